Source: an optimization exercise on an open RTL-to-GDS flow (aim: small area, a short achievable clock period and few clock cycles per item). Production flows keep margins and buffers that such runs may drop. Where RTL was checked, it was by simulation tests only, not by an equivalence proof against the original. The runs stand in the order in which they began. Some may have run side by side, so a run need not build on the results above it, and the first need not be the original design. Not every run is shown, and edits may drop behaviour that the tests do not exercise. The RTL of runs 2, 4 to 12, 17, 18, 21, 25, 30, 33, 37 and 42 was laid out without a check of its function. Power figures rest on the tool's default switching activity, not on a simulated workload.

`run.sh`:
```
#!/bin/bash
# synth_recipe.tcl (not shown) runs the flow's synth.tcl, then flattens the netlist and writes it again
# the make line also repeats each setting of config.mk as NAME=value (left out here)
make -C /OpenROAD-flow-scripts/flow DESIGN_CONFIG=/design/flow/config.mk WORK_HOME=/design/flow/orfs CLKGATE_MAP_FILE= SYNTH_SCRIPT=/design/flow/synth_recipe.tcl finish
```
`config.mk`:
```
export PLATFORM = sky130hd
export DESIGN_NAME = Divider
export DESIGN_NICKNAME = Divider
export VERILOG_FILES = /design/flow/design.v
export SDC_FILE = /design/flow/constraint.sdc
export NUM_CORES = 4
export LEC_CHECK = 0
export CAP_MARGIN = 20
export CORE_MARGIN = 2
export CORE_UTILIZATION = 40
export PLACE_DENSITY = 0.6
export SLEW_MARGIN = 20
```
`constraint.sdc`:
```
create_clock -name core_clock -period 5.0 [get_ports {CLK}]
set_input_delay 1.0000 -clock core_clock [delete_from_list [all_inputs] [get_ports {CLK}]]
set_output_delay 1.0000 -clock core_clock [all_outputs]
set_load 0.01 [all_outputs]
```
`design.v`:
```
module Divider(CLK, CS, WE, SN, AD, DI, DO, DONE);
    input CLK;
    input CS;
    input WE;
    input SN;
    input AD;
    input [17:0] DI;
    output DONE;
    output [17:0] DO;
    reg [17:0] num;  
    reg [17:0] den;  
    reg [17:0] quo;  
    reg [17:0] rem;  
    reg neg_quo;  
    reg neg_rem;  
    reg [4:0] cnt;
    reg busy;    
    assign DONE = cnt == 0;
    assign DO = (!AD & !neg_quo) ? quo :
                (!AD &  neg_quo) ? (~quo) + 1 :
                ( AD & !neg_rem) ? rem :
                (~rem) + 1;
    always @ (posedge CLK) begin
        busy = (cnt != 5'd0);
        casex ({CS, WE, AD})
            3'b110: begin
                if (SN && DI[17]) begin
                    neg_quo = 1;
                    neg_rem = 1;
                    num = (~DI) + 1;
                end
                else begin
                    neg_quo = 0;
                    neg_rem = 0;
                    num = DI;
                end
            end
            3'b111: begin
                if (SN && DI[17]) begin
                    neg_quo = !neg_quo;
                    den = (~DI) + 1;
                end
                else begin
                    den = DI;
                end
                quo = 0;
                rem = 0;
                cnt = 18;
            end
        endcase
        if (busy) begin
            rem = {rem[16:0], num[17]};
            num = {num[16:0], 1'd0};
            if (rem >= den) begin
                rem = rem - den;
                quo = {quo[16:0], 1'd1};
            end
            else begin
                quo = {quo[16:0], 1'd0};
            end
            cnt = cnt - 1;
        end
    end
endmodule
```
==> metrics.cfg, run 1 <==
[outcome]
outcome = complete, no violations

[sta]
post-route-period-util = 0.938
finalCriticalPeriod_ns = 4.69
clock-skew-final_ns = 0.00783
achievable-frequency_ghz = 0.213
rsz0062_at_grt = false
timing.setup.tns_ns = 0
final-max-slew-violation-count = 0
hold_violations = 0
relSlewSlack = 0.488
setup_viol = 0
worstMarginPinSlew_ns = 0.768

[critical_path]
cp_max_fo = 9
max_stage_delay_ns = 0.47
crit_path_end = rem[0]$_DFF_P_
endpoint_kind = register
destination_of_the_worst_register_to_register_timing_path = rem[0]$_DFF_P_
cp_data_arrival_time_ns = 4.97
required_ns = 5.28
category_of_the_worst_setup_path_launch_point = primary input
timing.setup.critical_path_class = in -> reg
worst-r2r-cell-count = 8
cp_cell_sequence = clkdlybuf4s50_1 -> nor4_1 -> nand3_1 -> o41ai_1 -> xor2_1 -> o21a_1 -> ha_1 -> a21oi_1 -> o21a_1 -> o21ai_0 -> a221oi_1 -> and2_1 -> mux2_4 -> a21oi_2
critPathSlowestCell = clkdlybuf4s50_1
critical_path.most_common_cell = o21a_1
regToRegSetupSlack_ns = 2.11
worst_r2r_startpoint = rem[4]$_DFF_P_
crit_start = DI[8]

[flow_run]
drv.max_cap_violation_count = 0

[global_routing]
grt_start_max_net_pins = 69
grt-ovfl-total = 0
first_global_vias = 4684
grt_first_pass_wirelength_um = 23100
antenna_found_initial = 0
gr-usage-all-layers = 0.200

[die]
core_region_area_um2 = 13200
placement_rows = 42
num_io_pins = 42
floorplan.die_area_um2 = 14400
floorplan.die.height_um = 120
die_width_um = 120
initial_utilization = 0.407

[synth]
synth.cell_area_um2 = 5370
post-synth-top-area-cell = dfxtp_1
ys_ff_latch = 79
synth.yosys.warnings = 1
synth_cell_type_count = 57
synthesis.instances = 688
synth.top_cells.by_area = dfxtp_1 28%, nand2_1 8.5%, a21oi_1 6.9%
proportion_of_register_bits_with_asynchronous_set_or_reset_after_synthesis = 0
count_of_flip_flops_with_a_built_in_enable_after_synthesis = 4
most_common_cell_in_the_synthesized_netlist = nand2_1
ys.flop_type = dfxtp_1
synth-seq-area-share = 0.302
leading_cell_types_by_count_after_synthesis = 121 x nand2_1, 75 x dfxtp_1, 74 x a21oi_1
synth.avg_cell_area_um2 = 7.81
top_cell_type_s_share_of_synthesized_area = 0.280

[detailed_routing]
antenna_left = 0
drc_errors = 0
wl_per_cell_um = 15.2
drt_wl_total_um = 13900
drt-initial-drc-count = 226
avgViaCountPerCell = 5.30
drt-pass1-iter-count = 5
vias = 4833

[final_layout]
syn_to_final_growth_pct = 18.2
antenna-diode-count = 0
post-route-util = 0.481
final_net_count = 777
drive_gt1_frac = 0.0829

[clock_tree]
post_cts_repair_setup_buffers = 0
postCtsResizedCells = 0
cts_tree = built
cts_hold_repair.buffers = 0
clock_tree_root = clkbuf_16
tritoncts_num_sinks = 79
cts.clk_slew.worst_paths_ns = 0.07
numCtsBuffers = 9
worst_skew_pair.late_latency_ns = 0.35
number_of_levels_in_the_clock_h_tree = 3
ctsLongestPathBuffers = 2

[power_and_ir_drop]
static-leakage-power_nw = 2.65
power.density_cell_area_nw_per_um2 = 657
vdd_drop_max_v = 0.000314

[placed_design]
finalWeightedCongestion = 0.934
portbufs = 41
dpl.hpwl_um = 10600

[worst_hold_path]
holdCritPathClass = reg -> reg

==> placed cells by master (no fill, tap or decap), types with 4 or more instances in the layout <==
| cell type | count |
|---|---|
| o31ai_1 | 12 |
| xnor2_1 | 31 |
| and2_1 | 26 |
| inv_1 | 28 |
| clkdlybuf4s50_1 | 41 |
| o21ai_0 | 35 |
| a21oi_1 | 74 |
| o21a_1 | 11 |
| mux4_2 | 10 |
| a21o_1 | 7 |
| ha_1 | 22 |
| nand2b_1 | 6 |
| nor3_1 | 9 |
| clkbuf_16 | 9 |
| o211ai_1 | 5 |
| nand3_1 | 8 |
| a31oi_1 | 8 |
| nor2_1 | 47 |
| xor2_1 | 30 |
| nand4_1 | 5 |
| dfxtp_1 | 75 |
| buf_4 | 27 |
| edfxtp_1 | 4 |
| nand2_1 | 121 |
| a211oi_1 | 4 |
| nor2b_1 | 4 |
| a21boi_0 | 4 |
| or4_1 | 6 |
| mux2i_1 | 14 |
| o41ai_1 | 4 |
| or3_1 | 6 |
==> where the power goes <==
group	switching (mW)	internal (mW)	leakage [nW]	total, mW
Combinational	1.24	1.14	1.84	2.38
Clock	0.293	0.347	0.140	0.640
Sequential	0.250	0.905	0.668	1.16
Total	1.78	2.39	2.65	4.17
==> state kept, by name (all words and copies together) (netlist names) <==
register	flops
cnt	5
quo	18
neg_quo	1
num	18
den	18
rem	18
neg_rem	1
==> per-stage QoR <==
stage	hold WS [ns]	area (um2)	power, mW	std cells	worst slack, ns
floorplan	0.431	5370	2.80	688	0.570
global placement	0.442	6060	3.49	896	0.0670
detailed placement	0.457	6060	3.52	896	0.0181
CTS	0.467	6350	4.18	912	0.365
global route	0.481	6350	4.53	912	0.143
finish	0.472	6350	4.17	912	0.312
==> area by class of cell <==
| cell class | instances | area, um2 |
|---|---|---|
| fill | 1316 | 6840 |
| clock buffer | 9 | 225 |
| sequential | 79 | 1620 |
| tap | 176 | 220 |
| inverter | 30 | 113 |
| clock inverter | 7 | 65.1 |
| timing repair buffer | 69 | 633 |
| multi-input combinational | 542 | 3470 |
==> cells by family (layout without fill, tap and decap cells) <==
group | after synthesis | after routing | share of synthesized area
multiplexers | 25 | 25 | 0.0708
adder cells (fa/ha/maj) | 23 | 23 | 0.0550
XOR/XNOR | 61 | 61 | 0.0995
flip-flops | 79 | 79 | 0.302
AO/OA/AOI/OAI | 183 | 183 | 0.208
AND/OR/NAND/NOR | 250 | 250 | 0.213
buffers and inverters | 67 | 115 | 0.0519
==> worst max-delay path: cells and delay by family <==
kind	cells	cell delay (ns)
simple gates	3	1.02
mux	1	0.34
buf+inv	1	0.47
fa+ha+maj	1	0.34
compound gates	7	1.60
xor+xnor	1	0.18
==> worst min-delay path by stage <==
stage | cells past startpoint | start | endpoint | slack (ns)
after CTS | 2 | num[0]$_SDFF_PN0_ | num[0]$_SDFF_PN0_ | 0.47
final | 2 | num[0]$_SDFF_PN0_ | num[0]$_SDFF_PN0_ | 0.47
after global placement | 2 | num[0]$_SDFF_PN0_ | num[0]$_SDFF_PN0_ | 0.44
after floorplan | 2 | den[4]$_DFF_P_ | den[4]$_DFF_P_ | 0.43
after detailed placement | 2 | num[0]$_SDFF_PN0_ | num[0]$_SDFF_PN0_ | 0.46
after global routing | 2 | num[0]$_SDFF_PN0_ | num[0]$_SDFF_PN0_ | 0.48
==> layer usage <==
layer | GRT usage | wire (um)
met5 | 0 | 0
met2 | 0.334 | 6670
met1 | 0.264 | 6570
met4 | 0.0478 | 142
met3 | 0.0437 | 481
Testbench counts, summed over its fixed seeds: cycles 48,008, items 2,400.
==> run 2: changes to the inputs <==
==> design.v (replaced) <==
module Divider(CLK, CS, WE, SN, AD, DI, DO, DONE);
    input CLK;
    input CS;
    input WE;
    input SN;
    input AD;
    input [17:0] DI;
    output DONE;
    output [17:0] DO;
    reg [17:0] R;        
    reg [17:0] D;        
    reg [17:0] Q;        
    reg [3:0]  K;        
    reg        busy;
    reg        neg_quo;
    reg        neg_rem;
    function [4:0] lzc;
        input [17:0] x;
        integer i;
        begin
            lzc = 5'd18;
            for (i = 0; i < 18; i = i + 1)
                if (x[i]) lzc = 5'd17 - i;
        end
    endfunction
    wire        neg_in = SN & DI[17];
    wire [17:0] mag_in = neg_in ? (~DI + 18'd1) : DI;
    wire [4:0]  lz_n = lzc(R);
    wire [4:0]  lz_d = lzc(mag_in);
    wire [5:0]  ldiff = {1'b0, lz_d} - {1'b0, lz_n};
    wire        d_zero = (lz_d == 5'd18);
    wire        q_zero = ldiff[5];           
    wire [17:0] D2 = D << {K, 1'b0};
    wire [18:0] D1 = {D2, 1'b0};
    wire [18:0] s1 = {1'b0, R} - D1;
    wire        c1 = ~s1[18] & ~D2[17];
    wire [17:0] R1 = c1 ? s1[17:0] : R;
    wire [18:0] s2 = {1'b0, R1} - {1'b0, D2};
    wire        c2 = ~s2[18];
    wire [17:0] R2 = c2 ? s2[17:0] : R1;
    assign DONE = ~busy;
    wire [17:0] quo_out = neg_quo ? (~Q + 18'd1) : Q;
    wire [17:0] rem_out = neg_rem ? (~R + 18'd1) : R;
    assign DO = AD ? rem_out : quo_out;
    always @(posedge CLK) begin
        if (busy) begin
            R <= R2;
            Q <= {Q[15:0], c1, c2};
            K <= K - 4'd1;
            if (K == 4'd0) busy <= 1'b0;
        end
        else if (CS & WE & ~AD) begin
            R <= mag_in;
            neg_quo <= neg_in;
            neg_rem <= neg_in;
        end
        else if (CS & WE & AD) begin
            D <= mag_in;
            neg_quo <= neg_quo ^ neg_in;
            Q <= {18{d_zero}};
            K <= ldiff[4:1];
            busy <= ~d_zero & ~q_zero;
        end
    end
endmodule
==> metrics.cfg, run 2 <==
[sta]
clock-skew-final_ns = 0.0104  ; +0.00260 ns
rsz0062_at_grt = true
relSlewSlack = 0.328  ; -0.160
finalCriticalPeriod_ns = 5.54  ; +0.850 ns
final-max-slew-violation-count = 0  ; unchanged
hold_violations = 0  ; unchanged
postLayoutSetupSlackWorst_ns = -0.538  ; -0.850 ns
achievable-frequency_ghz = 0.181  ; -15%
timing.setup.tns_ns = -9.38  ; -9.38 ns
setup_viol = 20  ; +20
post-route-period-util = 1.11  ; +0.170
worstMarginPinSlew_ns = 1.01  ; +0.237 ns

[outcome]
outcome = complete, but fails checks
check.faults = setup timing

[global_routing]
grt_first_pass_wirelength_um = 35300  ; +53%
gr-usage-all-layers = 0.245  ; +0.0447
first_global_vias = 6932  ; +48%
grt_start_max_net_pins = 47  ; -32%
antenna_found_initial = 0  ; unchanged
grt-ovfl-total = 0  ; unchanged

[worst_hold_path]
holdCritPathClass = reg -> reg

[die]
floorplan.die_area_um2 = 18400  ; +28%
die_width_um = 136  ; +13%
placement_rows = 48  ; +14%
floorplan.die.height_um = 136  ; +13%
core_region_area_um2 = 17100  ; +30%
initial_utilization = 0.404  ; -0.00299
num_io_pins = 42  ; unchanged

[critical_path]
timing.setup.critical_path_class = reg -> reg
endpoint_kind = register
category_of_the_worst_setup_path_launch_point = register
cp_max_fo = 8  ; -1
cp_data_arrival_time_ns = 5.61  ; +0.64 ns
required_ns = 5.07  ; -0.21 ns

[synth]
post-synth-top-area-cell = edfxtp_1
synth.cell_area_um2 = 6920  ; +29%
synth.yosys.warnings = 1  ; unchanged
ys_ff_latch = 61  ; -23%
synth.avg_cell_area_um2 = 8.31  ; +6.4%
synthesis.instances = 833  ; +21%
proportion_of_register_bits_with_asynchronous_set_or_reset_after_synthesis = 0  ; unchanged
count_of_flip_flops_with_a_built_in_enable_after_synthesis = 60  ; +56
top_cell_type_s_share_of_synthesized_area = 0.260  ; -0.0191
synth_cell_type_count = 75  ; +32%
most_common_cell_in_the_synthesized_netlist = nand2_1
synth-seq-area-share = 0.263  ; -0.0386
synth.top_cells.by_area = edfxtp_1 26%, ha_1 8.3%, xnor2_1 5.8%
ys.flop_type = edfxtp_1
leading_cell_types_by_count_after_synthesis = 99 x nand2_1, 72 x o21ai_0, 60 x edfxtp_1

[final_layout]
syn_to_final_growth_pct = 40.4
fillers = 1570  ; +19%
layout.cell_area.non_filler_um2 = 9710  ; +53%
final_common_cell = buf_4
final_net_count = 1121  ; +44%
top_regs = D x18, Q x18, R x18
antenna-diode-count = 0  ; unchanged
drive_gt1_frac = 0.306  ; +0.224
mostFrequentLayoutCells = 199 x buf_4, 96 x nand2_1, 60 x edfxtp_1

[detailed_routing]
antenna_left = 0  ; unchanged
vias = 7061  ; +46%
drc_errors = 0  ; unchanged
drt-pass1-iter-count = 5  ; unchanged
drt-initial-drc-count = 486  ; +120%
drt_wl_total_um = 21900  ; +58%
avgViaCountPerCell = 5.52  ; +4.2%
wl_per_cell_um = 17.1  ; +12%

[clock_tree]
tritoncts_num_sinks = 61  ; -23%
cts_tree = built
ctsLongestPathBuffers = 2  ; unchanged
number_of_levels_in_the_clock_h_tree = 3  ; unchanged
cts_hold_repair.buffers = 0  ; unchanged
cts.clk_slew.worst_paths_ns = 0.06  ; about the same
clock_tree_root = clkbuf_16
numCtsBuffers = 9  ; unchanged
worst_skew_pair.late_latency_ns = 0.33  ; -0.02 ns

[placed_design]
dpl.hpwl_um = 17400  ; +64%
postPlaceCellArea_um2 = 8990  ; +48%
finalWeightedCongestion = 0.918  ; -1.8%
portbufs = 41  ; unchanged

[flow_run]
drv.max_cap_violation_count = 0  ; unchanged

==> run 2: area by class of cell <==
| cell class | instances | area [um2] | area share |
|---|---|---|---|
| clock buffers | 12 | 246 | 0.0254 |
| multi-input cells | 682 | 5100 | 0.525 |
| well taps | 225 | 282 | 0.0290 |
| inverters | 45 | 170 | 0.0175 |
| repair buffers | 250 | 2050 | 0.211 |
| flip-flops and latches | 61 | 1820 | 0.188 |
| clock inverters | 4 | 47.5 | 0.00489 |
==> run 2: logic make-up (layout without fill, tap and decap cells) <==
kind of cell	count (synthesis)	in the layout	synth area share
AO/OA/AOI/OAI	252	252	0.242
AND/OR/NAND/NOR	271	271	0.194
adder cells (fa/ha/maj)	49	49	0.0919
flip-flops	61	61	0.263
buffers and inverters	90	311	0.0523
XOR/XNOR	73	73	0.0935
multiplexers	37	37	0.0635
==> run 2: critical path, cell delays in order (launching register included) <==
cell and delay, ns:
edfxtp_1 0.41, buf_6 0.16, buf_6 0.13, mux2i_2 0.15
or3_1 0.34, a21o_1 0.23, ha_1 0.22, or3_1 0.41
o21ai_2 0.18, a21boi_2 0.09, o221ai_2 0.22, buf_12 0.17
mux2_4 0.17, inv_2 0.05, fa_2 0.33, a21o_1 0.17
a21o_1 0.16, a2111o_1 0.41, a221oi_2 0.32, a31oi_2 0.16
a31oi_1 0.16, buf_4 0.21, buf_6 0.11, nor3_2 0.03
a221o_1 0.27
==> run 2: routing by layer <==
| layer | routed length (um) | vias to the layer above | track usage |
|---|---|---|---|
| met4 | 374 | 0 | 0.0799 |
| li1 | - | 3515 | - |
| met1 | 9990 | 3356 | 0.328 |
| met3 | 779 | 26 | 0.0243 |
| met2 | 10700 | 164 | 0.415 |
| met5 | 0 | - | 0 |
==> run 2: final timing paths <==
| path | start | to | slack (ns) | cells after the start |
|---|---|---|---|---|
| worst max-delay path | K[0]$_DFFE_PP_ | R[8]$_DFFE_PN_ | -0.54 | 24 |
| worst min-delay path | Q[3]$_DFFE_PP_ | Q[5]$_DFFE_PP_ | 0.60 | 2 |
| worst max register to register | K[0]$_DFFE_PP_ | R[8]$_DFFE_PN_ | -0.54 | 24 |
| worst min register to register | Q[3]$_DFFE_PP_ | Q[5]$_DFFE_PP_ | 0.60 | 2 |
==> run 2: repair_timing <==
item | CTS | global route
endpoints found under the hold margin | 0 | 0
gates resized for setup | 35 | 21
pin swaps | 19 | 10
cloned | 1 | 0
endpoints found under the setup margin | 20 | 21
buffers inserted | 16 | 5
==> run 2: per-stage QoR <==
stage	hold slack, ns	util	instances	setup WS, ns
3_5_place_dp	0.594	0.525	1241	-0.701
5_1_grt	0.644	0.568	1279	-0.739
4_1_cts	0.599	0.559	1274	-0.493
2_1_floorplan	0.550	-	833	-0.431
6_report	0.598	0.568	1279	-0.538
3_3_place_gp	0.588	0.525	1241	-0.601
Power of run 2 is left out: the tool's default activity adds up to more than one toggle a clock period on the data nets, which glitch-free logic cannot reach.
==> run 3: changes to the inputs <==
==> design.v (replaced) <==
module Divider(CLK, CS, WE, SN, AD, DI, DO, DONE);
    input CLK;
    input CS;
    input WE;
    input SN;
    input AD;
    input [17:0] DI;
    output DONE;
    output [17:0] DO;
    reg [17:0] R;        
    reg [17:0] D;        
    reg [17:0] Q;        
    reg [4:0]  K;        
    reg        busy;
    reg        first;
    reg        neg_quo;
    reg        neg_rem;
    function [4:0] lzc;
        input [17:0] x;
        integer i;
        begin
            lzc = 5'd18;
            for (i = 0; i < 18; i = i + 1)
                if (x[i]) lzc = 5'd17 - i;
        end
    endfunction
    wire        wr_n = CS & WE & ~AD;
    wire        wr_d = CS & WE & AD;
    wire        neg_in = SN & DI[17];
    wire [17:0] mag_in = neg_in ? (~DI + 18'd1) : DI;
    wire [5:0]  lz = {1'b0, lzc(D)} - {1'b0, lzc(R)};
    wire        align = first & ~lz[5] & (lz[4:0] != 5'd0);
    wire [18:0] diff = {1'b0, R} - {1'b0, D};
    wire        c = ~diff[18];
    wire        step = busy & ~align;
    assign DONE = ~busy | (first & ~c & ~align);
    wire [17:0] quo_out = neg_quo ? (~Q + 18'd1) : Q;
    wire [17:0] rem_out = neg_rem ? (~R + 18'd1) : R;
    assign DO = AD ? rem_out : quo_out;
    always @(posedge CLK) begin
        if (wr_n)
            R <= mag_in;
        else if (step & c)
            R <= diff[17:0];
        if (wr_d)
            D <= mag_in;
        else if (align)
            D <= D << lz[4:0];
        else
            D <= D >> 1;
        if (wr_d)
            Q <= {18{DI == 18'd0}};
        else if (step)
            Q <= {Q[16:0], c};
        K <= align ? lz[4:0] : K - 5'd1;
        if (wr_d) begin
            busy <= (DI != 18'd0);
            first <= 1'b1;
        end
        else begin
            if (step & (first | (K == 5'd0))) busy <= 1'b0;
            first <= 1'b0;
        end
        if (wr_n) begin
            neg_quo <= neg_in;
            neg_rem <= neg_in;
        end
        else if (wr_d)
            neg_quo <= neg_quo ^ neg_in;
    end
endmodule
==> metrics.cfg, run 3 <==
[outcome]
outcome = complete, no violations

[die]
placement_rows = 44  ; -8.3%
die_width_um = 126  ; -7.0%
floorplan.die_area_um2 = 15900  ; -14%
num_io_pins = 42  ; unchanged
floorplan.die.height_um = 126  ; -7.0%
initial_utilization = 0.410  ; +0.00528
core_region_area_um2 = 14500  ; -15%

[sta]
finalCriticalPeriod_ns = 4.68  ; -0.859 ns
timing.setup.tns_ns = 0  ; +9.38 ns
clock-skew-final_ns = 0.00909  ; -0.00133 ns
rsz0062_at_grt = false
achievable-frequency_ghz = 0.214  ; +18%
setup_viol = 0  ; -100%
hold_violations = 0  ; unchanged
final-max-slew-violation-count = 0  ; unchanged
post-route-period-util = 0.936  ; -0.172
worstMarginPinSlew_ns = 0.832  ; -0.174 ns
relSlewSlack = 0.438  ; +0.110

[synth]
post-synth-top-area-cell = edfxtp_1
synth_cell_type_count = 70  ; -6.7%
synth.cell_area_um2 = 5950  ; -14%
most_common_cell_in_the_synthesized_netlist = nand2_1
count_of_flip_flops_with_a_built_in_enable_after_synthesis = 41  ; -32%
synth-seq-area-share = 0.281  ; +0.0176
ys.flop_type = edfxtp_1
leading_cell_types_by_count_after_synthesis = 87 x nand2_1, 79 x nor2_1, 52 x o21ai_0
top_cell_type_s_share_of_synthesized_area = 0.207  ; -0.0535
proportion_of_register_bits_with_asynchronous_set_or_reset_after_synthesis = 0  ; unchanged
synthesis.instances = 736  ; -12%
synth.yosys.warnings = 1  ; unchanged
synth.top_cells.by_area = edfxtp_1 21%, dfxtp_1 7.4%, ha_1 6.3%
synth.avg_cell_area_um2 = 8.09  ; -2.6%
ys_ff_latch = 63  ; +3.3%

[placed_design]
dpl.hpwl_um = 14700  ; -15%
finalWeightedCongestion = 0.971  ; +5.9%
portbufs = 41  ; unchanged

[critical_path]
crit_buf_inv = 2  ; -4
required_ns = 4.00  ; -1.07 ns
category_of_the_worst_setup_path_launch_point = register
crit_start = D[1]$_DFF_P_
timing.setup.critical_path_class = reg -> out
endpoint_kind = output port
cp_data_arrival_time_ns = 3.68  ; -1.93 ns
cp_max_fo = 5  ; -3
worst_r2r_startpoint = D[1]$_DFF_P_
worst-r2r-cell-count = 13  ; -46%
destination_of_the_worst_register_to_register_timing_path = R[17]$_DFFE_PP_
critical-path-top-delay-family = compound AO/OA/AOI/OAI gates
max_stage_delay_ns = 0.46  ; +0.05 ns
regToRegSetupSlack_ns = 0.81  ; +1.35 ns
critical_path.most_common_cell = a311oi_1
cp_cell_sequence = buf_4 -> o211ai_1 -> a311oi_1 -> nor3_1 -> o311ai_0 -> a311oi_1 -> fa_2 -> a21o_1 -> a21oi_2 -> xnor2_1 -> o31ai_4 -> nand2_1 -> o21ai_1 -> clkbuf_2
crit_path_end = DONE
critical_path_depth = 14  ; -42%
critPathSlowestCell = fa_2

[clock_tree]
cts_hold_repair.buffers = 0  ; unchanged
clock_tree_root = clkbuf_16
cts_tree = built
worst_skew_pair.late_latency_ns = 0.35  ; +0.02 ns
cts.clk_slew.worst_paths_ns = 0.06  ; about the same
ctsLongestPathBuffers = 2  ; unchanged
number_of_levels_in_the_clock_h_tree = 3  ; unchanged
tritoncts_num_sinks = 63  ; +3.3%
numCtsBuffers = 9  ; unchanged

[global_routing]
antenna_found_initial = 0  ; unchanged
gr-usage-all-layers = 0.246  ; +0.00127
grt_start_max_net_pins = 30  ; -36%
grt-ovfl-total = 0  ; unchanged
first_global_vias = 5558  ; -20%
grt_first_pass_wirelength_um = 30600  ; -13%

[detailed_routing]
drc_errors = 0  ; unchanged
antenna_left = 0  ; unchanged
drt-initial-drc-count = 613  ; +26%
avgViaCountPerCell = 6.10  ; +11%
vias = 5950  ; -16%
drt_wl_total_um = 19500  ; -11%
wl_per_cell_um = 20.0  ; +17%
drt-pass1-iter-count = 5  ; unchanged

[final_layout]
top_regs = D x18, Q x18, R x18
final_net_count = 841  ; -25%
final_common_cell = nand2_1
syn_to_final_growth_pct = 18.4
mostFrequentLayoutCells = 87 x nand2_1, 79 x nor2_1, 51 x o21ai_0
post-route-util = 0.485  ; -0.0826
antenna-diode-count = 0  ; unchanged
drive_gt1_frac = 0.0973  ; -0.209

[flow_run]
drv.max_cap_violation_count = 0  ; unchanged

[worst_hold_path]
holdCritPathClass = reg -> reg

## run 3: changes by cell type after synthesis, sizes merged, moves of 11 or more
cell	change
edfxtp	-19
or3	-13
dfxtp	+21
ha	-16
nand2	-13
o21ai	-19
mux2	-14
or2	-11
o21a	-13
nor2	+29
## run 3: worst min-delay path by stage
stage | from | end | cells after the start
global placement | D[1]$_DFF_P_ | D[0]$_DFF_P_ | 2
global route | K[3]$_DFF_P_ | K[3]$_DFF_P_ | 2
finish | D[1]$_DFF_P_ | D[0]$_DFF_P_ | 2
CTS | D[1]$_DFF_P_ | D[0]$_DFF_P_ | 2
floorplan | K[3]$_DFF_P_ | K[3]$_DFF_P_ | 2
detailed placement | D[1]$_DFF_P_ | D[0]$_DFF_P_ | 2
## run 3: kinds of logic after synthesis
family,Yosys count,synth area share
buffers and inverters,76,0.0490
flip-flops,63,0.281
multiplexers,21,0.0523
adder cells (fa/ha/maj),32,0.0698
AO/OA/AOI/OAI,216,0.246
XOR/XNOR,63,0.0927
AND/OR/NAND/NOR,264,0.208
other,1,0.000630
## run 3: per-layer routing
metal,vias to the layer above,track usage,share of wire
met3,48,0.0518,0.080
met5,-,0,0
li1,2806,-,-
met2,285,0.392,0.46
met4,0,0.0834,0.025
met1,2811,0.333,0.44
## run 3: final cells by class
cell class | count | area, um2
Fill cell | 1389 | 7490
Multi-Input combinational cell | 598 | 4010
Sequential cell | 63 | 1670
Timing Repair Buffer | 74 | 653
Tap cell | 184 | 230
Clock buffer | 10 | 229
Inverter | 40 | 150
Clock inverter | 6 | 109
## run 3: worst register-to-register path, cell delays in order, from the launching register on
cell and delay (ns):
dfxtp_1 0.39, buf_4 0.16, o211ai_1 0.10, a311oi_1 0.29, nor3_1 0.07, o311ai_0 0.42
a311oi_1 0.26, fa_2 0.46, a21o_1 0.21, a21oi_2 0.20, xnor2_1 0.15, o31ai_4 0.24
buf_4 0.32, a31o_2 0.55
## run 3: stage by stage
stage                     instances  hold WS [ns]  setup slack [ns]  cell area, um2
final                           975         0.567             0.321            7050
after global routing            975         0.608            0.0343            7050
after CTS                       973         0.547             0.209            7040
after detailed placement        954         0.544          -0.00144            6670
after global placement          954         0.513             0.146            6670
after floorplan                 737         0.536             0.342            5960
## run 3: timing repair
item / CTS / global route
buffers inserted: 3 / 2
pin swaps: 0 / 4
gates resized for setup: 5 / 2
setup endpoints to repair: 1 / 1
Testbench counts for the RTL of run 3, summed over its fixed seeds: cycles 9,863, items 2,400.
Power of run 3 is not shown: the default activity estimate is doubtful for this run.
==> run 4: changes to the inputs <==
--- a/design.v
+++ b/design.v
@@ -33,7 +33,7 @@
     wire [18:0] diff = {1'b0, R} - {1'b0, D};
     wire        c = ~diff[18];
     wire        step = busy & ~align;
-    assign DONE = ~busy | (first & ~c & ~align);
+    assign DONE = ~busy | (first & ~c);    
     wire [17:0] quo_out = neg_quo ? (~Q + 18'd1) : Q;
     wire [17:0] rem_out = neg_rem ? (~R + 18'd1) : R;
     assign DO = AD ? rem_out : quo_out;
--- a/config.mk
+++ b/config.mk
@@ -7,6 +7,7 @@
 export LEC_CHECK = 0
 export CAP_MARGIN = 20
 export CORE_MARGIN = 2
-export CORE_UTILIZATION = 40
-export PLACE_DENSITY = 0.6
+export CORE_UTILIZATION = 60
+export PLACE_DENSITY = 0.7
+export SETUP_SLACK_MARGIN = 1.2
 export SLEW_MARGIN = 20
==> metrics.cfg, run 4 <==
[outcome]
outcome = complete, no violations

[placed_design]
dpl.hpwl_um = 14800  ; +0.18%
place.detailed.instances = 928  ; -2.7%
portbufs = 41  ; unchanged
place_ws_ns = 0.610  ; +0.611 ns
finalWeightedCongestion = 0.941  ; -3.2%

[synth]
leading_cell_types_by_count_after_synthesis = 89 x nand2_1, 88 x nor2_1, 55 x a21oi_1
post-synth-top-area-cell = edfxtp_1
synth-seq-area-share = 0.268  ; -0.0130
synth.cell_area_um2 = 6240  ; +4.8%
most_common_cell_in_the_synthesized_netlist = nand2_1
synthesis.instances = 782  ; +6.3%
synth.top_cells.by_area = edfxtp_1 20%, dfxtp_1 7.1%, ha_1 6.0%
proportion_of_register_bits_with_asynchronous_set_or_reset_after_synthesis = 0  ; unchanged
synth.yosys.warnings = 1  ; unchanged
synth_cell_type_count = 74  ; +5.7%
count_of_flip_flops_with_a_built_in_enable_after_synthesis = 41  ; unchanged
top_cell_type_s_share_of_synthesized_area = 0.197  ; -0.00954
ys.flop_type = edfxtp_1
ys_ff_latch = 63  ; unchanged
synth.avg_cell_area_um2 = 7.98  ; -1.3%

[sta]
clock-skew-final_ns = 0.00903  ; -0.0000651 ns
rsz0062_at_grt = true
achievable-frequency_ghz = 0.255  ; +19%
postLayoutSetupSlackWorst_ns = 1.07  ; +0.752 ns
hold_violations = 0  ; unchanged
relSlewSlack = 0.399  ; -0.0391
final-max-slew-violation-count = 0  ; unchanged
timing.setup.tns_ns = 0  ; unchanged
worstMarginPinSlew_ns = 0.893  ; +0.0612 ns
post-route-period-util = 0.785  ; -0.150
finalCriticalPeriod_ns = 3.93  ; -0.752 ns
setup_viol = 0  ; unchanged

[critical_path]
timing.setup.critical_path_class = reg -> reg
critical-path-top-delay-family = adder cells
cp_cell_sequence = inv_2 -> ha_4 -> inv_1 -> ha_1 -> inv_1 -> o21ai_1 -> a211oi_1 -> nor3_1 -> nor3_1 -> o31ai_2 -> buf_4 -> fa_2 -> clkbuf_16 -> buf_4 -> mux2i_1 -> mux2i_1 -> nor3_1 -> a311oi_1 -> o211ai_1
max_stage_delay_ns = 0.64  ; +0.18 ns
required_ns = 5.20  ; +1.20 ns
critPathSlowestCell = fa_2
cp_data_arrival_time_ns = 4.12  ; +0.44 ns
crit_buf_inv = 6  ; +4
cp_max_fo = 5  ; unchanged
endpoint_kind = register
critical_path.most_common_cell = nor3_1
category_of_the_worst_setup_path_launch_point = register

[die]
die_width_um = 106  ; -16%
core_region_area_um2 = 10200  ; -30%
placement_rows = 37  ; -16%
initial_utilization = 0.610  ; +0.200
num_io_pins = 42  ; unchanged
floorplan.die.height_um = 106  ; -16%
floorplan.die_area_um2 = 11200  ; -29%

[final_layout]
antenna-diode-count = 0  ; unchanged
drive_gt1_frac = 0.176  ; +0.0785
syn_to_final_growth_pct = 22.6
final_net_count = 903  ; +7.4%
instances_no_fill = 989  ; +1.4%
final_common_cell = nor2_1
mostFrequentLayoutCells = 86 x nor2_1, 83 x nand2_1, 52 x a21oi_1
top_regs = D x18, Q x18, R x18

[clock_tree]
worst_skew_pair.late_latency_ns = 0.36  ; about the same
ctsLongestPathBuffers = 2  ; unchanged
numCtsBuffers = 9  ; unchanged
clock_tree_root = clkbuf_8
cts.clk_slew.worst_paths_ns = 0.08  ; +0.02 ns
cts_hold_repair.buffers = 0  ; unchanged
cts_tree = built
number_of_levels_in_the_clock_h_tree = 3  ; unchanged
tritoncts_num_sinks = 63  ; unchanged

[global_routing]
grt_start_max_net_pins = 34  ; +13%
grt-ovfl-total = 0  ; unchanged
grt_first_pass_wirelength_um = 31900  ; +4.3%
first_global_vias = 6016  ; +8.2%
gr-usage-all-layers = 0.367  ; +0.121
antenna_found_initial = 0  ; unchanged

[flow_run]
drv.max_cap_violation_count = 0  ; unchanged

[detailed_routing]
antenna_left = 0  ; unchanged
avgViaCountPerCell = 6.59  ; +8.0%
vias = 6517  ; +9.5%
drt-initial-drc-count = 750  ; +22%
drc_errors = 0  ; unchanged
drt-pass1-iter-count = 6  ; +1
drt_wl_total_um = 21100  ; +8.4%
wl_per_cell_um = 21.4  ; +6.8%

[worst_hold_path]
holdCritPathClass = reg -> reg

## run 4: cell count changes after synthesis, moves of 6 or more
cell / change
o21ai_0: -14
nor2_1: +9
o22a_1: +6
mux2i_1: +16
o21a_1: +8
o221ai_1: -8
nand4_1: +7
buf_2: +13
o41ai_1: -6
nor3_1: +8
o21ai_1: +11
## run 4: area by class of cell
class / instances / area [um2]
Tap cell: 136 / 170
Fill cell: 761 / 2580
Sequential cell: 63 / 1690
Timing Repair Buffer: 97 / 915
Multi-Input combinational cell: 634 / 4480
Clock buffer: 9 / 124
Inverter: 43 / 161
Clock inverter: 7 / 111
## run 4: repair_timing
action                                  CTS  global route
cloned                                    3             1
setup buffers                            21            20
endpoints found under the setup margin   77            68
pin swaps                                10            24
resized for setup                        48            39
hold endpoints to repair                  0             0
## run 4: routing by layer
metal / wire [um] / global-route usage / vias up
met5: 0 / 0 / -
met4: 877 / 0.173 / 0
met3: 1940 / 0.0797 / 79
met2: 9800 / 0.583 / 404
met1: 8500 / 0.477 / 3052
li1: - / - / 2982
## run 4: metrics by stage
step	hold WS [ns]	util	instance area [um2]
2_1_floorplan	0.508	-	6240
3_3_place_gp	0.577	0.657	6720
3_5_place_dp	0.588	0.657	6720
4_1_cts	0.541	0.717	7330
5_1_grt	0.561	0.748	7650
6_report	0.552	0.748	7650
## run 4: worst reg2reg max path, stage by stage, from the launching register on
cell and delay, ns:
edfxtp_1 0.41, inv_2 0.13, ha_4 0.14, inv_1 0.04, ha_1 0.17, inv_1 0.05, o21ai_1 0.07, a211oi_1 0.24
nor3_1 0.10, nor3_1 0.24, o31ai_2 0.08, buf_4 0.16, fa_2 0.64, clkbuf_16 0.19, buf_4 0.11, mux2i_1 0.32
mux2i_1 0.15, nor3_1 0.23, a311oi_1 0.09, o211ai_1 0.21
## run 4: cell families after synthesis
group | synth area share
buf+inv | 0.0577
other cells | 0.000601
xor+xnor | 0.0898
simple gates | 0.220
compound gates | 0.220
mux | 0.0774
flops | 0.268
fa+ha+maj | 0.0666
## run 4: worst paths after layout
check | start | to | slack (ns) | cells past startpoint
setup / recovery | R[1]$_DFFE_PP_ | D[16]$_DFFE_PP_ | 1.07 | 19
hold / removal | D[1]$_DFF_P_ | D[0]$_DFF_P_ | 0.55 | 2
setup reg to reg | R[1]$_DFFE_PP_ | D[16]$_DFFE_PP_ | 1.07 | 19
hold reg to reg | D[1]$_DFF_P_ | D[0]$_DFF_P_ | 0.55 | 2
Power of run 4 is not shown: the default activity estimate is doubtful for this run.
==> run 5: changes to the inputs <==
--- a/config.mk
+++ b/config.mk
@@ -9,5 +9,4 @@
 export CORE_MARGIN = 2
 export CORE_UTILIZATION = 60
 export PLACE_DENSITY = 0.7
-export SETUP_SLACK_MARGIN = 1.2
 export SLEW_MARGIN = 20
==> metrics.cfg, run 5 <==
[sta]
finalCriticalPeriod_ns = 4.66  ; +0.731 ns
timing.setup.tns_ns = 0  ; unchanged
hold_violations = 0  ; unchanged
worstMarginPinSlew_ns = 0.781  ; -0.112 ns
holdWs_ns = 0.566  ; +0.0147 ns
post-route-period-util = 0.932  ; +0.146
postLayoutSetupSlackWorst_ns = 0.342  ; -0.731 ns
achievable-frequency_ghz = 0.215  ; -16%
relSlewSlack = 0.479  ; +0.0801
setup_viol = 0  ; unchanged
clock-skew-final_ns = 0.00701  ; -0.00202 ns
rsz0062_at_grt = false
final-max-slew-violation-count = 0  ; unchanged

[detailed_routing]
drc_errors = 0  ; unchanged
drt-pass1-iter-count = 6  ; unchanged
vias = 6186  ; -5.1%
antenna_left = 0  ; unchanged
drt_wl_total_um = 18900  ; -11%
avgViaCountPerCell = 6.55  ; -0.55%
wl_per_cell_um = 20.0  ; -6.3%
drt-initial-drc-count = 584  ; -22%

[global_routing]
antenna_found_initial = 0  ; unchanged
grt-ovfl-total = 0  ; unchanged
gr-usage-all-layers = 0.346  ; -0.0211
grt_first_pass_wirelength_um = 30400  ; -4.7%
first_global_vias = 5701  ; -5.2%
grt_start_max_net_pins = 35  ; +2.9%

[clock_tree]
cts.clk_slew.worst_paths_ns = 0.08  ; about the same
worst_skew_pair.late_latency_ns = 0.36  ; about the same
numCtsBuffers = 9  ; unchanged
tritoncts_num_sinks = 63  ; unchanged
ctsLongestPathBuffers = 2  ; unchanged
clock_tree_root = clkbuf_8
number_of_levels_in_the_clock_h_tree = 3  ; unchanged
post_cts_repair_setup_buffers = 0  ; -100%
cts_tree = built
postCtsResizedCells = 0  ; -100%
cts_hold_repair.buffers = 0  ; unchanged

[synth]
ys.flop_type = edfxtp_1
synthesis.instances = 782  ; unchanged
proportion_of_register_bits_with_asynchronous_set_or_reset_after_synthesis = 0  ; unchanged
synth.avg_cell_area_um2 = 7.98  ; unchanged
synth.yosys.warnings = 1  ; unchanged
count_of_flip_flops_with_a_built_in_enable_after_synthesis = 41  ; unchanged
leading_cell_types_by_count_after_synthesis = 89 x nand2_1, 88 x nor2_1, 55 x a21oi_1
ys_ff_latch = 63  ; unchanged
most_common_cell_in_the_synthesized_netlist = nand2_1
synth.cell_area_um2 = 6240  ; unchanged
synth.top_cells.by_area = edfxtp_1 20%, dfxtp_1 7.1%, ha_1 6.0%
post-synth-top-area-cell = edfxtp_1
top_cell_type_s_share_of_synthesized_area = 0.197  ; unchanged
synth-seq-area-share = 0.268  ; unchanged
synth_cell_type_count = 74  ; unchanged

[critical_path]
cp_data_arrival_time_ns = 4.65  ; +0.53 ns
cp_max_fo = 18  ; +13
required_ns = 5.00  ; -0.20 ns
timing.setup.critical_path_class = reg -> reg
category_of_the_worst_setup_path_launch_point = register
endpoint_kind = register

[die]
num_io_pins = 42  ; unchanged
die_width_um = 106  ; unchanged
floorplan.die_area_um2 = 11200  ; unchanged
placement_rows = 37  ; unchanged
core_region_area_um2 = 10200  ; unchanged
initial_utilization = 0.610  ; unchanged
floorplan.die.height_um = 106  ; unchanged

[outcome]
outcome = complete, no violations

[placed_design]
finalWeightedCongestion = 0.959  ; +1.9%
portbufs = 41  ; unchanged
dpl.hpwl_um = 14400  ; -2.7%
place_ws_ns = 0.463  ; -0.147 ns

[final_layout]
syn_to_final_growth_pct = 11.2
final_common_cell = nand2_1
drive_gt1_frac = 0.0668  ; -0.109
antenna-diode-count = 0  ; unchanged
fillers = 869  ; +14%
final_net_count = 858  ; -5.0%
post-route-util = 0.678  ; -0.0698
mostFrequentLayoutCells = 89 x nand2_1, 88 x nor2_1, 55 x a21oi_1
top_regs = D x18, Q x18, R x18

[worst_hold_path]
holdCritPathClass = reg -> reg

[flow_run]
drv.max_cap_violation_count = 0  ; unchanged

-- run 5: kinds of logic after synthesis --
kind of cell    Yosys count  synth area share
other cells               1          0.000601
mux                      39            0.0774
fa+ha+maj                32            0.0666
flops                    63             0.268
simple gates            286             0.220
buf+inv                  88            0.0577
compound gates          209             0.220
xor+xnor                 64            0.0898
-- run 5: stage by stage --
step	instance area, um2	cells
final	6940	944
after global routing	6940	944
after CTS	6940	944
after detailed placement	6720	928
after global placement	6720	928
after floorplan	6240	783
-- run 5: per-layer routing --
metal	vias up	track usage	wire, um
met4	0	0.127	529
met2	347	0.556	8780
met3	43	0.0423	1630
met1	2913	0.480	7950
li1	2883	-	-
met5	-	0	0
-- run 5: critical path, cell delays in order, from the launching register on --
cell	delay, ns
edfxtp_1	0.46
inv_1	0.16
ha_1	0.18
o21bai_1	0.07
a21oi_1	0.16
nor2_1	0.05
nor2_1	0.10
o21ai_0	0.08
a221oi_1	0.46
ha_1	0.27
inv_1	0.06
fa_1	0.45
or2_1	0.24
o22ai_1	0.28
a32o_1	0.37
and3_1	0.25
a21o_1	0.65
-- run 5: final timing paths --
| kind | end | startpoint | slack, ns | cells after the start |
|---|---|---|---|---|
| max | R[3]$_DFFE_PP_ | R[1]$_DFFE_PP_ | 0.34 | 16 |
| min | K[4]$_DFF_P_ | K[4]$_DFF_P_ | 0.57 | 2 |
| max reg2reg | R[3]$_DFFE_PP_ | R[1]$_DFFE_PP_ | 0.34 | 16 |
| min reg2reg | K[4]$_DFF_P_ | K[4]$_DFF_P_ | 0.57 | 2 |
-- run 5: area by class of cell --
class | count | area [um2] | area share
Multi-Input combinational cell | 632 | 4210 | 0.607
Sequential cell | 63 | 1670 | 0.241
Timing Repair Buffer | 54 | 508 | 0.0732
Tap cell | 136 | 170 | 0.0245
Inverter | 43 | 161 | 0.0233
Clock buffer | 10 | 149 | 0.0215
Clock inverter | 6 | 66.3 | 0.00956
Power of run 5 is not shown: the default activity estimate is doubtful for this run.
==> run 6: changes to the inputs <==
--- a/design.v
+++ b/design.v
@@ -10,6 +10,7 @@
     reg [17:0] R;        
     reg [17:0] D;        
     reg [17:0] Q;        
+    reg [4:0]  L;        
     reg [4:0]  K;        
     reg        busy;
     reg        first;
@@ -28,12 +29,31 @@
     wire        wr_d = CS & WE & AD;
     wire        neg_in = SN & DI[17];
     wire [17:0] mag_in = neg_in ? (~DI + 18'd1) : DI;
-    wire [5:0]  lz = {1'b0, lzc(D)} - {1'b0, lzc(R)};
-    wire        align = first & ~lz[5] & (lz[4:0] != 5'd0);
-    wire [18:0] diff = {1'b0, R} - {1'b0, D};
-    wire        c = ~diff[18];
+    wire [4:0]  lz_in = lzc(mag_in);
+    wire [5:0]  kd = {1'b0, lz_in} - {1'b0, L};
+    wire        d_zero = (DI == 18'd0);
+    wire        align = first & (K != 5'd0);
+    wire [18:0] sg [0:5];
+    wire [18:0] sp [0:5];
+    assign sg[0] = {R & ~D, 1'b1};
+    assign sp[0] = {R ^ ~D, 1'b0};
+    genvar l, i;
+    generate for (l = 0; l < 5; l = l + 1) begin : lv
+        for (i = 0; i < 19; i = i + 1) begin : b
+            if ((i >> l) & 1) begin : m
+                localparam integer j = ((i >> l) << l) - 1;
+                assign sg[l+1][i] = sg[l][i] | (sp[l][i] & sg[l][j]);
+                assign sp[l+1][i] = sp[l][i] & sp[l][j];
+            end else begin : t
+                assign sg[l+1][i] = sg[l][i];
+                assign sp[l+1][i] = sp[l][i];
+            end
+        end
+    end endgenerate
+    wire [18:0] diff = {sg[5][18], sp[0][18:1] ^ sg[5][17:0]};
+    wire        c = diff[18];
     wire        step = busy & ~align;
-    assign DONE = ~busy | (first & ~c);    
+    assign DONE = ~busy;
     wire [17:0] quo_out = neg_quo ? (~Q + 18'd1) : Q;
     wire [17:0] rem_out = neg_rem ? (~R + 18'd1) : R;
     assign DO = AD ? rem_out : quo_out;
@@ -42,23 +62,28 @@
             R <= mag_in;
         else if (step & c)
             R <= diff[17:0];
+        if (wr_n)
+            L <= lz_in;
         if (wr_d)
             D <= mag_in;
         else if (align)
-            D <= D << lz[4:0];
+            D <= D << K;
         else
             D <= D >> 1;
         if (wr_d)
-            Q <= {18{DI == 18'd0}};
+            Q <= {18{d_zero}};
         else if (step)
             Q <= {Q[16:0], c};
-        K <= align ? lz[4:0] : K - 5'd1;
+        if (wr_d)
+            K <= kd[4:0];
+        else if (~align)
+            K <= K - 5'd1;
         if (wr_d) begin
-            busy <= (DI != 18'd0);
+            busy <= ~d_zero & ~kd[5];
             first <= 1'b1;
         end
         else begin
-            if (step & (first | (K == 5'd0))) busy <= 1'b0;
+            if (step & (K == 5'd0)) busy <= 1'b0;
             first <= 1'b0;
         end
         if (wr_n) begin
--- a/config.mk
+++ b/config.mk
@@ -5,8 +5,10 @@
 export SDC_FILE = /design/flow/constraint.sdc
 export NUM_CORES = 4
 export LEC_CHECK = 0
+export ABC_CLOCK_PERIOD_IN_PS = 3500
 export CAP_MARGIN = 20
 export CORE_MARGIN = 2
 export CORE_UTILIZATION = 60
 export PLACE_DENSITY = 0.7
+export SETUP_SLACK_MARGIN = 1.0
 export SLEW_MARGIN = 20
==> metrics.cfg, run 6 <==
[power_and_ir_drop]
vdd_drop_max_v = 0.000274
static-leakage-power_nw = 2.93
power.density_cell_area_nw_per_um2 = 515

[clock_tree]
cts_tree = built
cts.clk_slew.worst_paths_ns = 0.08  ; about the same
clock_tree_root = clkbuf_8
worst_skew_pair.late_latency_ns = 0.36  ; about the same
tritoncts_num_sinks = 68  ; +7.9%
ctsLongestPathBuffers = 2  ; unchanged
numCtsBuffers = 9  ; unchanged
cts_hold_repair.buffers = 0  ; unchanged
number_of_levels_in_the_clock_h_tree = 3  ; unchanged

[critical_path]
crit_start = DI[8]
crit_path_end = busy$_SDFFCE_PN0P_
timing.setup.critical_path_class = in -> reg
category_of_the_worst_setup_path_launch_point = primary input
cp_data_arrival_time_ns = 4.09  ; -0.56 ns
required_ns = 5.12  ; +0.12 ns
destination_of_the_worst_register_to_register_timing_path = Q[3]$_DFFE_PP_
worst_r2r_startpoint = K[1]$_DFFE_PP_
endpoint_kind = register
worst-r2r-cell-count = 7  ; -9
regToRegSetupSlack_ns = 1.53  ; +1.19 ns
cp_max_fo = 6  ; -12

[synth]
ys.flop_type = edfxtp_1
post-synth-top-area-cell = edfxtp_1
proportion_of_register_bits_with_asynchronous_set_or_reset_after_synthesis = 0  ; unchanged
synth_cell_type_count = 68  ; -8.1%
ys_ff_latch = 68  ; +7.9%
leading_cell_types_by_count_after_synthesis = 62 x nor2_1, 57 x a21oi_1, 55 x nand2_1
synth.top_cells.by_area = edfxtp_1 26%, dfxtp_1 5.8%, ha_1 5.7%
synth-seq-area-share = 0.318  ; +0.0503
synth.yosys.warnings = 1  ; unchanged
synthesis.instances = 683  ; -13%
most_common_cell_in_the_synthesized_netlist = nor2_1
top_cell_type_s_share_of_synthesized_area = 0.260  ; +0.0630
count_of_flip_flops_with_a_built_in_enable_after_synthesis = 51  ; +24%
synth.cell_area_um2 = 5880  ; -5.7%
synth.avg_cell_area_um2 = 8.61  ; +8.0%

[sta]
post-route-period-util = 0.795  ; -0.137
achievable-frequency_ghz = 0.252  ; +17%
final-max-slew-violation-count = 0  ; unchanged
rsz0062_at_grt = true
finalCriticalPeriod_ns = 3.98  ; -0.683 ns
hold_violations = 0  ; unchanged
relSlewSlack = 0.414  ; -0.0659
setup_viol = 0  ; unchanged
clock-skew-final_ns = 0.00748  ; +0.000475 ns
worstMarginPinSlew_ns = 0.880  ; +0.0988 ns
timing.setup.tns_ns = 0  ; unchanged

[detailed_routing]
drc_errors = 0  ; unchanged
wl_per_cell_um = 18.2  ; -8.9%
avgViaCountPerCell = 6.15  ; -6.1%
drt_wl_total_um = 16200  ; -14%
vias = 5463  ; -12%
antenna_left = 0  ; unchanged
drt-pass1-iter-count = 5  ; -1
drt-initial-drc-count = 343  ; -41%

[placed_design]
portbufs = 41  ; unchanged
finalWeightedCongestion = 0.964  ; +0.56%
dpl.hpwl_um = 11900  ; -17%

[final_layout]
post-route-util = 0.749  ; +0.0706
drive_gt1_frac = 0.177  ; +0.111
final_net_count = 805  ; -6.2%
antenna-diode-count = 0  ; unchanged
final_common_cell = nor2_1
top_regs = D x18, Q x18, R x18
mostFrequentLayoutCells = 59 x nor2_1, 53 x nand2_1, 53 x a21oi_1
syn_to_final_growth_pct = 22.7

[die]
core_region_area_um2 = 9640  ; -5.8%
placement_rows = 36  ; -2.7%
floorplan.die.height_um = 103  ; -2.8%
num_io_pins = 42  ; unchanged
floorplan.die_area_um2 = 10600  ; -5.5%
initial_utilization = 0.610  ; about the same
die_width_um = 103  ; -2.8%

[global_routing]
gr-usage-all-layers = 0.306  ; -0.0399
grt-ovfl-total = 0  ; unchanged
first_global_vias = 5245  ; -8.0%
grt_start_max_net_pins = 36  ; +2.9%
grt_first_pass_wirelength_um = 25300  ; -17%
antenna_found_initial = 0  ; unchanged

[outcome]
outcome = complete, no violations

[worst_hold_path]
holdCritPathClass = reg -> reg

[flow_run]
drv.max_cap_violation_count = 0  ; unchanged

-- run 6: cell types whose count changed in the layout (fill, tap and decap cells not counted), sizes merged, moves of 6 or more --
| cell | previous run | this run |
|---|---|---|
| or3 | 4 | 11 |
| a221oi | 3 | 9 |
| o21a | 11 | 20 |
| buf | 13 | 49 |
| nor4 | 13 | 5 |
| dlygate4sd2 | 0 | 7 |
| nand3 | 16 | 10 |
| mux4 | 7 | 0 |
| nor2 | 89 | 62 |
| nand2 | 90 | 56 |
| edfxtp | 41 | 51 |
| nand4 | 12 | 0 |
| clkdlybuf4s50 | 41 | 26 |
| nor3 | 23 | 13 |
-- run 6: worst min path at each step --
| stage | slack (ns) | cells past startpoint | end | startpoint |
|---|---|---|---|---|
| after floorplan | 0.48 | 2 | D[15]$_DFF_P_ | first$_DFF_P_ |
| after global placement | 0.51 | 2 | D[15]$_DFF_P_ | first$_DFF_P_ |
| after detailed placement | 0.51 | 2 | D[15]$_DFF_P_ | first$_DFF_P_ |
| after CTS | 0.52 | 2 | D[15]$_DFF_P_ | first$_DFF_P_ |
| after global routing | 0.56 | 2 | D[15]$_DFF_P_ | first$_DFF_P_ |
| final | 0.52 | 2 | D[15]$_DFF_P_ | first$_DFF_P_ |
-- run 6: power breakdown --
group / switching (mW) / leakage (nW) / internal [mW]
logic: 1.06 / 2.16 / 0.913
registers: 0.277 / 0.630 / 0.867
clock network: 0.226 / 0.133 / 0.381
-- run 6: area by class of cell --
type | count | area, um2
flip-flops and latches | 68 | 1870
clock buffers | 9 | 124
multi-input cells | 542 | 4010
fillers | 757 | 2420
inverters | 40 | 155
repair buffers | 89 | 756
well taps | 133 | 166
clock inverters | 7 | 139
-- run 6: layer usage --
metal,vias up,part of all wire,track usage
li1,2630,-,-
met1,2570,0.41,0.384
met2,219,0.50,0.529
met3,44,0.058,0.0427
met4,0,0.029,0.127
met5,-,0,0
-- run 6: metrics by stage --
stage               cell area, um2  setup WS, ns  instances  hold slack, ns  total power [mW]
finish                        7220          1.02        888           0.521              3.72
global route                  7220         0.863        888           0.560              3.99
CTS                           7000         0.975        877           0.523              3.65
detailed placement            6510         0.184        846           0.513              3.01
global placement              6510         0.274        846           0.506              2.94
floorplan                     5900          1.02        684           0.482              2.48
-- run 6: cells by family after synthesis --
| family | Yosys count | synth area share |
|---|---|---|
| mux | 30 | 0.0517 |
| flops | 68 | 0.318 |
| fa+ha+maj | 32 | 0.0744 |
| xor+xnor | 62 | 0.0936 |
| buf+inv | 74 | 0.0474 |
| simple gates | 199 | 0.168 |
| other cells | 1 | 0.000637 |
| compound gates | 217 | 0.246 |
-- run 6: worst max-delay path: stages --
cell and delay, ns:
dlygate4sd2_1 0.34, nor3_4 0.36, nand3_4 0.17, o21a_1 0.25, xor2_2 0.20, or2_1 0.25
or3_1 0.32, a21oi_2 0.23, ha_1 0.26, a21o_1 0.16, a21o_1 0.18, a21o_1 0.17
a21oi_1 0.13, nor2_1 0.05
-- run 6: repair_timing --
| item | 4_1_cts | 5_1_grt |
|---|---|---|
| setup endpoints to repair | 9 | 14 |
| setup buffers | 15 | 11 |
| pin swaps | 13 | 22 |
| resized for setup | 41 | 46 |
==> run 7: changes to the inputs <==
--- a/config.mk
+++ b/config.mk
@@ -5,10 +5,10 @@
 export SDC_FILE = /design/flow/constraint.sdc
 export NUM_CORES = 4
 export LEC_CHECK = 0
-export ABC_CLOCK_PERIOD_IN_PS = 3500
 export CAP_MARGIN = 20
 export CORE_MARGIN = 2
 export CORE_UTILIZATION = 60
+export CTS_BUF_LIST = sky130_fd_sc_hd__clkbuf_8
+export CTS_CLUSTER_SIZE = 32
 export PLACE_DENSITY = 0.7
-export SETUP_SLACK_MARGIN = 1.0
 export SLEW_MARGIN = 20
==> metrics.cfg, run 7 <==
[synth]
count_of_flip_flops_with_a_built_in_enable_after_synthesis = 51  ; unchanged
synth.cell_area_um2 = 5880  ; unchanged
synth.top_cells.by_area = edfxtp_1 26%, dfxtp_1 5.8%, ha_1 5.7%
synth.avg_cell_area_um2 = 8.61  ; unchanged
top_cell_type_s_share_of_synthesized_area = 0.260  ; unchanged
proportion_of_register_bits_with_asynchronous_set_or_reset_after_synthesis = 0  ; unchanged
leading_cell_types_by_count_after_synthesis = 62 x nor2_1, 57 x a21oi_1, 55 x nand2_1
synthesis.instances = 683  ; unchanged
synth_cell_type_count = 68  ; unchanged
synth-seq-area-share = 0.318  ; unchanged
most_common_cell_in_the_synthesized_netlist = nor2_1
ys_ff_latch = 68  ; unchanged
post-synth-top-area-cell = edfxtp_1
synth.yosys.warnings = 1  ; unchanged
ys.flop_type = edfxtp_1

[placed_design]
dpl.hpwl_um = 12000  ; +0.99%
finalWeightedCongestion = 1.01  ; +4.6%
portbufs = 41  ; unchanged

[final_layout]
antenna-diode-count = 0  ; unchanged
fillers = 798  ; +5.4%
top_regs = D x18, Q x18, R x18
final_common_cell = nor2_1
mostFrequentLayoutCells = 62 x nor2_1, 57 x a21oi_1, 55 x nand2_1
multi_input_gate_area_in_the_final_layout_um2 = 3740  ; -6.7%
post-route-util = 0.697  ; -0.0514
syn_to_final_growth_pct = 14.2
layout.area.seq_um2 = 1870  ; unchanged
final_net_count = 779  ; -3.2%
drive_gt1_frac = 0.0850  ; -0.0924

[sta]
final-max-slew-violation-count = 0  ; unchanged
timing.setup.tns_ns = 0  ; unchanged
finalCriticalPeriod_ns = 4.47  ; +0.499 ns
post-route-period-util = 0.895  ; +0.0997
setup_viol = 0  ; unchanged
worstMarginPinSlew_ns = 0.932  ; +0.0523 ns
hold_violations = 0  ; unchanged
relSlewSlack = 0.379  ; -0.0349
clock-skew-final_ns = 0.00840  ; +0.000919 ns
rsz0062_at_grt = false
achievable-frequency_ghz = 0.224  ; -11%

[detailed_routing]
drc_errors = 0  ; unchanged
vias = 5421  ; -0.77%
drt-initial-drc-count = 391  ; +14%
wl_per_cell_um = 18.2  ; -0.43%
drt-pass1-iter-count = 5  ; unchanged
drt_wl_total_um = 15700  ; -3.3%
avgViaCountPerCell = 6.29  ; +2.2%
antenna_left = 0  ; unchanged

[clock_tree]
worst_skew_pair.late_latency_ns = 0.37  ; about the same
tritoncts_num_sinks = 68  ; unchanged
numCtsBuffers = 9  ; unchanged
cts_hold_repair.buffers = 0  ; unchanged
cts_tree = built
clock_tree_root = clkbuf_8
post_cts_repair_setup_buffers = 0  ; -15
postCtsResizedCells = 0  ; -100%
number_of_levels_in_the_clock_h_tree = 3  ; unchanged
ctsLongestPathBuffers = 2  ; unchanged
cts.clk_slew.worst_paths_ns = 0.07  ; about the same

[critical_path]
required_ns = 5.12  ; about the same
worst_r2r_startpoint = K[1]$_DFFE_PP_
max_stage_delay_ns = 0.64  ; +0.28 ns
destination_of_the_worst_register_to_register_timing_path = Q[4]$_DFFE_PP_
regToRegSetupSlack_ns = 1.47  ; -0.06 ns
worst-r2r-cell-count = 7  ; unchanged
cp_data_arrival_time_ns = 4.59  ; +0.50 ns
critical_path.most_common_cell = a21o_1
cp_cell_sequence = clkdlybuf4s50_1 -> or4_1 -> o21ai_0 -> o21ai_0 -> a32oi_1 -> a31oi_1 -> or3_1 -> a21oi_1 -> ha_1 -> a21o_1 -> a21o_1 -> a21o_1 -> a21oi_1 -> nor2_1
crit_start = DI[2]
cp_max_fo = 6  ; unchanged
timing.setup.critical_path_class = in -> reg
critPathSlowestCell = or4_1
category_of_the_worst_setup_path_launch_point = primary input
crit_path_end = busy$_SDFFCE_PN0P_
endpoint_kind = register

[die]
initial_utilization = 0.610  ; unchanged
floorplan.die.height_um = 103  ; unchanged
die_width_um = 103  ; unchanged
placement_rows = 36  ; unchanged
core_region_area_um2 = 9640  ; unchanged
floorplan.die_area_um2 = 10600  ; unchanged
num_io_pins = 42  ; unchanged

[flow_run]
drv.max_cap_violation_count = 0  ; unchanged

[worst_hold_path]
holdCritPathClass = reg -> reg

[global_routing]
grt-ovfl-total = 0  ; unchanged
first_global_vias = 5111  ; -2.6%
grt_start_max_net_pins = 36  ; unchanged
antenna_found_initial = 0  ; unchanged
gr-usage-all-layers = 0.305  ; -0.00133
grt_first_pass_wirelength_um = 24900  ; -1.7%

[power_and_ir_drop]
vdd_drop_max_v = 0.000254  ; -7.3%
static-leakage-power_nw = 2.66  ; -9.1%
power.density_cell_area_nw_per_um2 = 530  ; +2.9%

[outcome]
outcome = complete, no violations

## run 7: cells by family (layout without fill, tap and decap cells)
kind of cell,count (synthesis),count (layout),share of synthesized area
muxes,30,30,0.0517
other,1,2,0.000637
AOI/OAI and AO/OA,217,217,0.246
DFF,68,68,0.318
xor gates and xnor gates,62,62,0.0936
and+or+nand+nor,199,199,0.168
adders and majority gates,32,32,0.0744
buffers and inverters,74,119,0.0474
## run 7: area by class of cell
| cell class | instances | share of cell area |
|---|---|---|
| Tap cell | 133 | 0.0248 |
| Timing Repair Buffer | 63 | 0.0856 |
| Clock buffer | 13 | 0.0266 |
| Multi-Input combinational cell | 542 | 0.556 |
| Inverter | 40 | 0.0223 |
| Clock inverter | 3 | 0.00633 |
| Sequential cell | 68 | 0.278 |
## run 7: worst min-delay path by stage
stage | start | endpoint | cells after the start
3_5_place_dp | first$_DFF_P_ | D[15]$_DFF_P_ | 2
5_1_grt | first$_DFF_P_ | D[15]$_DFF_P_ | 2
6_report | first$_DFF_P_ | D[15]$_DFF_P_ | 2
4_1_cts | first$_DFF_P_ | D[15]$_DFF_P_ | 2
2_1_floorplan | first$_DFF_P_ | D[15]$_DFF_P_ | 2
3_3_place_gp | first$_DFF_P_ | D[15]$_DFF_P_ | 2
## run 7: per-layer routing
layer,wire [um],up-vias,part of all wire,global-route usage
li1,-,2581,-,-
met1,6570,2584,0.42,0.381
met2,7700,221,0.49,0.528
met3,850,35,0.054,0.0325
met4,534,0,0.034,0.140
met5,0,-,0,0
## run 7: report_power, final
group          switching (mW)  internal, mW  total (mW)
Combinational            1.03         0.886        1.92
Clock                   0.224         0.284       0.509
Sequential              0.272         0.867        1.14
Total                    1.53          2.04        3.57
## run 7: worst max-delay path, delay by kind of cell
family | cells | cell delay [ns]
buffers and inverters | 1 | 0.55
AO/OA/AOI/OAI | 9 | 1.72
adder cells (fa/ha/maj) | 1 | 0.31
AND/OR/NAND/NOR | 3 | 1.03
## run 7: through the flow
step | setup WS [ns] | power [mW] | std cells | cell area [um2] | hold slack (ns)
floorplan | 0.844 | 2.48 | 684 | 5890 | 0.482
global placement | 0.221 | 2.94 | 846 | 6500 | 0.495
detailed placement | 0.164 | 3.02 | 846 | 6500 | 0.511
CTS | 0.530 | 3.53 | 862 | 6720 | 0.520
global route | 0.148 | 3.82 | 862 | 6720 | 0.564
finish | 0.526 | 3.57 | 862 | 6720 | 0.523
==> run 8: changes to the inputs <==
--- a/design.v
+++ b/design.v
@@ -10,7 +10,6 @@
     reg [17:0] R;        
     reg [17:0] D;        
     reg [17:0] Q;        
-    reg [4:0]  L;        
     reg [4:0]  K;        
     reg        busy;
     reg        first;
@@ -29,10 +28,16 @@
     wire        wr_d = CS & WE & AD;
     wire        neg_in = SN & DI[17];
     wire [17:0] mag_in = neg_in ? (~DI + 18'd1) : DI;
-    wire [4:0]  lz_in = lzc(mag_in);
-    wire [5:0]  kd = {1'b0, lz_in} - {1'b0, L};
     wire        d_zero = (DI == 18'd0);
-    wire        align = first & (K != 5'd0);
+    wire [17:0] rmask;
+    genvar m;
+    generate for (m = 0; m < 18; m = m + 1) begin : rm
+        assign rmask[m] = |R[17:m];
+    end endgenerate
+    wire        d_big = |(mag_in & ~rmask);      
+    wire [17:0] rlead = rmask & ~{1'b0, rmask[17:1]};   
+    wire [4:0]  kk = K - lzc(R);
+    wire        align = first & ~|(D & rlead);        
     wire [18:0] sg [0:5];
     wire [18:0] sp [0:5];
     assign sg[0] = {R & ~D, 1'b1};
@@ -62,12 +67,10 @@
             R <= mag_in;
         else if (step & c)
             R <= diff[17:0];
-        if (wr_n)
-            L <= lz_in;
         if (wr_d)
             D <= mag_in;
         else if (align)
-            D <= D << K;
+            D <= D << kk;
         else
             D <= D >> 1;
         if (wr_d)
@@ -75,15 +78,17 @@
         else if (step)
             Q <= {Q[16:0], c};
         if (wr_d)
-            K <= kd[4:0];
-        else if (~align)
+            K <= lzc(mag_in);
+        else if (first)
+            K <= kk;
+        else
             K <= K - 5'd1;
         if (wr_d) begin
-            busy <= ~d_zero & ~kd[5];
+            busy <= ~d_zero & ~d_big;
             first <= 1'b1;
         end
         else begin
-            if (step & (K == 5'd0)) busy <= 1'b0;
+            if (step & (first | (K == 5'd0))) busy <= 1'b0;
             first <= 1'b0;
         end
         if (wr_n) begin
==> config.mk (replaced) <==
export PLATFORM = sky130hd
export DESIGN_NAME = Divider
export DESIGN_NICKNAME = Divider
export VERILOG_FILES = /design/flow/design.v
export SDC_FILE = /design/flow/constraint.sdc
export NUM_CORES = 4
export LEC_CHECK = 0
export ABC_CLOCK_PERIOD_IN_PS = 3500
export CAP_MARGIN = 20
export CORE_MARGIN = 2
export CORE_UTILIZATION = 60
export PLACE_DENSITY = 0.7
export SETUP_SLACK_MARGIN = 1.0
export SLEW_MARGIN = 20
==> metrics.cfg, run 8 <==
[outcome]
outcome = complete, no violations

[final_layout]
mostFrequentLayoutCells = 93 x nand2_1, 67 x nor2_1, 52 x o21ai_0
antenna-diode-count = 0  ; unchanged
top_regs = D x18, Q x18, R x18
final_net_count = 889  ; +14%
layout.area.seq_um2 = 1670  ; -11%
fillers = 824  ; +3.3%
final_common_cell = nand2_1
drive_gt1_frac = 0.121  ; +0.0359
layout.cell_area.non_filler_um2 = 7290  ; +8.4%
multi_input_gate_area_in_the_final_layout_um2 = 4320  ; +16%
syn_to_final_growth_pct = 16.0
post-route-util = 0.712  ; +0.0151

[worst_hold_path]
hold_path_startpoint = D[10]$_DFF_P_
holdCritPathClass = reg -> reg
min_delay_path_depth = 2  ; unchanged

[sta]
achievable-frequency_ghz = 0.253  ; +13%
final-max-slew-violation-count = 0  ; unchanged
clock-skew-final_ns = 0.0104  ; +0.00200 ns
timing.setup.tns_ns = 0  ; unchanged
setup_viol = 0  ; unchanged
finalCriticalPeriod_ns = 3.96  ; -0.516 ns
post-route-period-util = 0.792  ; -0.103
rsz0062_at_grt = true
hold_violations = 0  ; unchanged
relSlewSlack = 0.345  ; -0.0338
worstMarginPinSlew_ns = 0.983  ; +0.0508 ns

[synth]
synth-seq-area-share = 0.266  ; -0.0521
proportion_of_register_bits_with_asynchronous_set_or_reset_after_synthesis = 0  ; unchanged
synthesis.instances = 779  ; +14%
synth.avg_cell_area_um2 = 8.06  ; -6.4%
top_cell_type_s_share_of_synthesized_area = 0.196  ; -0.0643
synth.top_cells.by_area = edfxtp_1 20%, dfxtp_1 7.0%, ha_1 6.2%
synth.yosys.warnings = 1  ; unchanged
ys.flop_type = edfxtp_1
synth_cell_type_count = 70  ; +2.9%
leading_cell_types_by_count_after_synthesis = 93 x nand2_1, 68 x nor2_1, 56 x o21ai_0
synth.cell_area_um2 = 6280  ; +6.8%
post-synth-top-area-cell = edfxtp_1
ys_ff_latch = 63  ; -7.4%
most_common_cell_in_the_synthesized_netlist = nand2_1
count_of_flip_flops_with_a_built_in_enable_after_synthesis = 41  ; -20%

[global_routing]
first_global_vias = 5972  ; +17%
grt-ovfl-total = 0  ; unchanged
antenna_found_initial = 0  ; unchanged
grt_first_pass_wirelength_um = 31400  ; +26%
grt_start_max_net_pins = 35  ; -2.8%
gr-usage-all-layers = 0.361  ; +0.0566

[clock_tree]
number_of_levels_in_the_clock_h_tree = 3  ; unchanged
cts_tree = built
clock_tree_root = clkbuf_8
numCtsBuffers = 9  ; unchanged
cts.clk_slew.worst_paths_ns = 0.08  ; about the same
tritoncts_num_sinks = 63  ; -7.4%
worst_skew_pair.late_latency_ns = 0.38  ; about the same
ctsLongestPathBuffers = 2  ; unchanged
cts_hold_repair.buffers = 0  ; unchanged

[detailed_routing]
drt-initial-drc-count = 665  ; +70%
vias = 6402  ; +18%
antenna_left = 0  ; unchanged
avgViaCountPerCell = 6.59  ; +4.8%
drt-pass1-iter-count = 7  ; +2
drc_errors = 0  ; unchanged
drt_wl_total_um = 20700  ; +32%
wl_per_cell_um = 21.3  ; +17%

[placed_design]
portbufs = 41  ; unchanged
postPlaceCellArea_um2 = 6750  ; +3.9%
dpl.hpwl_um = 15100  ; +26%
finalWeightedCongestion = 0.944  ; -6.4%

[critical_path]
cp_max_fo = 7  ; +1
category_of_the_worst_setup_path_launch_point = register
cp_data_arrival_time_ns = 4.26  ; -0.33 ns
endpoint_kind = register
worst_r2r_startpoint = R[1]$_DFFE_PP_
timing.setup.critical_path_class = reg -> reg
required_ns = 5.30  ; +0.18 ns
worst-r2r-cell-count = 19  ; +12
crit_start = R[1]$_DFFE_PP_

[flow_run]
drv.max_cap_violation_count = 0  ; unchanged

[die]
die_width_um = 106  ; +3.2%
floorplan.die.height_um = 106  ; +3.2%
placement_rows = 37  ; +2.8%
core_region_area_um2 = 10200  ; +6.1%
num_io_pins = 42  ; unchanged
floorplan.die_area_um2 = 11300  ; +6.5%
initial_utilization = 0.614  ; +0.00371

-- run 8: cell count changes after synthesis, moves of 6 or more --
cell and delta:
nor2_1 +6, nand4_1 +9, or4_1 +6, nor2b_1 -7, nor4_1 +6, nand3_1 +7
o21ai_0 +7, a221oi_1 -8, edfxtp_1 -10, buf_2 +6, mux2i_1 +7, and3_1 +7
nand2_1 +38, buf_6 +6
-- run 8: cells by family after synthesis --
| family | count (synthesis) | share of synthesized area |
|---|---|---|
| mux | 38 | 0.0631 |
| compound gates | 220 | 0.227 |
| simple gates | 266 | 0.210 |
| flops | 63 | 0.266 |
| fa+ha+maj | 36 | 0.0777 |
| xor+xnor | 67 | 0.0934 |
| buf+inv | 89 | 0.0629 |
-- run 8: stage by stage --
stage	hold slack [ns]	setup WS, ns	std cells
global placement	0.584	0.873	927
CTS	0.589	0.909	952
floorplan	0.483	1.01	779
finish	0.603	1.04	971
global route	0.613	0.847	971
detailed placement	0.575	0.790	927
-- run 8: worst max-delay path, cell delays in order (launching register included) --
cell and delay [ns]:
edfxtp_1 0.38, inv_2 0.06, buf_4 0.13, ha_2 0.19
inv_1 0.06, ha_1 0.13, nand2_1 0.06, a211oi_1 0.25
o21ai_0 0.10, a211oi_1 0.25, or3_1 0.19, inv_1 0.08
fa_2 0.59, clkinv_2 0.16, o211a_1 0.17, a21oi_1 0.23
nand2_1 0.08, and3_1 0.16, a2111o_1 0.40, a31oi_1 0.21
-- run 8: final timing paths --
path | slack, ns | end
worst max-delay path | 1.04 | D[14]$_DFF_P_
worst max register to register | 1.04 | D[14]$_DFF_P_
worst min register to register | 0.60 | D[9]$_DFF_P_
worst min-delay path | 0.60 | D[9]$_DFF_P_
-- run 8: what timing repair did --
action | CTS | global route
setup buffers | 9 | 19
setup endpoints to repair | 21 | 21
gates resized for setup | 14 | 19
pin swaps | 5 | 9
-- run 8: cell type report --
| cell class | instances | area share |
|---|---|---|
| Multi-Input combinational cell | 627 | 0.593 |
| Sequential cell | 63 | 0.229 |
| Timing Repair Buffer | 85 | 0.104 |
| Tap cell | 136 | 0.0233 |
| Inverter | 44 | 0.0228 |
| Clock buffer | 9 | 0.0170 |
| Clock inverter | 7 | 0.0110 |
-- run 8: routing by layer --
layer / up-vias / share of wire / global-route usage
met3: 93 / 0.10 / 0.0852
met2: 416 / 0.47 / 0.587
li1: 2921 / - / -
met4: 0 / 0.051 / 0.181
met5: - / 0 / 0
met1: 2972 / 0.38 / 0.447
Power of run 8 is not shown: the default activity estimate is doubtful for this run.
==> run 9: changes to the inputs <==
--- a/config.mk
+++ b/config.mk
@@ -5,10 +5,10 @@
 export SDC_FILE = /design/flow/constraint.sdc
 export NUM_CORES = 4
 export LEC_CHECK = 0
-export ABC_CLOCK_PERIOD_IN_PS = 3500
+export ABC_CLOCK_PERIOD_IN_PS = 3000
 export CAP_MARGIN = 20
 export CORE_MARGIN = 2
 export CORE_UTILIZATION = 60
 export PLACE_DENSITY = 0.7
-export SETUP_SLACK_MARGIN = 1.0
+export SETUP_SLACK_MARGIN = 1.6
 export SLEW_MARGIN = 20
==> metrics.cfg, run 9 <==
[synth]
synth.area.mux_share = 0.0631  ; unchanged
most_common_cell_in_the_synthesized_netlist = nand2_1
synth.cell_area_um2 = 6280  ; unchanged
yosys.area_share.simple = 0.210  ; unchanged
ys.flop_type = edfxtp_1
synth_cell_type_count = 70  ; unchanged
leading_cell_types_by_count_after_synthesis = 93 x nand2_1, 68 x nor2_1, 56 x o21ai_0
largest_family_of_logic_cells_by_synthesized_area = compound AO/OA/AOI/OAI gates
synth.top_cells.by_area = edfxtp_1 20%, dfxtp_1 7.0%, ha_1 6.2%
top_cell_type_s_share_of_synthesized_area = 0.196  ; unchanged
synth_compound_area_frac = 0.227  ; unchanged
synth-seq-area-share = 0.266  ; unchanged
proportion_of_register_bits_with_asynchronous_set_or_reset_after_synthesis = 0  ; unchanged
synth.avg_cell_area_um2 = 8.06  ; unchanged
ys_ff_latch = 63  ; unchanged
synth_fa_ha_area_frac = 0.0777  ; unchanged
post-synth-top-area-cell = edfxtp_1
count_of_flip_flops_with_a_built_in_enable_after_synthesis = 41  ; unchanged
synth.yosys.warnings = 1  ; unchanged
synthesis.instances = 779  ; unchanged
synth-xor-area-share = 0.0934  ; unchanged

[detailed_routing]
drt_wl_total_um = 23700  ; +14%
drc_errors = 0  ; unchanged
drt-initial-drc-count = 1083  ; +63%
antenna_left = 0  ; unchanged
wl_per_cell_um = 23.1  ; +8.5%
drt-pass1-iter-count = 9  ; +2
avgViaCountPerCell = 6.88  ; +4.4%
vias = 7043  ; +10%

[final_layout]
final_common_cell = nand2_1
drive_gt1_frac = 0.253  ; +0.132
final_net_count = 941  ; +5.8%
post-route-util = 0.794  ; +0.0813
top_regs = D x18, Q x18, R x18
syn_to_final_growth_pct = 29.3
antenna-diode-count = 0  ; unchanged
mostFrequentLayoutCells = 87 x nand2_1, 84 x buf_4, 63 x nor2_1
fillers = 676  ; -18%

[critical_path]
category_of_the_worst_setup_path_launch_point = register
required_ns = 5.13  ; -0.17 ns
regToRegSetupSlack_ns = 1.04  ; about the same
destination_of_the_worst_register_to_register_timing_path = D[16]$_DFFE_PP_
crit_start = R[1]$_DFFE_PP_
worst-r2r-cell-count = 19  ; unchanged
endpoint_kind = register
cp_max_fo = 7  ; unchanged
worst_r2r_startpoint = R[1]$_DFFE_PP_
cp_data_arrival_time_ns = 4.08  ; -0.18 ns
crit_path_end = D[16]$_DFFE_PP_
timing.setup.critical_path_class = reg -> reg

[sta]
postLayoutSetupSlackWorst_ns = 1.04  ; +0.000550 ns
hold_violations = 0  ; unchanged
rsz0062_at_grt = true
achievable-frequency_ghz = 0.253  ; about the same
relSlewSlack = 0.518  ; +0.173
post-route-period-util = 0.792  ; about the same
worstMarginPinSlew_ns = 0.720  ; -0.262 ns
setup_viol = 0  ; unchanged
final-max-slew-violation-count = 0  ; unchanged
clock-skew-final_ns = 0.0133  ; +0.00294 ns
finalCriticalPeriod_ns = 3.96  ; -0.000550 ns
timing.setup.tns_ns = 0  ; unchanged
holdWs_ns = 0.615  ; +0.0126 ns

[clock_tree]
ctsLongestPathBuffers = 2  ; unchanged
cts_hold_repair.buffers = 0  ; unchanged
cts.clk_slew.worst_paths_ns = 0.09  ; about the same
tritoncts_num_sinks = 63  ; unchanged
cts_tree = built
numCtsBuffers = 9  ; unchanged
clock_tree_root = clkbuf_8
worst_skew_pair.late_latency_ns = 0.37  ; about the same
number_of_levels_in_the_clock_h_tree = 3  ; unchanged

[placed_design]
finalWeightedCongestion = 0.978  ; +3.6%
portbufs = 41  ; unchanged
dpl.hpwl_um = 15000  ; -0.56%
place_ws_ns = 0.862  ; +0.0716 ns

[worst_hold_path]
holdCritPathClass = reg -> reg

[die]
initial_utilization = 0.614  ; unchanged
die_width_um = 106  ; unchanged
floorplan.die_area_um2 = 11300  ; unchanged
core_region_area_um2 = 10200  ; unchanged
num_io_pins = 42  ; unchanged
placement_rows = 37  ; unchanged
floorplan.die.height_um = 106  ; unchanged

[global_routing]
grt_first_pass_wirelength_um = 33400  ; +6.5%
first_global_vias = 6362  ; +6.5%
grt-ovfl-total = 0  ; unchanged
antenna_found_initial = 0  ; unchanged
gr-usage-all-layers = 0.382  ; +0.0211
grt_start_max_net_pins = 37  ; +5.7%

[outcome]
outcome = complete, no violations

[flow_run]
drv.max_cap_violation_count = 0  ; unchanged

## run 9: cell counts after synthesis
No cell type changed its count.
## run 9: cell type report
cell class,instances,area [um2],share of cell area
clock buffers,9,124,0.0153
well taps,136,170,0.0210
multi-input cells,628,4730,0.582
flip-flops and latches,63,1670,0.206
inverters,44,175,0.0216
repair buffers,136,1150,0.142
clock inverters,7,97.6,0.0120
## run 9: worst min path at each step
stage                     slack [ns]     startpoint  cells after the start            to
after floorplan                 0.48  D[10]$_DFF_P_                      2  D[9]$_DFF_P_
after global placement          0.59   D[6]$_DFF_P_                      2  D[5]$_DFF_P_
after detailed placement        0.59  D[10]$_DFF_P_                      2  D[9]$_DFF_P_
after CTS                       0.60  D[10]$_DFF_P_                      2  D[9]$_DFF_P_
after global routing            0.64  D[10]$_DFF_P_                      2  D[9]$_DFF_P_
final                           0.62  D[10]$_DFF_P_                      2  D[9]$_DFF_P_
## run 9: cells by family after synthesis
family,Yosys count
buffers and inverters,89
XOR/XNOR,67
adder cells (fa/ha/maj),36
AND/OR/NAND/NOR,266
AO/OA/AOI/OAI,220
flip-flops,63
multiplexers,38
## run 9: metrics by stage
step	std cells	cell area, um2
detailed placement	924	6780
CTS	990	7660
global placement	924	6780
global route	1023	8120
floorplan	779	6360
finish	1023	8120
## run 9: worst max-delay path, stage by stage, from the launching register on
cell      delay (ns)
edfxtp_1        0.39
inv_2           0.08
buf_4           0.15
ha_4            0.17
inv_1           0.06
ha_1            0.14
nand2_1         0.09
a211oi_2        0.28
o21ai_1         0.08
a211oi_1        0.26
or3_1           0.21
inv_1           0.08
fa_2            0.64
clkinv_4        0.11
mux2i_1         0.16
mux2i_1         0.24
nand2b_4        0.17
a21oi_2         0.06
o311ai_1        0.23
o21ai_1         0.10
## run 9: routing by layer
metal,share of wire,global-route usage
met5,0,0
met3,0.11,0.0803
met1,0.36,0.469
met4,0.063,0.202
met2,0.46,0.630
## run 9: repair_timing
item,CTS,global route
buffers inserted,49,32
cloned,1,1
hold endpoints to repair,0,0
resized for setup,91,62
setup endpoints to repair,98,77
pin swaps,24,21
Power of run 9 is not shown: the default activity estimate is doubtful for this run.
==> run 10: changes to the inputs <==
==> flow/run.sh (new file) <==
#!/bin/bash
# The standard layout (standard.sh, unchanged synthesis and steps),
# with the port buffers that buffer_ports inserts made plain buf_2 cells
# instead of the delay buffers it picks by default.
set -euo pipefail
export BUFFER_PORTS_ARGS="-buffer_cell sky130_fd_sc_hd__buf_2"
bash standard.sh > standard.log 2>&1
==> standard.sh (new file) <==
#!/bin/bash
# synth_recipe.tcl (not shown) runs the flow's synth.tcl, then flattens the netlist and writes it again
# the make line also repeats each setting of config.mk as NAME=value (left out here)
make -C /OpenROAD-flow-scripts/flow DESIGN_CONFIG=/design/flow/config.mk WORK_HOME=/design/flow/orfs CLKGATE_MAP_FILE= SYNTH_SCRIPT=/design/flow/synth_recipe.tcl "${@:-finish}"
--- a/config.mk
+++ b/config.mk
@@ -5,10 +5,10 @@
 export SDC_FILE = /design/flow/constraint.sdc
 export NUM_CORES = 4
 export LEC_CHECK = 0
-export ABC_CLOCK_PERIOD_IN_PS = 3000
+export ABC_CLOCK_PERIOD_IN_PS = 3500
 export CAP_MARGIN = 20
 export CORE_MARGIN = 2
 export CORE_UTILIZATION = 60
 export PLACE_DENSITY = 0.7
-export SETUP_SLACK_MARGIN = 1.6
+export SETUP_SLACK_MARGIN = 1.0
 export SLEW_MARGIN = 20
removed: run.sh
==> metrics.cfg, run 10 <==
[placed_design]
dpl.hpwl_um = 14800  ; -1.4%
finalWeightedCongestion = 0.955  ; -2.3%
portbufs = 41  ; unchanged

[synth]
most_common_cell_in_the_synthesized_netlist = nand2_1
synth.area.mux_share = 0.0631  ; unchanged
top_cell_type_s_share_of_synthesized_area = 0.196  ; unchanged
leading_cell_types_by_count_after_synthesis = 93 x nand2_1, 68 x nor2_1, 56 x o21ai_0
synth.yosys.warnings = 1  ; unchanged
synth-seq-area-share = 0.266  ; unchanged
synth_cell_type_count = 70  ; unchanged
synth.avg_cell_area_um2 = 8.06  ; unchanged
post-synth-top-area-cell = edfxtp_1
synth_fa_ha_area_frac = 0.0777  ; unchanged
synth.top_cells.by_area = edfxtp_1 20%, dfxtp_1 7.0%, ha_1 6.2%
yosys.area_share.simple = 0.210  ; unchanged
count_of_flip_flops_with_a_built_in_enable_after_synthesis = 41  ; unchanged
synthesis.instances = 779  ; unchanged
synth_compound_area_frac = 0.227  ; unchanged
ys.flop_type = edfxtp_1
largest_family_of_logic_cells_by_synthesized_area = compound AO/OA/AOI/OAI gates
synth.cell_area_um2 = 6280  ; unchanged
synth-xor-area-share = 0.0934  ; unchanged
proportion_of_register_bits_with_asynchronous_set_or_reset_after_synthesis = 0  ; unchanged
ys_ff_latch = 63  ; unchanged

[worst_hold_path]
hold_path_startpoint = D[9]$_DFF_P_
min_delay_path_depth = 2  ; unchanged
holdCritPathClass = reg -> reg
worst_hold_path.endpoint = D[8]$_DFF_P_

[global_routing]
gr-usage-all-layers = 0.350  ; -0.0319
grt_first_pass_wirelength_um = 30700  ; -8.2%
antenna_found_initial = 0  ; unchanged
grt_start_max_net_pins = 38  ; +2.7%
first_global_vias = 5820  ; -8.5%
grt-ovfl-total = 0  ; unchanged

[sta]
timing.setup.tns_ns = 0  ; unchanged
finalCriticalPeriod_ns = 3.85  ; -0.111 ns
post-route-period-util = 0.769  ; -0.0222
rsz0062_at_grt = true
achievable-frequency_ghz = 0.260  ; +2.9%
worstMarginPinSlew_ns = 0.836  ; +0.115 ns
final-max-slew-violation-count = 0  ; unchanged
clock-skew-final_ns = 0.0136  ; +0.000277 ns
relSlewSlack = 0.439  ; -0.0793
setup_viol = 0  ; unchanged
hold_violations = 0  ; unchanged

[die]
floorplan.die.height_um = 106  ; unchanged
num_io_pins = 42  ; unchanged
initial_utilization = 0.614  ; unchanged
placement_rows = 37  ; unchanged
die_width_um = 106  ; unchanged
floorplan.die_area_um2 = 11300  ; unchanged
core_region_area_um2 = 10200  ; unchanged

[flow_run]
drv.max_cap_violation_count = 0  ; unchanged

[clock_tree]
cts_hold_repair.buffers = 0  ; unchanged
number_of_levels_in_the_clock_h_tree = 3  ; unchanged
cts_tree = built
cts.clk_slew.worst_paths_ns = 0.09  ; about the same
clock_tree_root = clkbuf_8
numCtsBuffers = 9  ; unchanged
ctsLongestPathBuffers = 2  ; unchanged
tritoncts_num_sinks = 63  ; unchanged
worst_skew_pair.late_latency_ns = 0.37  ; about the same

[critical_path]
destination_of_the_worst_register_to_register_timing_path = D[17]$_DFFE_PP_
cp_max_fo = 7  ; unchanged
max_stage_delay_ns = 0.68  ; +0.04 ns
category_of_the_worst_setup_path_launch_point = register
worst_r2r_startpoint = R[0]$_DFFE_PP_
endpoint_kind = register
worst-r2r-cell-count = 18  ; -1
cp_data_arrival_time_ns = 4.06  ; -0.02 ns
critPathSlowestCell = fa_2
crit_start = R[0]$_DFFE_PP_
timing.setup.critical_path_class = reg -> reg
regToRegSetupSlack_ns = 1.15  ; +0.11 ns
cp_cell_sequence = ha_4 -> o21bai_1 -> a21oi_1 -> nor2_1 -> nor2_1 -> o21bai_1 -> a221oi_2 -> o21ai_1 -> a21oi_2 -> ha_4 -> fa_2 -> buf_8 -> mux2i_2 -> mux2i_1 -> mux2i_1 -> nand2b_1 -> a211o_1 -> o21ai_0
required_ns = 5.21  ; +0.08 ns

[detailed_routing]
avgViaCountPerCell = 6.60  ; -4.2%
drt-initial-drc-count = 644  ; -41%
wl_per_cell_um = 20.9  ; -9.6%
drt-pass1-iter-count = 8  ; -1
vias = 6327  ; -10%
antenna_left = 0  ; unchanged
drc_errors = 0  ; unchanged
drt_wl_total_um = 20000  ; -15%

[final_layout]
mostFrequentLayoutCells = 93 x nand2_1, 67 x nor2_1, 52 x o21ai_0
antenna-diode-count = 0  ; unchanged
final_common_cell = nand2_1
fillers = 870  ; +29%
syn_to_final_growth_pct = 12.4
post-route-util = 0.690  ; -0.103
top_regs = D x18, Q x18, R x18
final_net_count = 877  ; -6.8%
drive_gt1_frac = 0.163  ; -0.0897

[outcome]
outcome = complete, no violations

==> run 10: final cells by class <==
cell class                 instances  area, um2  area share
multi-input combinational        627       4350       0.615
inverter                          44        168      0.0237
sequential                        63       1670       0.237
clock inverter                     7        104      0.0147
tap                              136        170      0.0241
clock buffer                       9        124      0.0175
timing repair buffer              73        480      0.0680
==> run 10: cell families (layout without fill, tap and decap cells) <==
family                     Yosys count  in the layout
AOI/OAI and AO/OA                  220            220
xor gates and xnor gates            67             67
adders and majority gates           36             36
buffers and inverters               89            133
DFF                                 63             63
muxes                               38             38
and+or+nand+nor                    266            266
==> run 10: repair_timing <==
action / in CTS / in global routing
pin swaps: 4 / 14
gates resized for setup: 9 / 27
setup endpoints to repair: 8 / 13
buffers inserted: 5 / 11
gates cloned: 0 / 2
hold endpoints to repair: 0 / 0
==> run 10: how the worst max path moves through the flow <==
stage | end | slack [ns] | cells past startpoint
after detailed placement | D[17]$_DFFE_PP_ | 0.76 | 21
after floorplan | R[0]$_DFFE_PP_ | 1.01 | 9
after global placement | D[17]$_DFFE_PP_ | 0.85 | 21
after CTS | D[17]$_DFFE_PP_ | 1.06 | 21
after global routing | D[17]$_DFFE_PP_ | 0.95 | 18
final | D[17]$_DFFE_PP_ | 1.15 | 18
==> run 10: layer usage <==
layer | wire [um] | up-vias | part of all wire | GRT usage
li1 | - | 2903 | - | -
met2 | 9440 | 359 | 0.47 | 0.577
met4 | 839 | 0 | 0.042 | 0.155
met3 | 1810 | 66 | 0.090 | 0.0595
met5 | 0 | - | 0 | 0
met1 | 7950 | 2999 | 0.40 | 0.451
==> run 10: critical path: cells and delay by family, from the launching register on <==
kind	cells	cell delay (ns)
AOI/OAI and AO/OA	8	1.16
adders and majority gates	3	1.07
buffers and inverters	1	0.19
DFF	1	0.48
muxes	3	0.55
and+or+nand+nor	3	0.24
==> run 10: per-stage QoR <==
stage          area [um2]  std cells  hold slack [ns]  worst slack [ns]
2_1_floorplan        6280        779            0.483              1.01
3_3_place_gp         6530        925            0.580             0.847
3_5_place_dp         6530        925            0.584             0.763
4_1_cts              6830        946            0.596              1.06
5_1_grt              7060        959            0.612             0.952
6_report             7060        959            0.601              1.15
Power of run 10 is not shown: the default activity estimate is doubtful for this run.
==> run 11: changes to the inputs <==
--- a/design.v
+++ b/design.v
@@ -11,6 +11,7 @@
     reg [17:0] D;        
     reg [17:0] Q;        
     reg [4:0]  K;        
+    reg [4:0]  L;        
     reg        busy;
     reg        first;
     reg        neg_quo;
@@ -35,9 +36,8 @@
         assign rmask[m] = |R[17:m];
     end endgenerate
     wire        d_big = |(mag_in & ~rmask);      
-    wire [17:0] rlead = rmask & ~{1'b0, rmask[17:1]};   
-    wire [4:0]  kk = K - lzc(R);
-    wire        align = first & ~|(D & rlead);        
+    wire [4:0]  kk = K - L;
+    wire        align = first & (K != L);            
     wire [18:0] sg [0:5];
     wire [18:0] sp [0:5];
     assign sg[0] = {R & ~D, 1'b1};
@@ -77,6 +77,7 @@
             Q <= {18{d_zero}};
         else if (step)
             Q <= {Q[16:0], c};
+        L <= lzc(R);
         if (wr_d)
             K <= lzc(mag_in);
         else if (first)
==> metrics.cfg, run 11 <==
[outcome]
outcome = complete, no violations

[sta]
setup_viol = 0  ; unchanged
final-max-slew-violation-count = 0  ; unchanged
post-route-period-util = 0.750  ; -0.0190
relSlewSlack = 0.306  ; -0.133
postLayoutSetupSlackWorst_ns = 1.25  ; +0.0951 ns
timing.setup.tns_ns = 0  ; unchanged
clock-skew-final_ns = 0.0183  ; +0.00465 ns
finalCriticalPeriod_ns = 3.75  ; -0.0951 ns
achievable-frequency_ghz = 0.267  ; +2.5%
rsz0062_at_grt = false
hold_violations = 0  ; unchanged
worstMarginPinSlew_ns = 1.04  ; +0.206 ns

[detailed_routing]
avgViaCountPerCell = 6.33  ; -4.1%
drt-initial-drc-count = 679  ; +5.4%
drc_errors = 0  ; unchanged
antenna_left = 0  ; unchanged
drt_wl_total_um = 18700  ; -6.8%
drt-pass1-iter-count = 5  ; -3
wl_per_cell_um = 19.6  ; -6.4%
vias = 6037  ; -4.6%

[critical_path]
cp_cell_sequence = or3_1 -> nor4_1 -> nand3_1 -> o31ai_1 -> xnor2_1 -> nor2_1 -> a21oi_1 -> buf_2
regToRegSetupSlack_ns = 1.39  ; +0.24 ns
worst_r2r_startpoint = R[2]$_DFFE_PP_
cp_data_arrival_time_ns = 2.75  ; -1.31 ns
destination_of_the_worst_register_to_register_timing_path = R[10]$_DFFE_PP_
endpoint_kind = output port
worst-r2r-cell-count = 9  ; -9
timing.setup.critical_path_class = reg -> out
max_stage_delay_ns = 0.48  ; -0.20 ns
required_ns = 4.00  ; -1.21 ns
critPathSlowestCell = edfxtp_1
category_of_the_worst_setup_path_launch_point = register
cp_max_fo = 5  ; -2

[synth]
leading_cell_types_by_count_after_synthesis = 102 x nand2_1, 69 x nor2_1, 67 x a21oi_1
synth-seq-area-share = 0.277  ; +0.0109
most_common_cell_in_the_synthesized_netlist = nand2_1
synth_cell_type_count = 76  ; +8.6%
count_of_flip_flops_with_a_built_in_enable_after_synthesis = 41  ; unchanged
synth.cell_area_um2 = 6400  ; +1.8%
post-synth-top-area-cell = edfxtp_1
synthesis.instances = 797  ; +2.3%
proportion_of_register_bits_with_asynchronous_set_or_reset_after_synthesis = 0  ; unchanged
top_cell_type_s_share_of_synthesized_area = 0.192  ; -0.00349
ys_ff_latch = 68  ; +7.9%
ys.flop_type = edfxtp_1
synth.avg_cell_area_um2 = 8.03  ; -0.49%
synth.yosys.warnings = 1  ; unchanged
synth.top_cells.by_area = edfxtp_1 19%, dfxtp_1 8.5%, mux2i_1 6.6%

[placed_design]
dpl.hpwl_um = 14100  ; -4.7%
place.detailed.instances = 938  ; +1.4%
portbufs = 41  ; unchanged
place_ws_ns = 1.21  ; +0.445 ns
finalWeightedCongestion = 0.968  ; +1.4%

[clock_tree]
cts_tree = built
number_of_levels_in_the_clock_h_tree = 3  ; unchanged
cts.clk_slew.worst_paths_ns = 0.09  ; about the same
cts_hold_repair.buffers = 0  ; unchanged
clock_tree_root = clkbuf_8
numCtsBuffers = 9  ; unchanged
worst_skew_pair.late_latency_ns = 0.37  ; about the same
tritoncts_num_sinks = 68  ; +7.9%
postCtsResizedCells = 0  ; -9
post_cts_repair_setup_buffers = 0  ; -5
ctsLongestPathBuffers = 2  ; unchanged

[flow_run]
drv.max_cap_violation_count = 0  ; unchanged

[final_layout]
fillers = 915  ; +5.2%
post-route-util = 0.657  ; -0.0338
syn_to_final_growth_pct = 5.99
final_common_cell = nand2_1
antenna-diode-count = 0  ; unchanged
multi_input_gate_area_in_the_final_layout_um2 = 4180  ; -3.9%
layout.area.seq_um2 = 1770  ; +6.0%
mostFrequentLayoutCells = 102 x nand2_1, 69 x nor2_1, 67 x a21oi_1
top_regs = D x18, Q x18, R x18
final_net_count = 870  ; -0.80%
drive_gt1_frac = 0.104  ; -0.0589
instances_no_fill = 954  ; -0.52%

[global_routing]
first_global_vias = 5733  ; -1.5%
grt_start_max_net_pins = 37  ; -2.6%
grt_first_pass_wirelength_um = 29600  ; -3.8%
gr-usage-all-layers = 0.335  ; -0.0153
antenna_found_initial = 0  ; unchanged
grt-ovfl-total = 0  ; unchanged

[worst_hold_path]
min_delay_path_depth = 1  ; -1
holdCritPathClass = reg -> reg
hold_path_startpoint = R[17]$_DFFE_PP_
worst_hold_path.endpoint = L[0]$_SDFF_PP0_

[die]
placement_rows = 37  ; unchanged
die_width_um = 107  ; +0.87%
core_region_area_um2 = 10300  ; +0.91%
initial_utilization = 0.620  ; +0.00552
floorplan.die.height_um = 107  ; +0.87%
num_io_pins = 42  ; unchanged
floorplan.die_area_um2 = 11500  ; +1.7%

==> run 11: cell count changes after synthesis, sizes merged, moves of 7 or more <==
| cell | previous run | this run |
|---|---|---|
| a21oi | 53 | 67 |
| buf | 19 | 8 |
| clkbuf | 26 | 38 |
| inv | 42 | 55 |
| mux2i | 34 | 42 |
| nand2 | 95 | 102 |
| o21a | 21 | 7 |
| or4 | 10 | 3 |
==> run 11: per-layer routing <==
layer	track usage	wire [um]	up-vias
li1	-	-	2882
met3	0.0581	1510	52
met4	0.165	795	0
met5	0	0	-
met1	0.446	7940	2812
met2	0.526	8430	291
==> run 11: worst max path at each step <==
stage                   startpoint                 end  slack (ns)  cells after the start
floorplan           R[2]$_DFFE_PP_      R[0]$_DFFE_PP_        1.08                      8
global placement             DI[0]  busy$_SDFFCE_PN0P_        1.22                     10
global route        R[2]$_DFFE_PP_     R[10]$_DFFE_PP_        1.05                      9
finish              Q[2]$_DFFE_PP_              DO[17]        1.25                      8
CTS                 Q[2]$_DFFE_PP_              DO[17]        1.27                      8
detailed placement           DI[3]  busy$_SDFFCE_PN0P_        1.21                      8
==> run 11: worst max-delay path, delay by kind of cell, from the launching register on <==
family | cells | cell delay, ns
buffers and inverters | 1 | 0.17
xor gates and xnor gates | 1 | 0.16
and+or+nand+nor | 4 | 1.06
DFF | 1 | 0.48
AOI/OAI and AO/OA | 2 | 0.50
==> run 11: cells by family after synthesis <==
family	count (synthesis)	synth area share
buffers and inverters	103	0.0696
and+or+nand+nor	261	0.195
AOI/OAI and AO/OA	218	0.219
DFF	68	0.277
adders and majority gates	34	0.0724
xor gates and xnor gates	67	0.0941
muxes	46	0.0728
==> run 11: metrics by stage <==
stage | hold WS (ns) | cell area [um2]
global route | 0.574 | 6780
finish | 0.549 | 6780
CTS | 0.549 | 6780
global placement | 0.527 | 6620
detailed placement | 0.524 | 6620
floorplan | 0.471 | 6400
==> run 11: layout make-up <==
type                    count  share of cell area
well taps                 136              0.0251
clock buffers              11              0.0194
repair buffers             52              0.0425
clock inverters             5             0.00425
inverters                  56              0.0310
flip-flops and latches     68               0.261
multi-input cells         626               0.616
Power of run 11 is not shown: the default activity estimate is doubtful for this run.
==> run 12: changes to the inputs <==
--- a/config.mk
+++ b/config.mk
@@ -10,5 +10,5 @@
 export CORE_MARGIN = 2
 export CORE_UTILIZATION = 60
 export PLACE_DENSITY = 0.7
-export SETUP_SLACK_MARGIN = 1.0
+export SETUP_SLACK_MARGIN = 1.5
 export SLEW_MARGIN = 20
==> metrics.cfg, run 12 <==
[sta]
relSlewSlack = 0.428  ; +0.123
rsz0062_at_grt = true
final-max-slew-violation-count = 0  ; unchanged
achievable-frequency_ghz = 0.285  ; +6.9%
postLayoutSetupSlackWorst_ns = 1.49  ; +0.241 ns
post-route-period-util = 0.702  ; -0.0482
clock-skew-final_ns = 0.00979  ; -0.00848 ns
worstMarginPinSlew_ns = 0.855  ; -0.186 ns
setup_viol = 0  ; unchanged
hold_violations = 0  ; unchanged
timing.setup.tns_ns = 0  ; unchanged
finalCriticalPeriod_ns = 3.51  ; -0.241 ns

[synth]
synth_compound_area_frac = 0.219  ; unchanged
synth-xor-area-share = 0.0941  ; unchanged
synth.top_cells.by_area = edfxtp_1 19%, dfxtp_1 8.5%, mux2i_1 6.6%
leading_cell_types_by_count_after_synthesis = 102 x nand2_1, 69 x nor2_1, 67 x a21oi_1
synth_fa_ha_area_frac = 0.0724  ; unchanged
largest_family_of_logic_cells_by_synthesized_area = compound AO/OA/AOI/OAI gates
post-synth-top-area-cell = edfxtp_1
ys_ff_latch = 68  ; unchanged
synth.area.mux_share = 0.0728  ; unchanged
count_of_flip_flops_with_a_built_in_enable_after_synthesis = 41  ; unchanged
proportion_of_register_bits_with_asynchronous_set_or_reset_after_synthesis = 0  ; unchanged
synth.cell_area_um2 = 6400  ; unchanged
synth.avg_cell_area_um2 = 8.03  ; unchanged
synth-seq-area-share = 0.277  ; unchanged
synthesis.instances = 797  ; unchanged
synth_cell_type_count = 76  ; unchanged
ys.flop_type = edfxtp_1
most_common_cell_in_the_synthesized_netlist = nand2_1
top_cell_type_s_share_of_synthesized_area = 0.192  ; unchanged
yosys.area_share.simple = 0.195  ; unchanged
synth.yosys.warnings = 1  ; unchanged

[global_routing]
antenna_found_initial = 1  ; +1
gr-usage-all-layers = 0.340  ; +0.00485
grt_start_max_net_pins = 37  ; unchanged
grt-ovfl-total = 0  ; unchanged
grt_first_pass_wirelength_um = 29900  ; +1.3%
first_global_vias = 5838  ; +1.8%

[die]
core_region_area_um2 = 10300  ; unchanged
placement_rows = 37  ; unchanged
floorplan.die_area_um2 = 11500  ; unchanged
num_io_pins = 42  ; unchanged
die_width_um = 107  ; unchanged
floorplan.die.height_um = 107  ; unchanged
initial_utilization = 0.620  ; unchanged

[detailed_routing]
wl_per_cell_um = 20.2  ; +3.0%
avgViaCountPerCell = 6.48  ; +2.4%
vias = 6288  ; +4.2%
antenna_left = 0  ; unchanged
drt_wl_total_um = 19500  ; +4.7%
drc_errors = 0  ; unchanged
drt-pass1-iter-count = 5  ; unchanged
drt-initial-drc-count = 670  ; -1.3%

[worst_hold_path]
holdCritPathClass = reg -> reg
min_delay_path_depth = 2  ; +1

[final_layout]
post-route-util = 0.684  ; +0.0270
syn_to_final_growth_pct = 10.3
top_regs = D x18, Q x18, R x18
final_common_cell = nand2_1
mostFrequentLayoutCells = 102 x nand2_1, 68 x nor2_1, 67 x a21oi_1
final_net_count = 885  ; +1.7%
drive_gt1_frac = 0.143  ; +0.0389

[clock_tree]
worst_skew_pair.late_latency_ns = 0.36  ; about the same
numCtsBuffers = 9  ; unchanged
number_of_levels_in_the_clock_h_tree = 3  ; unchanged
cts_tree = built
tritoncts_num_sinks = 68  ; unchanged
cts.clk_slew.worst_paths_ns = 0.07  ; -0.02 ns
cts_hold_repair.buffers = 0  ; unchanged
clock_tree_root = clkbuf_8
ctsLongestPathBuffers = 2  ; unchanged

[flow_run]
drv.max_cap_violation_count = 0  ; unchanged

[placed_design]
place_ws_ns = 1.12  ; -0.0854 ns
portbufs = 41  ; unchanged
dpl.hpwl_um = 14600  ; +3.4%
finalWeightedCongestion = 0.982  ; +1.4%

[critical_path]
required_ns = 4.00  ; about the same
destination_of_the_worst_register_to_register_timing_path = R[3]$_DFFE_PP_
timing.setup.critical_path_class = reg -> out
crit_path_end = DO[14]
crit_start = Q[4]$_DFFE_PP_
category_of_the_worst_setup_path_launch_point = register
cp_max_fo = 3  ; -2
cp_data_arrival_time_ns = 2.51  ; -0.24 ns
regToRegSetupSlack_ns = 1.66  ; +0.27 ns
worst_r2r_startpoint = R[1]$_DFFE_PP_
endpoint_kind = output port
worst-r2r-cell-count = 9  ; unchanged

[outcome]
outcome = complete, no violations

run 12: cell counts after synthesis:
Identical to the previous run, type by type.
run 12: logic make-up after synthesis:
logic type               Yosys count
flip-flops                        68
AO/OA/AOI/OAI                    218
multiplexers                      46
XOR/XNOR                          67
AND/OR/NAND/NOR                  261
buffers and inverters            103
adder cells (fa/ha/maj)           34
run 12: layout make-up:
class,count,area [um2]
antenna,1,2.50
clock buffer,11,141
clock inverter,5,26.3
fill,876,3270
inverter,56,210
multi-input combinational,626,4340
sequential,68,1770
tap,136,170
timing repair buffer,67,400
run 12: worst max-delay path, cell delays in order (launching register included):
cell and delay [ns]:
edfxtp_1 0.41, or3_4 0.45, o21ai_4 0.24, o21a_1 0.19, nand2_1 0.11, o31ai_2 0.25, xor2_1 0.23, mux2i_1 0.11
buf_2 0.17
run 12: how the worst min path moves through the flow:
stage                                  to  slack (ns)            start
after floorplan           L[0]$_SDFF_PP0_        0.47  R[17]$_DFFE_PP_
after global placement      D[10]$_DFF_P_        0.51    D[11]$_DFF_P_
after detailed placement    D[10]$_DFF_P_        0.52    D[11]$_DFF_P_
after CTS                   D[10]$_DFF_P_        0.53    D[11]$_DFF_P_
after global routing        D[10]$_DFF_P_        0.56    D[11]$_DFF_P_
final                       D[10]$_DFF_P_        0.53    D[11]$_DFF_P_
run 12: what timing repair did:
item	4_1_cts	5_1_grt
gates cloned	0	0
pin swaps	1	3
setup endpoints to repair	28	44
gates resized for setup	14	16
buffers inserted	3	12
run 12: through the flow:
| step | std cells | hold WS, ns | cell area (um2) |
|---|---|---|---|
| detailed placement | 938 | 0.520 | 6620 |
| global placement | 938 | 0.512 | 6620 |
| finish | 970 | 0.531 | 7060 |
| global route | 969 | 0.560 | 7060 |
| CTS | 957 | 0.530 | 6870 |
| floorplan | 797 | 0.471 | 6400 |
run 12: routing by layer:
metal,GRT usage,part of all wire,vias to the layer above
met3,0.0708,0.094,65
met5,0,0,-
met2,0.505,0.44,328
met1,0.467,0.42,2987
met4,0.173,0.041,0
li1,-,-,2908
Power of run 12 is not shown: the default activity estimate is doubtful for this run.
==> run 13: changes to the inputs <==
--- a/design.v
+++ b/design.v
@@ -30,14 +30,12 @@
     wire        neg_in = SN & DI[17];
     wire [17:0] mag_in = neg_in ? (~DI + 18'd1) : DI;
     wire        d_zero = (DI == 18'd0);
-    wire [17:0] rmask;
-    genvar m;
-    generate for (m = 0; m < 18; m = m + 1) begin : rm
-        assign rmask[m] = |R[17:m];
-    end endgenerate
-    wire        d_big = |(mag_in & ~rmask);      
+    wire        neg_q_in = neg_quo ^ neg_in;
     wire [4:0]  kk = K - L;
-    wire        align = first & (K != L);            
+    wire        q_zero = first & (K < L);            
+    wire        align = first & (K > L);
+    wire        step = busy & ~first | first & (K == L);
+    wire        pre = first & neg_quo;               
     wire [18:0] sg [0:5];
     wire [18:0] sp [0:5];
     assign sg[0] = {R & ~D, 1'b1};
@@ -55,18 +53,17 @@
             end
         end
     end endgenerate
-    wire [18:0] diff = {sg[5][18], sp[0][18:1] ^ sg[5][17:0]};
-    wire        c = diff[18];
-    wire        step = busy & ~align;
-    assign DONE = ~busy;
-    wire [17:0] quo_out = neg_quo ? (~Q + 18'd1) : Q;
+    wire [17:0] diff = sp[0][18:1] ^ sg[5][17:0];
+    wire        c = sg[5][18];                   
+    assign DONE = ~busy | q_zero;
+    wire [17:0] quo_out = Q ^ {18{neg_quo}};
     wire [17:0] rem_out = neg_rem ? (~R + 18'd1) : R;
     assign DO = AD ? rem_out : quo_out;
     always @(posedge CLK) begin
         if (wr_n)
             R <= mag_in;
-        else if (step & c)
-            R <= diff[17:0];
+        else if ((step | pre) & c)
+            R <= diff;
         if (wr_d)
             D <= mag_in;
         else if (align)
@@ -74,9 +71,11 @@
         else
             D <= D >> 1;
         if (wr_d)
-            Q <= {18{d_zero}};
+            Q <= {{17{d_zero | neg_q_in}}, d_zero ^ neg_q_in};
         else if (step)
-            Q <= {Q[16:0], c};
+            Q <= {Q[16:0] & ~{17{pre & c}}, c ^ pre};
+        else if (align)
+            Q <= 18'd0;
         L <= lzc(R);
         if (wr_d)
             K <= lzc(mag_in);
@@ -85,11 +84,11 @@
         else
             K <= K - 5'd1;
         if (wr_d) begin
-            busy <= ~d_zero & ~d_big;
-            first <= 1'b1;
+            busy <= ~d_zero;
+            first <= ~d_zero;
         end
         else begin
-            if (step & (first | (K == 5'd0))) busy <= 1'b0;
+            if (q_zero | step & (first | (K == 5'd0))) busy <= 1'b0;
             first <= 1'b0;
         end
         if (wr_n) begin
@@ -97,6 +96,6 @@
             neg_rem <= neg_in;
         end
         else if (wr_d)
-            neg_quo <= neg_quo ^ neg_in;
+            neg_quo <= neg_q_in;
     end
 endmodule
--- a/config.mk
+++ b/config.mk
@@ -10,5 +10,5 @@
 export CORE_MARGIN = 2
 export CORE_UTILIZATION = 60
 export PLACE_DENSITY = 0.7
-export SETUP_SLACK_MARGIN = 1.5
+export SETUP_SLACK_MARGIN = 2.0
 export SLEW_MARGIN = 20
==> metrics.cfg, run 13 <==
[sta]
rsz0062_at_grt = true
postLayoutSetupSlackWorst_ns = 1.65  ; +0.164 ns
relSlewSlack = 0.246  ; -0.183
timing.setup.tns_ns = 0  ; unchanged
setup_viol = 0  ; unchanged
worstMarginPinSlew_ns = 1.13  ; +0.276 ns
clock-skew-final_ns = 0.00807  ; -0.00172 ns
finalCriticalPeriod_ns = 3.35  ; -0.164 ns
final-max-slew-violation-count = 0  ; unchanged
post-route-period-util = 0.669  ; -0.0328
achievable-frequency_ghz = 0.299  ; +4.9%
hold_violations = 0  ; unchanged

[final_layout]
syn_to_final_growth_pct = 23.1
final_net_count = 891  ; +0.68%
antenna-diode-count = 0  ; -1
top_regs = D x18, Q x18, R x18
drive_gt1_frac = 0.256  ; +0.113
instances_no_fill = 973  ; +0.31%
mostFrequentLayoutCells = 72 x nor2_1, 67 x a21oi_1, 62 x buf_4
final_common_cell = nor2_1

[detailed_routing]
drt-pass1-iter-count = 8  ; +3
drc_errors = 0  ; unchanged
drt_wl_total_um = 20500  ; +5.0%
avgViaCountPerCell = 6.50  ; +0.34%
wl_per_cell_um = 21.1  ; +4.7%
vias = 6329  ; +0.65%
antenna_left = 0  ; unchanged
drt-initial-drc-count = 617  ; -7.9%

[synth]
synth.yosys.warnings = 1  ; unchanged
synth_cell_type_count = 66  ; -13%
most_common_cell_in_the_synthesized_netlist = nor2_1
post-synth-top-area-cell = edfxtp_1
top_cell_type_s_share_of_synthesized_area = 0.198  ; +0.00566
synthesis.instances = 755  ; -5.3%
proportion_of_register_bits_with_asynchronous_set_or_reset_after_synthesis = 0  ; unchanged
synth.top_cells.by_area = edfxtp_1 20%, dfxtp_1 8.7%, ha_1 6.2%
leading_cell_types_by_count_after_synthesis = 77 x nor2_1, 71 x a21oi_1, 52 x nand2_1
synth-seq-area-share = 0.285  ; +0.00814
synth.cell_area_um2 = 6210  ; -2.9%
count_of_flip_flops_with_a_built_in_enable_after_synthesis = 41  ; unchanged
ys.flop_type = edfxtp_1
synth.avg_cell_area_um2 = 8.23  ; +2.5%
ys_ff_latch = 68  ; unchanged

[global_routing]
antenna_found_initial = 0  ; -1
first_global_vias = 5849  ; +0.19%
grt-ovfl-total = 0  ; unchanged
grt_start_max_net_pins = 40  ; +8.1%
gr-usage-all-layers = 0.351  ; +0.0113
grt_first_pass_wirelength_um = 30500  ; +1.9%

[critical_path]
required_ns = 4.00  ; about the same
regToRegSetupSlack_ns = 1.91  ; +0.25 ns
endpoint_kind = output port
cp_max_fo = 4  ; +1
timing.setup.critical_path_class = reg -> out
worst-r2r-cell-count = 12  ; +3
category_of_the_worst_setup_path_launch_point = register
crit_start = R[6]$_DFFE_PP_
crit_path_end = DO[13]
destination_of_the_worst_register_to_register_timing_path = Q[14]$_DFFE_PP_
cp_data_arrival_time_ns = 2.35  ; -0.16 ns
worst_r2r_startpoint = R[6]$_DFFE_PP_

[die]
num_io_pins = 42  ; unchanged
floorplan.die.height_um = 106  ; -1.4%
core_region_area_um2 = 10200  ; -1.3%
placement_rows = 37  ; unchanged
initial_utilization = 0.610  ; -0.00949
die_width_um = 106  ; -1.4%
floorplan.die_area_um2 = 11200  ; -2.8%

[placed_design]
dpl.hpwl_um = 14000  ; -3.8%
portbufs = 41  ; unchanged
finalWeightedCongestion = 0.989  ; +0.73%
place.detailed.instances = 891  ; -5.0%
place_ws_ns = 1.32  ; +0.200 ns

[flow_run]
drv.max_cap_violation_count = 0  ; unchanged

[clock_tree]
numCtsBuffers = 9  ; unchanged
clock_tree_root = clkbuf_8
cts.clk_slew.worst_paths_ns = 0.08  ; about the same
cts_tree = built
tritoncts_num_sinks = 68  ; unchanged
number_of_levels_in_the_clock_h_tree = 3  ; unchanged
worst_skew_pair.late_latency_ns = 0.36  ; about the same
ctsLongestPathBuffers = 2  ; unchanged

[worst_hold_path]
holdCritPathClass = reg -> reg
hold_path_startpoint = R[16]$_DFFE_PP_

[outcome]
outcome = complete, no violations

run 13: worst min-delay path by stage:
stage,end,slack (ns),cells after the start
after global routing,L[1]$_SDFF_PP0_,0.58,1
after detailed placement,L[1]$_SDFF_PP0_,0.54,1
after CTS,L[1]$_SDFF_PP0_,0.55,1
after global placement,L[1]$_SDFF_PP0_,0.53,1
final,L[1]$_SDFF_PP0_,0.55,1
after floorplan,L[1]$_SDFF_PP0_,0.49,1
run 13: layout make-up:
class | instances | area (um2)
clock inverter | 5 | 28.8
tap | 136 | 170
fill | 733 | 2540
sequential | 68 | 1780
timing repair inverter | 1 | 5.00
inverter | 50 | 201
timing repair buffer | 113 | 863
clock buffer | 11 | 131
multi-input combinational | 589 | 4470
run 13: what timing repair did:
action | in CTS | in global routing
hold buffers | 0 | 0
endpoints found under the setup margin | 85 | 70
cloned | 3 | 0
hold endpoints to repair | 0 | 0
resized for setup | 55 | 49
buffers inserted | 33 | 30
pin swaps | 7 | 19
run 13: logic make-up after synthesis:
logic type | after synthesis | synth area share
xor+xnor | 69 | 0.0973
mux | 33 | 0.0636
compound gates | 230 | 0.244
buf+inv | 98 | 0.0618
fa+ha+maj | 36 | 0.0785
simple gates | 221 | 0.170
flops | 68 | 0.285
run 13: critical path, cell delays in order, from the launching register on:
cell	delay, ns
edfxtp_1	0.49
nor4_4	0.40
nand3_2	0.24
o41ai_2	0.38
xor2_1	0.13
a21oi_1	0.19
buf_2	0.15
run 13: per-stage QoR:
stage | util | hold slack [ns] | instance area, um2
CTS | 0.704 | 0.552 | 7170
finish | 0.751 | 0.555 | 7650
global route | 0.751 | 0.582 | 7650
global placement | 0.640 | 0.533 | 6520
floorplan | - | 0.490 | 6310
detailed placement | 0.640 | 0.543 | 6520
run 13: layer usage:
metal | wire [um] | track usage | vias to the layer above
met4 | 926 | 0.163 | 0
li1 | - | - | 2916
met3 | 2020 | 0.0662 | 71
met5 | 0 | 0 | -
met2 | 9530 | 0.568 | 364
met1 | 8050 | 0.455 | 2978
Testbench counts for the RTL of run 13, summed over its fixed seeds: cycles 10,057, items 2,400.
Power of run 13 is not shown: the default activity estimate is doubtful for this run.
==> run 14: changes to the inputs <==
--- a/config.mk
+++ b/config.mk
@@ -10,5 +10,5 @@
 export CORE_MARGIN = 2
 export CORE_UTILIZATION = 60
 export PLACE_DENSITY = 0.7
-export SETUP_SLACK_MARGIN = 2.0
+export SETUP_SLACK_MARGIN = 1.5
 export SLEW_MARGIN = 20
==> metrics.cfg, run 14 <==
[outcome]
outcome = complete, no violations

[detailed_routing]
drt_wl_total_um = 17700  ; -14%
drt-initial-drc-count = 609  ; -1.3%
vias = 5872  ; -7.2%
antenna_left = 0  ; unchanged
avgViaCountPerCell = 6.43  ; -1.1%
wl_per_cell_um = 19.4  ; -7.9%
drc_errors = 0  ; unchanged
drt-pass1-iter-count = 5  ; -3

[synth]
synth_cell_type_count = 66  ; unchanged
synth.area.mux_share = 0.0636  ; unchanged
yosys.area_share.simple = 0.170  ; unchanged
post-synth-top-area-cell = edfxtp_1
most_common_cell_in_the_synthesized_netlist = nor2_1
largest_family_of_logic_cells_by_synthesized_area = compound AO/OA/AOI/OAI gates
synth-seq-area-share = 0.285  ; unchanged
synthesis.instances = 755  ; unchanged
synth.top_cells.by_area = edfxtp_1 20%, dfxtp_1 8.7%, ha_1 6.2%
synth_compound_area_frac = 0.244  ; unchanged
synth.avg_cell_area_um2 = 8.23  ; unchanged
proportion_of_register_bits_with_asynchronous_set_or_reset_after_synthesis = 0  ; unchanged
ys.flop_type = edfxtp_1
ys_ff_latch = 68  ; unchanged
synth.yosys.warnings = 1  ; unchanged
synth-xor-area-share = 0.0973  ; unchanged
count_of_flip_flops_with_a_built_in_enable_after_synthesis = 41  ; unchanged
leading_cell_types_by_count_after_synthesis = 77 x nor2_1, 71 x a21oi_1, 52 x nand2_1
top_cell_type_s_share_of_synthesized_area = 0.198  ; unchanged
synth.cell_area_um2 = 6210  ; unchanged
synth_fa_ha_area_frac = 0.0785  ; unchanged

[clock_tree]
cts_hold_repair.buffers = 0  ; unchanged
ctsLongestPathBuffers = 2  ; unchanged
cts.clk_slew.worst_paths_ns = 0.08  ; about the same
tritoncts_num_sinks = 68  ; unchanged
cts_tree = built
number_of_levels_in_the_clock_h_tree = 3  ; unchanged
numCtsBuffers = 9  ; unchanged
clock_tree_root = clkbuf_8
worst_skew_pair.late_latency_ns = 0.36  ; about the same

[final_layout]
final_net_count = 831  ; -6.7%
mostFrequentLayoutCells = 76 x nor2_1, 71 x a21oi_1, 52 x nand2_1
final_common_cell = nor2_1
antenna-diode-count = 0  ; unchanged
syn_to_final_growth_pct = 8.74
drive_gt1_frac = 0.126  ; -0.130
top_regs = D x18, Q x18, R x18
fillers = 909  ; +24%

[global_routing]
grt_start_max_net_pins = 40  ; unchanged
antenna_found_initial = 0  ; unchanged
first_global_vias = 5435  ; -7.1%
grt_first_pass_wirelength_um = 28200  ; -7.4%
grt-ovfl-total = 0  ; unchanged
gr-usage-all-layers = 0.321  ; -0.0300

[critical_path]
endpoint_kind = register
cp_max_fo = 11  ; +7
critPathSlowestCell = fa_2
destination_of_the_worst_register_to_register_timing_path = D[16]$_DFFE_PP_
max_stage_delay_ns = 0.75  ; +0.26 ns
worst-r2r-cell-count = 9  ; -3
category_of_the_worst_setup_path_launch_point = register
cp_data_arrival_time_ns = 3.48  ; +1.13 ns
regToRegSetupSlack_ns = 1.58  ; -0.33 ns
required_ns = 5.06  ; +1.06 ns
timing.setup.critical_path_class = reg -> reg
cp_cell_sequence = inv_1 -> ha_2 -> inv_1 -> fa_2 -> mux4_2 -> mux2i_1 -> mux2i_1 -> a2111oi_0 -> a311oi_1
worst_r2r_startpoint = K[0]$_DFF_P_
crit_path_end = D[16]$_DFFE_PP_
crit_start = K[0]$_DFF_P_

[sta]
finalCriticalPeriod_ns = 3.42  ; +0.0717 ns
timing.setup.tns_ns = 0  ; unchanged
hold_violations = 0  ; unchanged
post-route-period-util = 0.684  ; +0.0143
clock-skew-final_ns = 0.0111  ; +0.00307 ns
worstMarginPinSlew_ns = 1.10  ; -0.0291 ns
rsz0062_at_grt = true
setup_viol = 0  ; unchanged
relSlewSlack = 0.265  ; +0.0194
achievable-frequency_ghz = 0.293  ; -2.1%
final-max-slew-violation-count = 0  ; unchanged

[placed_design]
finalWeightedCongestion = 0.954  ; -3.6%
dpl.hpwl_um = 13300  ; -5.2%
portbufs = 41  ; unchanged

[worst_hold_path]
holdCritPathClass = reg -> reg

[die]
floorplan.die_area_um2 = 11200  ; unchanged
core_region_area_um2 = 10200  ; unchanged
initial_utilization = 0.610  ; unchanged
num_io_pins = 42  ; unchanged
die_width_um = 106  ; unchanged
floorplan.die.height_um = 106  ; unchanged
placement_rows = 37  ; unchanged

[flow_run]
drv.max_cap_violation_count = 0  ; unchanged

==> run 14: cell counts after synthesis <==
No cell type changed its count.
==> run 14: repair_timing <==
item,in CTS,in global routing
setup endpoints to repair,12,31
resized for setup,4,11
gates cloned,0,1
buffers inserted,0,5
pin swaps,0,3
==> run 14: worst max-delay path, delay by kind of cell, from the launching register on <==
family | cells | cell delay [ns]
buffers and inverters | 2 | 0.19
DFF | 1 | 0.32
AOI/OAI and AO/OA | 2 | 0.76
muxes | 3 | 0.88
adders and majority gates | 2 | 0.97
==> run 14: cell type report <==
type | instances | area [um2] | share of cell area
Multi-Input combinational cell | 589 | 4130 | 0.611
Sequential cell | 68 | 1770 | 0.262
Timing Repair Buffer | 54 | 300 | 0.0444
Inverter | 50 | 191 | 0.0283
Tap cell | 136 | 170 | 0.0252
Clock buffer | 10 | 128 | 0.0189
Clock inverter | 6 | 65.1 | 0.00963
==> run 14: per-layer routing <==
| layer | share of wire | global-route usage | up-vias |
|---|---|---|---|
| met1 | 0.44 | 0.458 | 2779 |
| met5 | 0 | 0 | - |
| met3 | 0.081 | 0.0439 | 45 |
| met2 | 0.44 | 0.488 | 265 |
| met4 | 0.034 | 0.138 | 0 |
| li1 | - | - | 2783 |
==> run 14: kinds of logic after synthesis <==
logic type / after synthesis
buf+inv: 98
mux: 33
fa+ha+maj: 36
xor+xnor: 69
compound gates: 230
flops: 68
simple gates: 221
==> run 14: per-stage QoR <==
| stage | area [um2] | util | hold slack (ns) | setup slack, ns | cells |
|---|---|---|---|---|---|
| after floorplan | 6230 | - | 0.490 | 1.53 | 755 |
| after global placement | 6450 | 0.634 | 0.541 | 1.30 | 891 |
| after detailed placement | 6450 | 0.634 | 0.554 | 1.28 | 891 |
| after CTS | 6670 | 0.655 | 0.562 | 1.52 | 907 |
| after global routing | 6760 | 0.663 | 0.587 | 1.47 | 913 |
| final | 6760 | 0.663 | 0.556 | 1.58 | 913 |
==> run 14: worst min path at each step <==
| stage | startpoint | to | slack, ns | cells past startpoint |
|---|---|---|---|---|
| after floorplan | R[16]$_DFFE_PP_ | L[1]$_SDFF_PP0_ | 0.49 | 1 |
| after global placement | D[14]$_DFF_P_ | D[13]$_DFF_P_ | 0.54 | 2 |
| after detailed placement | D[14]$_DFF_P_ | D[13]$_DFF_P_ | 0.55 | 2 |
| after CTS | R[17]$_DFFE_PP_ | L[0]$_SDFF_PP0_ | 0.56 | 1 |
| after global routing | R[17]$_DFFE_PP_ | L[0]$_SDFF_PP0_ | 0.59 | 1 |
| final | R[17]$_DFFE_PP_ | L[0]$_SDFF_PP0_ | 0.56 | 1 |
Power of run 14 is not shown: the default activity estimate is doubtful for this run.
==> run 15: changes to the inputs <==
--- a/config.mk
+++ b/config.mk
@@ -8,7 +8,7 @@
 export ABC_CLOCK_PERIOD_IN_PS = 3500
 export CAP_MARGIN = 20
 export CORE_MARGIN = 2
-export CORE_UTILIZATION = 60
-export PLACE_DENSITY = 0.7
+export CORE_UTILIZATION = 75
+export PLACE_DENSITY = 0.85
 export SETUP_SLACK_MARGIN = 1.5
 export SLEW_MARGIN = 20
==> metrics.cfg, run 15 <==
[sta]
worstMarginPinSlew_ns = 1.12  ; +0.0209 ns
clock-skew-final_ns = 0.0137  ; +0.00260 ns
timing.setup.tns_ns = 0  ; unchanged
post-route-period-util = 0.710  ; +0.0267
achievable-frequency_ghz = 0.282  ; -3.8%
hold_violations = 0  ; unchanged
setup_viol = 0  ; unchanged
rsz0062_at_grt = true
relSlewSlack = 0.246  ; -0.0193
final-max-slew-violation-count = 0  ; unchanged
finalCriticalPeriod_ns = 3.55  ; +0.133 ns

[synth]
synth.top_cells.by_area = edfxtp_1 20%, dfxtp_1 8.7%, ha_1 6.2%
top_cell_type_s_share_of_synthesized_area = 0.198  ; unchanged
synth-seq-area-share = 0.285  ; unchanged
synth.avg_cell_area_um2 = 8.23  ; unchanged
proportion_of_register_bits_with_asynchronous_set_or_reset_after_synthesis = 0  ; unchanged
synth_cell_type_count = 66  ; unchanged
synth.yosys.warnings = 1  ; unchanged
count_of_flip_flops_with_a_built_in_enable_after_synthesis = 41  ; unchanged
synthesis.instances = 755  ; unchanged
ys_ff_latch = 68  ; unchanged
synth.cell_area_um2 = 6210  ; unchanged
post-synth-top-area-cell = edfxtp_1
leading_cell_types_by_count_after_synthesis = 77 x nor2_1, 71 x a21oi_1, 52 x nand2_1
most_common_cell_in_the_synthesized_netlist = nor2_1
ys.flop_type = edfxtp_1

[critical_path]
cp_data_arrival_time_ns = 2.55  ; -0.93 ns
endpoint_kind = output port
worst_r2r_startpoint = D[1]$_DFF_P_
worst-r2r-cell-count = 13  ; +4
regToRegSetupSlack_ns = 1.67  ; +0.09 ns
crit_start = R[7]$_DFFE_PP_
cp_max_fo = 6  ; -5
required_ns = 4.00  ; -1.06 ns
timing.setup.critical_path_class = reg -> out
category_of_the_worst_setup_path_launch_point = register

[final_layout]
final_common_cell = nor2_1
antenna-diode-count = 0  ; unchanged
syn_to_final_growth_pct = 7.69
layout.cell_area.non_filler_um2 = 6690  ; -0.96%
fillers = 521  ; -43%
top_regs = D x18, Q x18, R x18
drive_gt1_frac = 0.125  ; -0.000803
mostFrequentLayoutCells = 76 x nor2_1, 70 x a21oi_1, 52 x nand2_1
final_net_count = 828  ; -0.36%

[global_routing]
grt_first_pass_wirelength_um = 29500  ; +4.5%
grt-ovfl-total = 0  ; unchanged
grt_start_max_net_pins = 40  ; unchanged
gr-usage-all-layers = 0.429  ; +0.107
first_global_vias = 5888  ; +8.3%
antenna_found_initial = 0  ; unchanged

[detailed_routing]
drt-pass1-iter-count = 9  ; +4
drt_wl_total_um = 19200  ; +8.0%
drc_errors = 0  ; unchanged
drt-initial-drc-count = 776  ; +27%
antenna_left = 0  ; unchanged
wl_per_cell_um = 21.8  ; +12%
avgViaCountPerCell = 7.17  ; +11%
vias = 6301  ; +7.3%

[clock_tree]
ctsLongestPathBuffers = 2  ; unchanged
cts.clk_slew.worst_paths_ns = 0.09  ; about the same
numCtsBuffers = 9  ; unchanged
cts_tree = built
tritoncts_num_sinks = 68  ; unchanged
number_of_levels_in_the_clock_h_tree = 3  ; unchanged
cts_hold_repair.buffers = 0  ; unchanged
worst_skew_pair.late_latency_ns = 0.38  ; +0.02 ns
clock_tree_root = clkbuf_8

[outcome]
outcome = complete, no violations

[die]
num_io_pins = 42  ; unchanged
placement_rows = 33  ; -11%
initial_utilization = 0.764  ; +0.154
floorplan.die_area_um2 = 9030  ; -19%
floorplan.die.height_um = 95.0  ; -10%
die_width_um = 95.0  ; -10%
core_region_area_um2 = 8130  ; -20%

[worst_hold_path]
hold_path_startpoint = D[14]$_DFF_P_
min_delay_path_depth = 2  ; +1
holdCritPathClass = reg -> reg

[flow_run]
drv.max_cap_violation_count = 0  ; unchanged

[placed_design]
finalWeightedCongestion = 1.02  ; +6.9%
postPlaceCellArea_um2 = 6410  ; -0.60%
portbufs = 41  ; unchanged
dpl.hpwl_um = 13500  ; +1.5%

[run 15: cell counts after synthesis]
Identical to the previous run, type by type.
[run 15: critical path, cell delays in order (launching register included)]
cell,delay (ns)
edfxtp_1,0.55
nor4_4,0.45
nand3_1,0.26
o41ai_2,0.44
xnor2_1,0.20
a21oi_1,0.10
buf_2,0.17
[run 15: path summary, 6_finish.rpt]
path | end
worst min register to register | D[13]$_DFF_P_
worst max-delay path | DO[16]
worst min-delay path | D[13]$_DFF_P_
worst max register to register | Q[17]$_DFFE_PP_
[run 15: cells by family after synthesis]
group                    share of synthesized area
adder cells (fa/ha/maj)                     0.0785
buffers and inverters                       0.0618
XOR/XNOR                                    0.0973
AO/OA/AOI/OAI                                0.244
multiplexers                                0.0636
flip-flops                                   0.285
AND/OR/NAND/NOR                              0.170
[run 15: per-stage QoR]
step | setup slack, ns | hold slack [ns] | utilization | cells
finish | 1.45 | 0.563 | 0.823 | 879
floorplan | 1.53 | 0.490 | - | 755
global placement | 1.36 | 0.533 | 0.788 | 860
CTS | 1.48 | 0.564 | 0.814 | 876
global route | 1.39 | 0.596 | 0.823 | 879
detailed placement | 1.33 | 0.543 | 0.788 | 860
[run 15: metal layers]
metal | part of all wire | GRT usage
met2 | 0.44 | 0.642
met3 | 0.12 | 0.139
met5 | 0 | 0
met4 | 0.072 | 0.279
met1 | 0.36 | 0.530
[run 15: what timing repair did]
action                     4_1_cts  5_1_grt
pin swaps                        0        1
setup endpoints to repair       29       49
buffers inserted                 0        3
gates resized for setup          5        9
[run 15: layout make-up]
type | instances | area (um2) | area share
clock buffers | 9 | 124 | 0.0185
clock inverters | 7 | 52.6 | 0.00785
inverters | 50 | 188 | 0.0280
multi-input cells | 589 | 4140 | 0.619
flip-flops and latches | 68 | 1770 | 0.265
well taps | 105 | 131 | 0.0196
repair buffers | 51 | 280 | 0.0419
Power of run 15 is not shown: the default activity estimate is doubtful for this run.
==> run 16: changes to the inputs <==
--- a/config.mk
+++ b/config.mk
@@ -8,7 +8,7 @@
 export ABC_CLOCK_PERIOD_IN_PS = 3500
 export CAP_MARGIN = 20
 export CORE_MARGIN = 2
-export CORE_UTILIZATION = 75
-export PLACE_DENSITY = 0.85
-export SETUP_SLACK_MARGIN = 1.5
+export CORE_UTILIZATION = 60
+export PLACE_DENSITY = 0.7
+export SETUP_SLACK_MARGIN = 1.3
 export SLEW_MARGIN = 20
==> metrics.cfg, run 16 <==
[detailed_routing]
drt_wl_total_um = 17900  ; -6.5%
drt-initial-drc-count = 508  ; -35%
antenna_left = 0  ; unchanged
wl_per_cell_um = 19.8  ; -9.4%
avgViaCountPerCell = 6.42  ; -11%
vias = 5819  ; -7.6%
drt-pass1-iter-count = 7  ; -2
drc_errors = 0  ; unchanged

[synth]
synth-xor-area-share = 0.0973  ; unchanged
ys.flop_type = edfxtp_1
synth.area.mux_share = 0.0636  ; unchanged
synth.avg_cell_area_um2 = 8.23  ; unchanged
post-synth-top-area-cell = edfxtp_1
synth.top_cells.by_area = edfxtp_1 20%, dfxtp_1 8.7%, ha_1 6.2%
synth.yosys.warnings = 1  ; unchanged
proportion_of_register_bits_with_asynchronous_set_or_reset_after_synthesis = 0  ; unchanged
yosys.area_share.simple = 0.170  ; unchanged
synth.cell_area_um2 = 6210  ; unchanged
ys_ff_latch = 68  ; unchanged
synth_compound_area_frac = 0.244  ; unchanged
synth_cell_type_count = 66  ; unchanged
synth_fa_ha_area_frac = 0.0785  ; unchanged
largest_family_of_logic_cells_by_synthesized_area = compound AO/OA/AOI/OAI gates
leading_cell_types_by_count_after_synthesis = 77 x nor2_1, 71 x a21oi_1, 52 x nand2_1
synthesis.instances = 755  ; unchanged
most_common_cell_in_the_synthesized_netlist = nor2_1
synth-seq-area-share = 0.285  ; unchanged
top_cell_type_s_share_of_synthesized_area = 0.198  ; unchanged
count_of_flip_flops_with_a_built_in_enable_after_synthesis = 41  ; unchanged

[sta]
relSlewSlack = 0.269  ; +0.0230
hold_violations = 0  ; unchanged
finalCriticalPeriod_ns = 3.53  ; -0.0239 ns
postLayoutSetupSlackWorst_ns = 1.47  ; +0.0239 ns
achievable-frequency_ghz = 0.283  ; +0.68%
final-max-slew-violation-count = 0  ; unchanged
worstMarginPinSlew_ns = 1.10  ; -0.0264 ns
setup_viol = 0  ; unchanged
timing.setup.tns_ns = 0  ; unchanged
post-route-period-util = 0.705  ; -0.00479
rsz0062_at_grt = false
clock-skew-final_ns = 0.0173  ; +0.00357 ns

[critical_path]
endpoint_kind = output port
crit_path_end = DO[16]
category_of_the_worst_setup_path_launch_point = register
cp_data_arrival_time_ns = 2.53  ; -0.02 ns
worst_r2r_startpoint = L[1]$_SDFF_PP0_
critical_path_depth = 6  ; unchanged
max_stage_delay_ns = 0.52  ; -0.03 ns
critPathSlowestCell = edfxtp_1
timing.setup.critical_path_class = reg -> out
crit_start = R[2]$_DFFE_PP_
cp_max_fo = 7  ; +1
cp_cell_sequence = nor4_4 -> nand3_1 -> o41ai_1 -> xnor2_1 -> a21oi_1 -> buf_2
crit_buf_inv = 1  ; unchanged
destination_of_the_worst_register_to_register_timing_path = Q[15]$_DFFE_PP_
critical-path-top-delay-family = simple AND/OR/NAND/NOR gates
regToRegSetupSlack_ns = 1.56  ; -0.11 ns
required_ns = 4.00  ; about the same
worst-r2r-cell-count = 7  ; -6

[placed_design]
portbufs = 41  ; unchanged
dpl.hpwl_um = 13500  ; -0.20%
finalWeightedCongestion = 0.968  ; -5.0%
place.detailed.instances = 891  ; +3.6%
postPlaceCellArea_um2 = 6440  ; +0.49%
place_ws_ns = 1.31  ; -0.0194 ns

[clock_tree]
ctsLongestPathBuffers = 2  ; unchanged
clock_tree_root = clkbuf_8
number_of_levels_in_the_clock_h_tree = 3  ; unchanged
tritoncts_num_sinks = 68  ; unchanged
post_cts_repair_setup_buffers = 0  ; unchanged
cts.clk_slew.worst_paths_ns = 0.08  ; about the same
worst_skew_pair.late_latency_ns = 0.38  ; about the same
numCtsBuffers = 9  ; unchanged
cts_tree = built
cts_hold_repair.buffers = 0  ; unchanged

[global_routing]
first_global_vias = 5511  ; -6.4%
antenna_found_initial = 0  ; unchanged
grt-ovfl-total = 0  ; unchanged
grt_first_pass_wirelength_um = 28500  ; -3.4%
gr-usage-all-layers = 0.324  ; -0.104
grt_start_max_net_pins = 40  ; unchanged

[worst_hold_path]
holdCritPathClass = reg -> reg

[outcome]
outcome = complete, no violations

[final_layout]
mostFrequentLayoutCells = 77 x nor2_1, 71 x a21oi_1, 52 x nand2_1
final_net_count = 825  ; -0.36%
layout.cell_area.non_filler_um2 = 6680  ; -0.21%
top_regs = D x18, Q x18, R x18
syn_to_final_growth_pct = 7.47
antenna-diode-count = 0  ; unchanged
instances_no_fill = 907  ; +3.2%
drive_gt1_frac = 0.110  ; -0.0151
final_common_cell = nor2_1

[die]
floorplan.die.height_um = 106  ; +11%
floorplan.die_area_um2 = 11200  ; +24%
num_io_pins = 42  ; unchanged
initial_utilization = 0.610  ; -0.154
die_width_um = 106  ; +11%
placement_rows = 37  ; +12%
core_region_area_um2 = 10200  ; +25%

[flow_run]
drv.max_cap_violation_count = 0  ; unchanged

==> run 16: changes by cell type in the layout (fill, tap and decap cells not counted), moves of 2 or more <==
cell | previous run | this run
o41ai_1 | 2 | 4
buf_4 | 10 | 7
nor4_2 | 2 | 0
o41ai_2 | 3 | 1
nor4_1 | 8 | 10
==> run 16: worst min path at each step <==
stage / startpoint / cells after the start / slack, ns / endpoint
6_report: Q[15]$_DFFE_PP_ / 1 / 0.58 / Q[16]$_DFFE_PP_
5_1_grt: R[17]$_DFFE_PP_ / 1 / 0.60 / L[0]$_SDFF_PP0_
4_1_cts: D[14]$_DFF_P_ / 2 / 0.57 / D[13]$_DFF_P_
3_5_place_dp: D[14]$_DFF_P_ / 2 / 0.56 / D[13]$_DFF_P_
3_3_place_gp: D[14]$_DFF_P_ / 2 / 0.54 / D[13]$_DFF_P_
2_1_floorplan: R[16]$_DFFE_PP_ / 1 / 0.49 / L[1]$_SDFF_PP0_
==> run 16: cell type report <==
class	instances	area, um2
Fill cell	898	3510
Tap cell	136	170
Multi-Input combinational cell	589	4090
Inverter	50	188
Timing Repair Buffer	48	258
Clock buffer	9	124
Clock inverter	7	76.3
Sequential cell	68	1770
==> run 16: stage by stage <==
stage | utilization | hold slack, ns
2_1_floorplan | - | 0.490
3_3_place_gp | 0.633 | 0.539
3_5_place_dp | 0.633 | 0.556
4_1_cts | 0.654 | 0.573
5_1_grt | 0.656 | 0.604
6_report | 0.656 | 0.577
==> run 16: cell families after synthesis <==
| group | after synthesis |
|---|---|
| compound gates | 230 |
| flops | 68 |
| mux | 33 |
| buf+inv | 98 |
| fa+ha+maj | 36 |
| xor+xnor | 69 |
| simple gates | 221 |
==> run 16: metal layers <==
metal	part of all wire	up-vias	wire, um	track usage
met5	0	-	0	0
met4	0.033	0	590	0.133
met3	0.076	41	1370	0.0656
met2	0.45	245	8100	0.490
met1	0.44	2758	7870	0.453
li1	-	2775	-	-
==> run 16: what timing repair did <==
action / in CTS / in global routing
setup endpoints to repair: 8 / 8
resized for setup: 2 / 3
gates cloned: 0 / 0
Power of run 16 is not shown: the default activity estimate is doubtful for this run.
==> run 17: changes to the inputs <==
==> design.v (replaced) <==
module Divider(CLK, CS, WE, SN, AD, DI, DO, DONE);
    input CLK;
    input CS;
    input WE;
    input SN;
    input AD;
    input [17:0] DI;
    output DONE;
    output [17:0] DO;
    reg [17:0] R;        
    reg [18:0] D;        
    reg [17:0] Q;        
    reg [5:0]  K;        
    reg        busy;
    reg        first;
    reg        neg_quo;
    reg        neg_rem;
    function [4:0] lzc;
        input [17:0] x;
        integer i;
        begin
            lzc = 5'd18;
            for (i = 0; i < 18; i = i + 1)
                if (x[i]) lzc = 5'd17 - i;
        end
    endfunction
    wire        wr_n = CS & WE & ~AD;
    wire        wr_d = CS & WE & AD;
    wire        neg_in = SN & DI[17];
    wire        di_zero = (DI == 18'd0);
    wire        neg_q_in = neg_quo ^ neg_in;
    wire [17:0] por;
    genvar m;
    generate for (m = 0; m < 18; m = m + 1) begin : po
        if (m == 0) begin : z
            assign por[m] = 1'b0;
        end else begin : o
            assign por[m] = |DI[m-1:0];
        end
    end endgenerate
    wire [17:0] nmag = DI ^ ({18{~neg_in}} & por);
    wire [4:0]  lz_in = lzc(~nmag);              
    wire        q_zero = first & K[5];           
    wire        align = first & ~K[5] & (K != 6'd0);
    wire        step = busy & ~first | first & (K == 6'd0);
    wire        pre = first & neg_quo;           
    wire [18:0] a = {neg_rem & R[17], R};
    wire [18:0] sg [0:5];
    wire [18:0] sp [0:5];
    assign sg[0] = a & D;
    assign sp[0] = a ^ D;
    genvar l, i;
    generate for (l = 0; l < 5; l = l + 1) begin : lv
        for (i = 0; i < 19; i = i + 1) begin : b
            if ((i >> l) & 1) begin : m
                localparam integer j = ((i >> l) << l) - 1;
                assign sg[l+1][i] = sg[l][i] | (sp[l][i] & sg[l][j]);
                assign sp[l+1][i] = sp[l][i] & sp[l][j];
            end else begin : t
                assign sg[l+1][i] = sg[l][i];
                assign sp[l+1][i] = sp[l][i];
            end
        end
    end endgenerate
    wire [17:0] cy = {sg[5][16:0] | (sp[5][16:0] & {17{neg_rem}}), neg_rem};
    wire [17:0] sum = sp[0][17:0] ^ cy;
    wire        sign0 = sp[0][18] ^ sg[5][17];   
    wire        c = sign0 ^ ~neg_rem;            
    assign DONE = ~busy | q_zero;
    assign DO = AD ? R : Q ^ {18{neg_quo}};
    wire [37:0] dsh = {D, {19{neg_rem}}} << K[4:0];
    always @(posedge CLK) begin
        if (wr_n)
            R <= DI;
        else if ((step | pre) & c)
            R <= sum;
        if (wr_d)
            D <= {1'b1, nmag} ^ {19{neg_rem}};
        else if (align)
            D <= dsh[37:19];
        else
            D <= {D[18], D[18:1]};
        if (wr_d)
            Q <= {{17{di_zero | neg_q_in}}, di_zero ^ neg_q_in};
        else if (step)
            Q <= {Q[16:0] & ~{17{pre & c}}, c ^ pre};
        else if (align)
            Q <= 18'd0;
        if (wr_n)
            K <= di_zero ? 6'd18 : {1'b0, lz_in};
        else if (wr_d)
            K <= {1'b0, lz_in} - K;
        else if (busy)
            K <= K - 6'd1;
        if (wr_d) begin
            busy <= ~di_zero;
            first <= ~di_zero;
        end
        else begin
            if (q_zero | step & (first | K[5])) busy <= 1'b0;
            first <= 1'b0;
        end
        if (wr_n) begin
            neg_quo <= neg_in;
            neg_rem <= neg_in;
        end
        else if (wr_d)
            neg_quo <= neg_q_in;
    end
endmodule
--- a/config.mk
+++ b/config.mk
@@ -10,5 +10,5 @@
 export CORE_MARGIN = 2
 export CORE_UTILIZATION = 60
 export PLACE_DENSITY = 0.7
-export SETUP_SLACK_MARGIN = 1.3
+export SETUP_SLACK_MARGIN = 1.7
 export SLEW_MARGIN = 20
==> metrics.cfg, run 17 <==
[placed_design]
place_ws_ns = 0.507  ; -0.799 ns
finalWeightedCongestion = 1.01  ; +4.1%
place.detailed.instances = 885  ; -0.67%
postPlaceCellArea_um2 = 6560  ; +1.7%
dpl.hpwl_um = 13800  ; +2.1%
portbufs = 41  ; unchanged

[synth]
yosys.area_share.simple = 0.164  ; -0.00547
synth_compound_area_frac = 0.265  ; +0.0213
top_cell_type_s_share_of_synthesized_area = 0.224  ; +0.0262
post-synth-top-area-cell = edfxtp_1
ys.flop_type = edfxtp_1
synth_fa_ha_area_frac = 0.0581  ; -0.0205
synth-xor-area-share = 0.111  ; +0.0141
most_common_cell_in_the_synthesized_netlist = nand2_1
synth.top_cells.by_area = edfxtp_1 22%, xnor2_1 8.8%, nand2_1 5.9%
synth-seq-area-share = 0.282  ; -0.00352
largest_family_of_logic_cells_by_synthesized_area = compound AO/OA/AOI/OAI gates
synthesis.instances = 760  ; +0.66%
proportion_of_register_bits_with_asynchronous_set_or_reset_after_synthesis = 0  ; unchanged
synth.yosys.warnings = 1  ; unchanged
ys_ff_latch = 65  ; -4.4%
synth.avg_cell_area_um2 = 8.28  ; +0.58%
synth.cell_area_um2 = 6290  ; +1.2%
synth_cell_type_count = 73  ; +11%
count_of_flip_flops_with_a_built_in_enable_after_synthesis = 47  ; +15%
synth.area.mux_share = 0.0660  ; +0.00240
leading_cell_types_by_count_after_synthesis = 99 x nand2_1, 73 x o21ai_0, 63 x xnor2_1

[die]
num_io_pins = 42  ; unchanged
placement_rows = 37  ; unchanged
initial_utilization = 0.615  ; +0.00482
floorplan.die.height_um = 106  ; +0.60%
floorplan.die_area_um2 = 11300  ; +1.2%
die_width_um = 106  ; +0.60%
core_region_area_um2 = 10200  ; +0.45%

[final_layout]
instances_no_fill = 914  ; +0.77%
drive_gt1_frac = 0.185  ; +0.0748
layout.cell_area.non_filler_um2 = 7070  ; +5.8%
mostFrequentLayoutCells = 98 x nand2_1, 70 x o21ai_0, 61 x xnor2_1
final_net_count = 824  ; -0.12%
top_regs = D x19, Q x18, R x18
post-route-util = 0.691  ; +0.0352
syn_to_final_growth_pct = 12.4
multi_input_gate_area_in_the_final_layout_um2 = 4360  ; +6.6%
final_common_cell = nand2_1
top_register = D
fillers = 874  ; -2.7%
antenna-diode-count = 0  ; unchanged
max_ffs_per_register = 19
layout.area.seq_um2 = 1780  ; +0.21%

[power_and_ir_drop]
static-leakage-power_nw = 2.78
power.share.combinational = 0.535
totalPowerFinal_mw = 3.55
sequentialPowerShare = 0.305
vdd_drop_max_v = 0.000376
power.clock.fraction = 0.160
power.net_switching_mw = 1.54
power.density_cell_area_nw_per_um2 = 502
internal_power_mw = 2.01
power.share.switching = 0.433

[detailed_routing]
drt-initial-drc-count = 681  ; +34%
wl_per_cell_um = 20.9  ; +5.8%
vias = 6053  ; +4.0%
drt-pass1-iter-count = 8  ; +1
avgViaCountPerCell = 6.62  ; +3.2%
drt_wl_total_um = 19100  ; +6.7%
drc_errors = 0  ; unchanged
antenna_left = 0  ; unchanged

[global_routing]
gr-usage-all-layers = 0.345  ; +0.0208
first_global_vias = 5540  ; +0.53%
antenna_found_initial = 0  ; unchanged
grt_first_pass_wirelength_um = 30100  ; +5.6%
grt_start_max_net_pins = 50  ; +25%
grt-ovfl-total = 0  ; unchanged

[sta]
setup_viol = 0  ; unchanged
relSlewSlack = 0.281  ; +0.0128
hold_violations = 0  ; unchanged
postLayoutSetupSlackWorst_ns = 1.03  ; -0.441 ns
clock-skew-final_ns = 0.0174  ; +0.0000470 ns
holdWs_ns = 0.577  ; -0.000208 ns
finalCriticalPeriod_ns = 3.97  ; +0.441 ns
timing.setup.tns_ns = 0  ; unchanged
rsz0062_at_grt = true
post-route-period-util = 0.794  ; +0.0881
achievable-frequency_ghz = 0.252  ; -11%
final-max-slew-violation-count = 0  ; unchanged
worstMarginPinSlew_ns = 1.08  ; -0.0191 ns

[clock_tree]
tritoncts_num_sinks = 65  ; -4.4%
numCtsBuffers = 9  ; unchanged
cts_tree = built
number_of_levels_in_the_clock_h_tree = 3  ; unchanged
worst_skew_pair.late_latency_ns = 0.37  ; about the same
cts.clk_slew.worst_paths_ns = 0.08  ; about the same
ctsLongestPathBuffers = 2  ; unchanged
clock_tree_root = clkbuf_8

[worst_hold_path]
holdCritPathClass = reg -> reg

[flow_run]
drv.max_cap_violation_count = 0  ; unchanged

[critical_path]
timing.setup.critical_path_class = in -> reg
category_of_the_worst_setup_path_launch_point = primary input
cp_max_fo = 5  ; -2
endpoint_kind = register
required_ns = 5.11  ; +1.11 ns
cp_data_arrival_time_ns = 4.08  ; +1.55 ns

[outcome]
outcome = complete, no violations

==> run 17: worst max-delay path, stage by stage <==
cell      delay (ns)
buf_12          0.10
or4_4           0.59
nor2_4          0.16
o31ai_2         0.09
a221o_1         0.30
nor3_2          0.18
o221ai_2        0.12
a21oi_2         0.22
ha_2            0.20
inv_2           0.04
fa_2            0.34
a21oi_2         0.14
nor2_1          0.06
nor2_1          0.12
xor2_1          0.15
a21oi_1         0.08
o31ai_1         0.09
o21ai_1         0.09
==> run 17: worst paths after layout <==
| kind | cells after the start | start | slack [ns] | endpoint |
|---|---|---|---|---|
| worst max register to register | 8 | K[2]$_DFFE_PP_ | 1.59 | K[5]$_SDFFCE_PP0P_ |
| worst min-delay path | 1 | Q[4]$_DFFE_PP_ | 0.58 | Q[5]$_DFFE_PP_ |
| worst max-delay path | 18 | DI[0] | 1.03 | K[4]$_DFFE_PP_ |
| worst min register to register | 1 | Q[4]$_DFFE_PP_ | 0.58 | Q[5]$_DFFE_PP_ |
==> run 17: timing repair <==
item / 4_1_cts / 5_1_grt
pin swaps: 18 / 17
setup buffers: 11 / 2
gates resized for setup: 21 / 19
setup endpoints to repair: 70 / 70
hold buffers: 0 / 0
==> run 17: power groups by stage <==
| stage | clock network, mW | logic, mW | registers (mW) |
|---|---|---|---|
| 2_1_floorplan | 0 | 1.43 | 0.945 |
| 3_5_place_dp | 0 | 1.75 | 1.09 |
| 4_1_cts | 0.564 | 1.81 | 1.07 |
| 3_3_place_gp | 0 | 1.71 | 1.08 |
| 5_1_grt | 0.581 | 2.09 | 1.10 |
| 6_report | 0.567 | 1.90 | 1.08 |
==> run 17: per-layer routing <==
layer / GRT usage / vias up / routed length (um) / share of wire
li1: - / 2805 / - / -
met1: 0.489 / 2872 / 8140 / 0.43
met2: 0.537 / 328 / 8530 / 0.45
met3: 0.0546 / 48 / 1840 / 0.096
met4: 0.117 / 0 / 611 / 0.032
met5: 0 / - / 0 / 0
==> run 17: final cells by class <==
cell class | count | area share
repair buffers | 64 | 0.0616
well taps | 136 | 0.0241
flip-flops and latches | 65 | 0.251
clock buffers | 10 | 0.0181
clock inverters | 6 | 0.0163
multi-input cells | 611 | 0.617
inverters | 22 | 0.0120
==> run 17: logic make-up after synthesis <==
logic type      after synthesis
other cells                   1
flops                        65
fa+ha+maj                    28
buf+inv                      84
xor+xnor                     80
simple gates                219
mux                          28
compound gates              255
==> run 18: changes to the inputs <==
--- a/config.mk
+++ b/config.mk
@@ -10,5 +10,5 @@
 export CORE_MARGIN = 2
 export CORE_UTILIZATION = 60
 export PLACE_DENSITY = 0.7
-export SETUP_SLACK_MARGIN = 1.7
+export SETUP_SLACK_MARGIN = 1.5
 export SLEW_MARGIN = 20
==> metrics.cfg, run 18 <==
[sta]
clock-skew-final_ns = 0.0141  ; -0.00326 ns
hold_violations = 0  ; unchanged
timing.setup.tns_ns = 0  ; unchanged
worstMarginPinSlew_ns = 1.06  ; -0.0200 ns
holdWs_ns = 0.568  ; -0.00968 ns
achievable-frequency_ghz = 0.245  ; -2.7%
post-route-period-util = 0.815  ; +0.0218
rsz0062_at_grt = true
final-max-slew-violation-count = 0  ; unchanged
setup_viol = 0  ; unchanged
finalCriticalPeriod_ns = 4.08  ; +0.109 ns
postLayoutSetupSlackWorst_ns = 0.923  ; -0.109 ns
relSlewSlack = 0.295  ; +0.0134

[die]
initial_utilization = 0.615  ; unchanged
core_region_area_um2 = 10200  ; unchanged
placement_rows = 37  ; unchanged
die_width_um = 106  ; unchanged
num_io_pins = 42  ; unchanged
floorplan.die.height_um = 106  ; unchanged
floorplan.die_area_um2 = 11300  ; unchanged

[final_layout]
layout.area.seq_um2 = 1770  ; -0.14%
multi_input_gate_area_in_the_final_layout_um2 = 4420  ; +1.4%
post-route-util = 0.694  ; +0.00294
max_ffs_per_register = 19  ; unchanged
antenna-diode-count = 0  ; unchanged
top_regs = D x19, Q x18, R x18
final_common_cell = nand2_1
top_register = D
fillers = 880  ; +0.69%
layout.cell_area.non_filler_um2 = 7100  ; +0.42%
drive_gt1_frac = 0.196  ; +0.0108
instances_no_fill = 917  ; +0.33%
mostFrequentLayoutCells = 99 x nand2_1, 72 x o21ai_0, 59 x xnor2_1
final_net_count = 828  ; +0.49%
syn_to_final_growth_pct = 12.8

[clock_tree]
cts_hold_repair.buffers = 0  ; unchanged
ctsLongestPathBuffers = 2  ; unchanged
number_of_levels_in_the_clock_h_tree = 3  ; unchanged
clock_tree_root = clkbuf_8
worst_skew_pair.late_latency_ns = 0.37  ; about the same
numCtsBuffers = 9  ; unchanged
tritoncts_num_sinks = 65  ; unchanged
cts.clk_slew.worst_paths_ns = 0.07  ; about the same
cts_tree = built

[outcome]
outcome = complete, no violations

[detailed_routing]
drc_errors = 0  ; unchanged
vias = 6046  ; -0.12%
antenna_left = 0  ; unchanged
drt-pass1-iter-count = 8  ; unchanged
avgViaCountPerCell = 6.59  ; -0.44%
wl_per_cell_um = 20.8  ; -0.66%
drt_wl_total_um = 19100  ; -0.33%
drt-initial-drc-count = 636  ; -6.6%

[synth]
ys_ff_latch = 65  ; unchanged
top_cell_type_s_share_of_synthesized_area = 0.224  ; unchanged
post-synth-top-area-cell = edfxtp_1
synth-seq-area-share = 0.282  ; unchanged
leading_cell_types_by_count_after_synthesis = 99 x nand2_1, 73 x o21ai_0, 63 x xnor2_1
ys.flop_type = edfxtp_1
proportion_of_register_bits_with_asynchronous_set_or_reset_after_synthesis = 0  ; unchanged
synth.cell_area_um2 = 6290  ; unchanged
synth.top_cells.by_area = edfxtp_1 22%, xnor2_1 8.8%, nand2_1 5.9%
most_common_cell_in_the_synthesized_netlist = nand2_1
synth.avg_cell_area_um2 = 8.28  ; unchanged
synthesis.instances = 760  ; unchanged
synth_cell_type_count = 73  ; unchanged
count_of_flip_flops_with_a_built_in_enable_after_synthesis = 47  ; unchanged
synth.yosys.warnings = 1  ; unchanged

[placed_design]
place.detailed.instances = 885  ; unchanged
place_ws_ns = 0.473  ; -0.0342 ns
finalWeightedCongestion = 0.993  ; -1.5%
postPlaceCellArea_um2 = 6560  ; unchanged
portbufs = 41  ; unchanged
dpl.hpwl_um = 13800  ; +0.29%

[global_routing]
first_global_vias = 5568  ; +0.51%
grt_first_pass_wirelength_um = 29600  ; -1.5%
grt_start_max_net_pins = 50  ; unchanged
grt-ovfl-total = 0  ; unchanged
gr-usage-all-layers = 0.340  ; -0.00540
antenna_found_initial = 0  ; unchanged

[critical_path]
destination_of_the_worst_register_to_register_timing_path = K[5]$_SDFFCE_PP0P_
required_ns = 5.10  ; about the same
regToRegSetupSlack_ns = 1.57  ; -0.02 ns
worst-r2r-cell-count = 8  ; unchanged
category_of_the_worst_setup_path_launch_point = primary input
cp_data_arrival_time_ns = 4.17  ; +0.09 ns
cp_max_fo = 7  ; +2
timing.setup.critical_path_class = in -> reg
crit_start = DI[7]
endpoint_kind = register
worst_r2r_startpoint = K[2]$_DFFE_PP_

[power_and_ir_drop]
static-leakage-power_nw = 2.80  ; +0.73%
vdd_drop_max_v = 0.000386  ; +2.7%
totalPowerFinal_mw = 3.46  ; -2.5%
power.density_cell_area_nw_per_um2 = 487  ; -2.9%

[worst_hold_path]
min_delay_path_depth = 1  ; unchanged
holdCritPathClass = reg -> reg
worst_hold_path.endpoint = Q[1]$_DFFE_PP_
hold_path_startpoint = Q[0]$_DFFE_PP_

[flow_run]
drv.max_cap_violation_count = 0  ; unchanged

## run 18: per-layer routing
layer,vias to the layer above,global-route usage,share of wire
met4,0,0.135,0.031
met1,2886,0.472,0.42
met3,46,0.0570,0.091
li1,2811,-,-
met5,-,0,0
met2,303,0.528,0.46
## run 18: cell type report
class	count	share of cell area
Clock buffer	9	0.0175
Clock inverter	6	0.00846
Multi-Input combinational cell	611	0.623
Tap cell	136	0.0240
Timing Repair Buffer	68	0.0656
Sequential cell	65	0.250
Inverter	22	0.0120
## run 18: logic make-up after synthesis
| kind of cell | share of synthesized area |
|---|---|
| AO/OA/AOI/OAI | 0.265 |
| XOR/XNOR | 0.111 |
| adder cells (fa/ha/maj) | 0.0581 |
| buffers and inverters | 0.0529 |
| flip-flops | 0.282 |
| multiplexers | 0.0660 |
| other | 0.000596 |
| AND/OR/NAND/NOR | 0.164 |
## run 18: timing repair
action	CTS	global route
endpoints found under the setup margin	42	40
hold endpoints to repair	0	0
setup buffers	12	5
pin swaps	18	17
gates resized for setup	25	26
## run 18: worst max-delay path by stage
stage,cells past startpoint,to
floorplan,18,K[4]$_DFFE_PP_
global placement,18,K[4]$_DFFE_PP_
detailed placement,18,K[4]$_DFFE_PP_
CTS,18,K[4]$_DFFE_PP_
global route,18,K[4]$_DFFE_PP_
finish,18,K[4]$_DFFE_PP_
## run 18: power by group
part	internal [mW]	switching, mW
Clock	0.225	0.217
Sequential	0.844	0.245
Combinational	0.843	1.09
## run 18: critical path, stage by stage
cell and delay, ns:
buf_4 0.16, or4_4 0.51, nor4_4 0.31, o2bb2ai_1 0.10
a211oi_1 0.27, a21o_1 0.14, o221ai_2 0.10, a21oi_2 0.21
ha_2 0.21, inv_2 0.04, fa_2 0.34, a21oi_2 0.13
nor2_1 0.06, nor2_1 0.13, xor2_1 0.16, a21oi_1 0.08
o31ai_1 0.10, o21ai_1 0.12
==> run 19: changes to the inputs <==
--- a/design.v
+++ b/design.v
@@ -10,7 +10,8 @@
     reg [17:0] R;        
     reg [18:0] D;        
     reg [17:0] Q;        
-    reg [5:0]  K;        
+    reg [4:0]  K;        
+    reg [4:0]  L;        
     reg        busy;
     reg        first;
     reg        neg_quo;
@@ -40,9 +41,10 @@
     end endgenerate
     wire [17:0] nmag = DI ^ ({18{~neg_in}} & por);
     wire [4:0]  lz_in = lzc(~nmag);              
-    wire        q_zero = first & K[5];           
-    wire        align = first & ~K[5] & (K != 6'd0);
-    wire        step = busy & ~first | first & (K == 6'd0);
+    wire [4:0]  kk = K - L;
+    wire        q_zero = first & (K < L);        
+    wire        align = first & (K > L);
+    wire        step = busy & ~first | first & (K == L);
     wire        pre = first & neg_quo;           
     wire [18:0] a = {neg_rem & R[17], R};
     wire [18:0] sg [0:5];
@@ -68,7 +70,7 @@
     wire        c = sign0 ^ ~neg_rem;            
     assign DONE = ~busy | q_zero;
     assign DO = AD ? R : Q ^ {18{neg_quo}};
-    wire [37:0] dsh = {D, {19{neg_rem}}} << K[4:0];
+    wire [37:0] dsh = {D, {19{neg_rem}}} << kk;
     always @(posedge CLK) begin
         if (wr_n)
             R <= DI;
@@ -87,17 +89,19 @@
         else if (align)
             Q <= 18'd0;
         if (wr_n)
-            K <= di_zero ? 6'd18 : {1'b0, lz_in};
-        else if (wr_d)
-            K <= {1'b0, lz_in} - K;
-        else if (busy)
-            K <= K - 6'd1;
+            L <= di_zero ? 5'd18 : lz_in;
+        if (wr_d)
+            K <= lz_in;
+        else if (first)
+            K <= kk;
+        else
+            K <= K - 5'd1;
         if (wr_d) begin
             busy <= ~di_zero;
             first <= ~di_zero;
         end
         else begin
-            if (q_zero | step & (first | K[5])) busy <= 1'b0;
+            if (q_zero | step & (first | (K == 5'd0))) busy <= 1'b0;
             first <= 1'b0;
         end
         if (wr_n) begin
--- a/config.mk
+++ b/config.mk
@@ -9,6 +9,9 @@
 export CAP_MARGIN = 20
 export CORE_MARGIN = 2
 export CORE_UTILIZATION = 60
+export CTS_BUF_LIST = sky130_fd_sc_hd__clkbuf_16
+export CTS_CLUSTER_DIAMETER = 150
+export CTS_CLUSTER_SIZE = 40
 export PLACE_DENSITY = 0.7
 export SETUP_SLACK_MARGIN = 1.5
 export SLEW_MARGIN = 20
==> metrics.cfg, run 19 <==
[outcome]
outcome = complete, no violations

[placed_design]
postPlaceCellArea_um2 = 6630  ; +1.1%
portbufs = 41  ; unchanged
finalWeightedCongestion = 0.956  ; -3.7%
dpl.hpwl_um = 14300  ; +3.8%

[die]
floorplan.die.height_um = 107  ; +0.67%
floorplan.die_area_um2 = 11500  ; +1.3%
num_io_pins = 42  ; unchanged
initial_utilization = 0.618  ; +0.00297
die_width_um = 107  ; +0.67%
core_region_area_um2 = 10300  ; +0.91%
placement_rows = 37  ; unchanged

[synth]
synth.yosys.warnings = 1  ; unchanged
synth_cell_type_count = 64  ; -12%
most_common_cell_in_the_synthesized_netlist = nand2_1
synth.cell_area_um2 = 6380  ; +1.4%
top_cell_type_s_share_of_synthesized_area = 0.217  ; -0.00779
ys_ff_latch = 69  ; +6.2%
synth.top_cells.by_area = edfxtp_1 22%, xnor2_1 8.4%, dfxtp_1 7.2%
count_of_flip_flops_with_a_built_in_enable_after_synthesis = 46  ; -2.1%
ys.flop_type = edfxtp_1
synth-seq-area-share = 0.289  ; +0.00712
synthesis.instances = 783  ; +3.0%
post-synth-top-area-cell = edfxtp_1
proportion_of_register_bits_with_asynchronous_set_or_reset_after_synthesis = 0  ; unchanged
leading_cell_types_by_count_after_synthesis = 99 x nand2_1, 64 x o21ai_0, 61 x xnor2_1
synth.avg_cell_area_um2 = 8.15  ; -1.6%

[critical_path]
cp_max_fo = 17  ; +10
timing.setup.critical_path_class = reg -> reg
required_ns = 5.20  ; +0.10 ns
cp_data_arrival_time_ns = 3.56  ; -0.61 ns
category_of_the_worst_setup_path_launch_point = register
endpoint_kind = register
worst-r2r-cell-count = 12  ; +4

[final_layout]
syn_to_final_growth_pct = 8.55
mostFrequentLayoutCells = 99 x nand2_1, 64 x o21ai_0, 61 x xnor2_1
drive_gt1_frac = 0.117  ; -0.0789
layout.area.seq_um2 = 1840  ; +3.9%
multi_input_gate_area_in_the_final_layout_um2 = 4220  ; -4.5%
top_register = D
layout.cell_area.non_filler_um2 = 6920  ; -2.5%
antenna-diode-count = 0  ; unchanged
final_common_cell = nand2_1
top_regs = D x19, Q x18, R x18
final_net_count = 842  ; +1.7%
max_ffs_per_register = 19  ; unchanged
fillers = 894  ; +1.6%

[sta]
post-route-period-util = 0.672  ; -0.143
finalCriticalPeriod_ns = 3.36  ; -0.715 ns
final-max-slew-violation-count = 0  ; unchanged
achievable-frequency_ghz = 0.297  ; +21%
worstMarginPinSlew_ns = 1.06  ; -0.00135 ns
setup_viol = 0  ; unchanged
rsz0062_at_grt = false
hold_violations = 0  ; unchanged
clock-skew-final_ns = 0.00948  ; -0.00462 ns
relSlewSlack = 0.296  ; +0.000901
timing.setup.tns_ns = 0  ; unchanged

[global_routing]
grt_first_pass_wirelength_um = 30000  ; +1.4%
first_global_vias = 5530  ; -0.68%
grt-ovfl-total = 0  ; unchanged
gr-usage-all-layers = 0.342  ; +0.00251
antenna_found_initial = 0  ; unchanged
grt_start_max_net_pins = 40  ; -20%

[worst_hold_path]
holdCritPathClass = reg -> reg
min_delay_path_depth = 1  ; unchanged

[clock_tree]
numCtsBuffers = 9  ; unchanged
cts.clk_slew.worst_paths_ns = 0.05  ; -0.02 ns
cts_tree = built
tritoncts_num_sinks = 69  ; +6.2%
post_cts_repair_setup_buffers = 1  ; -11
postCtsResizedCells = 0  ; -100%
cts_hold_repair.buffers = 0  ; unchanged
worst_skew_pair.late_latency_ns = 0.34  ; -0.03 ns
clock_tree_root = clkbuf_16
number_of_levels_in_the_clock_h_tree = 3  ; unchanged
ctsLongestPathBuffers = 2  ; unchanged

[detailed_routing]
avgViaCountPerCell = 6.51  ; -1.2%
antenna_left = 0  ; unchanged
drt-initial-drc-count = 672  ; +5.7%
vias = 6063  ; +0.28%
drt-pass1-iter-count = 6  ; -2
drt_wl_total_um = 19300  ; +1.4%
drc_errors = 0  ; unchanged
wl_per_cell_um = 20.8  ; -0.11%

[power_and_ir_drop]
static-leakage-power_nw = 2.79  ; -0.21%
vdd_drop_max_v = 0.000803  ; +110%
totalPowerFinal_mw = 4.61  ; +33%
power.density_cell_area_nw_per_um2 = 666  ; +37%

[flow_run]
drv.max_cap_violation_count = 0  ; unchanged

-- run 19: changes by cell type in the layout (fill, tap and decap cells not counted), sizes merged, moves of 10 or more --
| cell | delta |
|---|---|
| a21oi | +10 |
| o22ai | +13 |
| a211oi | -10 |
| o21ai | -13 |
| mux2i | +12 |
| buf | -10 |
-- run 19: path summary, 6_finish.rpt --
path / startpoint / end / slack [ns]
max: K[0]$_DFF_P_ / D[5]$_DFF_P_ / 1.64
min: Q[1]$_DFFE_PP_ / Q[2]$_DFFE_PP_ / 0.59
max reg2reg: K[0]$_DFF_P_ / D[5]$_DFF_P_ / 1.64
min reg2reg: Q[1]$_DFFE_PP_ / Q[2]$_DFFE_PP_ / 0.59
-- run 19: logic make-up after synthesis --
family          count (synthesis)  share of synthesized area
xor+xnor                       78                      0.107
mux                            34                     0.0645
buf+inv                        81                     0.0504
compound gates                259                      0.258
flops                          69                      0.289
simple gates                  233                      0.172
fa+ha+maj                      29                     0.0592
-- run 19: through the flow --
step / setup slack [ns] / util / hold WS (ns) / cells
after floorplan: 1.67 / - / 0.493 / 783
after global placement: 1.23 / 0.642 / 0.552 / 914
after detailed placement: 1.11 / 0.642 / 0.573 / 914
after CTS: 1.77 / 0.670 / 0.586 / 931
after global routing: 1.51 / 0.671 / 0.612 / 931
final: 1.64 / 0.671 / 0.587 / 931
-- run 19: power by group --
part	total [mW]	leakage [nW]	switching [mW]	internal, mW
clock network	0.619	0.139	0.240	0.379
logic	2.87	2.02	1.71	1.16
registers	1.12	0.635	0.229	0.887
-- run 19: layout make-up --
cell class,instances,share of cell area
clock buffer,9,0.0325
multi-input combinational,633,0.610
clock inverter,7,0.00867
timing repair buffer,58,0.0481
sequential,69,0.266
tap,136,0.0246
inverter,19,0.0103
-- run 19: worst max-delay path: stages, from the launching register on --
cell      delay (ns)
dfxtp_1         0.33
inv_1           0.11
ha_1            0.21
inv_1           0.07
fa_1            0.43
a21o_1          0.20
a21oi_1         0.25
xnor2_1         0.10
buf_4           0.21
a21oi_1         0.74
a21oi_1         0.26
o211ai_1        0.22
a22oi_1         0.10
-- run 19: layer usage --
metal  share of wire  track usage  up-vias  wire (um)
met2            0.43        0.512      309       8380
li1                -            -     2886          -
met3           0.097       0.0784       46       1870
met4           0.039        0.135        0        759
met5               0            0        -          0
met1            0.43        0.478     2822       8310
Testbench counts for the RTL of run 19, summed over its fixed seeds: cycles 10,107, items 2,400.
==> run 20: changes to the inputs <==
==> config.mk (replaced) <==
export PLATFORM = sky130hd
export DESIGN_NAME = Divider
export DESIGN_NICKNAME = Divider
export VERILOG_FILES = /design/flow/design.v
export SDC_FILE = /design/flow/constraint.sdc
export NUM_CORES = 4
export LEC_CHECK = 0
export CAP_MARGIN = 20
export CORE_MARGIN = 2
export CORE_UTILIZATION = 60
export PLACE_DENSITY = 0.7
export SETUP_SLACK_MARGIN = 1.5
export SLEW_MARGIN = 20
==> metrics.cfg, run 20 <==
[sta]
setup_viol = 0  ; unchanged
final-max-slew-violation-count = 0  ; unchanged
relSlewSlack = 0.284  ; -0.0122
worstMarginPinSlew_ns = 1.07  ; +0.0183 ns
clock-skew-final_ns = 0.0142  ; +0.00472 ns
rsz0062_at_grt = false
postLayoutSetupSlackWorst_ns = 1.68  ; +0.0443 ns
post-route-period-util = 0.664  ; -0.00887
hold_violations = 0  ; unchanged
finalCriticalPeriod_ns = 3.32  ; -0.0443 ns
timing.setup.tns_ns = 0  ; unchanged
achievable-frequency_ghz = 0.301  ; +1.3%

[detailed_routing]
wl_per_cell_um = 20.5  ; -1.1%
vias = 5994  ; -1.1%
avgViaCountPerCell = 6.44  ; -1.1%
drt_wl_total_um = 19100  ; -1.1%
antenna_left = 0  ; unchanged
drt-initial-drc-count = 677  ; +0.74%
drt-pass1-iter-count = 6  ; unchanged
drc_errors = 0  ; unchanged

[clock_tree]
cts_hold_repair.buffers = 0  ; unchanged
number_of_levels_in_the_clock_h_tree = 3  ; unchanged
numCtsBuffers = 9  ; unchanged
cts.clk_slew.worst_paths_ns = 0.07  ; +0.02 ns
clock_tree_root = clkbuf_8
cts_tree = built
tritoncts_num_sinks = 69  ; unchanged
ctsLongestPathBuffers = 2  ; unchanged
worst_skew_pair.late_latency_ns = 0.34  ; about the same

[final_layout]
top_register = D
final_net_count = 842  ; unchanged
drive_gt1_frac = 0.118  ; +0.00126
top_regs = D x19, Q x18, R x18
mostFrequentLayoutCells = 99 x nand2_1, 64 x o21ai_0, 61 x xnor2_1
antenna-diode-count = 0  ; unchanged
max_ffs_per_register = 19  ; unchanged
syn_to_final_growth_pct = 7.12
instances_no_fill = 931  ; unchanged
final_common_cell = nand2_1

[die]
initial_utilization = 0.618  ; unchanged
num_io_pins = 42  ; unchanged
floorplan.die.height_um = 107  ; unchanged
core_region_area_um2 = 10300  ; unchanged
placement_rows = 37  ; unchanged
die_width_um = 107  ; unchanged
floorplan.die_area_um2 = 11500  ; unchanged

[placed_design]
place_ws_ns = 1.11  ; unchanged
dpl.hpwl_um = 14300  ; unchanged
place.detailed.instances = 914  ; unchanged
portbufs = 41  ; unchanged
finalWeightedCongestion = 0.956  ; unchanged

[critical_path]
category_of_the_worst_setup_path_launch_point = register
cp_data_arrival_time_ns = 3.53  ; -0.03 ns
max_stage_delay_ns = 0.70  ; -0.04 ns
critPathSlowestCell = a21oi_1
endpoint_kind = register
cp_max_fo = 17  ; unchanged
cp_cell_sequence = inv_1 -> ha_1 -> inv_1 -> fa_1 -> a21o_1 -> a21oi_1 -> xnor2_1 -> buf_4 -> a21oi_1 -> a21oi_1 -> o211ai_1 -> a22oi_1
required_ns = 5.21  ; about the same
critical_path.most_common_cell = a21oi_1
timing.setup.critical_path_class = reg -> reg

[synth]
ys.flop_type = edfxtp_1
synth.avg_cell_area_um2 = 8.15  ; unchanged
synth-seq-area-share = 0.289  ; unchanged
largest_family_of_logic_cells_by_synthesized_area = compound AO/OA/AOI/OAI gates
post-synth-top-area-cell = edfxtp_1
proportion_of_register_bits_with_asynchronous_set_or_reset_after_synthesis = 0  ; unchanged
ys_ff_latch = 69  ; unchanged
synth_cell_type_count = 64  ; unchanged
synth.area.mux_share = 0.0645  ; unchanged
leading_cell_types_by_count_after_synthesis = 99 x nand2_1, 64 x o21ai_0, 61 x xnor2_1
synth_fa_ha_area_frac = 0.0592  ; unchanged
synthesis.instances = 783  ; unchanged
synth-xor-area-share = 0.107  ; unchanged
synth.cell_area_um2 = 6380  ; unchanged
top_cell_type_s_share_of_synthesized_area = 0.217  ; unchanged
synth.top_cells.by_area = edfxtp_1 22%, xnor2_1 8.4%, dfxtp_1 7.2%
synth_compound_area_frac = 0.258  ; unchanged
count_of_flip_flops_with_a_built_in_enable_after_synthesis = 46  ; unchanged
most_common_cell_in_the_synthesized_netlist = nand2_1
yosys.area_share.simple = 0.172  ; unchanged
synth.yosys.warnings = 1  ; unchanged

[global_routing]
globalRouteMet1Util = 0.479  ; +0.000970
grt.met2_usage = 0.509  ; -0.00316
antenna_found_initial = 0  ; unchanged
groute.layer.met3.usage = 0.0705  ; -0.00790
gr-usage-all-layers = 0.339  ; -0.00340
grt-ovfl-total = 0  ; unchanged
grt_most_used_layer = met2
grt_start_max_net_pins = 40  ; unchanged
first_global_vias = 5529  ; -0.018%
grt_first_pass_wirelength_um = 29800  ; -0.83%

[power_and_ir_drop]
sequentialPowerShare = 0.252  ; +0.010
power.share.switching = 0.485  ; +0.0105
power.net_switching_mw = 2.15  ; -1.7%
vdd_drop_max_v = 0.000792  ; -1.4%
power.share.combinational = 0.644  ; +0.021
internal_power_mw = 2.29  ; -5.7%
power.density_cell_area_nw_per_um2 = 649  ; -2.5%
power.clock.fraction = 0.104  ; -0.030
static-leakage-power_nw = 2.74  ; -1.8%

[worst_hold_path]
holdCritPathClass = reg -> reg

[flow_run]
drv.max_cap_violation_count = 0  ; unchanged

[outcome]
outcome = complete, no violations

-- run 20: cell counts after synthesis --
Identical to the previous run, type by type.
-- run 20: timing repair --
item,in CTS,in global routing
resized for setup,0,0
setup buffers,1,0
setup endpoints to repair,17,0
-- run 20: per-layer routing --
metal	share of wire	wire, um	up-vias
met5	0	0	-
li1	-	-	2888
met2	0.44	8400	298
met1	0.42	8110	2771
met3	0.10	1980	37
met4	0.033	622	0
-- run 20: cells by family (layout without fill, tap and decap cells) --
family	count (synthesis)	after routing
DFF	69	69
xor gates and xnor gates	78	78
AOI/OAI and AO/OA	259	259
adders and majority gates	29	29
muxes	34	34
and+or+nand+nor	233	233
buffers and inverters	81	93
-- run 20: final timing paths --
path | from | slack [ns] | cells after the start | endpoint
min reg2reg | Q[1]$_DFFE_PP_ | 0.59 | 1 | Q[2]$_DFFE_PP_
min | Q[1]$_DFFE_PP_ | 0.59 | 1 | Q[2]$_DFFE_PP_
max reg2reg | K[0]$_DFF_P_ | 1.68 | 12 | D[5]$_DFF_P_
max | K[0]$_DFF_P_ | 1.68 | 12 | D[5]$_DFF_P_
-- run 20: power groups by stage --
stage / registers [mW] / logic (mW) / clock network [mW]
2_1_floorplan: 0.999 / 2.19 / 0
3_3_place_gp: 1.12 / 2.73 / 0
3_5_place_dp: 1.12 / 2.77 / 0
4_1_cts: 1.11 / 2.79 / 0.460
5_1_grt: 1.13 / 3.14 / 0.486
6_report: 1.12 / 2.85 / 0.461
-- run 20: cell type report --
cell class                 count  area (um2)
inverter                      19        71.3
clock inverter                 4        48.8
tap                          136         170
fill                         912        3490
timing repair buffer          58         333
sequential                    69        1840
clock buffer                  12         145
multi-input combinational    633        4220
-- run 20: critical path, delay by kind of cell (launching register included) --
kind                     cells  cell delay [ns]
AO/OA/AOI/OAI                6             1.74
adder cells (fa/ha/maj)      2             0.64
buffers and inverters        3             0.38
flip-flops                   1             0.33
XOR/XNOR                     1             0.10
-- run 20: per-stage QoR --
step / power [mW] / hold slack (ns) / util / cell area, um2
finish: 4.43 / 0.592 / 0.662 / 6830
CTS: 4.36 / 0.590 / 0.662 / 6830
global placement: 3.85 / 0.552 / 0.642 / 6630
detailed placement: 3.89 / 0.573 / 0.642 / 6630
floorplan: 3.18 / 0.493 / - / 6380
global route: 4.75 / 0.620 / 0.662 / 6830
==> run 21: changes to the inputs <==
--- a/design.v
+++ b/design.v
@@ -69,7 +69,7 @@
     wire        sign0 = sp[0][18] ^ sg[5][17];   
     wire        c = sign0 ^ ~neg_rem;            
     assign DONE = ~busy | q_zero;
-    assign DO = AD ? R : Q ^ {18{neg_quo}};
+    assign DO = AD ? R : Q;
     wire [37:0] dsh = {D, {19{neg_rem}}} << kk;
     always @(posedge CLK) begin
         if (wr_n)
@@ -83,11 +83,11 @@
         else
             D <= {D[18], D[18:1]};
         if (wr_d)
-            Q <= {{17{di_zero | neg_q_in}}, di_zero ^ neg_q_in};
+            Q <= {{17{di_zero & ~neg_q_in}}, di_zero};
         else if (step)
-            Q <= {Q[16:0] & ~{17{pre & c}}, c ^ pre};
+            Q <= pre ? {18{c}} : {Q[16:0], c ^ neg_quo};
         else if (align)
-            Q <= 18'd0;
+            Q <= {18{neg_quo}};
         if (wr_n)
             L <= di_zero ? 5'd18 : lz_in;
         if (wr_d)
--- a/config.mk
+++ b/config.mk
@@ -5,6 +5,7 @@
 export SDC_FILE = /design/flow/constraint.sdc
 export NUM_CORES = 4
 export LEC_CHECK = 0
+export ABC_CLOCK_PERIOD_IN_PS = 3500
 export CAP_MARGIN = 20
 export CORE_MARGIN = 2
 export CORE_UTILIZATION = 60
==> metrics.cfg, run 21 <==
[synth]
synth.yosys.warnings = 1  ; unchanged
synth_cell_type_count = 73  ; +14%
ys.flop_type = edfxtp_1
synthesis.instances = 800  ; +2.2%
post-synth-top-area-cell = edfxtp_1
most_common_cell_in_the_synthesized_netlist = nand2_1
top_cell_type_s_share_of_synthesized_area = 0.211  ; -0.00547
synth-seq-area-share = 0.281  ; -0.00729
largest_family_of_logic_cells_by_synthesized_area = compound AO/OA/AOI/OAI gates
leading_cell_types_by_count_after_synthesis = 80 x nand2_1, 66 x nor2_1, 65 x a21oi_1
synth.avg_cell_area_um2 = 8.18  ; +0.41%
synth_compound_area_frac = 0.259  ; +0.00172
synth_fa_ha_area_frac = 0.0539  ; -0.00532
count_of_flip_flops_with_a_built_in_enable_after_synthesis = 46  ; unchanged
yosys.area_share.simple = 0.196  ; +0.0239
synth.top_cells.by_area = edfxtp_1 21%, dfxtp_1 7.0%, a21oi_1 5.0%
proportion_of_register_bits_with_asynchronous_set_or_reset_after_synthesis = 0  ; unchanged
ys_ff_latch = 69  ; unchanged
synth.cell_area_um2 = 6540  ; +2.6%
synth-xor-area-share = 0.0616  ; -0.0455
synth.area.mux_share = 0.0962  ; +0.0316

[sta]
clock-skew-final_ns = 0.0134  ; -0.000782 ns
worstMarginPinSlew_ns = 0.857  ; -0.217 ns
hold_violations = 0  ; unchanged
final-max-slew-violation-count = 0  ; unchanged
post-route-period-util = 0.674  ; +0.0109
rsz0062_at_grt = true
setup_viol = 0  ; unchanged
timing.setup.tns_ns = 0  ; unchanged
finalCriticalPeriod_ns = 3.37  ; +0.0546 ns
achievable-frequency_ghz = 0.297  ; -1.6%
relSlewSlack = 0.428  ; +0.145

[clock_tree]
cts.clk_slew.worst_paths_ns = 0.08  ; about the same
ctsLongestPathBuffers = 2  ; unchanged
cts_tree = built
tritoncts_num_sinks = 69  ; unchanged
clock_tree_root = clkbuf_8
numCtsBuffers = 9  ; unchanged
number_of_levels_in_the_clock_h_tree = 3  ; unchanged
worst_skew_pair.late_latency_ns = 0.37  ; +0.03 ns

[detailed_routing]
drt-initial-drc-count = 761  ; +12%
maxUsedRoutingLayer = met4
drc_errors = 0  ; unchanged
avgViaCountPerCell = 6.77  ; +5.1%
vias = 6411  ; +7.0%
routed_wl_met3_um = 1750  ; -12%
wirelength_met1_um = 8850  ; +9.1%
drt_wl_total_um = 20200  ; +5.6%
drt-pass1-iter-count = 5  ; -1
antenna_left = 0  ; unchanged
wl_per_cell_um = 21.3  ; +3.8%
route.met2.wl_um = 8990  ; +7.1%

[power_and_ir_drop]
power.net_switching_mw = 2.18  ; +1.4%
vdd_drop_max_v = 0.000822  ; +3.9%
sequentialPowerShare = 0.238  ; -0.014
power.density_cell_area_nw_per_um2 = 635  ; -2.1%
power.clock.fraction = 0.105  ; about the same
internal_power_mw = 2.27  ; -0.79%
power.share.switching = 0.490  ; +0.00541
static-leakage-power_nw = 2.72  ; -0.78%
power.share.combinational = 0.657  ; +0.013

[critical_path]
category_of_the_worst_setup_path_launch_point = register
timing.setup.critical_path_class = reg -> out
crit_start = L[1]$_SDFFCE_PP1P_
required_ns = 4.00  ; -1.21 ns
cp_data_arrival_time_ns = 2.37  ; -1.16 ns
cp_max_fo = 4  ; -13
worst_r2r_startpoint = K[0]$_DFF_P_
endpoint_kind = output port
regToRegSetupSlack_ns = 1.70  ; +0.02 ns

[die]
num_io_pins = 42  ; unchanged
core_region_area_um2 = 10700  ; +4.1%
initial_utilization = 0.609  ; -0.00888
floorplan.die.height_um = 108  ; +1.2%
die_width_um = 108  ; +1.2%
placement_rows = 38  ; +2.7%
floorplan.die_area_um2 = 11800  ; +2.5%

[final_layout]
drive_gt1_frac = 0.152  ; +0.0342
multi_input_gate_area_in_the_final_layout_um2 = 4410  ; +4.5%
final_common_cell = nand2_1
mostFrequentLayoutCells = 79 x nand2_1, 65 x nor2_1, 65 x a21oi_1
final_net_count = 852  ; +1.2%
fillers = 930  ; +2.0%
layout.area.seq_um2 = 1840  ; unchanged
max_ffs_per_register = 19  ; unchanged
top_regs = D x19, Q x18, R x18
top_register = D
antenna-diode-count = 0  ; unchanged
instances_no_fill = 947  ; +1.7%
syn_to_final_growth_pct = 6.92

[global_routing]
grt-ovfl-total = 0  ; unchanged
antenna_found_initial = 0  ; unchanged
first_global_vias = 5779  ; +4.5%
grt_first_pass_wirelength_um = 31500  ; +5.9%
grt_start_max_net_pins = 35  ; -13%
gr-usage-all-layers = 0.352  ; +0.0134

[placed_design]
portbufs = 41  ; unchanged
place.detailed.instances = 931  ; +1.9%
finalWeightedCongestion = 0.987  ; +3.3%
dpl.hpwl_um = 14800  ; +3.1%

[worst_hold_path]
holdCritPathClass = reg -> reg
hold_path_startpoint = D[6]$_DFF_P_

[flow_run]
drv.max_cap_violation_count = 0  ; unchanged

[outcome]
outcome = complete, no violations

run 21: path summary, 6_finish.rpt:
check | end | cells past startpoint
worst max register to register | D[16]$_DFF_P_ | 11
worst min register to register | D[5]$_DFF_P_ | 2
worst max-delay path | DONE | 10
worst min-delay path | D[5]$_DFF_P_ | 2
run 21: logic make-up after synthesis:
family,after synthesis
mux,57
fa+ha+maj,27
buf+inv,83
xor+xnor,46
flops,69
compound gates,262
simple gates,256
run 21: worst max-delay path: stages (launching register included):
cell	delay, ns
edfxtp_1	0.40
inv_2	0.09
ha_1	0.24
nor2b_1	0.15
o21a_1	0.20
o21a_1	0.22
o21a_2	0.25
nor2_4	0.16
nand2_1	0.07
nand2_1	0.10
buf_2	0.14
run 21: repair_timing:
action                     4_1_cts  5_1_grt
hold endpoints to repair         0        0
setup endpoints to repair        0       62
hold buffers                     0        0
gates resized for setup          0       10
setup buffers                    0        0
run 21: routing by layer:
layer / GRT usage / up-vias
li1: - / 2997
met1: 0.504 / 3056
met2: 0.529 / 320
met3: 0.0567 / 38
met4: 0.137 / 0
met5: 0 / -
run 21: cell type report:
cell class | count | area share
multi-input combinational | 648 | 0.631
sequential | 69 | 0.263
timing repair buffer | 54 | 0.0433
tap | 140 | 0.0250
clock buffer | 10 | 0.0182
inverter | 20 | 0.0107
clock inverter | 6 | 0.00894
run 21: through the flow:
step / area, um2 / utilization / setup slack, ns / hold slack (ns) / power [mW]
global placement: 6770 / 0.630 / 1.33 / 0.532 / 3.80
CTS: 6960 / 0.648 / 1.53 / 0.530 / 4.35
floorplan: 6540 / - / 1.92 / 0.480 / 3.18
detailed placement: 6770 / 0.630 / 1.14 / 0.520 / 3.88
global route: 7000 / 0.651 / 1.50 / 0.586 / 4.77
finish: 7000 / 0.651 / 1.63 / 0.532 / 4.45
run 21: power groups by stage:
stage,logic [mW],clock network [mW],registers [mW]
after floorplan,2.20,0,0.981
after global placement,2.74,0,1.06
after detailed placement,2.81,0,1.07
after CTS,2.83,0.467,1.06
after global routing,3.20,0.492,1.08
final,2.92,0.467,1.06
==> run 22: changes to the inputs <==
--- a/design.v
+++ b/design.v
@@ -69,7 +69,7 @@
     wire        sign0 = sp[0][18] ^ sg[5][17];   
     wire        c = sign0 ^ ~neg_rem;            
     assign DONE = ~busy | q_zero;
-    assign DO = AD ? R : Q;
+    assign DO = AD ? R : Q ^ {18{neg_quo}};
     wire [37:0] dsh = {D, {19{neg_rem}}} << kk;
     always @(posedge CLK) begin
         if (wr_n)
@@ -83,11 +83,11 @@
         else
             D <= {D[18], D[18:1]};
         if (wr_d)
-            Q <= {{17{di_zero & ~neg_q_in}}, di_zero};
+            Q <= {{17{di_zero | neg_q_in}}, di_zero ^ neg_q_in};
         else if (step)
-            Q <= pre ? {18{c}} : {Q[16:0], c ^ neg_quo};
+            Q <= {Q[16:0] & ~{17{pre & c}}, c ^ pre};
         else if (align)
-            Q <= {18{neg_quo}};
+            Q <= 18'd0;
         if (wr_n)
             L <= di_zero ? 5'd18 : lz_in;
         if (wr_d)
--- a/config.mk
+++ b/config.mk
@@ -5,10 +5,10 @@
 export SDC_FILE = /design/flow/constraint.sdc
 export NUM_CORES = 4
 export LEC_CHECK = 0
-export ABC_CLOCK_PERIOD_IN_PS = 3500
 export CAP_MARGIN = 20
 export CORE_MARGIN = 2
 export CORE_UTILIZATION = 60
 export PLACE_DENSITY = 0.7
 export SETUP_SLACK_MARGIN = 1.5
 export SLEW_MARGIN = 20
+export TNS_END_PERCENT = 0
==> metrics.cfg, run 22 <==
[outcome]
outcome = complete, no violations

[sta]
achievable-frequency_ghz = 0.301  ; +1.6%
final-max-slew-violation-count = 0  ; unchanged
hold_violations = 0  ; unchanged
timing.setup.tns_ns = 0  ; unchanged
setup_viol = 0  ; unchanged
rsz0062_at_grt = false
holdWs_ns = 0.592  ; +0.0601 ns
postLayoutSetupSlackWorst_ns = 1.68  ; +0.0546 ns
worstMarginPinSlew_ns = 1.07  ; +0.217 ns
relSlewSlack = 0.284  ; -0.145
finalCriticalPeriod_ns = 3.32  ; -0.0546 ns
clock-skew-final_ns = 0.0142  ; +0.000782 ns
post-route-period-util = 0.664  ; -0.0109

[detailed_routing]
antenna_left = 0  ; unchanged
avgViaCountPerCell = 6.44  ; -4.9%
drt-pass1-iter-count = 6  ; +1
wl_per_cell_um = 20.5  ; -3.7%
drt-initial-drc-count = 677  ; -11%
drt_wl_total_um = 19100  ; -5.3%
drc_errors = 0  ; unchanged
vias = 5994  ; -6.5%

[final_layout]
final_net_count = 842  ; -1.2%
layout.cell_area.non_filler_um2 = 6830  ; -2.3%
final_common_cell = nand2_1
max_ffs_per_register = 19  ; unchanged
top_regs = D x19, Q x18, R x18
syn_to_final_growth_pct = 7.12
top_register = D
instances_no_fill = 931  ; -1.7%
mostFrequentLayoutCells = 99 x nand2_1, 64 x o21ai_0, 61 x xnor2_1
fillers = 912  ; -1.9%
antenna-diode-count = 0  ; unchanged
drive_gt1_frac = 0.118  ; -0.0342

[clock_tree]
cts.clk_slew.worst_paths_ns = 0.07  ; about the same
numCtsBuffers = 9  ; unchanged
clock_tree_root = clkbuf_8
ctsLongestPathBuffers = 2  ; unchanged
number_of_levels_in_the_clock_h_tree = 3  ; unchanged
tritoncts_num_sinks = 69  ; unchanged
worst_skew_pair.late_latency_ns = 0.34  ; -0.03 ns
postCtsResizedCells = 0  ; unchanged
cts_tree = built

[power_and_ir_drop]
power.clock.fraction = 0.104  ; about the same
internal_power_mw = 2.29  ; +0.79%
power.net_switching_mw = 2.15  ; -1.4%
power.share.switching = 0.485  ; -0.00541
static-leakage-power_nw = 2.74  ; +0.79%
power.share.combinational = 0.644  ; -0.013
vdd_drop_max_v = 0.000792  ; -3.7%
power.density_cell_area_nw_per_um2 = 649  ; +2.1%
sequentialPowerShare = 0.252  ; +0.014

[flow_run]
drv.max_cap_violation_count = 0  ; unchanged

[critical_path]
cp_max_fo = 17  ; +13
required_ns = 5.21  ; +1.21 ns
category_of_the_worst_setup_path_launch_point = register
cp_data_arrival_time_ns = 3.53  ; +1.16 ns
endpoint_kind = register
timing.setup.critical_path_class = reg -> reg

[placed_design]
postPlaceCellArea_um2 = 6630  ; -2.1%
dpl.hpwl_um = 14300  ; -3.0%
portbufs = 41  ; unchanged
place_ws_ns = 1.11  ; -0.0354 ns
finalWeightedCongestion = 0.956  ; -3.2%
place.detailed.instances = 914  ; -1.8%

[die]
die_width_um = 107  ; -1.2%
placement_rows = 37  ; -2.6%
core_region_area_um2 = 10300  ; -3.9%
floorplan.die_area_um2 = 11500  ; -2.4%
floorplan.die.height_um = 107  ; -1.2%
num_io_pins = 42  ; unchanged
initial_utilization = 0.618  ; +0.00888

[synth]
most_common_cell_in_the_synthesized_netlist = nand2_1
synthesis.instances = 783  ; -2.1%
synth.area.mux_share = 0.0645  ; -0.0316
synth_cell_type_count = 64  ; -12%
synth.avg_cell_area_um2 = 8.15  ; -0.41%
leading_cell_types_by_count_after_synthesis = 99 x nand2_1, 64 x o21ai_0, 61 x xnor2_1
synth-xor-area-share = 0.107  ; +0.0455
largest_family_of_logic_cells_by_synthesized_area = compound AO/OA/AOI/OAI gates
post-synth-top-area-cell = edfxtp_1
proportion_of_register_bits_with_asynchronous_set_or_reset_after_synthesis = 0  ; unchanged
synth.cell_area_um2 = 6380  ; -2.5%
yosys.area_share.simple = 0.172  ; -0.0239
synth_compound_area_frac = 0.258  ; -0.00172
ys_ff_latch = 69  ; unchanged
top_cell_type_s_share_of_synthesized_area = 0.217  ; +0.00547
synth.yosys.warnings = 1  ; unchanged
synth_fa_ha_area_frac = 0.0592  ; +0.00532
synth-seq-area-share = 0.289  ; +0.00729
synth.top_cells.by_area = edfxtp_1 22%, xnor2_1 8.4%, dfxtp_1 7.2%
count_of_flip_flops_with_a_built_in_enable_after_synthesis = 46  ; unchanged
ys.flop_type = edfxtp_1

[global_routing]
first_global_vias = 5529  ; -4.3%
gr-usage-all-layers = 0.339  ; -0.0134
grt_first_pass_wirelength_um = 29800  ; -5.5%
grt-ovfl-total = 0  ; unchanged
antenna_found_initial = 0  ; unchanged
grt_start_max_net_pins = 40  ; +14%

[worst_hold_path]
holdCritPathClass = reg -> reg

==> run 22: changes by cell type after synthesis, moves of 12 or more <==
cell / delta
a21o_1: +19
mux2_2: -20
xnor2_1: +27
nor2_1: -16
nand2_1: +19
a21oi_1: -12
o21ai_0: +14
==> run 22: per-stage QoR <==
step	util	power, mW
final	0.662	4.43
after floorplan	-	3.18
after detailed placement	0.642	3.89
after global placement	0.642	3.85
after global routing	0.662	4.75
after CTS	0.662	4.36
==> run 22: routing by layer <==
metal / track usage / wire length (um) / vias up
li1: - / - / 2888
met2: 0.509 / 8400 / 298
met4: 0.127 / 622 / 0
met1: 0.479 / 8110 / 2771
met3: 0.0705 / 1980 / 37
met5: 0 / 0 / -
==> run 22: kinds of logic after synthesis <==
kind of cell             after synthesis
AO/OA/AOI/OAI                        259
XOR/XNOR                              78
adder cells (fa/ha/maj)               29
buffers and inverters                 81
flip-flops                            69
multiplexers                          34
AND/OR/NAND/NOR                      233
==> run 22: path summary, 6_finish.rpt <==
kind                       start             end  slack [ns]  cells after the start
setup reg to reg    K[0]$_DFF_P_    D[5]$_DFF_P_        1.68                     12
hold / removal    Q[1]$_DFFE_PP_  Q[2]$_DFFE_PP_        0.59                      1
hold reg to reg   Q[1]$_DFFE_PP_  Q[2]$_DFFE_PP_        0.59                      1
setup / recovery    K[0]$_DFF_P_    D[5]$_DFF_P_        1.68                     12
==> run 22: what timing repair did <==
item	in CTS	in global routing
setup endpoints to repair	17	0
setup buffers	1	0
hold buffers	0	0
==> run 22: layout make-up <==
class	instances	area, um2	area share
inverters	19	71.3	0.0104
well taps	136	170	0.0249
clock inverters	4	48.8	0.00714
flip-flops and latches	69	1840	0.270
repair buffers	58	333	0.0487
clock buffers	12	145	0.0212
multi-input cells	633	4220	0.618
==> run 22: worst max-delay path, cell delays in order, from the launching register on <==
cell	delay [ns]
dfxtp_1	0.33
inv_1	0.11
ha_1	0.21
inv_1	0.06
fa_1	0.43
a21o_1	0.20
a21oi_1	0.26
xnor2_1	0.10
buf_4	0.21
a21oi_1	0.70
a21oi_1	0.26
o211ai_1	0.22
a22oi_1	0.10
==> run 22: power by group through the flow <==
stage,Clock (mW),Combinational [mW],Sequential [mW]
2_1_floorplan,0,2.19,0.999
3_3_place_gp,0,2.73,1.12
3_5_place_dp,0,2.77,1.12
4_1_cts,0.460,2.79,1.11
5_1_grt,0.486,3.14,1.13
6_report,0.461,2.85,1.12
Testbench counts for the RTL of run 22, summed over its fixed seeds: cycles 10,107, items 2,400.
==> run 23: changes to the inputs <==
--- a/config.mk
+++ b/config.mk
@@ -5,10 +5,10 @@
 export SDC_FILE = /design/flow/constraint.sdc
 export NUM_CORES = 4
 export LEC_CHECK = 0
+export ABC_CLOCK_PERIOD_IN_PS = 3500
 export CAP_MARGIN = 20
 export CORE_MARGIN = 2
 export CORE_UTILIZATION = 60
 export PLACE_DENSITY = 0.7
 export SETUP_SLACK_MARGIN = 1.5
 export SLEW_MARGIN = 20
-export TNS_END_PERCENT = 0
==> metrics.cfg, run 23 <==
[outcome]
outcome = complete, no violations

[placed_design]
finalWeightedCongestion = 0.956  ; unchanged
dpl.hpwl_um = 14300  ; unchanged
place.detailed.instances = 914  ; unchanged
portbufs = 41  ; unchanged

[detailed_routing]
wl_per_cell_um = 20.5  ; unchanged
drt-pass1-iter-count = 6  ; unchanged
drt-initial-drc-count = 677  ; unchanged
vias = 5994  ; unchanged
drc_errors = 0  ; unchanged
antenna_left = 0  ; unchanged
avgViaCountPerCell = 6.44  ; unchanged
drt_wl_total_um = 19100  ; unchanged

[clock_tree]
tritoncts_num_sinks = 69  ; unchanged
post_cts_repair_setup_buffers = 1  ; unchanged
cts_tree = built
number_of_levels_in_the_clock_h_tree = 3  ; unchanged
cts.clk_slew.worst_paths_ns = 0.07  ; about the same
cts_hold_repair.buffers = 0  ; unchanged
postCtsResizedCells = 0  ; unchanged
clock_tree_root = clkbuf_8
ctsLongestPathBuffers = 2  ; unchanged
worst_skew_pair.late_latency_ns = 0.34  ; about the same
numCtsBuffers = 9  ; unchanged

[sta]
clock-skew-final_ns = 0.0142  ; unchanged
worstMarginPinSlew_ns = 1.07  ; unchanged
timing.setup.tns_ns = 0  ; unchanged
achievable-frequency_ghz = 0.301  ; unchanged
post-route-period-util = 0.664  ; unchanged
hold_violations = 0  ; unchanged
finalCriticalPeriod_ns = 3.32  ; unchanged
final-max-slew-violation-count = 0  ; unchanged
rsz0062_at_grt = false
relSlewSlack = 0.284  ; unchanged
setup_viol = 0  ; unchanged

[power_and_ir_drop]
static-leakage-power_nw = 2.74  ; unchanged
power.density_cell_area_nw_per_um2 = 649  ; unchanged
totalPowerFinal_mw = 4.43  ; unchanged
vdd_drop_max_v = 0.000792  ; unchanged

[synth]
synth_compound_area_frac = 0.258  ; unchanged
synth.cell_area_um2 = 6380  ; unchanged
synth.yosys.warnings = 1  ; unchanged
proportion_of_register_bits_with_asynchronous_set_or_reset_after_synthesis = 0  ; unchanged
post-synth-top-area-cell = edfxtp_1
top_cell_type_s_share_of_synthesized_area = 0.217  ; unchanged
synth_cell_type_count = 64  ; unchanged
synth.top_cells.by_area = edfxtp_1 22%, xnor2_1 8.4%, dfxtp_1 7.2%
most_common_cell_in_the_synthesized_netlist = nand2_1
synth-xor-area-share = 0.107  ; unchanged
synth.area.mux_share = 0.0645  ; unchanged
leading_cell_types_by_count_after_synthesis = 99 x nand2_1, 64 x o21ai_0, 61 x xnor2_1
synthesis.instances = 783  ; unchanged
synth.avg_cell_area_um2 = 8.15  ; unchanged
yosys.area_share.simple = 0.172  ; unchanged
synth_fa_ha_area_frac = 0.0592  ; unchanged
count_of_flip_flops_with_a_built_in_enable_after_synthesis = 46  ; unchanged
largest_family_of_logic_cells_by_synthesized_area = compound AO/OA/AOI/OAI gates
ys.flop_type = edfxtp_1
ys_ff_latch = 69  ; unchanged
synth-seq-area-share = 0.289  ; unchanged

[critical_path]
destination_of_the_worst_register_to_register_timing_path = D[5]$_DFF_P_
endpoint_kind = register
timing.setup.critical_path_class = reg -> reg
cp_max_fo = 17  ; unchanged
cp_data_arrival_time_ns = 3.53  ; about the same
worst_r2r_startpoint = K[0]$_DFF_P_
required_ns = 5.21  ; about the same
regToRegSetupSlack_ns = 1.68  ; about the same
worst-r2r-cell-count = 12  ; unchanged
category_of_the_worst_setup_path_launch_point = register

[global_routing]
first_global_vias = 5529  ; unchanged
gr-usage-all-layers = 0.339  ; unchanged
grt-ovfl-total = 0  ; unchanged
antenna_found_initial = 0  ; unchanged
grt_start_max_net_pins = 40  ; unchanged
grt_first_pass_wirelength_um = 29800  ; unchanged

[worst_hold_path]
worst_hold_path.endpoint = Q[2]$_DFFE_PP_
min_delay_path_depth = 1  ; unchanged
hold_path_startpoint = Q[1]$_DFFE_PP_
holdCritPathClass = reg -> reg

[die]
num_io_pins = 42  ; unchanged
floorplan.die_area_um2 = 11500  ; unchanged
core_region_area_um2 = 10300  ; unchanged
placement_rows = 37  ; unchanged
initial_utilization = 0.618  ; unchanged
floorplan.die.height_um = 107  ; unchanged
die_width_um = 107  ; unchanged

[final_layout]
top_regs = D x19, Q x18, R x18
mostFrequentLayoutCells = 99 x nand2_1, 64 x o21ai_0, 61 x xnor2_1
top_register = D
antenna-diode-count = 0  ; unchanged
final_net_count = 842  ; unchanged
post-route-util = 0.662  ; unchanged
instances_no_fill = 931  ; unchanged
syn_to_final_growth_pct = 7.12  ; unchanged
max_ffs_per_register = 19  ; unchanged
drive_gt1_frac = 0.118  ; unchanged
final_common_cell = nand2_1

[flow_run]
drv.max_cap_violation_count = 0  ; unchanged

## run 23: worst max path at each step
stage / startpoint / to / slack, ns / cells past startpoint
2_1_floorplan: DI[11] / Q[10]$_DFFE_PP_ / 1.67 / 10
3_3_place_gp: DI[2] / Q[14]$_DFFE_PP_ / 1.23 / 9
3_5_place_dp: DI[3] / Q[5]$_DFFE_PP_ / 1.11 / 9
4_1_cts: K[0]$_DFF_P_ / D[7]$_DFF_P_ / 1.79 / 12
5_1_grt: K[0]$_DFF_P_ / D[7]$_DFF_P_ / 1.53 / 12
6_report: K[0]$_DFF_P_ / D[5]$_DFF_P_ / 1.68 / 12
## run 23: through the flow
| stage | area, um2 | setup WS, ns | hold slack, ns |
|---|---|---|---|
| final | 6830 | 1.68 | 0.592 |
| after global routing | 6830 | 1.53 | 0.620 |
| after CTS | 6830 | 1.79 | 0.590 |
| after detailed placement | 6630 | 1.11 | 0.573 |
| after global placement | 6630 | 1.23 | 0.552 |
| after floorplan | 6380 | 1.67 | 0.493 |
## run 23: cells by family after synthesis
kind of cell    count (synthesis)
compound gates                259
xor+xnor                       78
fa+ha+maj                      29
buf+inv                        81
flops                          69
mux                            34
simple gates                  233
## run 23: power by group
| group | leakage [nW] | internal (mW) | switching [mW] |
|---|---|---|---|
| combinational | 2.02 | 1.16 | 1.70 |
| clock | 0.0903 | 0.243 | 0.217 |
| sequential | 0.635 | 0.885 | 0.234 |
| total | 2.74 | 2.29 | 2.15 |
## run 23: final cells by class
type                       count  area, um2
tap                          136        170
clock inverter                 4       48.8
fill                         912       3490
inverter                      19       71.3
clock buffer                  12        145
multi-input combinational    633       4220
timing repair buffer          58        333
sequential                    69       1840
## run 23: critical path: stages (launching register included)
cell,delay (ns)
dfxtp_1,0.33
inv_1,0.11
ha_1,0.21
inv_1,0.06
fa_1,0.43
a21o_1,0.20
a21oi_1,0.26
xnor2_1,0.10
buf_4,0.21
a21oi_1,0.70
a21oi_1,0.26
o211ai_1,0.22
a22oi_1,0.10
## run 23: routing by layer
layer	track usage	wire length [um]
met3	0.0705	1980
met5	0	0
met1	0.479	8110
met2	0.509	8400
met4	0.127	622
==> run 24: changes to the inputs <==
--- a/config.mk
+++ b/config.mk
@@ -5,10 +5,9 @@
 export SDC_FILE = /design/flow/constraint.sdc
 export NUM_CORES = 4
 export LEC_CHECK = 0
-export ABC_CLOCK_PERIOD_IN_PS = 3500
 export CAP_MARGIN = 20
 export CORE_MARGIN = 2
 export CORE_UTILIZATION = 60
 export PLACE_DENSITY = 0.7
-export SETUP_SLACK_MARGIN = 1.5
+export SETUP_SLACK_MARGIN = 1.7
 export SLEW_MARGIN = 20
==> metrics.cfg, run 24 <==
[outcome]
outcome = complete, no violations

[synth]
synth.avg_cell_area_um2 = 8.15  ; unchanged
synth.top_cells.by_area = edfxtp_1 22%, xnor2_1 8.4%, dfxtp_1 7.2%
ys.flop_type = edfxtp_1
post-synth-top-area-cell = edfxtp_1
ys_ff_latch = 69  ; unchanged
synthesis.instances = 783  ; unchanged
leading_cell_types_by_count_after_synthesis = 99 x nand2_1, 64 x o21ai_0, 61 x xnor2_1
synth-seq-area-share = 0.289  ; unchanged
most_common_cell_in_the_synthesized_netlist = nand2_1
synth.yosys.warnings = 1  ; unchanged
synth.cell_area_um2 = 6380  ; unchanged
proportion_of_register_bits_with_asynchronous_set_or_reset_after_synthesis = 0  ; unchanged
top_cell_type_s_share_of_synthesized_area = 0.217  ; unchanged
count_of_flip_flops_with_a_built_in_enable_after_synthesis = 46  ; unchanged
synth_cell_type_count = 64  ; unchanged

[placed_design]
portbufs = 41  ; unchanged
dpl.hpwl_um = 14600  ; +2.0%
finalWeightedCongestion = 0.969  ; +1.4%
place_ws_ns = 1.14  ; +0.0353 ns
postPlaceCellArea_um2 = 6620  ; -0.11%

[sta]
clock-skew-final_ns = 0.0176  ; +0.00340 ns
post-route-period-util = 0.641  ; -0.0226
holdWs_ns = 0.586  ; -0.00651 ns
rsz0062_at_grt = false
worstMarginPinSlew_ns = 1.07  ; -0.00526 ns
achievable-frequency_ghz = 0.312  ; +3.5%
final-max-slew-violation-count = 0  ; unchanged
hold_violations = 0  ; unchanged
finalCriticalPeriod_ns = 3.20  ; -0.113 ns
relSlewSlack = 0.287  ; +0.00351
postLayoutSetupSlackWorst_ns = 1.80  ; +0.113 ns
setup_viol = 0  ; unchanged
timing.setup.tns_ns = 0  ; unchanged

[final_layout]
top_regs = D x19, Q x18, R x18
max_ffs_per_register = 19  ; unchanged
final_common_cell = nand2_1
top_register = D
final_net_count = 841  ; -0.12%
mostFrequentLayoutCells = 97 x nand2_1, 64 x o21ai_0, 61 x xnor2_1
drive_gt1_frac = 0.126  ; +0.00771
antenna-diode-count = 0  ; unchanged
layout.cell_area.non_filler_um2 = 6860  ; +0.46%
syn_to_final_growth_pct = 7.61

[detailed_routing]
drc_errors = 0  ; unchanged
wl_per_cell_um = 21.1  ; +2.9%
drt-initial-drc-count = 864  ; +28%
vias = 6255  ; +4.4%
drt-pass1-iter-count = 6  ; unchanged
avgViaCountPerCell = 6.73  ; +4.5%
drt_wl_total_um = 19600  ; +2.8%
antenna_left = 0  ; unchanged

[critical_path]
category_of_the_worst_setup_path_launch_point = register
timing.setup.critical_path_class = reg -> out
cp_cell_sequence = inv_1 -> ha_1 -> nor2b_1 -> o31a_1 -> o22ai_1 -> nand2_1 -> nand2_1 -> buf_2
critical_path.most_common_cell = nand2_1
endpoint_kind = output port
max_stage_delay_ns = 0.41  ; -0.29 ns
required_ns = 4.00  ; -1.21 ns
critPathSlowestCell = edfxtp_1
cp_data_arrival_time_ns = 2.20  ; -1.33 ns
cp_max_fo = 4  ; -13

[flow_run]
drv.max_cap_violation_count = 0  ; unchanged

[global_routing]
grt_first_pass_wirelength_um = 31400  ; +5.4%
grt-ovfl-total = 0  ; unchanged
gr-usage-all-layers = 0.356  ; +0.0173
first_global_vias = 5706  ; +3.2%
grt_start_max_net_pins = 40  ; unchanged
antenna_found_initial = 0  ; unchanged

[power_and_ir_drop]
power.share.combinational = 0.638  ; -0.006
power.density_cell_area_nw_per_um2 = 659  ; +1.5%
internal_power_mw = 2.35  ; +2.9%
static-leakage-power_nw = 2.75  ; +0.36%
power.share.switching = 0.480  ; -0.00472
power.clock.fraction = 0.115  ; +0.011
vdd_drop_max_v = 0.000518  ; -35%
sequentialPowerShare = 0.247  ; -0.005
power.net_switching_mw = 2.17  ; +0.98%

[clock_tree]
numCtsBuffers = 9  ; unchanged
cts.clk_slew.worst_paths_ns = 0.08  ; about the same
ctsLongestPathBuffers = 2  ; unchanged
number_of_levels_in_the_clock_h_tree = 3  ; unchanged
tritoncts_num_sinks = 69  ; unchanged
clock_tree_root = clkbuf_8
worst_skew_pair.late_latency_ns = 0.37  ; +0.03 ns
cts_tree = built

[die]
floorplan.die_area_um2 = 11500  ; unchanged
num_io_pins = 42  ; unchanged
die_width_um = 107  ; unchanged
placement_rows = 37  ; unchanged
floorplan.die.height_um = 107  ; unchanged
initial_utilization = 0.618  ; unchanged
core_region_area_um2 = 10300  ; unchanged

[worst_hold_path]
holdCritPathClass = reg -> reg

[run 24: cell counts after synthesis]
Identical to the previous run, type by type.
[run 24: final cells by class]
type | count | area [um2]
clock buffer | 12 | 145
timing repair buffer | 57 | 325
clock inverter | 4 | 72.6
sequential | 69 | 1840
tap | 136 | 170
multi-input combinational | 633 | 4240
fill | 894 | 3460
inverter | 19 | 72.6
[run 24: per-stage QoR]
step,cells,utilization,power [mW]
2_1_floorplan,783,-,3.18
3_3_place_gp,913,0.641,3.83
3_5_place_dp,913,0.641,3.90
4_1_cts,930,0.664,4.42
5_1_grt,930,0.665,4.85
6_report,930,0.665,4.52
[run 24: worst paths after layout]
path / startpoint / endpoint / slack, ns / depth (start not counted)
setup / recovery: L[1]$_SDFFCE_PP1P_ / DONE / 1.80 / 8
hold / removal: Q[16]$_DFFE_PP_ / Q[17]$_DFFE_PP_ / 0.59 / 1
setup reg to reg: K[0]$_DFF_P_ / D[17]$_DFFE_PP_ / 1.81 / 12
hold reg to reg: Q[16]$_DFFE_PP_ / Q[17]$_DFFE_PP_ / 0.59 / 1
[run 24: cell families (layout without fill, tap and decap cells)]
family | Yosys count | after routing | share of synthesized area
compound gates | 259 | 259 | 0.258
xor+xnor | 78 | 78 | 0.107
fa+ha+maj | 29 | 29 | 0.0592
buf+inv | 81 | 92 | 0.0504
flops | 69 | 69 | 0.289
mux | 34 | 34 | 0.0645
simple gates | 233 | 233 | 0.172
[run 24: routing by layer]
metal | part of all wire | global-route usage | wire, um
met5 | 0 | 0 | 0
met4 | 0.030 | 0.117 | 583
met3 | 0.12 | 0.0626 | 2330
met2 | 0.44 | 0.533 | 8650
met1 | 0.41 | 0.519 | 8090
[run 24: power by group through the flow]
stage                     sequential (mW)  combinational (mW)  clock (mW)
after floorplan                     0.999                2.19           0
after global placement               1.11                2.72           0
after detailed placement             1.12                2.78           0
after CTS                            1.11                2.80       0.513
after global routing                 1.13                3.18       0.535
final                                1.12                2.88       0.518
[run 24: repair_timing]
action | in CTS | in global routing
gates resized for setup | 2 | 5
pin swaps | 1 | 0
setup endpoints to repair | 27 | 49
hold buffers | 0 | 0
buffers inserted | 1 | 0
[run 24: critical path: cells and delay by family, from the launching register on]
family / cells / cell delay [ns]
buf+inv: 2 / 0.25
fa+ha+maj: 1 / 0.25
simple gates: 3 / 0.32
flops: 1 / 0.41
compound gates: 2 / 0.61
==> run 25: changes to the inputs <==
--- a/design.v
+++ b/design.v
@@ -16,6 +16,7 @@
     reg        first;
     reg        neg_quo;
     reg        neg_rem;
+    reg        q_ones;   
     function [4:0] lzc;
         input [17:0] x;
         integer i;
@@ -41,10 +42,30 @@
     end endgenerate
     wire [17:0] nmag = DI ^ ({18{~neg_in}} & por);
     wire [4:0]  lz_in = lzc(~nmag);              
-    wire [4:0]  kk = K - L;
-    wire        q_zero = first & (K < L);        
-    wire        align = first & (K > L);
-    wire        step = busy & ~first | first & (K == L);
+    wire [4:0]  kg [0:3];
+    wire [4:0]  kp [0:3];
+    assign kg[0] = K & ~L;
+    assign kp[0] = ~(K ^ L);
+    genvar kl, ki;
+    generate for (kl = 0; kl < 3; kl = kl + 1) begin : klv
+        for (ki = 0; ki < 5; ki = ki + 1) begin : kb
+            if ((ki >> kl) & 1) begin : m
+                localparam integer j = ((ki >> kl) << kl) - 1;
+                assign kg[kl+1][ki] = kg[kl][ki] | (kp[kl][ki] & kg[kl][j]);
+                assign kp[kl+1][ki] = kp[kl][ki] & kp[kl][j];
+            end else begin : t
+                assign kg[kl+1][ki] = kg[kl][ki];
+                assign kp[kl+1][ki] = kp[kl][ki];
+            end
+        end
+    end endgenerate
+    wire [4:0]  kc = {kg[3][3:0] | kp[3][3:0], 1'b1};      
+    wire [4:0]  kk = kp[0] ^ kc;
+    wire        k_ge = kg[3][4] | kp[3][4];                
+    wire        k_eq = kp[3][4];                           
+    wire        q_zero = first & ~k_ge;          
+    wire        align = first & k_ge & ~k_eq;
+    wire        step = busy & ~first | first & k_eq;
     wire        pre = first & neg_quo;           
     wire [18:0] a = {neg_rem & R[17], R};
     wire [18:0] sg [0:5];
@@ -69,7 +90,7 @@
     wire        sign0 = sp[0][18] ^ sg[5][17];   
     wire        c = sign0 ^ ~neg_rem;            
     assign DONE = ~busy | q_zero;
-    assign DO = AD ? R : Q ^ {18{neg_quo}};
+    assign DO = AD ? R : (Q ^ {18{neg_quo}}) | {{17{q_ones}}, 1'b0};
     wire [37:0] dsh = {D, {19{neg_rem}}} << kk;
     always @(posedge CLK) begin
         if (wr_n)
@@ -83,7 +104,7 @@
         else
             D <= {D[18], D[18:1]};
         if (wr_d)
-            Q <= {{17{di_zero | neg_q_in}}, di_zero ^ neg_q_in};
+            Q <= {{17{neg_q_in}}, di_zero ^ neg_q_in};
         else if (step)
             Q <= {Q[16:0] & ~{17{pre & c}}, c ^ pre};
         else if (align)
@@ -104,6 +125,8 @@
             if (q_zero | step & (first | (K == 5'd0))) busy <= 1'b0;
             first <= 1'b0;
         end
+        if (wr_d)
+            q_ones <= di_zero & ~neg_q_in;
         if (wr_n) begin
             neg_quo <= neg_in;
             neg_rem <= neg_in;
--- a/config.mk
+++ b/config.mk
@@ -9,5 +9,5 @@
 export CORE_MARGIN = 2
 export CORE_UTILIZATION = 60
 export PLACE_DENSITY = 0.7
-export SETUP_SLACK_MARGIN = 1.7
+export SETUP_SLACK_MARGIN = 1.5
 export SLEW_MARGIN = 20
==> metrics.cfg, run 25 <==
[global_routing]
grt.met2_usage = 0.543  ; +0.0103
gr-usage-all-layers = 0.363  ; +0.00731
grt-ovfl-total = 0  ; unchanged
grt_first_pass_wirelength_um = 32100  ; +2.2%
first_global_vias = 5813  ; +1.9%
groute.layer.met3.usage = 0.0723  ; +0.00971
globalRouteMet1Util = 0.514  ; -0.00552
antenna_found_initial = 0  ; unchanged
grt_most_used_layer = met2
grt_start_max_net_pins = 39  ; -2.5%

[clock_tree]
ctsLongestPathBuffers = 2  ; unchanged
cts_tree = built
cts.clk_slew.worst_paths_ns = 0.08  ; about the same
tritoncts_num_sinks = 70  ; +1.4%
cts_hold_repair.buffers = 0  ; unchanged
post_cts_repair_setup_buffers = 0  ; -1
clock_tree_root = clkbuf_8
number_of_levels_in_the_clock_h_tree = 3  ; unchanged
worst_skew_pair.late_latency_ns = 0.38  ; about the same
numCtsBuffers = 9  ; unchanged

[critical_path]
cp_data_arrival_time_ns = 3.59  ; +1.39 ns
category_of_the_worst_setup_path_launch_point = register
cp_max_fo = 10  ; +6
endpoint_kind = register
timing.setup.critical_path_class = reg -> reg
required_ns = 5.25  ; +1.25 ns

[final_layout]
drive_gt1_frac = 0.123  ; -0.00305
final_common_cell = nand2_1
top_regs = D x19, Q x18, R x18
max_ffs_per_register = 19  ; unchanged
final_net_count = 877  ; +4.3%
syn_to_final_growth_pct = 7.67  ; about the same
top_register = D
mostFrequentLayoutCells = 104 x nand2_1, 67 x o21ai_0, 65 x nor2_1
post-route-util = 0.658  ; -0.00723
antenna-diode-count = 0  ; unchanged
instances_no_fill = 970  ; +4.3%

[die]
die_width_um = 109  ; +1.6%
num_io_pins = 42  ; unchanged
floorplan.die_area_um2 = 11800  ; +3.2%
placement_rows = 38  ; +2.7%
core_region_area_um2 = 10800  ; +4.5%
initial_utilization = 0.611  ; -0.00704
floorplan.die.height_um = 109  ; +1.6%

[detailed_routing]
avgViaCountPerCell = 6.69  ; -0.60%
vias = 6485  ; +3.7%
drt-initial-drc-count = 776  ; -10%
drc_errors = 0  ; unchanged
drt-pass1-iter-count = 7  ; +1
drt_wl_total_um = 21100  ; +7.3%
antenna_left = 0  ; unchanged
wl_per_cell_um = 21.7  ; +2.9%

[synth]
synth.top_cells.by_area = edfxtp_1 21%, dfxtp_1 7.0%, nand2_1 6.0%
post-synth-top-area-cell = edfxtp_1
count_of_flip_flops_with_a_built_in_enable_after_synthesis = 47  ; +2.2%
synthesis.instances = 817  ; +4.3%
synth_cell_type_count = 68  ; +6.3%
proportion_of_register_bits_with_asynchronous_set_or_reset_after_synthesis = 0  ; unchanged
synth.yosys.warnings = 1  ; unchanged
leading_cell_types_by_count_after_synthesis = 105 x nand2_1, 68 x o21ai_0, 66 x nor2_1
top_cell_type_s_share_of_synthesized_area = 0.214  ; -0.00247
synth.avg_cell_area_um2 = 8.07  ; -0.95%
synth.cell_area_um2 = 6590  ; +3.4%
synth-seq-area-share = 0.284  ; -0.00482
ys.flop_type = edfxtp_1
ys_ff_latch = 70  ; +1.4%
most_common_cell_in_the_synthesized_netlist = nand2_1

[sta]
post-route-period-util = 0.669  ; +0.0276
achievable-frequency_ghz = 0.299  ; -4.1%
hold_violations = 0  ; unchanged
worstMarginPinSlew_ns = 1.04  ; -0.0306 ns
final-max-slew-violation-count = 0  ; unchanged
relSlewSlack = 0.307  ; +0.0204
setup_viol = 0  ; unchanged
timing.setup.tns_ns = 0  ; unchanged
finalCriticalPeriod_ns = 3.34  ; +0.138 ns
rsz0062_at_grt = false
clock-skew-final_ns = 0.0142  ; -0.00341 ns

[outcome]
outcome = complete, no violations

[placed_design]
dpl.hpwl_um = 15800  ; +7.9%
portbufs = 41  ; unchanged
place.detailed.instances = 954  ; +4.5%
finalWeightedCongestion = 1.09  ; +13%

[power_and_ir_drop]
vdd_drop_max_v = 0.000471  ; -9.0%
power.density_cell_area_nw_per_um2 = 619  ; -6.0%
static-leakage-power_nw = 2.91  ; +5.7%

[worst_hold_path]
holdCritPathClass = reg -> reg

[flow_run]
drv.max_cap_violation_count = 0  ; unchanged

==> run 25: cell count changes in the layout (fill, tap and decap cells not counted), sizes merged, moves of 13 or more <==
cell / delta
a21oi: -18
mux2i: +13
nand3: +17
nor2: +16
xnor2: -19
xor2: +14
==> run 25: area by class of cell <==
cell class | count | area, um2
Sequential cell | 70 | 1870
Multi-Input combinational cell | 669 | 4460
Clock inverter | 6 | 62.6
Tap cell | 140 | 175
Fill cell | 944 | 3690
Clock buffer | 10 | 128
Timing Repair Buffer | 58 | 333
Inverter | 17 | 63.8
==> run 25: stage by stage <==
step                power (mW)  area [um2]  hold slack [ns]  setup WS (ns)
detailed placement        3.81        6890            0.556           1.46
floorplan                 3.05        6600            0.495           1.68
global route              4.66        7100            0.593           1.50
finish                    4.39        7100            0.569           1.66
global placement          3.76        6890            0.546           1.54
CTS                       4.28        7080            0.564           1.57
==> run 25: worst max-delay path: stages, from the launching register on <==
cell and delay (ns):
dfxtp_1 0.36, inv_1 0.10, ha_1 0.32, o21ai_0 0.27
a22oi_1 0.20, xnor2_1 0.81, nor2_1 0.41, a311oi_1 0.57
o22ai_1 0.18
==> run 25: final timing paths <==
| path | from | slack, ns | cells past startpoint | to |
|---|---|---|---|---|
| max | K[0]$_DFF_P_ | 1.66 | 8 | D[2]$_DFF_P_ |
| min | D[5]$_DFF_P_ | 0.57 | 2 | D[4]$_DFF_P_ |
| max reg2reg | K[0]$_DFF_P_ | 1.66 | 8 | D[2]$_DFF_P_ |
| min reg2reg | D[5]$_DFF_P_ | 0.57 | 2 | D[4]$_DFF_P_ |
==> run 25: metal layers <==
metal | wire [um] | up-vias
li1 | - | 3023
met1 | 8990 | 3046
met2 | 9270 | 367
met3 | 2060 | 49
met4 | 754 | 0
met5 | 0 | -
==> run 25: timing repair <==
action,in CTS,in global routing
pin swaps,0,0
endpoints found under the setup margin,17,40
resized for setup,1,4
==> run 25: logic make-up (layout without fill, tap and decap cells) <==
group           Yosys count  count (layout)  synth area share
compound gates          247             247             0.247
flops                    70              70             0.284
xor+xnor                 73              73            0.0970
buf+inv                  78              91            0.0465
simple gates            275             275             0.190
mux                      45              45            0.0788
fa+ha+maj                29              29            0.0562
==> run 25: where the power goes <==
part | total (mW) | internal, mW | leakage [nW] | switching (mW)
Combinational | 2.82 | 1.12 | 2.17 | 1.70
Sequential | 1.11 | 0.878 | 0.646 | 0.229
Clock | 0.467 | 0.229 | 0.0899 | 0.238
==> run 26: changes to the inputs <==
==> design.v: back to that of run 19 <==
--- a/config.mk
+++ b/config.mk
@@ -9,5 +9,5 @@
 export CORE_MARGIN = 2
 export CORE_UTILIZATION = 60
 export PLACE_DENSITY = 0.7
-export SETUP_SLACK_MARGIN = 1.5
+export SETUP_SLACK_MARGIN = 2.1
 export SLEW_MARGIN = 20
==> metrics.cfg, run 26 <==
[outcome]
outcome = complete, no violations

[final_layout]
max_ffs_per_register = 19  ; unchanged
top_register = D
top_regs = D x19, Q x18, R x18
syn_to_final_growth_pct = 12.9
final_common_cell = nand2_1
final_net_count = 857  ; -2.3%
post-route-util = 0.698  ; +0.0401
drive_gt1_frac = 0.188  ; +0.0648
antenna-diode-count = 0  ; unchanged
mostFrequentLayoutCells = 96 x nand2_1, 61 x o21ai_0, 60 x xnor2_1

[sta]
finalCriticalPeriod_ns = 2.95  ; -0.393 ns
clock-skew-final_ns = 0.0148  ; +0.000603 ns
holdWs_ns = 0.585  ; +0.0169 ns
hold_violations = 0  ; unchanged
relSlewSlack = 0.270  ; -0.0375
post-route-period-util = 0.590  ; -0.0786
achievable-frequency_ghz = 0.339  ; +13%
setup_viol = 0  ; unchanged
rsz0062_at_grt = true
final-max-slew-violation-count = 0  ; unchanged
timing.setup.tns_ns = 0  ; unchanged
worstMarginPinSlew_ns = 1.09  ; +0.0536 ns

[critical_path]
worst-r2r-cell-count = 12  ; +4
endpoint_kind = register
worst_r2r_startpoint = K[0]$_DFF_P_
cp_max_fo = 8  ; -2
regToRegSetupSlack_ns = 2.05  ; +0.39 ns
cp_data_arrival_time_ns = 3.02  ; -0.57 ns
critical-path-top-delay-family = adder cells
cp_cell_sequence = inv_2 -> ha_4 -> inv_1 -> fa_2 -> clkinvlp_4 -> buf_6 -> nor3_2 -> a21oi_1 -> nand2_1 -> o211ai_1 -> a31oi_1 -> o22ai_1
required_ns = 5.07  ; -0.18 ns
timing.setup.critical_path_class = reg -> reg
crit_start = K[0]$_DFF_P_
destination_of_the_worst_register_to_register_timing_path = D[18]$_DFFE_PP_
crit_buf_inv = 4  ; +3
critical_path_depth = 12  ; +4
crit_path_end = D[18]$_DFFE_PP_
max_stage_delay_ns = 0.68  ; -0.13 ns
critPathSlowestCell = fa_2
category_of_the_worst_setup_path_launch_point = register

[worst_hold_path]
holdCritPathClass = reg -> reg

[detailed_routing]
antenna_left = 0  ; unchanged
drt-pass1-iter-count = 5  ; -2
drt_wl_total_um = 20400  ; -3.4%
wl_per_cell_um = 21.5  ; -0.96%
vias = 6364  ; -1.9%
avgViaCountPerCell = 6.73  ; +0.62%
drt-initial-drc-count = 846  ; +9.0%
drc_errors = 0  ; unchanged

[synth]
proportion_of_register_bits_with_asynchronous_set_or_reset_after_synthesis = 0  ; unchanged
synth.cell_area_um2 = 6380  ; -3.2%
top_cell_type_s_share_of_synthesized_area = 0.217  ; +0.00247
ys_ff_latch = 69  ; -1.4%
synth.top_cells.by_area = edfxtp_1 22%, xnor2_1 8.4%, dfxtp_1 7.2%
count_of_flip_flops_with_a_built_in_enable_after_synthesis = 46  ; -2.1%
synth_fa_ha_area_frac = 0.0592  ; +0.00306
ys.flop_type = edfxtp_1
synth_compound_area_frac = 0.258  ; +0.0101
synth_cell_type_count = 64  ; -5.9%
leading_cell_types_by_count_after_synthesis = 99 x nand2_1, 64 x o21ai_0, 61 x xnor2_1
largest_family_of_logic_cells_by_synthesized_area = compound AO/OA/AOI/OAI gates
yosys.area_share.simple = 0.172  ; -0.0177
synth.yosys.warnings = 1  ; unchanged
synth-seq-area-share = 0.289  ; +0.00482
synth.avg_cell_area_um2 = 8.15  ; +0.96%
post-synth-top-area-cell = edfxtp_1
synth-xor-area-share = 0.107  ; +0.0101
most_common_cell_in_the_synthesized_netlist = nand2_1
synth.area.mux_share = 0.0645  ; -0.0142
synthesis.instances = 783  ; -4.2%

[die]
placement_rows = 37  ; -2.6%
floorplan.die_area_um2 = 11500  ; -3.1%
die_width_um = 107  ; -1.6%
initial_utilization = 0.618  ; +0.00704
floorplan.die.height_um = 107  ; -1.6%
num_io_pins = 42  ; unchanged
core_region_area_um2 = 10300  ; -4.3%

[clock_tree]
worst_skew_pair.late_latency_ns = 0.38  ; about the same
cts.clk_slew.worst_paths_ns = 0.08  ; about the same
numCtsBuffers = 9  ; unchanged
ctsLongestPathBuffers = 2  ; unchanged
cts_tree = built
tritoncts_num_sinks = 69  ; -1.4%
number_of_levels_in_the_clock_h_tree = 3  ; unchanged
clock_tree_root = clkbuf_8

[power_and_ir_drop]
power.density_cell_area_nw_per_um2 = 655  ; +5.9%
static-leakage-power_nw = 2.85  ; -2.0%
vdd_drop_max_v = 0.000615  ; +31%

[global_routing]
antenna_found_initial = 0  ; unchanged
grt-ovfl-total = 0  ; unchanged
gr-usage-all-layers = 0.352  ; -0.0118
grt_start_max_net_pins = 40  ; +2.6%
first_global_vias = 5640  ; -3.0%
grt_first_pass_wirelength_um = 30600  ; -4.5%

[placed_design]
portbufs = 41  ; unchanged
finalWeightedCongestion = 0.958  ; -12%
dpl.hpwl_um = 14200  ; -9.8%

[flow_run]
drv.max_cap_violation_count = 0  ; unchanged

run 26: power by group:
part	leakage, nW	switching [mW]	internal [mW]
logic	2.13	1.85	1.32
clock network	0.0805	0.242	0.176
registers	0.635	0.236	0.888
total	2.85	2.33	2.39
run 26: final cells by class:
cell class / count / area, um2
multi-input cells: 633 / 4440
inverters: 19 / 77.6
fillers: 849 / 3120
clock inverters: 7 / 41.3
well taps: 136 / 170
repair buffers: 73 / 500
flip-flops and latches: 69 / 1850
clock buffers: 9 / 124
run 26: how the worst min path moves through the flow:
| stage | from | to | slack [ns] | depth (start not counted) |
|---|---|---|---|---|
| detailed placement | Q[4]$_DFFE_PP_ | Q[5]$_DFFE_PP_ | 0.57 | 1 |
| global placement | Q[15]$_DFFE_PP_ | Q[16]$_DFFE_PP_ | 0.55 | 1 |
| floorplan | D[17]$_DFFE_PP_ | D[16]$_DFF_P_ | 0.49 | 2 |
| CTS | Q[4]$_DFFE_PP_ | Q[5]$_DFFE_PP_ | 0.59 | 1 |
| finish | Q[4]$_DFFE_PP_ | Q[5]$_DFFE_PP_ | 0.59 | 1 |
| global route | Q[4]$_DFFE_PP_ | Q[5]$_DFFE_PP_ | 0.62 | 1 |
run 26: cell families (layout without fill, tap and decap cells):
kind of cell / Yosys count / count (layout)
AO/OA/AOI/OAI: 259 / 259
AND/OR/NAND/NOR: 233 / 233
buffers and inverters: 81 / 108
XOR/XNOR: 78 / 78
flip-flops: 69 / 69
multiplexers: 34 / 34
adder cells (fa/ha/maj): 29 / 29
run 26: through the flow:
step / instance area [um2] / std cells / setup slack, ns / total power [mW]
after floorplan: 6440 / 783 / 2.10 / 3.19
after global placement: 6620 / 908 / 1.33 / 3.85
after detailed placement: 6620 / 908 / 1.25 / 3.88
after CTS: 6970 / 936 / 2.01 / 4.42
after global routing: 7200 / 946 / 2.01 / 5.00
final: 7200 / 946 / 2.05 / 4.72
run 26: per-layer routing:
| layer | share of wire | routed length, um | up-vias | global-route usage |
|---|---|---|---|---|
| met4 | 0.030 | 611 | 0 | 0.113 |
| met2 | 0.45 | 9090 | 381 | 0.528 |
| met3 | 0.11 | 2170 | 62 | 0.0778 |
| li1 | - | - | 2910 | - |
| met1 | 0.42 | 8500 | 3011 | 0.503 |
| met5 | 0 | 0 | - | 0 |
run 26: timing repair:
item	CTS	global route
setup endpoints to repair	104	84
resized for setup	20	32
hold endpoints to repair	0	0
hold buffers	0	0
buffers inserted	12	9
pin swaps	7	6
Testbench counts for the RTL of run 26, summed over its fixed seeds: cycles 10,107, items 2,400.
==> run 27: changes to the inputs <==
--- a/config.mk
+++ b/config.mk
@@ -9,5 +9,5 @@
 export CORE_MARGIN = 2
 export CORE_UTILIZATION = 60
 export PLACE_DENSITY = 0.7
-export SETUP_SLACK_MARGIN = 2.1
+export SETUP_SLACK_MARGIN = 1.9
 export SLEW_MARGIN = 20
==> metrics.cfg, run 27 <==
[detailed_routing]
vias = 6199  ; -2.6%
antenna_left = 0  ; unchanged
drt-pass1-iter-count = 6  ; +1
drt_wl_total_um = 19700  ; -3.2%
drt-initial-drc-count = 754  ; -11%
drc_errors = 0  ; unchanged
wl_per_cell_um = 21.0  ; -2.3%
avgViaCountPerCell = 6.62  ; -1.7%

[critical_path]
cp_cell_sequence = inv_1 -> ha_1 -> nor2b_1 -> o31a_1 -> o22ai_2 -> nand2_1 -> nand2_1 -> buf_2
regToRegSetupSlack_ns = 2.00  ; -0.05 ns
critical_path.most_common_cell = nand2_1
destination_of_the_worst_register_to_register_timing_path = D[18]$_DFFE_PP_
max_stage_delay_ns = 0.39  ; -0.29 ns
worst-r2r-cell-count = 14  ; +2
cp_max_fo = 4  ; -4
critPathSlowestCell = edfxtp_1
endpoint_kind = output port
timing.setup.critical_path_class = reg -> out
crit_start = L[1]$_SDFFCE_PP1P_
required_ns = 4.00  ; -1.07 ns
cp_data_arrival_time_ns = 2.00  ; -1.02 ns
worst_r2r_startpoint = K[0]$_DFF_P_
category_of_the_worst_setup_path_launch_point = register

[global_routing]
grt_start_max_net_pins = 40  ; unchanged
antenna_found_initial = 0  ; unchanged
grt-ovfl-total = 0  ; unchanged
gr-usage-all-layers = 0.346  ; -0.00539
grt_first_pass_wirelength_um = 30500  ; -0.63%
first_global_vias = 5654  ; +0.25%

[outcome]
outcome = complete, no violations

[final_layout]
antenna-diode-count = 0  ; unchanged
instances_no_fill = 937  ; -0.95%
drive_gt1_frac = 0.146  ; -0.0416
top_register = D
mostFrequentLayoutCells = 99 x nand2_1, 62 x o21ai_0, 61 x xnor2_1
syn_to_final_growth_pct = 9.89
top_regs = D x19, Q x18, R x18
max_ffs_per_register = 19  ; unchanged
final_common_cell = nand2_1
final_net_count = 848  ; -1.1%
fillers = 876  ; +3.2%
post-route-util = 0.679  ; -0.0188

[die]
die_width_um = 107  ; unchanged
num_io_pins = 42  ; unchanged
placement_rows = 37  ; unchanged
floorplan.die_area_um2 = 11500  ; unchanged
core_region_area_um2 = 10300  ; unchanged
initial_utilization = 0.618  ; unchanged
floorplan.die.height_um = 107  ; unchanged

[synth]
synth.avg_cell_area_um2 = 8.15  ; unchanged
post-synth-top-area-cell = edfxtp_1
synth.cell_area_um2 = 6380  ; unchanged
count_of_flip_flops_with_a_built_in_enable_after_synthesis = 46  ; unchanged
most_common_cell_in_the_synthesized_netlist = nand2_1
top_cell_type_s_share_of_synthesized_area = 0.217  ; unchanged
synth-seq-area-share = 0.289  ; unchanged
ys.flop_type = edfxtp_1
synth.top_cells.by_area = edfxtp_1 22%, xnor2_1 8.4%, dfxtp_1 7.2%
proportion_of_register_bits_with_asynchronous_set_or_reset_after_synthesis = 0  ; unchanged
ys_ff_latch = 69  ; unchanged
synthesis.instances = 783  ; unchanged
leading_cell_types_by_count_after_synthesis = 99 x nand2_1, 64 x o21ai_0, 61 x xnor2_1
synth.yosys.warnings = 1  ; unchanged
synth_cell_type_count = 64  ; unchanged

[clock_tree]
tritoncts_num_sinks = 69  ; unchanged
clock_tree_root = clkbuf_8
worst_skew_pair.late_latency_ns = 0.37  ; about the same
cts_tree = built
cts.clk_slew.worst_paths_ns = 0.09  ; about the same
numCtsBuffers = 9  ; unchanged
number_of_levels_in_the_clock_h_tree = 3  ; unchanged
ctsLongestPathBuffers = 2  ; unchanged

[worst_hold_path]
min_delay_path_depth = 1  ; unchanged
worst_hold_path.endpoint = Q[2]$_DFFE_PP_
hold_path_startpoint = Q[1]$_DFFE_PP_
holdCritPathClass = reg -> reg

[power_and_ir_drop]
power.density_cell_area_nw_per_um2 = 667  ; +1.8%
static-leakage-power_nw = 2.81  ; -1.3%
vdd_drop_max_v = 0.000741  ; +20%

[sta]
finalCriticalPeriod_ns = 3.00  ; +0.0540 ns
rsz0062_at_grt = true
relSlewSlack = 0.314  ; +0.0440
worstMarginPinSlew_ns = 1.03  ; -0.0658 ns
post-route-period-util = 0.601  ; +0.0108
hold_violations = 0  ; unchanged
achievable-frequency_ghz = 0.333  ; -1.8%
timing.setup.tns_ns = 0  ; unchanged
final-max-slew-violation-count = 0  ; unchanged
setup_viol = 0  ; unchanged
clock-skew-final_ns = 0.0260  ; +0.0112 ns

[placed_design]
finalWeightedCongestion = 0.985  ; +2.9%
portbufs = 41  ; unchanged
place.detailed.instances = 912  ; +0.44%
dpl.hpwl_um = 14300  ; +0.80%

[flow_run]
drv.max_cap_violation_count = 0  ; unchanged

run 27: cells by family (layout without fill, tap and decap cells):
family	count (synthesis)	count (layout)	synth area share
xor+xnor	78	78	0.107
simple gates	233	233	0.172
compound gates	259	259	0.258
mux	34	34	0.0645
buf+inv	81	99	0.0504
fa+ha+maj	29	29	0.0592
flops	69	69	0.289
run 27: final cells by class:
cell class | instances | area [um2] | area share
Multi-Input combinational cell | 633 | 4270 | 0.609
Sequential cell | 69 | 1840 | 0.263
Clock inverter | 7 | 103 | 0.0146
Timing Repair Buffer | 64 | 424 | 0.0605
Clock buffer | 9 | 124 | 0.0177
Tap cell | 136 | 170 | 0.0243
Inverter | 19 | 75.1 | 0.0107
run 27: worst max-delay path, delay by kind of cell (launching register included):
| family | cells | cell delay, ns |
|---|---|---|
| flip-flops | 1 | 0.39 |
| AO/OA/AOI/OAI | 2 | 0.49 |
| AND/OR/NAND/NOR | 3 | 0.31 |
| buffers and inverters | 2 | 0.22 |
| adder cells (fa/ha/maj) | 1 | 0.24 |
run 27: through the flow:
stage	setup slack [ns]	total power, mW	area [um2]	hold WS [ns]
3_5_place_dp	1.13	3.89	6630	0.561
6_report	2.00	4.68	7010	0.582
5_1_grt	1.86	4.99	7010	0.611
4_1_cts	1.94	4.47	6910	0.582
3_3_place_gp	1.23	3.83	6630	0.551
2_1_floorplan	1.93	3.19	6400	0.493
run 27: what timing repair did:
| action | 4_1_cts | 5_1_grt |
|---|---|---|
| resized for setup | 5 | 13 |
| endpoints found under the setup margin | 44 | 68 |
| setup buffers | 5 | 3 |
| hold buffers | 0 | 0 |
| cloned | 0 | 1 |
| pin swaps | 2 | 3 |
run 27: power by group:
group,switching (mW),leakage [nW],total [mW],internal [mW]
Clock,0.251,0.111,0.539,0.288
Combinational,1.77,2.06,3.01,1.25
Sequential,0.239,0.635,1.12,0.885
Total,2.26,2.81,4.68,2.42
run 27: how the worst max path moves through the flow:
stage,endpoint,cells past startpoint
floorplan,Q[10]$_DFFE_PP_,10
global placement,Q[7]$_DFFE_PP_,8
detailed placement,Q[10]$_DFFE_PP_,8
CTS,D[9]$_DFF_P_,7
global route,D[8]$_DFF_P_,13
finish,DONE,8
run 27: metal layers:
layer | routed length [um] | global-route usage | share of wire | vias to the layer above
met5 | 0 | 0 | 0 | -
met4 | 929 | 0.173 | 0.047 | 0
met3 | 1930 | 0.0693 | 0.098 | 58
met2 | 8450 | 0.498 | 0.43 | 350
met1 | 8410 | 0.492 | 0.43 | 2897
li1 | - | - | - | 2894
==> run 28: changes to the inputs <==
--- a/config.mk
+++ b/config.mk
@@ -7,7 +7,7 @@
 export LEC_CHECK = 0
 export CAP_MARGIN = 20
 export CORE_MARGIN = 2
-export CORE_UTILIZATION = 60
-export PLACE_DENSITY = 0.7
+export CORE_UTILIZATION = 70
+export PLACE_DENSITY = 0.75
 export SETUP_SLACK_MARGIN = 1.9
 export SLEW_MARGIN = 20
==> metrics.cfg, run 28 <==
[synth]
top_cell_type_s_share_of_synthesized_area = 0.217  ; unchanged
proportion_of_register_bits_with_asynchronous_set_or_reset_after_synthesis = 0  ; unchanged
synth_cell_type_count = 64  ; unchanged
post-synth-top-area-cell = edfxtp_1
ys_ff_latch = 69  ; unchanged
synth.yosys.warnings = 1  ; unchanged
leading_cell_types_by_count_after_synthesis = 99 x nand2_1, 64 x o21ai_0, 61 x xnor2_1
synth.avg_cell_area_um2 = 8.15  ; unchanged
most_common_cell_in_the_synthesized_netlist = nand2_1
ys.flop_type = edfxtp_1
count_of_flip_flops_with_a_built_in_enable_after_synthesis = 46  ; unchanged
synthesis.instances = 783  ; unchanged
synth.top_cells.by_area = edfxtp_1 22%, xnor2_1 8.4%, dfxtp_1 7.2%
synth.cell_area_um2 = 6380  ; unchanged
synth-seq-area-share = 0.289  ; unchanged

[clock_tree]
clock_tree_root = clkbuf_8
numCtsBuffers = 9  ; unchanged
cts_tree = built
number_of_levels_in_the_clock_h_tree = 3  ; unchanged
tritoncts_num_sinks = 69  ; unchanged
worst_skew_pair.late_latency_ns = 0.37  ; about the same
ctsLongestPathBuffers = 2  ; unchanged
cts.clk_slew.worst_paths_ns = 0.09  ; about the same

[die]
floorplan.die_area_um2 = 9890  ; -14%
placement_rows = 34  ; -8.1%
num_io_pins = 42  ; unchanged
initial_utilization = 0.728  ; +0.110
die_width_um = 99.5  ; -7.1%
core_region_area_um2 = 8760  ; -15%
floorplan.die.height_um = 99.5  ; -7.1%

[critical_path]
endpoint_kind = register
timing.setup.critical_path_class = reg -> reg
regToRegSetupSlack_ns = 1.84  ; -0.15 ns
required_ns = 5.12  ; +1.12 ns
category_of_the_worst_setup_path_launch_point = register
worst_r2r_startpoint = K[0]$_DFF_P_
destination_of_the_worst_register_to_register_timing_path = D[17]$_DFFE_PP_
worst-r2r-cell-count = 12  ; -2
cp_max_fo = 21  ; +17
cp_data_arrival_time_ns = 3.28  ; +1.28 ns

[power_and_ir_drop]
vdd_drop_max_v = 0.000456  ; -38%
static-leakage-power_nw = 2.79  ; -0.71%
power.density_cell_area_nw_per_um2 = 676  ; +1.3%

[sta]
achievable-frequency_ghz = 0.317  ; -4.9%
rsz0062_at_grt = true
post-route-period-util = 0.632  ; +0.0308
postLayoutSetupSlackWorst_ns = 1.84  ; -0.154 ns
hold_violations = 0  ; unchanged
setup_viol = 0  ; unchanged
final-max-slew-violation-count = 0  ; unchanged
timing.setup.tns_ns = 0  ; unchanged
relSlewSlack = 0.305  ; -0.00922
finalCriticalPeriod_ns = 3.16  ; +0.154 ns
worstMarginPinSlew_ns = 1.04  ; +0.0163 ns
clock-skew-final_ns = 0.0168  ; -0.00923 ns

[global_routing]
grt_first_pass_wirelength_um = 31100  ; +2.0%
first_global_vias = 5958  ; +5.4%
grt.met2_usage = 0.617  ; +0.119
grt_most_used_layer = met2
grt-ovfl-total = 0  ; unchanged
globalRouteMet1Util = 0.556  ; +0.0647
gr-usage-all-layers = 0.401  ; +0.0550
groute.layer.met3.usage = 0.0892  ; +0.0199
antenna_found_initial = 0  ; unchanged
grt_start_max_net_pins = 40  ; unchanged

[final_layout]
max_ffs_per_register = 19  ; unchanged
instances_no_fill = 910  ; -2.9%
drive_gt1_frac = 0.156  ; +0.00979
final_net_count = 849  ; +0.12%
top_register = D
syn_to_final_growth_pct = 9.51
top_regs = D x19, Q x18, R x18
final_common_cell = nand2_1
mostFrequentLayoutCells = 99 x nand2_1, 63 x o21ai_0, 61 x xnor2_1
antenna-diode-count = 0  ; unchanged

[placed_design]
place.detailed.instances = 883  ; -3.2%
place_ws_ns = 1.12  ; -0.0136 ns
finalWeightedCongestion = 0.999  ; +1.4%
portbufs = 41  ; unchanged
dpl.hpwl_um = 14300  ; -0.38%

[detailed_routing]
avgViaCountPerCell = 7.10  ; +7.3%
drt-initial-drc-count = 1013  ; +34%
antenna_left = 0  ; unchanged
drc_errors = 0  ; unchanged
drt-pass1-iter-count = 6  ; unchanged
wl_per_cell_um = 22.0  ; +4.8%
drt_wl_total_um = 20100  ; +1.8%
vias = 6458  ; +4.2%

[outcome]
outcome = complete, no violations

[flow_run]
drv.max_cap_violation_count = 0  ; unchanged

[worst_hold_path]
hold_path_startpoint = Q[4]$_DFFE_PP_
worst_hold_path.endpoint = Q[5]$_DFFE_PP_
min_delay_path_depth = 1  ; unchanged
holdCritPathClass = reg -> reg

==> run 28: critical path: stages (launching register included) <==
cell,delay [ns]
dfxtp_1,0.35
inv_1,0.12
ha_2,0.21
inv_1,0.05
fa_1,0.55
buf_12,0.19
clkinvlp_4,0.16
buf_4,0.21
mux2i_1,0.14
mux4_2,0.48
nand2_1,0.12
a311oi_1,0.14
a21o_1,0.18
==> run 28: repair_timing <==
item / in CTS / in global routing
hold buffers: 0 / 0
cloned: 0 / 0
setup endpoints to repair: 53 / 53
resized for setup: 7 / 20
setup buffers: 8 / 3
pin swaps: 3 / 4
==> run 28: cells by family after synthesis <==
logic type / count (synthesis) / synth area share
buffers and inverters: 81 / 0.0504
muxes: 34 / 0.0645
adders and majority gates: 29 / 0.0592
xor gates and xnor gates: 78 / 0.107
DFF: 69 / 0.289
and+or+nand+nor: 233 / 0.172
AOI/OAI and AO/OA: 259 / 0.258
==> run 28: worst max-delay path by stage <==
stage / startpoint / end / cells past startpoint
floorplan: DI[7] / Q[10]$_DFFE_PP_ / 10
global route: K[0]$_DFF_P_ / D[17]$_DFFE_PP_ / 12
global placement: DI[3] / Q[5]$_DFFE_PP_ / 8
finish: K[0]$_DFF_P_ / D[17]$_DFFE_PP_ / 12
CTS: K[0]$_DFF_P_ / D[17]$_DFFE_PP_ / 12
detailed placement: DI[3] / Q[11]$_DFFE_PP_ / 8
==> run 28: layout make-up <==
class                   instances  area (um2)
inverters                      19        78.8
fillers                       603        1780
multi-input cells             633        4330
repair buffers                 65         405
clock buffers                   9         124
well taps                     108         135
flip-flops and latches         69        1840
clock inverters                 7        73.8
==> run 28: metrics by stage <==
| stage | power (mW) | hold WS [ns] | cell area (um2) | util |
|---|---|---|---|---|
| 3_3_place_gp | 3.76 | 0.550 | 6590 | 0.751 |
| 6_report | 4.72 | 0.577 | 6990 | 0.797 |
| 2_1_floorplan | 3.19 | 0.493 | 6400 | - |
| 4_1_cts | 4.46 | 0.583 | 6870 | 0.784 |
| 5_1_grt | 4.97 | 0.606 | 6990 | 0.797 |
| 3_5_place_dp | 3.89 | 0.562 | 6590 | 0.751 |
==> run 28: per-layer routing <==
| metal | part of all wire | wire length [um] |
|---|---|---|
| met1 | 0.38 | 7630 |
| met2 | 0.45 | 8970 |
| met3 | 0.14 | 2710 |
| met4 | 0.038 | 756 |
| met5 | 0 | 0 |
==> run 28: power by group <==
part           internal [mW]  switching, mW
registers              0.886          0.243
logic                   1.27           1.85
clock network          0.232          0.242
total                   2.39           2.33
==> run 29: changes to the inputs <==
--- a/config.mk
+++ b/config.mk
@@ -7,7 +7,7 @@
 export LEC_CHECK = 0
 export CAP_MARGIN = 20
 export CORE_MARGIN = 2
-export CORE_UTILIZATION = 70
-export PLACE_DENSITY = 0.75
+export CORE_UTILIZATION = 50
+export PLACE_DENSITY = 0.6
 export SETUP_SLACK_MARGIN = 1.9
 export SLEW_MARGIN = 20
==> metrics.cfg, run 29 <==
[critical_path]
worst_r2r_startpoint = K[0]$_DFF_P_
regToRegSetupSlack_ns = 1.93  ; +0.09 ns
category_of_the_worst_setup_path_launch_point = register
destination_of_the_worst_register_to_register_timing_path = D[17]$_DFFE_PP_
endpoint_kind = register
crit_start = K[0]$_DFF_P_
timing.setup.critical_path_class = reg -> reg
cp_max_fo = 21  ; unchanged
crit_path_end = D[17]$_DFFE_PP_
worst-r2r-cell-count = 12  ; unchanged
required_ns = 5.10  ; -0.02 ns
cp_data_arrival_time_ns = 3.17  ; -0.11 ns

[final_layout]
final_common_cell = nand2_1
final_net_count = 846  ; -0.35%
drive_gt1_frac = 0.144  ; -0.0119
max_ffs_per_register = 19  ; unchanged
mostFrequentLayoutCells = 98 x nand2_1, 62 x o21ai_0, 60 x xnor2_1
syn_to_final_growth_pct = 12.2
antenna-diode-count = 0  ; unchanged
top_regs = D x19, Q x18, R x18
instances_no_fill = 971  ; +6.7%
top_register = D

[die]
initial_utilization = 0.510  ; -0.218
die_width_um = 117  ; +18%
floorplan.die_area_um2 = 13700  ; +38%
num_io_pins = 42  ; unchanged
core_region_area_um2 = 12500  ; +43%
floorplan.die.height_um = 117  ; +18%
placement_rows = 41  ; +21%

[detailed_routing]
antenna_left = 0  ; unchanged
avgViaCountPerCell = 6.28  ; -11%
drc_errors = 0  ; unchanged
drt-initial-drc-count = 698  ; -31%
drt_wl_total_um = 20600  ; +2.8%
vias = 6101  ; -5.5%
drt-pass1-iter-count = 5  ; -1
wl_per_cell_um = 21.2  ; -3.7%

[synth]
top_cell_type_s_share_of_synthesized_area = 0.217  ; unchanged
post-synth-top-area-cell = edfxtp_1
count_of_flip_flops_with_a_built_in_enable_after_synthesis = 46  ; unchanged
ys.flop_type = edfxtp_1
leading_cell_types_by_count_after_synthesis = 99 x nand2_1, 64 x o21ai_0, 61 x xnor2_1
most_common_cell_in_the_synthesized_netlist = nand2_1
synth.yosys.warnings = 1  ; unchanged
ys_ff_latch = 69  ; unchanged
synth-seq-area-share = 0.289  ; unchanged
synth.avg_cell_area_um2 = 8.15  ; unchanged
synth.cell_area_um2 = 6380  ; unchanged
synth.top_cells.by_area = edfxtp_1 22%, xnor2_1 8.4%, dfxtp_1 7.2%
synth_cell_type_count = 64  ; unchanged
proportion_of_register_bits_with_asynchronous_set_or_reset_after_synthesis = 0  ; unchanged
synthesis.instances = 783  ; unchanged

[placed_design]
portbufs = 41  ; unchanged
finalWeightedCongestion = 0.934  ; -6.5%
place.detailed.instances = 948  ; +7.4%
dpl.hpwl_um = 15200  ; +6.6%

[clock_tree]
cts_hold_repair.buffers = 0  ; unchanged
ctsLongestPathBuffers = 2  ; unchanged
tritoncts_num_sinks = 69  ; unchanged
clock_tree_root = clkbuf_16
worst_skew_pair.late_latency_ns = 0.34  ; -0.03 ns
number_of_levels_in_the_clock_h_tree = 3  ; unchanged
cts_tree = built
numCtsBuffers = 9  ; unchanged
cts.clk_slew.worst_paths_ns = 0.06  ; -0.03 ns

[sta]
timing.setup.tns_ns = 0  ; unchanged
post-route-period-util = 0.614  ; -0.0174
hold_violations = 0  ; unchanged
rsz0062_at_grt = true
achievable-frequency_ghz = 0.326  ; +2.8%
worstMarginPinSlew_ns = 0.976  ; -0.0668 ns
clock-skew-final_ns = 0.00603  ; -0.0108 ns
setup_viol = 0  ; unchanged
final-max-slew-violation-count = 0  ; unchanged
relSlewSlack = 0.348  ; +0.0430
finalCriticalPeriod_ns = 3.07  ; -0.0872 ns

[global_routing]
grt-ovfl-total = 0  ; unchanged
grt.met2_usage = 0.469  ; -0.148
antenna_found_initial = 0  ; unchanged
grt_start_max_net_pins = 40  ; unchanged
gr-usage-all-layers = 0.306  ; -0.0955
first_global_vias = 5409  ; -9.2%
grt_first_pass_wirelength_um = 31100  ; +0.18%
globalRouteMet1Util = 0.455  ; -0.102
grt_most_used_layer = met2
groute.layer.met3.usage = 0.0340  ; -0.0553

[worst_hold_path]
holdCritPathClass = reg -> reg

[power_and_ir_drop]
vdd_drop_max_v = 0.000335  ; -26%
power.density_cell_area_nw_per_um2 = 671  ; -0.76%
static-leakage-power_nw = 2.83  ; +1.4%
totalPowerFinal_mw = 4.80  ; +1.6%

[outcome]
outcome = complete, no violations

[flow_run]
drv.max_cap_violation_count = 0  ; unchanged

==> run 29: cell counts after synthesis <==
Identical to the previous run, type by type.
==> run 29: worst min-delay path by stage <==
| stage | cells after the start | slack [ns] | start | end |
|---|---|---|---|---|
| 4_1_cts | 1 | 0.58 | Q[2]$_DFFE_PP_ | Q[3]$_DFFE_PP_ |
| 6_report | 1 | 0.57 | Q[3]$_DFFE_PP_ | Q[4]$_DFFE_PP_ |
| 3_5_place_dp | 1 | 0.56 | Q[2]$_DFFE_PP_ | Q[3]$_DFFE_PP_ |
| 5_1_grt | 1 | 0.60 | Q[3]$_DFFE_PP_ | Q[4]$_DFFE_PP_ |
| 2_1_floorplan | 2 | 0.49 | D[17]$_DFFE_PP_ | D[16]$_DFF_P_ |
| 3_3_place_gp | 1 | 0.55 | Q[1]$_DFFE_PP_ | Q[2]$_DFFE_PP_ |
==> run 29: per-stage QoR <==
stage                     hold WS [ns]  utilization  instance area, um2  setup slack (ns)
after floorplan                  0.493            -                6400              1.93
after global placement           0.546        0.533                6670              1.23
after detailed placement         0.561        0.533                6670              1.11
after CTS                        0.579        0.562                7040              1.90
after global routing             0.600        0.572                7150              1.81
final                            0.572        0.572                7150              1.93
==> run 29: what timing repair did <==
item	4_1_cts	5_1_grt
endpoints found under the hold margin	0	0
endpoints found under the setup margin	50	69
buffers inserted	4	3
gates resized for setup	7	16
pin swaps	2	2
==> run 29: final cells by class <==
| cell class | instances | area (um2) |
|---|---|---|
| Clock buffer | 9 | 225 |
| Timing Repair Buffer | 62 | 395 |
| Multi-Input combinational cell | 633 | 4320 |
| Tap cell | 172 | 215 |
| Fill cell | 1218 | 5360 |
| Clock inverter | 7 | 83.8 |
| Sequential cell | 69 | 1840 |
| Inverter | 19 | 75.1 |
==> run 29: critical path: stages (launching register included) <==
cell and delay (ns):
dfxtp_1 0.32, inv_1 0.10, ha_1 0.20, inv_1 0.06, fa_1 0.54, buf_12 0.18, clkinvlp_4 0.16, buf_4 0.21
mux2i_1 0.14, mux4_2 0.49, nand2_1 0.11, a311oi_1 0.13, a21o_1 0.17
==> run 29: cells by family after synthesis <==
family                   count (synthesis)  synth area share
AO/OA/AOI/OAI                          259             0.258
XOR/XNOR                                78             0.107
adder cells (fa/ha/maj)                 29            0.0592
buffers and inverters                   81            0.0504
flip-flops                              69             0.289
multiplexers                            34            0.0645
AND/OR/NAND/NOR                        233             0.172
==> run 29: layer usage <==
metal | routed length (um) | part of all wire
met5 | 0 | 0
met4 | 451 | 0.022
met3 | 1240 | 0.060
met2 | 9360 | 0.45
met1 | 9570 | 0.46
==> run 29: power by group <==
group | internal [mW] | switching [mW]
registers | 0.885 | 0.224
clock network | 0.394 | 0.276
logic | 1.23 | 1.79
total | 2.51 | 2.29
==> run 30: changes to the inputs <==
--- a/design.v
+++ b/design.v
@@ -41,10 +41,30 @@
     end endgenerate
     wire [17:0] nmag = DI ^ ({18{~neg_in}} & por);
     wire [4:0]  lz_in = lzc(~nmag);              
-    wire [4:0]  kk = K - L;
-    wire        q_zero = first & (K < L);        
-    wire        align = first & (K > L);
-    wire        step = busy & ~first | first & (K == L);
+    wire [4:0]  kg [0:3];
+    wire [4:0]  kp [0:3];
+    assign kg[0] = K & ~L;
+    assign kp[0] = ~(K ^ L);
+    genvar kl, ki;
+    generate for (kl = 0; kl < 3; kl = kl + 1) begin : klv
+        for (ki = 0; ki < 5; ki = ki + 1) begin : kb
+            if ((ki >> kl) & 1) begin : m
+                localparam integer j = ((ki >> kl) << kl) - 1;
+                assign kg[kl+1][ki] = kg[kl][ki] | (kp[kl][ki] & kg[kl][j]);
+                assign kp[kl+1][ki] = kp[kl][ki] & kp[kl][j];
+            end else begin : t
+                assign kg[kl+1][ki] = kg[kl][ki];
+                assign kp[kl+1][ki] = kp[kl][ki];
+            end
+        end
+    end endgenerate
+    wire [4:0]  kc = {kg[3][3:0] | kp[3][3:0], 1'b1};      
+    wire [4:0]  kk = kp[0] ^ kc;
+    wire        k_ge = kg[3][4] | kp[3][4];                
+    wire        k_eq = kp[3][4];                           
+    wire        q_zero = first & ~k_ge;          
+    wire        align = first & k_ge & ~k_eq;
+    wire        step = busy & ~first | first & k_eq;
     wire        pre = first & neg_quo;           
     wire [18:0] a = {neg_rem & R[17], R};
     wire [18:0] sg [0:5];
--- a/config.mk
+++ b/config.mk
@@ -7,7 +7,7 @@
 export LEC_CHECK = 0
 export CAP_MARGIN = 20
 export CORE_MARGIN = 2
-export CORE_UTILIZATION = 50
-export PLACE_DENSITY = 0.6
-export SETUP_SLACK_MARGIN = 1.9
+export CORE_UTILIZATION = 60
+export PLACE_DENSITY = 0.7
+export SETUP_SLACK_MARGIN = 2.0
 export SLEW_MARGIN = 20
==> metrics.cfg, run 30 <==
[detailed_routing]
drt_wl_total_um = 20000  ; -3.2%
vias = 6295  ; +3.2%
drt-initial-drc-count = 647  ; -7.3%
antenna_left = 0  ; unchanged
wl_per_cell_um = 21.0  ; -1.0%
drc_errors = 0  ; unchanged
drt-pass1-iter-count = 6  ; +1
avgViaCountPerCell = 6.63  ; +5.5%

[global_routing]
gr-usage-all-layers = 0.341  ; +0.0353
grt-ovfl-total = 0  ; unchanged
first_global_vias = 5603  ; +3.6%
grt_first_pass_wirelength_um = 30300  ; -2.7%
antenna_found_initial = 0  ; unchanged
grt_start_max_net_pins = 43  ; +7.5%

[sta]
rsz0062_at_grt = true
clock-skew-final_ns = 0.0184  ; +0.0124 ns
post-route-period-util = 0.592  ; -0.0219
finalCriticalPeriod_ns = 2.96  ; -0.110 ns
relSlewSlack = 0.527  ; +0.180
final-max-slew-violation-count = 0  ; unchanged
hold_violations = 0  ; unchanged
worstMarginPinSlew_ns = 0.709  ; -0.267 ns
achievable-frequency_ghz = 0.338  ; +3.7%
setup_viol = 0  ; unchanged
timing.setup.tns_ns = 0  ; unchanged
holdWs_ns = 0.584  ; +0.0118 ns

[power_and_ir_drop]
power.density_cell_area_nw_per_um2 = 598  ; -11%
vdd_drop_max_v = 0.000437  ; +30%
static-leakage-power_nw = 2.95  ; +4.2%

[critical_path]
cp_data_arrival_time_ns = 3.20  ; +0.03 ns
category_of_the_worst_setup_path_launch_point = register
endpoint_kind = register
critPathSlowestCell = edfxtp_1
worst_r2r_startpoint = R[3]$_DFFE_PP_
required_ns = 5.24  ; +0.14 ns
cp_max_fo = 9  ; -57%
max_stage_delay_ns = 0.41  ; -0.13 ns
crit_start = R[3]$_DFFE_PP_
timing.setup.critical_path_class = reg -> reg
cp_cell_sequence = ha_1 -> a21oi_2 -> o21ai_4 -> a21oi_1 -> o2111ai_2 -> a31oi_1 -> xnor2_1 -> ha_1 -> nor3_2 -> buf_4 -> a21o_1
critical_path.most_common_cell = ha_1

[flow_run]
drv.max_cap_violation_count = 0  ; unchanged

[clock_tree]
numCtsBuffers = 9  ; unchanged
number_of_levels_in_the_clock_h_tree = 3  ; unchanged
ctsLongestPathBuffers = 2  ; unchanged
worst_skew_pair.late_latency_ns = 0.38  ; +0.04 ns
cts.clk_slew.worst_paths_ns = 0.08  ; +0.02 ns
tritoncts_num_sinks = 69  ; unchanged
clock_tree_root = clkbuf_8
cts_tree = built
cts_hold_repair.buffers = 0  ; unchanged

[synth]
ys_ff_latch = 69  ; unchanged
synth.cell_area_um2 = 6480  ; +1.6%
leading_cell_types_by_count_after_synthesis = 111 x nand2_1, 63 x o21ai_0, 58 x nor2_1
top_cell_type_s_share_of_synthesized_area = 0.213  ; -0.00343
most_common_cell_in_the_synthesized_netlist = nand2_1
synth_cell_type_count = 71  ; +11%
ys.flop_type = edfxtp_1
synth.yosys.warnings = 1  ; unchanged
proportion_of_register_bits_with_asynchronous_set_or_reset_after_synthesis = 0  ; unchanged
synthesis.instances = 784  ; +0.13%
synth-seq-area-share = 0.284  ; -0.00457
synth.avg_cell_area_um2 = 8.27  ; +1.5%
post-synth-top-area-cell = edfxtp_1
synth.top_cells.by_area = edfxtp_1 21%, xnor2_1 7.6%, dfxtp_1 7.1%
count_of_flip_flops_with_a_built_in_enable_after_synthesis = 46  ; unchanged

[die]
die_width_um = 108  ; -7.7%
num_io_pins = 42  ; unchanged
floorplan.die.height_um = 108  ; -7.7%
placement_rows = 37  ; -9.8%
floorplan.die_area_um2 = 11600  ; -15%
core_region_area_um2 = 10400  ; -17%
initial_utilization = 0.622  ; +0.113

[final_layout]
final_net_count = 860  ; +1.7%
top_regs = D x19, Q x18, R x18
max_ffs_per_register = 19  ; unchanged
syn_to_final_growth_pct = 12.6
instances_no_fill = 950  ; -2.2%
top_register = D
final_common_cell = nand2_1
drive_gt1_frac = 0.194  ; +0.0504
mostFrequentLayoutCells = 108 x nand2_1, 58 x o21ai_0, 55 x nor2_1, 55 x xnor2_1, 46 x edfxtp_1

[placed_design]
place.detailed.instances = 913  ; -3.7%
finalWeightedCongestion = 0.991  ; +6.1%
portbufs = 41  ; unchanged
dpl.hpwl_um = 14100  ; -7.2%

[worst_hold_path]
holdCritPathClass = reg -> reg
hold_path_startpoint = D[16]$_DFF_P_

[outcome]
outcome = complete, no violations

## run 30: cell count changes after synthesis, moves of 6 or more
cell | previous run | this run
nor2_1 | 50 | 58
a21oi_1 | 53 | 42
nand4_1 | 7 | 1
nand2_1 | 99 | 111
mux4_2 | 5 | 12
## run 30: path summary, 6_finish.rpt
path | endpoint | slack, ns | cells after the start
setup / recovery | Q[3]$_DFFE_PP_ | 2.04 | 11
hold / removal | D[15]$_DFF_P_ | 0.58 | 2
setup reg to reg | Q[3]$_DFFE_PP_ | 2.04 | 11
hold reg to reg | D[15]$_DFF_P_ | 0.58 | 2
## run 30: metrics by stage
| step | instance area (um2) | util | total power [mW] | setup slack, ns |
|---|---|---|---|---|
| after floorplan | 6560 | - | 3.04 | 1.92 |
| after global placement | 6750 | 0.648 | 3.66 | 1.63 |
| after detailed placement | 6750 | 0.648 | 3.70 | 1.50 |
| after CTS | 6990 | 0.671 | 4.15 | 1.98 |
| after global routing | 7290 | 0.700 | 4.63 | 1.89 |
| final | 7300 | 0.700 | 4.36 | 2.04 |
## run 30: repair_timing
item / 4_1_cts / 5_1_grt
gates resized for setup: 9 / 54
buffers inserted: 5 / 14
endpoints found under the hold margin: 0 / 0
pin swaps: 4 / 12
cloned: 0 / 1
endpoints found under the setup margin: 71 / 69
## run 30: report_power, final
part	switching, mW	internal [mW]	total, mW
Sequential	0.200	0.877	1.08
Clock	0.238	0.179	0.417
Combinational	1.69	1.18	2.87
Total	2.13	2.24	4.36
## run 30: cell families after synthesis
logic type / Yosys count / share of synthesized area
AND/OR/NAND/NOR: 258 / 0.187
AO/OA/AOI/OAI: 240 / 0.244
XOR/XNOR: 78 / 0.105
buffers and inverters: 77 / 0.0481
flip-flops: 69 / 0.284
multiplexers: 33 / 0.0747
adder cells (fa/ha/maj): 29 / 0.0571
## run 30: cell type report
class | count | area (um2)
multi-input combinational | 638 | 4550
fill | 855 | 3120
sequential | 69 | 1850
timing repair buffer | 74 | 499
tap | 136 | 170
clock buffer | 10 | 128
inverter | 16 | 63.8
clock inverter | 6 | 40.0
antenna | 1 | 2.50
## run 30: per-layer routing
metal	up-vias	routed length (um)	track usage
met4	0	763	0.156
met1	2909	8390	0.482
met3	61	2280	0.0820
li1	2939	-	-
met2	386	8530	0.494
met5	-	0	0
## run 30: critical path, delay by kind of cell, from the launching register on
family / cells / cell delay, ns
buf+inv: 1 / 0.24
xor+xnor: 1 / 0.13
fa+ha+maj: 2 / 0.58
flops: 1 / 0.41
simple gates: 1 / 0.26
compound gates: 6 / 1.20
==> run 31: changes to the inputs <==
--- a/design.v
+++ b/design.v
@@ -41,30 +41,10 @@
     end endgenerate
     wire [17:0] nmag = DI ^ ({18{~neg_in}} & por);
     wire [4:0]  lz_in = lzc(~nmag);              
-    wire [4:0]  kg [0:3];
-    wire [4:0]  kp [0:3];
-    assign kg[0] = K & ~L;
-    assign kp[0] = ~(K ^ L);
-    genvar kl, ki;
-    generate for (kl = 0; kl < 3; kl = kl + 1) begin : klv
-        for (ki = 0; ki < 5; ki = ki + 1) begin : kb
-            if ((ki >> kl) & 1) begin : m
-                localparam integer j = ((ki >> kl) << kl) - 1;
-                assign kg[kl+1][ki] = kg[kl][ki] | (kp[kl][ki] & kg[kl][j]);
-                assign kp[kl+1][ki] = kp[kl][ki] & kp[kl][j];
-            end else begin : t
-                assign kg[kl+1][ki] = kg[kl][ki];
-                assign kp[kl+1][ki] = kp[kl][ki];
-            end
-        end
-    end endgenerate
-    wire [4:0]  kc = {kg[3][3:0] | kp[3][3:0], 1'b1};      
-    wire [4:0]  kk = kp[0] ^ kc;
-    wire        k_ge = kg[3][4] | kp[3][4];                
-    wire        k_eq = kp[3][4];                           
-    wire        q_zero = first & ~k_ge;          
-    wire        align = first & k_ge & ~k_eq;
-    wire        step = busy & ~first | first & k_eq;
+    wire [4:0]  kk = K - L;
+    wire        q_zero = first & (K < L);        
+    wire        align = first & (K > L);
+    wire        step = busy & ~first | first & (K == L);
     wire        pre = first & neg_quo;           
     wire [18:0] a = {neg_rem & R[17], R};
     wire [18:0] sg [0:5];
--- a/config.mk
+++ b/config.mk
@@ -9,5 +9,5 @@
 export CORE_MARGIN = 2
 export CORE_UTILIZATION = 60
 export PLACE_DENSITY = 0.7
-export SETUP_SLACK_MARGIN = 2.0
+export SETUP_SLACK_MARGIN = 1.8
 export SLEW_MARGIN = 20
==> metrics.cfg, run 31 <==
[clock_tree]
number_of_levels_in_the_clock_h_tree = 3  ; unchanged
clock_tree_root = clkbuf_8
worst_skew_pair.late_latency_ns = 0.38  ; about the same
numCtsBuffers = 9  ; unchanged
ctsLongestPathBuffers = 2  ; unchanged
cts_tree = built
cts.clk_slew.worst_paths_ns = 0.09  ; about the same
tritoncts_num_sinks = 69  ; unchanged

[die]
floorplan.die_area_um2 = 11500  ; -1.5%
die_width_um = 107  ; -0.76%
num_io_pins = 42  ; unchanged
placement_rows = 37  ; unchanged
floorplan.die.height_um = 107  ; -0.76%
initial_utilization = 0.618  ; -0.00436
core_region_area_um2 = 10300  ; -0.89%

[global_routing]
gr-usage-all-layers = 0.351  ; +0.00962
antenna_found_initial = 0  ; unchanged
grt_first_pass_wirelength_um = 30600  ; +1.1%
grt_start_max_net_pins = 40  ; -7.0%
first_global_vias = 5574  ; -0.52%
grt-ovfl-total = 0  ; unchanged

[critical_path]
cp_max_fo = 4  ; -5
regToRegSetupSlack_ns = 1.92  ; -0.12 ns
required_ns = 4.00  ; -1.24 ns
category_of_the_worst_setup_path_launch_point = register
critical_path.most_common_cell = nand2_1
cp_data_arrival_time_ns = 2.12  ; -1.08 ns
cp_cell_sequence = inv_1 -> ha_1 -> nor2b_1 -> o31a_1 -> o22ai_2 -> nand2_1 -> nand2_1 -> buf_2
endpoint_kind = output port
timing.setup.critical_path_class = reg -> out
max_stage_delay_ns = 0.41  ; about the same
critPathSlowestCell = edfxtp_1

[synth]
post-synth-top-area-cell = edfxtp_1
synth.cell_area_um2 = 6380  ; -1.6%
ys.flop_type = edfxtp_1
ys_ff_latch = 69  ; unchanged
leading_cell_types_by_count_after_synthesis = 99 x nand2_1, 64 x o21ai_0, 61 x xnor2_1
count_of_flip_flops_with_a_built_in_enable_after_synthesis = 46  ; unchanged
synth.yosys.warnings = 1  ; unchanged
synthesis.instances = 783  ; -0.13%
synth-seq-area-share = 0.289  ; +0.00457
most_common_cell_in_the_synthesized_netlist = nand2_1
top_cell_type_s_share_of_synthesized_area = 0.217  ; +0.00343
synth.top_cells.by_area = edfxtp_1 22%, xnor2_1 8.4%, dfxtp_1 7.2%
proportion_of_register_bits_with_asynchronous_set_or_reset_after_synthesis = 0  ; unchanged
synth_cell_type_count = 64  ; -9.9%
synth.avg_cell_area_um2 = 8.15  ; -1.5%

[sta]
finalCriticalPeriod_ns = 3.12  ; +0.157 ns
holdWs_ns = 0.583  ; -0.000956 ns
timing.setup.tns_ns = 0  ; unchanged
final-max-slew-violation-count = 0  ; unchanged
hold_violations = 0  ; unchanged
achievable-frequency_ghz = 0.321  ; -5.0%
worstMarginPinSlew_ns = 1.08  ; +0.370 ns
setup_viol = 0  ; unchanged
relSlewSlack = 0.281  ; -0.247
post-route-period-util = 0.624  ; +0.0313
clock-skew-final_ns = 0.0133  ; -0.00514 ns
rsz0062_at_grt = false

[power_and_ir_drop]
sequentialPowerShare = 0.237  ; -0.010
power.density_cell_area_nw_per_um2 = 670  ; +12%
vdd_drop_max_v = 0.000690  ; +58%
power.share.switching = 0.482  ; -0.00521
totalPowerFinal_mw = 4.68  ; +7.2%
static-leakage-power_nw = 2.80  ; -5.2%
power.net_switching_mw = 2.26  ; +6.1%
internal_power_mw = 2.42  ; +8.3%
power.clock.fraction = 0.118  ; +0.022
power.share.combinational = 0.645  ; -0.013

[worst_hold_path]
holdCritPathClass = reg -> reg

[placed_design]
portbufs = 41  ; unchanged
place.detailed.instances = 914  ; +0.11%
dpl.hpwl_um = 14600  ; +3.2%
finalWeightedCongestion = 0.943  ; -4.8%

[final_layout]
mostFrequentLayoutCells = 98 x nand2_1, 63 x o21ai_0, 61 x xnor2_1
top_register = D
fillers = 865  ; +1.2%
antenna-diode-count = 0  ; -1
top_regs = D x19, Q x18, R x18
instances_no_fill = 938  ; -1.3%
max_ffs_per_register = 19  ; unchanged
drive_gt1_frac = 0.143  ; -0.0510
final_common_cell = nand2_1
syn_to_final_growth_pct = 9.49
post-route-util = 0.677  ; -0.0239
final_net_count = 849  ; -1.3%

[detailed_routing]
drt-initial-drc-count = 822  ; +27%
antenna_left = 0  ; unchanged
avgViaCountPerCell = 6.70  ; +1.0%
wl_per_cell_um = 21.4  ; +1.8%
drc_errors = 0  ; unchanged
drt_wl_total_um = 20100  ; +0.49%
vias = 6280  ; -0.24%
drt-pass1-iter-count = 6  ; unchanged

[flow_run]
drv.max_cap_violation_count = 0  ; unchanged

[outcome]
outcome = complete, no violations

-- run 31: changes by cell type after synthesis, sizes merged, moves of 5 or more --
| cell | before | now |
|---|---|---|
| o221ai | 5 | 0 |
| nand2 | 112 | 99 |
| xnor2 | 56 | 61 |
| mux4 | 12 | 5 |
| nand4 | 1 | 7 |
| and3 | 10 | 5 |
| a31oi | 10 | 15 |
| a21oi | 42 | 53 |
| xor2 | 22 | 17 |
| nor2 | 58 | 50 |
-- run 31: cells by family (layout without fill, tap and decap cells) --
family                   Yosys count  count (layout)  synth area share
AO/OA/AOI/OAI                    259             259             0.258
multiplexers                      34              34            0.0645
adder cells (fa/ha/maj)           29              29            0.0592
XOR/XNOR                          78              78             0.107
flip-flops                        69              69             0.289
buffers and inverters             81             100            0.0504
AND/OR/NAND/NOR                  233             233             0.172
-- run 31: layout make-up --
| type | count | area [um2] | share of cell area |
|---|---|---|---|
| Sequential cell | 69 | 1840 | 0.264 |
| Timing Repair Buffer | 65 | 393 | 0.0563 |
| Tap cell | 136 | 170 | 0.0244 |
| Inverter | 19 | 78.8 | 0.0113 |
| Clock buffer | 9 | 124 | 0.0177 |
| Clock inverter | 7 | 105 | 0.0150 |
| Multi-Input combinational cell | 633 | 4270 | 0.612 |
-- run 31: per-layer routing --
metal | vias up | part of all wire | global-route usage
met2 | 410 | 0.43 | 0.516
met3 | 52 | 0.12 | 0.0766
met4 | 0 | 0.032 | 0.140
met5 | - | 0 | 0
li1 | 2897 | - | -
met1 | 2921 | 0.42 | 0.499
-- run 31: power groups by stage --
stage	logic, mW	registers, mW	clock network (mW)
after floorplan	2.19	0.999	0
after global placement	2.73	1.11	0
after detailed placement	2.78	1.11	0
after CTS	2.84	1.10	0.549
after global routing	3.27	1.13	0.570
final	3.02	1.11	0.550
-- run 31: through the flow --
stage | instance area, um2 | worst slack [ns]
after floorplan | 6380 | 1.84
after global placement | 6630 | 0.959
after detailed placement | 6630 | 0.836
after CTS | 6910 | 1.79
after global routing | 6980 | 1.80
final | 6980 | 1.88
-- run 31: critical path: cells and delay by family (launching register included) --
| kind | cells | cell delay (ns) |
|---|---|---|
| fa+ha+maj | 1 | 0.24 |
| flops | 1 | 0.41 |
| compound gates | 2 | 0.53 |
| buf+inv | 2 | 0.23 |
| simple gates | 3 | 0.33 |
-- run 31: path summary, 6_finish.rpt --
check	startpoint	cells past startpoint	endpoint
max	L[1]$_SDFFCE_PP1P_	8	DONE
min	Q[15]$_DFFE_PP_	1	Q[16]$_DFFE_PP_
max reg2reg	K[0]$_DFF_P_	13	D[9]$_DFF_P_
min reg2reg	Q[15]$_DFFE_PP_	1	Q[16]$_DFFE_PP_
-- run 31: timing repair --
| item | in CTS | in global routing |
|---|---|---|
| hold buffers | 0 | 0 |
| gates resized for setup | 3 | 13 |
| endpoints found under the setup margin | 23 | 73 |
| pin swaps | 2 | 1 |
| setup buffers | 5 | 3 |
Testbench counts for the RTL of run 31, summed over its fixed seeds: cycles 10,107, items 2,400.
==> run 32: changes to the inputs <==
--- a/config.mk
+++ b/config.mk
@@ -9,5 +9,5 @@
 export CORE_MARGIN = 2
 export CORE_UTILIZATION = 60
 export PLACE_DENSITY = 0.7
-export SETUP_SLACK_MARGIN = 1.8
+export SETUP_SLACK_MARGIN = 2.0
 export SLEW_MARGIN = 20
==> metrics.cfg, run 32 <==
[clock_tree]
number_of_levels_in_the_clock_h_tree = 3  ; unchanged
clock_tree_root = clkbuf_8
cts_tree = built
cts_hold_repair.buffers = 0  ; unchanged
tritoncts_num_sinks = 69  ; unchanged
ctsLongestPathBuffers = 2  ; unchanged
numCtsBuffers = 9  ; unchanged
worst_skew_pair.late_latency_ns = 0.37  ; about the same
cts.clk_slew.worst_paths_ns = 0.08  ; about the same

[sta]
achievable-frequency_ghz = 0.330  ; +2.9%
holdWs_ns = 0.579  ; -0.00385 ns
timing.setup.tns_ns = 0  ; unchanged
clock-skew-final_ns = 0.00840  ; -0.00486 ns
rsz0062_at_grt = true
hold_violations = 0  ; unchanged
worstMarginPinSlew_ns = 1.03  ; -0.0467 ns
post-route-period-util = 0.606  ; -0.0174
relSlewSlack = 0.310  ; +0.0295
final-max-slew-violation-count = 0  ; unchanged
finalCriticalPeriod_ns = 3.03  ; -0.0869 ns
setup_viol = 0  ; unchanged

[die]
core_region_area_um2 = 10300  ; unchanged
floorplan.die_area_um2 = 11500  ; unchanged
floorplan.die.height_um = 107  ; unchanged
placement_rows = 37  ; unchanged
initial_utilization = 0.618  ; unchanged
die_width_um = 107  ; unchanged
num_io_pins = 42  ; unchanged

[global_routing]
grt-ovfl-total = 0  ; unchanged
grt_first_pass_wirelength_um = 31500  ; +2.9%
antenna_found_initial = 0  ; unchanged
gr-usage-all-layers = 0.358  ; +0.00766
first_global_vias = 5721  ; +2.6%
grt_start_max_net_pins = 40  ; unchanged

[synth]
ys.flop_type = edfxtp_1
synth_cell_type_count = 64  ; unchanged
leading_cell_types_by_count_after_synthesis = 99 x nand2_1, 64 x o21ai_0, 61 x xnor2_1
ys_ff_latch = 69  ; unchanged
synth.cell_area_um2 = 6380  ; unchanged
post-synth-top-area-cell = edfxtp_1
synth.yosys.warnings = 1  ; unchanged
proportion_of_register_bits_with_asynchronous_set_or_reset_after_synthesis = 0  ; unchanged
synth.avg_cell_area_um2 = 8.15  ; unchanged
synth-seq-area-share = 0.289  ; unchanged
synthesis.instances = 783  ; unchanged
synth.top_cells.by_area = edfxtp_1 22%, xnor2_1 8.4%, dfxtp_1 7.2%
most_common_cell_in_the_synthesized_netlist = nand2_1
top_cell_type_s_share_of_synthesized_area = 0.217  ; unchanged
count_of_flip_flops_with_a_built_in_enable_after_synthesis = 46  ; unchanged

[critical_path]
max_stage_delay_ns = 0.58  ; +0.17 ns
cp_max_fo = 11  ; +7
cp_cell_sequence = inv_2 -> ha_4 -> inv_1 -> fa_2 -> buf_12 -> clkinvlp_4 -> buf_8 -> mux2i_1 -> mux4_2 -> nand2_1 -> a311oi_2 -> a21o_1
timing.setup.critical_path_class = reg -> reg
critPathSlowestCell = fa_2
worst-r2r-cell-count = 12  ; -1
worst_r2r_startpoint = K[0]$_DFF_P_
crit_buf_inv = 5  ; +3
endpoint_kind = register
category_of_the_worst_setup_path_launch_point = register
required_ns = 5.13  ; +1.13 ns
critical-path-top-delay-family = adder cells
destination_of_the_worst_register_to_register_timing_path = D[17]$_DFFE_PP_
regToRegSetupSlack_ns = 1.97  ; +0.05 ns
cp_data_arrival_time_ns = 3.16  ; +1.04 ns

[worst_hold_path]
holdCritPathClass = reg -> reg
hold_path_startpoint = Q[1]$_DFFE_PP_
worst_hold_path.endpoint = Q[2]$_DFFE_PP_
min_delay_path_depth = 1  ; unchanged

[final_layout]
fillers = 878  ; +1.5%
instances_no_fill = 946  ; +0.85%
layout.area.seq_um2 = 1840  ; about the same
final_net_count = 857  ; +0.94%
multi_input_gate_area_in_the_final_layout_um2 = 4390  ; +2.7%
final_common_cell = nand2_1
top_register = D
syn_to_final_growth_pct = 12.0
mostFrequentLayoutCells = 98 x nand2_1, 63 x o21ai_0, 61 x xnor2_1
max_ffs_per_register = 19  ; unchanged
post-route-util = 0.692  ; +0.0153
drive_gt1_frac = 0.175  ; +0.0319
antenna-diode-count = 0  ; unchanged
top_regs = D x19, Q x18, R x18

[detailed_routing]
antenna_left = 0  ; unchanged
vias = 6360  ; +1.3%
avgViaCountPerCell = 6.72  ; +0.42%
drt-pass1-iter-count = 5  ; -1
drt-initial-drc-count = 802  ; -2.4%
drc_errors = 0  ; unchanged
drt_wl_total_um = 20500  ; +2.0%
wl_per_cell_um = 21.6  ; +1.2%

[placed_design]
portbufs = 41  ; unchanged
finalWeightedCongestion = 0.968  ; +2.6%
dpl.hpwl_um = 14400  ; -1.1%
place.detailed.instances = 910  ; -0.44%

[power_and_ir_drop]
vdd_drop_max_v = 0.000713  ; +3.3%
static-leakage-power_nw = 2.86  ; +2.2%
totalPowerFinal_mw = 4.72  ; +0.87%
power.density_cell_area_nw_per_um2 = 660  ; -1.4%

[flow_run]
drv.max_cap_violation_count = 0  ; unchanged

[outcome]
outcome = complete, no violations

run 32: kinds of logic after synthesis:
kind of cell	Yosys count	share of synthesized area
compound gates	259	0.258
simple gates	233	0.172
buf+inv	81	0.0504
xor+xnor	78	0.107
flops	69	0.289
mux	34	0.0645
fa+ha+maj	29	0.0592
run 32: worst max-delay path by stage:
stage,cells past startpoint,from,to,slack (ns)
after floorplan,10,DI[11],Q[10]$_DFFE_PP_,2.02
after global placement,8,DI[3],Q[7]$_DFFE_PP_,1.32
after detailed placement,8,DI[3],Q[3]$_DFFE_PP_,1.20
after CTS,12,K[0]$_DFF_P_,D[17]$_DFFE_PP_,1.89
after global routing,11,K[0]$_DFF_P_,D[0]$_DFF_P_,1.88
final,12,K[0]$_DFF_P_,D[17]$_DFFE_PP_,1.97
run 32: cell type report:
class,count,area share
Multi-Input combinational cell,633,0.614
Clock buffer,9,0.0173
Tap cell,136,0.0238
Inverter,19,0.0107
Timing Repair Buffer,73,0.0699
Sequential cell,69,0.258
Clock inverter,7,0.00596
run 32: routing by layer:
metal,track usage,wire length (um)
met2,0.556,9080
met1,0.513,8490
met4,0.114,750
met5,0,0
met3,0.0541,2150
run 32: where the power goes:
group | switching, mW | internal [mW]
Clock | 0.230 | 0.176
Sequential | 0.235 | 0.886
Combinational | 1.84 | 1.35
Total | 2.31 | 2.41
run 32: through the flow:
| stage | worst slack (ns) | instance area [um2] |
|---|---|---|
| 6_report | 1.97 | 7140 |
| 5_1_grt | 1.88 | 7140 |
| 4_1_cts | 1.89 | 6880 |
| 3_5_place_dp | 1.20 | 6620 |
| 3_3_place_gp | 1.32 | 6620 |
| 2_1_floorplan | 2.02 | 6410 |
run 32: what timing repair did:
item | 4_1_cts | 5_1_grt
endpoints found under the setup margin | 76 | 74
cloned | 0 | 2
buffers inserted | 6 | 12
resized for setup | 14 | 30
pin swaps | 3 | 7
==> run 33: changes to the inputs <==
--- a/design.v
+++ b/design.v
@@ -69,7 +69,7 @@
     wire        sign0 = sp[0][18] ^ sg[5][17];   
     wire        c = sign0 ^ ~neg_rem;            
     assign DONE = ~busy | q_zero;
-    assign DO = AD ? R : Q ^ {18{neg_quo}};
+    assign DO = AD ? R : Q;
     wire [37:0] dsh = {D, {19{neg_rem}}} << kk;
     always @(posedge CLK) begin
         if (wr_n)
@@ -83,11 +83,11 @@
         else
             D <= {D[18], D[18:1]};
         if (wr_d)
-            Q <= {{17{di_zero | neg_q_in}}, di_zero ^ neg_q_in};
+            Q <= {{17{di_zero & ~neg_q_in}}, di_zero};
         else if (step)
-            Q <= {Q[16:0] & ~{17{pre & c}}, c ^ pre};
+            Q <= pre ? {18{c}} : {Q[16:0], c ^ neg_quo};
         else if (align)
-            Q <= 18'd0;
+            Q <= {18{neg_quo}};
         if (wr_n)
             L <= di_zero ? 5'd18 : lz_in;
         if (wr_d)
--- a/config.mk
+++ b/config.mk
@@ -9,5 +9,5 @@
 export CORE_MARGIN = 2
 export CORE_UTILIZATION = 60
 export PLACE_DENSITY = 0.7
-export SETUP_SLACK_MARGIN = 2.0
+export SETUP_SLACK_MARGIN = 1.9
 export SLEW_MARGIN = 20
==> metrics.cfg, run 33 <==
[global_routing]
grt-ovfl-total = 0  ; unchanged
antenna_found_initial = 0  ; unchanged
first_global_vias = 5767  ; +0.80%
grt_first_pass_wirelength_um = 31700  ; +0.66%
gr-usage-all-layers = 0.354  ; -0.00463
grt_start_max_net_pins = 35  ; -13%

[synth]
most_common_cell_in_the_synthesized_netlist = nand2_1
synthesis.instances = 800  ; +2.2%
count_of_flip_flops_with_a_built_in_enable_after_synthesis = 46  ; unchanged
proportion_of_register_bits_with_asynchronous_set_or_reset_after_synthesis = 0  ; unchanged
ys_ff_latch = 69  ; unchanged
top_cell_type_s_share_of_synthesized_area = 0.211  ; -0.00547
synth_cell_type_count = 73  ; +14%
synth.cell_area_um2 = 6540  ; +2.6%
post-synth-top-area-cell = edfxtp_1
leading_cell_types_by_count_after_synthesis = 80 x nand2_1, 66 x nor2_1, 65 x a21oi_1
ys.flop_type = edfxtp_1
synth.yosys.warnings = 1  ; unchanged
synth-seq-area-share = 0.281  ; -0.00729
synth.avg_cell_area_um2 = 8.18  ; +0.41%
synth.top_cells.by_area = edfxtp_1 21%, dfxtp_1 7.0%, a21oi_1 5.0%

[critical_path]
required_ns = 4.00  ; -1.13 ns
endpoint_kind = output port
cp_data_arrival_time_ns = 2.15  ; -1.01 ns
cp_cell_sequence = inv_2 -> ha_4 -> nor2b_4 -> o21a_1 -> o21a_1 -> o21a_1 -> nor2_4 -> nand2_2 -> nand2_2 -> buf_6
cp_max_fo = 3  ; -8
max_stage_delay_ns = 0.40  ; -0.18 ns
category_of_the_worst_setup_path_launch_point = register
regToRegSetupSlack_ns = 1.99  ; +0.02 ns
critPathSlowestCell = edfxtp_1
critical_path.most_common_cell = o21a_1
timing.setup.critical_path_class = reg -> out

[power_and_ir_drop]
power.density_cell_area_nw_per_um2 = 635  ; -3.9%
vdd_drop_max_v = 0.000870  ; +22%
static-leakage-power_nw = 2.80  ; -2.0%

[worst_hold_path]
holdCritPathClass = reg -> reg

[die]
floorplan.die_area_um2 = 11800  ; +2.5%
initial_utilization = 0.609  ; -0.00888
num_io_pins = 42  ; unchanged
placement_rows = 38  ; +2.7%
core_region_area_um2 = 10700  ; +4.1%
floorplan.die.height_um = 108  ; +1.2%
die_width_um = 108  ; +1.2%

[flow_run]
drv.max_cap_violation_count = 0  ; unchanged

[final_layout]
max_ffs_per_register = 19  ; unchanged
final_net_count = 864  ; +0.82%
top_regs = D x19, Q x18, R x18
final_common_cell = nand2_1
top_register = D
antenna-diode-count = 0  ; unchanged
mostFrequentLayoutCells = 76 x nand2_1, 65 x nor2_1, 62 x a21oi_1
drive_gt1_frac = 0.189  ; +0.0139
syn_to_final_growth_pct = 10.3

[placed_design]
dpl.hpwl_um = 14800  ; +2.3%
place_ws_ns = 1.14  ; -0.0589 ns
portbufs = 41  ; unchanged
finalWeightedCongestion = 0.987  ; +2.0%

[sta]
rsz0062_at_grt = true
relSlewSlack = 0.428  ; +0.118
timing.setup.tns_ns = 0  ; unchanged
finalCriticalPeriod_ns = 3.15  ; +0.121 ns
post-route-period-util = 0.630  ; +0.0241
clock-skew-final_ns = 0.0103  ; +0.00188 ns
postLayoutSetupSlackWorst_ns = 1.85  ; -0.121 ns
achievable-frequency_ghz = 0.317  ; -3.8%
worstMarginPinSlew_ns = 0.857  ; -0.175 ns
setup_viol = 0  ; unchanged
final-max-slew-violation-count = 0  ; unchanged
hold_violations = 0  ; unchanged

[detailed_routing]
vias = 6513  ; +2.4%
drc_errors = 0  ; unchanged
drt_wl_total_um = 20500  ; about the same
wl_per_cell_um = 21.3  ; -1.4%
drt-pass1-iter-count = 6  ; +1
antenna_left = 0  ; unchanged
avgViaCountPerCell = 6.79  ; +1.0%
drt-initial-drc-count = 815  ; +1.6%

[clock_tree]
tritoncts_num_sinks = 69  ; unchanged
number_of_levels_in_the_clock_h_tree = 3  ; unchanged
worst_skew_pair.late_latency_ns = 0.37  ; about the same
cts.clk_slew.worst_paths_ns = 0.07  ; about the same
clock_tree_root = clkbuf_8
cts_tree = built
ctsLongestPathBuffers = 2  ; unchanged
cts_hold_repair.buffers = 0  ; unchanged
numCtsBuffers = 9  ; unchanged

[outcome]
outcome = complete, no violations

## run 33: area by class of cell
type                            count  area [um2]
Sequential cell                    69        1840
Tap cell                          140         175
Clock inverter                      6        62.6
Fill cell                         907        3530
Clock buffer                       10         128
Multi-Input combinational cell    648        4510
Timing Repair Buffer               66         424
Inverter                           20        77.6
## run 33: where the power goes
part	total [mW]	internal, mW	switching [mW]	leakage, nW
logic	3.06	1.24	1.82	2.08
registers	1.06	0.877	0.185	0.626
clock network	0.464	0.230	0.234	0.0903
total	4.58	2.35	2.24	2.80
## run 33: cell families after synthesis
logic type      share of synthesized area
compound gates                      0.259
simple gates                        0.196
buf+inv                            0.0512
flops                               0.281
mux                                0.0962
xor+xnor                           0.0616
fa+ha+maj                          0.0539
## run 33: path summary, 6_finish.rpt
| path | from | cells past startpoint | endpoint |
|---|---|---|---|
| setup / recovery | L[1]$_SDFFCE_PP1P_ | 10 | DONE |
| hold / removal | D[6]$_DFF_P_ | 2 | D[5]$_DFF_P_ |
| setup reg to reg | K[0]$_DFF_P_ | 8 | D[18]$_DFFE_PP_ |
| hold reg to reg | D[6]$_DFF_P_ | 2 | D[5]$_DFF_P_ |
## run 33: stage by stage
step	util	area [um2]	cells	power, mW	hold slack [ns]
6_report	0.672	7220	959	4.58	0.530
5_1_grt	0.672	7220	959	4.91	0.583
4_1_cts	0.659	7080	953	4.43	0.530
3_5_place_dp	0.630	6770	931	3.88	0.520
3_3_place_gp	0.630	6770	931	3.80	0.532
2_1_floorplan	-	6540	800	3.18	0.480
## run 33: critical path, delay by kind of cell, from the launching register on
family / cells / cell delay [ns]
AOI/OAI and AO/OA: 3 / 0.60
adders and majority gates: 1 / 0.20
buffers and inverters: 2 / 0.19
DFF: 1 / 0.40
and+or+nand+nor: 4 / 0.40
## run 33: layer usage
metal,part of all wire,vias up,GRT usage
met3,0.10,40,0.0524
met2,0.45,369,0.532
met5,0,-,0
li1,-,3023,-
met1,0.42,3081,0.512
met4,0.028,0,0.132
## run 33: what timing repair did
item / in CTS / in global routing
endpoints found under the hold margin: 0 / 0
cloned: 0 / 0
endpoints found under the setup margin: 67 / 56
setup buffers: 6 / 6
pin swaps: 8 / 9
gates resized for setup: 18 / 20
==> run 34: changes to the inputs <==
--- a/design.v
+++ b/design.v
@@ -69,7 +69,7 @@
     wire        sign0 = sp[0][18] ^ sg[5][17];   
     wire        c = sign0 ^ ~neg_rem;            
     assign DONE = ~busy | q_zero;
-    assign DO = AD ? R : Q;
+    assign DO = AD ? R : Q ^ {18{neg_quo}};
     wire [37:0] dsh = {D, {19{neg_rem}}} << kk;
     always @(posedge CLK) begin
         if (wr_n)
@@ -83,11 +83,11 @@
         else
             D <= {D[18], D[18:1]};
         if (wr_d)
-            Q <= {{17{di_zero & ~neg_q_in}}, di_zero};
+            Q <= {{17{di_zero | neg_q_in}}, di_zero ^ neg_q_in};
         else if (step)
-            Q <= pre ? {18{c}} : {Q[16:0], c ^ neg_quo};
+            Q <= {Q[16:0] & ~{17{pre & c}}, c ^ pre};
         else if (align)
-            Q <= {18{neg_quo}};
+            Q <= 18'd0;
         if (wr_n)
             L <= di_zero ? 5'd18 : lz_in;
         if (wr_d)
--- a/config.mk
+++ b/config.mk
@@ -5,6 +5,7 @@
 export SDC_FILE = /design/flow/constraint.sdc
 export NUM_CORES = 4
 export LEC_CHECK = 0
+export ABC_AREA = 1
 export CAP_MARGIN = 20
 export CORE_MARGIN = 2
 export CORE_UTILIZATION = 60
==> metrics.cfg, run 34 <==
[outcome]
outcome = complete, no violations

[clock_tree]
clock_tree_root = clkbuf_8
worst_skew_pair.late_latency_ns = 0.37  ; about the same
cts.clk_slew.worst_paths_ns = 0.09  ; +0.02 ns
ctsLongestPathBuffers = 2  ; unchanged
cts_hold_repair.buffers = 0  ; unchanged
cts_tree = built
numCtsBuffers = 9  ; unchanged
number_of_levels_in_the_clock_h_tree = 3  ; unchanged
tritoncts_num_sinks = 69  ; unchanged

[sta]
timing.setup.tns_ns = 0  ; unchanged
clock-skew-final_ns = 0.0209  ; +0.0106 ns
finalCriticalPeriod_ns = 3.04  ; -0.111 ns
postLayoutSetupSlackWorst_ns = 1.96  ; +0.111 ns
achievable-frequency_ghz = 0.329  ; +3.7%
setup_viol = 0  ; unchanged
post-route-period-util = 0.608  ; -0.0222
hold_violations = 0  ; unchanged
final-max-slew-violation-count = 0  ; unchanged
rsz0062_at_grt = true
worstMarginPinSlew_ns = 0.891  ; +0.0341 ns
relSlewSlack = 0.405  ; -0.0234

[synth]
synth.top_cells.by_area = edfxtp_1 23%, nand2_1 15%, o21ai_0 9.7%
top_cell_type_s_share_of_synthesized_area = 0.230  ; +0.0191
proportion_of_register_bits_with_asynchronous_set_or_reset_after_synthesis = 0  ; unchanged
post-synth-top-area-cell = edfxtp_1
ys_ff_latch = 69  ; unchanged
synth_cell_type_count = 50  ; -32%
synthesis.instances = 861  ; +7.6%
ys.flop_type = edfxtp_1
synth.avg_cell_area_um2 = 6.97  ; -15%
synth.cell_area_um2 = 6000  ; -8.3%
count_of_flip_flops_with_a_built_in_enable_after_synthesis = 46  ; unchanged
leading_cell_types_by_count_after_synthesis = 241 x nand2_1, 116 x o21ai_0, 102 x inv_1
synth.yosys.warnings = 1  ; unchanged
synth-seq-area-share = 0.307  ; +0.0255
most_common_cell_in_the_synthesized_netlist = nand2_1

[placed_design]
postPlaceCellArea_um2 = 6290  ; -7.0%
finalWeightedCongestion = 0.942  ; -4.5%
place_ws_ns = 1.14  ; -0.000300 ns
dpl.hpwl_um = 13500  ; -8.4%
place.detailed.instances = 1008  ; +8.3%
portbufs = 41  ; unchanged

[detailed_routing]
drc_errors = 0  ; unchanged
drt-pass1-iter-count = 5  ; -1
drt-initial-drc-count = 592  ; -27%
antenna_left = 0  ; unchanged
drt_wl_total_um = 18200  ; -11%
wl_per_cell_um = 17.5  ; -18%
avgViaCountPerCell = 5.96  ; -12%
vias = 6188  ; -5.0%

[die]
die_width_um = 104  ; -4.1%
initial_utilization = 0.617  ; +0.00778
floorplan.die_area_um2 = 10800  ; -8.0%
floorplan.die.height_um = 104  ; -4.1%
placement_rows = 36  ; -5.3%
core_region_area_um2 = 9730  ; -9.5%
num_io_pins = 42  ; unchanged

[critical_path]
destination_of_the_worst_register_to_register_timing_path = Q[15]$_DFFE_PP_
category_of_the_worst_setup_path_launch_point = register
worst-r2r-cell-count = 17  ; +9
cp_max_fo = 17  ; +14
worst_r2r_startpoint = R[5]$_DFFE_PP_
endpoint_kind = register
required_ns = 5.20  ; +1.20 ns
cp_data_arrival_time_ns = 3.24  ; +1.09 ns
regToRegSetupSlack_ns = 1.96  ; -0.03 ns
timing.setup.critical_path_class = reg -> reg

[final_layout]
mostFrequentLayoutCells = 237 x nand2_1, 102 x o21ai_0, 96 x inv_1
top_regs = D x19, Q x18, R x18
instances_no_fill = 1038  ; +8.2%
final_common_cell = nand2_1
syn_to_final_growth_pct = 12.1
antenna-diode-count = 0  ; unchanged
top_register = D
fillers = 817  ; -9.9%
max_ffs_per_register = 19  ; unchanged
drive_gt1_frac = 0.155  ; -0.0346
layout.cell_area.non_filler_um2 = 6730  ; -6.8%
final_net_count = 952  ; +10%

[worst_hold_path]
holdCritPathClass = reg -> reg
hold_path_startpoint = K[0]$_DFF_P_
min_delay_path_depth = 3  ; +1
worst_hold_path.endpoint = K[0]$_DFF_P_

[power_and_ir_drop]
power.density_cell_area_nw_per_um2 = 635  ; about the same
totalPowerFinal_mw = 4.27  ; -6.9%
static-leakage-power_nw = 3.09  ; +10%
vdd_drop_max_v = 0.000420  ; -52%

[global_routing]
grt-ovfl-total = 0  ; unchanged
antenna_found_initial = 1  ; +1
gr-usage-all-layers = 0.328  ; -0.0256
first_global_vias = 5794  ; +0.47%
grt_start_max_net_pins = 39  ; +11%
grt_first_pass_wirelength_um = 28600  ; -9.7%

[flow_run]
drv.max_cap_violation_count = 0  ; unchanged

run 34: changes by cell type after synthesis, moves of 14 or more:
| cell | change |
|---|---|
| mux2i_1 | -21 |
| mux2_2 | -27 |
| nor2_1 | -17 |
| o21ai_0 | +66 |
| nand2_1 | +161 |
| o31ai_1 | -20 |
| inv_1 | +84 |
| a21oi_1 | -33 |
| xnor2_1 | -14 |
| a211oi_1 | -16 |
| nor3_1 | -21 |
| nand3_1 | +23 |
| clkbuf_1 | -18 |
run 34: what timing repair did:
| action | CTS | global route |
|---|---|---|
| resized for setup | 8 | 34 |
| setup endpoints to repair | 72 | 83 |
| buffers inserted | 3 | 10 |
| gates cloned | 0 | 1 |
| endpoints found under the hold margin | 0 | 0 |
| pin swaps | 1 | 4 |
run 34: how the worst max path moves through the flow:
stage                             from         endpoint  slack [ns]  depth (start not counted)
CTS                 L[1]$_SDFFCE_PP1P_             DONE        1.92                         10
global route            R[1]$_DFFE_PP_  Q[15]$_DFFE_PP_        1.84                         18
finish                  R[5]$_DFFE_PP_  Q[15]$_DFFE_PP_        1.96                         17
global placement                    AD  Q[13]$_DFFE_PP_        1.26                          7
detailed placement                  AD  Q[13]$_DFFE_PP_        1.14                          7
floorplan                        DI[1]  Q[11]$_DFFE_PP_        1.91                         15
run 34: critical path, stage by stage (launching register included):
cell	delay, ns
edfxtp_1	0.50
ha_4	0.34
a21oi_1	0.09
o21ai_0	0.23
a21oi_1	0.13
nand2_2	0.13
nand2_1	0.08
nand2_2	0.09
nand2_1	0.06
nand2_1	0.06
a21oi_1	0.07
or2_2	0.27
nand2_1	0.08
inv_1	0.05
ha_1	0.19
nand3b_1	0.16
buf_6	0.17
o21ai_0	0.16
run 34: cells by family after synthesis:
group,count (synthesis),share of synthesized area
xor+xnor,36,0.0619
flops,69,0.307
simple gates,368,0.268
buf+inv,143,0.0920
mux,7,0.0117
compound gates,209,0.197
fa+ha+maj,29,0.0630
run 34: area by class of cell:
cell class	count	area [um2]	share of cell area
repair inverters	1	5.00	0.000744
clock inverters	7	73.8	0.0110
inverters	108	415	0.0617
clock buffers	9	124	0.0184
multi-input cells	649	3720	0.553
flip-flops and latches	69	1840	0.274
repair buffers	62	380	0.0565
well taps	133	166	0.0247
run 34: metrics by stage:
step	hold WS, ns	util
finish	0.569	0.691
global route	0.598	0.691
CTS	0.572	0.671
detailed placement	0.558	0.647
global placement	0.549	0.647
floorplan	0.490	-
run 34: where the power goes:
group	leakage (nW)	switching, mW	internal (mW)
Combinational	2.35	1.73	0.983
Sequential	0.638	0.207	0.872
Clock	0.100	0.249	0.233
Total	3.09	2.18	2.09
run 34: metal layers:
layer,up-vias,track usage,part of all wire
met4,0,0.112,0.032
li1,2955,-,-
met2,356,0.530,0.46
met3,64,0.0620,0.10
met5,-,0,0
met1,2813,0.443,0.41
Testbench counts for the RTL of run 34, summed over its fixed seeds: cycles 10,107, items 2,400.
==> run 35: changes to the inputs <==
--- a/config.mk
+++ b/config.mk
@@ -10,5 +10,5 @@
 export CORE_MARGIN = 2
 export CORE_UTILIZATION = 60
 export PLACE_DENSITY = 0.7
-export SETUP_SLACK_MARGIN = 1.9
+export SETUP_SLACK_MARGIN = 2.1
 export SLEW_MARGIN = 20
==> metrics.cfg, run 35 <==
[synth]
synth_cell_type_count = 50  ; unchanged
count_of_flip_flops_with_a_built_in_enable_after_synthesis = 46  ; unchanged
synth.yosys.warnings = 1  ; unchanged
top_cell_type_s_share_of_synthesized_area = 0.230  ; unchanged
synth-seq-area-share = 0.307  ; unchanged
synth.cell_area_um2 = 6000  ; unchanged
synth.avg_cell_area_um2 = 6.97  ; unchanged
ys.flop_type = edfxtp_1
synthesis.instances = 861  ; unchanged
leading_cell_types_by_count_after_synthesis = 241 x nand2_1, 116 x o21ai_0, 102 x inv_1
ys_ff_latch = 69  ; unchanged
most_common_cell_in_the_synthesized_netlist = nand2_1
synth.top_cells.by_area = edfxtp_1 23%, nand2_1 15%, o21ai_0 9.7%
proportion_of_register_bits_with_asynchronous_set_or_reset_after_synthesis = 0  ; unchanged
post-synth-top-area-cell = edfxtp_1

[placed_design]
place.detailed.instances = 1007  ; -0.099%
portbufs = 41  ; unchanged
place_ws_ns = 1.15  ; +0.0102 ns
dpl.hpwl_um = 13600  ; +0.49%
postPlaceCellArea_um2 = 6300  ; +0.14%
finalWeightedCongestion = 0.994  ; +5.5%

[die]
initial_utilization = 0.617  ; unchanged
core_region_area_um2 = 9730  ; unchanged
placement_rows = 36  ; unchanged
floorplan.die_area_um2 = 10800  ; unchanged
floorplan.die.height_um = 104  ; unchanged
num_io_pins = 42  ; unchanged
die_width_um = 104  ; unchanged

[flow_run]
drv.max_cap_violation_count = 0  ; unchanged

[final_layout]
final_net_count = 991  ; +4.1%
antenna-diode-count = 0  ; unchanged
drive_gt1_frac = 0.238  ; +0.0837
top_regs = D x19, Q x18, R x18
instances_no_fill = 1077  ; +3.8%
fillers = 734  ; -10%
layout.cell_area.non_filler_um2 = 7280  ; +8.2%
syn_to_final_growth_pct = 21.3
final_common_cell = nand2_1
top_register = D
mostFrequentLayoutCells = 229 x nand2_1, 94 x inv_1, 93 x o21ai_0
max_ffs_per_register = 19  ; unchanged

[critical_path]
category_of_the_worst_setup_path_launch_point = register
worst_r2r_startpoint = D[8]$_DFF_P_
regToRegSetupSlack_ns = 2.04  ; +0.08 ns
timing.setup.critical_path_class = reg -> reg
cp_max_fo = 8  ; -9
worst-r2r-cell-count = 19  ; +2
cp_data_arrival_time_ns = 3.19  ; -0.05 ns
destination_of_the_worst_register_to_register_timing_path = Q[8]$_DFFE_PP_
required_ns = 5.23  ; +0.03 ns
endpoint_kind = register

[power_and_ir_drop]
sequentialPowerShare = 0.232  ; -0.021
internal_power_mw = 2.34  ; +12%
static-leakage-power_nw = 3.32  ; +7.5%
power.share.switching = 0.503  ; -0.00842
totalPowerFinal_mw = 4.71  ; +10%
power.net_switching_mw = 2.37  ; +8.5%
power.density_cell_area_nw_per_um2 = 647  ; +2.0%
power.share.combinational = 0.650  ; +0.015
vdd_drop_max_v = 0.000382  ; -9.1%
power.clock.fraction = 0.118  ; +0.005

[global_routing]
gr-usage-all-layers = 0.356  ; +0.0285
grt_first_pass_wirelength_um = 30500  ; +6.7%
grt-ovfl-total = 0  ; unchanged
grt_start_max_net_pins = 39  ; unchanged
first_global_vias = 5907  ; +2.0%
antenna_found_initial = 1  ; unchanged

[sta]
relSlewSlack = 0.334  ; -0.0713
post-route-period-util = 0.592  ; -0.0162
hold_violations = 0  ; unchanged
clock-skew-final_ns = 0.0121  ; -0.00881 ns
final-max-slew-violation-count = 0  ; unchanged
worstMarginPinSlew_ns = 0.998  ; +0.107 ns
finalCriticalPeriod_ns = 2.96  ; -0.0812 ns
setup_viol = 0  ; unchanged
postLayoutSetupSlackWorst_ns = 2.04  ; +0.0812 ns
timing.setup.tns_ns = 0  ; unchanged
achievable-frequency_ghz = 0.338  ; +2.7%
rsz0062_at_grt = true

[detailed_routing]
antenna_left = 0  ; unchanged
vias = 6614  ; +6.9%
drt_wl_total_um = 20600  ; +13%
drt-pass1-iter-count = 6  ; +1
avgViaCountPerCell = 6.14  ; +3.0%
wl_per_cell_um = 19.1  ; +9.0%
drc_errors = 0  ; unchanged
drt-initial-drc-count = 678  ; +15%

[clock_tree]
clock_tree_root = clkbuf_8
cts_hold_repair.buffers = 0  ; unchanged
numCtsBuffers = 9  ; unchanged
cts.clk_slew.worst_paths_ns = 0.09  ; about the same
ctsLongestPathBuffers = 2  ; unchanged
cts_tree = built
worst_skew_pair.late_latency_ns = 0.38  ; about the same
tritoncts_num_sinks = 69  ; unchanged
number_of_levels_in_the_clock_h_tree = 3  ; unchanged

[worst_hold_path]
holdCritPathClass = reg -> reg
worst_hold_path.endpoint = K[0]$_DFF_P_
min_delay_path_depth = 3  ; unchanged
hold_path_startpoint = K[0]$_DFF_P_

[outcome]
outcome = complete, no violations

## run 35: metrics by stage
stage | hold slack (ns) | util
after global routing | 0.624 | 0.748
after detailed placement | 0.547 | 0.648
final | 0.609 | 0.748
after floorplan | 0.490 | -
after global placement | 0.543 | 0.648
after CTS | 0.582 | 0.711
## run 35: critical path, cell delays in order (launching register included)
cell and delay (ns):
dfxtp_1 0.54, ha_1 0.24, nand2_1 0.06, nand2_1 0.07, a21oi_1 0.07, o21bai_1 0.19, inv_1 0.08, nor2_1 0.09
nor2_1 0.05, nand2_2 0.10, nand2_2 0.06, nand2_2 0.07, a21oi_2 0.06, or2_4 0.24, nand2_4 0.08, inv_2 0.03
ha_2 0.15, nand3b_1 0.26, buf_6 0.24, o21ai_2 0.14
## run 35: layout make-up
cell class                      count  area, um2  share of cell area
Tap cell                          133        166              0.0229
Sequential cell                    69       1850               0.254
Clock buffer                        9        124              0.0170
Timing Repair inverter              3       17.5             0.00241
Multi-Input combinational cell    650       3910               0.536
Clock inverter                      7       97.6              0.0134
Inverter                          108        422              0.0579
Timing Repair Buffer               98        701              0.0963
## run 35: power groups by stage
| stage | Sequential [mW] | Clock [mW] | Combinational (mW) |
|---|---|---|---|
| 4_1_cts | 1.08 | 0.536 | 2.65 |
| 6_report | 1.09 | 0.555 | 3.06 |
| 3_5_place_dp | 1.09 | 0 | 2.37 |
| 5_1_grt | 1.10 | 0.574 | 3.31 |
| 3_3_place_gp | 1.09 | 0 | 2.33 |
| 2_1_floorplan | 0.976 | 0 | 1.80 |
## run 35: cell families after synthesis
logic type	count (synthesis)	synth area share
adder cells (fa/ha/maj)	29	0.0630
AND/OR/NAND/NOR	368	0.268
multiplexers	7	0.0117
flip-flops	69	0.307
XOR/XNOR	36	0.0619
AO/OA/AOI/OAI	209	0.197
buffers and inverters	143	0.0920
## run 35: how the worst max path moves through the flow
stage                       startpoint              end  slack [ns]  depth (start not counted)
floorplan                        DI[1]  Q[10]$_DFFE_PP_        1.93                         15
global placement                    AD  Q[10]$_DFFE_PP_        1.28                          7
detailed placement                  AD  Q[10]$_DFFE_PP_        1.15                          7
CTS                     R[1]$_DFFE_PP_   Q[3]$_DFFE_PP_        2.09                         18
global route        L[1]$_SDFFCE_PP1P_             DONE        1.90                         10
finish                    D[8]$_DFF_P_   Q[8]$_DFFE_PP_        2.04                         19
## run 35: repair_timing
item / 4_1_cts / 5_1_grt
setup endpoints to repair: 86 / 84
resized for setup: 41 / 59
gates cloned: 4 / 3
setup buffers: 29 / 18
pin swaps: 17 / 19
## run 35: layer usage
metal,wire (um),track usage,part of all wire,up-vias
met4,1020,0.164,0.050,0
met1,8040,0.478,0.39,3033
met5,0,0,0,-
li1,-,-,-,3036
met3,2360,0.0846,0.11,96
met2,9140,0.546,0.44,449
==> run 36: changes to the inputs <==
--- a/config.mk
+++ b/config.mk
@@ -10,5 +10,5 @@
 export CORE_MARGIN = 2
 export CORE_UTILIZATION = 60
 export PLACE_DENSITY = 0.7
-export SETUP_SLACK_MARGIN = 2.1
+export SETUP_SLACK_MARGIN = 1.7
 export SLEW_MARGIN = 20
==> metrics.cfg, run 36 <==
[critical_path]
destination_of_the_worst_register_to_register_timing_path = D[17]$_DFFE_PP_
timing.setup.critical_path_class = reg -> reg
worst-r2r-cell-count = 14  ; -5
cp_cell_sequence = inv_1 -> ha_1 -> a21oi_1 -> nor2_1 -> nor2_1 -> nand2_1 -> nand2_1 -> clkinvlp_4 -> nand2_1 -> o21ai_0 -> o21ai_0 -> o22ai_1 -> a21oi_2 -> o21ai_1
crit_buf_inv = 2  ; -1
max_stage_delay_ns = 0.42  ; -0.12 ns
cp_max_fo = 13  ; +5
regToRegSetupSlack_ns = 1.86  ; -0.18 ns
required_ns = 5.11  ; -0.12 ns
worst_r2r_startpoint = L[1]$_SDFFCE_PP1P_
critical-path-top-delay-family = compound AO/OA/AOI/OAI gates
cp_data_arrival_time_ns = 3.25  ; +0.06 ns
endpoint_kind = register
category_of_the_worst_setup_path_launch_point = register
critPathSlowestCell = nand2_1
critical_path.most_common_cell = nand2_1

[final_layout]
syn_to_final_growth_pct = 10.9
antenna-diode-count = 0  ; unchanged
layout.cell_area.non_filler_um2 = 6660  ; -8.6%
max_ffs_per_register = 19  ; unchanged
final_net_count = 948  ; -4.3%
drive_gt1_frac = 0.137  ; -0.102
post-route-util = 0.684  ; -0.0642
mostFrequentLayoutCells = 240 x nand2_1, 112 x o21ai_0, 98 x inv_1
top_regs = D x19, Q x18, R x18
instances_no_fill = 1034  ; -4.0%
top_register = D
final_common_cell = nand2_1

[placed_design]
portbufs = 41  ; unchanged
postPlaceCellArea_um2 = 6290  ; -0.26%
dpl.hpwl_um = 13300  ; -2.0%
place.detailed.instances = 1008  ; +0.099%
place_ws_ns = 1.22  ; +0.0685 ns
finalWeightedCongestion = 0.953  ; -4.1%

[synth]
post-synth-top-area-cell = edfxtp_1
synthesis.instances = 861  ; unchanged
synth.yosys.warnings = 1  ; unchanged
leading_cell_types_by_count_after_synthesis = 241 x nand2_1, 116 x o21ai_0, 102 x inv_1
ys_ff_latch = 69  ; unchanged
synth-seq-area-share = 0.307  ; unchanged
synth_cell_type_count = 50  ; unchanged
synth.avg_cell_area_um2 = 6.97  ; unchanged
top_cell_type_s_share_of_synthesized_area = 0.230  ; unchanged
count_of_flip_flops_with_a_built_in_enable_after_synthesis = 46  ; unchanged
most_common_cell_in_the_synthesized_netlist = nand2_1
ys.flop_type = edfxtp_1
synth.top_cells.by_area = edfxtp_1 23%, nand2_1 15%, o21ai_0 9.7%
synth.cell_area_um2 = 6000  ; unchanged
proportion_of_register_bits_with_asynchronous_set_or_reset_after_synthesis = 0  ; unchanged

[die]
num_io_pins = 42  ; unchanged
placement_rows = 36  ; unchanged
floorplan.die_area_um2 = 10800  ; unchanged
die_width_um = 104  ; unchanged
core_region_area_um2 = 9730  ; unchanged
initial_utilization = 0.617  ; unchanged
floorplan.die.height_um = 104  ; unchanged

[clock_tree]
ctsLongestPathBuffers = 2  ; unchanged
number_of_levels_in_the_clock_h_tree = 3  ; unchanged
tritoncts_num_sinks = 69  ; unchanged
cts.clk_slew.worst_paths_ns = 0.09  ; about the same
numCtsBuffers = 9  ; unchanged
worst_skew_pair.late_latency_ns = 0.36  ; -0.02 ns
cts_tree = built
clock_tree_root = clkbuf_8

[sta]
relSlewSlack = 0.282  ; -0.0512
timing.setup.tns_ns = 0  ; unchanged
achievable-frequency_ghz = 0.318  ; -5.8%
postLayoutSetupSlackWorst_ns = 1.86  ; -0.183 ns
hold_violations = 0  ; unchanged
final-max-slew-violation-count = 0  ; unchanged
holdWs_ns = 0.543  ; -0.0661 ns
finalCriticalPeriod_ns = 3.14  ; +0.183 ns
post-route-period-util = 0.628  ; +0.0366
setup_viol = 0  ; unchanged
worstMarginPinSlew_ns = 1.08  ; +0.0780 ns
clock-skew-final_ns = 0.0110  ; -0.00108 ns
rsz0062_at_grt = true

[global_routing]
grt-ovfl-total = 0  ; unchanged
antenna_found_initial = 0  ; -1
grt_start_max_net_pins = 39  ; unchanged
grt_first_pass_wirelength_um = 28200  ; -7.5%
first_global_vias = 5668  ; -4.0%
gr-usage-all-layers = 0.324  ; -0.0327

[power_and_ir_drop]
power.clock.fraction = 0.129  ; +0.011
power.share.switching = 0.501  ; -0.00186
vdd_drop_max_v = 0.000362  ; -5.1%
power.net_switching_mw = 2.08  ; -12%
static-leakage-power_nw = 3.07  ; -7.6%
internal_power_mw = 2.08  ; -11%
power.share.combinational = 0.613  ; -0.037
power.density_cell_area_nw_per_um2 = 626  ; -3.3%
totalPowerFinal_mw = 4.16  ; -12%
sequentialPowerShare = 0.259  ; +0.027

[worst_hold_path]
holdCritPathClass = reg -> reg
worst_hold_path.endpoint = K[0]$_DFF_P_
min_delay_path_depth = 3  ; unchanged
hold_path_startpoint = K[0]$_DFF_P_

[detailed_routing]
drt-pass1-iter-count = 7  ; +1
drt-initial-drc-count = 488  ; -28%
antenna_left = 0  ; unchanged
avgViaCountPerCell = 5.88  ; -4.2%
wl_per_cell_um = 16.9  ; -12%
drt_wl_total_um = 17400  ; -15%
drc_errors = 0  ; unchanged
vias = 6085  ; -8.0%

[flow_run]
drv.max_cap_violation_count = 0  ; unchanged

[outcome]
outcome = complete, no violations

==> run 36: cell families (layout without fill, tap and decap cells) <==
family                     after synthesis  after routing  share of synthesized area
adders and majority gates               29             29                     0.0630
muxes                                    7              7                     0.0117
buffers and inverters                  143            183                     0.0920
AOI/OAI and AO/OA                      209            209                      0.197
DFF                                     69             69                      0.307
and+or+nand+nor                        368            368                      0.268
xor gates and xnor gates                36             36                     0.0619
==> run 36: power by group through the flow <==
stage	registers [mW]	logic (mW)	clock network, mW
final	1.08	2.55	0.535
after global routing	1.09	2.86	0.561
after CTS	1.07	2.37	0.534
after detailed placement	1.08	2.35	0
after global placement	1.07	2.34	0
after floorplan	0.977	1.80	0
==> run 36: per-layer routing <==
metal / share of wire / GRT usage / routed length, um
met3: 0.067 / 0.0407 / 1170
met2: 0.47 / 0.545 / 8210
met4: 0.042 / 0.129 / 731
met1: 0.42 / 0.424 / 7330
met5: 0 / 0 / 0
==> run 36: repair_timing <==
action	4_1_cts	5_1_grt
setup buffers	1	7
gates resized for setup	2	13
pin swaps	0	0
cloned	0	2
hold buffers	0	0
endpoints found under the setup margin	26	42
==> run 36: worst max-delay path by stage <==
stage	from	to	slack [ns]	cells after the start
final	L[1]$_SDFFCE_PP1P_	D[17]$_DFFE_PP_	1.86	14
after global routing	L[1]$_SDFFCE_PP1P_	D[17]$_DFFE_PP_	1.66	14
after CTS	K[0]$_DFF_P_	D[17]$_DFFE_PP_	1.72	15
after detailed placement	AD	Q[5]$_DFFE_PP_	1.22	7
after global placement	AD	Q[5]$_DFFE_PP_	1.38	7
after floorplan	DI[0]	Q[10]$_DFFE_PP_	1.83	15
==> run 36: area by class of cell <==
cell class | count | area [um2]
Clock buffer | 10 | 138
Clock inverter | 6 | 92.6
Sequential cell | 69 | 1840
Inverter | 108 | 420
Tap cell | 133 | 166
Timing Repair inverter | 2 | 10.0
Multi-Input combinational cell | 649 | 3650
Timing Repair Buffer | 57 | 338
Fill cell | 849 | 3070
==> run 36: worst min-delay path, stage by stage (launching register included) <==
cell	delay, ns
dfxtp_1	0.33
o21ai_0	0.07
nand2_1	0.05
nand2_1	0.04
==> run 37: changes to the inputs <==
--- a/design.v
+++ b/design.v
@@ -41,10 +41,30 @@
     end endgenerate
     wire [17:0] nmag = DI ^ ({18{~neg_in}} & por);
     wire [4:0]  lz_in = lzc(~nmag);              
-    wire [4:0]  kk = K - L;
-    wire        q_zero = first & (K < L);        
-    wire        align = first & (K > L);
-    wire        step = busy & ~first | first & (K == L);
+    wire [4:0]  kg [0:3];
+    wire [4:0]  kp [0:3];
+    assign kg[0] = K & ~L;
+    assign kp[0] = ~(K ^ L);
+    genvar kl, ki;
+    generate for (kl = 0; kl < 3; kl = kl + 1) begin : klv
+        for (ki = 0; ki < 5; ki = ki + 1) begin : kb
+            if ((ki >> kl) & 1) begin : m
+                localparam integer j = ((ki >> kl) << kl) - 1;
+                assign kg[kl+1][ki] = kg[kl][ki] | (kp[kl][ki] & kg[kl][j]);
+                assign kp[kl+1][ki] = kp[kl][ki] & kp[kl][j];
+            end else begin : t
+                assign kg[kl+1][ki] = kg[kl][ki];
+                assign kp[kl+1][ki] = kp[kl][ki];
+            end
+        end
+    end endgenerate
+    wire [4:0]  kc = {kg[3][3:0] | kp[3][3:0], 1'b1};      
+    wire [4:0]  kk = kp[0] ^ kc;
+    wire        k_ge = kg[3][4] | kp[3][4];                
+    wire        k_eq = kp[3][4];                           
+    wire        q_zero = first & ~k_ge;          
+    wire        align = first & k_ge & ~k_eq;
+    wire        step = busy & ~first | first & k_eq;
     wire        pre = first & neg_quo;           
     wire [18:0] a = {neg_rem & R[17], R};
     wire [18:0] sg [0:5];
--- a/config.mk
+++ b/config.mk
@@ -10,5 +10,5 @@
 export CORE_MARGIN = 2
 export CORE_UTILIZATION = 60
 export PLACE_DENSITY = 0.7
-export SETUP_SLACK_MARGIN = 1.7
+export SETUP_SLACK_MARGIN = 2.0
 export SLEW_MARGIN = 20
==> metrics.cfg, run 37 <==
[detailed_routing]
wl_per_cell_um = 17.8  ; +5.7%
drt-initial-drc-count = 560  ; +15%
vias = 6343  ; +4.2%
antenna_left = 0  ; unchanged
drc_errors = 0  ; unchanged
avgViaCountPerCell = 5.92  ; +0.54%
drt_wl_total_um = 19100  ; +9.6%
drt-pass1-iter-count = 6  ; -1

[critical_path]
timing.setup.critical_path_class = reg -> out
worst-r2r-cell-count = 17  ; +3
worst_r2r_startpoint = R[1]$_DFFE_PP_
cp_data_arrival_time_ns = 2.06  ; -1.19 ns
cp_max_fo = 4  ; -9
critical_path.most_common_cell = nand2_2
cp_cell_sequence = inv_2 -> ha_4 -> a21o_1 -> o21ai_2 -> nand2_1 -> nand2_2 -> nand2_1 -> nand2_2 -> inv_2 -> nor2_4 -> nand2_2 -> nand2_2 -> buf_6
endpoint_kind = output port
crit_start = L[1]$_SDFFCE_PP1P_
max_stage_delay_ns = 0.41  ; about the same
critPathSlowestCell = edfxtp_1
category_of_the_worst_setup_path_launch_point = register
required_ns = 4.00  ; -1.11 ns

[synth]
yosys.area_share.simple = 0.255  ; -0.0122
synthesis.instances = 894  ; +3.8%
synth.cell_area_um2 = 6070  ; +1.1%
post-synth-top-area-cell = edfxtp_1
synth-xor-area-share = 0.0650  ; +0.00305
synth.avg_cell_area_um2 = 6.79  ; -2.6%
ys.flop_type = edfxtp_1
top_cell_type_s_share_of_synthesized_area = 0.228  ; -0.00247
synth_cell_type_count = 46  ; -8.0%
synth_fa_ha_area_frac = 0.0611  ; -0.00191
synth.yosys.warnings = 1  ; unchanged
leading_cell_types_by_count_after_synthesis = 255 x nand2_1, 131 x o21ai_0, 114 x inv_1
synth_compound_area_frac = 0.210  ; +0.0129
largest_family_of_logic_cells_by_synthesized_area = simple AND/OR/NAND/NOR gates
synth.top_cells.by_area = edfxtp_1 23%, nand2_1 16%, o21ai_0 11%
synth.area.mux_share = 0.00330  ; -0.00838
most_common_cell_in_the_synthesized_netlist = nand2_1
synth-seq-area-share = 0.304  ; -0.00329
ys_ff_latch = 69  ; unchanged
proportion_of_register_bits_with_asynchronous_set_or_reset_after_synthesis = 0  ; unchanged
count_of_flip_flops_with_a_built_in_enable_after_synthesis = 46  ; unchanged

[global_routing]
groute.layer.met3.usage = 0.0699  ; +0.0291
first_global_vias = 5897  ; +4.0%
globalRouteMet1Util = 0.447  ; +0.0230
antenna_found_initial = 0  ; unchanged
grt_most_used_layer = met2
grt_first_pass_wirelength_um = 29200  ; +3.5%
grt.met2_usage = 0.543  ; -0.00170
grt-ovfl-total = 0  ; unchanged
gr-usage-all-layers = 0.337  ; +0.0134
grt_start_max_net_pins = 39  ; unchanged

[clock_tree]
clock_tree_root = clkbuf_8
worst_skew_pair.late_latency_ns = 0.36  ; about the same
cts_tree = built
numCtsBuffers = 9  ; unchanged
cts_hold_repair.buffers = 0  ; unchanged
tritoncts_num_sinks = 69  ; unchanged
number_of_levels_in_the_clock_h_tree = 3  ; unchanged
cts.clk_slew.worst_paths_ns = 0.09  ; about the same
ctsLongestPathBuffers = 2  ; unchanged

[sta]
timing.setup.tns_ns = 0  ; unchanged
post-route-period-util = 0.613  ; -0.0159
hold_violations = 0  ; unchanged
relSlewSlack = 0.379  ; +0.0970
clock-skew-final_ns = 0.0155  ; +0.00450 ns
worstMarginPinSlew_ns = 0.927  ; -0.149 ns
setup_viol = 0  ; unchanged
final-max-slew-violation-count = 0  ; unchanged
rsz0062_at_grt = true
postLayoutSetupSlackWorst_ns = 1.94  ; +0.0793 ns
finalCriticalPeriod_ns = 3.06  ; -0.0793 ns
achievable-frequency_ghz = 0.326  ; +2.6%

[die]
placement_rows = 36  ; unchanged
floorplan.die_area_um2 = 10900  ; +1.0%
core_region_area_um2 = 9770  ; +0.46%
die_width_um = 105  ; +0.52%
num_io_pins = 42  ; unchanged
floorplan.die.height_um = 105  ; +0.52%
initial_utilization = 0.621  ; +0.00381

[final_layout]
post-route-util = 0.708  ; +0.0239
antenna-diode-count = 0  ; unchanged
final_net_count = 986  ; +4.0%
final_common_cell = nand2_1
syn_to_final_growth_pct = 14.1
top_regs = D x19, Q x18, R x18
mostFrequentLayoutCells = 239 x nand2_1, 113 x o21ai_0, 106 x inv_1
top_register = D
layout.area.seq_um2 = 1850  ; +0.27%
fillers = 817  ; -3.8%
drive_gt1_frac = 0.182  ; +0.0456
max_ffs_per_register = 19  ; unchanged
multi_input_gate_area_in_the_final_layout_um2 = 3800  ; +4.3%

[placed_design]
dpl.hpwl_um = 13800  ; +3.9%
finalWeightedCongestion = 0.963  ; +0.99%
portbufs = 41  ; unchanged
place_ws_ns = 1.16  ; -0.0625 ns

[outcome]
outcome = complete, no violations

[worst_hold_path]
holdCritPathClass = reg -> reg
min_delay_path_depth = 3  ; unchanged
hold_path_startpoint = K[0]$_DFF_P_

[power_and_ir_drop]
vdd_drop_max_v = 0.000395  ; +9.2%
static-leakage-power_nw = 3.21  ; +4.7%
power.density_cell_area_nw_per_um2 = 622  ; -0.54%

[flow_run]
drv.max_cap_violation_count = 0  ; unchanged

==> run 37: area by class of cell <==
cell class / instances / area share
clock buffer: 9 / 0.0179
clock inverter: 7 / 0.0107
inverter: 119 / 0.0664
multi-input combinational: 664 / 0.550
sequential: 69 / 0.267
tap: 133 / 0.0241
timing repair buffer: 69 / 0.0626
timing repair inverter: 2 / 0.00181
==> run 37: report_power, final <==
part / internal, mW / total, mW / switching, mW
logic: 0.992 / 2.74 / 1.75
clock network: 0.232 / 0.483 / 0.250
registers: 0.878 / 1.08 / 0.200
==> run 37: cell families after synthesis <==
kind of cell | after synthesis
fa+ha+maj | 29
simple gates | 369
flops | 69
buf+inv | 161
xor+xnor | 42
compound gates | 222
mux | 2
==> run 37: repair_timing <==
action | CTS | global route
setup buffers | 9 | 14
endpoints found under the setup margin | 76 | 69
gates cloned | 1 | 2
gates resized for setup | 17 | 61
pin swaps | 4 | 10
endpoints found under the hold margin | 0 | 0
==> run 37: worst max-delay path: cells and delay by family (launching register included) <==
| kind | cells | cell delay [ns] |
|---|---|---|
| AND/OR/NAND/NOR | 7 | 0.55 |
| adder cells (fa/ha/maj) | 1 | 0.21 |
| buffers and inverters | 3 | 0.23 |
| AO/OA/AOI/OAI | 2 | 0.30 |
| flip-flops | 1 | 0.41 |
==> run 37: worst paths after layout <==
| kind | slack [ns] | end |
|---|---|---|
| hold / removal | 0.57 | K[0]$_DFF_P_ |
| setup / recovery | 1.94 | DONE |
| hold reg to reg | 0.57 | K[0]$_DFF_P_ |
| setup reg to reg | 1.99 | Q[10]$_DFFE_PP_ |
==> run 37: per-layer routing <==
| layer | vias to the layer above | part of all wire |
|---|---|---|
| li1 | 3047 | - |
| met3 | 66 | 0.095 |
| met5 | - | 0 |
| met4 | 0 | 0.037 |
| met1 | 2898 | 0.41 |
| met2 | 332 | 0.46 |
==> run 37: metrics by stage <==
stage          hold slack, ns  power, mW  cell area (um2)  std cells
2_1_floorplan           0.501       2.79             6100        894
3_3_place_gp            0.564       3.36             6310       1030
3_5_place_dp            0.575       3.40             6310       1030
4_1_cts                 0.590       3.97             6650       1056
5_1_grt                 0.612       4.61             6920       1072
6_report                0.572       4.31             6920       1072
==> run 38: changes to the inputs <==
--- a/design.v
+++ b/design.v
@@ -41,30 +41,10 @@
     end endgenerate
     wire [17:0] nmag = DI ^ ({18{~neg_in}} & por);
     wire [4:0]  lz_in = lzc(~nmag);              
-    wire [4:0]  kg [0:3];
-    wire [4:0]  kp [0:3];
-    assign kg[0] = K & ~L;
-    assign kp[0] = ~(K ^ L);
-    genvar kl, ki;
-    generate for (kl = 0; kl < 3; kl = kl + 1) begin : klv
-        for (ki = 0; ki < 5; ki = ki + 1) begin : kb
-            if ((ki >> kl) & 1) begin : m
-                localparam integer j = ((ki >> kl) << kl) - 1;
-                assign kg[kl+1][ki] = kg[kl][ki] | (kp[kl][ki] & kg[kl][j]);
-                assign kp[kl+1][ki] = kp[kl][ki] & kp[kl][j];
-            end else begin : t
-                assign kg[kl+1][ki] = kg[kl][ki];
-                assign kp[kl+1][ki] = kp[kl][ki];
-            end
-        end
-    end endgenerate
-    wire [4:0]  kc = {kg[3][3:0] | kp[3][3:0], 1'b1};      
-    wire [4:0]  kk = kp[0] ^ kc;
-    wire        k_ge = kg[3][4] | kp[3][4];                
-    wire        k_eq = kp[3][4];                           
-    wire        q_zero = first & ~k_ge;          
-    wire        align = first & k_ge & ~k_eq;
-    wire        step = busy & ~first | first & k_eq;
+    wire [4:0]  kk = K - L;
+    wire        q_zero = first & (K < L);        
+    wire        align = first & (K > L);
+    wire        step = busy & ~first | first & (K == L);
     wire        pre = first & neg_quo;           
     wire [18:0] a = {neg_rem & R[17], R};
     wire [18:0] sg [0:5];
==> metrics.cfg, run 38 <==
[outcome]
outcome = complete, no violations

[critical_path]
endpoint_kind = register
crit_path_end = Q[15]$_DFFE_PP_
cp_cell_sequence = ha_4 -> nand2_1 -> nand2_1 -> a21oi_1 -> o21bai_1 -> inv_1 -> nor2_1 -> nor2_1 -> nand2_4 -> nand2_2 -> nand2_2 -> a21oi_2 -> or2_4 -> nand2_2 -> inv_2 -> ha_2 -> nand3b_1 -> buf_6 -> o21ai_2
max_stage_delay_ns = 0.44  ; +0.03 ns
worst-r2r-cell-count = 19  ; +2
regToRegSetupSlack_ns = 1.96  ; -0.03 ns
cp_max_fo = 8  ; +4
destination_of_the_worst_register_to_register_timing_path = Q[15]$_DFFE_PP_
critical_path.most_common_cell = nand2_2
critical-path-top-delay-family = simple AND/OR/NAND/NOR gates
worst_r2r_startpoint = R[9]$_DFFE_PP_
critPathSlowestCell = edfxtp_1
crit_buf_inv = 3  ; unchanged
critical_path_depth = 19  ; +6
crit_start = R[9]$_DFFE_PP_
cp_data_arrival_time_ns = 3.26  ; +1.20 ns
timing.setup.critical_path_class = reg -> reg
required_ns = 5.22  ; +1.22 ns
category_of_the_worst_setup_path_launch_point = register

[placed_design]
portbufs = 41  ; unchanged
postPlaceCellArea_um2 = 6300  ; -0.24%
dpl.hpwl_um = 13800  ; -0.17%
finalWeightedCongestion = 0.953  ; -1.0%

[sta]
clock-skew-final_ns = 0.0128  ; -0.00269 ns
finalCriticalPeriod_ns = 3.04  ; -0.0219 ns
rsz0062_at_grt = true
hold_violations = 0  ; unchanged
final-max-slew-violation-count = 0  ; unchanged
timing.setup.tns_ns = 0  ; unchanged
worstMarginPinSlew_ns = 0.892  ; -0.0354 ns
relSlewSlack = 0.405  ; +0.0252
post-route-period-util = 0.608  ; -0.00438
achievable-frequency_ghz = 0.329  ; +0.72%
setup_viol = 0  ; unchanged

[power_and_ir_drop]
vdd_drop_max_v = 0.000449  ; +14%
totalPowerFinal_mw = 4.47  ; +3.8%
power.density_cell_area_nw_per_um2 = 641  ; +3.1%
static-leakage-power_nw = 3.18  ; -0.90%

[die]
placement_rows = 36  ; unchanged
die_width_um = 104  ; -0.52%
num_io_pins = 42  ; unchanged
core_region_area_um2 = 9730  ; -0.46%
floorplan.die.height_um = 104  ; -0.52%
floorplan.die_area_um2 = 10800  ; -1.0%
initial_utilization = 0.617  ; -0.00381

[synth]
synthesis.instances = 861  ; -3.7%
synth.yosys.warnings = 1  ; unchanged
leading_cell_types_by_count_after_synthesis = 241 x nand2_1, 116 x o21ai_0, 102 x inv_1
synth-seq-area-share = 0.307  ; +0.00329
most_common_cell_in_the_synthesized_netlist = nand2_1
synth.top_cells.by_area = edfxtp_1 23%, nand2_1 15%, o21ai_0 9.7%
proportion_of_register_bits_with_asynchronous_set_or_reset_after_synthesis = 0  ; unchanged
ys_ff_latch = 69  ; unchanged
synth.cell_area_um2 = 6000  ; -1.1%
post-synth-top-area-cell = edfxtp_1
synth.avg_cell_area_um2 = 6.97  ; +2.7%
top_cell_type_s_share_of_synthesized_area = 0.230  ; +0.00247
ys.flop_type = edfxtp_1
count_of_flip_flops_with_a_built_in_enable_after_synthesis = 46  ; unchanged
synth_cell_type_count = 50  ; +8.7%

[clock_tree]
tritoncts_num_sinks = 69  ; unchanged
cts.clk_slew.worst_paths_ns = 0.08  ; about the same
numCtsBuffers = 9  ; unchanged
ctsLongestPathBuffers = 2  ; unchanged
cts_tree = built
number_of_levels_in_the_clock_h_tree = 3  ; unchanged
clock_tree_root = clkbuf_8
worst_skew_pair.late_latency_ns = 0.36  ; about the same
cts_hold_repair.buffers = 0  ; unchanged

[global_routing]
grt-ovfl-total = 0  ; unchanged
antenna_found_initial = 0  ; unchanged
first_global_vias = 5890  ; -0.12%
grt_start_max_net_pins = 39  ; unchanged
grt_first_pass_wirelength_um = 29500  ; +1.2%
gr-usage-all-layers = 0.341  ; +0.00434

[final_layout]
drive_gt1_frac = 0.199  ; +0.0172
antenna-diode-count = 0  ; unchanged
top_regs = D x19, Q x18, R x18
syn_to_final_growth_pct = 16.1
layout.cell_area.non_filler_um2 = 6970  ; +0.69%
final_common_cell = nand2_1
top_register = D
fillers = 791  ; -3.2%
final_net_count = 965  ; -2.1%
max_ffs_per_register = 19  ; unchanged
mostFrequentLayoutCells = 230 x nand2_1, 93 x inv_1, 90 x o21ai_0

[detailed_routing]
wl_per_cell_um = 18.1  ; +1.3%
avgViaCountPerCell = 5.99  ; +1.3%
drt-initial-drc-count = 642  ; +15%
antenna_left = 0  ; unchanged
vias = 6297  ; -0.73%
drt_wl_total_um = 19000  ; -0.64%
drt-pass1-iter-count = 8  ; +2
drc_errors = 0  ; unchanged

[worst_hold_path]
holdCritPathClass = reg -> reg

[flow_run]
drv.max_cap_violation_count = 0  ; unchanged

-- run 38: changes by cell type after synthesis, moves of 4 or more --
cell      before  now
nor2_4         0    4
inv_1        114  102
mux2i_1        2    7
buf_2         10    6
o211ai_1      23   17
nand3_1       33   37
or2_2          8    4
a22oi_1        2    7
o21ai_0      131  116
xor2_1        19   10
nor2_1        43   49
xor2_2         1    5
nand2_1      255  241
clkbuf_1      31   27
-- run 38: kinds of logic after synthesis --
kind of cell / count (synthesis) / synth area share
AND/OR/NAND/NOR: 368 / 0.268
AO/OA/AOI/OAI: 209 / 0.197
buffers and inverters: 143 / 0.0920
flip-flops: 69 / 0.307
XOR/XNOR: 36 / 0.0619
adder cells (fa/ha/maj): 29 / 0.0630
multiplexers: 7 / 0.0117
-- run 38: cell type report --
class / count / area (um2) / area share
inverters: 108 / 419 / 0.0602
repair inverters: 2 / 12.5 / 0.00180
clock inverters: 7 / 75.1 / 0.0108
repair buffers: 74 / 500 / 0.0718
well taps: 133 / 166 / 0.0239
multi-input cells: 649 / 3820 / 0.549
clock buffers: 9 / 124 / 0.0178
flip-flops and latches: 69 / 1850 / 0.265
-- run 38: through the flow --
step,hold slack [ns],cells,util,setup slack (ns)
after detailed placement,0.576,1007,0.647,1.16
after global placement,0.546,1007,0.647,1.37
after global routing,0.604,1051,0.716,1.91
final,0.580,1051,0.716,1.96
after floorplan,0.490,861,-,1.93
after CTS,0.587,1038,0.685,2.00
-- run 38: power by group --
part / leakage (nW) / total (mW) / internal (mW) / switching [mW]
logic: 2.45 / 2.92 / 1.09 / 1.83
clock network: 0.0918 / 0.474 / 0.232 / 0.243
registers: 0.639 / 1.07 / 0.874 / 0.198
-- run 38: worst min-delay path by stage --
stage	cells past startpoint	startpoint	endpoint
floorplan	2	D[12]$_DFF_P_	D[11]$_DFF_P_
global placement	3	K[0]$_DFF_P_	K[0]$_DFF_P_
detailed placement	2	D[4]$_DFF_P_	D[3]$_DFF_P_
CTS	2	D[4]$_DFF_P_	D[3]$_DFF_P_
global route	2	D[6]$_DFF_P_	D[5]$_DFF_P_
finish	2	D[4]$_DFF_P_	D[3]$_DFF_P_
-- run 38: routing by layer --
metal,GRT usage,vias to the layer above,routed length (um)
li1,-,2982,-
met1,0.467,2885,7730
met2,0.548,368,8750
met3,0.0614,62,1890
met4,0.113,0,627
met5,0,-,0
-- run 38: what timing repair did --
| item | in CTS | in global routing |
|---|---|---|
| gates resized for setup | 19 | 76 |
| setup endpoints to repair | 75 | 81 |
| buffers inserted | 13 | 10 |
| cloned | 2 | 3 |
| pin swaps | 2 | 12 |
-- run 38: worst min-delay path, cell delays in order, from the launching register on --
cell     delay (ns)
dfxtp_1        0.36
nand2_1        0.08
nand4_1        0.08
Testbench counts for the RTL of run 38, summed over its fixed seeds: cycles 10,107, items 2,400.
==> run 39: changes to the inputs <==
--- a/config.mk
+++ b/config.mk
@@ -9,6 +9,6 @@
 export CAP_MARGIN = 20
 export CORE_MARGIN = 2
 export CORE_UTILIZATION = 60
-export PLACE_DENSITY = 0.7
-export SETUP_SLACK_MARGIN = 2.0
+export PLACE_DENSITY = 0.65
+export SETUP_SLACK_MARGIN = 1.9
 export SLEW_MARGIN = 20
==> metrics.cfg, run 39 <==
[clock_tree]
clock_tree_root = clkbuf_8
numCtsBuffers = 9  ; unchanged
tritoncts_num_sinks = 69  ; unchanged
cts_hold_repair.buffers = 0  ; unchanged
worst_skew_pair.late_latency_ns = 0.37  ; about the same
number_of_levels_in_the_clock_h_tree = 3  ; unchanged
ctsLongestPathBuffers = 2  ; unchanged
cts.clk_slew.worst_paths_ns = 0.09  ; about the same
cts_tree = built

[detailed_routing]
wl_per_cell_um = 17.5  ; -3.0%
drt-pass1-iter-count = 5  ; -3
antenna_left = 0  ; unchanged
vias = 6188  ; -1.7%
drc_errors = 0  ; unchanged
avgViaCountPerCell = 5.96  ; -0.50%
drt_wl_total_um = 18200  ; -4.2%
drt-initial-drc-count = 592  ; -7.8%

[global_routing]
gr-usage-all-layers = 0.328  ; -0.0135
grt_first_pass_wirelength_um = 28600  ; -3.2%
first_global_vias = 5794  ; -1.6%
grt-ovfl-total = 0  ; unchanged
grt_start_max_net_pins = 39  ; unchanged
antenna_found_initial = 1  ; +1

[synth]
ys.flop_type = edfxtp_1
synth.avg_cell_area_um2 = 6.97  ; unchanged
synth.yosys.warnings = 1  ; unchanged
count_of_flip_flops_with_a_built_in_enable_after_synthesis = 46  ; unchanged
proportion_of_register_bits_with_asynchronous_set_or_reset_after_synthesis = 0  ; unchanged
post-synth-top-area-cell = edfxtp_1
synth.top_cells.by_area = edfxtp_1 23%, nand2_1 15%, o21ai_0 9.7%
ys_ff_latch = 69  ; unchanged
leading_cell_types_by_count_after_synthesis = 241 x nand2_1, 116 x o21ai_0, 102 x inv_1
top_cell_type_s_share_of_synthesized_area = 0.230  ; unchanged
synthesis.instances = 861  ; unchanged
synth.cell_area_um2 = 6000  ; unchanged
most_common_cell_in_the_synthesized_netlist = nand2_1
synth-seq-area-share = 0.307  ; unchanged
synth_cell_type_count = 50  ; unchanged

[sta]
achievable-frequency_ghz = 0.329  ; about the same
hold_violations = 0  ; unchanged
rsz0062_at_grt = true
final-max-slew-violation-count = 0  ; unchanged
finalCriticalPeriod_ns = 3.04  ; -0.000480 ns
timing.setup.tns_ns = 0  ; unchanged
relSlewSlack = 0.405  ; about the same
setup_viol = 0  ; unchanged
worstMarginPinSlew_ns = 0.891  ; -0.000480 ns
post-route-period-util = 0.608  ; about the same
clock-skew-final_ns = 0.0209  ; +0.00808 ns

[final_layout]
fillers = 817  ; +3.3%
antenna-diode-count = 0  ; unchanged
top_regs = D x19, Q x18, R x18
final_net_count = 952  ; -1.3%
max_ffs_per_register = 19  ; unchanged
mostFrequentLayoutCells = 237 x nand2_1, 102 x o21ai_0, 96 x inv_1
instances_no_fill = 1038  ; -1.2%
syn_to_final_growth_pct = 12.1
drive_gt1_frac = 0.155  ; -0.0447
top_register = D
final_common_cell = nand2_1

[critical_path]
category_of_the_worst_setup_path_launch_point = register
timing.setup.critical_path_class = reg -> reg
required_ns = 5.20  ; -0.02 ns
endpoint_kind = register
cp_max_fo = 17  ; +9
cp_data_arrival_time_ns = 3.24  ; -0.02 ns

[flow_run]
drv.max_cap_violation_count = 0  ; unchanged

[placed_design]
place.detailed.instances = 1008  ; +0.099%
portbufs = 41  ; unchanged
dpl.hpwl_um = 13500  ; -2.0%
finalWeightedCongestion = 0.942  ; -1.1%

[die]
num_io_pins = 42  ; unchanged
die_width_um = 104  ; unchanged
floorplan.die.height_um = 104  ; unchanged
placement_rows = 36  ; unchanged
floorplan.die_area_um2 = 10800  ; unchanged
initial_utilization = 0.617  ; unchanged
core_region_area_um2 = 9730  ; unchanged

[outcome]
outcome = complete, no violations

[worst_hold_path]
holdCritPathClass = reg -> reg

[power_and_ir_drop]
vdd_drop_max_v = 0.000420  ; -6.6%
power.density_cell_area_nw_per_um2 = 635  ; -1.1%
static-leakage-power_nw = 3.09  ; -2.9%

run 39: path summary, 6_finish.rpt:
kind                                      from               to  slack [ns]  depth (start not counted)
worst max register to register  R[5]$_DFFE_PP_  Q[15]$_DFFE_PP_        1.96                         17
worst min register to register    K[0]$_DFF_P_     K[0]$_DFF_P_        0.57                          3
worst min-delay path              K[0]$_DFF_P_     K[0]$_DFF_P_        0.57                          3
worst max-delay path            R[5]$_DFFE_PP_  Q[15]$_DFFE_PP_        1.96                         17
run 39: final cells by class:
| type | instances | area [um2] | share of cell area |
|---|---|---|---|
| tap | 133 | 166 | 0.0247 |
| multi-input combinational | 649 | 3720 | 0.553 |
| inverter | 108 | 415 | 0.0617 |
| clock inverter | 7 | 73.8 | 0.0110 |
| timing repair inverter | 1 | 5.00 | 0.000744 |
| sequential | 69 | 1840 | 0.274 |
| timing repair buffer | 62 | 380 | 0.0565 |
| clock buffer | 9 | 124 | 0.0184 |
run 39: what timing repair did:
| action | 4_1_cts | 5_1_grt |
|---|---|---|
| pin swaps | 1 | 4 |
| gates resized for setup | 8 | 34 |
| endpoints found under the setup margin | 72 | 83 |
| setup buffers | 3 | 10 |
| cloned | 0 | 1 |
run 39: report_power, final:
group	leakage (nW)	total, mW	switching (mW)	internal (mW)
registers	0.638	1.08	0.207	0.872
clock network	0.100	0.482	0.249	0.233
logic	2.35	2.71	1.73	0.983
total	3.09	4.27	2.18	2.09
run 39: critical path, stage by stage (launching register included):
cell and delay [ns]:
edfxtp_1 0.50, ha_4 0.34, a21oi_1 0.09, o21ai_0 0.23
a21oi_1 0.13, nand2_2 0.13, nand2_1 0.08, nand2_2 0.09
nand2_1 0.06, nand2_1 0.06, a21oi_1 0.07, or2_2 0.27
nand2_1 0.08, inv_1 0.05, ha_1 0.19, nand3b_1 0.16
buf_6 0.17, o21ai_0 0.16
run 39: kinds of logic (layout without fill, tap and decap cells):
group                      Yosys count  count (layout)  share of synthesized area
AOI/OAI and AO/OA                  209             209                      0.197
buffers and inverters              143             187                     0.0920
muxes                                7               7                     0.0117
and+or+nand+nor                    368             368                      0.268
adders and majority gates           29              29                     0.0630
xor gates and xnor gates            36              36                     0.0619
DFF                                 69              69                      0.307
run 39: through the flow:
stage | hold slack, ns | power [mW] | worst slack (ns) | utilization | area, um2
floorplan | 0.490 | 2.77 | 1.91 | - | 6030
global placement | 0.549 | 3.46 | 1.26 | 0.647 | 6290
detailed placement | 0.558 | 3.49 | 1.14 | 0.647 | 6290
CTS | 0.572 | 4.00 | 1.92 | 0.671 | 6530
global route | 0.598 | 4.59 | 1.84 | 0.691 | 6730
finish | 0.569 | 4.27 | 1.96 | 0.691 | 6730
run 39: layer usage:
layer / GRT usage / routed length [um] / vias to the layer above
met3: 0.0620 / 1830 / 64
met4: 0.112 / 576 / 0
met1: 0.443 / 7440 / 2813
met5: 0 / 0 / -
li1: - / - / 2955
met2: 0.530 / 8350 / 356
==> run 40: changes to the inputs <==
--- a/config.mk
+++ b/config.mk
@@ -8,7 +8,7 @@
 export ABC_AREA = 1
 export CAP_MARGIN = 20
 export CORE_MARGIN = 2
-export CORE_UTILIZATION = 60
-export PLACE_DENSITY = 0.65
+export CORE_UTILIZATION = 65
+export PLACE_DENSITY = 0.75
 export SETUP_SLACK_MARGIN = 1.9
 export SLEW_MARGIN = 20
==> metrics.cfg, run 40 <==
[synth]
most_common_cell_in_the_synthesized_netlist = nand2_1
synth.avg_cell_area_um2 = 6.97  ; unchanged
proportion_of_register_bits_with_asynchronous_set_or_reset_after_synthesis = 0  ; unchanged
synth.cell_area_um2 = 6000  ; unchanged
count_of_flip_flops_with_a_built_in_enable_after_synthesis = 46  ; unchanged
top_cell_type_s_share_of_synthesized_area = 0.230  ; unchanged
synthesis.instances = 861  ; unchanged
synth.area.mux_share = 0.0117  ; unchanged
synth_fa_ha_area_frac = 0.0630  ; unchanged
synth_cell_type_count = 50  ; unchanged
synth_compound_area_frac = 0.197  ; unchanged
synth.yosys.warnings = 1  ; unchanged
synth.top_cells.by_area = edfxtp_1 23%, nand2_1 15%, o21ai_0 9.7%
synth-seq-area-share = 0.307  ; unchanged
leading_cell_types_by_count_after_synthesis = 241 x nand2_1, 116 x o21ai_0, 102 x inv_1
ys.flop_type = edfxtp_1
post-synth-top-area-cell = edfxtp_1
synth-xor-area-share = 0.0619  ; unchanged
ys_ff_latch = 69  ; unchanged
yosys.area_share.simple = 0.268  ; unchanged
largest_family_of_logic_cells_by_synthesized_area = simple AND/OR/NAND/NOR gates

[critical_path]
endpoint_kind = register
max_stage_delay_ns = 0.47  ; -0.03 ns
required_ns = 5.21  ; about the same
timing.setup.critical_path_class = reg -> reg
cp_data_arrival_time_ns = 3.22  ; -0.02 ns
critical_path.most_common_cell = nand2_2
category_of_the_worst_setup_path_launch_point = register
cp_max_fo = 8  ; -9
cp_cell_sequence = ha_4 -> nand2_1 -> nand2_1 -> a21oi_1 -> o21bai_1 -> inv_1 -> nor2_1 -> nor2_1 -> nand2_2 -> nand2_2 -> nand2_2 -> a21oi_2 -> or2_4 -> nand2_2 -> inv_1 -> ha_1 -> nand3b_1 -> buf_6 -> o21ai_1
regToRegSetupSlack_ns = 1.99  ; +0.03 ns
critPathSlowestCell = edfxtp_1

[power_and_ir_drop]
power.density_cell_area_nw_per_um2 = 635  ; about the same
vdd_drop_max_v = 0.000378  ; -9.9%
static-leakage-power_nw = 3.16  ; +2.2%

[sta]
relSlewSlack = 0.424  ; +0.0194
holdWs_ns = 0.569  ; -0.000123 ns
worstMarginPinSlew_ns = 0.862  ; -0.0290 ns
post-route-period-util = 0.602  ; -0.00636
setup_viol = 0  ; unchanged
achievable-frequency_ghz = 0.332  ; +1.1%
final-max-slew-violation-count = 0  ; unchanged
hold_violations = 0  ; unchanged
timing.setup.tns_ns = 0  ; unchanged
finalCriticalPeriod_ns = 3.01  ; -0.0318 ns
clock-skew-final_ns = 0.0141  ; -0.00679 ns
rsz0062_at_grt = true

[placed_design]
finalWeightedCongestion = 0.997  ; +5.8%
portbufs = 41  ; unchanged
dpl.hpwl_um = 13000  ; -3.8%

[clock_tree]
clock_tree_root = clkbuf_8
tritoncts_num_sinks = 69  ; unchanged
numCtsBuffers = 9  ; unchanged
ctsLongestPathBuffers = 2  ; unchanged
worst_skew_pair.late_latency_ns = 0.35  ; -0.02 ns
cts.clk_slew.worst_paths_ns = 0.08  ; about the same
cts_tree = built
cts_hold_repair.buffers = 0  ; unchanged
number_of_levels_in_the_clock_h_tree = 3  ; unchanged

[final_layout]
top_regs = D x19, Q x18, R x18
max_ffs_per_register = 19  ; unchanged
drive_gt1_frac = 0.177  ; +0.0224
final_net_count = 962  ; +1.1%
final_common_cell = nand2_1
mostFrequentLayoutCells = 233 x nand2_1, 95 x inv_1, 93 x o21ai_0
top_register = D
syn_to_final_growth_pct = 14.0
antenna-diode-count = 0  ; unchanged

[global_routing]
antenna_found_initial = 0  ; -1
gr-usage-all-layers = 0.346  ; +0.0176
grt-ovfl-total = 0  ; unchanged
grt_start_max_net_pins = 39  ; unchanged
grt_first_pass_wirelength_um = 27100  ; -5.2%
first_global_vias = 5562  ; -4.0%

[flow_run]
drv.max_cap_violation_count = 0  ; unchanged

[detailed_routing]
antenna_left = 0  ; unchanged
avgViaCountPerCell = 6.06  ; +1.6%
drt-initial-drc-count = 537  ; -9.3%
drt_wl_total_um = 17900  ; -1.6%
vias = 6217  ; +0.47%
drc_errors = 0  ; unchanged
wl_per_cell_um = 17.4  ; -0.48%
drt-pass1-iter-count = 5  ; unchanged

[die]
floorplan.die_area_um2 = 10000  ; -7.4%
floorplan.die.height_um = 100  ; -3.8%
core_region_area_um2 = 9110  ; -6.4%
initial_utilization = 0.659  ; +0.0420
die_width_um = 100  ; -3.8%
placement_rows = 35  ; -2.8%
num_io_pins = 42  ; unchanged

[worst_hold_path]
holdCritPathClass = reg -> reg

[outcome]
outcome = complete, no violations

==> run 40: cell counts after synthesis <==
Identical to the previous run, type by type.
==> run 40: per-layer routing <==
| layer | global-route usage | share of wire |
|---|---|---|
| met2 | 0.587 | 0.48 |
| met3 | 0.0550 | 0.070 |
| met5 | 0 | 0 |
| met1 | 0.442 | 0.41 |
| met4 | 0.138 | 0.037 |
==> run 40: cell type report <==
cell class | count | area [um2]
Clock buffer | 11 | 153
Sequential cell | 69 | 1840
Fill cell | 714 | 2270
Multi-Input combinational cell | 649 | 3760
Timing Repair Buffer | 71 | 458
Timing Repair inverter | 2 | 12.5
Tap cell | 111 | 139
Inverter | 108 | 419
Clock inverter | 5 | 57.6
==> run 40: path summary, 6_finish.rpt <==
kind,from,endpoint,cells past startpoint
max,R[9]$_DFFE_PP_,Q[1]$_DFFE_PP_,19
min reg2reg,K[0]$_DFF_P_,K[0]$_DFF_P_,3
min,K[0]$_DFF_P_,K[0]$_DFF_P_,3
max reg2reg,R[9]$_DFFE_PP_,Q[1]$_DFFE_PP_,19
==> run 40: critical path: cells and delay by family (launching register included) <==
kind | cells | cell delay [ns]
DFF | 1 | 0.47
buffers and inverters | 3 | 0.38
AOI/OAI and AO/OA | 4 | 0.43
and+or+nand+nor | 10 | 1.08
adders and majority gates | 2 | 0.50
==> run 40: stage by stage <==
stage / power [mW] / setup WS (ns) / cells / cell area [um2] / utilization
finish: 4.34 / 1.99 / 1026 / 6840 / 0.751
global route: 4.67 / 1.79 / 1026 / 6840 / 0.751
CTS: 3.95 / 1.74 / 1003 / 6490 / 0.713
detailed placement: 3.43 / 1.24 / 985 / 6260 / 0.687
global placement: 3.36 / 1.32 / 985 / 6260 / 0.687
floorplan: 2.77 / 1.91 / 861 / 6030 / -
==> run 40: power breakdown <==
part | internal [mW] | leakage (nW) | total (mW) | switching (mW)
sequential | 0.872 | 0.638 | 1.09 | 0.213
combinational | 1.03 | 2.41 | 2.77 | 1.73
clock | 0.262 | 0.109 | 0.493 | 0.231
==> run 40: repair_timing <==
item                                    CTS  global route
setup buffers                             1            20
cloned                                    1             3
endpoints found under the setup margin   64            81
pin swaps                                 0            12
endpoints found under the hold margin     0             0
resized for setup                         6            65
==> run 40: cell families (layout without fill, tap and decap cells) <==
kind of cell,after synthesis,after routing
DFF,69,69
AOI/OAI and AO/OA,209,209
and+or+nand+nor,368,368
muxes,7,7
buffers and inverters,143,197
adders and majority gates,29,29
xor gates and xnor gates,36,36
==> run 41: changes to the inputs <==
--- a/design.v
+++ b/design.v
@@ -16,6 +16,7 @@
     reg        first;
     reg        neg_quo;
     reg        neg_rem;
+    reg        q_neg0;   
     function [4:0] lzc;
         input [17:0] x;
         integer i;
@@ -69,7 +70,7 @@
     wire        sign0 = sp[0][18] ^ sg[5][17];   
     wire        c = sign0 ^ ~neg_rem;            
     assign DONE = ~busy | q_zero;
-    assign DO = AD ? R : Q ^ {18{neg_quo}};
+    assign DO = AD ? R : (Q ^ {18{neg_quo}}) & ~{18{q_neg0}};
     wire [37:0] dsh = {D, {19{neg_rem}}} << kk;
     always @(posedge CLK) begin
         if (wr_n)
@@ -83,11 +84,15 @@
         else
             D <= {D[18], D[18:1]};
         if (wr_d)
-            Q <= {{17{di_zero | neg_q_in}}, di_zero ^ neg_q_in};
+            Q <= {{17{di_zero}}, di_zero & ~neg_q_in};
         else if (step)
-            Q <= {Q[16:0] & ~{17{pre & c}}, c ^ pre};
+            Q <= {Q[16:0] & ~{17{pre}}, c & ~pre};
+        if (wr_d)
+            q_neg0 <= neg_q_in & ~di_zero;
         else if (align)
-            Q <= 18'd0;
+            q_neg0 <= 1'b0;
+        else if (step & pre)
+            q_neg0 <= ~c;
         if (wr_n)
             L <= di_zero ? 5'd18 : lz_in;
         if (wr_d)
--- a/config.mk
+++ b/config.mk
@@ -8,7 +8,7 @@
 export ABC_AREA = 1
 export CAP_MARGIN = 20
 export CORE_MARGIN = 2
-export CORE_UTILIZATION = 65
-export PLACE_DENSITY = 0.75
+export CORE_UTILIZATION = 60
+export PLACE_DENSITY = 0.7
 export SETUP_SLACK_MARGIN = 1.9
 export SLEW_MARGIN = 20
==> metrics.cfg, run 41 <==
[detailed_routing]
wl_per_cell_um = 18.0  ; +3.4%
drt-initial-drc-count = 591  ; +10%
antenna_left = 0  ; unchanged
drt-pass1-iter-count = 6  ; +1
drc_errors = 0  ; unchanged
vias = 6285  ; +1.1%
avgViaCountPerCell = 6.13  ; +1.2%
drt_wl_total_um = 18500  ; +3.3%

[final_layout]
instances_no_fill = 1025  ; -0.097%
final_common_cell = nand2_1
post-route-util = 0.677  ; -0.0738
final_net_count = 937  ; -2.6%
fillers = 856  ; +20%
layout.area.seq_um2 = 1870  ; +1.6%
antenna-diode-count = 0  ; unchanged
drive_gt1_frac = 0.138  ; -0.0392
mostFrequentLayoutCells = 250 x nand2_1, 91 x o21ai_0, 86 x inv_1
syn_to_final_growth_pct = 10.7
multi_input_gate_area_in_the_final_layout_um2 = 3600  ; -4.2%
top_register = D
top_regs = D x19, Q x18, R x18
max_ffs_per_register = 19  ; unchanged
layout.cell_area.non_filler_um2 = 6560  ; -4.1%

[sta]
finalCriticalPeriod_ns = 3.03  ; +0.0203 ns
relSlewSlack = 0.503  ; +0.0786
holdWs_ns = 0.534  ; -0.0354 ns
rsz0062_at_grt = true
timing.setup.tns_ns = 0  ; unchanged
achievable-frequency_ghz = 0.330  ; -0.67%
worstMarginPinSlew_ns = 0.744  ; -0.119 ns
final-max-slew-violation-count = 0  ; unchanged
postLayoutSetupSlackWorst_ns = 1.97  ; -0.0203 ns
hold_violations = 0  ; unchanged
setup_viol = 0  ; unchanged
clock-skew-final_ns = 0.00926  ; -0.00486 ns
post-route-period-util = 0.606  ; +0.00405

[placed_design]
place_ws_ns = 1.30  ; +0.0603 ns
postPlaceCellArea_um2 = 6220  ; -0.62%
portbufs = 41  ; unchanged
finalWeightedCongestion = 0.977  ; -2.0%
place.detailed.instances = 999  ; +1.4%
dpl.hpwl_um = 13900  ; +6.6%

[power_and_ir_drop]
power.share.combinational = 0.625  ; -0.012
static-leakage-power_nw = 3.00  ; -5.1%
power.clock.fraction = 0.112  ; -0.002
internal_power_mw = 2.08  ; -4.2%
power.share.switching = 0.507  ; +0.00639
sequentialPowerShare = 0.262  ; +0.012
power.density_cell_area_nw_per_um2 = 643  ; +1.2%
power.net_switching_mw = 2.14  ; -1.7%
vdd_drop_max_v = 0.000420  ; +11%
totalPowerFinal_mw = 4.22  ; -3.0%

[global_routing]
grt_first_pass_wirelength_um = 29200  ; +7.7%
antenna_found_initial = 0  ; unchanged
grt_start_max_net_pins = 33  ; -15%
first_global_vias = 5775  ; +3.8%
gr-usage-all-layers = 0.356  ; +0.0103
grt-ovfl-total = 0  ; unchanged

[synth]
synth.top_cells.by_area = edfxtp_1 24%, nand2_1 16%, o21ai_0 7.9%
proportion_of_register_bits_with_asynchronous_set_or_reset_after_synthesis = 0  ; unchanged
top_cell_type_s_share_of_synthesized_area = 0.238  ; +0.00813
count_of_flip_flops_with_a_built_in_enable_after_synthesis = 47  ; +2.2%
synth-seq-area-share = 0.316  ; +0.00916
most_common_cell_in_the_synthesized_netlist = nand2_1
synth.avg_cell_area_um2 = 6.97  ; about the same
synth.yosys.warnings = 1  ; unchanged
synth.cell_area_um2 = 5920  ; -1.3%
ys_ff_latch = 70  ; +1.4%
ys.flop_type = edfxtp_1
leading_cell_types_by_count_after_synthesis = 252 x nand2_1, 93 x o21ai_0, 87 x inv_1
synthesis.instances = 850  ; -1.3%
synth_cell_type_count = 45  ; -10%
post-synth-top-area-cell = edfxtp_1

[critical_path]
worst-r2r-cell-count = 13  ; -6
worst_r2r_startpoint = K[0]$_DFF_P_
regToRegSetupSlack_ns = 2.02  ; +0.03 ns
required_ns = 4.00  ; -1.21 ns
cp_max_fo = 19  ; +11
category_of_the_worst_setup_path_launch_point = primary input
destination_of_the_worst_register_to_register_timing_path = D[17]$_DFFE_PP_
endpoint_kind = output port
cp_data_arrival_time_ns = 2.03  ; -1.19 ns
timing.setup.critical_path_class = in -> out

[die]
num_io_pins = 42  ; unchanged
floorplan.die.height_um = 103  ; +3.3%
initial_utilization = 0.611  ; -0.0473
placement_rows = 36  ; +2.9%
floorplan.die_area_um2 = 10700  ; +6.6%
core_region_area_um2 = 9680  ; +6.3%
die_width_um = 103  ; +3.3%

[clock_tree]
cts_hold_repair.buffers = 0  ; unchanged
clock_tree_root = clkbuf_8
cts.clk_slew.worst_paths_ns = 0.08  ; about the same
numCtsBuffers = 9  ; unchanged
number_of_levels_in_the_clock_h_tree = 3  ; unchanged
ctsLongestPathBuffers = 2  ; unchanged
worst_skew_pair.late_latency_ns = 0.36  ; about the same
tritoncts_num_sinks = 70  ; +1.4%
cts_tree = built

[worst_hold_path]
min_delay_path_depth = 3  ; unchanged
hold_path_startpoint = K[0]$_DFF_P_
worst_hold_path.endpoint = K[0]$_DFF_P_
holdCritPathClass = reg -> reg

[flow_run]
drv.max_cap_violation_count = 0  ; unchanged

[outcome]
outcome = complete, no violations

[run 41: cells by family after synthesis]
kind of cell             count (synthesis)  share of synthesized area
AND/OR/NAND/NOR                        386                      0.277
buffers and inverters                  129                     0.0830
multiplexers                             5                    0.00845
XOR/XNOR                                24                     0.0380
flip-flops                              70                      0.316
AO/OA/AOI/OAI                          209                      0.218
adder cells (fa/ha/maj)                 27                     0.0596
[run 41: metal layers]
layer / global-route usage / wire (um) / up-vias
li1: - / - / 2986
met1: 0.472 / 7640 / 2919
met2: 0.583 / 8830 / 335
met3: 0.0491 / 1500 / 45
met4: 0.152 / 524 / 0
met5: 0 / 0 / -
[run 41: how the worst max path moves through the flow]
stage	from	to	cells past startpoint
2_1_floorplan	AD	DO[17]	5
3_3_place_gp	AD	D[1]$_DFF_P_	7
3_5_place_dp	AD	D[1]$_DFF_P_	7
4_1_cts	K[0]$_DFF_P_	D[17]$_DFFE_PP_	17
5_1_grt	K[0]$_DFF_P_	D[17]$_DFFE_PP_	13
6_report	AD	DO[8]	5
[run 41: area by class of cell]
class,count,area share
Sequential cell,70,0.285
Clock buffer,9,0.0189
Multi-Input combinational cell,651,0.549
Clock inverter,7,0.0114
Inverter,98,0.0574
Timing Repair inverter,2,0.00191
Tap cell,133,0.0254
Timing Repair Buffer,55,0.0504
[run 41: critical path, stage by stage]
cell,delay [ns]
buf_2,0.36
nor2_4,0.08
buf_12,0.17
a32o_1,0.26
buf_2,0.14
[run 41: power by group through the flow]
stage | clock [mW] | sequential, mW | combinational [mW]
final | 0.474 | 1.10 | 2.64
after global routing | 0.499 | 1.12 | 2.93
after CTS | 0.473 | 1.10 | 2.48
after detailed placement | 0 | 1.11 | 2.45
after global placement | 0 | 1.11 | 2.40
after floorplan | 0 | 1.00 | 1.86
[run 41: repair_timing]
action / in CTS / in global routing
gates resized for setup: 6 / 12
gates cloned: 0 / 2
buffers inserted: 1 / 7
setup endpoints to repair: 37 / 42
pin swaps: 0 / 1
Testbench counts for the RTL of run 41, summed over its fixed seeds: cycles 10,107, items 2,400.
==> run 42: changes to the inputs <==
--- a/design.v
+++ b/design.v
@@ -86,7 +86,7 @@
         if (wr_d)
             Q <= {{17{di_zero}}, di_zero & ~neg_q_in};
         else if (step)
-            Q <= {Q[16:0] & ~{17{pre}}, c & ~pre};
+            Q <= {Q[16:0], c & ~pre};        
         if (wr_d)
             q_neg0 <= neg_q_in & ~di_zero;
         else if (align)
==> metrics.cfg, run 42 <==
[critical_path]
category_of_the_worst_setup_path_launch_point = primary input
crit_start = AD
critPathSlowestCell = buf_2
cp_data_arrival_time_ns = 2.04  ; about the same
endpoint_kind = output port
cp_max_fo = 19  ; unchanged
crit_buf_inv = 3  ; unchanged
cp_cell_sequence = buf_2 -> nor2_4 -> buf_12 -> a32o_1 -> buf_2
critical-path-top-delay-family = buffers and inverters
timing.setup.critical_path_class = in -> out
required_ns = 4.00  ; about the same
worst_r2r_startpoint = K[0]$_DFF_P_
max_stage_delay_ns = 0.35  ; about the same
critical_path.most_common_cell = buf_2

[synth]
leading_cell_types_by_count_after_synthesis = 273 x nand2_1, 96 x inv_1, 92 x o21ai_0
proportion_of_register_bits_with_asynchronous_set_or_reset_after_synthesis = 0  ; unchanged
ys.flop_type = edfxtp_1
synth.avg_cell_area_um2 = 6.81  ; -2.2%
synth.yosys.warnings = 1  ; unchanged
synth_cell_type_count = 46  ; +2.2%
synth-xor-area-share = 0.0321  ; -0.00594
synth.top_cells.by_area = edfxtp_1 24%, nand2_1 17%, dfxtp_1 7.8%
synth_fa_ha_area_frac = 0.0595  ; about the same
synth-seq-area-share = 0.316  ; about the same
yosys.area_share.simple = 0.288  ; +0.0114
ys_ff_latch = 70  ; unchanged
synth.cell_area_um2 = 5930  ; about the same
most_common_cell_in_the_synthesized_netlist = nand2_1
synth_compound_area_frac = 0.211  ; -0.00736
top_cell_type_s_share_of_synthesized_area = 0.238  ; about the same
count_of_flip_flops_with_a_built_in_enable_after_synthesis = 47  ; unchanged
largest_family_of_logic_cells_by_synthesized_area = simple AND/OR/NAND/NOR gates
synth.area.mux_share = 0.00338  ; -0.00507
synthesis.instances = 870  ; +2.4%
post-synth-top-area-cell = edfxtp_1

[clock_tree]
number_of_levels_in_the_clock_h_tree = 3  ; unchanged
numCtsBuffers = 9  ; unchanged
tritoncts_num_sinks = 70  ; unchanged
cts.clk_slew.worst_paths_ns = 0.08  ; about the same
clock_tree_root = clkbuf_8
ctsLongestPathBuffers = 2  ; unchanged
worst_skew_pair.late_latency_ns = 0.37  ; about the same
cts_tree = built

[worst_hold_path]
holdCritPathClass = reg -> reg
hold_path_startpoint = Q[15]$_DFFE_PP_

[die]
placement_rows = 36  ; unchanged
die_width_um = 103  ; about the same
core_region_area_um2 = 9680  ; unchanged
floorplan.die.height_um = 103  ; about the same
num_io_pins = 42  ; unchanged
initial_utilization = 0.612  ; about the same
floorplan.die_area_um2 = 10700  ; about the same

[final_layout]
final_common_cell = nand2_1
drive_gt1_frac = 0.146  ; +0.00794
syn_to_final_growth_pct = 11.0
max_ffs_per_register = 19  ; unchanged
layout.cell_area.non_filler_um2 = 6580  ; +0.31%
top_regs = D x19, Q x18, R x18
fillers = 874  ; +2.1%
antenna-diode-count = 0  ; unchanged
mostFrequentLayoutCells = 270 x nand2_1, 93 x inv_1, 92 x o21ai_0
final_net_count = 957  ; +2.1%
top_register = D

[sta]
clock-skew-final_ns = 0.0172  ; +0.00796 ns
hold_violations = 0  ; unchanged
relSlewSlack = 0.495  ; -0.00834
achievable-frequency_ghz = 0.329  ; -0.42%
post-route-period-util = 0.608  ; +0.00257
final-max-slew-violation-count = 0  ; unchanged
worstMarginPinSlew_ns = 0.756  ; +0.0125 ns
rsz0062_at_grt = true
timing.setup.tns_ns = 0  ; unchanged
finalCriticalPeriod_ns = 3.04  ; +0.0129 ns
setup_viol = 0  ; unchanged

[global_routing]
grt_start_max_net_pins = 28  ; -15%
first_global_vias = 5717  ; -1.0%
grt_first_pass_wirelength_um = 28400  ; -2.8%
grt-ovfl-total = 0  ; unchanged
antenna_found_initial = 0  ; unchanged
gr-usage-all-layers = 0.348  ; -0.00785

[outcome]
outcome = complete, no violations

[placed_design]
dpl.hpwl_um = 13600  ; -2.2%
finalWeightedCongestion = 0.949  ; -2.9%
portbufs = 41  ; unchanged
postPlaceCellArea_um2 = 6210  ; -0.14%

[power_and_ir_drop]
power.density_cell_area_nw_per_um2 = 638  ; -0.79%
static-leakage-power_nw = 3.08  ; +2.8%
totalPowerFinal_mw = 4.19  ; -0.49%
vdd_drop_max_v = 0.000410  ; -2.3%

[detailed_routing]
drc_errors = 0  ; unchanged
drt-initial-drc-count = 602  ; +1.9%
vias = 6365  ; +1.3%
avgViaCountPerCell = 6.09  ; -0.67%
antenna_left = 0  ; unchanged
drt-pass1-iter-count = 5  ; -1
wl_per_cell_um = 17.4  ; -3.3%
drt_wl_total_um = 18200  ; -1.4%

[flow_run]
drv.max_cap_violation_count = 0  ; unchanged

==> run 42: cell count changes after synthesis, sizes merged, moves of 4 or more <==
cell / before / now
a21oi: 37 / 41
a22oi: 7 / 3
inv: 94 / 100
nand2: 256 / 276
nand3: 50 / 42
o221ai: 8 / 3
or2: 11 / 16
xnor2: 8 / 4
==> run 42: metrics by stage <==
| stage | hold WS [ns] | setup WS [ns] | util | cells |
|---|---|---|---|---|
| after floorplan | 0.481 | 1.97 | - | 870 |
| after global placement | 0.560 | 1.45 | 0.641 | 1015 |
| after detailed placement | 0.561 | 1.26 | 0.641 | 1015 |
| after CTS | 0.581 | 1.88 | 0.664 | 1034 |
| final | 0.578 | 1.96 | 0.679 | 1045 |
| after global routing | 0.609 | 1.87 | 0.679 | 1045 |
==> run 42: worst register-to-register path, cell delays in order, from the launching register on <==
cell and delay, ns:
dfxtp_1 0.33, inv_1 0.14, ha_4 0.15, inv_1 0.05
fa_2 0.74, clkinvlp_2 0.48, nand3_1 0.26, a31oi_1 0.15
a21oi_1 0.17, a21oi_1 0.10, o21ai_0 0.21, a21oi_1 0.06
o21ai_0 0.07
==> run 42: power breakdown <==
part | switching (mW) | leakage (nW) | internal, mW | total [mW]
registers | 0.201 | 0.644 | 0.897 | 1.10
logic | 1.69 | 2.35 | 0.966 | 2.66
clock network | 0.243 | 0.0849 | 0.195 | 0.438
==> run 42: path summary, 6_finish.rpt <==
kind | to | slack, ns | depth (start not counted)
max | DO[15] | 1.96 | 5
min | Q[16]$_DFFE_PP_ | 0.58 | 2
max reg2reg | D[15]$_DFF_P_ | 2.02 | 12
min reg2reg | Q[16]$_DFFE_PP_ | 0.58 | 2
==> run 42: metal layers <==
layer	track usage	routed length (um)	vias up
li1	-	-	3003
met1	0.471	7570	2975
met2	0.573	8630	339
met3	0.0397	1420	48
met4	0.134	615	0
met5	0	0	-
==> run 42: layout make-up <==
class	count	area (um2)	area share
flip-flops and latches	70	1870	0.285
repair inverters	2	12.5	0.00190
clock buffers	10	138	0.0209
multi-input cells	660	3570	0.543
inverters	104	407	0.0618
repair buffers	60	364	0.0554
well taps	133	166	0.0253
clock inverters	6	45.0	0.00685
==> run 42: logic make-up (layout without fill, tap and decap cells) <==
group	after synthesis	count (layout)
simple gates	405	405
compound gates	206	206
buf+inv	140	182
flops	70	70
fa+ha+maj	27	27
xor+xnor	20	20
mux	2	2
==> run 42: repair_timing <==
item                                    CTS  global route
endpoints found under the setup margin   71            70
pin swaps                                 0             2
gates resized for setup                   7            13
cloned                                    2             0
hold buffers                              0             0
setup buffers                             1            11
==> run 43: changes to the inputs <==
--- a/design.v
+++ b/design.v
@@ -86,7 +86,7 @@
         if (wr_d)
             Q <= {{17{di_zero}}, di_zero & ~neg_q_in};
         else if (step)
-            Q <= {Q[16:0], c & ~pre};        
+            Q <= {Q[16:0] & ~{17{pre}}, c & ~pre};
         if (wr_d)
             q_neg0 <= neg_q_in & ~di_zero;
         else if (align)
--- a/config.mk
+++ b/config.mk
@@ -10,5 +10,5 @@
 export CORE_MARGIN = 2
 export CORE_UTILIZATION = 60
 export PLACE_DENSITY = 0.7
-export SETUP_SLACK_MARGIN = 1.9
+export SETUP_SLACK_MARGIN = 2.0
 export SLEW_MARGIN = 20
==> metrics.cfg, run 43 <==
[outcome]
outcome = complete, no violations

[final_layout]
multi_input_gate_area_in_the_final_layout_um2 = 3670  ; +2.7%
antenna-diode-count = 0  ; unchanged
top_register = D
top_regs = D x19, Q x18, R x18
fillers = 820  ; -6.2%
layout.cell_area.non_filler_um2 = 6800  ; +3.3%
drive_gt1_frac = 0.167  ; +0.0208
layout.area.seq_um2 = 1870  ; about the same
mostFrequentLayoutCells = 249 x nand2_1, 90 x o21ai_0, 85 x inv_1
final_common_cell = nand2_1
final_net_count = 951  ; -0.63%
max_ffs_per_register = 19  ; unchanged
syn_to_final_growth_pct = 14.7
post-route-util = 0.702  ; +0.0225

[worst_hold_path]
holdCritPathClass = reg -> reg
hold_path_startpoint = K[0]$_DFF_P_
min_delay_path_depth = 3  ; +1

[synth]
synth.avg_cell_area_um2 = 6.97  ; +2.3%
leading_cell_types_by_count_after_synthesis = 252 x nand2_1, 93 x o21ai_0, 87 x inv_1
ys.flop_type = edfxtp_1
post-synth-top-area-cell = edfxtp_1
synth.yosys.warnings = 1  ; unchanged
top_cell_type_s_share_of_synthesized_area = 0.238  ; about the same
synth-seq-area-share = 0.316  ; about the same
synthesis.instances = 850  ; -2.3%
ys_ff_latch = 70  ; unchanged
synth.cell_area_um2 = 5920  ; about the same
proportion_of_register_bits_with_asynchronous_set_or_reset_after_synthesis = 0  ; unchanged
count_of_flip_flops_with_a_built_in_enable_after_synthesis = 47  ; unchanged
most_common_cell_in_the_synthesized_netlist = nand2_1
synth.top_cells.by_area = edfxtp_1 24%, nand2_1 16%, o21ai_0 7.9%
synth_cell_type_count = 45  ; -2.2%

[clock_tree]
clock_tree_root = clkbuf_8
ctsLongestPathBuffers = 2  ; unchanged
cts.clk_slew.worst_paths_ns = 0.08  ; about the same
number_of_levels_in_the_clock_h_tree = 3  ; unchanged
worst_skew_pair.late_latency_ns = 0.36  ; about the same
numCtsBuffers = 9  ; unchanged
cts_hold_repair.buffers = 0  ; unchanged
tritoncts_num_sinks = 70  ; unchanged
cts_tree = built

[die]
die_width_um = 103  ; about the same
floorplan.die.height_um = 103  ; about the same
num_io_pins = 42  ; unchanged
initial_utilization = 0.611  ; about the same
placement_rows = 36  ; unchanged
floorplan.die_area_um2 = 10700  ; about the same
core_region_area_um2 = 9680  ; unchanged

[sta]
relSlewSlack = 0.472  ; -0.0229
final-max-slew-violation-count = 0  ; unchanged
hold_violations = 0  ; unchanged
clock-skew-final_ns = 0.0145  ; -0.00267 ns
rsz0062_at_grt = true
achievable-frequency_ghz = 0.344  ; +4.6%
worstMarginPinSlew_ns = 0.791  ; +0.0343 ns
post-route-period-util = 0.581  ; -0.0269
finalCriticalPeriod_ns = 2.91  ; -0.135 ns
postLayoutSetupSlackWorst_ns = 2.09  ; +0.135 ns
timing.setup.tns_ns = 0  ; unchanged
setup_viol = 0  ; unchanged

[detailed_routing]
drt_wl_total_um = 18600  ; +2.3%
drt-pass1-iter-count = 5  ; unchanged
drt-initial-drc-count = 527  ; -12%
drc_errors = 0  ; unchanged
antenna_left = 0  ; unchanged
wl_per_cell_um = 17.9  ; +2.8%
avgViaCountPerCell = 6.17  ; +1.4%
vias = 6414  ; +0.77%

[critical_path]
cp_max_fo = 4  ; -15
timing.setup.critical_path_class = reg -> out
worst-r2r-cell-count = 16  ; +4
category_of_the_worst_setup_path_launch_point = register
required_ns = 4.00  ; about the same
worst_r2r_startpoint = K[0]$_DFF_P_
crit_start = L[2]$_SDFFCE_PP0P_
endpoint_kind = output port
cp_data_arrival_time_ns = 1.91  ; -0.13 ns

[global_routing]
first_global_vias = 5772  ; +0.96%
grt_first_pass_wirelength_um = 28700  ; +1.0%
gr-usage-all-layers = 0.351  ; +0.00264
grt-ovfl-total = 0  ; unchanged
antenna_found_initial = 0  ; unchanged
grt_start_max_net_pins = 33  ; +18%

[power_and_ir_drop]
totalPowerFinal_mw = 4.43  ; +5.6%
vdd_drop_max_v = 0.000416  ; +1.5%
static-leakage-power_nw = 3.09  ; +0.24%
power.density_cell_area_nw_per_um2 = 652  ; +2.3%

[placed_design]
dpl.hpwl_um = 13800  ; +1.5%
finalWeightedCongestion = 1.04  ; +9.8%
portbufs = 41  ; unchanged
postPlaceCellArea_um2 = 6230  ; +0.26%
place_ws_ns = 1.31  ; +0.0479 ns

[flow_run]
drv.max_cap_violation_count = 0  ; unchanged

## run 43: layer usage
metal  share of wire  vias to the layer above  GRT usage
li1                -                     3008          -
met2            0.46                      363      0.555
met4           0.051                        0      0.175
met5               0                        -          0
met1            0.40                     2967      0.467
met3           0.085                       76     0.0551
## run 43: cells by family after synthesis
| logic type | synth area share |
|---|---|
| compound gates | 0.218 |
| flops | 0.316 |
| xor+xnor | 0.0380 |
| fa+ha+maj | 0.0596 |
| simple gates | 0.277 |
| buf+inv | 0.0830 |
| mux | 0.00845 |
## run 43: repair_timing
item / 4_1_cts / 5_1_grt
endpoints found under the hold margin: 0 / 0
endpoints found under the setup margin: 39 / 56
pin swaps: 1 / 5
buffers inserted: 2 / 15
gates cloned: 0 / 6
gates resized for setup: 8 / 35
## run 43: where the power goes
part	internal [mW]	switching (mW)	leakage, nW	total (mW)
sequential	0.900	0.209	0.645	1.11
clock	0.331	0.225	0.114	0.556
combinational	1.04	1.73	2.33	2.77
total	2.27	2.16	3.09	4.43
## run 43: final timing paths
check / endpoint / slack [ns]
worst max-delay path: DONE / 2.09
worst min register to register: K[0]$_DFF_P_ / 0.53
worst min-delay path: K[0]$_DFF_P_ / 0.53
worst max register to register: D[10]$_DFF_P_ / 2.15
## run 43: per-stage QoR
stage                     std cells  hold slack, ns
after detailed placement       1000           0.518
after global routing           1039           0.575
final                          1039           0.527
after global placement         1000           0.525
after CTS                      1018           0.531
after floorplan                 850           0.500
## run 43: cell type report
| class | count | share of cell area |
|---|---|---|
| repair buffers | 68 | 0.0650 |
| flip-flops and latches | 70 | 0.276 |
| repair inverters | 3 | 0.00258 |
| clock inverters | 6 | 0.0162 |
| well taps | 133 | 0.0245 |
| inverters | 98 | 0.0571 |
| clock buffers | 10 | 0.0188 |
| multi-input cells | 651 | 0.540 |
## run 43: critical path, cell delays in order (launching register included)
cell	delay (ns)
edfxtp_1	0.36
inv_1	0.10
ha_4	0.22
a21oi_2	0.12
o21ai_1	0.10
nand2_1	0.11
nand2_1	0.07
a21oi_2	0.20
nand2_1	0.09
nand2_1	0.07
buf_2	0.12
Testbench counts for the RTL of run 43, summed over its fixed seeds: cycles 10,107, items 2,400.
==> run 44: changes to the inputs <==
--- a/config.mk
+++ b/config.mk
@@ -10,5 +10,5 @@
 export CORE_MARGIN = 2
 export CORE_UTILIZATION = 60
 export PLACE_DENSITY = 0.7
-export SETUP_SLACK_MARGIN = 2.0
+export SETUP_SLACK_MARGIN = 1.8
 export SLEW_MARGIN = 20
==> metrics.cfg, run 44 <==
[sta]
final-max-slew-violation-count = 0  ; unchanged
postLayoutSetupSlackWorst_ns = 1.95  ; -0.146 ns
clock-skew-final_ns = 0.0191  ; +0.00457 ns
timing.setup.tns_ns = 0  ; unchanged
worstMarginPinSlew_ns = 0.760  ; -0.0303 ns
hold_violations = 0  ; unchanged
relSlewSlack = 0.492  ; +0.0203
finalCriticalPeriod_ns = 3.05  ; +0.146 ns
post-route-period-util = 0.611  ; +0.0292
achievable-frequency_ghz = 0.328  ; -4.8%
setup_viol = 0  ; unchanged
rsz0062_at_grt = false

[critical_path]
required_ns = 4.00  ; about the same
critPathSlowestCell = nor2_4
worst_r2r_startpoint = K[0]$_DFF_P_
cp_max_fo = 19  ; +15
cp_cell_sequence = buf_2 -> nor2_4 -> o21ai_0 -> o22ai_1 -> buf_2
max_stage_delay_ns = 0.40  ; +0.04 ns
critical-path-top-delay-family = simple AND/OR/NAND/NOR gates
category_of_the_worst_setup_path_launch_point = primary input
timing.setup.critical_path_class = in -> out
crit_start = AD
crit_buf_inv = 2  ; unchanged
endpoint_kind = output port
cp_data_arrival_time_ns = 2.05  ; +0.14 ns
critical_path.most_common_cell = buf_2

[placed_design]
place_ws_ns = 1.38  ; +0.0700 ns
finalWeightedCongestion = 0.967  ; -7.1%
portbufs = 41  ; unchanged
dpl.hpwl_um = 13400  ; -2.7%

[die]
placement_rows = 36  ; unchanged
floorplan.die_area_um2 = 10700  ; unchanged
floorplan.die.height_um = 103  ; unchanged
num_io_pins = 42  ; unchanged
die_width_um = 103  ; unchanged
initial_utilization = 0.611  ; unchanged
core_region_area_um2 = 9680  ; unchanged

[synth]
synth.avg_cell_area_um2 = 6.97  ; unchanged
synth_cell_type_count = 45  ; unchanged
most_common_cell_in_the_synthesized_netlist = nand2_1
synth-seq-area-share = 0.316  ; unchanged
ys.flop_type = edfxtp_1
ys_ff_latch = 70  ; unchanged
proportion_of_register_bits_with_asynchronous_set_or_reset_after_synthesis = 0  ; unchanged
synth.top_cells.by_area = edfxtp_1 24%, nand2_1 16%, o21ai_0 7.9%
top_cell_type_s_share_of_synthesized_area = 0.238  ; unchanged
count_of_flip_flops_with_a_built_in_enable_after_synthesis = 47  ; unchanged
synth.yosys.warnings = 1  ; unchanged
leading_cell_types_by_count_after_synthesis = 252 x nand2_1, 93 x o21ai_0, 87 x inv_1
synthesis.instances = 850  ; unchanged
synth.cell_area_um2 = 5920  ; unchanged
post-synth-top-area-cell = edfxtp_1

[detailed_routing]
drt-pass1-iter-count = 7  ; +2
wl_per_cell_um = 16.9  ; -5.8%
avgViaCountPerCell = 5.94  ; -3.7%
vias = 6075  ; -5.3%
drt-initial-drc-count = 437  ; -17%
drt_wl_total_um = 17300  ; -7.3%
drc_errors = 0  ; unchanged
antenna_left = 0  ; unchanged

[power_and_ir_drop]
static-leakage-power_nw = 2.99  ; -3.2%
vdd_drop_max_v = 0.000396  ; -4.8%
power.density_cell_area_nw_per_um2 = 635  ; -2.7%

[flow_run]
drv.max_cap_violation_count = 0  ; unchanged

[clock_tree]
cts_tree = built
number_of_levels_in_the_clock_h_tree = 3  ; unchanged
worst_skew_pair.late_latency_ns = 0.35  ; about the same
ctsLongestPathBuffers = 2  ; unchanged
tritoncts_num_sinks = 70  ; unchanged
clock_tree_root = clkbuf_8
numCtsBuffers = 9  ; unchanged
cts.clk_slew.worst_paths_ns = 0.08  ; about the same

[final_layout]
syn_to_final_growth_pct = 9.61
top_register = D
final_net_count = 934  ; -1.8%
final_common_cell = nand2_1
mostFrequentLayoutCells = 251 x nand2_1, 89 x o21ai_0, 86 x inv_1
antenna-diode-count = 0  ; unchanged
max_ffs_per_register = 19  ; unchanged
fillers = 864  ; +5.4%
top_regs = D x19, Q x18, R x18
drive_gt1_frac = 0.129  ; -0.0373

[global_routing]
antenna_found_initial = 0  ; unchanged
gr-usage-all-layers = 0.331  ; -0.0197
grt.met2_usage = 0.534  ; -0.0208
grt_start_max_net_pins = 33  ; unchanged
grt_most_used_layer = met2
grt_first_pass_wirelength_um = 26900  ; -6.2%
groute.layer.met3.usage = 0.0504  ; -0.00470
globalRouteMet1Util = 0.444  ; -0.0233
grt-ovfl-total = 0  ; unchanged
first_global_vias = 5348  ; -7.3%

[worst_hold_path]
holdCritPathClass = reg -> reg
hold_path_startpoint = K[0]$_DFF_P_

[outcome]
outcome = complete, no violations

-- run 44: cell type report --
| class | count | area [um2] | area share |
|---|---|---|---|
| clock buffers | 12 | 145 | 0.0224 |
| clock inverters | 4 | 48.8 | 0.00752 |
| inverters | 98 | 373 | 0.0574 |
| multi-input cells | 651 | 3590 | 0.552 |
| flip-flops and latches | 70 | 1870 | 0.288 |
| well taps | 133 | 166 | 0.0256 |
| repair buffers | 53 | 295 | 0.0455 |
| repair inverters | 1 | 5.00 | 0.000771 |
-- run 44: worst min-delay path, cell delays in order, from the launching register on --
cell	delay, ns
dfxtp_1	0.33
o21ai_0	0.08
nand2_1	0.06
nand2_1	0.04
-- run 44: power breakdown --
| part | internal (mW) | switching (mW) | leakage, nW | total, mW |
|---|---|---|---|---|
| Clock | 0.244 | 0.219 | 0.100 | 0.463 |
| Sequential | 0.899 | 0.199 | 0.645 | 1.10 |
| Combinational | 0.920 | 1.64 | 2.24 | 2.56 |
-- run 44: per-layer routing --
layer  share of wire  wire length (um)
met1            0.42              7290
met2            0.47              8120
met3           0.073              1270
met4           0.035               600
met5               0                 0
-- run 44: per-stage QoR --
step	cell area [um2]	util	power, mW	std cells	hold slack [ns]
floorplan	5920	-	2.87	850	0.500
global placement	6230	0.644	3.49	1001	0.525
detailed placement	6230	0.644	3.54	1001	0.528
CTS	6460	0.667	4.03	1019	0.541
global route	6490	0.670	4.46	1022	0.597
finish	6490	0.670	4.12	1022	0.537
-- run 44: cell families after synthesis --
| family | synth area share |
|---|---|
| simple gates | 0.277 |
| compound gates | 0.218 |
| buf+inv | 0.0830 |
| flops | 0.316 |
| fa+ha+maj | 0.0596 |
| xor+xnor | 0.0380 |
| mux | 0.00845 |
-- run 44: what timing repair did --
action                                  in CTS  in global routing
hold buffers                                 0                  0
buffers inserted                             1                  3
cloned                                       1                  0
gates resized for setup                      6                  6
endpoints found under the setup margin      30                 15
hold endpoints to repair                     0                  0
pin swaps                                    0                  1
-- run 44: worst paths after layout --
| check | endpoint | slack [ns] | cells after the start |
|---|---|---|---|
| min reg2reg | K[0]$_DFF_P_ | 0.54 | 3 |
| max | DO[17] | 1.95 | 5 |
| min | K[0]$_DFF_P_ | 0.54 | 3 |
| max reg2reg | D[2]$_DFF_P_ | 2.02 | 16 |

## separate check: timing with driven ports
In the flow no input, the clock included, has a driving cell. The finished layouts below were timed again as built, in two steps.
Step 1, drivers: a clkbuf_16 drives CLK and a buf_2 each remaining input, both assumed.
Step 2 times the ports against the registers' clock, not the clock port: input delays grow and output delays shrink by t, the midpoint of the rising clock arrivals with the driver on.
Slacks: ideal / step 1 / step 2; pairs: ideal / step 1.
run	t (ns)	setup WS [ns]	worst register clock-pin slew, ns	worst slew at a driven data input, ns
run 1	0.380	0.312 / 0.324 / -0.055	0.07 / 0.07	0.03
run 2	0.373	-0.538 / -0.538 / -0.538	0.06 / 0.06	0.05
run 3	0.387	0.321 / 0.281 / 0.668	0.06 / 0.06	0.04
run 4	0.395	1.073 / 1.073 / 1.073	0.08 / 0.08	0.04
run 5	0.391	0.342 / 0.342 / 0.342	0.08 / 0.08	0.04
run 6	0.394	1.025 / 1.042 / 0.648	0.08 / 0.08	0.03
run 7	0.404	0.526 / 0.543 / 0.139	0.08 / 0.08	0.03
run 8	0.406	1.042 / 1.042 / 0.801	0.09 / 0.09	0.05
run 9	0.404	1.042 / 1.042 / 1.042	0.09 / 0.09	0.05
run 10	0.400	1.154 / 1.154 / 1.093	0.09 / 0.09	0.05
run 11	0.399	1.249 / 1.213 / 1.128	0.09 / 0.09	0.03
run 12	0.393	1.490 / 1.453 / 1.278	0.08 / 0.08	0.04
run 13	0.394	1.654 / 1.620 / 1.507	0.08 / 0.08	0.05
run 14	0.386	1.582 / 1.582 / 1.312	0.08 / 0.08	0.03
run 15	0.401	1.449 / 1.417 / 1.246	0.09 / 0.09	0.03
run 16	0.403	1.473 / 1.437 / 1.239	0.10 / 0.10	0.03
run 17	0.395	1.032 / 1.020 / 0.626	0.09 / 0.09	0.06
run 18	0.401	0.923 / 0.932 / 0.531	0.08 / 0.08	0.06
run 19	0.372	1.638 / 1.638 / 1.348	0.06 / 0.06	0.03
run 20	0.372	1.682 / 1.682 / 1.358	0.08 / 0.08	0.03
run 21	0.402	1.628 / 1.592 / 1.297	0.08 / 0.08	0.03
run 22	0.372	1.682 / 1.682 / 1.358	0.08 / 0.08	0.03
run 23	0.372	1.682 / 1.682 / 1.358	0.08 / 0.08	0.03
run 24	0.398	1.795 / 1.760 / 1.483	0.09 / 0.09	0.03
run 25	0.408	1.657 / 1.657 / 1.411	0.08 / 0.08	0.03
run 26	0.404	2.050 / 2.050 / 1.791	0.08 / 0.08	0.03
run 27	0.388	1.996 / 1.962 / 1.627	0.10 / 0.10	0.03
run 28	0.393	1.842 / 1.842 / 1.671	0.09 / 0.09	0.04
run 29	0.374	1.929 / 1.929 / 1.647	0.06 / 0.06	0.03
run 30	0.403	2.039 / 2.039 / 1.650	0.09 / 0.09	0.04
run 31	0.406	1.882 / 1.847 / 1.598	0.09 / 0.09	0.03
run 32	0.405	1.969 / 1.956 / 1.741	0.08 / 0.08	0.03
run 33	0.400	1.848 / 1.813 / 1.640	0.08 / 0.08	0.03
run 34	0.390	1.959 / 1.959 / 1.623	0.10 / 0.10	0.04
run 35	0.406	2.041 / 2.019 / 1.749	0.09 / 0.09	0.03
run 36	0.384	1.858 / 1.858 / 1.588	0.09 / 0.09	0.03
run 37	0.387	1.937 / 1.905 / 1.777	0.09 / 0.09	0.03
run 38	0.391	1.959 / 1.959 / 1.702	0.09 / 0.09	0.03
run 39	0.390	1.959 / 1.959 / 1.623	0.10 / 0.10	0.04
run 40	0.379	1.991 / 1.984 / 1.727	0.09 / 0.09	0.03
run 41	0.394	1.971 / 1.939 / 1.701	0.09 / 0.09	0.04
run 42	0.395	1.958 / 1.931 / 1.615	0.09 / 0.09	0.04
run 43	0.387	2.093 / 2.058 / 1.862	0.08 / 0.08	0.03
run 44	0.377	1.947 / 1.923 / 1.612	0.09 / 0.09	0.03
With both steps, setup timing fails in run 1, where it was met with ideal ports. For run 17, which loses most, drivers alone change the setup slack by -0.012 ns; drivers and shift together by -0.406 ns.
